Background: an optimization exercise with open tools, aiming at small area, a short achievable clock period and few clock cycles per item. Do not read the settings as production practice.
At most, simulation tests tie the RTL to the original design; equivalence was not proved.
The runs stand in the order in which they began. Some may have run side by side, so a run need not build on the results above it, and the first need not be the original design.
Some runs may be left out. An edit can pass the tests and still lose a function that they never use.
The RTL of runs 1 to 8, 12 to 19 and 24 was laid out without a check of its function.
No activity file was given, so power comes from the tool's default toggle rates.

**flow/design.v**
```verilog
module complex_multiplier #(
    parameter INT_WIDTH = 8,     
    parameter FRAC_WIDTH = 8     
) (
    input wire clk,
    input wire rst,
    input wire signed [INT_WIDTH+FRAC_WIDTH-1:0] a_real,
    input wire signed [INT_WIDTH+FRAC_WIDTH-1:0] a_imag,
    input wire signed [INT_WIDTH+FRAC_WIDTH-1:0] b_real,
    input wire signed [INT_WIDTH+FRAC_WIDTH-1:0] b_imag,
    output reg signed [INT_WIDTH+FRAC_WIDTH-1:0] out_real,
    output reg signed [INT_WIDTH+FRAC_WIDTH-1:0] out_imag,
    input wire start,
    output reg done
);
    reg signed [2*(INT_WIDTH+FRAC_WIDTH)-1:0] ac, bd, ad, bc;
    localparam IDLE = 2'b00;
    localparam CALC = 2'b01;
    localparam DONE = 2'b10;
    reg [1:0] state, next_state;
    always @(posedge clk or posedge rst) begin
        if (rst) begin
            state <= IDLE;
        end else begin
            state <= next_state;
        end
    end
    always @(*) begin
        case (state)
            IDLE: next_state = start ? CALC : IDLE;
            CALC: next_state = DONE;
            DONE: next_state = IDLE;
            default: next_state = IDLE;
        endcase
    end
    always @(posedge clk) begin
        case (state)
            IDLE: begin
                done <= 0;
            end
            CALC: begin
                ac <= (a_real * b_real) >>> FRAC_WIDTH;
                bd <= (a_imag * b_imag) >>> FRAC_WIDTH;
                ad <= (a_real * b_imag) >>> FRAC_WIDTH;
                bc <= (a_imag * b_real) >>> FRAC_WIDTH;
            end
            DONE: begin
                out_real <= ac - bd;
                out_imag <= ad + bc;
                done <= 1;
            end
        endcase
    end
endmodule
```
**flow/run.sh**
```bash
#!/bin/bash
# synth_recipe.tcl (not shown) runs the flow's synth.tcl, then flattens the netlist and writes it again
# the make line also repeats each setting of config.mk as NAME=value (left out here)
make -C /OpenROAD-flow-scripts/flow DESIGN_CONFIG=/design/flow/config.mk WORK_HOME=/design/flow/orfs CLKGATE_MAP_FILE= SYNTH_SCRIPT=/design/flow/synth_recipe.tcl finish
```
**flow/constraint.sdc**
```tcl
create_clock -name core_clock -period 10.0 [get_ports {clk}]
set_input_delay 2.0000 -clock core_clock [delete_from_list [all_inputs] [get_ports {clk}]]
set_output_delay 2.0000 -clock core_clock [all_outputs]
set_load 0.01 [all_outputs]
```
**flow/config.mk**
```make
export PLATFORM = sky130hd
export DESIGN_NAME = complex_multiplier
export DESIGN_NICKNAME = complex_multiplier
export VERILOG_FILES = /design/flow/design.v
export SDC_FILE = /design/flow/constraint.sdc
export NUM_CORES = 4
export LEC_CHECK = 0
export CAP_MARGIN = 20
export CORE_MARGIN = 2
export CORE_UTILIZATION = 40
export SLEW_MARGIN = 20
```
==> flow_summary.json, run 1 <==
{
  "insertedDiodeCount": 0,
  "finalHoldViolations": 0,
  "critical_path.startpoint_type": "primary input",
  "gr-usage-met1": 0.2922,
  "tns_ps": 0,
  "detailed_router_s_first_iteration_violation_count": 1140,
  "timing.final.crit_period_ps": 8489,
  "cts_resized": 0,
  "worst_path_largest_cell_delay_ps": 1200,
  "number_of_global_route_vias_before_repair": 25250,
  "hold_fix_buffers_cts": 0,
  "timing.critical_path.max_delay_family": "adder cells",
  "clock_latency_ps": 400,
  "synth-edff-count": 97,
  "drt.antenna.violating_nets": 0,
  "library_cell_used_as_clock_root_buffer": "clkbuf_16",
  "max_clock_freq_mhz": 117.8,
  "hold_depth": 1,
  "dieHeight_um": 295.9,
  "report.final.setup_viol": 0,
  "groute.layer.met3.usage": 0.02196,
  "cts_post_setup_buffers_inserted": 0,
  "clock-sinks": 99,
  "grt_util_all_layers": 0.2033,
  "cts.htree.levels": 3,
  "layout-drive-gt1-share": 0.03540,
  "syn2layout_area_growth_pct": 8.050,
  "setup.worst_path.class": "primary input to flip-flop",
  "grt_overflow_total": 0,
  "postSynthRegisterBits": 99,
  "syn-cell-area_mm2": 0.03407,
  "die_width_um": 295.9,
  "hpwlAfterDp_um": 66630,
  "yosysWarningCount": 1,
  "path_common_cell": "fa_1",
  "fin_crit_sh": 0.8489,
  "slew-limit-headroom": 0.1842,
  "post_synthesis_cell_type_count": 54,
  "hold_path_class": "flip-flop to flip-flop",
  "grt_start_max_net_pins": 66,
  "gpl.final_weighted_congestion": 0.8480,
  "route.detailed.wl_per_inst_um": 16.72,
  "number_of_cell_rows": 107,
  "drc": 0,
  "cap_viol_max_count": 0,
  "postSynth.asyncResetShare": 0.02020,
  "cp_cell_sequence": "clkdlybuf4s50_1, buf_4, nand2_1, fa_1, inv_1, fa_1, fa_1, fa_1, fa_1, inv_1, fa_1, inv_1, ha_1, or4_1, a31oi_1, o31ai_2, a31o_2, a21oi_1, xnor2_1",
  "syn-mean-instance-area_um2": 9.151,
  "tritoncts": "yes",
  "final-max-slew-violation-count": 0,
  "fin_worst_skew_ps": 7.917,
  "tightestPinTransition_ps": 1220,
  "vias": 23450,
  "clk_path_buf_depth": 2,
  "cts_made_buffers": 9,
  "path_clk_slew_ps": 70,
  "initial_antenna_violation_count": 1,
  "ys_seq_area_frac": 0.08696,
  "prevailing_post_synth_register_cell": "edfxtp_1",
  "io-pin-count": 100,
  "drt_pre_antenna_iters": 6,
  "element_type_at_the_critical_path_end": "flip-flop",
  "leading_post_synthesis_cells_by_cell_area": "fa_1 44%, ha_1 11%, inv_1 11%",
  "crit_required_ps": 10150,
  "timing.critical_path.depth": 19,
  "viasPerCell": 4.785,
  "netlist_instances": 3723,
  "wire_length_of_the_first_global_routing_pass_um": 137100,
  "final_net_count": 4875,
  "final.hold.worst_slack_ps": 513.4,
  "critical_path_peak_fanout": 21,
  "grtUsageMet2": 0.3252,
  "core-area_mm2": 0.08475,
  "path_buf_inv": 5,
  "unrepaired_setup_endpoints_after_global_routing": "no",
  "synth.top_cell.area_share": 0.4383,
  "initial_core_util": 0.4020,
  "gr_busiest_metal": "met2",
  "io_buffer_count": 99,
  "run_status": "complete, no violations",
  "timing.reg2reg.worst_path_depth": 10,
  "worst_ep_arrival_time_ps": 8640,
  "wl_um": 81950,
  "crit_slowest_cell": "clkdlybuf4s50_1",
  "n_fill_cell": 8364,
  "synth_largest_area_cell": "fa_1",
  "design.die.area_mm2": 0.08753
}
[cell usage after synthesis, types with 9 or more instances]
| master | instances |
|---|---|
| and2_1 | 435 |
| nor2_1 | 73 |
| inv_1 | 1008 |
| and3_1 | 11 |
| nand3_1 | 19 |
| xnor2_1 | 130 |
| o21ai_0 | 25 |
| nand2_1 | 457 |
| o21a_1 | 13 |
| ha_1 | 310 |
| a211oi_1 | 9 |
| nand2b_1 | 19 |
| a21o_1 | 17 |
| xor2_1 | 37 |
| nor3_1 | 23 |
| a21oi_1 | 43 |
| fa_1 | 746 |
| clkbuf_1 | 165 |
| nor2b_1 | 9 |
| edfxtp_1 | 97 |
[sequential cells by signal, indices dropped and copies added (netlist names)]
register  flops
out_imag     16
out_real     16
ac           16
bd           16
state         2
done          1
ad           16
bc           16
[worst paths after layout]
| check | start | to | slack, ps |
|---|---|---|---|
| min reg2reg | state[0]$_DFF_PP0_ | state[0]$_DFF_PP0_ | 510 |
| min in group asynchronous | rst | state[0]$_DFF_PP0_ | 1760 |
| max in group asynchronous | rst | state[1]$_DFF_PP0_ | 8130 |
| min | state[0]$_DFF_PP0_ | state[0]$_DFF_PP0_ | 510 |
| max | b_real[7] | bc[14]$_DFFE_PP_ | 1510 |
| max reg2reg | bc[0]$_DFFE_PP_ | out_imag[14]$_DFFE_PP_ | 6970 |
[per-stage QoR]
stage / utilization / area (um2) / std cells / worst slack, ps
after floorplan: - / 34070 / 3723 / 2465
after CTS: 0.4347 / 36840 / 4901 / 1515
after global routing: 0.4344 / 36810 / 4901 / 1294
after global placement: 0.4312 / 36540 / 4885 / 1169
final: 0.4344 / 36810 / 4901 / 1511
after detailed placement: 0.4309 / 36520 / 4885 / 1099
[kinds of logic (layout without fill, tap and decap cells)]
family | Yosys count | count (layout) | share of synthesized area
AOI/OAI and AO/OA | 155 | 155 | 0.03184
DFF | 99 | 99 | 0.08696
adders and majority gates | 1056 | 1056 | 0.5522
and+or+nand+nor | 1070 | 1070 | 0.1565
buffers and inverters | 1176 | 1210 | 0.1296
xor gates and xnor gates | 167 | 167 | 0.04293
[layer usage]
layer,vias to the layer above,part of all wire,routed length [um]
met5,-,0.00016,13
li1,10810,-,-
met2,542,0.46,37560
met4,2,0.028,2282
met3,81,0.050,4084
met1,12020,0.46,38010
[layout by cell type (no fill, tap or decap), types with 4 or more instances in the layout]
cell / n
a21o_1: 17
nand4_1: 8
a211oi_1: 9
a31oi_1: 6
o21ai_0: 25
nand2_1: 457
nand2b_1: 19
inv_1: 1008
and2_1: 435
o21a_1: 13
xor2_1: 37
o211ai_1: 4
fa_1: 746
nand3_1: 19
clkbuf_16: 9
nor2b_1: 8
ha_1: 310
a21oi_1: 43
nor2_1: 72
buf_4: 85
buf_2: 13
xnor2_1: 130
and3_1: 11
edfxtp_1: 97
clkdlybuf4s50_1: 86
nor3_1: 23
o21bai_1: 6
[layout make-up]
type                            instances  area, um2  share of cell area
Multi-Input combinational cell       2448      26710              0.7255
Tap cell                             1144       1431             0.03888
Timing Repair Buffer                  186       1604             0.04357
Clock inverter                          4      76.32            0.002073
Sequential cell                        99       2963             0.08048
Clock buffer                           12      246.5            0.006696
Inverter                             1008       3784              0.1028
[worst register-to-register path, stage by stage, from the launching register on]
cell      delay (ps)
edfxtp_1         430
ha_1             230
inv_1             70
fa_1             210
nor2b_1           60
o21ai_0          240
a21boi_0         170
o21ai_0          380
a211oi_1         210
o31ai_1          580
o211ai_1         190
Power of run 1 is not shown: the default activity estimate is doubtful for this run.
--- run 2: outline of the changes from run 1 ---
flow/design.v: 54 -> 1452 lines; modules unchanged: 0
  complex_multiplier: edited, 54 -> 1452 lines, shown in part
==> module complex_multiplier, changes in run 2, first 54 of 1484 lines <==
@@ -1,4 +1,4 @@
 module complex_multiplier #(
-    parameter INT_WIDTH = 8,     
-    parameter FRAC_WIDTH = 8     
+    parameter INT_WIDTH = 8,
+    parameter FRAC_WIDTH = 8
 ) (
@@ -15,40 +15,1438 @@
 );
-    reg signed [2*(INT_WIDTH+FRAC_WIDTH)-1:0] ac, bd, ad, bc;
-    localparam IDLE = 2'b00;
-    localparam CALC = 2'b01;
-    localparam DONE = 2'b10;
-    reg [1:0] state, next_state;
-    always @(posedge clk or posedge rst) begin
-        if (rst) begin
-            state <= IDLE;
-        end else begin
-            state <= next_state;
-        end
-    end
-    always @(*) begin
-        case (state)
-            IDLE: next_state = start ? CALC : IDLE;
-            CALC: next_state = DONE;
-            DONE: next_state = IDLE;
-            default: next_state = IDLE;
-        endcase
-    end
-    always @(posedge clk) begin
-        case (state)
-            IDLE: begin
-                done <= 0;
-            end
-            CALC: begin
-                ac <= (a_real * b_real) >>> FRAC_WIDTH;
-                bd <= (a_imag * b_imag) >>> FRAC_WIDTH;
-                ad <= (a_real * b_imag) >>> FRAC_WIDTH;
-                bc <= (a_imag * b_real) >>> FRAC_WIDTH;
-            end
-            DONE: begin
-                out_real <= ac - bd;
-                out_imag <= ad + bc;
-                done <= 1;
-            end
-        endcase
-    end
+  wire one1 = b_real[0] ^ 1'b0;
+  wire two2 = (b_real[1] & ~b_real[0] & ~1'b0) | (~b_real[1] & b_real[0] & 1'b0);
+  wire one3 = b_real[2] ^ b_real[1];
+  wire two4 = (b_real[3] & ~b_real[2] & ~b_real[1]) | (~b_real[3] & b_real[2] & b_real[1]);
+  wire one5 = b_real[4] ^ b_real[3];
+  wire two6 = (b_real[5] & ~b_real[4] & ~b_real[3]) | (~b_real[5] & b_real[4] & b_real[3]);
+  wire one7 = b_real[6] ^ b_real[5];
==> run 2 against run 1 <==
Against the previous run:
- still clean
- sequential cell count down 66
- die area fell by 19%
- area after synthesis is 19% lower
- synthesized cell count grew 3.6%
- critical path depth is 2 higher
- non-clock buffer count is 61 higher
- largest cell class unchanged
- highest routed layer unchanged
==> flow_summary.json, run 2 <==
{
  "post-synth-top-count-cell": "inv_1",
  "number_of_global_route_vias_before_repair": 26240,
  "timing.final.crit_period_ps": 9136,
  "grt_overflow_total": 0,
  "post_synthesis_cell_type_count": 68,
  "path_common_cell": "fa_1",
  "drt_pre_antenna_iters": 7,
  "drc": 0,
  "tns_ps": 0,
  "layout-drive-gt1-share": 0.06569,
  "final_util": 0.4234,
  "viasPerCell": 6.415,
  "hpwlAfterDp_um": 93830,
  "setup_ws_ps": 864.3,
  "clock-sinks": 33,
  "route.detailed.wl_per_inst_um": 27.81,
  "slew-limit-headroom": 0.1585,
  "crit_required_ps": 10240,
  "final_net_count": 4150,
  "cp_cell_sequence": "clkdlybuf4s50_1, buf_4, and2_1, nand2_1, o21ai_0, a21oi_1, a221oi_1, fa_1, fa_1, fa_1, fa_1, inv_1, fa_1, fa_1, a21oi_1, o21bai_1, a2111oi_0, o31a_1, o21ai_0, or4_1, nand4_1",
  "critical_path.startpoint_type": "primary input",
  "timing.critical_path.depth": 21,
  "prevailing_post_synth_register_cell": "dfxtp_1",
  "die_width_um": 267.0,
  "most-common-layout-cells": "402 x inv_1, 365 x fa_1, 352 x a21oi_1, 328 x nor2_1, 297 x o21ai_0",
  "cap_viol_max_count": 0,
  "synth.top_cell.area_share": 0.2641,
  "tightestPinTransition_ps": 1262,
  "dieHeight_um": 267.0,
  "worst_ep_arrival_time_ps": 9380,
  "library_cell_used_as_clock_root_buffer": "clkbuf_16",
  "postSynthRegisterBits": 33,
  "cts_made_buffers": 5,
  "core-area_mm2": 0.06859,
  "preCtsSetupSlack_ps": 661.4,
  "dp_cells": 4531,
  "max_clock_freq_mhz": 109.5,
  "setup.worst_path.class": "primary input to flip-flop",
  "critical_path_peak_fanout": 17,
  "syn-cell-area_mm2": 0.02767,
  "insertedDiodeCount": 0,
  "io_buffer_count": 99,
  "syn2layout_area_growth_pct": 4.942,
  "finalHoldViolations": 0,
  "io-pin-count": 100,
  "detailed_router_s_first_iteration_violation_count": 4710,
  "initial_core_util": 0.4035,
  "postSynth.asyncResetShare": 0.03030,
  "synth.top_cells.by_count": "402 x inv_1, 393 x clkbuf_1, 365 x fa_1",
  "gpl.final_weighted_congestion": 1.032,
  "n_fill_cell": 7151,
  "number_of_cell_rows": 96,
  "run_status": "complete, no violations",
  "wire_length_of_the_first_global_routing_pass_um": 184800,
  "drt.antenna.violating_nets": 0,
  "synth_largest_area_cell": "fa_1",
  "layout.cells.most_common": "inv_1",
  "report.final.setup_viol": 0,
  "syn-mean-instance-area_um2": 7.174,
  "fin_crit_sh": 0.9136,
  "hold_fix_buffers_cts": 0,
  "fin_cells": 4539,
  "cts_resized": 0,
  "netlist_instances": 3857,
  "synth-edff-count": 0,
  "wl_um": 126200,
  "hold_path_class": "primary input to async pin",
  "unrepaired_setup_endpoints_after_global_routing": "no",
  "leading_post_synthesis_cells_by_cell_area": "fa_1 26%, a21oi_1 6.4%, inv_1 5.5%",
  "clk_path_buf_depth": 2,
  "tritoncts": "yes",
  "final-max-slew-violation-count": 0,
  "crit_slowest_cell": "clkdlybuf4s50_1",
  "ys_seq_area_frac": 0.02405,
  "element_type_at_the_critical_path_end": "flip-flop",
  "vias": 29120,
  "yosysWarningCount": 1,
  "worst_path_largest_cell_delay_ps": 810,
  "design.die.area_mm2": 0.07130,
  "path_buf_inv": 3,
  "timing.critical_path.max_delay_family": "adder cells",
  "path_clk_slew_ps": 60,
  "grt_start_max_net_pins": 149,
  "grt_util_all_layers": 0.3508,
  "initial_antenna_violation_count": 4,
  "cts_post_setup_buffers_inserted": 0,
  "cts.htree.levels": 2,
  "biggestRegsByFlops": "out_imag x16, out_real x16, done x1"
}
[run 2: changes by cell type after synthesis, sizes merged, moves of 128 or more]
cell and change:
a211oi +128, a21oi +309, a22oi +154, and2 -408, clkbuf +228, fa -381, ha -199, inv -604
nand2 -178, nor2 +265, o21ai +269, o22ai +138
[run 2: cell families (layout without fill, tap and decap cells)]
| kind of cell | Yosys count | after routing | share of synthesized area |
|---|---|---|---|
| AOI/OAI and AO/OA | 1392 | 1392 | 0.3245 |
| buffers and inverters | 914 | 665 | 0.1252 |
| and+or+nand+nor | 765 | 765 | 0.1178 |
| adders and majority gates | 573 | 573 | 0.3493 |
| xor gates and xnor gates | 166 | 166 | 0.05381 |
| DFF | 33 | 33 | 0.02405 |
| muxes | 14 | 14 | 0.005381 |
[run 2: metrics by stage]
stage,instance area (um2),hold slack [ps]
6_report,29040,1832
5_1_grt,29040,1831
4_1_cts,29040,1824
3_5_place_dp,28880,2143
3_3_place_gp,28880,2147
2_1_floorplan,27670,1729
[run 2: cell type report]
cell class / count / area (um2) / area share
clock inverters: 1 / 5.005 / 0.0001723
clock buffers: 7 / 152.6 / 0.005257
multi-input cells: 2910 / 23570 / 0.8118
repair buffers: 247 / 1939 / 0.06678
inverters: 410 / 1539 / 0.05300
flip-flops and latches: 33 / 665.6 / 0.02292
well taps: 931 / 1165 / 0.04011
[run 2: worst max-delay path by stage]
stage	startpoint	to	slack [ps]
final	b_imag[2]	out_real[14]$_DFF_P_	860
after global routing	b_imag[2]	out_real[14]$_DFF_P_	660
after CTS	b_imag[2]	out_real[14]$_DFF_P_	970
after detailed placement	b_imag[2]	out_real[14]$_DFF_P_	660
after global placement	b_imag[2]	out_real[14]$_DFF_P_	720
after floorplan	b_imag[7]	out_real[15]$_DFF_P_	2000
[run 2: per-layer routing]
metal | part of all wire | vias up | track usage
met3 | 0.13 | 383 | 0.09254
met5 | 0.00027 | - | 0
li1 | - | 12790 | -
met4 | 0.069 | 6 | 0.1921
met2 | 0.41 | 2043 | 0.5027
met1 | 0.39 | 13900 | 0.4775
Power of run 2 is not shown: the default activity estimate is doubtful for this run.
==> inputs of run 3 (changes only) <==
--- a/flow/design.v
+++ b/flow/design.v
@@ -10,4 +10,4 @@
     input wire signed [INT_WIDTH+FRAC_WIDTH-1:0] b_imag,
-    output reg signed [INT_WIDTH+FRAC_WIDTH-1:0] out_real,
-    output reg signed [INT_WIDTH+FRAC_WIDTH-1:0] out_imag,
+    output wire signed [INT_WIDTH+FRAC_WIDTH-1:0] out_real,
+    output wire signed [INT_WIDTH+FRAC_WIDTH-1:0] out_imag,
     input wire start,
@@ -1443,10 +1443,18 @@
   end
-  wire [15:0] re_r0 = {c736, c734, c732, c730, c728, c726, c724, c722, c720, c718, c716, c714, c712, c710, c708, s707};
-  wire [15:0] re_r1 = {s737, s735, s733, s731, s729, s727, s725, s723, s721, s719, s717, s715, s713, s711, s709, s675};
-  wire [15:0] im_r0 = {c1418, c1416, c1414, c1412, c1410, c1408, c1406, c1404, c1402, c1400, c1398, c1396, c1394, c1392, c1390, s1389};
-  wire [15:0] im_r1 = {s1419, s1417, s1415, s1413, s1411, s1409, s1407, s1405, s1403, s1401, s1399, s1397, s1395, s1393, s1391, s1357};
+  wire [15:0] re_d0 = {c736, c734, c732, c730, c728, c726, c724, c722, c720, c718, c716, c714, c712, c710, c708, s707};
+  reg [15:0] re_q0;
+  wire [15:0] re_d1 = {s737, s735, s733, s731, s729, s727, s725, s723, s721, s719, s717, s715, s713, s711, s709, s675};
+  reg [15:0] re_q1;
+  wire [15:0] im_d0 = {c1418, c1416, c1414, c1412, c1410, c1408, c1406, c1404, c1402, c1400, c1398, c1396, c1394, c1392, c1390, s1389};
+  reg [15:0] im_q0;
+  wire [15:0] im_d1 = {s1419, s1417, s1415, s1413, s1411, s1409, s1407, s1405, s1403, s1401, s1399, s1397, s1395, s1393, s1391, s1357};
+  reg [15:0] im_q1;
   always @(posedge clk) begin
-    out_real <= re_r0 + re_r1;
-    out_imag <= im_r0 + im_r1;
+    re_q0 <= re_d0;
+    re_q1 <= re_d1;
+    im_q0 <= im_d0;
+    im_q1 <= im_d1;
   end
+  assign out_real = re_q0 + re_q1;
+  assign out_imag = im_q0 + im_q1;
 endmodule
==> run 3 against run 2 <==
Against the previous run:
- synthesized cell count up 6.0%
- still clean
- largest cell class unchanged
- critical path type unchanged
- fmax up 19%
- critical endpoint is now re_q1[9]$_DFF_P_
- die area up 5.5%
- cell count up 4.4%
==> flow_summary.json, run 3 <==
{
  "run_status": "complete, no violations",
  "initial_antenna_violation_count": 1,
  "grt_start_max_net_pins": 167,
  "tritoncts": "yes",
  "drc": 0,
  "viasPerCell": 6.440,
  "setup_ws_ps": 2293,
  "number_of_cell_rows": 99,
  "critical_path_peak_fanout": 24,
  "crit_required_ps": 10250,
  "postSynth.asyncResetShare": 0.01538,
  "hpwlAfterDp_um": 92350,
  "gpl.final_weighted_congestion": 1.016,
  "cts_made_buffers": 9,
  "slew-limit-headroom": 0.2514,
  "fin_cells": 4740,
  "cts_resized": 0,
  "hold_fix_buffers_cts": 0,
  "grt_util_all_layers": 0.3420,
  "io-pin-count": 100,
  "n_fill_cell": 7584,
  "final-max-slew-violation-count": 0,
  "io_buffer_count": 99,
  "grt_overflow_total": 0,
  "fin_area_mm2": 0.03026,
  "number_of_global_route_vias_before_repair": 27340,
  "path_common_cell": "fa_1",
  "synthesized_area_fraction_occupied_by_and_or_nand_nor_cells": 0.1220,
  "initial_core_util": 0.4025,
  "insertedDiodeCount": 0,
  "dp_cells": 4724,
  "wire_length_of_the_first_global_routing_pass_um": 190300,
  "max_clock_freq_mhz": 129.7,
  "most-common-layout-cells": "427 x a21oi_1, 414 x inv_1, 365 x fa_1, 343 x nand2_1, 326 x nor2_1",
  "postSynthRegisterBits": 65,
  "clock-sinks": 65,
  "report.final.setup_viol": 0,
  "cap_viol_max_count": 0,
  "cp_cell_sequence": "clkdlybuf4s50_1, nand2_1, buf_4, a211oi_1, nor2_1, a221oi_1, fa_1, fa_1, inv_1, fa_1, inv_1, fa_1, inv_1, fa_1",
  "synth_largest_area_cell": "fa_1",
  "library_cell_used_as_clock_root_buffer": "clkbuf_16",
  "detailed_router_s_first_iteration_violation_count": 4777,
  "final_net_count": 4319,
  "drt.antenna.violating_nets": 0,
  "wl_um": 129900,
  "preCtsSetupSlack_ps": 2069,
  "placed_area_mm2": 0.02995,
  "worst_path_largest_cell_delay_ps": 1160,
  "cts_post_setup_buffers_inserted": 0,
  "prevailing_post_synth_register_cell": "dfxtp_1",
  "route.detailed.wl_per_inst_um": 27.40,
  "setup.worst_path.class": "primary input to flip-flop",
  "post_synth_xor_area_fraction": 0.04231,
  "fin_crit_sh": 0.7707,
  "post_synth_fa_ha_maj_area_fraction": 0.3319,
  "synth_top_family_by_area": "adder cells",
  "syn2layout_area_growth_pct": 3.563,
  "syn-cell-area_mm2": 0.02921,
  "crit_slowest_cell": "clkdlybuf4s50_1",
  "element_type_at_the_critical_path_end": "flip-flop",
  "ys_seq_area_frac": 0.04471,
  "tightestPinTransition_ps": 1120,
  "critical_path.startpoint_type": "primary input",
  "layout.cells.most_common": "a21oi_1",
  "yosysWarningCount": 1,
  "synthesized_area_fraction_occupied_by_ao_oa_aoi_and_oai_cells": 0.3228,
  "hold_path_class": "primary input to async pin",
  "unrepaired_setup_endpoints_after_global_routing": "no",
  "finalHoldViolations": 0,
  "die_width_um": 274.3,
  "worst_ep_arrival_time_ps": 7960,
  "power-per-cell-area_mw_per_mm2": 249.4,
  "syn-mean-instance-area_um2": 7.145,
  "max-vdd-ir-drop_v": 0.0002146,
  "power.static_leakage_nw": 12.16,
  "layout-drive-gt1-share": 0.05792,
  "cts.htree.levels": 3,
  "vias": 30530,
  "timing.final.crit_period_ps": 7707,
  "synth-edff-count": 0,
  "dieHeight_um": 274.3,
  "post_synthesis_cell_type_count": 67,
  "drt_pre_antenna_iters": 8,
  "design.die.area_mm2": 0.07521,
  "tns_ps": 0,
  "leading_post_synthesis_cells_by_cell_area": "fa_1 25%, a21oi_1 7.3%, inv_1 5.3%",
  "synth.top_cells.by_count": "427 x a21oi_1, 415 x inv_1, 365 x clkbuf_1, 365 x fa_1, 343 x nand2_1",
  "synth_mux_area_frac": 0.009893,
  "clk_path_buf_depth": 2,
  "path_clk_slew_ps": 60,
  "post-synth-top-count-cell": "a21oi_1",
  "power_mw": 7.544,
  "synth.top_cell.area_share": 0.2501,
  "core-area_mm2": 0.07259,
  "netlist_instances": 4089
}
-- run 3: changes by cell type in the layout (fill, tap and decap cells not counted), moves of 27 or more --
cell / delta
o311a_1: +27
dfxtp_1: +32
buf_4: -34
o22ai_1: +55
nand2_1: +64
a21oi_1: +75
-- run 3: cell type report --
type,count,area (um2),share of cell area
Multi-Input combinational cell,3062,24230,0.8010
Inverter,430,1622,0.05360
Timing Repair Buffer,208,1589,0.05252
Sequential cell,65,1306,0.04317
Tap cell,959,1200,0.03966
Clock buffer,10,239.0,0.007899
Clock inverter,6,66.31,0.002192
-- run 3: worst paths after layout --
path	from	endpoint	slack, ps
worst max-delay path	b_imag[4]	re_q1[9]$_DFF_P_	2290
worst min-delay path	rst	done$_DFF_PP0_	1750
max in group asynchronous	rst	done$_DFF_PP0_	8160
min in group core_clock	start	done$_DFF_PP0_	2060
-- run 3: stage by stage --
step	util	hold slack, ps
after floorplan	-	1729
final	0.4168	1750
after detailed placement	0.4126	2147
after CTS	0.4168	1737
after global placement	0.4126	2142
after global routing	0.4168	1747
-- run 3: critical path, delay by kind of cell --
kind                       cells  cell delay, ps
and+or+nand+nor                2            1000
AOI/OAI and AO/OA              2             690
buffers and inverters          5            1760
adders and majority gates      5            2470
-- run 3: logic make-up after synthesis --
logic type / after synthesis
buffers and inverters: 962
xor gates and xnor gates: 138
and+or+nand+nor: 841
muxes: 27
DFF: 65
adders and majority gates: 576
AOI/OAI and AO/OA: 1480
-- run 3: layer usage --
layer	routed length, um	global-route usage
met3	16530	0.07128
met1	49210	0.4575
met5	0	0
met2	53380	0.4961
met4	10760	0.2264
-- run 3: report_power, final --
group          internal, mW  total, mW  leakage, nW  switching, mW
logic                  2.82       6.62         11.5           3.81
clock network         0.200      0.344        0.153          0.143
registers             0.525      0.577        0.551         0.0519
total                  3.54       7.54         12.2           4.00
==> inputs of run 4 (changes only) <==
--- a/flow/config.mk
+++ b/flow/config.mk
@@ -10,2 +10,3 @@
 export CORE_UTILIZATION = 40
+export SETUP_SLACK_MARGIN = 3
 export SLEW_MARGIN = 20
==> run 4 against run 3 <==
Against the previous run:
- area after synthesis unchanged
- hold slack about the same
- final area up 0.49%
- global-route usage up 0.090 points
- critical path type unchanged
- critical endpoint is now im_q1[15]$_DFF_P_
- largest power group unchanged
==> flow_summary.json, run 4 <==
{
  "cts_made_buffers": 9,
  "power.static_leakage_nw": 12.23,
  "hpwlAfterDp_um": 92350,
  "post-synth-top-count-cell": "a21oi_1",
  "most-common-layout-cells": "427 x a21oi_1, 412 x inv_1, 365 x fa_1, 339 x nand2_1, 325 x nor2_1",
  "critical_path.startpoint_type": "primary input",
  "hold_fix_buffers_cts": 0,
  "postSynth.asyncResetShare": 0.01538,
  "clock-sinks": 65,
  "dp_cells": 4724,
  "wire_length_of_the_first_global_routing_pass_um": 190500,
  "post_synthesis_cell_type_count": 67,
  "element_type_at_the_critical_path_end": "flip-flop",
  "viasPerCell": 6.466,
  "initial_antenna_violation_count": 2,
  "prevailing_post_synth_register_cell": "dfxtp_1",
  "synth.top_cells.by_count": "427 x a21oi_1, 415 x inv_1, 365 x clkbuf_1, 365 x fa_1, 343 x nand2_1",
  "run_status": "complete, no violations",
  "dieHeight_um": 274.3,
  "route.detailed.wl_per_inst_um": 27.44,
  "design.die.area_mm2": 0.07521,
  "netlist_instances": 4089,
  "crit_slowest_cell": "buf_4",
  "io_buffer_count": 99,
  "io-pin-count": 100,
  "critical_path_peak_fanout": 43,
  "number_of_global_route_vias_before_repair": 27300,
  "tightestPinTransition_ps": 1062,
  "number_of_cell_rows": 99,
  "fin_area_mm2": 0.03040,
  "finalHoldViolations": 0,
  "comb_power_frac": 0.878,
  "path_clk_slew_ps": 60,
  "detailed_router_s_first_iteration_violation_count": 4644,
  "grt_start_max_net_pins": 167,
  "unrepaired_setup_endpoints_after_global_routing": "yes",
  "drt.antenna.violating_nets": 0,
  "core-area_mm2": 0.07259,
  "die_width_um": 274.3,
  "final_net_count": 4328,
  "slew-limit-headroom": 0.2917,
  "syn-mean-instance-area_um2": 7.145,
  "syn2layout_area_growth_pct": 4.073,
  "report.final.setup_viol": 0,
  "worst_ep_arrival_time_ps": 7230,
  "grt_overflow_total": 0,
  "wl_um": 130400,
  "share_of_power_burned_in_registers": 0.076,
  "grt_util_all_layers": 0.3429,
  "crit_required_ps": 10250,
  "max-vdd-ir-drop_v": 0.0002161,
  "cts.htree.levels": 3,
  "setup.worst_path.class": "primary input to flip-flop",
  "portion_of_total_power_attributed_to_the_clock_network": 0.046,
  "worst_path_largest_cell_delay_ps": 600,
  "synth-edff-count": 0,
  "postSynthRegisterBits": 65,
  "drc": 0,
  "path_common_cell": "xnor2_1",
  "gpl.final_weighted_congestion": 1.016,
  "timing.critical_path.max_delay_family": "adder cells",
  "placed_area_mm2": 0.02995,
  "ys_seq_area_frac": 0.04471,
  "fin_cells": 4751,
  "layout.cells.most_common": "a21oi_1",
  "final.hold.worst_slack_ps": 1749,
  "final_util": 0.4189,
  "library_cell_used_as_clock_root_buffer": "clkbuf_16",
  "clk_path_buf_depth": 2,
  "cp_cell_sequence": "buf_2, buf_4, nor2_2, buf_4, a22oi_1, o21ai_0, fa_1, fa_1, fa_1, fa_1, xnor2_1, xnor2_1, xnor2_1, xnor2_1, xnor2_1, xnor3_1",
  "initial_core_util": 0.4025,
  "fin_crit_sh": 0.6976,
  "cap_viol_max_count": 0,
  "swShare": 0.5307,
  "max_clock_freq_mhz": 143.3,
  "preCtsSetupSlack_ps": 2069,
  "layout-drive-gt1-share": 0.06544,
  "drt_pre_antenna_iters": 7,
  "leading_post_synthesis_cells_by_cell_area": "fa_1 25%, a21oi_1 7.3%, inv_1 5.3%",
  "power-per-cell-area_mw_per_mm2": 248.7,
  "hold_path_class": "primary input to async pin",
  "tns_ps": 0,
  "synth.top_cell.area_share": 0.2501,
  "power.switching_mw": 4.012,
  "vias": 30720,
  "tritoncts": "yes",
  "power_mw": 7.560,
  "yosysWarningCount": 1,
  "timing.final.crit_period_ps": 6976,
  "setup_ws_ps": 3024,
  "path_buf_inv": 3,
  "final-max-slew-violation-count": 0,
  "synth_largest_area_cell": "fa_1",
  "syn-cell-area_mm2": 0.02921,
  "p_int_mw": 3.548
}
## run 4: cell counts after synthesis
No cell type changed its count.
## run 4: worst max path at each step
stage | from | endpoint | slack, ps | cells after the start
CTS | b_imag[12] | im_q1[7]$_DFF_P_ | 3000 | 14
detailed placement | b_imag[4] | re_q1[9]$_DFF_P_ | 2070 | 14
floorplan | b_imag[8] | im_q1[15]$_DFF_P_ | 3600 | 20
finish | b_real[5] | im_q1[15]$_DFF_P_ | 3020 | 16
global placement | b_imag[4] | re_q1[9]$_DFF_P_ | 2160 | 14
global route | b_imag[6] | im_q1[15]$_DFF_P_ | 2800 | 19
## run 4: area by class of cell
| class | instances | area (um2) |
|---|---|---|
| Fill cell | 7573 | 42180 |
| Multi-Input combinational cell | 3062 | 24290 |
| Timing Repair Buffer | 217 | 1672 |
| Inverter | 430 | 1629 |
| Sequential cell | 65 | 1306 |
| Tap cell | 959 | 1200 |
| Clock buffer | 10 | 239.0 |
| Clock inverter | 6 | 66.31 |
| Antenna cell | 2 | 5.005 |
## run 4: what timing repair did
| item | in CTS | in global routing |
|---|---|---|
| hold endpoints to repair | 0 | 0 |
| endpoints found under the setup margin | 46 | 28 |
| gates resized for setup | 17 | 13 |
| setup buffers | 0 | 9 |
| pin swaps | 0 | 1 |
## run 4: power by group through the flow
stage	Combinational [mW]	Sequential (mW)	Clock, mW
5_1_grt	7.53	0.590	0.366
6_report	6.64	0.576	0.344
3_3_place_gp	6.51	0.585	0
3_5_place_dp	6.66	0.583	0
2_1_floorplan	4.23	0.562	0
4_1_cts	6.68	0.578	0.354
## run 4: routing by layer
layer | vias to the layer above | routed length (um) | GRT usage
met5 | - | 0 | 0
li1 | 13510 | - | -
met2 | 2192 | 53780 | 0.4973
met4 | 0 | 10620 | 0.2201
met3 | 412 | 16760 | 0.07680
met1 | 14610 | 49210 | 0.4581
## run 4: kinds of logic after synthesis
family | count (synthesis) | share of synthesized area
compound gates | 1480 | 0.3228
fa+ha+maj | 576 | 0.3319
xor+xnor | 138 | 0.04231
simple gates | 841 | 0.1220
mux | 27 | 0.009893
flops | 65 | 0.04471
buf+inv | 962 | 0.1264
==> inputs of run 5 (changes only) <==
--- a/flow/config.mk
+++ b/flow/config.mk
@@ -7,2 +7,3 @@
 export LEC_CHECK = 0
+export ABC_AREA = 1
 export CAP_MARGIN = 20
==> run 5 against run 4 <==
Against the previous run:
- fmax up 0.17%
- largest cell class unchanged
- highest routed layer is now met5
- die area down 25%
- global-route usage down 2.2 points
- via count down 34%
- combinational power up 7.5%
- critical path type unchanged
- first-iteration DRC count down 48%
==> flow_summary.json, run 5 <==
{
  "setup.worst_path.class": "primary input to flip-flop",
  "cts.htree.levels": 3,
  "report.final.setup_viol": 0,
  "io_buffer_count": 99,
  "wl_um": 90220,
  "timing.final.crit_period_ps": 6965,
  "netlist_instances": 2631,
  "tns_ps": 0,
  "max-vdd-ir-drop_v": 0.0002488,
  "tightestPinTransition_ps": 1094,
  "slew-limit-headroom": 0.2677,
  "prevailing_post_synth_register_cell": "dfxtp_1",
  "wire_length_of_the_first_global_routing_pass_um": 132700,
  "clock-sinks": 65,
  "element_type_at_the_critical_path_end": "flip-flop",
  "final.hold.worst_slack_ps": 1749,
  "syn2layout_area_growth_pct": 10.45,
  "hold_path_class": "primary input to async pin",
  "drt.antenna.violating_nets": 0,
  "post-synth-top-count-cell": "inv_1",
  "core-area_mm2": 0.05381,
  "detailed_router_s_first_iteration_violation_count": 2418,
  "worst_ep_arrival_time_ps": 7240,
  "finalHoldViolations": 0,
  "number_of_cell_rows": 85,
  "most-common-layout-cells": "482 x inv_1, 464 x xor2_1, 410 x o22ai_1, 364 x fa_1, 220 x nand2_1",
  "synth_largest_area_cell": "fa_1",
  "insertedDiodeCount": 0,
  "synth.top_cells.by_count": "498 x inv_1, 464 x xor2_1, 410 x o22ai_1",
  "layout.cells.most_common": "inv_1",
  "initial_antenna_violation_count": 1,
  "multiInputGateArea_mm2": 0.01771,
  "leading_post_synthesis_cells_by_cell_area": "fa_1 34%, xor2_1 19%, o22ai_1 12%",
  "route.detailed.wl_per_inst_um": 27.09,
  "grt_overflow_total": 0,
  "final-max-slew-violation-count": 0,
  "grt_start_max_net_pins": 33,
  "layout-drive-gt1-share": 0.06986,
  "final_net_count": 3172,
  "clk_path_buf_depth": 2,
  "path_clk_slew_ps": 70,
  "tritoncts": "yes",
  "grt_util_all_layers": 0.3211,
  "run_status": "complete, no violations",
  "critical_path_peak_fanout": 10,
  "syn-mean-instance-area_um2": 8.284,
  "storage_element_area_mm2": 0.001306,
  "number_of_global_route_vias_before_repair": 21010,
  "design.die.area_mm2": 0.05637,
  "synth-edff-count": 0,
  "hpwlAfterDp_um": 62860,
  "syn-cell-area_mm2": 0.02180,
  "library_cell_used_as_clock_root_buffer": "clkbuf_16",
  "drc": 0,
  "cap_viol_max_count": 0,
  "yosysWarningCount": 1,
  "ys_seq_area_frac": 0.05993,
  "postSynthRegisterBits": 65,
  "n_fill_cell": 5319,
  "vias": 20380,
  "dieHeight_um": 237.4,
  "final_util": 0.4474,
  "viasPerCell": 6.120,
  "synth.top_cell.area_share": 0.3352,
  "drt_pre_antenna_iters": 8,
  "gpl.final_weighted_congestion": 1.006,
  "critical_path.startpoint_type": "primary input",
  "io-pin-count": 100,
  "power-per-cell-area_mw_per_mm2": 337.2,
  "fin_crit_sh": 0.6965,
  "power.static_leakage_nw": 11.59,
  "unrepaired_setup_endpoints_after_global_routing": "yes",
  "crit_required_ps": 10280,
  "hold_fix_buffers_cts": 0,
  "post_synthesis_cell_type_count": 47,
  "die_width_um": 237.4,
  "initial_core_util": 0.4050,
  "postSynth.asyncResetShare": 0.01538,
  "cts_made_buffers": 9,
  "max_clock_freq_mhz": 143.6
}
[run 5: cell count changes after synthesis, sizes merged, moves of 87 or more]
cell / change
a221oi: -87
clkbuf: -251
xor2: +418
o22ai: +217
a21oi: -385
nor2: -280
o21ai: -234
a211oi: -124
nand2: -107
inv: +93
a22oi: -165
maj3: -100
[run 5: kinds of logic after synthesis]
kind of cell / share of synthesized area
multiplexers: 0.0004593
adder cells (fa/ha/maj): 0.3990
flip-flops: 0.05993
XOR/XNOR: 0.1925
AO/OA/AOI/OAI: 0.1493
AND/OR/NAND/NOR: 0.06676
buffers and inverters: 0.1321
[run 5: critical path: stages]
cell	delay [ps]
clkdlybuf4s50_1	450
buf_4	310
nor2_1	90
nor2_1	580
clkinvlp_4	220
buf_4	210
buf_4	150
o22ai_1	170
xor2_1	210
fa_1	480
fa_1	490
fa_1	520
inv_1	50
fa_1	360
inv_1	70
fa_1	400
inv_1	80
fa_1	390
[run 5: metrics by stage]
step	power [mW]	setup WS [ps]	instance area, um2	instances
6_report	8.118	3035	24070	3330
5_1_grt	9.215	2960	24070	3330
4_1_cts	8.198	3000	23860	3322
3_5_place_dp	7.793	2053	23380	3295
3_3_place_gp	7.596	2076	23380	3295
2_1_floorplan	5.286	3729	21800	2631
[run 5: layout make-up]
cell class	instances	area share
Clock buffer	11	0.01008
Clock inverter	5	0.003274
Inverter	525	0.08482
Multi-Input combinational cell	1833	0.7358
Sequential cell	65	0.05426
Tap cell	696	0.03617
Timing Repair Buffer	195	0.07562
[run 5: what timing repair did]
item	in CTS	in global routing
pin swaps	0	1
setup endpoints to repair	49	37
resized for setup	19	47
cloned	0	1
setup buffers	11	7
[run 5: power by group]
group	leakage, nW	internal [mW]	switching [mW]	total [mW]
clock network	0.159	0.224	0.140	0.365
registers	0.551	0.563	0.0472	0.610
logic	10.9	3.01	4.14	7.14
[run 5: metal layers]
metal	wire length, um	vias up	GRT usage
li1	-	8374	-
met1	33630	9968	0.3989
met2	37680	1576	0.4785
met3	11450	459	0.09743
met4	7447	2	0.2207
met5	13	-	0
[run 5: path summary, 6_finish.rpt]
kind / start / slack (ps) / endpoint
min in group core_clock: start / 2060 / done$_DFF_PP0_
worst min-delay path: rst / 1750 / done$_DFF_PP0_
max in group asynchronous: rst / 8160 / done$_DFF_PP0_
worst max-delay path: b_real[13] / 3040 / re_q1[11]$_DFF_P_
## Run 6: large edit since run 5, in outline
flow/design.v: 1460 -> 2936 lines; modules unchanged: 0
  complex_multiplier: edited, 1460 -> 2906 lines, shown in part
  cm_enc: new, 4 lines
  cm_sel: new, 3 lines
  cm_sel0: new, 3 lines
  cm_sels: new, 3 lines
  cm_fa: new, 4 lines
  cm_ha: new, 4 lines
  cm_x3: new, 3 lines
  cm_x2: new, 3 lines
  cm_xn2: new, 3 lines
==> module complex_multiplier as of run 6, first 42 of 2906 lines <==
module complex_multiplier #(
    parameter INT_WIDTH = 8,
    parameter FRAC_WIDTH = 8
) (
    input wire clk,
    input wire rst,
    input wire signed [INT_WIDTH+FRAC_WIDTH-1:0] a_real,
    input wire signed [INT_WIDTH+FRAC_WIDTH-1:0] a_imag,
    input wire signed [INT_WIDTH+FRAC_WIDTH-1:0] b_real,
    input wire signed [INT_WIDTH+FRAC_WIDTH-1:0] b_imag,
    output wire signed [INT_WIDTH+FRAC_WIDTH-1:0] out_real,
    output wire signed [INT_WIDTH+FRAC_WIDTH-1:0] out_imag,
    input wire start,
    output reg done
);
  wire onen1, twon1;
  cm_enc u1 (.y2(b_real[1]), .y1(b_real[0]), .y0(1'b0), .onen(onen1), .twon(twon1));
  wire negn2 = ~b_real[1];
  wire onen3, twon3;
  cm_enc u3 (.y2(b_real[3]), .y1(b_real[2]), .y0(b_real[1]), .onen(onen3), .twon(twon3));
  wire negn4 = ~b_real[3];
  wire onen5, twon5;
  cm_enc u5 (.y2(b_real[5]), .y1(b_real[4]), .y0(b_real[3]), .onen(onen5), .twon(twon5));
  wire negn6 = ~b_real[5];
  wire onen7, twon7;
  cm_enc u7 (.y2(b_real[7]), .y1(b_real[6]), .y0(b_real[5]), .onen(onen7), .twon(twon7));
  wire negn8 = ~b_real[7];
  wire onen9, twon9;
  cm_enc u9 (.y2(b_real[9]), .y1(b_real[8]), .y0(b_real[7]), .onen(onen9), .twon(twon9));
  wire negn10 = ~b_real[9];
  wire onen11, twon11;
  cm_enc u11 (.y2(b_real[11]), .y1(b_real[10]), .y0(b_real[9]), .onen(onen11), .twon(twon11));
  wire negn12 = ~b_real[11];
  wire onen13, twon13;
  cm_enc u13 (.y2(b_real[13]), .y1(b_real[12]), .y0(b_real[11]), .onen(onen13), .twon(twon13));
  wire negn14 = ~b_real[13];
  wire onen15, twon15;
  cm_enc u15 (.y2(b_real[15]), .y1(b_real[14]), .y0(b_real[13]), .onen(onen15), .twon(twon15));
  wire negn16 = ~b_real[15];
  wire onen17, twon17;
  cm_enc u17 (.y2(b_imag[1]), .y1(b_imag[0]), .y0(1'b0), .onen(onen17), .twon(twon17));
  wire negn18 = ~b_imag[1];
==> module cm_enc as of run 6 <==
module cm_enc (input wire y2, input wire y1, input wire y0, output wire onen, output wire twon);
  assign onen = ~(y1 ^ y0);
  assign twon = ~((y2 & ~y1 & ~y0) | (~y2 & y1 & y0));
endmodule
==> module cm_sel as of run 6 <==
module cm_sel (input wire onen, input wire twon, input wire xn1, input wire xn0, output wire s);
  assign s = ~((onen | xn1) & (twon | xn0));
endmodule
==> module cm_sel0 as of run 6 <==
module cm_sel0 (input wire onen, input wire xn1, output wire s);
  assign s = ~(onen | xn1);
endmodule
==> module cm_sels as of run 6 <==
module cm_sels (input wire onen, input wire twon, input wire xn1, output wire s);
  assign s = ~((onen & twon) | xn1);
endmodule
==> module cm_fa as of run 6 <==
module cm_fa (input wire a, input wire b, input wire c, output wire s, output wire co);
  assign s = a ^ b ^ c;
  assign co = (a & b) | (a & c) | (b & c);
endmodule
==> module cm_ha as of run 6 <==
module cm_ha (input wire a, input wire b, output wire s, output wire co);
  assign s = a ^ b;
  assign co = a & b;
endmodule
==> module cm_x3 as of run 6 <==
module cm_x3 (input wire a, input wire b, input wire c, output wire s);
  assign s = a ^ b ^ c;
endmodule
==> module cm_x2 as of run 6 <==
module cm_x2 (input wire a, input wire b, output wire s);
  assign s = a ^ b;
endmodule
==> module cm_xn2 as of run 6 <==
module cm_xn2 (input wire a, input wire b, output wire s);
  assign s = ~(a ^ b);
endmodule
--- a/flow/config.mk
+++ b/flow/config.mk
@@ -7,3 +7,2 @@
 export LEC_CHECK = 0
-export ABC_AREA = 1
 export CAP_MARGIN = 20
@@ -13 +12,3 @@
 export SLEW_MARGIN = 20
+export SYNTH_HIERARCHICAL = 1
+export SYNTH_MINIMUM_KEEP_SIZE = 0
==> run 6 against run 5 <==
Against the previous run:
- still clean on timing, DRC and antenna
- setup slack better by 100 ps
- final area is 6.0% lower
- sequential share of layout area is 0.35 points higher
- sequential cell count stayed put
- hold slack better by 14 ps
- sequential power is 2% higher
- critical path depth is 5 lower
- fmax is 1.5% higher
- largest cell class unchanged
==> flow_summary.json, run 6 <==
{
  "worst_ep_arrival_time_ps": 7100,
  "ys_seq_area_frac": 0.06623,
  "storage_element_area_mm2": 0.001306,
  "slew-limit-headroom": 0.2473,
  "synth-edff-count": 0,
  "power_mw": 7.742,
  "die_width_um": 226.1,
  "path_clk_slew_ps": 50,
  "multiInputGateArea_mm2": 0.01844,
  "fin_area_mm2": 0.02262,
  "setup.worst_path.class": "primary input to flip-flop",
  "drt_pre_antenna_iters": 7,
  "power-per-cell-area_mw_per_mm2": 342.2,
  "cts_post_setup_buffers_inserted": 0,
  "post-synth-top-count-cell": "xor2_1",
  "critical_path.startpoint_type": "primary input",
  "syn-mean-instance-area_um2": 10.73,
  "swShare": 0.4684,
  "fin_crit_sh": 0.6865,
  "prevailing_post_synth_register_cell": "dfxtp_1",
  "final_util": 0.4631,
  "report.final.setup_viol": 0,
  "library_cell_used_as_clock_root_buffer": "clkbuf_16",
  "insertedDiodeCount": 0,
  "yosysWarningCount": 7,
  "hold_fix_buffers_cts": 0,
  "cp_cell_sequence": "buf_2, buf_4, and3b_1, a21oi_2, buf_4, o22ai_1, xor2_1, fa_1, fa_1, fa_1, fa_1, fa_1, fa_1",
  "synth.top_cell.area_share": 0.3826,
  "tightestPinTransition_ps": 1128,
  "tns_ps": 0,
  "syn2layout_area_growth_pct": 14.70,
  "viasPerCell": 6.338,
  "core-area_mm2": 0.04885,
  "io_buffer_count": 99,
  "wl_um": 66500,
  "power.switching_mw": 3.626,
  "finalHoldViolations": 0,
  "number_of_global_route_vias_before_repair": 18340,
  "element_type_at_the_critical_path_end": "flip-flop",
  "grt_util_all_layers": 0.2646,
  "clock-sinks": 65,
  "postSynthRegisterBits": 65,
  "postSynth.asyncResetShare": 0.01538,
  "dieHeight_um": 226.1,
  "leading_post_synthesis_cells_by_cell_area": "fa_1 38%, xor2_1 21%, o22ai_1 14%",
  "drc": 0,
  "final-max-slew-violation-count": 0,
  "portion_of_total_power_attributed_to_the_clock_network": 0.043,
  "clk_path_buf_depth": 2,
  "synth_largest_area_cell": "fa_1",
  "cts.htree.levels": 3,
  "cap_viol_max_count": 0,
  "crit_slowest_cell": "fa_1",
  "vias": 17200,
  "n_fill_cell": 4647,
  "final_net_count": 2600,
  "gpl.final_weighted_congestion": 0.8867,
  "grt_start_max_net_pins": 42,
  "worst_path_largest_cell_delay_ps": 650,
  "p_int_mw": 4.116,
  "layout-drive-gt1-share": 0.07418,
  "io-pin-count": 100,
  "fin_cells": 2713,
  "route.detailed.wl_per_inst_um": 24.51,
  "comb_power_frac": 0.877,
  "layout.cells.most_common": "xor2_1",
  "synth.top_cells.by_count": "472 x xor2_1, 433 x o22ai_1, 377 x fa_1",
  "unrepaired_setup_endpoints_after_global_routing": "no",
  "power.static_leakage_nw": 9.393,
  "initial_core_util": 0.4038,
  "cts_made_buffers": 9,
  "path_common_cell": "fa_1",
  "syn-cell-area_mm2": 0.01972,
  "drt.antenna.violating_nets": 0,
  "most-common-layout-cells": "472 x xor2_1, 433 x o22ai_1, 377 x fa_1, 112 x ha_1, 92 x clkdlybuf4s50_1",
  "detailed_router_s_first_iteration_violation_count": 1991,
  "setup.worst_path.start": "b_real[5]",
  "hold_path_class": "primary input to async pin",
  "crit_required_ps": 10240,
  "grt_overflow_total": 0,
  "max-vdd-ir-drop_v": 0.0002441,
  "share_of_power_burned_in_registers": 0.081,
  "dp_cells": 2697,
  "initial_antenna_violation_count": 0,
  "number_of_cell_rows": 81,
  "max_clock_freq_mhz": 145.7,
  "wire_length_of_the_first_global_routing_pass_um": 103500,
  "tritoncts": "yes",
  "netlist_instances": 1839,
  "hpwlAfterDp_um": 45380,
  "critical_path_peak_fanout": 32,
  "timing.final.crit_period_ps": 6865,
  "post_synthesis_cell_type_count": 53,
  "placed_area_mm2": 0.02231,
  "design.die.area_mm2": 0.05110,
  "run_status": "complete, no violations"
}
run 6: layout make-up:
class,instances,share of cell area
flip-flops and latches,65,0.05774
repair buffers,177,0.06824
multi-input cells,1738,0.8148
clock buffers,14,0.01211
inverters,53,0.008793
well taps,664,0.03672
clock inverters,2,0.001549
run 6: final timing paths:
check                      depth (start not counted)          endpoint  slack (ps)
min in group core_clock                            1    done$_DFF_PP0_        2070
worst max-delay path                              13  re_q1[9]$_DFF_P_        3140
worst min-delay path                               2    done$_DFF_PP0_        1760
max in group asynchronous                          2    done$_DFF_PP0_        8150
run 6: stage by stage:
step | hold WS (ps) | setup WS [ps]
floorplan | 1729 | 3263
global placement | 2142 | 2745
detailed placement | 2147 | 2668
CTS | 1738 | 3040
global route | 1751 | 3048
finish | 1763 | 3135
run 6: routing by layer:
metal  track usage  vias up  part of all wire
li1              -     7119                 -
met1        0.3508     8653              0.40
met4        0.1216        0             0.043
met5             0        -                 0
met2        0.4056     1232              0.45
met3       0.06844      191              0.11
run 6: Yosys stat by module (local to each module, per instance), a selection:
| module | area, um2 | flops+latches | cells |
|---|---|---|---|
| cm_x2 | 8.758 | 0 | 1 |
| cm_xn2 | 8.758 | 0 | 1 |
| cm_ha | 12.51 | 0 | 1 |
| cm_sel0 | 3.754 | 0 | 1 |
| cm_fa | 20.02 | 0 | 1 |
| cm_sels | 8.758 | 0 | 1 |
| cm_x3 | 23.77 | 0 | 1 |
| cm_sel | 6.256 | 0 | 1 |
| complex_multiplier | 3476 | 65 | 367 |
run 6: cell families (layout without fill, tap and decap cells):
group | count (synthesis) | after routing | share of synthesized area
mux | 2 | 2 | 0.001269
buf+inv | 56 | 246 | 0.01072
flops | 65 | 65 | 0.06623
simple gates | 124 | 124 | 0.03064
fa+ha+maj | 489 | 489 | 0.4537
xor+xnor | 538 | 538 | 0.2511
other cells | 2 | 22 | 0.0003808
compound gates | 563 | 563 | 0.1860
run 6: power groups by stage:
stage | logic (mW) | clock network, mW | registers, mW
3_5_place_dp | 6.97 | 0 | 0.632
4_1_cts | 6.98 | 0.344 | 0.628
2_1_floorplan | 4.86 | 0 | 0.618
5_1_grt | 7.88 | 0.356 | 0.640
6_report | 6.79 | 0.329 | 0.625
3_3_place_gp | 6.79 | 0 | 0.632
run 6: worst max-delay path: cells and delay by family:
kind	cells	cell delay, ps
AOI/OAI and AO/OA	2	260
buffers and inverters	3	1390
xor gates and xnor gates	1	200
adders and majority gates	6	2960
and+or+nand+nor	1	250
run 6: what timing repair did:
action | in CTS | in global routing
endpoints found under the hold margin | 0 | 0
resized for setup | 0 | 2
endpoints found under the setup margin | 0 | 17
--- run 7: outline of the changes from run 6 ---
flow/design.v: 2936 -> 2820 lines; modules unchanged: 9
  complex_multiplier: edited, 2906 -> 2790 lines, shown in part
==> module complex_multiplier as of run 7, first 42 of 2790 lines <==
module complex_multiplier #(
    parameter INT_WIDTH = 8,
    parameter FRAC_WIDTH = 8
) (
    input wire clk,
    input wire rst,
    input wire signed [INT_WIDTH+FRAC_WIDTH-1:0] a_real,
    input wire signed [INT_WIDTH+FRAC_WIDTH-1:0] a_imag,
    input wire signed [INT_WIDTH+FRAC_WIDTH-1:0] b_real,
    input wire signed [INT_WIDTH+FRAC_WIDTH-1:0] b_imag,
    output wire signed [INT_WIDTH+FRAC_WIDTH-1:0] out_real,
    output wire signed [INT_WIDTH+FRAC_WIDTH-1:0] out_imag,
    input wire start,
    output reg done
);
  wire onen1, twon1;
  cm_enc u1 (.y2(b_real[1]), .y1(b_real[0]), .y0(1'b0), .onen(onen1), .twon(twon1));
  wire negn2 = ~b_real[1];
  wire onen3, twon3;
  cm_enc u3 (.y2(b_real[3]), .y1(b_real[2]), .y0(b_real[1]), .onen(onen3), .twon(twon3));
  wire negn4 = ~b_real[3];
  wire onen5, twon5;
  cm_enc u5 (.y2(b_real[5]), .y1(b_real[4]), .y0(b_real[3]), .onen(onen5), .twon(twon5));
  wire negn6 = ~b_real[5];
  wire onen7, twon7;
  cm_enc u7 (.y2(b_real[7]), .y1(b_real[6]), .y0(b_real[5]), .onen(onen7), .twon(twon7));
  wire negn8 = ~b_real[7];
  wire onen9, twon9;
  cm_enc u9 (.y2(b_real[9]), .y1(b_real[8]), .y0(b_real[7]), .onen(onen9), .twon(twon9));
  wire negn10 = ~b_real[9];
  wire onen11, twon11;
  cm_enc u11 (.y2(b_real[11]), .y1(b_real[10]), .y0(b_real[9]), .onen(onen11), .twon(twon11));
  wire negn12 = ~b_real[11];
  wire onen13, twon13;
  cm_enc u13 (.y2(b_real[13]), .y1(b_real[12]), .y0(b_real[11]), .onen(onen13), .twon(twon13));
  wire negn14 = ~b_real[13];
  wire onen15, twon15;
  cm_enc u15 (.y2(b_real[15]), .y1(b_real[14]), .y0(b_real[13]), .onen(onen15), .twon(twon15));
  wire negn16 = ~b_real[15];
  wire onen17, twon17;
  cm_enc u17 (.y2(b_imag[1]), .y1(b_imag[0]), .y0(1'b0), .onen(onen17), .twon(twon17));
  wire negn18 = ~b_imag[1];
--- a/flow/config.mk
+++ b/flow/config.mk
@@ -10,3 +10,3 @@
 export CORE_UTILIZATION = 40
-export SETUP_SLACK_MARGIN = 3
+export SETUP_SLACK_MARGIN = 4
 export SLEW_MARGIN = 20
==> run 7 against run 6 <==
Against the previous run:
- still clean on timing, DRC and antenna
- routed wire length is 6.0% higher
- cell count up 8.8%
- area after synthesis increased by 8.4%
- core utilization is 0.50 points higher
- sequential share of layout area increased by 4.7 points
- critical endpoint is now im_q3[8]$_DFF_P_
- highest routed layer unchanged
==> flow_summary.json, run 7 <==
{
  "setup.worst_path.start": "b_real[9]",
  "initial_core_util": 0.4054,
  "crit_end": "im_q3[8]$_DFF_P_",
  "critical_path.startpoint_type": "primary input",
  "path_common_cell": "fa_1",
  "fin_crit_sh": 0.5866,
  "ys_seq_area_frac": 0.1210,
  "library_cell_used_as_clock_root_buffer": "clkbuf_16",
  "drt_pre_antenna_iters": 6,
  "post_synthesis_cell_type_count": 44,
  "unrepaired_setup_endpoints_after_global_routing": "yes",
  "leading_post_synthesis_cells_by_cell_area": "fa_1 35%, xor2_1 19%, o22ai_1 13%",
  "element_type_at_the_critical_path_end": "flip-flop",
  "cap_viol_max_count": 0,
  "cp_cell_sequence": "buf_2, buf_4, and3b_1, a21oi_4, o22ai_1, xor2_1, fa_1, fa_1, fa_1, fa_1",
  "layout.cells.most_common": "xor2_1",
  "hold_path_class": "primary input to async pin",
  "insertedDiodeCount": 0,
  "yosysWarningCount": 7,
  "number_of_cell_rows": 84,
  "final_net_count": 2804,
  "synth-edff-count": 0,
  "gpl.final_weighted_congestion": 0.8525,
  "final-max-slew-violation-count": 0,
  "path_clk_slew_ps": 60,
  "drt.antenna.violating_nets": 0,
  "synth_largest_area_cell": "fa_1",
  "post-synth-top-count-cell": "xor2_1",
  "postSynthRegisterBits": 129,
  "wl_um": 70520,
  "synth.top_cell.area_share": 0.3547,
  "io-pin-count": 100,
  "final_util": 0.4681,
  "drc": 0,
  "clk_path_buf_depth": 2,
  "design.die.area_mm2": 0.05534,
  "dieHeight_um": 235.2,
  "n_fill_cell": 4972,
  "wire_length_of_the_first_global_routing_pass_um": 109700,
  "syn-mean-instance-area_um2": 10.53,
  "grt_start_max_net_pins": 42,
  "detailed_router_s_first_iteration_violation_count": 2081,
  "setup.worst_path.class": "primary input to flip-flop",
  "io_buffer_count": 99,
  "hpwlAfterDp_um": 45220,
  "clock-sinks": 129,
  "route.detailed.wl_per_inst_um": 23.90,
  "finalHoldViolations": 0,
  "worst_ep_arrival_time_ps": 6190,
  "crit_required_ps": 10330,
  "tns_ps": 0,
  "synth.top_cells.by_count": "473 x xor2_1, 433 x o22ai_1, 379 x fa_1",
  "slew-limit-headroom": 0.1741,
  "tritoncts": "yes",
  "cts_made_buffers": 17,
  "tightestPinTransition_ps": 1239,
  "prevailing_post_synth_register_cell": "dfxtp_1",
  "viasPerCell": 6.151,
  "most-common-layout-cells": "473 x xor2_1, 433 x o22ai_1, 377 x fa_1, 203 x inv_1, 128 x dfxtp_1",
  "hold_fix_buffers_cts": 0,
  "cts.htree.levels": 4,
  "die_width_um": 235.2,
  "crit_slowest_cell": "a21oi_4",
  "number_of_global_route_vias_before_repair": 19430,
  "grt_util_all_layers": 0.2545,
  "run_status": "complete, no violations",
  "max_clock_freq_mhz": 170.5,
  "core-area_mm2": 0.05276,
  "postSynth.asyncResetShare": 0.007752,
  "worst_path_largest_cell_delay_ps": 790,
  "syn-cell-area_mm2": 0.02139,
  "vias": 18150,
  "grt_overflow_total": 0,
  "syn2layout_area_growth_pct": 15.47,
  "timing.final.crit_period_ps": 5866,
  "initial_antenna_violation_count": 2,
  "report.final.setup_viol": 0,
  "critical_path_peak_fanout": 39,
  "layout-drive-gt1-share": 0.08396,
  "netlist_instances": 2032
}
run 7: cells by family after synthesis:
kind of cell | synth area share
flip-flops | 0.1210
adder cells (fa/ha/maj) | 0.4179
AO/OA/AOI/OAI | 0.1686
AND/OR/NAND/NOR | 0.02597
other | 0.0003511
XOR/XNOR | 0.2304
buffers and inverters | 0.03580
run 7: area by class of cell:
class	instances	area, um2	area share
multi-input cells	1719	18330	0.7422
flip-flops and latches	129	2587	0.1048
repair buffers	179	1549	0.06272
well taps	688	860.8	0.03485
inverters	204	765.7	0.03100
clock buffers	18	439.2	0.01778
clock inverters	14	165.2	0.006687
run 7: modules after synthesis, one instance, submodules excluded:
module	flops+latches	copies in the design	cell area (um2)	cells inside
cm_enc	0	16	30.03	4
cm_fa	0	319	20.02	1
cm_ha	0	53	12.51	1
cm_sel	0	432	6.256	1
cm_sel0	0	32	3.754	1
cm_sels	0	16	8.758	1
cm_x2	0	464	8.758	1
cm_x3	0	12	23.77	1
cm_xn2	0	16	8.758	1
complex_multiplier	129	1	6406	624
run 7: metrics by stage:
step	hold slack [ps]	setup slack, ps	std cells	cell area, um2
3_5_place_dp	2151	3776	2913	24000
4_1_cts	1675	3927	2947	24630
5_1_grt	1686	3978	2951	24700
2_1_floorplan	1729	4110	2052	21460
3_3_place_gp	2142	3847	2913	24000
6_report	1686	4134	2951	24700
run 7: how the worst min path moves through the flow:
| stage | from | to | slack, ps | cells past startpoint |
|---|---|---|---|---|
| 4_1_cts | rst | done$_DFF_PP0_ | 1670 | 2 |
| 5_1_grt | rst | done$_DFF_PP0_ | 1690 | 2 |
| 3_5_place_dp | rst | done$_DFF_PP0_ | 2150 | 2 |
| 2_1_floorplan | rst | done$_DFF_PP0_ | 1730 | 1 |
| 3_3_place_gp | rst | done$_DFF_PP0_ | 2140 | 2 |
| 6_report | rst | done$_DFF_PP0_ | 1690 | 2 |
run 7: what timing repair did:
item,CTS,global route
resized for setup,10,18
cloned,0,0
buffers inserted,2,4
setup endpoints to repair,7,13
pin swaps,3,11
run 7: per-layer routing:
layer | track usage | up-vias | wire (um)
met5 | 0 | - | 0
met4 | 0.1071 | 0 | 3200
met3 | 0.06449 | 259 | 7776
met2 | 0.3951 | 1269 | 31650
met1 | 0.3383 | 9082 | 27890
li1 | - | 7543 | -
run 7: critical path: cells and delay by family:
| kind | cells | cell delay, ps |
|---|---|---|
| AOI/OAI and AO/OA | 2 | 960 |
| and+or+nand+nor | 1 | 290 |
| adders and majority gates | 4 | 2030 |
| buffers and inverters | 2 | 650 |
| xor gates and xnor gates | 1 | 210 |
Power of run 7 is not shown: the default activity estimate is doubtful for this run.
==> run 8: too many edits to list; what changed since run 7 <==
flow/design.v: 2820 -> 2878 lines; modules unchanged: 9
  complex_multiplier: edited, 2790 -> 2848 lines, shown in part
==> module complex_multiplier, changes in run 8, first 41 of 2052 lines <==
@@ -1419,36 +1419,36 @@
   cm_x3 u710 (.a(s678), .b(c676), .c(s679), .s(s710));
-  wire sl711;
-  cm_sel0 u711 (.onen(onen17), .xn1(a_real_n[0]), .s(sl711));
-  wire pp712;
-  cm_x2 u712 (.a(sl711), .b(b_imag[1]), .s(pp712));
-  wire sl713;
-  cm_sel u713 (.onen(onen17), .twon(twon17), .xn1(a_real_n[1]), .xn0(a_real_n[0]), .s(sl713));
-  wire pp714;
-  cm_x2 u714 (.a(sl713), .b(b_imag[1]), .s(pp714));
-  wire sl715;
-  cm_sel u715 (.onen(onen17), .twon(twon17), .xn1(a_real_n[2]), .xn0(a_real_n[1]), .s(sl715));
-  wire pp716;
-  cm_x2 u716 (.a(sl715), .b(b_imag[1]), .s(pp716));
-  wire sl717;
-  cm_sel u717 (.onen(onen17), .twon(twon17), .xn1(a_real_n[3]), .xn0(a_real_n[2]), .s(sl717));
-  wire pp718;
-  cm_x2 u718 (.a(sl717), .b(b_imag[1]), .s(pp718));
-  wire sl719;
-  cm_sel u719 (.onen(onen17), .twon(twon17), .xn1(a_real_n[4]), .xn0(a_real_n[3]), .s(sl719));
-  wire pp720;
-  cm_x2 u720 (.a(sl719), .b(b_imag[1]), .s(pp720));
-  wire sl721;
-  cm_sel u721 (.onen(onen17), .twon(twon17), .xn1(a_real_n[5]), .xn0(a_real_n[4]), .s(sl721));
-  wire pp722;
-  cm_x2 u722 (.a(sl721), .b(b_imag[1]), .s(pp722));
-  wire sl723;
-  cm_sel u723 (.onen(onen17), .twon(twon17), .xn1(a_real_n[6]), .xn0(a_real_n[5]), .s(sl723));
-  wire pp724;
-  cm_x2 u724 (.a(sl723), .b(b_imag[1]), .s(pp724));
-  wire sl725;
-  cm_sel u725 (.onen(onen17), .twon(twon17), .xn1(a_real_n[7]), .xn0(a_real_n[6]), .s(sl725));
-  wire pp726;
-  cm_x2 u726 (.a(sl725), .b(b_imag[1]), .s(pp726));
+  wire s711, c711;
+  cm_ha u711 (.a(s634), .b(s680), .s(s711), .co(c711));
+  wire s712, c712;
+  cm_fa u712 (.a(s637), .b(s681), .c(c680), .s(s712), .co(c712));
+  wire s713, c713;
+  cm_fa u713 (.a(c681), .b(s683), .c(c682), .s(s713), .co(c713));
+  wire s714, c714;
==> run 8 against run 7 <==
Against the previous run:
- critical path depth is 2 higher
- core utilization shrank 0.18 points
- routed wire length down 1.9%
- first-iteration DRC count rose by 15%
- hold slack improved by 74 ps
- synthesized cell count decreased by 8.9%
- global-route usage increased by 1.1 points
- non-clock buffer count rose by 6
- still clean on timing, DRC and antenna
- die area down 5.5%
- cell count decreased by 7.0%
- sequential cell count down 32
- via count decreased by 3.8%
==> flow_summary.json, run 8 <==
{
  "run_status": "complete, no violations",
  "synthesized_area_fraction_occupied_by_and_or_nand_nor_cells": 0.02868,
  "cap_viol_max_count": 0,
  "critical_path_peak_fanout": 32,
  "grt_start_max_net_pins": 42,
  "initial_core_util": 0.4042,
  "viasPerCell": 6.364,
  "n_fill_cell": 4661,
  "fin_cells": 2743,
  "critical_path.startpoint_type": "primary input",
  "cts_made_buffers": 9,
  "dp_cells": 2715,
  "core-area_mm2": 0.04997,
  "drt_pre_antenna_iters": 8,
  "syn2layout_area_growth_pct": 15.36,
  "synth_top_family_by_area": "adder cells",
  "swShare": 0.4660,
  "drt.antenna.violating_nets": 0,
  "path_clk_slew_ps": 60,
  "synth.top_cell.area_share": 0.3757,
  "dieHeight_um": 228.7,
  "tns_ps": 0,
  "fin_area_mm2": 0.02330,
  "post_synth_xor_area_fraction": 0.2437,
  "detailed_router_s_first_iteration_violation_count": 2385,
  "tritoncts": "yes",
  "final_net_count": 2620,
  "die_width_um": 228.7,
  "power-per-cell-area_mw_per_mm2": 365.0,
  "ys_seq_area_frac": 0.09640,
  "gpl.final_weighted_congestion": 0.8662,
  "grt_util_all_layers": 0.2655,
  "grt_overflow_total": 0,
  "drc": 0,
  "post_synthesis_cell_type_count": 47,
  "unrepaired_setup_endpoints_after_global_routing": "no",
  "number_of_cell_rows": 82,
  "layout.cells.most_common": "xor2_1",
  "report.final.setup_viol": 0,
  "wire_length_of_the_first_global_routing_pass_um": 108100,
  "prevailing_post_synth_register_cell": "dfxtp_1",
  "timing.final.crit_period_ps": 5930,
  "hold_path_class": "primary input to async pin",
  "synth-edff-count": 0,
  "max_clock_freq_mhz": 168.6,
  "hold_fix_buffers_cts": 0,
  "io-pin-count": 100,
  "comb_power_frac": 0.861,
  "design.die.area_mm2": 0.05230,
  "setup.worst_path.class": "primary input to flip-flop",
  "synth.top_cells.by_count": "472 x xor2_1, 432 x o22ai_1, 379 x fa_1",
  "element_type_at_the_critical_path_end": "flip-flop",
  "clock-sinks": 97,
  "cts.htree.levels": 3,
  "placed_area_mm2": 0.02275,
  "share_of_power_burned_in_registers": 0.095,
  "post-synth-top-count-cell": "xor2_1",
  "wl_um": 69170,
  "postSynth.asyncResetShare": 0.01031,
  "worst_ep_arrival_time_ps": 6180,
  "syn-mean-instance-area_um2": 10.91,
  "synth_largest_area_cell": "fa_1",
  "post_synth_fa_ha_maj_area_fraction": 0.4426,
  "setup_ws_ps": 4070,
  "netlist_instances": 1851,
  "max-vdd-ir-drop_v": 0.0002460,
  "p_int_mw": 4.541,
  "hpwlAfterDp_um": 43680,
  "power.static_leakage_nw": 9.663,
  "syn-cell-area_mm2": 0.02020,
  "number_of_global_route_vias_before_repair": 18790,
  "clk_path_buf_depth": 2,
  "portion_of_total_power_attributed_to_the_clock_network": 0.044,
  "power.switching_mw": 3.963,
  "initial_antenna_violation_count": 0,
  "final-max-slew-violation-count": 0,
  "yosysWarningCount": 7,
  "slew-limit-headroom": 0.2528,
  "vias": 17460,
  "leading_post_synthesis_cells_by_cell_area": "fa_1 38%, xor2_1 20%, o22ai_1 13%",
  "most-common-layout-cells": "472 x xor2_1, 432 x o22ai_1, 379 x fa_1, 108 x ha_1, 96 x dfxtp_1",
  "fin_crit_sh": 0.5930,
  "synth_mux_area_frac": 0,
  "synthesized_area_fraction_occupied_by_ao_oa_aoi_and_oai_cells": 0.1767,
  "finalHoldViolations": 0,
  "tightestPinTransition_ps": 1120,
  "preCtsSetupSlack_ps": 3534,
  "insertedDiodeCount": 0,
  "postSynthRegisterBits": 97,
  "io_buffer_count": 99,
  "library_cell_used_as_clock_root_buffer": "clkbuf_16",
  "crit_required_ps": 10250,
  "power_mw": 8.504,
  "layout-drive-gt1-share": 0.07726,
  "route.detailed.wl_per_inst_um": 25.22
}
==> run 8: area by class of cell <==
cell class | count | area [um2] | area share
multi-input combinational | 1715 | 18250 | 0.7835
sequential | 97 | 1947 | 0.08356
timing repair buffer | 185 | 1714 | 0.07357
tap | 672 | 840.8 | 0.03609
clock buffer | 11 | 242.7 | 0.01042
inverter | 58 | 221.5 | 0.009505
clock inverter | 5 | 78.83 | 0.003383
==> run 8: power by group through the flow <==
| stage | clock (mW) | combinational [mW] | sequential (mW) |
|---|---|---|---|
| floorplan | 0 | 4.75 | 0.802 |
| global placement | 0 | 7.31 | 0.821 |
| detailed placement | 0 | 7.41 | 0.825 |
| CTS | 0.387 | 7.45 | 0.817 |
| global route | 0.403 | 8.23 | 0.841 |
| finish | 0.374 | 7.32 | 0.812 |
==> run 8: kinds of logic (layout without fill, tap and decap cells) <==
logic type / after synthesis / after routing
AO/OA/AOI/OAI: 554 / 555
XOR/XNOR: 538 / 538
flip-flops: 97 / 97
buffers and inverters: 60 / 259
AND/OR/NAND/NOR: 113 / 113
adder cells (fa/ha/maj): 487 / 487
other: 2 / 22
==> run 8: critical path, stage by stage <==
cell	delay (ps)
clkdlybuf4s50_1	470
clkbuf_8	310
and3b_1	230
a21oi_2	140
buf_8	310
o22ai_1	150
xor2_1	220
fa_1	430
fa_1	560
fa_1	440
fa_1	420
fa_1	440
==> run 8: per-module statistics from Yosys, one instance, submodules excluded, excerpt <==
| module | area (um2) | copies in the design | cells |
|---|---|---|---|
| cm_sel0 | 3.754 | 32 | 1 |
| complex_multiplier | 4581 | 1 | 411 |
| cm_x3 | 23.77 | 14 | 1 |
| cm_enc | 30.03 | 16 | 4 |
| cm_sel | 6.256 | 432 | 1 |
| cm_x2 | 8.758 | 464 | 1 |
| cm_fa | 20.02 | 347 | 1 |
| cm_ha | 12.51 | 55 | 1 |
| cm_xn2 | 8.758 | 16 | 1 |
==> run 8: path summary, 6_finish.rpt <==
kind	from	end	slack [ps]	cells after the start
max	b_imag[5]	re_q1[11]$_DFF_P_	4070	12
min	rst	done$_DFF_PP0_	1760	2
max in group asynchronous	rst	done$_DFF_PP0_	8150	2
min in group core_clock	start	done$_DFF_PP0_	2070	1
==> run 8: metrics by stage <==
step                hold WS, ps    util
finish                     1760  0.4663
global route               1762  0.4663
floorplan                  1729       -
CTS                        1745  0.4623
detailed placement         2152  0.4553
global placement           2143  0.4553
==> run 8: repair_timing <==
item / in CTS / in global routing
pin swaps: 0 / 0
endpoints found under the setup margin: 8 / 55
gates cloned: 1 / 0
resized for setup: 4 / 17
buffers inserted: 0 / 10
==> run 8: per-layer routing <==
metal,GRT usage,up-vias,routed length (um)
li1,-,7150,-
met1,0.3589,8709,27580
met2,0.4049,1349,30500
met3,0.06437,248,7889
met4,0.1156,0,3202
met5,0,-,0
## Run 9: large edit since run 8, in outline
flow/design.v: 2878 -> 3413 lines; modules unchanged: 9
  complex_multiplier: edited, 2848 -> 3377 lines, shown in part
  cm_g: new, 3 lines
  cm_and2: new, 3 lines
==> module complex_multiplier, changes in run 9, first 40 of 3841 lines <==
@@ -1049,1774 +1049,1916 @@
   cm_fa u524 (.a(c517), .b(s514), .c(s518), .s(s524), .co(c524));
-  wire [8:0] re_lo525 = {1'b0, c523, c522, c521, c520, c519, s519, pp36, b_real[1]} + {1'b0, s524, s523, s522, s521, s520, pp68, 1'b0, pp34};
-  wire s526, c526;
-  cm_ha u526 (.a(1'b1), .b(negn22), .s(s526), .co(c526));
-  wire s527, c527;
-  cm_ha u527 (.a(1'b1), .b(pp284), .s(s527), .co(c527));
-  wire s528, c528;
-  cm_fa u528 (.a(1'b1), .b(negn24), .c(pp286), .s(s528), .co(c528));
-  wire s529, c529;
-  cm_ha u529 (.a(pp316), .b(pp346), .s(s529), .co(c529));
-  wire s530, c530;
-  cm_fa u530 (.a(1'b1), .b(pp288), .c(pp318), .s(s530), .co(c530));
-  wire s531, c531;
-  cm_ha u531 (.a(pp348), .b(pp378), .s(s531), .co(c531));
-  wire s532, c532;
-  cm_ha u532 (.a(1'b1), .b(negn20), .s(s532), .co(c532));
-  wire s533, c533;
-  cm_ha u533 (.a(1'b1), .b(pp280), .s(s533), .co(c533));
-  wire s534, c534;
-  cm_fa u534 (.a(s526), .b(pp282), .c(pp312), .s(s534), .co(c534));
-  wire s535, c535;
-  cm_fa u535 (.a(c526), .b(pp314), .c(pp344), .s(s535), .co(c535));
-  wire s536, c536;
-  cm_fa u536 (.a(pp376), .b(c527), .c(s528), .s(s536), .co(c536));
-  wire s537, c537;
-  cm_fa u537 (.a(c528), .b(c529), .c(s530), .s(s537), .co(c537));
-  wire s538, c538;
-  cm_ha u538 (.a(1'b1), .b(negn18), .s(s538), .co(c538));
-  wire s539, c539;
-  cm_ha u539 (.a(1'b1), .b(pp276), .s(s539), .co(c539));
-  wire s540, c540;
-  cm_fa u540 (.a(s532), .b(pp278), .c(pp308), .s(s540), .co(c540));
-  wire s541, c541;
-  cm_fa u541 (.a(c532), .b(pp310), .c(s533), .s(s541), .co(c541));
-  wire s542, c542;
-  cm_fa u542 (.a(pp342), .b(c533), .c(s534), .s(s542), .co(c542));
+  wire p525, g525;
+  cm_ha u525 (.a(b_real[1]), .b(pp34), .s(p525), .co(g525));
+  wire p526, g526;
==> module cm_g as of run 9 <==
module cm_g (input wire g1, input wire p1, input wire g0, output wire g);
  assign g = g1 | (p1 & g0);
endmodule
==> module cm_and2 as of run 9 <==
module cm_and2 (input wire a, input wire b, output wire y);
  assign y = a & b;
endmodule
--- a/flow/config.mk
+++ b/flow/config.mk
@@ -10,3 +10,3 @@
 export CORE_UTILIZATION = 40
-export SETUP_SLACK_MARGIN = 4
+export SETUP_SLACK_MARGIN = 4.5
 export SLEW_MARGIN = 20
==> run 9 against run 8 <==
Against the previous run:
- cell count grew 0.77%
- critical path type unchanged
- hold slack worse by 12 ps
- largest power group unchanged
- total power decreased by 4.1%
- setup slack improved by 440 ps
==> flow_summary.json, run 9 <==
{
  "run_status": "complete, no violations",
  "max-vdd-ir-drop_v": 0.0001915,
  "postSynth.asyncResetShare": 0.01031,
  "design.die.area_mm2": 0.05270,
  "most-common-layout-cells": "496 x xor2_1, 430 x o22ai_1, 375 x fa_1, 116 x ha_1, 96 x dfxtp_1",
  "library_cell_used_as_clock_root_buffer": "clkbuf_16",
  "dieHeight_um": 229.6,
  "io_buffer_count": 99,
  "finalHoldViolations": 0,
  "max_clock_freq_mhz": 182.1,
  "fin_area_mm2": 0.02442,
  "worst_ep_arrival_time_ps": 5750,
  "fin_cells": 2764,
  "syn-mean-instance-area_um2": 11.07,
  "number_of_cell_rows": 82,
  "synth_top_family_by_area": "adder cells",
  "unrepaired_setup_endpoints_after_global_routing": "yes",
  "vias": 17390,
  "crit_required_ps": 10260,
  "cp_cell_sequence": "buf_12, buf_12, and3b_1, a21oi_4, buf_12, o22ai_1, xor2_1, fa_1, fa_1, fa_1, fa_1, fa_1",
  "timing.final.crit_period_ps": 5492,
  "power.switching_mw": 3.681,
  "insertedDiodeCount": 0,
  "layout.cells.most_common": "xor2_1",
  "netlist_instances": 1839,
  "share_of_power_burned_in_registers": 0.100,
  "post_synth_fa_ha_maj_area_fraction": 0.4402,
  "syn-cell-area_mm2": 0.02035,
  "yosysWarningCount": 7,
  "drt.antenna.violating_nets": 0,
  "synth.top_cells.by_count": "496 x xor2_1, 432 x o22ai_1, 375 x fa_1",
  "io-pin-count": 100,
  "layout-drive-gt1-share": 0.1162,
  "swShare": 0.4517,
  "route.detailed.wl_per_inst_um": 26.13,
  "portion_of_total_power_attributed_to_the_clock_network": 0.047,
  "ys_seq_area_frac": 0.09566,
  "hold_fix_buffers_cts": 0,
  "syn2layout_area_growth_pct": 19.97,
  "final_util": 0.4867,
  "placed_area_mm2": 0.02282,
  "post_synth_xor_area_fraction": 0.2459,
  "critical_path_peak_fanout": 30,
  "drt_pre_antenna_iters": 6,
  "post-synth-top-count-cell": "xor2_1",
  "viasPerCell": 6.291,
  "grt_overflow_total": 0,
  "n_fill_cell": 4546,
  "comb_power_frac": 0.853,
  "synth_mux_area_frac": 0,
  "cts_made_buffers": 9,
  "initial_core_util": 0.4057,
  "power-per-cell-area_mw_per_mm2": 333.8,
  "die_width_um": 229.6,
  "storage_element_area_mm2": 0.001947,
  "element_type_at_the_critical_path_end": "flip-flop",
  "clock-sinks": 97,
  "final-max-slew-violation-count": 0,
  "clk_path_buf_depth": 2,
  "gpl.final_weighted_congestion": 0.8620,
  "tns_ps": 0,
  "cts.htree.levels": 3,
  "grt_start_max_net_pins": 42,
  "multiInputGateArea_mm2": 0.01845,
  "tightestPinTransition_ps": 963.9,
  "prevailing_post_synth_register_cell": "dfxtp_1",
  "wl_um": 72230,
  "crit_slowest_cell": "fa_1",
  "slew-limit-headroom": 0.3567,
  "tritoncts": "yes",
  "synthesized_area_fraction_occupied_by_and_or_nand_nor_cells": 0.02650,
  "grt_util_all_layers": 0.2700,
  "post_synthesis_cell_type_count": 16,
  "synthesized_area_fraction_occupied_by_ao_oa_aoi_and_oai_cells": 0.1720,
  "detailed_router_s_first_iteration_violation_count": 2353,
  "synth.top_cell.area_share": 0.3689,
  "drc": 0,
  "final_net_count": 2645,
  "setup.worst_path.class": "primary input to flip-flop",
  "wire_length_of_the_first_global_routing_pass_um": 108900,
  "hold_path_class": "primary input to async pin",
  "synth-edff-count": 0,
  "dp_cells": 2672,
  "power.static_leakage_nw": 10.63,
  "path_common_cell": "fa_1",
  "core-area_mm2": 0.05017,
  "critical_path.startpoint_type": "primary input",
  "initial_antenna_violation_count": 0,
  "path_clk_slew_ps": 70,
  "cap_viol_max_count": 0,
  "postSynthRegisterBits": 97,
  "worst_path_largest_cell_delay_ps": 560,
  "number_of_global_route_vias_before_repair": 18250,
  "hpwlAfterDp_um": 44290,
  "fin_crit_sh": 0.5492,
  "leading_post_synthesis_cells_by_cell_area": "fa_1 37%, xor2_1 21%, o22ai_1 13%",
  "p_int_mw": 4.470,
  "report.final.setup_viol": 0,
  "synth_largest_area_cell": "fa_1"
}
## run 9: cell count changes in the layout (fill, tap and decap cells not counted), moves of 13 or more
cell and change:
clkdlybuf4s50_1 -23, a21o_1 +54, and2_1 +35, xnor2_1 -23, buf_4 +20, buf_12 +20
a21oi_1 -26, xor2_1 +24, inv_1 -26, clkinvlp_4 +13
## run 9: power by group through the flow
stage | Combinational (mW) | Clock (mW) | Sequential [mW]
floorplan | 5.13 | 0 | 0.803
global placement | 6.90 | 0 | 0.824
detailed placement | 7.03 | 0 | 0.827
CTS | 7.09 | 0.401 | 0.819
global route | 7.80 | 0.415 | 0.839
finish | 6.95 | 0.385 | 0.815
## run 9: what timing repair did
item / 4_1_cts / 5_1_grt
gates resized for setup: 91 / 58
pin swaps: 5 / 5
setup buffers: 52 / 6
cloned: 10 / 8
endpoints found under the setup margin: 94 / 44
## run 9: worst paths after layout
| path | depth (start not counted) | slack [ps] | to | startpoint |
|---|---|---|---|---|
| min in group core_clock | 1 | 2050 | done$_DFF_PP0_ | start |
| hold / removal | 2 | 1750 | done$_DFF_PP0_ | rst |
| max in group asynchronous | 2 | 8160 | done$_DFF_PP0_ | rst |
| setup / recovery | 12 | 4510 | im_q1_8$_DFF_P_ | b_real[9] |
## run 9: critical path, delay by kind of cell
family	cells	cell delay [ps]
AOI/OAI and AO/OA	2	280
xor gates and xnor gates	1	240
adders and majority gates	5	2340
buffers and inverters	3	620
and+or+nand+nor	1	220
## run 9: routing by layer
metal / part of all wire / track usage / routed length [um]
met2: 0.44 / 0.4088 / 31550
met1: 0.39 / 0.3649 / 28280
met3: 0.13 / 0.06499 / 9070
met4: 0.046 / 0.1232 / 3303
met5: 0.00037 / 0.003676 / 27
## run 9: cell type report
class,instances,area share
Clock inverter,6,0.003587
Multi-Input combinational cell,1690,0.7555
Clock buffer,10,0.009787
Sequential cell,97,0.07973
Timing Repair Buffer,241,0.1073
Timing Repair inverter,7,0.001845
Inverter,41,0.007840
Tap cell,672,0.03443
## run 9: cell families (layout without fill, tap and decap cells)
group	Yosys count	after routing
buf+inv	73	305
fa+ha+maj	491	491
xor+xnor	544	544
compound gates	533	534
other cells	2	22
simple gates	99	99
flops	97	97
## run 9: stage by stage
stage,setup WS (ps),hold WS (ps),total power [mW]
after global placement,3302,2155,7.726
after floorplan,4500,1729,5.930
after detailed placement,3248,2159,7.856
final,4508,1748,8.151
after CTS,4491,1729,8.309
after global routing,4486,1735,9.050
## run 9: Yosys stat by module, one instance, submodules excluded
module / cell area [um2] / copies in the design / cells inside / flip-flops and latches
cm_g: 7.507 / 69 / 1 / 0
cm_ha: 12.51 / 116 / 1 / 0
cm_x2: 8.758 / 496 / 1 / 0
complex_multiplier: 2349 / 1 / 172 / 97
cm_x3: 23.77 / 16 / 1 / 0
cm_enc: 30.03 / 16 / 4 / 0
cm_sel: 6.256 / 432 / 1 / 0
cm_and2: 6.256 / 35 / 1 / 0
cm_xn2: 8.758 / 16 / 1 / 0
cm_sels: 8.758 / 16 / 1 / 0
cm_fa: 20.02 / 375 / 1 / 0
cm_sel0: 3.754 / 32 / 1 / 0
Testbench counts for the RTL of run 9, summed over its fixed seeds: cycles 4,000, items 4,000.
==> inputs of run 10 (changes only) <==
--- a/flow/config.mk
+++ b/flow/config.mk
@@ -10,3 +10,3 @@
 export CORE_UTILIZATION = 40
-export SETUP_SLACK_MARGIN = 4.5
+export SETUP_SLACK_MARGIN = 5
 export SLEW_MARGIN = 20
==> run 10 against run 9 <==
Against the previous run:
- still clean on timing, DRC and antenna
- critical path depth down 2
- final area up 21%
- hold slack worse by 1.8 ps
- clock power down 7.0%
- synthesized cell count unchanged
==> flow_summary.json, run 10 <==
{
  "run_status": "complete, no violations",
  "grt_overflow_total": 0,
  "slew-limit-headroom": 0.3557,
  "cts.htree.levels": 3,
  "library_cell_used_as_clock_root_buffer": "clkbuf_16",
  "syn-cell-area_mm2": 0.02035,
  "multiInputGateArea_mm2": 0.02021,
  "layout.cells.most_common": "xor2_1",
  "timing.final.crit_period_ps": 5641,
  "critical_path_peak_fanout": 7,
  "route.detailed.wl_per_inst_um": 31.76,
  "clk_path_buf_depth": 2,
  "netlist_instances": 1839,
  "power-per-cell-area_mw_per_mm2": 299.1,
  "die_width_um": 229.6,
  "grt_start_max_net_pins": 35,
  "n_fill_cell": 3849,
  "storage_element_area_mm2": 0.001947,
  "io_buffer_count": 99,
  "design.die.area_mm2": 0.05270,
  "synth.top_cell.area_share": 0.3689,
  "tns_ps": 0,
  "yosysWarningCount": 7,
  "max_clock_freq_mhz": 177.3,
  "drt_pre_antenna_iters": 11,
  "ys_seq_area_frac": 0.09566,
  "layout-drive-gt1-share": 0.3423,
  "worst_ep_arrival_time_ps": 5910,
  "synth.top_cells.by_count": "496 x xor2_1, 432 x o22ai_1, 375 x fa_1",
  "most-common-layout-cells": "449 x xor2_1, 332 x o22ai_1, 259 x fa_1, 180 x buf_4, 116 x fa_2",
  "grt_util_all_layers": 0.3353,
  "initial_antenna_violation_count": 9,
  "drt.antenna.violating_nets": 0,
  "element_type_at_the_critical_path_end": "flip-flop",
  "path_clk_slew_ps": 70,
  "final_net_count": 2858,
  "report.final.setup_viol": 0,
  "tritoncts": "yes",
  "drc": 0,
  "final-max-slew-violation-count": 0,
  "dieHeight_um": 229.6,
  "portion_of_total_power_attributed_to_the_clock_network": 0.041,
  "comb_power_frac": 0.867,
  "number_of_cell_rows": 82,
  "leading_post_synthesis_cells_by_cell_area": "fa_1 37%, xor2_1 21%, o22ai_1 13%",
  "gpl.final_weighted_congestion": 0.8462,
  "synth-edff-count": 0,
  "finalHoldViolations": 0,
  "post-synth-top-count-cell": "xor2_1",
  "core-area_mm2": 0.05017,
  "fin_crit_sh": 0.5641,
  "fin_cells": 2980,
  "io-pin-count": 100,
  "postSynthRegisterBits": 97,
  "crit_required_ps": 10270,
  "initial_core_util": 0.4057,
  "cap_viol_max_count": 0,
  "vias": 20460,
  "tightestPinTransition_ps": 966.5,
  "wire_length_of_the_first_global_routing_pass_um": 130800,
  "hold_path_class": "primary input to async pin",
  "max-vdd-ir-drop_v": 0.0001853,
  "syn-mean-instance-area_um2": 11.07,
  "power.static_leakage_nw": 12.67,
  "hpwlAfterDp_um": 43780,
  "clock-sinks": 97,
  "postSynth.asyncResetShare": 0.01031,
  "cts_made_buffers": 9,
  "detailed_router_s_first_iteration_violation_count": 3889,
  "number_of_global_route_vias_before_repair": 20800,
  "synth_largest_area_cell": "fa_1",
  "syn2layout_area_growth_pct": 44.90,
  "wl_um": 94640,
  "swShare": 0.4613,
  "viasPerCell": 6.867,
  "post_synthesis_cell_type_count": 16,
  "prevailing_post_synth_register_cell": "dfxtp_1",
  "p_int_mw": 4.751,
  "share_of_power_burned_in_registers": 0.092,
  "dp_cells": 2668,
  "power.switching_mw": 4.069,
  "critical_path.startpoint_type": "primary input",
  "unrepaired_setup_endpoints_after_global_routing": "yes",
  "setup.worst_path.class": "primary input to flip-flop"
}
run 10: cell counts after synthesis:
Identical to the previous run, type by type.
run 10: metrics by stage:
stage	hold WS (ps)	area [um2]	utilization	setup WS (ps)	total power, mW
finish	1746	29490	0.5878	4359	8.820
global route	1745	29480	0.5876	4374	9.693
CTS	1733	27860	0.5554	4777	8.605
detailed placement	2155	23010	0.4587	3295	7.967
global placement	2142	23010	0.4587	3338	7.849
floorplan	1729	20910	-	4603	5.986
run 10: cell type report:
class	instances	share of cell area
inverter	41	0.007680
timing repair buffer	452	0.2009
clock inverter	5	0.002164
multi-input combinational	1694	0.6853
sequential	97	0.06602
antenna	3	0.0002546
timing repair inverter	5	0.001273
clock buffer	11	0.007892
tap	672	0.02851
run 10: cell families (layout without fill, tap and decap cells):
| family | count (synthesis) | count (layout) | share of synthesized area |
|---|---|---|---|
| fa+ha+maj | 491 | 491 | 0.4402 |
| compound gates | 533 | 536 | 0.1720 |
| simple gates | 99 | 99 | 0.02650 |
| flops | 97 | 97 | 0.09566 |
| other cells | 2 | 25 | 0.0003690 |
| xor+xnor | 544 | 546 | 0.2459 |
| buf+inv | 73 | 514 | 0.01937 |
run 10: worst max path at each step:
stage | slack [ps] | to | start | cells after the start
floorplan | 4600 | im_q1_10$_DFF_P_ | b_real[5] | 9
global placement | 3340 | re_q1_8$_DFF_P_ | b_imag[5] | 12
detailed placement | 3290 | im_q1_8$_DFF_P_ | b_real[9] | 11
CTS | 4780 | re_q1_8$_DFF_P_ | b_real[11] | 13
global route | 4370 | re_q1_10$_DFF_P_ | a_real[14] | 10
finish | 4360 | re_q1_10$_DFF_P_ | a_real[14] | 10
run 10: worst max-delay path: stages:
cell             delay (ps)
clkdlybuf4s15_1         350
clkinvlp_4              140
buf_4                   220
buf_4                   180
o22ai_1                 740
xor2_2                  300
fa_1                    520
fa_1                    480
fa_1                    530
fa_2                    430
run 10: repair_timing:
item                                    4_1_cts  5_1_grt
gates resized for setup                     546      218
pin swaps                                   158      159
hold buffers                                  0        0
endpoints found under the setup margin      112       83
buffers inserted                            180       53
gates cloned                                 53        7
run 10: layer usage:
| layer | vias to the layer above | GRT usage | part of all wire |
|---|---|---|---|
| met5 | - | 0.02206 | 0.0032 |
| met4 | 20 | 0.1930 | 0.087 |
| met3 | 765 | 0.1675 | 0.18 |
| met2 | 2192 | 0.4708 | 0.40 |
| met1 | 9969 | 0.4114 | 0.33 |
| li1 | 7518 | - | - |
run 10: power groups by stage:
stage	clock network (mW)	registers [mW]	logic [mW]
6_report	0.358	0.813	7.65
5_1_grt	0.387	0.841	8.47
4_1_cts	0.371	0.817	7.42
3_5_place_dp	0	0.825	7.14
3_3_place_gp	0	0.820	7.03
2_1_floorplan	0	0.803	5.18
run 10: per-module statistics from Yosys, one instance, submodules excluded, a selection:
| module | cells inside | times used |
|---|---|---|
| cm_enc | 4 | 16 |
| cm_ha | 1 | 116 |
| cm_sels | 1 | 16 |
| cm_x2 | 1 | 496 |
| cm_and2 | 1 | 35 |
| cm_sel | 1 | 432 |
| cm_g | 1 | 69 |
==> inputs of run 11 (changes only) <==
==> flow/flow/run.sh (new file) <==
#!/bin/bash
# The standard layout (standard.sh, standard synthesis unchanged), with two
# placement/resizer settings changed: the input and output ports get a plain buffer
# (buf_4) instead of the resizer's default pick, and the resizer may swap a cell for one
# of another footprint when it repairs timing.
set -euo pipefail
bash standard.sh BUFFER_PORTS_ARGS="-buffer_cell sky130_fd_sc_hd__buf_4" MATCH_CELL_FOOTPRINT=0 finish > layout.log 2>&1
==> flow/standard.sh (new file) <==
#!/bin/bash
# synth_recipe.tcl (not shown) runs the flow's synth.tcl, then flattens the netlist and writes it again
# the make line also repeats each setting of config.mk as NAME=value (left out here)
make -C /OpenROAD-flow-scripts/flow DESIGN_CONFIG=/design/flow/config.mk WORK_HOME=/design/flow/orfs CLKGATE_MAP_FILE= SYNTH_SCRIPT=/design/flow/synth_recipe.tcl "${@:-finish}"
--- a/flow/config.mk
+++ b/flow/config.mk
@@ -10,3 +10,3 @@
 export CORE_UTILIZATION = 40
-export SETUP_SLACK_MARGIN = 5
+export SETUP_SLACK_MARGIN = 4.5
 export SLEW_MARGIN = 20
removed: flow/run.sh
==> run 11 against run 10 <==
Against the previous run:
- non-clock buffer count shrank 271
- cell count shrank 9.5%
- setup slack gained 200 ps
- sequential power grew 2%
- sequential cell count is the same
- first-iteration DRC count shrank 48%
- sequential share of layout area grew 1.8 points
- core utilization shrank 13 points
- critical path depth grew 1
- total power shrank 11%
- critical endpoint is now im_q1_6$_DFF_P_
- largest cell class unchanged
- largest power group unchanged
- highest routed layer is now met4
==> flow_summary.json, run 11 <==
{
  "gr_busiest_metal": "met2",
  "layout-drive-gt1-share": 0.1230,
  "synthesized_area_fraction_occupied_by_and_or_nand_nor_cells": 0.02650,
  "hold_fix_buffers_cts": 0,
  "run_status": "complete, no violations",
  "synthesized_area_fraction_occupied_by_ao_oa_aoi_and_oai_cells": 0.1720,
  "power.switching_mw": 3.701,
  "most-common-layout-cells": "496 x xor2_1, 432 x o22ai_1, 375 x fa_1, 164 x buf_4, 116 x ha_1",
  "postSynth.asyncResetShare": 0.01031,
  "synth_largest_area_cell": "fa_1",
  "gpl.final_weighted_congestion": 0.8680,
  "vias": 16980,
  "fin_crit_sh": 0.5445,
  "io-pin-count": 100,
  "core-area_mm2": 0.05017,
  "post_synth_fa_ha_maj_area_fraction": 0.4402,
  "synth_top_family_by_area": "adder cells",
  "dieHeight_um": 229.6,
  "clock-sinks": 97,
  "share_of_power_burned_in_registers": 0.105,
  "report.final.setup_viol": 0,
  "unrepaired_setup_endpoints_after_global_routing": "yes",
  "critical_path_peak_fanout": 41,
  "element_type_at_the_critical_path_end": "flip-flop",
  "grt_start_max_net_pins": 42,
  "clk_path_buf_depth": 2,
  "number_of_global_route_vias_before_repair": 18530,
  "worst_ep_arrival_time_ps": 5720,
  "initial_antenna_violation_count": 0,
  "timing.final.crit_period_ps": 5445,
  "comb_power_frac": 0.852,
  "wl_um": 68510,
  "post_synthesis_cell_type_count": 16,
  "slew-limit-headroom": 0.2860,
  "grt_overflow_total": 0,
  "hpwlAfterDp_um": 43960,
  "final_net_count": 2579,
  "ys_seq_area_frac": 0.09566,
  "drt.antenna.violating_nets": 0,
  "leading_post_synthesis_cells_by_cell_area": "fa_1 37%, xor2_1 21%, o22ai_1 13%",
  "max-vdd-ir-drop_v": 0.0001936,
  "syn-cell-area_mm2": 0.02035,
  "insertedDiodeCount": 0,
  "n_fill_cell": 4726,
  "final_util": 0.4608,
  "library_cell_used_as_clock_root_buffer": "clkbuf_16",
  "cts.htree.levels": 3,
  "yosysWarningCount": 7,
  "swShare": 0.4700,
  "critical_path.startpoint_type": "primary input",
  "netlist_instances": 1839,
  "portion_of_total_power_attributed_to_the_clock_network": 0.043,
  "post-synth-top-count-cell": "xor2_1",
  "synth-edff-count": 0,
  "path_clk_slew_ps": 70,
  "io_buffer_count": 99,
  "tritoncts": "yes",
  "wire_length_of_the_first_global_routing_pass_um": 106000,
  "number_of_cell_rows": 82,
  "synth.top_cells.by_count": "496 x xor2_1, 432 x o22ai_1, 375 x fa_1",
  "hold_path_class": "primary input to async pin",
  "route.detailed.wl_per_inst_um": 25.40,
  "crit_required_ps": 10270,
  "max_clock_freq_mhz": 183.7,
  "drc": 0,
  "tightestPinTransition_ps": 1070,
  "groute.layer.met3.usage": 0.07159,
  "syn2layout_area_growth_pct": 13.59,
  "cap_viol_max_count": 0,
  "synth.top_cell.area_share": 0.3689,
  "postSynthRegisterBits": 97,
  "design.die.area_mm2": 0.05270,
  "final-max-slew-violation-count": 0,
  "setup.worst_path.start": "b_real[3]",
  "gr-usage-met1": 0.3410,
  "tns_ps": 0,
  "power-per-cell-area_mw_per_mm2": 340.6,
  "power.static_leakage_nw": 10.12,
  "viasPerCell": 6.296,
  "drt_pre_antenna_iters": 6,
  "crit_end": "im_q1_6$_DFF_P_",
  "grt_util_all_layers": 0.2596,
  "initial_core_util": 0.4057,
  "prevailing_post_synth_register_cell": "dfxtp_1",
  "grtUsageMet2": 0.4040,
  "die_width_um": 229.6,
  "p_int_mw": 4.172,
  "post_synth_xor_area_fraction": 0.2459,
  "syn-mean-instance-area_um2": 11.07,
  "setup.worst_path.class": "primary input to flip-flop",
  "layout.cells.most_common": "xor2_1",
  "synth_mux_area_frac": 0,
  "detailed_router_s_first_iteration_violation_count": 2018,
  "finalHoldViolations": 0,
  "cts_made_buffers": 9
}
-- run 11: stage by stage --
step | power, mW | worst slack, ps | instances | cell area, um2 | hold WS [ps]
6_report | 7.873 | 4555 | 2697 | 23120 | 1454
5_1_grt | 8.756 | 4472 | 2697 | 23120 | 1438
4_1_cts | 8.043 | 4493 | 2696 | 23040 | 1438
3_5_place_dp | 7.657 | 3561 | 2661 | 22530 | 1856
3_3_place_gp | 7.480 | 3688 | 2660 | 22500 | 1854
2_1_floorplan | 5.930 | 4500 | 1859 | 20670 | 1729
-- run 11: worst min path at each step --
stage | slack, ps | endpoint | cells after the start
6_report | 1450 | done$_DFF_PP0_ | 2
5_1_grt | 1440 | done$_DFF_PP0_ | 2
4_1_cts | 1440 | done$_DFF_PP0_ | 2
3_5_place_dp | 1860 | done$_DFF_PP0_ | 2
3_3_place_gp | 1850 | done$_DFF_PP0_ | 2
2_1_floorplan | 1730 | done$_DFF_PP0_ | 1
-- run 11: layout make-up --
cell class | instances | area (um2) | share of cell area
timing repair buffer | 181 | 1506 | 0.06516
clock inverter | 5 | 31.28 | 0.001353
clock buffer | 10 | 239.0 | 0.01034
timing repair inverter | 1 | 5.005 | 0.0002165
inverter | 41 | 168.9 | 0.007306
sequential | 97 | 1947 | 0.08421
tap | 672 | 840.8 | 0.03637
multi-input combinational | 1690 | 18380 | 0.7950
-- run 11: worst max-delay path: stages --
cell     delay (ps)
buf_12          260
and3b_1         250
a21oi_4         130
buf_8           280
o22ai_1         140
xor2_1          250
fa_1            510
fa_1            560
fa_1            450
fa_1            400
fa_1            430
-- run 11: timing repair --
item | CTS | global route
setup buffers | 19 | 0
endpoints found under the hold margin | 0 | 0
cloned | 1 | 1
resized for setup | 21 | 22
setup endpoints to repair | 72 | 58
pin swaps | 4 | 0
-- run 11: cell families (layout without fill, tap and decap cells) --
logic type / after synthesis / count (layout)
XOR/XNOR: 544 / 544
adder cells (fa/ha/maj): 491 / 491
AO/OA/AOI/OAI: 533 / 534
other: 2 / 22
buffers and inverters: 73 / 238
AND/OR/NAND/NOR: 99 / 99
flip-flops: 97 / 97
-- run 11: power by group through the flow --
stage                     logic, mW  clock network (mW)  registers, mW
after floorplan                5.13                   0          0.803
after global placement         6.64                   0          0.835
after detailed placement       6.82                   0          0.838
after CTS                      6.86               0.349          0.831
after global routing           7.54               0.364          0.850
final                          6.71               0.337          0.826
-- run 11: per-layer routing --
layer | up-vias | wire length, um | part of all wire
met5 | - | 0 | 0
li1 | 6959 | - | -
met3 | 195 | 8133 | 0.12
met4 | 0 | 2551 | 0.037
met1 | 8593 | 26460 | 0.39
met2 | 1233 | 31360 | 0.46
-- run 11: Yosys stat by module, one instance, submodules excluded --
module | area (um2) | cells
cm_x2 | 8.758 | 1
cm_enc | 30.03 | 4
cm_sels | 8.758 | 1
complex_multiplier | 2349 | 172
cm_x3 | 23.77 | 1
cm_g | 7.507 | 1
cm_fa | 20.02 | 1
cm_sel | 6.256 | 1
cm_ha | 12.51 | 1
cm_sel0 | 3.754 | 1
cm_xn2 | 8.758 | 1
cm_and2 | 6.256 | 1
==> inputs of run 12 (changes only) <==
--- a/flow/design.v
+++ b/flow/design.v
@@ -16,3 +16,3 @@
   wire onen1, twon1;
-  cm_enc u1 (.y2(b_real[1]), .y1(b_real[0]), .y0(1'b0), .onen(onen1), .twon(twon1));
+  cm_enc0 u1 (.y2(b_real[1]), .y1(b_real[0]), .onen(onen1), .twon(twon1));
   wire negn2 = ~b_real[1];
@@ -40,3 +40,3 @@
   wire onen17, twon17;
-  cm_enc u17 (.y2(b_imag[1]), .y1(b_imag[0]), .y0(1'b0), .onen(onen17), .twon(twon17));
+  cm_enc0 u17 (.y2(b_imag[1]), .y1(b_imag[0]), .onen(onen17), .twon(twon17));
   wire negn18 = ~b_imag[1];
@@ -1085,8 +1085,6 @@
   cm_g u542 (.g1(g536), .p1(p537), .g0(g541), .g(g542));
-  wire s543, c543;
-  cm_ha u543 (.a(1'b1), .b(negn22), .s(s543), .co(c543));
-  wire s544, c544;
-  cm_ha u544 (.a(1'b1), .b(pp284), .s(s544), .co(c544));
+  wire inv543 = ~negn22;
+  wire inv544 = ~pp284;
   wire s545, c545;
-  cm_fa u545 (.a(1'b1), .b(negn24), .c(pp286), .s(s545), .co(c545));
+  cm_fa1 u545 (.a(negn24), .b(pp286), .s(s545), .co(c545));
   wire s546, c546;
@@ -1094,29 +1092,25 @@
   wire s547, c547;
-  cm_fa u547 (.a(1'b1), .b(pp288), .c(pp318), .s(s547), .co(c547));
+  cm_fa1 u547 (.a(pp288), .b(pp318), .s(s547), .co(c547));
   wire s548, c548;
   cm_ha u548 (.a(pp348), .b(pp378), .s(s548), .co(c548));
-  wire s549, c549;
-  cm_ha u549 (.a(1'b1), .b(negn20), .s(s549), .co(c549));
-  wire s550, c550;
-  cm_ha u550 (.a(1'b1), .b(pp280), .s(s550), .co(c550));
+  wire inv549 = ~negn20;
+  wire inv550 = ~pp280;
   wire s551, c551;
-  cm_fa u551 (.a(s543), .b(pp282), .c(pp312), .s(s551), .co(c551));
+  cm_fa u551 (.a(inv543), .b(pp282), .c(pp312), .s(s551), .co(c551));
   wire s552, c552;
-  cm_fa u552 (.a(c543), .b(pp314), .c(pp344), .s(s552), .co(c552));
+  cm_fa u552 (.a(negn22), .b(pp314), .c(pp344), .s(s552), .co(c552));
   wire s553, c553;
-  cm_fa u553 (.a(pp376), .b(c544), .c(s545), .s(s553), .co(c553));
+  cm_fa u553 (.a(pp376), .b(pp284), .c(s545), .s(s553), .co(c553));
   wire s554, c554;
   cm_fa u554 (.a(c545), .b(c546), .c(s547), .s(s554), .co(c554));
-  wire s555, c555;
-  cm_ha u555 (.a(1'b1), .b(negn18), .s(s555), .co(c555));
-  wire s556, c556;
-  cm_ha u556 (.a(1'b1), .b(pp276), .s(s556), .co(c556));
+  wire inv555 = ~negn18;
+  wire inv556 = ~pp276;
   wire s557, c557;
-  cm_fa u557 (.a(s549), .b(pp278), .c(pp308), .s(s557), .co(c557));
+  cm_fa u557 (.a(inv549), .b(pp278), .c(pp308), .s(s557), .co(c557));
   wire s558, c558;
-  cm_fa u558 (.a(c549), .b(pp310), .c(s550), .s(s558), .co(c558));
+  cm_fa u558 (.a(negn20), .b(pp310), .c(inv550), .s(s558), .co(c558));
   wire s559, c559;
-  cm_fa u559 (.a(pp342), .b(c550), .c(s551), .s(s559), .co(c559));
+  cm_fa u559 (.a(pp342), .b(pp280), .c(s551), .s(s559), .co(c559));
   wire s560, c560;
-  cm_fa u560 (.a(c551), .b(s544), .c(s552), .s(s560), .co(c560));
+  cm_fa u560 (.a(c551), .b(inv544), .c(s552), .s(s560), .co(c560));
   wire s561, c561;
@@ -1126,7 +1120,7 @@
   wire p563, g563;
-  cm_ha u563 (.a(s555), .b(pp274), .s(p563), .co(g563));
+  cm_ha u563 (.a(inv555), .b(pp274), .s(p563), .co(g563));
   wire p564, g564;
-  cm_ha u564 (.a(c555), .b(s556), .s(p564), .co(g564));
+  cm_ha u564 (.a(negn18), .b(inv556), .s(p564), .co(g564));
   wire p565, g565;
-  cm_ha u565 (.a(c556), .b(s557), .s(p565), .co(g565));
+  cm_ha u565 (.a(pp276), .b(s557), .s(p565), .co(g565));
   wire p566, g566;
@@ -1208,3 +1202,3 @@
   wire s604, c604;
-  cm_fa u604 (.a(1'b1), .b(pp128), .c(pp158), .s(s604), .co(c604));
+  cm_fa1 u604 (.a(pp128), .b(pp158), .s(s604), .co(c604));
   wire s605, c605;
@@ -1214,3 +1208,3 @@
   wire s607, c607;
-  cm_fa u607 (.a(1'b1), .b(pp100), .c(pp130), .s(s607), .co(c607));
+  cm_fa1 u607 (.a(pp100), .b(pp130), .s(s607), .co(c607));
   wire s608, c608;
@@ -1221,4 +1215,3 @@
   cm_fa u610 (.a(pp132), .b(pp162), .c(pp192), .s(s610), .co(c610));
-  wire s611, c611;
-  cm_ha u611 (.a(1'b1), .b(pp134), .s(s611), .co(c611));
+  wire inv611 = ~pp134;
   wire s612, c612;
@@ -1328,3 +1321,3 @@
   wire s664, c664;
-  cm_fa u664 (.a(1'b1), .b(pp168), .c(pp198), .s(s664), .co(c664));
+  cm_fa1 u664 (.a(pp168), .b(pp198), .s(s664), .co(c664));
   wire s665, c665;
@@ -1408,3 +1401,3 @@
   wire s704, c704;
-  cm_fa u704 (.a(s611), .b(s657), .c(s658), .s(s704), .co(c704));
+  cm_fa u704 (.a(inv611), .b(s657), .c(s658), .s(s704), .co(c704));
   wire s705, c705;
@@ -1412,5 +1405,5 @@
   wire s706, c706;
-  cm_fa u706 (.a(pp508), .b(c611), .c(c657), .s(s706), .co(c706));
+  cm_fa u706 (.a(pp508), .b(c657), .c(c658), .s(s706), .co(c706));
   wire s707, c707;
-  cm_fa u707 (.a(c658), .b(c659), .c(s661), .s(s707), .co(c707));
+  cm_fa u707 (.a(c659), .b(pp134), .c(s661), .s(s707), .co(c707));
   wire s708, c708;
@@ -2648,3 +2641,3 @@
   wire s1324, c1324;
-  cm_fa u1324 (.a(1'b1), .b(pp1067), .c(pp1097), .s(s1324), .co(c1324));
+  cm_fa1 u1324 (.a(pp1067), .b(pp1097), .s(s1324), .co(c1324));
   wire s1325, c1325;
@@ -2654,3 +2647,3 @@
   wire s1327, c1327;
-  cm_fa u1327 (.a(1'b1), .b(pp1069), .c(pp1099), .s(s1327), .co(c1327));
+  cm_fa1 u1327 (.a(pp1069), .b(pp1099), .s(s1327), .co(c1327));
   wire s1328, c1328;
@@ -2661,4 +2654,3 @@
   cm_fa u1330 (.a(pp1101), .b(pp1131), .c(pp1161), .s(s1330), .co(c1330));
-  wire s1331, c1331;
-  cm_ha u1331 (.a(1'b1), .b(pp1103), .s(s1331), .co(c1331));
+  wire inv1331 = ~pp1103;
   wire s1332, c1332;
@@ -2768,3 +2760,3 @@
   wire s1384, c1384;
-  cm_fa u1384 (.a(1'b1), .b(pp1137), .c(pp1167), .s(s1384), .co(c1384));
+  cm_fa1 u1384 (.a(pp1137), .b(pp1167), .s(s1384), .co(c1384));
   wire s1385, c1385;
@@ -2848,3 +2840,3 @@
   wire s1424, c1424;
-  cm_fa u1424 (.a(s1331), .b(s1377), .c(s1378), .s(s1424), .co(c1424));
+  cm_fa u1424 (.a(inv1331), .b(s1377), .c(s1378), .s(s1424), .co(c1424));
   wire s1425, c1425;
@@ -2852,5 +2844,5 @@
   wire s1426, c1426;
-  cm_fa u1426 (.a(pp997), .b(c1331), .c(c1377), .s(s1426), .co(c1426));
+  cm_fa u1426 (.a(pp997), .b(c1377), .c(c1378), .s(s1426), .co(c1426));
   wire s1427, c1427;
-  cm_fa u1427 (.a(c1378), .b(c1379), .c(s1381), .s(s1427), .co(c1427));
+  cm_fa u1427 (.a(c1379), .b(pp1103), .c(s1381), .s(s1427), .co(c1427));
   wire s1428, c1428;
@@ -3407,2 +3399,10 @@
 endmodule
+module cm_fa1 (input wire a, input wire b, output wire s, output wire co);
+  assign s = ~(a ^ b);
+  assign co = a | b;
+endmodule
+module cm_enc0 (input wire y2, input wire y1, output wire onen, output wire twon);
+  assign onen = ~y1;
+  assign twon = ~(y2 & ~y1);
+endmodule
 module cm_g (input wire g1, input wire p1, input wire g0, output wire g);
==> run 12 against run 11 <==
Against the previous run:
- still clean on timing, DRC and antenna
- critical path depth fell by 1
- setup slack got worse by 2.8 ps
- synthesized cell count rose by 1.3%
- clock power rose by 13%
- area after synthesis fell by 0.34%
- global-route usage barely moved
- total power fell by 0.83%
- routed wire length fell by 0.41%
- final area fell by 0.59%
- die area fell by 0.33%
- highest routed layer unchanged
==> flow_summary.json, run 12 <==
{
  "run_status": "complete, no violations",
  "layout.cells.most_common": "xor2_1",
  "io_buffer_count": 99,
  "power.static_leakage_nw": 10.14,
  "postSynthRegisterBits": 97,
  "synth-edff-count": 0,
  "grt_overflow_total": 0,
  "preCtsSetupSlack_ps": 3618,
  "hpwlAfterDp_um": 43800,
  "unrepaired_setup_endpoints_after_global_routing": "yes",
  "route.detailed.wl_per_inst_um": 25.30,
  "cp_cell_sequence": "buf_12, xnor2_4, buf_4, o22ai_1, xor2_1, fa_1, fa_1, fa_1, fa_1, fa_1",
  "crit_slowest_cell": "fa_1",
  "timing.final.crit_period_ps": 5448,
  "grt_start_max_net_pins": 42,
  "final_net_count": 2571,
  "synth.top_cells.by_count": "496 x xor2_1, 432 x o22ai_1, 367 x fa_1",
  "prevailing_post_synth_register_cell": "dfxtp_1",
  "setup.worst_path.class": "primary input to flip-flop",
  "path_clk_slew_ps": 60,
  "final-max-slew-violation-count": 0,
  "gpl.final_weighted_congestion": 0.8875,
  "cts.htree.levels": 3,
  "cts_made_buffers": 9,
  "tightestPinTransition_ps": 1092,
  "element_type_at_the_critical_path_end": "flip-flop",
  "detailed_router_s_first_iteration_violation_count": 2070,
  "placed_area_mm2": 0.02233,
  "synth.top_cell.area_share": 0.3622,
  "drt_pre_antenna_iters": 6,
  "worst_ep_arrival_time_ps": 5710,
  "syn2layout_area_growth_pct": 13.31,
  "tns_ps": 0,
  "post-synth-top-count-cell": "xor2_1",
  "worst_path_largest_cell_delay_ps": 540,
  "library_cell_used_as_clock_root_buffer": "clkbuf_16",
  "io-pin-count": 100,
  "finalHoldViolations": 0,
  "power-per-cell-area_mw_per_mm2": 339.7,
  "dieHeight_um": 229.2,
  "crit_required_ps": 10260,
  "report.final.setup_viol": 0,
  "setup_ws_ps": 4552,
  "clock-sinks": 97,
  "layout-drive-gt1-share": 0.1175,
  "initial_core_util": 0.4051,
  "syn-cell-area_mm2": 0.02028,
  "max_clock_freq_mhz": 183.6,
  "postSynth.asyncResetShare": 0.01031,
  "initial_antenna_violation_count": 0,
  "ys_seq_area_frac": 0.09598,
  "tritoncts": "yes",
  "clk_path_buf_depth": 2,
  "max-vdd-ir-drop_v": 0.0001728,
  "syn-mean-instance-area_um2": 10.89,
  "fin_area_mm2": 0.02298,
  "power_mw": 7.807,
  "fin_crit_sh": 0.5448,
  "critical_path.startpoint_type": "primary input",
  "die_width_um": 229.2,
  "post_synthesis_cell_type_count": 16,
  "drc": 0,
  "path_buf_inv": 2,
  "hold_fix_buffers_cts": 0,
  "drt.antenna.violating_nets": 0,
  "timing.critical_path.max_delay_family": "adder cells",
  "design.die.area_mm2": 0.05253,
  "insertedDiodeCount": 0,
  "grt_util_all_layers": 0.2594,
  "hold_path_class": "primary input to async pin",
  "number_of_cell_rows": 82,
  "slew-limit-headroom": 0.2715,
  "viasPerCell": 6.257,
  "critical_path_peak_fanout": 41,
  "netlist_instances": 1862,
  "synth_largest_area_cell": "fa_1",
  "final_util": 0.4590,
  "cap_viol_max_count": 0,
  "most-common-layout-cells": "496 x xor2_1, 432 x o22ai_1, 367 x fa_1, 158 x buf_4, 116 x ha_1",
  "wl_um": 68230,
  "leading_post_synthesis_cells_by_cell_area": "fa_1 36%, xor2_1 21%, o22ai_1 13%",
  "yosysWarningCount": 7,
  "wire_length_of_the_first_global_routing_pass_um": 105200,
  "number_of_global_route_vias_before_repair": 18140,
  "path_common_cell": "fa_1",
  "core-area_mm2": 0.05007,
  "vias": 16880
}
==> run 12: cell types whose count changed after synthesis, sizes merged <==
| cell | delta |
|---|---|
| conb | -2 |
| nor2 | -2 |
| inv | +39 |
| fa | -8 |
| a21oi | -2 |
| nand2b | +2 |
| xnor2 | -2 |
| and3b | -2 |
==> run 12: final timing paths <==
kind / startpoint / endpoint / slack (ps) / cells after the start
worst max-delay path: b_real[5] / re_q1_7$_DFF_P_ / 4550 / 10
worst min-delay path: rst / done$_DFF_PP0_ / 1450 / 2
max in group asynchronous: rst / done$_DFF_PP0_ / 8460 / 2
min in group core_clock: start / done$_DFF_PP0_ / 1730 / 1
==> run 12: cell families (layout without fill, tap and decap cells) <==
group,Yosys count,after routing,share of synthesized area
fa+ha+maj,483,483,0.4338
buf+inv,112,274,0.02665
flops,97,97,0.09598
compound gates,531,532,0.1717
xor+xnor,542,542,0.2459
simple gates,97,97,0.02597
==> run 12: repair_timing <==
action / 4_1_cts / 5_1_grt
buffers inserted: 8 / 9
endpoints found under the setup margin: 69 / 30
resized for setup: 24 / 20
gates cloned: 1 / 1
pin swaps: 2 / 3
==> run 12: layout make-up <==
| class | count | area, um2 |
|---|---|---|
| clock buffers | 12 | 246.5 |
| clock inverters | 3 | 65.06 |
| fillers | 4746 | 27090 |
| inverters | 80 | 307.8 |
| multi-input cells | 1654 | 18070 |
| flip-flops and latches | 97 | 1947 |
| well taps | 672 | 840.8 |
| repair buffers | 178 | 1499 |
| repair inverters | 1 | 5.005 |
==> run 12: per-layer routing <==
layer	vias up	wire length (um)	global-route usage
li1	6956	-	-
met1	8511	26820	0.3432
met2	1218	31460	0.4023
met3	190	7424	0.07234
met4	0	2521	0.1013
met5	-	0	0.004596
==> run 12: through the flow <==
stage	std cells	hold slack, ps
after CTS	2687	1427
after detailed placement	2663	1846
after global placement	2663	1846
final	2697	1451
after global routing	2697	1429
after floorplan	1862	1729
==> run 12: per-module statistics from Yosys, one instance, submodules excluded, excerpt <==
module	cells	copies in the design	area (um2)
cm_sel	1	432	6.256
cm_g	1	69	7.507
complex_multiplier	175	1	2360
cm_enc0	2	2	10.01
cm_x3	1	16	23.77
cm_ha	1	108	12.51
cm_enc	4	14	30.03
cm_xn2	1	16	8.758
cm_sel0	1	32	3.754
cm_fa	1	367	20.02
cm_sels	1	16	8.758
==> run 12: power breakdown <==
part	switching, mW	leakage, nW	internal (mW)	total [mW]
Clock	0.156	0.153	0.224	0.380
Sequential	0.114	0.821	0.706	0.821
Combinational	3.36	9.17	3.25	6.61
## Run 13: large edit since run 12, in outline
flow/design.v: 3413 -> 3557 lines; modules unchanged: 13
  complex_multiplier: edited, 3369 -> 3504 lines, shown in part
  cm_sgn: new, 3 lines
  cm_negp: new, 3 lines
  cm_negm: new, 3 lines
==> module complex_multiplier, changes in run 13, first 32 of 6066 lines <==
@@ -17,3231 +17,3212 @@
   cm_enc0 u1 (.y2(b_real[1]), .y1(b_real[0]), .onen(onen1), .twon(twon1));
-  wire negn2 = ~b_real[1];
+  wire onen2, twon2;
+  cm_enc u2 (.y2(b_real[3]), .y1(b_real[2]), .y0(b_real[1]), .onen(onen2), .twon(twon2));
   wire onen3, twon3;
-  cm_enc u3 (.y2(b_real[3]), .y1(b_real[2]), .y0(b_real[1]), .onen(onen3), .twon(twon3));
-  wire negn4 = ~b_real[3];
+  cm_enc u3 (.y2(b_real[5]), .y1(b_real[4]), .y0(b_real[3]), .onen(onen3), .twon(twon3));
+  wire onen4, twon4;
+  cm_enc u4 (.y2(b_real[7]), .y1(b_real[6]), .y0(b_real[5]), .onen(onen4), .twon(twon4));
   wire onen5, twon5;
-  cm_enc u5 (.y2(b_real[5]), .y1(b_real[4]), .y0(b_real[3]), .onen(onen5), .twon(twon5));
-  wire negn6 = ~b_real[5];
+  cm_enc u5 (.y2(b_real[9]), .y1(b_real[8]), .y0(b_real[7]), .onen(onen5), .twon(twon5));
+  wire onen6, twon6;
+  cm_enc u6 (.y2(b_real[11]), .y1(b_real[10]), .y0(b_real[9]), .onen(onen6), .twon(twon6));
   wire onen7, twon7;
-  cm_enc u7 (.y2(b_real[7]), .y1(b_real[6]), .y0(b_real[5]), .onen(onen7), .twon(twon7));
-  wire negn8 = ~b_real[7];
+  cm_enc u7 (.y2(b_real[13]), .y1(b_real[12]), .y0(b_real[11]), .onen(onen7), .twon(twon7));
+  wire onen8, twon8;
+  cm_enc u8 (.y2(b_real[15]), .y1(b_real[14]), .y0(b_real[13]), .onen(onen8), .twon(twon8));
   wire onen9, twon9;
-  cm_enc u9 (.y2(b_real[9]), .y1(b_real[8]), .y0(b_real[7]), .onen(onen9), .twon(twon9));
-  wire negn10 = ~b_real[9];
+  cm_enc0 u9 (.y2(b_imag[1]), .y1(b_imag[0]), .onen(onen9), .twon(twon9));
+  wire onen10, twon10;
+  cm_enc u10 (.y2(b_imag[3]), .y1(b_imag[2]), .y0(b_imag[1]), .onen(onen10), .twon(twon10));
   wire onen11, twon11;
-  cm_enc u11 (.y2(b_real[11]), .y1(b_real[10]), .y0(b_real[9]), .onen(onen11), .twon(twon11));
-  wire negn12 = ~b_real[11];
==> module cm_sgn as of run 13 <==
module cm_sgn (input wire onen, input wire twon, input wire xn1, output wire s);
  assign s = (onen & twon) | xn1;
endmodule
==> module cm_negp as of run 13 <==
module cm_negp (input wire y2, input wire y1, input wire y0, output wire n);
  assign n = y2 & ~(y1 & y0);
endmodule
==> module cm_negm as of run 13 <==
module cm_negm (input wire y2, input wire y1, input wire y0, output wire n);
  assign n = ~y2 & (y1 | y0);
endmodule
==> run 13 against run 12 <==
Against the previous run:
- still clean
- die area increased by 0.76%
- clock power decreased by 2%
- count of clock-buffer cells in the layout unchanged
- area after synthesis increased by 0.77%
- core utilization decreased by 0.94 points
- non-clock buffer count decreased by 45
- highest routed layer unchanged
==> flow_summary.json, run 13 <==
{
  "hold_path_class": "primary input to async pin",
  "critical_path.startpoint_type": "primary input",
  "max_clock_freq_mhz": 183.8,
  "worst_path_largest_cell_delay_ps": 590,
  "tightestPinTransition_ps": 979.3,
  "share_of_power_burned_in_registers": 0.111,
  "power_mw": 6.984,
  "power.static_leakage_nw": 9.283,
  "max-vdd-ir-drop_v": 0.0002008,
  "yosysWarningCount": 7,
  "most-common-layout-cells": "464 x o22ai_1, 367 x fa_1, 350 x xnor2_1, 148 x xor2_1, 116 x ha_1",
  "post_synthesis_cell_type_count": 19,
  "drt_pre_antenna_iters": 5,
  "number_of_cell_rows": 82,
  "final_util": 0.4496,
  "timing.final.crit_period_ps": 5442,
  "report.final.setup_viol": 0,
  "layout.cells.most_common": "o22ai_1",
  "postSynthRegisterBits": 97,
  "io_buffer_count": 99,
  "clk_path_buf_depth": 2,
  "gpl.final_weighted_congestion": 0.9090,
  "dp_cells": 2626,
  "p_int_mw": 3.764,
  "dieHeight_um": 230.1,
  "n_fill_cell": 4861,
  "portion_of_total_power_attributed_to_the_clock_network": 0.053,
  "library_cell_used_as_clock_root_buffer": "clkbuf_16",
  "initial_core_util": 0.4066,
  "ys_seq_area_frac": 0.09525,
  "syn-mean-instance-area_um2": 11.02,
  "slew-limit-headroom": 0.3457,
  "netlist_instances": 1854,
  "insertedDiodeCount": 0,
  "path_common_cell": "fa_1",
  "syn-cell-area_mm2": 0.02044,
  "crit_required_ps": 10250,
  "worst_ep_arrival_time_ps": 5690,
  "swShare": 0.4611,
  "post-synth-top-count-cell": "o22ai_1",
  "number_of_global_route_vias_before_repair": 17190,
  "clock-sinks": 97,
  "final-max-slew-violation-count": 0,
  "tritoncts": "yes",
  "element_type_at_the_critical_path_end": "flip-flop",
  "route.detailed.wl_per_inst_um": 24.74,
  "fin_cells": 2643,
  "path_clk_slew_ps": 70,
  "path_buf_inv": 2,
  "hold_fix_buffers_cts": 0,
  "die_width_um": 230.1,
  "timing.critical_path.max_delay_family": "adder cells",
  "core-area_mm2": 0.05027,
  "vias": 16630,
  "run_status": "complete, no violations",
  "initial_antenna_violation_count": 0,
  "preCtsSetupSlack_ps": 3767,
  "wire_length_of_the_first_global_routing_pass_um": 101700,
  "cts_made_buffers": 9,
  "viasPerCell": 6.291,
  "synth_largest_area_cell": "fa_1",
  "synth-edff-count": 0,
  "detailed_router_s_first_iteration_violation_count": 2389,
  "cap_viol_max_count": 0,
  "drc": 0,
  "drt.antenna.violating_nets": 0,
  "prevailing_post_synth_register_cell": "dfxtp_1",
  "io-pin-count": 100,
  "fin_crit_sh": 0.5442,
  "cp_cell_sequence": "clkbuf_8, and3b_1, a21oi_2, buf_6, o22ai_1, fa_1, fa_1, fa_1, fa_1, fa_1",
  "wl_um": 65400,
  "grt_util_all_layers": 0.2506,
  "power.switching_mw": 3.220,
  "postSynth.asyncResetShare": 0.01031,
  "comb_power_frac": 0.836,
  "power-per-cell-area_mw_per_mm2": 309.0,
  "cts.htree.levels": 3,
  "setup_ws_ps": 4558,
  "grt_start_max_net_pins": 44,
  "crit_slowest_cell": "fa_1",
  "setup.worst_path.class": "primary input to flip-flop",
  "leading_post_synthesis_cells_by_cell_area": "fa_1 36%, xnor2_1 16%, o22ai_1 14%",
  "tns_ps": 0,
  "syn2layout_area_growth_pct": 10.58,
  "grt_overflow_total": 0,
  "unrepaired_setup_endpoints_after_global_routing": "yes",
  "layout-drive-gt1-share": 0.09792,
  "hpwlAfterDp_um": 46050,
  "synth.top_cell.area_share": 0.3595,
  "final_net_count": 2516,
  "synth.top_cells.by_count": "464 x o22ai_1, 367 x fa_1, 362 x xnor2_1",
  "critical_path_peak_fanout": 42,
  "design.die.area_mm2": 0.05292,
  "finalHoldViolations": 0
}
run 13: what timing repair did:
item                       4_1_cts  5_1_grt
setup endpoints to repair       35       30
hold endpoints to repair         0        0
resized for setup               12       22
setup buffers                    0        1
run 13: worst paths after layout:
check,start,endpoint,slack (ps),cells past startpoint
min,rst,done$_DFF_PP0_,1450,2
max,b_real[9],re_q1_11$_DFF_P_,4560,10
max in group asynchronous,rst,done$_DFF_PP0_,8460,2
min in group core_clock,start,done$_DFF_PP0_,1730,1
run 13: through the flow:
step           cell area [um2]  hold WS [ps]
2_1_floorplan            20540          1729
3_3_place_gp             22150          1844
3_5_place_dp             22150          1847
4_1_cts                  22520          1428
5_1_grt                  22600          1430
6_report                 22600          1454
run 13: per-module statistics from Yosys, one instance, submodules excluded, excerpt:
| module | cell area [um2] | cells |
|---|---|---|
| cm_enc | 30.03 | 4 |
| cm_x3 | 23.77 | 1 |
| cm_ha | 12.51 | 1 |
| cm_negm | 10.01 | 1 |
| cm_enc0 | 10.01 | 2 |
| cm_xn2 | 8.758 | 1 |
| cm_sel | 6.256 | 1 |
| cm_and2 | 6.256 | 1 |
run 13: area by class of cell:
type                            instances  area [um2]  share of cell area
Clock buffer                           12       236.5             0.01046
Sequential cell                        97        1947             0.08614
Multi-Input combinational cell       1667       18190              0.8047
Tap cell                              672       840.8             0.03720
Inverter                               58       217.7            0.009632
Timing Repair Buffer                  133        1095             0.04844
Clock inverter                          4       76.32            0.003377
run 13: routing by layer:
layer,wire (um),GRT usage,vias to the layer above
met5,0,0,-
met4,1672,0.06734,0
met3,8625,0.06982,99
met2,27970,0.3648,1259
met1,27120,0.3638,8280
li1,-,-,6989
run 13: logic make-up after synthesis:
family          count (synthesis)  synth area share
buf+inv                        90           0.02240
simple gates                   67           0.02051
fa+ha+maj                     483            0.4305
flops                          97           0.09525
xor+xnor                      526            0.2371
compound gates                591            0.1942
run 13: power groups by stage:
stage / clock network (mW) / logic (mW) / registers, mW
floorplan: 0 / 4.53 / 0.766
CTS: 0.388 / 6.03 / 0.778
global route: 0.403 / 6.67 / 0.799
detailed placement: 0 / 6.00 / 0.786
global placement: 0 / 5.91 / 0.782
finish: 0.373 / 5.84 / 0.772
## Run 14: large edit since run 13, in outline
flow/design.v: 3557 -> 3572 lines; modules unchanged: 15
  complex_multiplier: edited, 3504 -> 3520 lines, shown in part
  cm_or2: new, 3 lines
  removed: cm_fa1
==> module complex_multiplier, changes in run 14, first 46 of 3539 lines <==
@@ -1146,44 +1146,44 @@
   wire inv575 = ~pp302;
-  wire s576, c576;
-  cm_fa1 u576 (.a(ng419), .b(pp303), .s(s576), .co(c576));
-  wire s577, c577;
-  cm_ha u577 (.a(pp336), .b(pp369), .s(s577), .co(c577));
+  wire s576;
+  cm_xn2 u576 (.a(ng419), .b(pp303), .s(s576));
+  wire c577;
+  cm_or2 u577 (.a(ng419), .b(pp303), .y(c577));
   wire s578, c578;
-  cm_fa1 u578 (.a(pp304), .b(pp337), .s(s578), .co(c578));
-  wire s579, c579;
-  cm_ha u579 (.a(pp370), .b(pp403), .s(s579), .co(c579));
-  wire inv580 = ~ng349;
-  wire inv581 = ~pp300;
-  wire s582, c582;
-  cm_fa u582 (.a(pp301), .b(pp334), .c(pp367), .s(s582), .co(c582));
-  wire s583, c583;
-  cm_fa u583 (.a(ng384), .b(pp335), .c(pp368), .s(s583), .co(c583));
+  cm_ha u578 (.a(pp336), .b(pp369), .s(s578), .co(c578));
+  wire s579;
+  cm_xn2 u579 (.a(pp304), .b(pp337), .s(s579));
+  wire c580;
+  cm_or2 u580 (.a(pp304), .b(pp337), .y(c580));
+  wire s581, c581;
+  cm_ha u581 (.a(pp370), .b(pp403), .s(s581), .co(c581));
+  wire inv582 = ~ng349;
+  wire inv583 = ~pp300;
   wire s584, c584;
-  cm_fa u584 (.a(pp402), .b(pp302), .c(s576), .s(s584), .co(c584));
+  cm_fa u584 (.a(pp301), .b(pp334), .c(pp367), .s(s584), .co(c584));
   wire s585, c585;
-  cm_fa u585 (.a(c576), .b(c577), .c(s578), .s(s585), .co(c585));
-  wire inv586 = ~ng314;
-  wire inv587 = ~pp298;
-  wire s588, c588;
-  cm_fa u588 (.a(pp299), .b(pp332), .c(inv580), .s(s588), .co(c588));
-  wire s589, c589;
-  cm_fa u589 (.a(ng349), .b(pp333), .c(inv581), .s(s589), .co(c589));
+  cm_fa u585 (.a(ng384), .b(pp335), .c(pp368), .s(s585), .co(c585));
+  wire s586, c586;
+  cm_fa u586 (.a(pp402), .b(pp302), .c(s576), .s(s586), .co(c586));
+  wire s587, c587;
+  cm_fa u587 (.a(c577), .b(c578), .c(s579), .s(s587), .co(c587));
+  wire inv588 = ~ng314;
==> module cm_or2 as of run 14 <==
module cm_or2 (input wire a, input wire b, output wire y);
  assign y = a | b;
endmodule
--- a/flow/config.mk
+++ b/flow/config.mk
@@ -10,3 +10,3 @@
 export CORE_UTILIZATION = 40
-export SETUP_SLACK_MARGIN = 4.5
+export SETUP_SLACK_MARGIN = 4.8
 export SLEW_MARGIN = 20
==> run 14 against run 13 <==
Against the previous run:
- sequential share of layout area shrank 0.30 points
- critical path depth is the same
- clock power grew 8.3%
- total power grew 4.0%
- setup slack gained 290 ps
- sequential power is essentially flat
- routed wire length grew 7.2%
- hold slack lost 7.9 ps
- critical path type unchanged
==> flow_summary.json, run 14 <==
{
  "prevailing_post_synth_register_cell": "dfxtp_1",
  "core-area_mm2": 0.05017,
  "ys_seq_area_frac": 0.09572,
  "gpl.final_weighted_congestion": 0.9322,
  "initial_antenna_violation_count": 0,
  "dieHeight_um": 229.5,
  "grt_start_max_net_pins": 45,
  "power-per-cell-area_mw_per_mm2": 310.1,
  "number_of_cell_rows": 82,
  "path_clk_slew_ps": 70,
  "postSynth.asyncResetShare": 0.01031,
  "hold_path_class": "primary input to async pin",
  "clk_path_buf_depth": 2,
  "most-common-layout-cells": "452 x o22ai_1, 356 x xnor2_1, 348 x fa_1, 148 x xor2_1, 119 x buf_4",
  "comb_power_frac": 0.838,
  "synth_largest_area_cell": "fa_1",
  "n_fill_cell": 4518,
  "report.final.setup_viol": 0,
  "setup_ws_ps": 4849,
  "drt_pre_antenna_iters": 5,
  "die_width_um": 229.5,
  "multiInputGateArea_mm2": 0.01866,
  "share_of_power_burned_in_registers": 0.106,
  "syn2layout_area_growth_pct": 15.13,
  "placed_area_mm2": 0.02225,
  "route.detailed.wl_per_inst_um": 26.47,
  "final.hold.worst_slack_ps": 1446,
  "fin_crit_sh": 0.5151,
  "power.static_leakage_nw": 9.428,
  "syn-cell-area_mm2": 0.02034,
  "viasPerCell": 6.348,
  "max_clock_freq_mhz": 194.1,
  "max-vdd-ir-drop_v": 0.0002982,
  "preCtsSetupSlack_ps": 3606,
  "synth.top_cells.by_count": "464 x o22ai_1, 370 x xnor2_1, 367 x fa_1",
  "setup.worst_path.class": "primary input to flip-flop",
  "cts_made_buffers": 9,
  "grt_util_all_layers": 0.2642,
  "tightestPinTransition_ps": 1086,
  "final_net_count": 2513,
  "io_buffer_count": 99,
  "timing.final.crit_period_ps": 5151,
  "run_status": "complete, no violations",
  "postSynthRegisterBits": 97,
  "post-synth-top-count-cell": "o22ai_1",
  "syn-mean-instance-area_um2": 11.11,
  "cts.htree.levels": 3,
  "tritoncts": "yes",
  "fin_area_mm2": 0.02342,
  "power_mw": 7.260,
  "cap_viol_max_count": 0,
  "slew-limit-headroom": 0.2725,
  "synth-edff-count": 0,
  "swShare": 0.4591,
  "grt_overflow_total": 0,
  "post_synthesis_cell_type_count": 20,
  "portion_of_total_power_attributed_to_the_clock_network": 0.056,
  "worst_ep_arrival_time_ps": 5410,
  "design.die.area_mm2": 0.05267,
  "initial_core_util": 0.4054,
  "crit_required_ps": 10260,
  "final-max-slew-violation-count": 0,
  "vias": 16810,
  "leading_post_synthesis_cells_by_cell_area": "fa_1 36%, xnor2_1 16%, o22ai_1 14%",
  "p_int_mw": 3.927,
  "tns_ps": 0,
  "drt.antenna.violating_nets": 0,
  "insertedDiodeCount": 0,
  "clock-sinks": 97,
  "storage_element_area_mm2": 0.001947,
  "element_type_at_the_critical_path_end": "flip-flop",
  "critical_path.startpoint_type": "primary input",
  "hpwlAfterDp_um": 47320,
  "library_cell_used_as_clock_root_buffer": "clkbuf_16",
  "wire_length_of_the_first_global_routing_pass_um": 106600,
  "netlist_instances": 1830,
  "io-pin-count": 100,
  "layout.cells.most_common": "o22ai_1",
  "power.switching_mw": 3.333,
  "critical_path_peak_fanout": 42,
  "drc": 0,
  "synth.top_cell.area_share": 0.3612,
  "unrepaired_setup_endpoints_after_global_routing": "no",
  "number_of_global_route_vias_before_repair": 18210,
  "finalHoldViolations": 0,
  "wl_um": 70090,
  "layout-drive-gt1-share": 0.1346,
  "detailed_router_s_first_iteration_violation_count": 1516,
  "yosysWarningCount": 7
}
==> run 14: changes by cell type after synthesis, sizes merged <==
| cell | delta |
|---|---|
| inv | -32 |
| xnor2 | +8 |
| or2 | +8 |
| ha | -8 |
==> run 14: power groups by stage <==
stage	Combinational (mW)	Sequential, mW	Clock [mW]
global placement	5.95	0.787	0
finish	6.08	0.773	0.404
floorplan	4.57	0.766	0
detailed placement	6.03	0.787	0
global route	6.90	0.801	0.428
CTS	6.16	0.781	0.415
==> run 14: cell type report <==
cell class | instances | area share
multi-input cells | 1685 | 0.7968
flip-flops and latches | 97 | 0.08314
repair buffers | 152 | 0.06524
well taps | 672 | 0.03591
clock buffers | 11 | 0.01037
clock inverters | 5 | 0.004381
inverters | 26 | 0.004168
==> run 14: worst paths after layout <==
path	start	depth (start not counted)	slack (ps)	to
max	b_real[3]	10	4850	im_q1_11$_DFF_P_
min	rst	2	1450	done$_DFF_PP0_
max in group asynchronous	rst	2	8470	done$_DFF_PP0_
min in group core_clock	start	1	1720	done$_DFF_PP0_
==> run 14: metrics by stage <==
step,utilization,cells
after floorplan,-,1830
after global placement,0.4434,2593
after detailed placement,0.4434,2593
after CTS,0.4597,2633
after global routing,0.4667,2648
final,0.4667,2648
==> run 14: worst max-delay path, cell delays in order <==
cell     delay, ps
buf_16         230
and3b_1        240
a21oi_4        140
buf_12         210
o22ai_1        180
fa_1           600
fa_1           440
fa_1           410
fa_1           460
fa_1           450
==> run 14: routing by layer <==
metal,routed length [um],up-vias,track usage
met5,0,-,0.0009191
met4,4404,0,0.1617
met3,5660,326,0.05366
met2,33760,1007,0.4432
met1,26260,8450,0.3111
li1,-,7026,-
==> run 14: cells by family (layout without fill, tap and decap cells) <==
family	after synthesis	after routing	synth area share
fa+ha+maj	475	475	0.4277
compound gates	591	598	0.1952
buf+inv	58	194	0.01661
flops	97	97	0.09572
xor+xnor	534	537	0.2418
simple gates	75	75	0.02307
==> run 14: per-module statistics from Yosys (local to each module, per instance), a selection <==
module | flops+latches | cell area, um2 | copies in the design | cells
cm_enc | 0 | 30.03 | 14 | 4
cm_enc0 | 0 | 10.01 | 2 | 2
cm_fa | 0 | 20.02 | 367 | 1
cm_ha | 0 | 12.51 | 108 | 1
cm_negp | 0 | 11.26 | 21 | 1
cm_or2 | 0 | 6.256 | 8 | 1
cm_sel | 0 | 6.256 | 464 | 1
cm_sgn | 0 | 7.507 | 16 | 1
cm_x2 | 0 | 8.758 | 148 | 1
complex_multiplier | 97 | 2290 | 1 | 155
==> run 14: timing repair <==
action                     4_1_cts  5_1_grt
gates cloned                     8        5
setup buffers                   16       10
gates resized for setup         58       34
setup endpoints to repair       93       46
pin swaps                        8        4
hold buffers                     0        0
==> inputs of run 15 (changes only) <==
--- a/flow/config.mk
+++ b/flow/config.mk
@@ -10,3 +10,3 @@
 export CORE_UTILIZATION = 40
-export SETUP_SLACK_MARGIN = 4.8
+export SETUP_SLACK_MARGIN = 5.0
 export SLEW_MARGIN = 20
==> run 15 against run 14 <==
Against the previous run:
- setup slack improved by 110 ps
- global-route usage rose by 3.1 points
- hold slack is essentially flat
- cell count up 3.5%
- critical path type unchanged
==> flow_summary.json, run 15 <==
{
  "library_cell_used_as_clock_root_buffer": "clkbuf_16",
  "design.die.area_mm2": 0.05267,
  "path_clk_slew_ps": 60,
  "postSynth.asyncResetShare": 0.01031,
  "power.static_leakage_nw": 10.18,
  "crit_required_ps": 10260,
  "fin_cells": 2742,
  "fin_area_mm2": 0.02522,
  "synth_largest_area_cell": "fa_1",
  "element_type_at_the_critical_path_end": "flip-flop",
  "max_clock_freq_mhz": 198.2,
  "most-common-layout-cells": "435 x o22ai_1, 356 x xnor2_1, 318 x fa_1, 167 x buf_4, 147 x xor2_1",
  "io-pin-count": 100,
  "final_net_count": 2607,
  "layout-drive-gt1-share": 0.2082,
  "crit_end": "re_q1_8$_DFF_P_",
  "synth.top_cells.by_count": "464 x o22ai_1, 370 x xnor2_1, 367 x fa_1",
  "run_status": "complete, no violations",
  "synth.top_cell.area_share": 0.3612,
  "dieHeight_um": 229.5,
  "setup_ws_ps": 4954,
  "clk_path_buf_depth": 2,
  "tritoncts": "yes",
  "critical_path.startpoint_type": "primary input",
  "post-synth-top-count-cell": "o22ai_1",
  "cts_made_buffers": 9,
  "grt_start_max_net_pins": 45,
  "power-per-cell-area_mw_per_mm2": 306.9,
  "hpwlAfterDp_um": 47750,
  "leading_post_synthesis_cells_by_cell_area": "fa_1 36%, xnor2_1 16%, o22ai_1 14%",
  "cap_viol_max_count": 0,
  "drt_pre_antenna_iters": 5,
  "grt_util_all_layers": 0.2950,
  "ys_seq_area_frac": 0.09572,
  "fin_crit_sh": 0.5046,
  "hold_path_class": "primary input to async pin",
  "layout.cells.most_common": "o22ai_1",
  "power_mw": 7.741,
  "clock-sinks": 97,
  "finalHoldViolations": 0,
  "slew-limit-headroom": 0.4648,
  "timing.final.crit_period_ps": 5046,
  "critical_path_peak_fanout": 20,
  "report.final.setup_viol": 0,
  "max-vdd-ir-drop_v": 0.0003957,
  "prevailing_post_synth_register_cell": "dfxtp_1",
  "gpl.final_weighted_congestion": 0.9349,
  "final.hold.worst_slack_ps": 1447,
  "syn-cell-area_mm2": 0.02034,
  "worst_ep_arrival_time_ps": 5310,
  "cts.htree.levels": 3,
  "number_of_global_route_vias_before_repair": 18760,
  "yosysWarningCount": 7,
  "syn-mean-instance-area_um2": 11.11,
  "dp_cells": 2589,
  "core-area_mm2": 0.05017,
  "io_buffer_count": 99,
  "final_util": 0.5027,
  "grt_overflow_total": 0,
  "netlist_instances": 1830,
  "route.detailed.wl_per_inst_um": 29.15,
  "syn2layout_area_growth_pct": 24.00,
  "vias": 18030,
  "number_of_cell_rows": 82,
  "synth-edff-count": 0,
  "detailed_router_s_first_iteration_violation_count": 1981,
  "drt.antenna.violating_nets": 0,
  "tns_ps": 0,
  "unrepaired_setup_endpoints_after_global_routing": "yes",
  "preCtsSetupSlack_ps": 3625,
  "drc": 0,
  "post_synthesis_cell_type_count": 20,
  "insertedDiodeCount": 0,
  "initial_core_util": 0.4054,
  "setup.worst_path.class": "primary input to flip-flop",
  "postSynthRegisterBits": 97,
  "final-max-slew-violation-count": 0,
  "tightestPinTransition_ps": 802.8,
  "placed_area_mm2": 0.02234,
  "wire_length_of_the_first_global_routing_pass_um": 116200,
  "hold_fix_buffers_cts": 0,
  "initial_antenna_violation_count": 1,
  "wl_um": 79930,
  "viasPerCell": 6.576,
  "die_width_um": 229.5,
  "setup.worst_path.start": "b_real[11]"
}
run 15: cell counts after synthesis:
No cell type changed its count.
run 15: per-layer routing:
| layer | vias to the layer above | share of wire | GRT usage |
|---|---|---|---|
| li1 | 7226 | - | - |
| met1 | 8946 | 0.35 | 0.3487 |
| met5 | - | 0 | 0 |
| met2 | 1393 | 0.46 | 0.4849 |
| met3 | 466 | 0.11 | 0.06536 |
| met4 | 0 | 0.082 | 0.1901 |
run 15: worst min path at each step:
stage | from | end | cells after the start
6_report | rst | done$_DFF_PP0_ | 2
5_1_grt | rst | done$_DFF_PP0_ | 2
4_1_cts | rst | done$_DFF_PP0_ | 2
3_5_place_dp | rst | done$_DFF_PP0_ | 2
3_3_place_gp | rst | done$_DFF_PP0_ | 2
2_1_floorplan | rst | done$_DFF_PP0_ | 1
run 15: area by class of cell:
cell class	count	area (um2)
Clock buffer	10	239.0
Clock inverter	6	105.1
Fill cell	4385	24950
Inverter	26	97.59
Multi-Input combinational cell	1688	19120
Sequential cell	97	1949
Tap cell	672	840.8
Timing Repair Buffer	243	2868
run 15: what timing repair did:
item                       CTS  global route
resized for setup          122            66
setup endpoints to repair   98            62
pin swaps                   34            32
setup buffers               69            31
cloned                      29             8
run 15: power by group:
part / internal (mW) / switching, mW / total (mW)
logic: 3.30 / 3.26 / 6.56
clock network: 0.249 / 0.153 / 0.402
registers: 0.676 / 0.103 / 0.778
run 15: modules after synthesis, one instance, submodules excluded, excerpt:
module / times used / flops+latches / cell area, um2
cm_and2: 35 / 0 / 6.256
cm_enc: 14 / 0 / 30.03
cm_fa: 367 / 0 / 20.02
cm_negp: 21 / 0 / 11.26
cm_or2: 8 / 0 / 6.256
cm_sel: 464 / 0 / 6.256
cm_xn2: 356 / 0 / 8.758
complex_multiplier: 1 / 97 / 2290
run 15: cells by family (layout without fill, tap and decap cells):
family | count (synthesis) | count (layout) | synth area share
fa+ha+maj | 475 | 475 | 0.4277
simple gates | 75 | 75 | 0.02307
flops | 97 | 97 | 0.09572
buf+inv | 58 | 285 | 0.01661
compound gates | 591 | 601 | 0.1952
xor+xnor | 534 | 537 | 0.2418
run 15: worst max-delay path, cell delays in order:
cell,delay (ps)
buf_16,180
and3b_2,340
a21oi_4,50
buf_12,150
o22ai_1,210
fa_1,520
fa_1,580
fa_1,460
fa_2,360
fa_1,430
==> inputs of run 16 (changes only) <==
--- a/flow/design.v
+++ b/flow/design.v
@@ -1124,22 +1124,22 @@
   cm_g u563 (.g1(g562), .p1(p562), .g0(g561), .g(g563));
-  wire p564;
-  cm_and2 u564 (.a(p562), .b(p561), .y(p564));
-  wire g565;
-  cm_g u565 (.g1(g560), .p1(p560), .g0(g559), .g(g565));
-  wire p566;
-  cm_and2 u566 (.a(p560), .b(p559), .y(p566));
+  wire g564;
+  cm_g u564 (.g1(g560), .p1(p560), .g0(g559), .g(g564));
+  wire p565;
+  cm_and2 u565 (.a(p562), .b(p561), .y(p565));
+  wire g566;
+  cm_g u566 (.g1(g563), .p1(p565), .g0(g564), .g(g566));
   wire g567;
-  cm_g u567 (.g1(g563), .p1(p564), .g0(g565), .g(g567));
-  wire p568;
-  cm_and2 u568 (.a(p564), .b(p566), .y(p568));
-  wire g569;
-  cm_g u569 (.g1(g558), .p1(p558), .g0(g557), .g(g569));
-  wire p570;
-  cm_and2 u570 (.a(p558), .b(p557), .y(p570));
-  wire g571;
-  cm_and2 u571 (.a(pp35), .b(g556), .y(g571));
-  wire g572;
-  cm_g u572 (.g1(g569), .p1(p570), .g0(g571), .g(g572));
+  cm_g u567 (.g1(g558), .p1(p558), .g0(g557), .g(g567));
+  wire g568;
+  cm_and2 u568 (.a(pp35), .b(g556), .y(g568));
+  wire p569;
+  cm_and2 u569 (.a(p558), .b(p557), .y(p569));
+  wire g570;
+  cm_g u570 (.g1(g567), .p1(p569), .g0(g568), .g(g570));
+  wire p571;
+  cm_and2 u571 (.a(p560), .b(p559), .y(p571));
+  wire p572;
+  cm_and2 u572 (.a(p565), .b(p571), .y(p572));
   wire g573;
-  cm_g u573 (.g1(g567), .p1(p568), .g0(g572), .g(g573));
+  cm_g u573 (.g1(g566), .p1(p572), .g0(g570), .g(g573));
   wire inv574 = ~ng384;
@@ -1200,22 +1200,22 @@
   cm_g u604 (.g1(g603), .p1(p603), .g0(g602), .g(g604));
-  wire p605;
-  cm_and2 u605 (.a(p603), .b(p602), .y(p605));
-  wire g606;
-  cm_g u606 (.g1(g601), .p1(p601), .g0(g600), .g(g606));
-  wire p607;
-  cm_and2 u607 (.a(p601), .b(p600), .y(p607));
+  wire g605;
+  cm_g u605 (.g1(g601), .p1(p601), .g0(g600), .g(g605));
+  wire p606;
+  cm_and2 u606 (.a(p603), .b(p602), .y(p606));
+  wire g607;
+  cm_g u607 (.g1(g604), .p1(p606), .g0(g605), .g(g607));
   wire g608;
-  cm_g u608 (.g1(g604), .p1(p605), .g0(g606), .g(g608));
-  wire p609;
-  cm_and2 u609 (.a(p605), .b(p607), .y(p609));
-  wire g610;
-  cm_g u610 (.g1(g599), .p1(p599), .g0(g598), .g(g610));
-  wire p611;
-  cm_and2 u611 (.a(p599), .b(p598), .y(p611));
-  wire g612;
-  cm_g u612 (.g1(g597), .p1(p597), .g0(g596), .g(g612));
-  wire g613;
-  cm_g u613 (.g1(g610), .p1(p611), .g0(g612), .g(g613));
+  cm_g u608 (.g1(g599), .p1(p599), .g0(g598), .g(g608));
+  wire g609;
+  cm_g u609 (.g1(g597), .p1(p597), .g0(g596), .g(g609));
+  wire p610;
+  cm_and2 u610 (.a(p599), .b(p598), .y(p610));
+  wire g611;
+  cm_g u611 (.g1(g608), .p1(p610), .g0(g609), .g(g611));
+  wire p612;
+  cm_and2 u612 (.a(p601), .b(p600), .y(p612));
+  wire p613;
+  cm_and2 u613 (.a(p606), .b(p612), .y(p613));
   wire g614;
-  cm_g u614 (.g1(g608), .p1(p609), .g0(g613), .g(g614));
+  cm_g u614 (.g1(g607), .p1(p613), .g0(g611), .g(g614));
   wire s615, c615;
@@ -2661,22 +2661,22 @@
   cm_g u1343 (.g1(g1342), .p1(p1342), .g0(g1341), .g(g1343));
-  wire p1344;
-  cm_and2 u1344 (.a(p1342), .b(p1341), .y(p1344));
-  wire g1345;
-  cm_g u1345 (.g1(g1340), .p1(p1340), .g0(g1339), .g(g1345));
-  wire p1346;
-  cm_and2 u1346 (.a(p1340), .b(p1339), .y(p1346));
+  wire g1344;
+  cm_g u1344 (.g1(g1340), .p1(p1340), .g0(g1339), .g(g1344));
+  wire p1345;
+  cm_and2 u1345 (.a(p1342), .b(p1341), .y(p1345));
+  wire g1346;
+  cm_g u1346 (.g1(g1343), .p1(p1345), .g0(g1344), .g(g1346));
   wire g1347;
-  cm_g u1347 (.g1(g1343), .p1(p1344), .g0(g1345), .g(g1347));
-  wire p1348;
-  cm_and2 u1348 (.a(p1344), .b(p1346), .y(p1348));
-  wire g1349;
-  cm_g u1349 (.g1(g1338), .p1(p1338), .g0(g1337), .g(g1349));
-  wire p1350;
-  cm_and2 u1350 (.a(p1338), .b(p1337), .y(p1350));
-  wire g1351;
-  cm_and2 u1351 (.a(pp816), .b(g1336), .y(g1351));
-  wire g1352;
-  cm_g u1352 (.g1(g1349), .p1(p1350), .g0(g1351), .g(g1352));
+  cm_g u1347 (.g1(g1338), .p1(p1338), .g0(g1337), .g(g1347));
+  wire g1348;
+  cm_and2 u1348 (.a(pp816), .b(g1336), .y(g1348));
+  wire p1349;
+  cm_and2 u1349 (.a(p1338), .b(p1337), .y(p1349));
+  wire g1350;
+  cm_g u1350 (.g1(g1347), .p1(p1349), .g0(g1348), .g(g1350));
+  wire p1351;
+  cm_and2 u1351 (.a(p1340), .b(p1339), .y(p1351));
+  wire p1352;
+  cm_and2 u1352 (.a(p1345), .b(p1351), .y(p1352));
   wire g1353;
-  cm_g u1353 (.g1(g1347), .p1(p1348), .g0(g1352), .g(g1353));
+  cm_g u1353 (.g1(g1346), .p1(p1352), .g0(g1350), .g(g1353));
   wire s1354, c1354;
@@ -2721,22 +2721,22 @@
   cm_g u1373 (.g1(g1372), .p1(p1372), .g0(g1371), .g(g1373));
-  wire p1374;
-  cm_and2 u1374 (.a(p1372), .b(p1371), .y(p1374));
-  wire g1375;
-  cm_g u1375 (.g1(g1370), .p1(p1370), .g0(g1369), .g(g1375));
-  wire p1376;
-  cm_and2 u1376 (.a(p1370), .b(p1369), .y(p1376));
+  wire g1374;
+  cm_g u1374 (.g1(g1370), .p1(p1370), .g0(g1369), .g(g1374));
+  wire p1375;
+  cm_and2 u1375 (.a(p1372), .b(p1371), .y(p1375));
+  wire g1376;
+  cm_g u1376 (.g1(g1373), .p1(p1375), .g0(g1374), .g(g1376));
   wire g1377;
-  cm_g u1377 (.g1(g1373), .p1(p1374), .g0(g1375), .g(g1377));
-  wire p1378;
-  cm_and2 u1378 (.a(p1374), .b(p1376), .y(p1378));
-  wire g1379;
-  cm_g u1379 (.g1(g1368), .p1(p1368), .g0(g1367), .g(g1379));
-  wire p1380;
-  cm_and2 u1380 (.a(p1368), .b(p1367), .y(p1380));
-  wire g1381;
-  cm_and2 u1381 (.a(pp1079), .b(g1366), .y(g1381));
-  wire g1382;
-  cm_g u1382 (.g1(g1379), .p1(p1380), .g0(g1381), .g(g1382));
+  cm_g u1377 (.g1(g1368), .p1(p1368), .g0(g1367), .g(g1377));
+  wire g1378;
+  cm_and2 u1378 (.a(pp1079), .b(g1366), .y(g1378));
+  wire p1379;
+  cm_and2 u1379 (.a(p1368), .b(p1367), .y(p1379));
+  wire g1380;
+  cm_g u1380 (.g1(g1377), .p1(p1379), .g0(g1378), .g(g1380));
+  wire p1381;
+  cm_and2 u1381 (.a(p1370), .b(p1369), .y(p1381));
+  wire p1382;
+  cm_and2 u1382 (.a(p1375), .b(p1381), .y(p1382));
   wire g1383;
-  cm_g u1383 (.g1(g1377), .p1(p1378), .g0(g1382), .g(g1383));
+  cm_g u1383 (.g1(g1376), .p1(p1382), .g0(g1380), .g(g1383));
   wire s1384, c1384;
@@ -3304,119 +3304,119 @@
   wire g1614;
-  cm_g u1614 (.g1(g1589), .p1(p1589), .g0(g1612), .g(g1614));
-  wire sum1615;
-  cm_x2 u1615 (.a(p1590), .b(g1614), .s(sum1615));
+  cm_g u1614 (.g1(g1589), .p1(p1589), .g0(g1610), .g(g1614));
+  wire p1615;
+  cm_and2 u1615 (.a(p1589), .b(p1611), .y(p1615));
   wire g1616;
-  cm_g u1616 (.g1(g1590), .p1(p1590), .g0(g1589), .g(g1616));
-  wire p1617;
-  cm_and2 u1617 (.a(p1590), .b(p1589), .y(p1617));
+  cm_g u1616 (.g1(g1614), .p1(p1615), .g0(g1606), .g(g1616));
+  wire sum1617;
+  cm_x2 u1617 (.a(p1590), .b(g1616), .s(sum1617));
   wire g1618;
-  cm_g u1618 (.g1(g1616), .p1(p1617), .g0(g1610), .g(g1618));
+  cm_g u1618 (.g1(g1590), .p1(p1590), .g0(g1589), .g(g1618));
   wire p1619;
-  cm_and2 u1619 (.a(p1617), .b(p1611), .y(p1619));
+  cm_and2 u1619 (.a(p1590), .b(p1589), .y(p1619));
   wire g1620;
-  cm_g u1620 (.g1(g1618), .p1(p1619), .g0(g1606), .g(g1620));
-  wire sum1621;
-  cm_x2 u1621 (.a(p1591), .b(g1620), .s(sum1621));
+  cm_g u1620 (.g1(g1618), .p1(p1619), .g0(g1610), .g(g1620));
+  wire p1621;
+  cm_and2 u1621 (.a(p1619), .b(p1611), .y(p1621));
   wire g1622;
-  cm_g u1622 (.g1(g1591), .p1(p1591), .g0(g1620), .g(g1622));
+  cm_g u1622 (.g1(g1620), .p1(p1621), .g0(g1606), .g(g1622));
   wire sum1623;
-  cm_x2 u1623 (.a(p1592), .b(g1622), .s(sum1623));
+  cm_x2 u1623 (.a(p1591), .b(g1622), .s(sum1623));
   wire g1624;
-  cm_g u1624 (.g1(g1592), .p1(p1592), .g0(g1591), .g(g1624));
-  wire p1625;
-  cm_and2 u1625 (.a(p1592), .b(p1591), .y(p1625));
+  cm_g u1624 (.g1(g1591), .p1(p1591), .g0(g1622), .g(g1624));
+  wire sum1625;
+  cm_x2 u1625 (.a(p1592), .b(g1624), .s(sum1625));
   wire g1626;
-  cm_g u1626 (.g1(g1624), .p1(p1625), .g0(g1620), .g(g1626));
-  wire sum1627;
-  cm_x2 u1627 (.a(p1593), .b(g1626), .s(sum1627));
+  cm_g u1626 (.g1(g1592), .p1(p1592), .g0(g1591), .g(g1626));
+  wire p1627;
+  cm_and2 u1627 (.a(p1592), .b(p1591), .y(p1627));
   wire g1628;
-  cm_g u1628 (.g1(g1593), .p1(p1593), .g0(g1626), .g(g1628));
+  cm_g u1628 (.g1(g1626), .p1(p1627), .g0(g1622), .g(g1628));
   wire sum1629;
-  cm_x2 u1629 (.a(p1594), .b(g1628), .s(sum1629));
+  cm_x2 u1629 (.a(p1593), .b(g1628), .s(sum1629));
   wire g1630;
-  cm_g u1630 (.g1(g1594), .p1(p1594), .g0(g1593), .g(g1630));
+  cm_g u1630 (.g1(g1593), .p1(p1593), .g0(g1626), .g(g1630));
   wire p1631;
-  cm_and2 u1631 (.a(p1594), .b(p1593), .y(p1631));
+  cm_and2 u1631 (.a(p1593), .b(p1627), .y(p1631));
   wire g1632;
-  cm_g u1632 (.g1(g1630), .p1(p1631), .g0(g1624), .g(g1632));
-  wire p1633;
-  cm_and2 u1633 (.a(p1631), .b(p1625), .y(p1633));
+  cm_g u1632 (.g1(g1630), .p1(p1631), .g0(g1622), .g(g1632));
+  wire sum1633;
+  cm_x2 u1633 (.a(p1594), .b(g1632), .s(sum1633));
   wire g1634;
-  cm_g u1634 (.g1(g1632), .p1(p1633), .g0(g1620), .g(g1634));
-  wire sum1635;
-  cm_x2 u1635 (.a(p1595), .b(g1634), .s(sum1635));
+  cm_g u1634 (.g1(g1594), .p1(p1594), .g0(g1593), .g(g1634));
+  wire p1635;
+  cm_and2 u1635 (.a(p1594), .b(p1593), .y(p1635));
   wire g1636;
-  cm_g u1636 (.g1(g1595), .p1(p1595), .g0(g1634), .g(g1636));
-  wire sum1637;
-  cm_x2 u1637 (.a(p1596), .b(g1636), .s(sum1637));
+  cm_g u1636 (.g1(g1634), .p1(p1635), .g0(g1626), .g(g1636));
+  wire p1637;
+  cm_and2 u1637 (.a(p1635), .b(p1627), .y(p1637));
   wire g1638;
-  cm_g u1638 (.g1(g1596), .p1(p1596), .g0(g1595), .g(g1638));
-  wire p1639;
-  cm_and2 u1639 (.a(p1596), .b(p1595), .y(p1639));
+  cm_g u1638 (.g1(g1636), .p1(p1637), .g0(g1622), .g(g1638));
+  wire sum1639;
+  cm_x2 u1639 (.a(p1595), .b(g1638), .s(sum1639));
   wire g1640;
-  cm_g u1640 (.g1(g1638), .p1(p1639), .g0(g1634), .g(g1640));
-  wire sum1641;
-  cm_x2 u1641 (.a(p1597), .b(g1640), .s(sum1641));
+  cm_g u1640 (.g1(g1595), .p1(p1595), .g0(g1636), .g(g1640));
+  wire p1641;
+  cm_and2 u1641 (.a(p1595), .b(p1637), .y(p1641));
   wire g1642;
-  cm_g u1642 (.g1(g1597), .p1(p1597), .g0(g1640), .g(g1642));
+  cm_g u1642 (.g1(g1640), .p1(p1641), .g0(g1622), .g(g1642));
   wire sum1643;
-  cm_x2 u1643 (.a(p1598), .b(g1642), .s(sum1643));
-  wire s1644, c1644;
-  cm_ha u1644 (.a(im_q0_0), .b(im_q1_0), .s(s1644), .co(c1644));
-  wire s1645, c1645;
-  cm_fa u1645 (.a(im_q0_1), .b(im_q1_1), .c(im_q2_1), .s(s1645), .co(c1645));
-  wire s1646, c1646;
-  cm_fa u1646 (.a(im_q0_2), .b(im_q1_2), .c(im_q2_2), .s(s1646), .co(c1646));
-  wire s1647, c1647;
-  cm_fa u1647 (.a(im_q0_3), .b(im_q1_3), .c(im_q2_3), .s(s1647), .co(c1647));
-  wire s1648, c1648;
-  cm_fa u1648 (.a(im_q0_4), .b(im_q1_4), .c(im_q2_4), .s(s1648), .co(c1648));
-  wire s1649, c1649;
-  cm_fa u1649 (.a(im_q0_5), .b(im_q1_5), .c(im_q2_5), .s(s1649), .co(c1649));
-  wire s1650, c1650;
-  cm_fa u1650 (.a(im_q0_6), .b(im_q1_6), .c(im_q2_6), .s(s1650), .co(c1650));
-  wire s1651, c1651;
-  cm_fa u1651 (.a(im_q0_7), .b(im_q1_7), .c(im_q2_7), .s(s1651), .co(c1651));
-  wire s1652, c1652;
-  cm_fa u1652 (.a(im_q0_8), .b(im_q1_8), .c(im_q2_8), .s(s1652), .co(c1652));
-  wire s1653, c1653;
-  cm_fa u1653 (.a(im_q0_9), .b(im_q1_9), .c(im_q2_9), .s(s1653), .co(c1653));
-  wire s1654, c1654;
-  cm_fa u1654 (.a(im_q0_10), .b(im_q1_10), .c(im_q2_10), .s(s1654), .co(c1654));
-  wire s1655, c1655;
-  cm_fa u1655 (.a(im_q0_11), .b(im_q1_11), .c(im_q2_11), .s(s1655), .co(c1655));
+  cm_x2 u1643 (.a(p1596), .b(g1642), .s(sum1643));
+  wire g1644;
+  cm_g u1644 (.g1(g1596), .p1(p1596), .g0(g1595), .g(g1644));
+  wire p1645;
+  cm_and2 u1645 (.a(p1596), .b(p1595), .y(p1645));
+  wire g1646;
+  cm_g u1646 (.g1(g1644), .p1(p1645), .g0(g1636), .g(g1646));
+  wire p1647;
+  cm_and2 u1647 (.a(p1645), .b(p1637), .y(p1647));
+  wire g1648;
+  cm_g u1648 (.g1(g1646), .p1(p1647), .g0(g1622), .g(g1648));
+  wire sum1649;
+  cm_x2 u1649 (.a(p1597), .b(g1648), .s(sum1649));
+  wire g1650;
+  cm_g u1650 (.g1(g1597), .p1(p1597), .g0(g1644), .g(g1650));
+  wire p1651;
+  cm_and2 u1651 (.a(p1597), .b(p1645), .y(p1651));
+  wire g1652;
+  cm_g u1652 (.g1(g1650), .p1(p1651), .g0(g1636), .g(g1652));
+  wire p1653;
+  cm_and2 u1653 (.a(p1651), .b(p1637), .y(p1653));
+  wire g1654;
+  cm_g u1654 (.g1(g1652), .p1(p1653), .g0(g1622), .g(g1654));
+  wire sum1655;
+  cm_x2 u1655 (.a(p1598), .b(g1654), .s(sum1655));
   wire s1656, c1656;
-  cm_fa u1656 (.a(im_q0_12), .b(im_q1_12), .c(im_q2_12), .s(s1656), .co(c1656));
+  cm_ha u1656 (.a(im_q0_0), .b(im_q1_0), .s(s1656), .co(c1656));
   wire s1657, c1657;
-  cm_fa u1657 (.a(im_q0_13), .b(im_q1_13), .c(im_q2_13), .s(s1657), .co(c1657));
+  cm_fa u1657 (.a(im_q0_1), .b(im_q1_1), .c(im_q2_1), .s(s1657), .co(c1657));
   wire s1658, c1658;
-  cm_fa u1658 (.a(im_q0_14), .b(im_q1_14), .c(im_q2_14), .s(s1658), .co(c1658));
-  wire s1659;
-  cm_x3 u1659 (.a(im_q0_15), .b(im_q1_15), .c(im_q2_15), .s(s1659));
-  wire p1660, g1660;
-  cm_ha u1660 (.a(s1644), .b(im_q2_0), .s(p1660), .co(g1660));
-  wire p1661, g1661;
-  cm_ha u1661 (.a(c1644), .b(s1645), .s(p1661), .co(g1661));
-  wire p1662, g1662;
-  cm_ha u1662 (.a(c1645), .b(s1646), .s(p1662), .co(g1662));
-  wire p1663, g1663;
-  cm_ha u1663 (.a(c1646), .b(s1647), .s(p1663), .co(g1663));
-  wire p1664, g1664;
-  cm_ha u1664 (.a(c1647), .b(s1648), .s(p1664), .co(g1664));
-  wire p1665, g1665;
-  cm_ha u1665 (.a(c1648), .b(s1649), .s(p1665), .co(g1665));
-  wire p1666, g1666;
-  cm_ha u1666 (.a(c1649), .b(s1650), .s(p1666), .co(g1666));
-  wire p1667, g1667;
-  cm_ha u1667 (.a(c1650), .b(s1651), .s(p1667), .co(g1667));
-  wire p1668, g1668;
-  cm_ha u1668 (.a(c1651), .b(s1652), .s(p1668), .co(g1668));
-  wire p1669, g1669;
-  cm_ha u1669 (.a(c1652), .b(s1653), .s(p1669), .co(g1669));
-  wire p1670, g1670;
-  cm_ha u1670 (.a(c1653), .b(s1654), .s(p1670), .co(g1670));
-  wire p1671, g1671;
-  cm_ha u1671 (.a(c1654), .b(s1655), .s(p1671), .co(g1671));
+  cm_fa u1658 (.a(im_q0_2), .b(im_q1_2), .c(im_q2_2), .s(s1658), .co(c1658));
+  wire s1659, c1659;
+  cm_fa u1659 (.a(im_q0_3), .b(im_q1_3), .c(im_q2_3), .s(s1659), .co(c1659));
+  wire s1660, c1660;
+  cm_fa u1660 (.a(im_q0_4), .b(im_q1_4), .c(im_q2_4), .s(s1660), .co(c1660));
+  wire s1661, c1661;
+  cm_fa u1661 (.a(im_q0_5), .b(im_q1_5), .c(im_q2_5), .s(s1661), .co(c1661));
+  wire s1662, c1662;
+  cm_fa u1662 (.a(im_q0_6), .b(im_q1_6), .c(im_q2_6), .s(s1662), .co(c1662));
+  wire s1663, c1663;
+  cm_fa u1663 (.a(im_q0_7), .b(im_q1_7), .c(im_q2_7), .s(s1663), .co(c1663));
+  wire s1664, c1664;
+  cm_fa u1664 (.a(im_q0_8), .b(im_q1_8), .c(im_q2_8), .s(s1664), .co(c1664));
+  wire s1665, c1665;
+  cm_fa u1665 (.a(im_q0_9), .b(im_q1_9), .c(im_q2_9), .s(s1665), .co(c1665));
+  wire s1666, c1666;
+  cm_fa u1666 (.a(im_q0_10), .b(im_q1_10), .c(im_q2_10), .s(s1666), .co(c1666));
+  wire s1667, c1667;
+  cm_fa u1667 (.a(im_q0_11), .b(im_q1_11), .c(im_q2_11), .s(s1667), .co(c1667));
+  wire s1668, c1668;
+  cm_fa u1668 (.a(im_q0_12), .b(im_q1_12), .c(im_q2_12), .s(s1668), .co(c1668));
+  wire s1669, c1669;
+  cm_fa u1669 (.a(im_q0_13), .b(im_q1_13), .c(im_q2_13), .s(s1669), .co(c1669));
+  wire s1670, c1670;
+  cm_fa u1670 (.a(im_q0_14), .b(im_q1_14), .c(im_q2_14), .s(s1670), .co(c1670));
+  wire s1671;
+  cm_x3 u1671 (.a(im_q0_15), .b(im_q1_15), .c(im_q2_15), .s(s1671));
   wire p1672, g1672;
-  cm_ha u1672 (.a(c1655), .b(s1656), .s(p1672), .co(g1672));
+  cm_ha u1672 (.a(s1656), .b(im_q2_0), .s(p1672), .co(g1672));
   wire p1673, g1673;
@@ -3425,86 +3425,86 @@
   cm_ha u1674 (.a(c1657), .b(s1658), .s(p1674), .co(g1674));
-  wire p1675;
-  cm_x2 u1675 (.a(c1658), .b(s1659), .s(p1675));
-  wire sum1676;
-  cm_x2 u1676 (.a(p1661), .b(g1660), .s(sum1676));
-  wire g1677;
-  cm_g u1677 (.g1(g1661), .p1(p1661), .g0(g1660), .g(g1677));
-  wire sum1678;
-  cm_x2 u1678 (.a(p1662), .b(g1677), .s(sum1678));
-  wire g1679;
-  cm_g u1679 (.g1(g1662), .p1(p1662), .g0(g1677), .g(g1679));
-  wire sum1680;
-  cm_x2 u1680 (.a(p1663), .b(g1679), .s(sum1680));
-  wire g1681;
-  cm_g u1681 (.g1(g1663), .p1(p1663), .g0(g1662), .g(g1681));
-  wire p1682;
-  cm_and2 u1682 (.a(p1663), .b(p1662), .y(p1682));
-  wire g1683;
-  cm_g u1683 (.g1(g1681), .p1(p1682), .g0(g1677), .g(g1683));
-  wire sum1684;
-  cm_x2 u1684 (.a(p1664), .b(g1683), .s(sum1684));
-  wire g1685;
-  cm_g u1685 (.g1(g1664), .p1(p1664), .g0(g1683), .g(g1685));
-  wire sum1686;
-  cm_x2 u1686 (.a(p1665), .b(g1685), .s(sum1686));
-  wire g1687;
-  cm_g u1687 (.g1(g1665), .p1(p1665), .g0(g1664), .g(g1687));
-  wire p1688;
-  cm_and2 u1688 (.a(p1665), .b(p1664), .y(p1688));
+  wire p1675, g1675;
+  cm_ha u1675 (.a(c1658), .b(s1659), .s(p1675), .co(g1675));
+  wire p1676, g1676;
+  cm_ha u1676 (.a(c1659), .b(s1660), .s(p1676), .co(g1676));
+  wire p1677, g1677;
+  cm_ha u1677 (.a(c1660), .b(s1661), .s(p1677), .co(g1677));
+  wire p1678, g1678;
+  cm_ha u1678 (.a(c1661), .b(s1662), .s(p1678), .co(g1678));
+  wire p1679, g1679;
+  cm_ha u1679 (.a(c1662), .b(s1663), .s(p1679), .co(g1679));
+  wire p1680, g1680;
+  cm_ha u1680 (.a(c1663), .b(s1664), .s(p1680), .co(g1680));
+  wire p1681, g1681;
+  cm_ha u1681 (.a(c1664), .b(s1665), .s(p1681), .co(g1681));
+  wire p1682, g1682;
+  cm_ha u1682 (.a(c1665), .b(s1666), .s(p1682), .co(g1682));
+  wire p1683, g1683;
+  cm_ha u1683 (.a(c1666), .b(s1667), .s(p1683), .co(g1683));
+  wire p1684, g1684;
+  cm_ha u1684 (.a(c1667), .b(s1668), .s(p1684), .co(g1684));
+  wire p1685, g1685;
+  cm_ha u1685 (.a(c1668), .b(s1669), .s(p1685), .co(g1685));
+  wire p1686, g1686;
+  cm_ha u1686 (.a(c1669), .b(s1670), .s(p1686), .co(g1686));
+  wire p1687;
+  cm_x2 u1687 (.a(c1670), .b(s1671), .s(p1687));
+  wire sum1688;
+  cm_x2 u1688 (.a(p1673), .b(g1672), .s(sum1688));
   wire g1689;
-  cm_g u1689 (.g1(g1687), .p1(p1688), .g0(g1683), .g(g1689));
+  cm_g u1689 (.g1(g1673), .p1(p1673), .g0(g1672), .g(g1689));
   wire sum1690;
-  cm_x2 u1690 (.a(p1666), .b(g1689), .s(sum1690));
+  cm_x2 u1690 (.a(p1674), .b(g1689), .s(sum1690));
   wire g1691;
-  cm_g u1691 (.g1(g1666), .p1(p1666), .g0(g1689), .g(g1691));
+  cm_g u1691 (.g1(g1674), .p1(p1674), .g0(g1689), .g(g1691));
   wire sum1692;
-  cm_x2 u1692 (.a(p1667), .b(g1691), .s(sum1692));
+  cm_x2 u1692 (.a(p1675), .b(g1691), .s(sum1692));
   wire g1693;
-  cm_g u1693 (.g1(g1667), .p1(p1667), .g0(g1666), .g(g1693));
+  cm_g u1693 (.g1(g1675), .p1(p1675), .g0(g1674), .g(g1693));
   wire p1694;
-  cm_and2 u1694 (.a(p1667), .b(p1666), .y(p1694));
+  cm_and2 u1694 (.a(p1675), .b(p1674), .y(p1694));
   wire g1695;
-  cm_g u1695 (.g1(g1693), .p1(p1694), .g0(g1687), .g(g1695));
-  wire p1696;
-  cm_and2 u1696 (.a(p1694), .b(p1688), .y(p1696));
+  cm_g u1695 (.g1(g1693), .p1(p1694), .g0(g1689), .g(g1695));
+  wire sum1696;
+  cm_x2 u1696 (.a(p1676), .b(g1695), .s(sum1696));
   wire g1697;
-  cm_g u1697 (.g1(g1695), .p1(p1696), .g0(g1683), .g(g1697));
+  cm_g u1697 (.g1(g1676), .p1(p1676), .g0(g1695), .g(g1697));
   wire sum1698;
-  cm_x2 u1698 (.a(p1668), .b(g1697), .s(sum1698));
+  cm_x2 u1698 (.a(p1677), .b(g1697), .s(sum1698));
   wire g1699;
-  cm_g u1699 (.g1(g1668), .p1(p1668), .g0(g1697), .g(g1699));
-  wire sum1700;
-  cm_x2 u1700 (.a(p1669), .b(g1699), .s(sum1700));
+  cm_g u1699 (.g1(g1677), .p1(p1677), .g0(g1676), .g(g1699));
+  wire p1700;
+  cm_and2 u1700 (.a(p1677), .b(p1676), .y(p1700));
   wire g1701;
-  cm_g u1701 (.g1(g1669), .p1(p1669), .g0(g1668), .g(g1701));
-  wire p1702;
-  cm_and2 u1702 (.a(p1669), .b(p1668), .y(p1702));
+  cm_g u1701 (.g1(g1699), .p1(p1700), .g0(g1695), .g(g1701));
+  wire sum1702;
+  cm_x2 u1702 (.a(p1678), .b(g1701), .s(sum1702));
   wire g1703;
-  cm_g u1703 (.g1(g1701), .p1(p1702), .g0(g1697), .g(g1703));
-  wire sum1704;
-  cm_x2 u1704 (.a(p1670), .b(g1703), .s(sum1704));
+  cm_g u1703 (.g1(g1678), .p1(p1678), .g0(g1699), .g(g1703));
+  wire p1704;
+  cm_and2 u1704 (.a(p1678), .b(p1700), .y(p1704));
   wire g1705;
-  cm_g u1705 (.g1(g1670), .p1(p1670), .g0(g1703), .g(g1705));
+  cm_g u1705 (.g1(g1703), .p1(p1704), .g0(g1695), .g(g1705));
   wire sum1706;
-  cm_x2 u1706 (.a(p1671), .b(g1705), .s(sum1706));
+  cm_x2 u1706 (.a(p1679), .b(g1705), .s(sum1706));
   wire g1707;
-  cm_g u1707 (.g1(g1671), .p1(p1671), .g0(g1670), .g(g1707));
+  cm_g u1707 (.g1(g1679), .p1(p1679), .g0(g1678), .g(g1707));
   wire p1708;
-  cm_and2 u1708 (.a(p1671), .b(p1670), .y(p1708));
+  cm_and2 u1708 (.a(p1679), .b(p1678), .y(p1708));
   wire g1709;
-  cm_g u1709 (.g1(g1707), .p1(p1708), .g0(g1701), .g(g1709));
+  cm_g u1709 (.g1(g1707), .p1(p1708), .g0(g1699), .g(g1709));
   wire p1710;
-  cm_and2 u1710 (.a(p1708), .b(p1702), .y(p1710));
+  cm_and2 u1710 (.a(p1708), .b(p1700), .y(p1710));
   wire g1711;
-  cm_g u1711 (.g1(g1709), .p1(p1710), .g0(g1697), .g(g1711));
+  cm_g u1711 (.g1(g1709), .p1(p1710), .g0(g1695), .g(g1711));
   wire sum1712;
-  cm_x2 u1712 (.a(p1672), .b(g1711), .s(sum1712));
+  cm_x2 u1712 (.a(p1680), .b(g1711), .s(sum1712));
   wire g1713;
-  cm_g u1713 (.g1(g1672), .p1(p1672), .g0(g1711), .g(g1713));
+  cm_g u1713 (.g1(g1680), .p1(p1680), .g0(g1711), .g(g1713));
   wire sum1714;
-  cm_x2 u1714 (.a(p1673), .b(g1713), .s(sum1714));
+  cm_x2 u1714 (.a(p1681), .b(g1713), .s(sum1714));
   wire g1715;
-  cm_g u1715 (.g1(g1673), .p1(p1673), .g0(g1672), .g(g1715));
+  cm_g u1715 (.g1(g1681), .p1(p1681), .g0(g1680), .g(g1715));
   wire p1716;
-  cm_and2 u1716 (.a(p1673), .b(p1672), .y(p1716));
+  cm_and2 u1716 (.a(p1681), .b(p1680), .y(p1716));
   wire g1717;
@@ -3512,9 +3512,57 @@
   wire sum1718;
-  cm_x2 u1718 (.a(p1674), .b(g1717), .s(sum1718));
+  cm_x2 u1718 (.a(p1682), .b(g1717), .s(sum1718));
   wire g1719;
-  cm_g u1719 (.g1(g1674), .p1(p1674), .g0(g1717), .g(g1719));
-  wire sum1720;
-  cm_x2 u1720 (.a(p1675), .b(g1719), .s(sum1720));
-  assign out_real = {sum1643, sum1641, sum1637, sum1635, sum1629, sum1627, sum1623, sum1621, sum1615, sum1613, sum1609, sum1607, sum1603, sum1601, sum1599, p1583};
-  assign out_imag = {sum1720, sum1718, sum1714, sum1712, sum1706, sum1704, sum1700, sum1698, sum1692, sum1690, sum1686, sum1684, sum1680, sum1678, sum1676, p1660};
+  cm_g u1719 (.g1(g1682), .p1(p1682), .g0(g1715), .g(g1719));
+  wire p1720;
+  cm_and2 u1720 (.a(p1682), .b(p1716), .y(p1720));
+  wire g1721;
+  cm_g u1721 (.g1(g1719), .p1(p1720), .g0(g1711), .g(g1721));
+  wire sum1722;
+  cm_x2 u1722 (.a(p1683), .b(g1721), .s(sum1722));
+  wire g1723;
+  cm_g u1723 (.g1(g1683), .p1(p1683), .g0(g1682), .g(g1723));
+  wire p1724;
+  cm_and2 u1724 (.a(p1683), .b(p1682), .y(p1724));
+  wire g1725;
+  cm_g u1725 (.g1(g1723), .p1(p1724), .g0(g1715), .g(g1725));
+  wire p1726;
+  cm_and2 u1726 (.a(p1724), .b(p1716), .y(p1726));
+  wire g1727;
+  cm_g u1727 (.g1(g1725), .p1(p1726), .g0(g1711), .g(g1727));
+  wire sum1728;
+  cm_x2 u1728 (.a(p1684), .b(g1727), .s(sum1728));
+  wire g1729;
+  cm_g u1729 (.g1(g1684), .p1(p1684), .g0(g1725), .g(g1729));
+  wire p1730;
+  cm_and2 u1730 (.a(p1684), .b(p1726), .y(p1730));
+  wire g1731;
+  cm_g u1731 (.g1(g1729), .p1(p1730), .g0(g1711), .g(g1731));
+  wire sum1732;
+  cm_x2 u1732 (.a(p1685), .b(g1731), .s(sum1732));
+  wire g1733;
+  cm_g u1733 (.g1(g1685), .p1(p1685), .g0(g1684), .g(g1733));
+  wire p1734;
+  cm_and2 u1734 (.a(p1685), .b(p1684), .y(p1734));
+  wire g1735;
+  cm_g u1735 (.g1(g1733), .p1(p1734), .g0(g1725), .g(g1735));
+  wire p1736;
+  cm_and2 u1736 (.a(p1734), .b(p1726), .y(p1736));
+  wire g1737;
+  cm_g u1737 (.g1(g1735), .p1(p1736), .g0(g1711), .g(g1737));
+  wire sum1738;
+  cm_x2 u1738 (.a(p1686), .b(g1737), .s(sum1738));
+  wire g1739;
+  cm_g u1739 (.g1(g1686), .p1(p1686), .g0(g1733), .g(g1739));
+  wire p1740;
+  cm_and2 u1740 (.a(p1686), .b(p1734), .y(p1740));
+  wire g1741;
+  cm_g u1741 (.g1(g1739), .p1(p1740), .g0(g1725), .g(g1741));
+  wire p1742;
+  cm_and2 u1742 (.a(p1740), .b(p1726), .y(p1742));
+  wire g1743;
+  cm_g u1743 (.g1(g1741), .p1(p1742), .g0(g1711), .g(g1743));
+  wire sum1744;
+  cm_x2 u1744 (.a(p1687), .b(g1743), .s(sum1744));
+  assign out_real = {sum1655, sum1649, sum1643, sum1639, sum1633, sum1629, sum1625, sum1623, sum1617, sum1613, sum1609, sum1607, sum1603, sum1601, sum1599, p1583};
+  assign out_imag = {sum1744, sum1738, sum1732, sum1728, sum1722, sum1718, sum1714, sum1712, sum1706, sum1702, sum1698, sum1696, sum1692, sum1690, sum1688, p1672};
 endmodule
--- a/flow/config.mk
+++ b/flow/config.mk
@@ -10,3 +10,3 @@
 export CORE_UTILIZATION = 40
-export SETUP_SLACK_MARGIN = 5.0
+export SETUP_SLACK_MARGIN = 4.8
 export SLEW_MARGIN = 20
==> run 16 against run 15 <==
Against the previous run:
- clock power about the same
- combinational power down 4.3%
- routed wire length down 13%
- count of clock-buffer cells in the layout unchanged
- sequential power about the same
- total power down 3.7%
- cell count down 2.7%
- die area up 0.80%
- fmax down 2.4%
- core utilization down 3.6 points
- first-iteration DRC count down 29%
- final area down 6.8%
- largest cell class unchanged
- largest power group unchanged
- highest routed layer is now met5
==> flow_summary.json, run 16 <==
{
  "wire_length_of_the_first_global_routing_pass_um": 106200,
  "hold_path_class": "primary input to async pin",
  "crit_required_ps": 10260,
  "max-vdd-ir-drop_v": 0.0002687,
  "cts_made_buffers": 9,
  "library_cell_used_as_clock_root_buffer": "clkbuf_16",
  "setup.worst_path.class": "primary input to flip-flop",
  "final_net_count": 2533,
  "post-synth-top-count-cell": "o22ai_1",
  "grt_start_max_net_pins": 45,
  "clock-sinks": 97,
  "tns_ps": 0,
  "critical_path_peak_fanout": 43,
  "viasPerCell": 6.327,
  "report.final.setup_viol": 0,
  "synth_largest_area_cell": "fa_1",
  "cts.htree.levels": 3,
  "timing.final.crit_period_ps": 5167,
  "netlist_instances": 1854,
  "drc": 0,
  "run_status": "complete, no violations",
  "insertedDiodeCount": 0,
  "unrepaired_setup_endpoints_after_global_routing": "yes",
  "hpwlAfterDp_um": 47620,
  "prevailing_post_synth_register_cell": "dfxtp_1",
  "fin_crit_sh": 0.5167,
  "element_type_at_the_critical_path_end": "flip-flop",
  "synth.top_cells.by_count": "464 x o22ai_1, 370 x xnor2_1, 367 x fa_1",
  "finalHoldViolations": 0,
  "synth.top_cell.area_share": 0.3583,
  "detailed_router_s_first_iteration_violation_count": 1401,
  "worst_ep_arrival_time_ps": 5430,
  "power-per-cell-area_mw_per_mm2": 317.2,
  "most-common-layout-cells": "452 x o22ai_1, 356 x xnor2_1, 348 x fa_1, 148 x xor2_1, 120 x buf_4",
  "power_mw": 7.456,
  "gpl.final_weighted_congestion": 0.9244,
  "vias": 16880,
  "number_of_global_route_vias_before_repair": 18280,
  "initial_core_util": 0.4070,
  "path_clk_slew_ps": 60,
  "number_of_cell_rows": 82,
  "syn-cell-area_mm2": 0.02050,
  "slew-limit-headroom": 0.3152,
  "leading_post_synthesis_cells_by_cell_area": "fa_1 36%, xnor2_1 16%, o22ai_1 14%",
  "design.die.area_mm2": 0.05309,
  "yosysWarningCount": 7,
  "io_buffer_count": 99,
  "grt_overflow_total": 0,
  "route.detailed.wl_per_inst_um": 26.10,
  "postSynth.asyncResetShare": 0.01031,
  "final-max-slew-violation-count": 0,
  "max_clock_freq_mhz": 193.5,
  "io-pin-count": 100,
  "tritoncts": "yes",
  "clk_path_buf_depth": 2,
  "cap_viol_max_count": 0,
  "core-area_mm2": 0.05038,
  "syn-mean-instance-area_um2": 11.06,
  "power.static_leakage_nw": 9.538,
  "tightestPinTransition_ps": 1022,
  "drt.antenna.violating_nets": 0,
  "dieHeight_um": 230.4,
  "post_synthesis_cell_type_count": 20,
  "grt_util_all_layers": 0.2614,
  "layout-drive-gt1-share": 0.1318,
  "synth-edff-count": 0,
  "drt_pre_antenna_iters": 5,
  "layout.cells.most_common": "o22ai_1",
  "syn2layout_area_growth_pct": 14.63,
  "critical_path.startpoint_type": "primary input",
  "postSynthRegisterBits": 97,
  "ys_seq_area_frac": 0.09495,
  "die_width_um": 230.4,
  "wl_um": 69650,
  "initial_antenna_violation_count": 1
}
-- run 16: stage by stage --
stage | util | hold WS, ps | instances | area, um2 | setup slack [ps]
final | 0.4666 | 1458 | 2668 | 23510 | 4833
after detailed placement | 0.4449 | 1847 | 2617 | 22410 | 3711
after CTS | 0.4619 | 1445 | 2662 | 23270 | 4802
after floorplan | - | 1729 | 1854 | 20880 | 4751
after global placement | 0.4449 | 1844 | 2617 | 22410 | 3742
after global routing | 0.4666 | 1451 | 2668 | 23510 | 4796
-- run 16: per-module statistics from Yosys, one instance, submodules excluded --
| module | area [um2] | times used | cells |
|---|---|---|---|
| complex_multiplier | 2290 | 1 | 155 |
| cm_sel | 6.256 | 464 | 1 |
| cm_sgn | 7.507 | 16 | 1 |
| cm_and2 | 6.256 | 47 | 1 |
| cm_x2 | 8.758 | 148 | 1 |
| cm_xn2 | 8.758 | 356 | 1 |
| cm_x3 | 23.77 | 16 | 1 |
| cm_enc | 30.03 | 14 | 4 |
| cm_negp | 11.26 | 21 | 1 |
| cm_g | 7.507 | 81 | 1 |
| cm_enc0 | 10.01 | 2 | 2 |
| cm_fa | 20.02 | 367 | 1 |
| cm_negm | 10.01 | 7 | 1 |
| cm_or2 | 6.256 | 8 | 1 |
| cm_ha | 12.51 | 108 | 1 |
-- run 16: cell families (layout without fill, tap and decap cells) --
group / Yosys count / after routing / share of synthesized area
AO/OA/AOI/OAI: 603 / 609 / 0.1980
XOR/XNOR: 534 / 536 / 0.2398
flip-flops: 97 / 97 / 0.09495
adder cells (fa/ha/maj): 475 / 475 / 0.4242
buffers and inverters: 58 / 192 / 0.01648
AND/OR/NAND/NOR: 87 / 87 / 0.02654
-- run 16: final timing paths --
check / start / slack [ps] / endpoint / depth (start not counted)
max in group asynchronous: rst / 8450 / done$_DFF_PP0_ / 2
setup / recovery: b_real[7] / 4830 / im_q1_7$_DFF_P_ / 10
hold / removal: rst / 1460 / done$_DFF_PP0_ / 2
min in group core_clock: start / 1730 / done$_DFF_PP0_ / 1
-- run 16: what timing repair did --
action / in CTS / in global routing
gates resized for setup: 63 / 31
hold buffers: 0 / 0
gates cloned: 8 / 2
setup endpoints to repair: 83 / 36
buffers inserted: 21 / 4
pin swaps: 9 / 2
-- run 16: report_power, final --
group	switching [mW]	internal, mW
Clock	0.150	0.249
Sequential	0.103	0.675
Combinational	3.20	3.08
Total	3.45	4.00
-- run 16: layout make-up --
cell class	count	area, um2
clock buffer	10	239.0
clock inverter	6	105.1
fill	4588	26870
inverter	26	97.59
multi-input combinational	1707	18790
sequential	97	1947
tap	672	840.8
timing repair buffer	150	1483
-- run 16: per-layer routing --
metal | vias up | routed length, um | global-route usage
li1 | 7101 | - | -
met1 | 8500 | 26030 | 0.3054
met2 | 969 | 34010 | 0.4502
met3 | 309 | 5212 | 0.04459
met4 | 2 | 4390 | 0.1569
met5 | - | 13 | 0
-- run 16: worst max-delay path: stages --
cell     delay (ps)
buf_16          250
and3b_2         340
a21oi_4          50
buf_4           190
o22ai_1         230
fa_2            490
fa_1            560
fa_2            480
fa_2            350
fa_1            420
==> inputs of run 17 (changes only) <==
--- a/flow/config.mk
+++ b/flow/config.mk
@@ -10,3 +10,3 @@
 export CORE_UTILIZATION = 40
-export SETUP_SLACK_MARGIN = 4.8
+export SETUP_SLACK_MARGIN = 5.0
 export SLEW_MARGIN = 20
==> run 17 against run 16 <==
Against the previous run:
- first-iteration DRC count grew 29%
- cell count grew 3.4%
- core utilization grew 3.3 points
- critical path type unchanged
- highest routed layer is now met4
- fmax grew 2.6%
- synthesized cell count is the same
- clock power shrank 15%
- global-route usage grew 1.7 points
- setup slack gained 130 ps
- die area is the same
- final area grew 7.0%
- critical endpoint is now re_q1_7$_DFF_P_
- hold slack lost 6.4 ps
==> flow_summary.json, run 17 <==
{
  "run_status": "complete, no violations",
  "tritoncts": "yes",
  "gpl.final_weighted_congestion": 0.9190,
  "report.final.setup_viol": 0,
  "layout-drive-gt1-share": 0.1926,
  "drt_pre_antenna_iters": 9,
  "hold_fix_buffers_cts": 0,
  "viasPerCell": 6.518,
  "clock-sinks": 97,
  "worst_ep_arrival_time_ps": 5360,
  "power.switching_mw": 3.510,
  "number_of_global_route_vias_before_repair": 18490,
  "vias": 17980,
  "die_width_um": 230.4,
  "grt_overflow_total": 0,
  "drt.antenna.violating_nets": 0,
  "cts_made_buffers": 9,
  "setup.worst_path.start": "b_real[10]",
  "grt_util_all_layers": 0.2783,
  "syn2layout_area_growth_pct": 22.68,
  "layout.cells.most_common": "o22ai_1",
  "insertedDiodeCount": 0,
  "final_net_count": 2625,
  "fin_area_mm2": 0.02516,
  "path_common_cell": "fa_2",
  "postSynthRegisterBits": 97,
  "drc": 0,
  "detailed_router_s_first_iteration_violation_count": 1811,
  "max_clock_freq_mhz": 198.5,
  "design.die.area_mm2": 0.05309,
  "number_of_cell_rows": 82,
  "io-pin-count": 100,
  "p_int_mw": 4.039,
  "power-per-cell-area_mw_per_mm2": 300.1,
  "worst_path_largest_cell_delay_ps": 550,
  "setup.worst_path.class": "primary input to flip-flop",
  "synth_largest_area_cell": "fa_1",
  "element_type_at_the_critical_path_end": "flip-flop",
  "wl_um": 78800,
  "path_clk_slew_ps": 60,
  "portion_of_total_power_attributed_to_the_clock_network": 0.045,
  "syn-mean-instance-area_um2": 11.06,
  "unrepaired_setup_endpoints_after_global_routing": "yes",
  "path_buf_inv": 1,
  "postSynth.asyncResetShare": 0.01031,
  "io_buffer_count": 99,
  "post_synthesis_cell_type_count": 20,
  "timing.final.crit_period_ps": 5037,
  "prevailing_post_synth_register_cell": "dfxtp_1",
  "route.detailed.wl_per_inst_um": 28.56,
  "share_of_power_burned_in_registers": 0.103,
  "finalHoldViolations": 0,
  "dieHeight_um": 230.4,
  "post-synth-top-count-cell": "o22ai_1",
  "crit_required_ps": 10320,
  "placed_area_mm2": 0.02252,
  "yosysWarningCount": 7,
  "leading_post_synthesis_cells_by_cell_area": "fa_1 36%, xnor2_1 16%, o22ai_1 14%",
  "core-area_mm2": 0.05038,
  "tightestPinTransition_ps": 830.0,
  "slew-limit-headroom": 0.4439,
  "synth.top_cell.area_share": 0.3583,
  "syn-cell-area_mm2": 0.02050,
  "clk_path_buf_depth": 2,
  "cap_viol_max_count": 0,
  "max-vdd-ir-drop_v": 0.0002397,
  "netlist_instances": 1854,
  "critical_path_peak_fanout": 14,
  "library_cell_used_as_clock_root_buffer": "clkbuf_16",
  "initial_antenna_violation_count": 0,
  "fin_crit_sh": 0.5037,
  "synth.top_cells.by_count": "464 x o22ai_1, 370 x xnor2_1, 367 x fa_1",
  "wire_length_of_the_first_global_routing_pass_um": 110800,
  "power.static_leakage_nw": 10.28,
  "synth-edff-count": 0,
  "final-max-slew-violation-count": 0,
  "cp_cell_sequence": "buf_6, xnor2_4, o22ai_1, fa_1, fa_1, fa_2, fa_2, fa_2",
  "ys_seq_area_frac": 0.09495,
  "crit_slowest_cell": "xnor2_4",
  "cts.htree.levels": 3,
  "timing.critical_path.max_delay_family": "adder cells",
  "most-common-layout-cells": "433 x o22ai_1, 354 x xnor2_1, 329 x fa_1, 159 x buf_4, 148 x xor2_1",
  "comb_power_frac": 0.852,
  "hold_path_class": "primary input to async pin",
  "grt_start_max_net_pins": 45,
  "critical_path.startpoint_type": "primary input",
  "hpwlAfterDp_um": 47880,
  "tns_ps": 0,
  "swShare": 0.4650,
  "initial_core_util": 0.4070
}
## run 17: cell counts after synthesis
Identical to the previous run, type by type.
## run 17: per-module statistics from Yosys (local to each module, per instance), excerpt
module	cells inside	cell area, um2	flip-flops and latches	times used
cm_and2	1	6.256	0	47
cm_enc	4	30.03	0	14
cm_fa	1	20.02	0	367
cm_ha	1	12.51	0	108
cm_negm	1	10.01	0	7
cm_negp	1	11.26	0	21
cm_or2	1	6.256	0	8
cm_sel	1	6.256	0	464
cm_sgn	1	7.507	0	16
cm_x2	1	8.758	0	148
cm_x3	1	23.77	0	16
cm_xn2	1	8.758	0	356
complex_multiplier	155	2290	97	1
## run 17: repair_timing
| item | CTS | global route |
|---|---|---|
| buffers inserted | 38 | 54 |
| gates cloned | 21 | 16 |
| endpoints found under the setup margin | 95 | 40 |
| pin swaps | 14 | 28 |
| gates resized for setup | 103 | 68 |
## run 17: final cells by class
cell class / instances / area, um2
Inverter: 26 / 97.59
Fill cell: 4326 / 25220
Multi-Input combinational cell: 1711 / 19130
Tap cell: 672 / 840.8
Timing Repair Buffer: 238 / 2859
Clock buffer: 11 / 232.7
Clock inverter: 4 / 45.04
Sequential cell: 97 / 1947
## run 17: per-stage QoR
step / utilization / hold WS [ps] / setup WS (ps) / std cells / power [mW]
after floorplan: - / 1729 / 4751 / 1854 / 5.545
after global routing: 0.4994 / 1439 / 4928 / 2759 / 8.414
final: 0.4994 / 1452 / 4963 / 2759 / 7.549
after CTS: 0.4757 / 1442 / 4982 / 2689 / 7.583
after global placement: 0.4470 / 1844 / 3679 / 2615 / 7.000
after detailed placement: 0.4470 / 1849 / 3645 / 2615 / 7.061
## run 17: cells by family after synthesis
kind of cell | Yosys count | synth area share
AO/OA/AOI/OAI | 603 | 0.1980
XOR/XNOR | 534 | 0.2398
adder cells (fa/ha/maj) | 475 | 0.4242
flip-flops | 97 | 0.09495
AND/OR/NAND/NOR | 87 | 0.02654
buffers and inverters | 58 | 0.01648
## run 17: path summary, 6_finish.rpt
kind                                    to  slack, ps  depth (start not counted)
max                        re_q1_7$_DFF_P_       4960                          8
min                         done$_DFF_PP0_       1450                          2
max in group asynchronous   done$_DFF_PP0_       8460                          2
min in group core_clock     done$_DFF_PP0_       1720                          1
## run 17: power by group through the flow
| stage | sequential (mW) | combinational (mW) | clock (mW) |
|---|---|---|---|
| final | 0.777 | 6.43 | 0.340 |
| after global routing | 0.802 | 7.25 | 0.366 |
| after CTS | 0.784 | 6.45 | 0.351 |
| after detailed placement | 0.790 | 6.27 | 0 |
| after global placement | 0.786 | 6.21 | 0 |
| after floorplan | 0.766 | 4.78 | 0 |
## run 17: per-layer routing
layer,vias up,global-route usage,share of wire
met2,1415,0.4684,0.47
li1,7281,-,-
met4,0,0.1784,0.077
met1,8855,0.3253,0.35
met5,-,0,0
met3,431,0.05422,0.10
==> inputs of run 18 (changes only) <==
==> flow/design.v: back to that of run 14 <==
--- a/flow/config.mk
+++ b/flow/config.mk
@@ -10,3 +10,5 @@
 export CORE_UTILIZATION = 40
-export SETUP_SLACK_MARGIN = 5.0
+export CTS_BUF_LIST = sky130_fd_sc_hd__clkbuf_4 sky130_fd_sc_hd__clkbuf_8
+export CTS_CLUSTER_SIZE = 30
+export SETUP_SLACK_MARGIN = 4.8
 export SLEW_MARGIN = 20
==> run 18 against run 17 <==
Against the previous run:
- setup slack worse by 120 ps
- largest cell class unchanged
- largest power group unchanged
- die area is 0.79% lower
- routed wire length is 12% lower
- cell count down 4.2%
- total power shrank 3.6%
==> flow_summary.json, run 18 <==
{
  "initial_core_util": 0.4054,
  "power.static_leakage_nw": 9.283,
  "tns_ps": 0,
  "initial_antenna_violation_count": 0,
  "storage_element_area_mm2": 0.001947,
  "critical_path.startpoint_type": "primary input",
  "drc": 0,
  "layout.cells.most_common": "o22ai_1",
  "synth_largest_area_cell": "fa_1",
  "preCtsSetupSlack_ps": 3606,
  "multiInputGateArea_mm2": 0.01866,
  "n_fill_cell": 4558,
  "viasPerCell": 6.314,
  "route.detailed.wl_per_inst_um": 26.21,
  "leading_post_synthesis_cells_by_cell_area": "fa_1 36%, xnor2_1 16%, o22ai_1 14%",
  "dieHeight_um": 229.5,
  "io_buffer_count": 99,
  "yosysWarningCount": 7,
  "gpl.final_weighted_congestion": 0.9322,
  "layout-drive-gt1-share": 0.1325,
  "core-area_mm2": 0.05017,
  "timing.critical_path.max_delay_family": "adder cells",
  "path_common_cell": "fa_1",
  "prevailing_post_synth_register_cell": "dfxtp_1",
  "placed_area_mm2": 0.02225,
  "cts.htree.levels": 3,
  "setup.worst_path.class": "primary input to flip-flop",
  "finalHoldViolations": 0,
  "synthesized_area_fraction_occupied_by_and_or_nand_nor_cells": 0.02307,
  "vias": 16680,
  "number_of_cell_rows": 82,
  "design.die.area_mm2": 0.05267,
  "syn2layout_area_growth_pct": 13.63,
  "max_clock_freq_mhz": 194.0,
  "tightestPinTransition_ps": 1084,
  "swShare": 0.4607,
  "die_width_um": 229.5,
  "postSynth.asyncResetShare": 0.01031,
  "insertedDiodeCount": 0,
  "worst_path_largest_cell_delay_ps": 590,
  "post_synthesis_cell_type_count": 20,
  "clock-sinks": 97,
  "wire_length_of_the_first_global_routing_pass_um": 106600,
  "post_synth_fa_ha_maj_area_fraction": 0.4277,
  "syn-cell-area_mm2": 0.02034,
  "critical_path_peak_fanout": 44,
  "fin_area_mm2": 0.02311,
  "grt_util_all_layers": 0.2649,
  "unrepaired_setup_endpoints_after_global_routing": "yes",
  "cp_cell_sequence": "buf_12, and3b_1, a21oi_4, buf_4, o22ai_1, fa_1, fa_1, fa_1, fa_1, fa_1",
  "cts_made_buffers": 9,
  "synth_top_family_by_area": "adder cells",
  "crit_slowest_cell": "fa_1",
  "tritoncts": "yes",
  "synthesized_area_fraction_occupied_by_ao_oa_aoi_and_oai_cells": 0.1952,
  "final-max-slew-violation-count": 0,
  "number_of_global_route_vias_before_repair": 18170,
  "synth_mux_area_frac": 0,
  "path_buf_inv": 2,
  "crit_required_ps": 10330,
  "power.switching_mw": 3.352,
  "synth-edff-count": 0,
  "grt_start_max_net_pins": 45,
  "report.final.setup_viol": 0,
  "synth.top_cell.area_share": 0.3612,
  "path_clk_slew_ps": 90,
  "element_type_at_the_critical_path_end": "flip-flop",
  "power-per-cell-area_mw_per_mm2": 314.8,
  "fin_crit_sh": 0.5156,
  "synth.top_cells.by_count": "464 x o22ai_1, 370 x xnor2_1, 367 x fa_1",
  "hpwlAfterDp_um": 47320,
  "drt_pre_antenna_iters": 5,
  "run_status": "complete, no violations",
  "post-synth-top-count-cell": "o22ai_1",
  "share_of_power_burned_in_registers": 0.106,
  "hold_path_class": "primary input to async pin",
  "syn-mean-instance-area_um2": 11.11,
  "final.hold.worst_slack_ps": 1383,
  "final_net_count": 2507,
  "library_cell_used_as_clock_root_buffer": "clkbuf_8",
  "drt.antenna.violating_nets": 0,
  "worst_ep_arrival_time_ps": 5480,
  "comb_power_frac": 0.850,
  "ys_seq_area_frac": 0.09572,
  "postSynthRegisterBits": 97,
  "wl_um": 69250,
  "slew-limit-headroom": 0.2740,
  "grt_overflow_total": 0,
  "netlist_instances": 1830,
  "final_util": 0.4606,
  "setup_ws_ps": 4844,
  "io-pin-count": 100,
  "cap_viol_max_count": 0,
  "post_synth_xor_area_fraction": 0.2418,
  "clk_path_buf_depth": 2,
  "p_int_mw": 3.924,
  "hold_fix_buffers_cts": 0,
  "max-vdd-ir-drop_v": 0.0002982,
  "detailed_router_s_first_iteration_violation_count": 1522,
  "timing.final.crit_period_ps": 5156,
  "most-common-layout-cells": "452 x o22ai_1, 356 x xnor2_1, 348 x fa_1, 148 x xor2_1, 125 x buf_4",
  "portion_of_total_power_attributed_to_the_clock_network": 0.044
}
-- run 18: area by class of cell --
type / instances / share of cell area
clock buffer: 11 / 0.006280
clock inverter: 5 / 0.004439
inverter: 26 / 0.004223
multi-input combinational: 1684 / 0.8076
sequential: 97 / 0.08424
tap: 672 / 0.03638
timing repair buffer: 147 / 0.05685
-- run 18: path summary, 6_finish.rpt --
kind | start | end | slack (ps) | cells after the start
worst max-delay path | b_real[9] | re_q1_10$_DFF_P_ | 4840 | 10
worst min-delay path | rst | done$_DFF_PP0_ | 1380 | 2
max in group asynchronous | rst | done$_DFF_PP0_ | 8530 | 2
min in group core_clock | start | done$_DFF_PP0_ | 1660 | 1
-- run 18: routing by layer --
metal / vias to the layer above / global-route usage / share of wire
li1: 7017 / - / -
met1: 8485 / 0.3127 / 0.38
met2: 895 / 0.4433 / 0.48
met3: 284 / 0.05316 / 0.079
met4: 0 / 0.1636 / 0.057
met5: - / 0 / 0
-- run 18: cells by family after synthesis --
| logic type | after synthesis |
|---|---|
| AOI/OAI and AO/OA | 591 |
| xor gates and xnor gates | 534 |
| adders and majority gates | 475 |
| buffers and inverters | 58 |
| DFF | 97 |
| and+or+nand+nor | 75 |
-- run 18: power by group through the flow --
stage / logic (mW) / registers (mW) / clock network (mW)
finish: 6.18 / 0.773 / 0.319
global route: 7.00 / 0.800 / 0.343
CTS: 6.17 / 0.780 / 0.331
detailed placement: 6.03 / 0.787 / 0
global placement: 5.95 / 0.787 / 0
floorplan: 4.57 / 0.766 / 0
-- run 18: timing repair --
action                                 CTS  global route
resized for setup                       45            28
setup buffers                           16             8
setup endpoints to repair               89            39
pin swaps                                7            12
endpoints found under the hold margin    0             0
cloned                                   8             1
-- run 18: metrics by stage --
stage                     std cells  power, mW
after global routing           2642      8.142
final                          2642      7.275
after floorplan                1830      5.339
after CTS                      2633      7.284
after global placement         2593      6.740
after detailed placement       2593      6.818
-- run 18: per-module statistics from Yosys, one instance, submodules excluded, a selection --
module              cells  flops+latches  cell area, um2
cm_negp                 1              0           11.26
cm_g                    1              0           7.507
cm_ha                   1              0           12.51
cm_x3                   1              0           23.77
cm_enc                  4              0           30.03
cm_or2                  1              0           6.256
cm_sel                  1              0           6.256
complex_multiplier    155             97            2290
cm_negm                 1              0           10.01
cm_and2                 1              0           6.256
cm_x2                   1              0           8.758
==> inputs of run 19 (changes only) <==
--- a/flow/config.mk
+++ b/flow/config.mk
@@ -9,5 +9,4 @@
 export CORE_MARGIN = 2
-export CORE_UTILIZATION = 40
-export CTS_BUF_LIST = sky130_fd_sc_hd__clkbuf_4 sky130_fd_sc_hd__clkbuf_8
-export CTS_CLUSTER_SIZE = 30
+export CORE_UTILIZATION = 60
+export PLACE_DENSITY = 0.75
 export SETUP_SLACK_MARGIN = 4.8
==> run 19 against run 18 <==
Against the previous run:
- setup slack got worse by 41 ps
- fmax decreased by 0.78%
- critical path depth unchanged
- global-route usage grew 13 points
- largest cell class unchanged
- highest routed layer is now met5
==> flow_summary.json, run 19 <==
{
  "cap_viol_max_count": 0,
  "wire_length_of_the_first_global_routing_pass_um": 103900,
  "number_of_global_route_vias_before_repair": 18120,
  "grt_start_max_net_pins": 45,
  "clock-sinks": 97,
  "vias": 17410,
  "cts.htree.levels": 3,
  "netlist_instances": 1830,
  "wl_um": 68360,
  "ys_seq_area_frac": 0.09572,
  "report.final.setup_viol": 0,
  "fin_crit_sh": 0.5196,
  "final.hold.worst_slack_ps": 1430,
  "tritoncts": "yes",
  "insertedDiodeCount": 0,
  "viasPerCell": 7.151,
  "synth-edff-count": 0,
  "drc": 0,
  "unrepaired_setup_endpoints_after_global_routing": "no",
  "max_clock_freq_mhz": 192.4,
  "drt.antenna.violating_nets": 0,
  "synth.top_cells.by_count": "464 x o22ai_1, 370 x xnor2_1, 367 x fa_1",
  "prevailing_post_synth_register_cell": "dfxtp_1",
  "io_buffer_count": 99,
  "clk_path_buf_depth": 2,
  "layout-drive-gt1-share": 0.1399,
  "drt_pre_antenna_iters": 8,
  "design.die.area_mm2": 0.03539,
  "tns_ps": 0,
  "setup.worst_path.class": "primary input to flip-flop",
  "postSynth.asyncResetShare": 0.01031,
  "synth_largest_area_cell": "fa_1",
  "grt_overflow_total": 0,
  "post_synthesis_cell_type_count": 20,
  "critical_path_peak_fanout": 43,
  "power-per-cell-area_mw_per_mm2": 312.1,
  "route.detailed.wl_per_inst_um": 28.07,
  "most-common-layout-cells": "451 x o22ai_1, 356 x xnor2_1, 348 x fa_1, 148 x xor2_1, 125 x buf_4",
  "leading_post_synthesis_cells_by_cell_area": "fa_1 36%, xnor2_1 16%, o22ai_1 14%",
  "slew-limit-headroom": 0.3191,
  "die_width_um": 188.1,
  "critical_path.startpoint_type": "primary input",
  "timing.final.crit_period_ps": 5196,
  "initial_antenna_violation_count": 1,
  "element_type_at_the_critical_path_end": "flip-flop",
  "tightestPinTransition_ps": 1016,
  "crit_required_ps": 10250,
  "final-max-slew-violation-count": 0,
  "hpwlAfterDp_um": 45080,
  "gpl.final_weighted_congestion": 0.9369,
  "library_cell_used_as_clock_root_buffer": "clkbuf_16",
  "number_of_cell_rows": 67,
  "finalHoldViolations": 0,
  "crit_slowest_cell": "fa_1",
  "max-vdd-ir-drop_v": 0.0005216,
  "syn-mean-instance-area_um2": 11.11,
  "path_common_cell": "fa_1",
  "layout.cells.most_common": "o22ai_1",
  "syn2layout_area_growth_pct": 14.33,
  "fin_cells": 2435,
  "initial_core_util": 0.6081,
  "power.static_leakage_nw": 9.485,
  "cp_cell_sequence": "buf_16, and3b_1, a21oi_4, buf_12, o22ai_2, fa_1, fa_1, fa_1, fa_2, fa_1",
  "io-pin-count": 100,
  "worst_ep_arrival_time_ps": 5440,
  "core-area_mm2": 0.03345,
  "run_status": "complete, no violations",
  "worst_path_largest_cell_delay_ps": 580,
  "dieHeight_um": 188.1,
  "final_net_count": 2524,
  "postSynthRegisterBits": 97,
  "hold_path_class": "primary input to async pin",
  "yosysWarningCount": 7,
  "cts_made_buffers": 9,
  "dp_cells": 2365,
  "syn-cell-area_mm2": 0.02034,
  "post-synth-top-count-cell": "o22ai_1",
  "path_clk_slew_ps": 90,
  "grt_util_all_layers": 0.3899,
  "hold_fix_buffers_cts": 0,
  "synth.top_cell.area_share": 0.3612,
  "detailed_router_s_first_iteration_violation_count": 2256
}
==> run 19: cell families after synthesis <==
kind of cell,share of synthesized area
compound gates,0.1952
xor+xnor,0.2418
fa+ha+maj,0.4277
flops,0.09572
simple gates,0.02307
buf+inv,0.01661
==> run 19: critical path: cells and delay by family <==
family	cells	cell delay, ps
adder cells (fa/ha/maj)	5	2360
buffers and inverters	2	450
AND/OR/NAND/NOR	1	320
AO/OA/AOI/OAI	2	280
==> run 19: per-layer routing <==
| metal | share of wire | up-vias | GRT usage |
|---|---|---|---|
| met5 | 0.00010 | - | 0 |
| met4 | 0.068 | 2 | 0.2332 |
| met3 | 0.11 | 391 | 0.08815 |
| met2 | 0.46 | 1406 | 0.6177 |
| met1 | 0.36 | 8592 | 0.4907 |
| li1 | - | 7022 | - |
==> run 19: Yosys stat by module, one instance, submodules excluded, a selection <==
| module | cell area, um2 | flops+latches | copies in the design |
|---|---|---|---|
| cm_enc | 30.03 | 0 | 14 |
| cm_x3 | 23.77 | 0 | 16 |
| cm_fa | 20.02 | 0 | 367 |
| cm_ha | 12.51 | 0 | 108 |
| cm_negp | 11.26 | 0 | 21 |
| cm_negm | 10.01 | 0 | 7 |
| cm_enc0 | 10.01 | 0 | 2 |
| cm_sgn | 7.507 | 0 | 16 |
| cm_sel | 6.256 | 0 | 464 |
| cm_and2 | 6.256 | 0 | 35 |
==> run 19: how the worst max path moves through the flow <==
stage / depth (start not counted) / start / endpoint / slack (ps)
2_1_floorplan: 8 / b_real[3] / re_q1_9$_DFF_P_ / 4750
3_3_place_gp: 9 / b_real[5] / re_q1_13$_DFF_P_ / 3740
3_5_place_dp: 9 / b_imag[3] / re_q1_9$_DFF_P_ / 3660
4_1_cts: 10 / b_real[11] / re_q1_9$_DFF_P_ / 4790
5_1_grt: 10 / b_real[5] / re_q1_7$_DFF_P_ / 4750
6_report: 10 / b_real[5] / re_q1_7$_DFF_P_ / 4800
==> run 19: where the power goes <==
part	internal, mW	switching (mW)
logic	3.01	3.06
clock network	0.229	0.189
registers	0.674	0.0996
total	3.91	3.35
==> run 19: stage by stage <==
step	total power [mW]	util	area, um2	setup slack, ps
2_1_floorplan	5.339	-	20720	4751
3_3_place_gp	6.533	0.6559	21940	3738
3_5_place_dp	6.685	0.6559	21940	3657
4_1_cts	7.265	0.6839	22880	4791
5_1_grt	7.994	0.6952	23250	4751
6_report	7.258	0.6952	23250	4804
==> run 19: final cells by class <==
cell class | instances | area, um2
sequential | 97 | 1947
fill | 2490 | 10190
tap | 448 | 560.5
inverter | 26 | 97.59
clock buffer | 11 | 242.7
timing repair buffer | 160 | 1604
multi-input combinational | 1688 | 18720
clock inverter | 5 | 85.08
==> run 19: what timing repair did <==
item	in CTS	in global routing
pin swaps	13	4
cloned	12	3
setup buffers	24	15
resized for setup	58	35
hold endpoints to repair	0	0
setup endpoints to repair	92	51
==> inputs of run 20 (changes only) <==
--- a/flow/design.v
+++ b/flow/design.v
@@ -1124,22 +1124,22 @@
   cm_g u563 (.g1(g562), .p1(p562), .g0(g561), .g(g563));
-  wire p564;
-  cm_and2 u564 (.a(p562), .b(p561), .y(p564));
-  wire g565;
-  cm_g u565 (.g1(g560), .p1(p560), .g0(g559), .g(g565));
-  wire p566;
-  cm_and2 u566 (.a(p560), .b(p559), .y(p566));
+  wire g564;
+  cm_g u564 (.g1(g560), .p1(p560), .g0(g559), .g(g564));
+  wire p565;
+  cm_and2 u565 (.a(p562), .b(p561), .y(p565));
+  wire g566;
+  cm_g u566 (.g1(g563), .p1(p565), .g0(g564), .g(g566));
   wire g567;
-  cm_g u567 (.g1(g563), .p1(p564), .g0(g565), .g(g567));
-  wire p568;
-  cm_and2 u568 (.a(p564), .b(p566), .y(p568));
-  wire g569;
-  cm_g u569 (.g1(g558), .p1(p558), .g0(g557), .g(g569));
-  wire p570;
-  cm_and2 u570 (.a(p558), .b(p557), .y(p570));
-  wire g571;
-  cm_and2 u571 (.a(pp35), .b(g556), .y(g571));
-  wire g572;
-  cm_g u572 (.g1(g569), .p1(p570), .g0(g571), .g(g572));
+  cm_g u567 (.g1(g558), .p1(p558), .g0(g557), .g(g567));
+  wire g568;
+  cm_and2 u568 (.a(pp35), .b(g556), .y(g568));
+  wire p569;
+  cm_and2 u569 (.a(p558), .b(p557), .y(p569));
+  wire g570;
+  cm_g u570 (.g1(g567), .p1(p569), .g0(g568), .g(g570));
+  wire p571;
+  cm_and2 u571 (.a(p560), .b(p559), .y(p571));
+  wire p572;
+  cm_and2 u572 (.a(p565), .b(p571), .y(p572));
   wire g573;
-  cm_g u573 (.g1(g567), .p1(p568), .g0(g572), .g(g573));
+  cm_g u573 (.g1(g566), .p1(p572), .g0(g570), .g(g573));
   wire inv574 = ~ng384;
@@ -1200,22 +1200,22 @@
   cm_g u604 (.g1(g603), .p1(p603), .g0(g602), .g(g604));
-  wire p605;
-  cm_and2 u605 (.a(p603), .b(p602), .y(p605));
-  wire g606;
-  cm_g u606 (.g1(g601), .p1(p601), .g0(g600), .g(g606));
-  wire p607;
-  cm_and2 u607 (.a(p601), .b(p600), .y(p607));
+  wire g605;
+  cm_g u605 (.g1(g601), .p1(p601), .g0(g600), .g(g605));
+  wire p606;
+  cm_and2 u606 (.a(p603), .b(p602), .y(p606));
+  wire g607;
+  cm_g u607 (.g1(g604), .p1(p606), .g0(g605), .g(g607));
   wire g608;
-  cm_g u608 (.g1(g604), .p1(p605), .g0(g606), .g(g608));
-  wire p609;
-  cm_and2 u609 (.a(p605), .b(p607), .y(p609));
-  wire g610;
-  cm_g u610 (.g1(g599), .p1(p599), .g0(g598), .g(g610));
-  wire p611;
-  cm_and2 u611 (.a(p599), .b(p598), .y(p611));
-  wire g612;
-  cm_g u612 (.g1(g597), .p1(p597), .g0(g596), .g(g612));
-  wire g613;
-  cm_g u613 (.g1(g610), .p1(p611), .g0(g612), .g(g613));
+  cm_g u608 (.g1(g599), .p1(p599), .g0(g598), .g(g608));
+  wire g609;
+  cm_g u609 (.g1(g597), .p1(p597), .g0(g596), .g(g609));
+  wire p610;
+  cm_and2 u610 (.a(p599), .b(p598), .y(p610));
+  wire g611;
+  cm_g u611 (.g1(g608), .p1(p610), .g0(g609), .g(g611));
+  wire p612;
+  cm_and2 u612 (.a(p601), .b(p600), .y(p612));
+  wire p613;
+  cm_and2 u613 (.a(p606), .b(p612), .y(p613));
   wire g614;
-  cm_g u614 (.g1(g608), .p1(p609), .g0(g613), .g(g614));
+  cm_g u614 (.g1(g607), .p1(p613), .g0(g611), .g(g614));
   wire s615, c615;
@@ -2661,22 +2661,22 @@
   cm_g u1343 (.g1(g1342), .p1(p1342), .g0(g1341), .g(g1343));
-  wire p1344;
-  cm_and2 u1344 (.a(p1342), .b(p1341), .y(p1344));
-  wire g1345;
-  cm_g u1345 (.g1(g1340), .p1(p1340), .g0(g1339), .g(g1345));
-  wire p1346;
-  cm_and2 u1346 (.a(p1340), .b(p1339), .y(p1346));
+  wire g1344;
+  cm_g u1344 (.g1(g1340), .p1(p1340), .g0(g1339), .g(g1344));
+  wire p1345;
+  cm_and2 u1345 (.a(p1342), .b(p1341), .y(p1345));
+  wire g1346;
+  cm_g u1346 (.g1(g1343), .p1(p1345), .g0(g1344), .g(g1346));
   wire g1347;
-  cm_g u1347 (.g1(g1343), .p1(p1344), .g0(g1345), .g(g1347));
-  wire p1348;
-  cm_and2 u1348 (.a(p1344), .b(p1346), .y(p1348));
-  wire g1349;
-  cm_g u1349 (.g1(g1338), .p1(p1338), .g0(g1337), .g(g1349));
-  wire p1350;
-  cm_and2 u1350 (.a(p1338), .b(p1337), .y(p1350));
-  wire g1351;
-  cm_and2 u1351 (.a(pp816), .b(g1336), .y(g1351));
-  wire g1352;
-  cm_g u1352 (.g1(g1349), .p1(p1350), .g0(g1351), .g(g1352));
+  cm_g u1347 (.g1(g1338), .p1(p1338), .g0(g1337), .g(g1347));
+  wire g1348;
+  cm_and2 u1348 (.a(pp816), .b(g1336), .y(g1348));
+  wire p1349;
+  cm_and2 u1349 (.a(p1338), .b(p1337), .y(p1349));
+  wire g1350;
+  cm_g u1350 (.g1(g1347), .p1(p1349), .g0(g1348), .g(g1350));
+  wire p1351;
+  cm_and2 u1351 (.a(p1340), .b(p1339), .y(p1351));
+  wire p1352;
+  cm_and2 u1352 (.a(p1345), .b(p1351), .y(p1352));
   wire g1353;
-  cm_g u1353 (.g1(g1347), .p1(p1348), .g0(g1352), .g(g1353));
+  cm_g u1353 (.g1(g1346), .p1(p1352), .g0(g1350), .g(g1353));
   wire s1354, c1354;
@@ -2721,22 +2721,22 @@
   cm_g u1373 (.g1(g1372), .p1(p1372), .g0(g1371), .g(g1373));
-  wire p1374;
-  cm_and2 u1374 (.a(p1372), .b(p1371), .y(p1374));
-  wire g1375;
-  cm_g u1375 (.g1(g1370), .p1(p1370), .g0(g1369), .g(g1375));
-  wire p1376;
-  cm_and2 u1376 (.a(p1370), .b(p1369), .y(p1376));
+  wire g1374;
+  cm_g u1374 (.g1(g1370), .p1(p1370), .g0(g1369), .g(g1374));
+  wire p1375;
+  cm_and2 u1375 (.a(p1372), .b(p1371), .y(p1375));
+  wire g1376;
+  cm_g u1376 (.g1(g1373), .p1(p1375), .g0(g1374), .g(g1376));
   wire g1377;
-  cm_g u1377 (.g1(g1373), .p1(p1374), .g0(g1375), .g(g1377));
-  wire p1378;
-  cm_and2 u1378 (.a(p1374), .b(p1376), .y(p1378));
-  wire g1379;
-  cm_g u1379 (.g1(g1368), .p1(p1368), .g0(g1367), .g(g1379));
-  wire p1380;
-  cm_and2 u1380 (.a(p1368), .b(p1367), .y(p1380));
-  wire g1381;
-  cm_and2 u1381 (.a(pp1079), .b(g1366), .y(g1381));
-  wire g1382;
-  cm_g u1382 (.g1(g1379), .p1(p1380), .g0(g1381), .g(g1382));
+  cm_g u1377 (.g1(g1368), .p1(p1368), .g0(g1367), .g(g1377));
+  wire g1378;
+  cm_and2 u1378 (.a(pp1079), .b(g1366), .y(g1378));
+  wire p1379;
+  cm_and2 u1379 (.a(p1368), .b(p1367), .y(p1379));
+  wire g1380;
+  cm_g u1380 (.g1(g1377), .p1(p1379), .g0(g1378), .g(g1380));
+  wire p1381;
+  cm_and2 u1381 (.a(p1370), .b(p1369), .y(p1381));
+  wire p1382;
+  cm_and2 u1382 (.a(p1375), .b(p1381), .y(p1382));
   wire g1383;
-  cm_g u1383 (.g1(g1377), .p1(p1378), .g0(g1382), .g(g1383));
+  cm_g u1383 (.g1(g1376), .p1(p1382), .g0(g1380), .g(g1383));
   wire s1384, c1384;
--- a/flow/config.mk
+++ b/flow/config.mk
@@ -9,4 +9,5 @@
 export CORE_MARGIN = 2
-export CORE_UTILIZATION = 60
-export PLACE_DENSITY = 0.75
+export CORE_UTILIZATION = 40
+export CTS_BUF_LIST = sky130_fd_sc_hd__clkbuf_4 sky130_fd_sc_hd__clkbuf_8
+export CTS_CLUSTER_SIZE = 30
 export SETUP_SLACK_MARGIN = 4.8
==> run 20 against run 19 <==
Against the previous run:
- cell count up 8.7%
- total power increased by 0.58%
- critical path type unchanged
- fmax up 0.49%
- highest routed layer is now met4
- non-clock buffer count shrank 6
- sequential share of layout area hardly changed
- critical path depth unchanged
- critical endpoint is now im_q1_11$_DFF_P_
- still clean
==> flow_summary.json, run 20 <==
{
  "initial_antenna_violation_count": 0,
  "fin_area_mm2": 0.02325,
  "cp_cell_sequence": "buf_12, and3b_1, a21oi_4, buf_8, o22ai_1, fa_1, fa_1, fa_1, fa_1, fa_1",
  "synth_largest_area_cell": "fa_1",
  "unrepaired_setup_endpoints_after_global_routing": "yes",
  "wl_um": 68500,
  "clock-sinks": 97,
  "wire_length_of_the_first_global_routing_pass_um": 105400,
  "initial_core_util": 0.4054,
  "gpl.final_weighted_congestion": 0.9237,
  "crit_required_ps": 10310,
  "comb_power_frac": 0.848,
  "report.final.setup_viol": 0,
  "number_of_global_route_vias_before_repair": 17940,
  "prevailing_post_synth_register_cell": "dfxtp_1",
  "syn2layout_area_growth_pct": 14.30,
  "power_mw": 7.300,
  "tritoncts": "yes",
  "element_type_at_the_critical_path_end": "flip-flop",
  "share_of_power_burned_in_registers": 0.106,
  "tns_ps": 0,
  "ys_seq_area_frac": 0.09572,
  "layout-drive-gt1-share": 0.1351,
  "worst_ep_arrival_time_ps": 5480,
  "power.switching_mw": 3.344,
  "timing.critical_path.depth": 10,
  "dieHeight_um": 229.5,
  "postSynthRegisterBits": 97,
  "power-per-cell-area_mw_per_mm2": 314.0,
  "crit_end": "im_q1_11$_DFF_P_",
  "grt_start_max_net_pins": 45,
  "vias": 16720,
  "setup.worst_path.class": "primary input to flip-flop",
  "leading_post_synthesis_cells_by_cell_area": "fa_1 36%, xnor2_1 16%, o22ai_1 14%",
  "swShare": 0.4581,
  "placed_area_mm2": 0.02225,
  "drc": 0,
  "slew-limit-headroom": 0.2908,
  "max-vdd-ir-drop_v": 0.0003144,
  "path_buf_inv": 2,
  "final-max-slew-violation-count": 0,
  "critical_path_peak_fanout": 43,
  "insertedDiodeCount": 0,
  "detailed_router_s_first_iteration_violation_count": 1466,
  "power.static_leakage_nw": 9.349,
  "io-pin-count": 100,
  "grt_util_all_layers": 0.2615,
  "max_clock_freq_mhz": 193.4,
  "final_net_count": 2514,
  "layout.cells.most_common": "o22ai_1",
  "tightestPinTransition_ps": 1059,
  "synth.top_cells.by_count": "464 x o22ai_1, 370 x xnor2_1, 367 x fa_1",
  "run_status": "complete, no violations",
  "syn-mean-instance-area_um2": 11.11,
  "library_cell_used_as_clock_root_buffer": "clkbuf_8",
  "critical_path.startpoint_type": "primary input",
  "netlist_instances": 1830,
  "cts_made_buffers": 9,
  "hpwlAfterDp_um": 47590,
  "post-synth-top-count-cell": "o22ai_1",
  "post_synthesis_cell_type_count": 20,
  "yosysWarningCount": 7,
  "fin_crit_sh": 0.5171,
  "synth-edff-count": 0,
  "cap_viol_max_count": 0,
  "route.detailed.wl_per_inst_um": 25.87,
  "clk_path_buf_depth": 2,
  "syn-cell-area_mm2": 0.02034,
  "finalHoldViolations": 0,
  "timing.critical_path.max_delay_family": "adder cells",
  "p_int_mw": 3.956,
  "most-common-layout-cells": "452 x o22ai_1, 356 x xnor2_1, 348 x fa_1, 148 x xor2_1, 127 x buf_4",
  "grt_overflow_total": 0,
  "postSynth.asyncResetShare": 0.01031,
  "path_common_cell": "fa_1",
  "drt.antenna.violating_nets": 0,
  "path_clk_slew_ps": 90,
  "timing.final.crit_period_ps": 5171,
  "hold_path_class": "primary input to async pin",
  "cts.htree.levels": 3,
  "drt_pre_antenna_iters": 5,
  "io_buffer_count": 99,
  "core-area_mm2": 0.05017,
  "design.die.area_mm2": 0.05267,
  "number_of_cell_rows": 82,
  "die_width_um": 229.5,
  "setup.worst_path.start": "b_real[7]",
  "worst_path_largest_cell_delay_ps": 560,
  "crit_slowest_cell": "fa_1",
  "synth.top_cell.area_share": 0.3612,
  "viasPerCell": 6.313,
  "portion_of_total_power_attributed_to_the_clock_network": 0.046
}
-- run 20: cell types whose count changed in the layout (fill, tap and decap cells not counted), sizes merged --
cell / delta
clkbuf: +1
bufinv: +2
buf: -8
xnor2: -2
a21oi: -2
inv: -2
-- run 20: logic make-up (layout without fill, tap and decap cells) --
group / count (synthesis) / after routing / synth area share
AOI/OAI and AO/OA: 591 / 597 / 0.1952
adders and majority gates: 475 / 475 / 0.4277
and+or+nand+nor: 75 / 75 / 0.02307
DFF: 97 / 97 / 0.09572
xor gates and xnor gates: 534 / 537 / 0.2418
buffers and inverters: 58 / 195 / 0.01661
-- run 20: layer usage --
metal | track usage | routed length (um) | vias to the layer above
met5 | 0 | 0 | -
met4 | 0.1589 | 4376 | 0
met3 | 0.04071 | 5119 | 336
met2 | 0.4450 | 33430 | 978
met1 | 0.3109 | 25570 | 8378
li1 | - | - | 7024
-- run 20: worst min path at each step --
stage                     from             end  slack (ps)
after global placement     rst  done$_DFF_PP0_        1840
after detailed placement   rst  done$_DFF_PP0_        1850
after floorplan            rst  done$_DFF_PP0_        1730
after CTS                  rst  done$_DFF_PP0_        1360
final                      rst  done$_DFF_PP0_        1390
after global routing       rst  done$_DFF_PP0_        1380
-- run 20: power groups by stage --
stage | sequential [mW] | combinational, mW | clock (mW)
2_1_floorplan | 0.766 | 4.57 | 0
3_3_place_gp | 0.787 | 5.93 | 0
3_5_place_dp | 0.787 | 6.04 | 0
4_1_cts | 0.780 | 6.22 | 0.349
5_1_grt | 0.798 | 6.98 | 0.361
6_report | 0.773 | 6.19 | 0.337
-- run 20: final cells by class --
cell class	count	area, um2
inverter	26	97.59
fill	4615	26920
tap	672	840.8
sequential	97	1947
clock inverter	5	127.6
timing repair buffer	154	1424
clock buffer	10	137.6
multi-input combinational	1684	18670
-- run 20: per-module statistics from Yosys (local to each module, per instance), excerpt --
module	flops+latches	area, um2	cells	copies in the design
complex_multiplier	97	2290	155	1
cm_x2	0	8.758	1	148
cm_and2	0	6.256	1	35
cm_or2	0	6.256	1	8
cm_enc	0	30.03	4	14
cm_sel	0	6.256	1	464
-- run 20: repair_timing --
action | in CTS | in global routing
gates cloned | 8 | 2
pin swaps | 10 | 10
setup endpoints to repair | 79 | 41
buffers inserted | 24 | 6
hold buffers | 0 | 0
gates resized for setup | 45 | 30
-- run 20: stage by stage --
| stage | cells | setup slack, ps | utilization | hold slack [ps] |
|---|---|---|---|---|
| floorplan | 1830 | 4751 | - | 1729 |
| global placement | 2593 | 3713 | 0.4434 | 1843 |
| detailed placement | 2593 | 3635 | 0.4434 | 1846 |
| CTS | 2640 | 4779 | 0.4587 | 1356 |
| global route | 2648 | 4779 | 0.4634 | 1378 |
| finish | 2648 | 4829 | 0.4634 | 1395 |
Testbench counts for the RTL of run 20, summed over its fixed seeds: cycles 4,000, items 4,000.
==> inputs of run 21 (changes only) <==
==> flow/flow/run.sh (replaced) <==
#!/bin/bash
# The standard layout (standard.sh, standard synthesis unchanged), with two
# placement/resizer settings changed: the input and output ports get a plain buffer
# (buf_2) instead of the resizer's default pick, and the resizer may swap a cell for one
# of another footprint when it repairs timing.
set -euo pipefail
bash standard.sh BUFFER_PORTS_ARGS="-buffer_cell sky130_fd_sc_hd__buf_2" MATCH_CELL_FOOTPRINT=0 finish > layout.log 2>&1
==> run 21 against run 20 <==
Against the previous run:
- synthesized cell count stayed put
- core utilization increased by 1.1 points
- final area up 2.4%
- setup slack lost 95 ps
- count of clock-buffer cells in the layout stayed put
- non-clock buffer count grew 58
- combinational power shrank 4.0%
- via count is 4.0% higher
- first-iteration DRC count increased by 27%
- critical path type unchanged
==> flow_summary.json, run 21 <==
{
  "grt_overflow_total": 0,
  "post-synth-top-count-cell": "o22ai_1",
  "tns_ps": 0,
  "synth.top_cell.area_share": 0.3612,
  "synth.top_cells.by_count": "464 x o22ai_1, 370 x xnor2_1, 367 x fa_1",
  "run_status": "complete, no violations",
  "dieHeight_um": 229.5,
  "hold_path_class": "primary input to async pin",
  "layout.cells.most_common": "o22ai_1",
  "swShare": 0.4778,
  "netlist_instances": 1830,
  "max_clock_freq_mhz": 189.9,
  "number_of_cell_rows": 82,
  "crit_required_ps": 10310,
  "cap_viol_max_count": 0,
  "n_fill_cell": 4587,
  "most-common-layout-cells": "452 x o22ai_1, 356 x xnor2_1, 344 x fa_1, 148 x xor2_1, 104 x ha_1",
  "io_buffer_count": 99,
  "synth_largest_area_cell": "fa_1",
  "power-per-cell-area_mw_per_mm2": 294.2,
  "ys_seq_area_frac": 0.09572,
  "clk_path_buf_depth": 2,
  "wl_met3_um": 6351,
  "library_cell_used_as_clock_root_buffer": "clkbuf_8",
  "vias": 17390,
  "cts.htree.levels": 3,
  "drt.antenna.violating_nets": 0,
  "syn-cell-area_mm2": 0.02034,
  "tritoncts": "yes",
  "power.static_leakage_nw": 9.674,
  "grt_start_max_net_pins": 44,
  "route.top_layer_used": "met5",
  "storage_element_area_mm2": 0.001947,
  "critical_path_peak_fanout": 40,
  "synth-edff-count": 0,
  "syn2layout_area_growth_pct": 17.03,
  "timing.final.crit_period_ps": 5266,
  "report.final.setup_viol": 0,
  "hpwlAfterDp_um": 48190,
  "slew-limit-headroom": 0.2473,
  "dp_cells": 2606,
  "element_type_at_the_critical_path_end": "flip-flop",
  "drt_pre_antenna_iters": 6,
  "grt_util_all_layers": 0.2686,
  "postSynthRegisterBits": 97,
  "gpl.final_weighted_congestion": 0.9101,
  "leading_post_synthesis_cells_by_cell_area": "fa_1 36%, xnor2_1 16%, o22ai_1 14%",
  "design.die.area_mm2": 0.05267,
  "share_of_power_burned_in_registers": 0.110,
  "prevailing_post_synth_register_cell": "dfxtp_1",
  "comb_power_frac": 0.849,
  "core-area_mm2": 0.05017,
  "portion_of_total_power_attributed_to_the_clock_network": 0.041,
  "viasPerCell": 6.420,
  "postSynth.asyncResetShare": 0.01031,
  "max-vdd-ir-drop_v": 0.0002169,
  "die_width_um": 229.5,
  "setup.worst_path.class": "primary input to flip-flop",
  "multiInputGateArea_mm2": 0.01870,
  "io-pin-count": 100,
  "initial_core_util": 0.4054,
  "yosysWarningCount": 7,
  "route.detailed.wl_per_inst_um": 27.19,
  "tightestPinTransition_ps": 1124,
  "cts_made_buffers": 9,
  "dr_wl_met2_um": 34520,
  "layout-drive-gt1-share": 0.1632,
  "post_synthesis_cell_type_count": 20,
  "critical_path.startpoint_type": "primary input",
  "finalHoldViolations": 0,
  "wl_um": 73620,
  "path_clk_slew_ps": 90,
  "power.switching_mw": 3.346,
  "clock-sinks": 97,
  "final-max-slew-violation-count": 0,
  "wire_length_of_the_first_global_routing_pass_um": 107400,
  "unrepaired_setup_endpoints_after_global_routing": "yes",
  "m1WireLength_um": 27140,
  "fin_cells": 2708,
  "p_int_mw": 3.657,
  "initial_antenna_violation_count": 3,
  "detailed_router_s_first_iteration_violation_count": 1865,
  "drc": 0,
  "final_net_count": 2572,
  "worst_ep_arrival_time_ps": 5580,
  "number_of_global_route_vias_before_repair": 18200,
  "syn-mean-instance-area_um2": 11.11,
  "fin_crit_sh": 0.5266
}
[run 21: kinds of logic after synthesis]
family                     Yosys count  share of synthesized area
AOI/OAI and AO/OA                  591                     0.1952
and+or+nand+nor                     75                    0.02307
DFF                                 97                    0.09572
buffers and inverters               58                    0.01661
xor gates and xnor gates           534                     0.2418
adders and majority gates          475                     0.4277
[run 21: power groups by stage]
stage | Sequential (mW) | Clock, mW | Combinational [mW]
floorplan | 0.766 | 0 | 4.57
global placement | 0.787 | 0 | 5.63
detailed placement | 0.788 | 0 | 5.71
CTS | 0.780 | 0.298 | 5.90
global route | 0.797 | 0.310 | 6.72
finish | 0.773 | 0.286 | 5.94
[run 21: worst max-delay path by stage]
stage          startpoint               end  slack [ps]  cells past startpoint
2_1_floorplan   b_real[3]   re_q1_9$_DFF_P_        4750                      8
3_3_place_gp    b_real[9]  im_q1_11$_DFF_P_        3640                     10
3_5_place_dp    b_real[7]   re_q1_9$_DFF_P_        3580                     11
4_1_cts         b_imag[5]  re_q1_10$_DFF_P_        4810                     10
5_1_grt        b_imag[11]   im_q1_6$_DFF_P_        4770                     10
6_report       b_imag[11]   im_q1_5$_DFF_P_        4730                     10
[run 21: final cells by class]
class / count / share of cell area
clock inverters: 5 / 0.003417
multi-input cells: 1684 / 0.7855
well taps: 672 / 0.03532
clock buffers: 10 / 0.005519
flip-flops and latches: 97 / 0.08179
inverters: 26 / 0.004100
diodes: 2 / 0.0002103
repair buffers: 212 / 0.08416
[run 21: through the flow]
step           worst slack, ps  total power [mW]    util  hold slack (ps)  cell area [um2]
4_1_cts                   4811             6.983  0.4582             1346            22990
3_3_place_gp              3638             6.417  0.4404             1831            22100
5_1_grt                   4769             7.830  0.4744             1363            23800
6_report                  4734             7.002  0.4744             1378            23800
3_5_place_dp              3577             6.493  0.4404             1834            22100
2_1_floorplan             4751             5.339       -             1729            20720
[run 21: metal layers]
layer | GRT usage | vias up
met5 | 0 | -
met4 | 0.1725 | 2
met3 | 0.04557 | 398
met2 | 0.4484 | 1149
met1 | 0.3208 | 8690
li1 | - | 7147
[run 21: repair_timing]
action | CTS | global route
hold buffers | 0 | 0
setup buffers | 19 | 42
gates resized for setup | 85 | 33
gates cloned | 11 | 13
pin swaps | 15 | 10
endpoints found under the setup margin | 93 | 45
[run 21: worst max-delay path, cell delays in order]
cell and delay, ps:
buf_2 110, buf_12 190, and3b_2 340, a21oi_4 290, o22ai_1 140, fa_2 610, fa_1 470, fa_1 500
fa_1 400, fa_1 440
[run 21: Yosys stat by module, one instance, submodules excluded, excerpt]
module              cells  cell area [um2]
cm_enc0                 2            10.01
cm_negm                 1            10.01
cm_negp                 1            11.26
cm_g                    1            7.507
cm_x3                   1            23.77
cm_enc                  4            30.03
complex_multiplier    155             2290
cm_or2                  1            6.256
cm_ha                   1            12.51
cm_and2                 1            6.256
cm_xn2                  1            8.758
==> inputs of run 22 (changes only) <==
==> flow/flow/run.sh (replaced) <==
#!/bin/bash
# The standard layout (standard.sh, standard synthesis unchanged), with two
# placement/resizer settings changed: the input and output ports get a plain buffer
# (buf_4) instead of the resizer's default pick, and the resizer may swap a cell for one
# of another footprint when it repairs timing.
set -euo pipefail
bash standard.sh BUFFER_PORTS_ARGS="-buffer_cell sky130_fd_sc_hd__buf_4" MATCH_CELL_FOOTPRINT=0 finish > layout.log 2>&1
--- a/flow/config.mk
+++ b/flow/config.mk
@@ -12,3 +12,3 @@
 export CTS_CLUSTER_SIZE = 30
-export SETUP_SLACK_MARGIN = 4.8
+export SETUP_SLACK_MARGIN = 4.9
 export SLEW_MARGIN = 20
==> run 22 against run 21 <==
Against the previous run:
- hold slack better by 9.5 ps
- first-iteration DRC count increased by 0.38%
- sequential cell count is the same
- fmax grew 3.0%
- sequential power is 0.6% higher
- cell count shrank 1.8%
- area after synthesis did not move
- critical path type unchanged
- final area is 0.46% lower
- critical path depth fell by 2
- non-clock buffer count decreased by 53
- core utilization decreased by 0.22 points
==> flow_summary.json, run 22 <==
{
  "synth_largest_area_cell": "fa_1",
  "clock-sinks": 97,
  "viasPerCell": 6.410,
  "preCtsSetupSlack_ps": 3671,
  "post-synth-top-count-cell": "o22ai_1",
  "setup.worst_path.class": "primary input to flip-flop",
  "yosysWarningCount": 7,
  "hold_path_class": "primary input to async pin",
  "power-per-cell-area_mw_per_mm2": 312.9,
  "path_common_cell": "fa_1",
  "final_net_count": 2524,
  "critical_path.startpoint_type": "primary input",
  "crit_required_ps": 10390,
  "route.detailed.wl_per_inst_um": 27.35,
  "path_clk_slew_ps": 80,
  "unrepaired_setup_endpoints_after_global_routing": "yes",
  "timing.critical_path.max_delay_family": "adder cells",
  "layout.cells.most_common": "o22ai_1",
  "drt.antenna.violating_nets": 0,
  "wl_um": 72720,
  "report.final.setup_viol": 0,
  "crit_slowest_cell": "a21oi_4",
  "initial_antenna_violation_count": 0,
  "postSynth.asyncResetShare": 0.01031,
  "postSynthRegisterBits": 97,
  "grt_start_max_net_pins": 45,
  "slew-limit-headroom": 0.2892,
  "ys_seq_area_frac": 0.09572,
  "run_status": "complete, no violations",
  "critical_path_peak_fanout": 14,
  "syn-mean-instance-area_um2": 11.11,
  "max_clock_freq_mhz": 195.6,
  "hpwlAfterDp_um": 48060,
  "multiInputGateArea_mm2": 0.01890,
  "worst_ep_arrival_time_ps": 5500,
  "synth.top_cells.by_count": "464 x o22ai_1, 370 x xnor2_1, 367 x fa_1",
  "cts_made_buffers": 9,
  "tritoncts": "yes",
  "prevailing_post_synth_register_cell": "dfxtp_1",
  "io-pin-count": 100,
  "drc": 0,
  "die_width_um": 229.5,
  "power.static_leakage_nw": 9.484,
  "element_type_at_the_critical_path_end": "flip-flop",
  "design.die.area_mm2": 0.05267,
  "tightestPinTransition_ps": 1061,
  "post_synthesis_cell_type_count": 20,
  "syn-cell-area_mm2": 0.02034,
  "tns_ps": 0,
  "vias": 17040,
  "core-area_mm2": 0.05017,
  "power_mw": 7.414,
  "finalHoldViolations": 0,
  "fin_crit_sh": 0.5113,
  "synth.top_cell.area_share": 0.3612,
  "cp_cell_sequence": "buf_4, and3b_1, a21oi_4, o22ai_1, fa_1, fa_1, fa_1, fa_2",
  "cts.htree.levels": 3,
  "timing.final.crit_period_ps": 5113,
  "gpl.final_weighted_congestion": 0.9312,
  "timing.critical_path.depth": 8,
  "netlist_instances": 1830,
  "io_buffer_count": 99,
  "grt_util_all_layers": 0.2681,
  "layout-drive-gt1-share": 0.1535,
  "storage_element_area_mm2": 0.001951,
  "clk_path_buf_depth": 2,
  "initial_core_util": 0.4054,
  "syn2layout_area_growth_pct": 16.49,
  "n_fill_cell": 4597,
  "number_of_cell_rows": 82,
  "number_of_global_route_vias_before_repair": 17920,
  "detailed_router_s_first_iteration_violation_count": 1872,
  "setup_ws_ps": 4887,
  "drt_pre_antenna_iters": 8,
  "max-vdd-ir-drop_v": 0.0004539,
  "most-common-layout-cells": "446 x o22ai_1, 356 x xnor2_1, 339 x fa_1, 148 x xor2_1, 123 x buf_4",
  "leading_post_synthesis_cells_by_cell_area": "fa_1 36%, xnor2_1 16%, o22ai_1 14%",
  "grt_overflow_total": 0,
  "path_buf_inv": 1,
  "synth-edff-count": 0,
  "dieHeight_um": 229.5,
  "insertedDiodeCount": 0,
  "final-max-slew-violation-count": 0,
  "wire_length_of_the_first_global_routing_pass_um": 107300,
  "worst_path_largest_cell_delay_ps": 680,
  "cap_viol_max_count": 0,
  "library_cell_used_as_clock_root_buffer": "clkbuf_8"
}
==> run 22: cell counts after synthesis <==
No cell type changed its count.
==> run 22: layout make-up <==
cell class                 instances  area share
clock inverter                     5    0.004330
multi-input combinational       1689      0.7977
timing repair buffer             159     0.06987
clock buffer                      11    0.006126
sequential                        97     0.08233
inverter                          26    0.004119
tap                              672     0.03549
==> run 22: cells by family after synthesis <==
kind of cell	count (synthesis)	synth area share
compound gates	591	0.1952
xor+xnor	534	0.2418
buf+inv	58	0.01661
fa+ha+maj	475	0.4277
simple gates	75	0.02307
flops	97	0.09572
==> run 22: timing repair <==
action | in CTS | in global routing
setup buffers | 28 | 9
hold buffers | 0 | 0
endpoints found under the setup margin | 92 | 43
pin swaps | 21 | 16
cloned | 11 | 7
gates resized for setup | 63 | 34
==> run 22: through the flow <==
| stage | hold slack (ps) | std cells | utilization | cell area (um2) |
|---|---|---|---|---|
| 2_1_floorplan | 1729 | 1830 | - | 20810 |
| 3_3_place_gp | 1843 | 2588 | 0.4445 | 22300 |
| 3_5_place_dp | 1846 | 2588 | 0.4445 | 22300 |
| 4_1_cts | 1353 | 2643 | 0.4635 | 23250 |
| 5_1_grt | 1386 | 2659 | 0.4722 | 23690 |
| 6_report | 1387 | 2659 | 0.4722 | 23690 |
==> run 22: modules after synthesis (local to each module, per instance), excerpt <==
module	flip-flops and latches	cell area [um2]
cm_enc0	0	10.01
cm_x3	0	23.77
complex_multiplier	97	2290
cm_sgn	0	7.507
cm_fa	0	20.02
cm_g	0	7.507
cm_negp	0	11.26
cm_ha	0	12.51
cm_and2	0	6.256
cm_negm	0	10.01
cm_xn2	0	8.758
cm_sel	0	6.256
==> run 22: where the power goes <==
part / leakage (nW) / internal [mW] / switching (mW) / total, mW
Sequential: 0.820 / 0.675 / 0.103 / 0.778
Clock: 0.123 / 0.175 / 0.144 / 0.318
Combinational: 8.54 / 3.17 / 3.14 / 6.32
==> run 22: final timing paths <==
check / slack [ps] / startpoint / endpoint
max in group asynchronous: 8530 / rst / done$_DFF_PP0_
min in group core_clock: 1660 / start / done$_DFF_PP0_
worst min-delay path: 1390 / rst / done$_DFF_PP0_
worst max-delay path: 4890 / b_imag[11] / re_q1_7$_DFF_P_
==> run 22: per-layer routing <==
metal / part of all wire / routed length, um / track usage / vias to the layer above
li1: - / - / - / 7045
met1: 0.37 / 26790 / 0.3247 / 8534
met2: 0.48 / 35070 / 0.4518 / 1140
met3: 0.087 / 6301 / 0.03947 / 324
met4: 0.063 / 4552 / 0.1613 / 0
met5: 0 / 0 / 0 / -
==> inputs of run 23 (changes only) <==
--- a/flow/config.mk
+++ b/flow/config.mk
@@ -10,5 +10,6 @@
 export CORE_UTILIZATION = 40
-export CTS_BUF_LIST = sky130_fd_sc_hd__clkbuf_4 sky130_fd_sc_hd__clkbuf_8
-export CTS_CLUSTER_SIZE = 30
-export SETUP_SLACK_MARGIN = 4.9
+export CTS_BUF_LIST = sky130_fd_sc_hd__clkbuf_8
+export CTS_CLUSTER_DIAMETER = 100
+export CTS_CLUSTER_SIZE = 50
+export SETUP_SLACK_MARGIN = 4.8
 export SLEW_MARGIN = 20
==> run 23 against run 22 <==
Against the previous run:
- cell count down 0.41%
- clock power up 6%
- count of clock-buffer cells in the layout down 1
- die area unchanged
- setup slack worse by 58 ps
- global-route usage down 0.66 points
- first-iteration DRC count down 22%
- area after synthesis unchanged
- via count down 1.9%
- hold slack better by 7.0 ps
- core utilization down 0.89 points
- critical path type unchanged
==> flow_summary.json, run 23 <==
{
  "insertedDiodeCount": 0,
  "crit_required_ps": 10310,
  "library_cell_used_as_clock_root_buffer": "clkbuf_8",
  "worst_path_largest_cell_delay_ps": 560,
  "io-pin-count": 100,
  "synth-edff-count": 0,
  "cts.htree.levels": 3,
  "gpl.final_weighted_congestion": 0.9237,
  "route.detailed.wl_per_inst_um": 25.87,
  "wire_length_of_the_first_global_routing_pass_um": 105400,
  "syn2layout_area_growth_pct": 14.30,
  "tns_ps": 0,
  "fin_area_mm2": 0.02325,
  "preCtsSetupSlack_ps": 3635,
  "number_of_global_route_vias_before_repair": 17940,
  "fin_crit_sh": 0.5171,
  "post_synth_fa_ha_maj_area_fraction": 0.4277,
  "timing.final.crit_period_ps": 5171,
  "post-synth-top-count-cell": "o22ai_1",
  "initial_antenna_violation_count": 0,
  "synth_mux_area_frac": 0,
  "design.die.area_mm2": 0.05267,
  "worst_ep_arrival_time_ps": 5480,
  "postSynthRegisterBits": 97,
  "critical_path_peak_fanout": 43,
  "path_clk_slew_ps": 90,
  "prevailing_post_synth_register_cell": "dfxtp_1",
  "tritoncts": "yes",
  "critical_path.startpoint_type": "primary input",
  "layout.cells.most_common": "o22ai_1",
  "placed_area_mm2": 0.02225,
  "unrepaired_setup_endpoints_after_global_routing": "yes",
  "max_clock_freq_mhz": 193.4,
  "setup_ws_ps": 4829,
  "clk_path_buf_depth": 2,
  "syn-mean-instance-area_um2": 11.11,
  "netlist_instances": 1830,
  "max-vdd-ir-drop_v": 0.0003144,
  "synth.top_cell.area_share": 0.3612,
  "timing.critical_path.max_delay_family": "adder cells",
  "hold_path_class": "primary input to async pin",
  "layout-drive-gt1-share": 0.1351,
  "finalHoldViolations": 0,
  "yosysWarningCount": 7,
  "power-per-cell-area_mw_per_mm2": 314.0,
  "initial_core_util": 0.4054,
  "dieHeight_um": 229.5,
  "cts_made_buffers": 9,
  "power_mw": 7.300,
  "syn-cell-area_mm2": 0.02034,
  "synthesized_area_fraction_occupied_by_and_or_nand_nor_cells": 0.02307,
  "power.static_leakage_nw": 9.349,
  "grt_start_max_net_pins": 45,
  "post_synth_xor_area_fraction": 0.2418,
  "postSynth.asyncResetShare": 0.01031,
  "wl_um": 68500,
  "grt_overflow_total": 0,
  "viasPerCell": 6.313,
  "vias": 16720,
  "detailed_router_s_first_iteration_violation_count": 1466,
  "cp_cell_sequence": "buf_12, and3b_1, a21oi_4, buf_8, o22ai_1, fa_1, fa_1, fa_1, fa_1, fa_1",
  "clock-sinks": 97,
  "synthesized_area_fraction_occupied_by_ao_oa_aoi_and_oai_cells": 0.1952,
  "cap_viol_max_count": 0,
  "core-area_mm2": 0.05017,
  "crit_slowest_cell": "fa_1",
  "tightestPinTransition_ps": 1059,
  "run_status": "complete, no violations",
  "ys_seq_area_frac": 0.09572,
  "leading_post_synthesis_cells_by_cell_area": "fa_1 36%, xnor2_1 16%, o22ai_1 14%",
  "drt.antenna.violating_nets": 0,
  "element_type_at_the_critical_path_end": "flip-flop",
  "synth_top_family_by_area": "adder cells",
  "synth.top_cells.by_count": "464 x o22ai_1, 370 x xnor2_1, 367 x fa_1",
  "drc": 0,
  "n_fill_cell": 4615,
  "path_buf_inv": 2,
  "number_of_cell_rows": 82,
  "final_net_count": 2514,
  "report.final.setup_viol": 0,
  "synth_largest_area_cell": "fa_1",
  "post_synthesis_cell_type_count": 20,
  "setup.worst_path.class": "primary input to flip-flop",
  "die_width_um": 229.5,
  "drt_pre_antenna_iters": 5,
  "grt_util_all_layers": 0.2615,
  "hpwlAfterDp_um": 47590,
  "slew-limit-headroom": 0.2908,
  "io_buffer_count": 99,
  "final-max-slew-violation-count": 0,
  "most-common-layout-cells": "452 x o22ai_1, 356 x xnor2_1, 348 x fa_1, 148 x xor2_1, 127 x buf_4",
  "path_common_cell": "fa_1"
}
-- run 23: cell counts after synthesis --
No cell type changed its count.
-- run 23: how the worst max path moves through the flow --
| stage | depth (start not counted) | startpoint | endpoint | slack (ps) |
|---|---|---|---|---|
| after global placement | 9 | b_real[7] | im_q1_11$_DFF_P_ | 3710 |
| after CTS | 10 | b_real[3] | im_q1_11$_DFF_P_ | 4780 |
| final | 10 | b_real[7] | im_q1_11$_DFF_P_ | 4830 |
| after floorplan | 8 | b_real[3] | re_q1_9$_DFF_P_ | 4750 |
| after detailed placement | 9 | b_real[9] | im_q1_11$_DFF_P_ | 3630 |
| after global routing | 10 | b_real[3] | im_q1_11$_DFF_P_ | 4780 |
-- run 23: layer usage --
metal,vias to the layer above,part of all wire,track usage
met5,-,0,0
met4,0,0.064,0.1589
met3,336,0.075,0.04071
met2,978,0.49,0.4450
met1,8378,0.37,0.3109
li1,7024,-,-
-- run 23: per-module statistics from Yosys, one instance, submodules excluded, a selection --
| module | flip-flops and latches | cells |
|---|---|---|
| cm_g | 0 | 1 |
| cm_ha | 0 | 1 |
| cm_negm | 0 | 1 |
| cm_sgn | 0 | 1 |
| cm_x3 | 0 | 1 |
| cm_xn2 | 0 | 1 |
-- run 23: where the power goes --
part	internal (mW)	switching [mW]	leakage [nW]	total (mW)
clock	0.196	0.141	0.129	0.337
sequential	0.674	0.0988	0.820	0.773
combinational	3.09	3.10	8.40	6.19
-- run 23: area by class of cell --
type / count / area, um2 / share of cell area
Inverter: 26 / 97.59 / 0.004198
Clock buffer: 10 / 137.6 / 0.005920
Multi-Input combinational cell: 1684 / 18670 / 0.8032
Sequential cell: 97 / 1947 / 0.08374
Clock inverter: 5 / 127.6 / 0.005489
Timing Repair Buffer: 154 / 1424 / 0.06125
Tap cell: 672 / 840.8 / 0.03617
-- run 23: what timing repair did --
action	4_1_cts	5_1_grt
resized for setup	45	30
hold buffers	0	0
setup endpoints to repair	79	41
gates cloned	8	2
pin swaps	10	10
buffers inserted	24	6
-- run 23: cell families (layout without fill, tap and decap cells) --
logic type / Yosys count / in the layout
AO/OA/AOI/OAI: 591 / 597
XOR/XNOR: 534 / 537
adder cells (fa/ha/maj): 475 / 475
buffers and inverters: 58 / 195
flip-flops: 97 / 97
AND/OR/NAND/NOR: 75 / 75
-- run 23: per-stage QoR --
| stage | utilization | cells | hold slack [ps] |
|---|---|---|---|
| floorplan | - | 1830 | 1729 |
| global placement | 0.4434 | 2593 | 1843 |
| detailed placement | 0.4434 | 2593 | 1846 |
| CTS | 0.4587 | 2640 | 1356 |
| global route | 0.4634 | 2648 | 1378 |
| finish | 0.4634 | 2648 | 1395 |
## Run 24: large edit since run 23, in outline
flow/design.v: 3572 -> 3604 lines; modules unchanged: 16
  complex_multiplier: edited, 3520 -> 3552 lines, shown in part
==> module complex_multiplier, changes in run 24, first 39 of 4981 lines <==
@@ -31,53 +31,53 @@
   cm_enc u8 (.y2(b_real[15]), .y1(b_real[14]), .y0(b_real[13]), .onen(onen8), .twon(twon8));
-  wire onen9, twon9;
-  cm_enc0 u9 (.y2(b_imag[1]), .y1(b_imag[0]), .onen(onen9), .twon(twon9));
-  wire onen10, twon10;
-  cm_enc u10 (.y2(b_imag[3]), .y1(b_imag[2]), .y0(b_imag[1]), .onen(onen10), .twon(twon10));
-  wire onen11, twon11;
-  cm_enc u11 (.y2(b_imag[5]), .y1(b_imag[4]), .y0(b_imag[3]), .onen(onen11), .twon(twon11));
-  wire onen12, twon12;
-  cm_enc u12 (.y2(b_imag[7]), .y1(b_imag[6]), .y0(b_imag[5]), .onen(onen12), .twon(twon12));
-  wire onen13, twon13;
-  cm_enc u13 (.y2(b_imag[9]), .y1(b_imag[8]), .y0(b_imag[7]), .onen(onen13), .twon(twon13));
-  wire onen14, twon14;
-  cm_enc u14 (.y2(b_imag[11]), .y1(b_imag[10]), .y0(b_imag[9]), .onen(onen14), .twon(twon14));
-  wire onen15, twon15;
-  cm_enc u15 (.y2(b_imag[13]), .y1(b_imag[12]), .y0(b_imag[11]), .onen(onen15), .twon(twon15));
-  wire onen16, twon16;
-  cm_enc u16 (.y2(b_imag[15]), .y1(b_imag[14]), .y0(b_imag[13]), .onen(onen16), .twon(twon16));
-  wire hin17 = ~b_real[1];
+  wire hin9 = ~b_real[1];
+  wire xn10;
+  cm_xn2 u10 (.a(a_real[0]), .b(b_real[1]), .s(xn10));
+  wire xn11;
+  cm_xn2 u11 (.a(a_real[1]), .b(b_real[1]), .s(xn11));
+  wire xn12;
+  cm_xn2 u12 (.a(a_real[2]), .b(b_real[1]), .s(xn12));
+  wire xn13;
+  cm_xn2 u13 (.a(a_real[3]), .b(b_real[1]), .s(xn13));
+  wire xn14;
+  cm_xn2 u14 (.a(a_real[4]), .b(b_real[1]), .s(xn14));
+  wire xn15;
+  cm_xn2 u15 (.a(a_real[5]), .b(b_real[1]), .s(xn15));
+  wire xn16;
+  cm_xn2 u16 (.a(a_real[6]), .b(b_real[1]), .s(xn16));
+  wire xn17;
+  cm_xn2 u17 (.a(a_real[7]), .b(b_real[1]), .s(xn17));
   wire xn18;
-  cm_xn2 u18 (.a(a_real[0]), .b(b_real[1]), .s(xn18));
+  cm_xn2 u18 (.a(a_real[8]), .b(b_real[1]), .s(xn18));
--- a/flow/config.mk
+++ b/flow/config.mk
@@ -10,5 +10,4 @@
 export CORE_UTILIZATION = 40
-export CTS_BUF_LIST = sky130_fd_sc_hd__clkbuf_8
-export CTS_CLUSTER_DIAMETER = 100
-export CTS_CLUSTER_SIZE = 50
+export CTS_BUF_LIST = sky130_fd_sc_hd__clkbuf_4 sky130_fd_sc_hd__clkbuf_8
+export CTS_CLUSTER_SIZE = 30
 export SETUP_SLACK_MARGIN = 4.8
==> run 24 against run 23 <==
Against the previous run:
- still clean
- clock power fell by 18%
- count of clock-buffer cells in the layout is 1 higher
- sequential share of layout area is 0.066 points lower
- synthesized cell count increased by 3.3%
- core utilization fell by 0.63 points
- largest cell class unchanged
- largest power group unchanged
==> flow_summary.json, run 24 <==
{
  "worst_path_largest_cell_delay_ps": 620,
  "report.final.setup_viol": 0,
  "io-pin-count": 100,
  "post-synth-top-count-cell": "o22ai_1",
  "hpwlAfterDp_um": 49040,
  "number_of_global_route_vias_before_repair": 17190,
  "initial_core_util": 0.4051,
  "element_type_at_the_critical_path_end": "flip-flop",
  "most-common-layout-cells": "464 x o22ai_1, 367 x fa_1, 366 x xnor2_1, 148 x xor2_1, 124 x buf_4",
  "yosysWarningCount": 7,
  "final-max-slew-violation-count": 0,
  "run_status": "complete, no violations",
  "setup.worst_path.class": "primary input to flip-flop",
  "syn-cell-area_mm2": 0.02078,
  "grt_util_all_layers": 0.2454,
  "core-area_mm2": 0.05130,
  "slew-limit-headroom": 0.3178,
  "timing.final.crit_period_ps": 5177,
  "path_common_cell": "fa_1",
  "comb_power_frac": 0.851,
  "fin_crit_sh": 0.5177,
  "leading_post_synthesis_cells_by_cell_area": "fa_1 35%, xnor2_1 16%, o22ai_1 14%",
  "die_width_um": 231.9,
  "io_buffer_count": 99,
  "vias": 17040,
  "max-vdd-ir-drop_v": 0.0001743,
  "ys_seq_area_frac": 0.09369,
  "worst_ep_arrival_time_ps": 5500,
  "wire_length_of_the_first_global_routing_pass_um": 100700,
  "post_synthesis_cell_type_count": 20,
  "cts_made_buffers": 9,
  "hold_fix_buffers_cts": 0,
  "layout.cells.most_common": "o22ai_1",
  "library_cell_used_as_clock_root_buffer": "clkbuf_8",
  "postSynthRegisterBits": 97,
  "finalHoldViolations": 0,
  "cts.htree.levels": 3,
  "wl_um": 65130,
  "power.static_leakage_nw": 9.493,
  "grt_overflow_total": 0,
  "layout-drive-gt1-share": 0.1180,
  "clock-sinks": 97,
  "crit_slowest_cell": "fa_1",
  "tightestPinTransition_ps": 1016,
  "syn2layout_area_growth_pct": 12.84,
  "synth_top_family_by_area": "adder cells",
  "prevailing_post_synth_register_cell": "dfxtp_1",
  "post_synth_xor_area_fraction": 0.2425,
  "tritoncts": "yes",
  "gpl.final_weighted_congestion": 0.9266,
  "cp_cell_sequence": "buf_8, nor2_1, a21oi_4, o22ai_1, fa_1, fa_1, fa_1, fa_1, fa_1",
  "path_clk_slew_ps": 90,
  "route.detailed.wl_per_inst_um": 24.08,
  "syn-mean-instance-area_um2": 10.99,
  "power_mw": 7.056,
  "tns_ps": 0,
  "detailed_router_s_first_iteration_violation_count": 2401,
  "insertedDiodeCount": 0,
  "critical_path_peak_fanout": 47,
  "cap_viol_max_count": 0,
  "final_util": 0.4571,
  "initial_antenna_violation_count": 1,
  "hold_path_class": "primary input to async pin",
  "critical_path.startpoint_type": "primary input",
  "synth-edff-count": 0,
  "netlist_instances": 1890,
  "portion_of_total_power_attributed_to_the_clock_network": 0.039,
  "synthesized_area_fraction_occupied_by_ao_oa_aoi_and_oai_cells": 0.1970,
  "unrepaired_setup_endpoints_after_global_routing": "yes",
  "drc": 0,
  "dieHeight_um": 231.9,
  "number_of_cell_rows": 83,
  "p_int_mw": 3.807,
  "final_net_count": 2562,
  "synth.top_cells.by_count": "464 x o22ai_1, 384 x xnor2_1, 367 x fa_1",
  "design.die.area_mm2": 0.05379,
  "share_of_power_burned_in_registers": 0.110,
  "post_synth_fa_ha_maj_area_fraction": 0.4186,
  "synth_mux_area_frac": 0,
  "synth_largest_area_cell": "fa_1",
  "grt_start_max_net_pins": 49,
  "synthesized_area_fraction_occupied_by_and_or_nand_nor_cells": 0.03161,
  "swShare": 0.4604,
  "clk_path_buf_depth": 2,
  "max_clock_freq_mhz": 193.2,
  "synth.top_cell.area_share": 0.3536,
  "viasPerCell": 6.300,
  "drt.antenna.violating_nets": 0,
  "crit_required_ps": 10330,
  "power-per-cell-area_mw_per_mm2": 300.9,
  "drt_pre_antenna_iters": 8,
  "postSynth.asyncResetShare": 0.01031,
  "power.switching_mw": 3.249
}
run 24: cell count changes after synthesis:
cell and delta:
a21oi_2 +14, nand2b_1 +2, nor2_1 +14, xnor2_1 +14
and3b_1 +14, inv_1 +2
run 24: path summary, 6_finish.rpt:
path                           start         endpoint  slack (ps)  depth (start not counted)
setup / recovery           b_real[9]  re_q1_8$_DFF_P_        4820                          9
hold / removal                   rst   done$_DFF_PP0_        1380                          2
max in group asynchronous        rst   done$_DFF_PP0_        8540                          2
min in group core_clock        start   done$_DFF_PP0_        1650                          1
run 24: per-layer routing:
layer,part of all wire,GRT usage,up-vias,routed length (um)
li1,-,-,7190,-
met1,0.42,0.3555,8544,27500
met2,0.43,0.3606,1190,28130
met3,0.12,0.06152,116,7581
met4,0.029,0.07091,2,1897
met5,0.00020,0,-,13
run 24: Yosys stat by module (local to each module, per instance), a selection:
| module | copies in the design | flops+latches | area [um2] |
|---|---|---|---|
| complex_multiplier | 1 | 97 | 2290 |
| cm_sel | 464 | 0 | 6.256 |
| cm_or2 | 8 | 0 | 6.256 |
| cm_xn2 | 356 | 0 | 8.758 |
| cm_negm | 7 | 0 | 10.01 |
| cm_x3 | 16 | 0 | 23.77 |
| cm_enc0 | 4 | 0 | 10.01 |
| cm_negp | 21 | 0 | 11.26 |
| cm_x2 | 148 | 0 | 8.758 |
| cm_and2 | 35 | 0 | 6.256 |
run 24: cells by family (layout without fill, tap and decap cells):
kind of cell | Yosys count | in the layout
compound gates | 605 | 605
xor+xnor | 548 | 548
fa+ha+maj | 475 | 475
buf+inv | 60 | 195
flops | 97 | 97
simple gates | 105 | 105
run 24: through the flow:
step | hold slack, ps | std cells | area (um2) | setup WS [ps]
floorplan | 1729 | 1890 | 20860 | 4836
global placement | 1843 | 2653 | 22350 | 3851
detailed placement | 1849 | 2653 | 22350 | 3765
CTS | 1330 | 2686 | 23020 | 4788
global route | 1343 | 2705 | 23450 | 4789
finish | 1377 | 2705 | 23450 | 4823
run 24: power by group through the flow:
stage / registers (mW) / clock network, mW / logic (mW)
global placement: 0.783 / 0 / 5.87
floorplan: 0.766 / 0 / 4.54
global route: 0.800 / 0.306 / 6.80
finish: 0.775 / 0.276 / 6.01
detailed placement: 0.789 / 0 / 5.95
CTS: 0.780 / 0.293 / 6.07
run 24: what timing repair did:
action | in CTS | in global routing
setup buffers | 17 | 19
resized for setup | 51 | 34
pin swaps | 7 | 10
setup endpoints to repair | 76 | 47
run 24: final cells by class:
type | instances | area, um2
Clock buffer | 11 | 145.1
Clock inverter | 5 | 63.81
Fill cell | 4864 | 27850
Inverter | 28 | 105.1
Multi-Input combinational cell | 1733 | 18950
Sequential cell | 97 | 1948
Tap cell | 680 | 850.8
Timing Repair Buffer | 151 | 1388
run 24: critical path: cells and delay by family:
kind | cells | cell delay, ps
AND/OR/NAND/NOR | 1 | 160
AO/OA/AOI/OAI | 2 | 500
adder cells (fa/ha/maj) | 5 | 2410
buffers and inverters | 1 | 360
==> inputs of run 25 (changes only) <==
==> flow/design.v: back to that of run 20 <==
--- a/flow/config.mk
+++ b/flow/config.mk
@@ -12,2 +12,4 @@
 export CTS_CLUSTER_SIZE = 30
+export GPL_ROUTABILITY_DRIVEN = 0
+export PLACE_DENSITY = 0.7
 export SETUP_SLACK_MARGIN = 4.8
==> run 25 against run 24 <==
Against the previous run:
- still clean
- routed wire length up 6.2%
- global-route usage up 1.8 points
- die area down 2.1%
- total power up 3.9%
- count of clock-buffer cells in the layout up 1
- non-clock buffer count down 2
- combinational power up 3.5%
- sequential cell count unchanged
- critical endpoint is now im_q1_8$_DFF_P_
- largest cell class unchanged
- largest power group unchanged
- highest routed layer is now met4
==> flow_summary.json, run 25 <==
{
  "run_status": "complete, no violations",
  "core-area_mm2": 0.05017,
  "final-max-slew-violation-count": 0,
  "wl_um": 69170,
  "leading_post_synthesis_cells_by_cell_area": "fa_1 36%, xnor2_1 16%, o22ai_1 14%",
  "element_type_at_the_critical_path_end": "flip-flop",
  "syn-cell-area_mm2": 0.02034,
  "swShare": 0.4645,
  "tightestPinTransition_ps": 943.7,
  "critical_path.startpoint_type": "primary input",
  "prevailing_post_synth_register_cell": "dfxtp_1",
  "yosysWarningCount": 7,
  "max_clock_freq_mhz": 192.5,
  "power_mw": 7.331,
  "wire_length_of_the_first_global_routing_pass_um": 106000,
  "synth-edff-count": 0,
  "synth.top_cells.by_count": "464 x o22ai_1, 370 x xnor2_1, 367 x fa_1",
  "comb_power_frac": 0.848,
  "power.switching_mw": 3.406,
  "drt_pre_antenna_iters": 6,
  "dr_wl_met2_um": 32510,
  "cts_made_buffers": 9,
  "layout-drive-gt1-share": 0.1358,
  "final.hold.worst_slack_ps": 1417,
  "final_net_count": 2510,
  "report.final.setup_viol": 0,
  "drc": 0,
  "synth.top_cell.area_share": 0.3612,
  "ys_seq_area_frac": 0.09572,
  "tritoncts": "yes",
  "drt.antenna.violating_nets": 0,
  "tns_ps": 0,
  "syn2layout_area_growth_pct": 14.51,
  "timing.final.crit_period_ps": 5195,
  "die_width_um": 229.5,
  "power-per-cell-area_mw_per_mm2": 314.8,
  "p_int_mw": 3.925,
  "detailed_router_s_first_iteration_violation_count": 1936,
  "cts.htree.levels": 3,
  "design.die.area_mm2": 0.05267,
  "preCtsSetupSlack_ps": 3722,
  "number_of_global_route_vias_before_repair": 18250,
  "critical_path_peak_fanout": 41,
  "unrepaired_setup_endpoints_after_global_routing": "yes",
  "clock-sinks": 97,
  "number_of_cell_rows": 82,
  "slew-limit-headroom": 0.3678,
  "hpwlAfterDp_um": 46760,
  "grt_util_all_layers": 0.2633,
  "io_buffer_count": 99,
  "route.detailed.wl_per_inst_um": 26.14,
  "setup_ws_ps": 4805,
  "placed_area_mm2": 0.02225,
  "post_synthesis_cell_type_count": 20,
  "path_clk_slew_ps": 100,
  "layout.cells.most_common": "o22ai_1",
  "m1WireLength_um": 24290,
  "worst_ep_arrival_time_ps": 5500,
  "initial_antenna_violation_count": 0,
  "postSynthRegisterBits": 97,
  "cap_viol_max_count": 0,
  "viasPerCell": 6.463,
  "share_of_power_burned_in_registers": 0.106,
  "grt_start_max_net_pins": 45,
  "post-synth-top-count-cell": "o22ai_1",
  "synth_largest_area_cell": "fa_1",
  "syn-mean-instance-area_um2": 11.11,
  "dieHeight_um": 229.5,
  "route.top_layer_used": "met4",
  "wl_met3_um": 7678,
  "hold_path_class": "primary input to async pin",
  "finalHoldViolations": 0,
  "setup.worst_path.class": "primary input to flip-flop",
  "postSynth.asyncResetShare": 0.01031,
  "portion_of_total_power_attributed_to_the_clock_network": 0.046,
  "fin_area_mm2": 0.02329,
  "hold_fix_buffers_cts": 0,
  "max-vdd-ir-drop_v": 0.0002054,
  "initial_core_util": 0.4054,
  "clk_path_buf_depth": 2,
  "vias": 17100,
  "library_cell_used_as_clock_root_buffer": "clkbuf_8",
  "io-pin-count": 100,
  "n_fill_cell": 4507,
  "most-common-layout-cells": "452 x o22ai_1, 356 x xnor2_1, 348 x fa_1, 148 x xor2_1, 124 x buf_4",
  "crit_required_ps": 10300,
  "netlist_instances": 1830,
  "fin_crit_sh": 0.5195,
  "grt_overflow_total": 0,
  "power.static_leakage_nw": 9.348
}
==> run 25: cell types whose count changed in the layout (fill, tap and decap cells not counted), sizes merged <==
cell	change
nand2b	-2
nor2	-14
inv	-3
bufinv	+2
clkinv	-2
diode	+1
and3b	-14
clkbuf	-1
a21oi	-7
xnor2	-11
==> run 25: area by class of cell <==
class,instances,area [um2],area share
inverters,26,97.59,0.004190
clock inverters,4,97.59,0.004190
flip-flops and latches,97,1947,0.08359
multi-input cells,1685,18720,0.8036
clock buffers,12,165.2,0.007091
repair buffers,149,1424,0.06114
diodes,1,2.502,0.0001074
well taps,672,840.8,0.03610
==> run 25: cell families after synthesis <==
logic type / synth area share
xor+xnor: 0.2418
flops: 0.09572
compound gates: 0.1952
simple gates: 0.02307
fa+ha+maj: 0.4277
buf+inv: 0.01661
==> run 25: modules after synthesis, one instance, submodules excluded <==
| module | area, um2 | flip-flops and latches | times used | cells |
|---|---|---|---|---|
| cm_and2 | 6.256 | 0 | 35 | 1 |
| cm_enc | 30.03 | 0 | 14 | 4 |
| cm_enc0 | 10.01 | 0 | 2 | 2 |
| cm_fa | 20.02 | 0 | 367 | 1 |
| cm_g | 7.507 | 0 | 69 | 1 |
| cm_ha | 12.51 | 0 | 108 | 1 |
| cm_negm | 10.01 | 0 | 7 | 1 |
| cm_negp | 11.26 | 0 | 21 | 1 |
| cm_or2 | 6.256 | 0 | 8 | 1 |
| cm_sel | 6.256 | 0 | 464 | 1 |
| cm_sgn | 7.507 | 0 | 16 | 1 |
| cm_x2 | 8.758 | 0 | 148 | 1 |
| cm_x3 | 23.77 | 0 | 16 | 1 |
| cm_xn2 | 8.758 | 0 | 356 | 1 |
| complex_multiplier | 2290 | 97 | 1 | 155 |
==> run 25: worst max-delay path: stages <==
cell and delay [ps]:
clkbuf_8 280, nor2_1 420, a21oi_4 100, buf_12 160, o22ai_1 210, fa_2 490
fa_1 540, fa_2 480, fa_2 360, fa_1 440
==> run 25: per-layer routing <==
layer / global-route usage / vias up
met5: 0 / -
met4: 0.1644 / 0
met3: 0.07184 / 392
met2: 0.4309 / 1235
met1: 0.3062 / 8452
li1: - / 7023
==> run 25: how the worst max path moves through the flow <==
| stage | depth (start not counted) | from | endpoint | slack (ps) |
|---|---|---|---|---|
| 6_report | 10 | b_real[1] | im_q1_8$_DFF_P_ | 4800 |
| 3_5_place_dp | 9 | b_real[3] | im_q1_8$_DFF_P_ | 3720 |
| 2_1_floorplan | 8 | b_real[3] | re_q1_9$_DFF_P_ | 4750 |
| 5_1_grt | 10 | re_q0_1$_DFF_P_ | out_real[15] | 4770 |
| 4_1_cts | 10 | re_q0_1$_DFF_P_ | out_real[15] | 4810 |
| 3_3_place_gp | 9 | b_real[3] | im_q1_8$_DFF_P_ | 3790 |
==> run 25: power groups by stage <==
stage	Combinational [mW]	Clock [mW]	Sequential, mW
final	6.22	0.335	0.776
after global placement	5.92	0	0.787
after CTS	6.18	0.342	0.782
after global routing	6.98	0.357	0.802
after floorplan	4.57	0	0.766
after detailed placement	6.06	0	0.789
==> run 25: what timing repair did <==
| action | in CTS | in global routing |
|---|---|---|
| gates resized for setup | 51 | 38 |
| endpoints found under the setup margin | 83 | 51 |
| buffers inserted | 16 | 10 |
| cloned | 9 | 1 |
| pin swaps | 9 | 8 |
==> run 25: through the flow <==
stage	utilization	instances
6_report	0.4642	2646
5_1_grt	0.4642	2645
4_1_cts	0.4584	2634
3_5_place_dp	0.4434	2593
3_3_place_gp	0.4434	2593
2_1_floorplan	-	1830
Testbench counts for the RTL of run 25, summed over its fixed seeds: cycles 4,000, items 4,000.
==> inputs of run 26 (changes only) <==
--- a/flow/flow/run.sh
+++ b/flow/flow/run.sh
@@ -6,2 +6,2 @@
 set -euo pipefail
-bash standard.sh BUFFER_PORTS_ARGS="-buffer_cell sky130_fd_sc_hd__buf_4" MATCH_CELL_FOOTPRINT=0 finish > layout.log 2>&1
+bash standard.sh BUFFER_PORTS_ARGS="-buffer_cell sky130_fd_sc_hd__buf_4" MATCH_CELL_FOOTPRINT=0 RECOVER_POWER=100 finish > layout.log 2>&1
--- a/flow/config.mk
+++ b/flow/config.mk
@@ -12,4 +12,2 @@
 export CTS_CLUSTER_SIZE = 30
-export GPL_ROUTABILITY_DRIVEN = 0
-export PLACE_DENSITY = 0.7
 export SETUP_SLACK_MARGIN = 4.8
==> run 26 against run 25 <==
Against the previous run:
- die area stayed put
- global-route usage fell by 0.19 points
- final area decreased by 1.1%
- synthesized cell count unchanged
- first-iteration DRC count shrank 24%
- critical path type unchanged
- sequential power hardly changed
- routed wire length is 0.86% lower
- highest routed layer is now met5
- hold slack worse by 21 ps
- via count shrank 2.6%
- core utilization decreased by 0.51 points
- the layout now fails its checks (max-capacitance violations, max-slew violations)
- combinational power shrank 7.4%
- total power shrank 6.3%
==> flow_summary.json, run 26 <==
{
  "worst_path_largest_cell_delay_ps": 2280,
  "gpl.final_weighted_congestion": 0.9237,
  "synthesized_area_fraction_occupied_by_and_or_nand_nor_cells": 0.02307,
  "cts.htree.levels": 3,
  "multiInputGateArea_mm2": 0.01861,
  "max_clock_freq_mhz": 139.3,
  "swShare": 0.4849,
  "layout-drive-gt1-share": 0.1103,
  "cts_made_buffers": 9,
  "clock-sinks": 97,
  "crit_slowest_cell": "clkbuf_1",
  "final_util": 0.4592,
  "syn-mean-instance-area_um2": 11.11,
  "leading_post_synthesis_cells_by_cell_area": "fa_1 36%, xnor2_1 16%, o22ai_1 14%",
  "dp_cells": 2593,
  "synth_largest_area_cell": "fa_1",
  "vias": 16660,
  "power-per-cell-area_mw_per_mm2": 298.2,
  "fin_cells": 2648,
  "post_synthesis_cell_type_count": 20,
  "viasPerCell": 6.292,
  "initial_core_util": 0.4054,
  "report.final.setup_viol": 0,
  "hpwlAfterDp_um": 47590,
  "drc": 0,
  "hold_path_class": "primary input to async pin",
  "synthesized_area_fraction_occupied_by_ao_oa_aoi_and_oai_cells": 0.1952,
  "setup.worst_path.start": "b_imag[7]",
  "number_of_cell_rows": 82,
  "critical_path.startpoint_type": "primary input",
  "post_synth_xor_area_fraction": 0.2418,
  "synth.top_cells.by_count": "464 x o22ai_1, 370 x xnor2_1, 367 x fa_1",
  "portion_of_total_power_attributed_to_the_clock_network": 0.049,
  "synth-edff-count": 0,
  "detailed_router_s_first_iteration_violation_count": 1475,
  "wire_length_of_the_first_global_routing_pass_um": 105400,
  "number_of_global_route_vias_before_repair": 17940,
  "initial_antenna_violation_count": 1,
  "design.die.area_mm2": 0.05267,
  "insertedDiodeCount": 0,
  "power.switching_mw": 3.331,
  "grt_util_all_layers": 0.2615,
  "path_clk_slew_ps": 80,
  "tightestPinTransition_ps": 3301,
  "die_width_um": 229.5,
  "drt.antenna.violating_nets": 0,
  "setup.worst_path.class": "primary input to flip-flop",
  "timing.critical_path.max_delay_family": "buffers and inverters",
  "io_buffer_count": 99,
  "finalHoldViolations": 0,
  "share_of_power_burned_in_registers": 0.113,
  "postSynthRegisterBits": 97,
  "final_net_count": 2514,
  "power_mw": 6.869,
  "netlist_instances": 1830,
  "layout.cells.most_common": "o22ai_1",
  "grt_overflow_total": 0,
  "comb_power_frac": 0.838,
  "unrepaired_setup_endpoints_after_global_routing": "yes",
  "tritoncts": "yes",
  "ys_seq_area_frac": 0.09572,
  "prevailing_post_synth_register_cell": "dfxtp_1",
  "grt_start_max_net_pins": 45,
  "post-synth-top-count-cell": "o22ai_1",
  "worst_ep_arrival_time_ps": 7480,
  "cap_viol_max_count": 2,
  "synth_top_family_by_area": "adder cells",
  "fin_area_mm2": 0.02304,
  "tns_ps": 0,
  "syn-cell-area_mm2": 0.02034,
  "route.detailed.wl_per_inst_um": 25.90,
  "critical_path_peak_fanout": 43,
  "p_int_mw": 3.538,
  "post_synth_fa_ha_maj_area_fraction": 0.4277,
  "n_fill_cell": 4648,
  "fin_crit_sh": 0.7176,
  "final-max-slew-violation-count": 87,
  "cp_cell_sequence": "clkbuf_1, and3b_1, a21oi_1, buf_6, o22ai_1, ha_1, fa_1, fa_1, fa_1, fa_1",
  "most-common-layout-cells": "454 x o22ai_1, 357 x fa_1, 356 x xnor2_1, 148 x xor2_1, 106 x ha_1",
  "timing.critical_path.depth": 10,
  "path_common_cell": "fa_1",
  "max-vdd-ir-drop_v": 0.0002567,
  "synth.top_cell.area_share": 0.3612,
  "dieHeight_um": 229.5,
  "wl_um": 68580,
  "crit_required_ps": 10310,
  "run_status": "failed layout checks",
  "hold_fix_buffers_cts": 0,
  "library_cell_used_as_clock_root_buffer": "clkbuf_8",
  "synth_mux_area_frac": 0,
  "path_buf_inv": 2,
  "power.static_leakage_nw": 9.215,
  "yosysWarningCount": 7,
  "timing.final.crit_period_ps": 7176,
  "syn2layout_area_growth_pct": 13.26,
  "element_type_at_the_critical_path_end": "flip-flop",
  "placed_area_mm2": 0.02225,
  "slew-limit-headroom": -1.201,
  "clk_path_buf_depth": 2,
  "storage_element_area_mm2": 0.001947,
  "list_of_failed_layout_checks": "max-capacitance violations, max-slew violations",
  "postSynth.asyncResetShare": 0.01031,
  "core-area_mm2": 0.05017,
  "drt_pre_antenna_iters": 5,
  "io-pin-count": 100
}
[run 26: cell counts after synthesis]
Identical to the previous run, type by type.
[run 26: final timing paths]
check	end
min in group core_clock	done$_DFF_PP0_
max in group asynchronous	done$_DFF_PP0_
worst max-delay path	re_q1_10$_DFF_P_
worst min-delay path	done$_DFF_PP0_
[run 26: Yosys stat by module, one instance, submodules excluded, a selection]
module              cell area [um2]  cells inside  copies in the design  flops+latches
cm_enc0                       10.01             2                     2              0
cm_x2                         8.758             1                   148              0
cm_fa                         20.02             1                   367              0
cm_sel                        6.256             1                   464              0
cm_g                          7.507             1                    69              0
complex_multiplier             2290           155                     1             97
cm_sgn                        7.507             1                    16              0
cm_and2                       6.256             1                    35              0
cm_x3                         23.77             1                    16              0
[run 26: repair_timing]
item                       CTS  global route
gates resized for setup     45            30
pin swaps                   10            10
setup endpoints to repair   79            41
gates cloned                 8             2
buffers inserted            24             6
[run 26: logic make-up (layout without fill, tap and decap cells)]
logic type      count (synthesis)  after routing
flops                          97             97
buf+inv                        58            195
compound gates                591            597
fa+ha+maj                     475            475
xor+xnor                      534            537
simple gates                   75             75
[run 26: layer usage]
metal / global-route usage / wire length, um / up-vias / part of all wire
li1: - / - / 7024 / -
met1: 0.3109 / 25300 / 8349 / 0.37
met2: 0.4450 / 33520 / 955 / 0.49
met3: 0.04071 / 5405 / 330 / 0.079
met4: 0.1589 / 4341 / 2 / 0.063
met5: 0 / 7 / - / 0.00010
[run 26: power groups by stage]
stage               clock (mW)  sequential (mW)  combinational, mW
floorplan                    0            0.766               4.57
global placement             0            0.787               5.93
detailed placement           0            0.787               6.04
CTS                      0.349            0.780               6.22
global route             0.361            0.799               6.54
finish                   0.337            0.773               5.76
[run 26: stage by stage]
| step | worst slack [ps] | hold WS [ps] |
|---|---|---|
| finish | 2824 | 1396 |
| CTS | 4779 | 1356 |
| detailed placement | 3635 | 1846 |
| global placement | 3713 | 1843 |
| floorplan | 4751 | 1729 |
| global route | 2619 | 1381 |
[run 26: layout make-up]
class / instances / area share
flip-flops and latches: 97 / 0.08451
well taps: 672 / 0.03650
clock buffers: 10 / 0.005975
multi-input cells: 1684 / 0.8079
clock inverters: 5 / 0.005540
repair buffers: 154 / 0.05529
inverters: 26 / 0.004237
==> inputs of run 27 (changes only) <==
--- a/flow/flow/run.sh
+++ b/flow/flow/run.sh
@@ -6,2 +6,2 @@
 set -euo pipefail
-bash standard.sh BUFFER_PORTS_ARGS="-buffer_cell sky130_fd_sc_hd__buf_4" MATCH_CELL_FOOTPRINT=0 RECOVER_POWER=100 finish > layout.log 2>&1
+bash standard.sh BUFFER_PORTS_ARGS="-buffer_cell sky130_fd_sc_hd__buf_4" MATCH_CELL_FOOTPRINT=0 finish > layout.log 2>&1
--- a/flow/config.mk
+++ b/flow/config.mk
@@ -12,3 +12,3 @@
 export CTS_CLUSTER_SIZE = 30
-export SETUP_SLACK_MARGIN = 4.8
+export SETUP_SLACK_MARGIN = 4.7
 export SLEW_MARGIN = 20
==> run 27 against run 26 <==
Against the previous run:
- the run now finishes clean
- setup slack better by 1900 ps
- critical endpoint is now re_q1_11$_DFF_P_
- clock power decreased by 12%
- combinational power is 5.6% higher
- largest cell class unchanged
- critical path type unchanged
- core utilization shrank 0.17 points
- fmax increased by 37%
- sequential power about the same
- via count down 0.29%
- largest power group unchanged
- count of clock-buffer cells in the layout up 1
- highest routed layer is now met4
- synthesized cell count unchanged
- die area stayed put
- global-route usage up 0.36 points
==> flow_summary.json, run 27 <==
{
  "drt_pre_antenna_iters": 7,
  "wl_um": 69220,
  "hold_fix_buffers_cts": 0,
  "power.static_leakage_nw": 9.277,
  "grt_util_all_layers": 0.2651,
  "setup.worst_path.class": "primary input to flip-flop",
  "netlist_instances": 1830,
  "finalHoldViolations": 0,
  "synth.top_cells.by_count": "464 x o22ai_1, 370 x xnor2_1, 367 x fa_1",
  "critical_path_peak_fanout": 35,
  "clk_path_buf_depth": 2,
  "n_fill_cell": 4638,
  "most-common-layout-cells": "464 x o22ai_1, 367 x fa_1, 356 x xnor2_1, 148 x xor2_1, 128 x buf_4",
  "initial_antenna_violation_count": 0,
  "cts.htree.levels": 3,
  "critical_path.startpoint_type": "primary input",
  "drt.antenna.violating_nets": 0,
  "slew-limit-headroom": 0.1909,
  "timing.final.crit_period_ps": 5252,
  "die_width_um": 229.5,
  "io_buffer_count": 99,
  "core-area_mm2": 0.05017,
  "leading_post_synthesis_cells_by_cell_area": "fa_1 36%, xnor2_1 16%, o22ai_1 14%",
  "synth_largest_area_cell": "fa_1",
  "drc": 0,
  "dieHeight_um": 229.5,
  "syn2layout_area_growth_pct": 12.84,
  "cap_viol_max_count": 0,
  "ys_seq_area_frac": 0.09572,
  "viasPerCell": 6.276,
  "path_clk_slew_ps": 90,
  "layout.cells.most_common": "o22ai_1",
  "number_of_global_route_vias_before_repair": 17770,
  "io-pin-count": 100,
  "postSynth.asyncResetShare": 0.01031,
  "number_of_cell_rows": 82,
  "element_type_at_the_critical_path_end": "flip-flop",
  "layout-drive-gt1-share": 0.1170,
  "run_status": "complete, no violations",
  "grt_overflow_total": 0,
  "postSynthRegisterBits": 97,
  "post_synthesis_cell_type_count": 20,
  "prevailing_post_synth_register_cell": "dfxtp_1",
  "grt_start_max_net_pins": 44,
  "syn-cell-area_mm2": 0.02034,
  "hpwlAfterDp_um": 47660,
  "gpl.final_weighted_congestion": 0.9216,
  "fin_crit_sh": 0.5252,
  "design.die.area_mm2": 0.05267,
  "syn-mean-instance-area_um2": 11.11,
  "crit_required_ps": 10320,
  "report.final.setup_viol": 0,
  "preCtsSetupSlack_ps": 3635,
  "wire_length_of_the_first_global_routing_pass_um": 105900,
  "max_clock_freq_mhz": 190.4,
  "yosysWarningCount": 7,
  "library_cell_used_as_clock_root_buffer": "clkbuf_8",
  "power-per-cell-area_mw_per_mm2": 311.7,
  "tightestPinTransition_ps": 1208,
  "hold_path_class": "primary input to async pin",
  "detailed_router_s_first_iteration_violation_count": 1338,
  "unrepaired_setup_endpoints_after_global_routing": "yes",
  "tritoncts": "yes",
  "final.hold.worst_slack_ps": 1395,
  "synth.top_cell.area_share": 0.3612,
  "vias": 16610,
  "route.detailed.wl_per_inst_um": 26.15,
  "max-vdd-ir-drop_v": 0.0004289,
  "final-max-slew-violation-count": 0,
  "insertedDiodeCount": 0,
  "post-synth-top-count-cell": "o22ai_1",
  "worst_ep_arrival_time_ps": 5570,
  "cts_made_buffers": 9,
  "initial_core_util": 0.4054,
  "synth-edff-count": 0,
  "final_net_count": 2512,
  "tns_ps": 0,
  "setup_ws_ps": 4748,
  "clock-sinks": 97
}
run 27: per-module statistics from Yosys, one instance, submodules excluded:
module	cells inside	flip-flops and latches	copies in the design	area, um2
cm_and2	1	0	35	6.256
cm_enc	4	0	14	30.03
cm_enc0	2	0	2	10.01
cm_fa	1	0	367	20.02
cm_g	1	0	69	7.507
cm_ha	1	0	108	12.51
cm_negm	1	0	7	10.01
cm_negp	1	0	21	11.26
cm_or2	1	0	8	6.256
cm_sel	1	0	464	6.256
cm_sgn	1	0	16	7.507
cm_x2	1	0	148	8.758
cm_x3	1	0	16	23.77
cm_xn2	1	0	356	8.758
complex_multiplier	155	97	1	2290
run 27: cell families (layout without fill, tap and decap cells):
| kind of cell | Yosys count | in the layout | synth area share |
|---|---|---|---|
| compound gates | 591 | 599 | 0.1952 |
| xor+xnor | 534 | 535 | 0.2418 |
| fa+ha+maj | 475 | 475 | 0.4277 |
| flops | 97 | 97 | 0.09572 |
| simple gates | 75 | 75 | 0.02307 |
| buf+inv | 58 | 194 | 0.01661 |
run 27: area by class of cell:
type	instances	area, um2	share of cell area
clock buffer	11	138.9	0.006051
clock inverter	5	86.33	0.003761
multi-input combinational	1684	18510	0.8064
inverter	26	97.59	0.004252
sequential	97	1947	0.08482
timing repair buffer	152	1334	0.05811
tap	672	840.8	0.03663
run 27: critical path: stages:
cell,delay (ps)
buf_6,330
nor2_1,240
a21oi_4,410
o22ai_1,190
fa_1,500
fa_1,570
fa_1,440
fa_1,420
fa_1,430
run 27: where the power goes:
group	internal [mW]	switching, mW
registers	0.674	0.0995
clock network	0.149	0.147
logic	2.99	3.09
total	3.82	3.34
run 27: metal layers:
metal,GRT usage,routed length [um],up-vias
met5,0,0,-
met4,0.1502,4117,0
met3,0.04943,5010,283
met2,0.4520,33850,913
met1,0.3136,26240,8402
li1,-,-,7014
run 27: repair_timing:
action                                  in CTS  in global routing
endpoints found under the setup margin      77                 39
endpoints found under the hold margin        0                  0
pin swaps                                    7                  9
gates resized for setup                     30                 31
buffers inserted                            20                 12
cloned                                       9                  0
run 27: stage by stage:
stage	cells	cell area, um2	power [mW]	util
final	2647	22950	7.153	0.4575
after global routing	2647	22950	7.992	0.4575
after CTS	2635	22740	7.210	0.4533
after detailed placement	2590	22090	6.796	0.4403
after global placement	2590	22090	6.710	0.4403
after floorplan	1830	20570	5.300	-
run 27: final timing paths:
path | from | endpoint | slack, ps | depth (start not counted)
min | rst | done$_DFF_PP0_ | 1390 | 2
max in group asynchronous | rst | done$_DFF_PP0_ | 8520 | 2
max | b_real[13] | re_q1_11$_DFF_P_ | 4750 | 9
min in group core_clock | start | done$_DFF_PP0_ | 1670 | 1
==> inputs of run 28 (changes only) <==
--- a/flow/config.mk
+++ b/flow/config.mk
@@ -12,3 +12,3 @@
 export CTS_CLUSTER_SIZE = 30
-export SETUP_SLACK_MARGIN = 4.7
+export SETUP_SLACK_MARGIN = 4.85
 export SLEW_MARGIN = 20
==> run 28 against run 27 <==
Against the previous run:
- count of clock-buffer cells in the layout up 1
- non-clock buffer count grew 6
- sequential power hardly changed
- still clean on timing, DRC and antenna
- combinational power up 3%
- largest power group unchanged
- die area unchanged
==> flow_summary.json, run 28 <==
{
  "run_status": "complete, no violations",
  "slew-limit-headroom": 0.2573,
  "wl_um": 70580,
  "critical_path_peak_fanout": 39,
  "tns_ps": 0,
  "io_buffer_count": 99,
  "final_util": 0.4675,
  "synth.top_cell.area_share": 0.3612,
  "post-synth-top-count-cell": "o22ai_1",
  "postSynthRegisterBits": 97,
  "prevailing_post_synth_register_cell": "dfxtp_1",
  "timing.final.crit_period_ps": 5101,
  "power.static_leakage_nw": 9.414,
  "synth-edff-count": 0,
  "dieHeight_um": 229.5,
  "crit_slowest_cell": "fa_1",
  "netlist_instances": 1830,
  "initial_antenna_violation_count": 0,
  "design.die.area_mm2": 0.05267,
  "path_clk_slew_ps": 90,
  "number_of_global_route_vias_before_repair": 18090,
  "leading_post_synthesis_cells_by_cell_area": "fa_1 36%, xnor2_1 16%, o22ai_1 14%",
  "synth_largest_area_cell": "fa_1",
  "die_width_um": 229.5,
  "hold_path_class": "primary input to async pin",
  "cp_cell_sequence": "buf_16, and3b_1, a21oi_4, buf_12, o22ai_1, fa_1, fa_1, fa_1, fa_2, fa_1",
  "postSynth.asyncResetShare": 0.01031,
  "initial_core_util": 0.4054,
  "syn-mean-instance-area_um2": 11.11,
  "worst_path_largest_cell_delay_ps": 540,
  "path_common_cell": "fa_1",
  "yosysWarningCount": 7,
  "io-pin-count": 100,
  "hpwlAfterDp_um": 47700,
  "preCtsSetupSlack_ps": 3681,
  "post_synthesis_cell_type_count": 20,
  "drt_pre_antenna_iters": 7,
  "worst_ep_arrival_time_ps": 5420,
  "final_net_count": 2521,
  "element_type_at_the_critical_path_end": "flip-flop",
  "clock-sinks": 97,
  "most-common-layout-cells": "448 x o22ai_1, 356 x xnor2_1, 344 x fa_1, 148 x xor2_1, 131 x buf_4",
  "core-area_mm2": 0.05017,
  "setup_ws_ps": 4899,
  "finalHoldViolations": 0,
  "unrepaired_setup_endpoints_after_global_routing": "no",
  "drt.antenna.violating_nets": 0,
  "library_cell_used_as_clock_root_buffer": "clkbuf_8",
  "syn2layout_area_growth_pct": 15.31,
  "grt_util_all_layers": 0.2695,
  "hold_fix_buffers_cts": 0,
  "drc": 0,
  "insertedDiodeCount": 0,
  "syn-cell-area_mm2": 0.02034,
  "viasPerCell": 6.341,
  "cap_viol_max_count": 0,
  "grt_start_max_net_pins": 45,
  "route.detailed.wl_per_inst_um": 26.57,
  "final.hold.worst_slack_ps": 1389,
  "fin_crit_sh": 0.5101,
  "ys_seq_area_frac": 0.09572,
  "cts_made_buffers": 9,
  "synth.top_cells.by_count": "464 x o22ai_1, 370 x xnor2_1, 367 x fa_1",
  "number_of_cell_rows": 82,
  "layout-drive-gt1-share": 0.1462,
  "tightestPinTransition_ps": 1109,
  "cts.htree.levels": 3,
  "grt_overflow_total": 0,
  "report.final.setup_viol": 0,
  "power_mw": 7.294,
  "max_clock_freq_mhz": 196.1,
  "max-vdd-ir-drop_v": 0.0003933,
  "crit_required_ps": 10320,
  "gpl.final_weighted_congestion": 0.9084,
  "wire_length_of_the_first_global_routing_pass_um": 107500,
  "power-per-cell-area_mw_per_mm2": 311.0,
  "vias": 16840,
  "final-max-slew-violation-count": 0,
  "setup.worst_path.class": "primary input to flip-flop",
  "clk_path_buf_depth": 2,
  "critical_path.startpoint_type": "primary input",
  "tritoncts": "yes",
  "detailed_router_s_first_iteration_violation_count": 1648,
  "layout.cells.most_common": "o22ai_1"
}
[run 28: changes by cell type in the layout (fill, tap and decap cells not counted), moves of 3 or more]
cell     change
buf_6        -5
buf_4        +3
buf_8        -5
fa_1        -23
ha_1         -4
o22ai_2     +16
fa_2        +23
o22ai_1     -16
ha_4         +4
xnor2_2      +4
buf_16       +5
buf_12       +8
a21oi_2      -3
inv_6        -3
[run 28: worst max path at each step]
stage / endpoint / from / cells after the start
after global placement: im_q1_9$_DFF_P_ / b_real[9] / 9
after floorplan: re_q1_9$_DFF_P_ / b_real[3] / 8
after detailed placement: re_q1_8$_DFF_P_ / b_real[9] / 9
after global routing: re_q1_10$_DFF_P_ / b_imag[9] / 9
after CTS: out_imag[15] / im_q0_1$_DFF_P_ / 10
final: re_q1_7$_DFF_P_ / b_real[11] / 10
[run 28: where the power goes]
| group | switching [mW] | leakage (nW) | internal, mW | total (mW) |
|---|---|---|---|---|
| clock | 0.144 | 0.106 | 0.131 | 0.276 |
| combinational | 3.11 | 8.49 | 3.14 | 6.25 |
| sequential | 0.0975 | 0.820 | 0.674 | 0.771 |
| total | 3.35 | 9.41 | 3.94 | 7.29 |
[run 28: area by class of cell]
type	count	area, um2
timing repair buffer	158	1545
inverter	26	97.59
multi-input combinational	1687	18810
clock inverter	4	51.30
sequential	97	1947
tap	672	840.8
clock buffer	12	158.9
fill	4566	26720
[run 28: kinds of logic after synthesis]
logic type               after synthesis  synth area share
adder cells (fa/ha/maj)              475            0.4277
flip-flops                            97           0.09572
XOR/XNOR                             534            0.2418
AO/OA/AOI/OAI                        591            0.1952
AND/OR/NAND/NOR                       75           0.02307
buffers and inverters                 58           0.01661
[run 28: per-module statistics from Yosys (local to each module, per instance), excerpt]
module | flip-flops and latches | cells | area, um2
cm_negp | 0 | 1 | 11.26
cm_x2 | 0 | 1 | 8.758
cm_ha | 0 | 1 | 12.51
cm_g | 0 | 1 | 7.507
complex_multiplier | 97 | 155 | 2290
cm_enc | 0 | 4 | 30.03
cm_x3 | 0 | 1 | 23.77
cm_xn2 | 0 | 1 | 8.758
cm_sel | 0 | 1 | 6.256
cm_or2 | 0 | 1 | 6.256
cm_and2 | 0 | 1 | 6.256
cm_sgn | 0 | 1 | 7.507
cm_enc0 | 0 | 2 | 10.01
cm_negm | 0 | 1 | 10.01
[run 28: repair_timing]
action                     4_1_cts  5_1_grt
pin swaps                       22        7
resized for setup               66       29
setup endpoints to repair       88       40
cloned                          11        3
setup buffers                   33        3
[run 28: stage by stage]
stage / instance area, um2 / std cells
floorplan: 20760 / 1830
detailed placement: 22270 / 2590
finish: 23450 / 2656
CTS: 23190 / 2650
global route: 23450 / 2656
global placement: 22270 / 2590
[run 28: worst max-delay path, delay by kind of cell]
family                     cells  cell delay (ps)
adders and majority gates      5             2250
and+or+nand+nor                1              430
AOI/OAI and AO/OA              2              370
buffers and inverters          2              330
[run 28: routing by layer]
metal | wire length [um] | GRT usage | vias up
li1 | - | - | 7045
met1 | 26360 | 0.3263 | 8436
met2 | 33930 | 0.4517 | 1047
met3 | 6199 | 0.04744 | 313
met4 | 4091 | 0.1546 | 0
met5 | 0 | 0 | -

[static timing again, ports no longer ideal]
How much do the figures lean on ideal ports? The routed layouts below were timed once more, with nothing changed but the port constraints.
Step 1: set_driving_cell puts a clkbuf_16 on clk and a buf_2 on each other input, an assumption about the parent block.
Step 2 times the ports against the registers' clock, not the clock port: input delays grow and output delays shrink by t, the midpoint of the rising clock arrivals with the driver on.
a / b / c = ideal / step 1 / step 2; a / b = the first two.
run	t (ns)	slack for setup (ns)	worst slew at a driven data input, ns
run 1	0.451	1.511 / 1.544 / 1.094	0.08
run 2	0.353	0.864 / 0.895 / 0.541	0.19
run 3	0.445	2.293 / 2.312 / 1.868	0.07
run 4	0.443	3.024 / 3.072 / 2.629	0.07
run 5	0.439	3.035 / 3.068 / 2.629	0.04
run 6	0.420	3.135 / 3.158 / 2.738	0.07
run 7	0.499	4.134 / 4.122 / 3.663	0.07
run 8	0.418	4.070 / 4.094 / 3.676	0.12
run 9	0.438	4.508 / 4.503 / 4.066	0.08
run 10	0.439	4.359 / 4.390 / 3.951	0.18
run 11	0.438	4.555 / 4.528 / 4.090	0.08
run 12	0.433	4.552 / 4.548 / 4.114	0.08
run 13	0.423	4.558 / 4.567 / 4.144	0.07
run 14	0.435	4.849 / 4.746 / 4.311	0.25
run 15	0.440	4.954 / 4.707 / 4.268	0.36
run 16	0.433	4.833 / 4.781 / 4.348	0.21
run 17	0.438	4.963 / 4.673 / 4.235	0.44
run 18	0.490	4.844 / 4.808 / 4.317	0.08
run 19	0.435	4.804 / 4.749 / 4.314	0.20
run 20	0.478	4.829 / 4.772 / 4.294	0.23
run 21	0.481	4.734 / 4.763 / 4.282	0.12
run 22	0.493	4.887 / 4.761 / 4.267	0.24
run 23	0.478	4.829 / 4.772 / 4.294	0.23
run 24	0.493	4.823 / 4.815 / 4.322	0.11
run 25	0.469	4.805 / 4.787 / 4.318	0.10
run 26	0.477	2.824 / 2.801 / 2.323	0.22
run 27	0.481	4.748 / 4.744 / 4.263	0.08
run 28	0.485	4.899 / 4.823 / 4.338	0.20
For run 17, which loses most, drivers alone change the setup slack by -0.290 ns; drivers and shift together by -0.728 ns.
